What follows belongs to an exercise in optimizing a design on an open flow for small area; a production flow would make more cautious choices.
Where RTL was checked, it was by simulation tests only, not by an equivalence proof against the original.
Runs are listed by start time; runs that overlapped did not see each other's results, and the first one shown may already differ from the original design.
Not every run is shown, and edits may drop behaviour that the tests do not exercise.
The RTL of runs 8 and 9 was laid out without a check of its function.

<file path="flow/run.sh">
#!/bin/bash
# synth_recipe.tcl (not shown) runs the flow's synth.tcl, then flattens the netlist and writes it again
# the make line also repeats each setting of config.mk as NAME=value (left out here)
make -C /OpenROAD-flow-scripts/flow DESIGN_CONFIG=/design/flow/config.mk WORK_HOME=/design/flow/orfs CLKGATE_MAP_FILE= SYNTH_SCRIPT=/design/flow/synth_recipe.tcl finish
</file>
<file path="flow/config.mk">
export PLATFORM = sky130hd
export DESIGN_NAME = PEArray2
export DESIGN_NICKNAME = PEArray2
export VERILOG_FILES = /design/flow/design.v
export SDC_FILE = /design/flow/constraint.sdc
export NUM_CORES = 4
export LEC_CHECK = 0
export CAP_MARGIN = 20
export CORE_MARGIN = 2
export CORE_UTILIZATION = 40
export SLEW_MARGIN = 20
</file>
<file path="flow/constraint.sdc">
create_clock -name core_clock -period 6.5 [get_ports {clk}]
set_input_delay 1.3000 -clock core_clock [delete_from_list [all_inputs] [get_ports {clk}]]
set_output_delay 1.3000 -clock core_clock [all_outputs]
set_load 0.01 [all_outputs]
</file>
<file path="flow/design.v">
module PE #(parameter W=8) (
    input logic clk, rst, stationaryCtrl,
    input logic [W-1:0] a_in,
    input logic [W-1:0] b_in,
    output logic [W-1:0] a_out,
    output logic [W-1:0] c_out
);
    logic [W-1:0] a;
    always_ff @(posedge clk) begin
        if (rst) begin
            a <= 0;
        end else begin
            if (stationaryCtrl)
                a <= a_in;
        end
    end
    assign a_out = a;
    assign c_out = a * b_in;
endmodule
module PEArray_inner #(
    parameter W = 8,
    parameter N = 4
)(
    input logic clk, rst, stationaryCtrl,
    input logic [N-1:0][W-1:0] a_in,
    input logic [N-1:0][W-1:0] b_in,
    input logic [N-1:0][W-1:0] c_in,
    output logic [N-1:0][W-1:0] c_out
);
    logic [N-1:0][N-1:0][W-1:0] a_ins;
    logic [N-1:0][N-1:0][W-1:0] a_outs, c_outs;
    logic [N-1:0][W-1:0] c;
    logic [N-1:0][2:0][W-1:0] layer;
    genvar i, j;
    for (i=0;i<N;i++)
        for (j=0;j<N;j++)
            PE#(.W(W)) pe( .a_in(a_ins[i][j]), .b_in(b_in[j]),
                .a_out(a_outs[i][j]), .c_out(c_outs[i][j]), .*);
    for (j=0;j<N;j++) 
        assign a_ins[0][j] = a_in[j];
    for (i=1;i<N;i++) for (j=0;j<N;j++)
        assign a_ins[i][j] = a_outs[i-1][j];
    for (i=0;i<N;i++) begin
        always_ff @(posedge clk) begin
            if (rst) begin
                layer[i][0] <= 0;
                layer[i][1] <= 0;
                layer[i][2] <= 0;
                c[i] <= 0;
            end else begin
                layer[i][0] <= layer[i][1] + layer[i][2];
                layer[i][1] <= c_outs[i][0] + c_outs[i][1];
                layer[i][2] <= c_outs[i][2] + c_outs[i][3];
                c[i] <= c_in[i] + layer[i][0];
            end
        end
        assign c_out[i] = c[i];
    end
endmodule
module PEArray2 #(
    parameter W = 8,
    parameter N = 4
)(
    input logic clk, rst, stationaryCtrl,
    input logic [N-1:0][W-1:0] a_in,
    input logic [N-1:0][W-1:0] b_in,
    input logic [N-1:0][W-1:0] c_in,
    output logic [N-1:0][W-1:0] c_out
);
    PEArray_inner #(.W(W), .N(N)) pe(.*);
endmodule
</file>
==> results of run 1 <==
[path summary, 6_finish.rpt]
| kind | startpoint | end | slack [ns] |
|---|---|---|---|
| worst max-delay path | b_in[17] | pe.layer[23] | 0.43 |
| worst min-delay path | pe.genblk1[3].genblk1[1].pe.a[7] | pe.genblk1[3].genblk1[1].pe.a[7] | 0.52 |
| worst max register to register | pe.genblk1[1].genblk1[2].pe.a[2] | pe.layer[47] | 1.31 |
| worst min register to register | pe.genblk1[3].genblk1[1].pe.a[7] | pe.genblk1[3].genblk1[1].pe.a[7] | 0.52 |
[registers in the layout, indices dropped and copies added, names as in the netlist]
| register | flops |
|---|---|
| pe.c | 32 |
| pe.layer | 96 |
| pe.genblk1.genblk1.pe.a | 128 |
[worst register-to-register path: stages (launching register included)]
cell	delay, ns
dfxtp_1	0.57
nand2_1	0.14
fa_1	0.57
fa_1	0.43
fa_1	0.52
inv_1	0.05
fa_1	0.55
fa_1	0.43
fa_1	0.40
xor2_1	0.21
xnor3_1	0.33
xnor3_1	0.38
xnor3_1	0.22
xnor3_1	0.20
nor2_1	0.04
[cells in the final DEF (no fill, tap or decap)]
| master | Yosys | layout |
|---|---|---|
| clkbuf_8 | 0 | 4 |
| nand2_2 | 1 | 1 |
| and2_1 | 280 | 280 |
| clkbuf_16 | 0 | 31 |
| a21boi_0 | 16 | 16 |
| clkinv_2 | 0 | 6 |
| diode_2 | 0 | 1 |
| xor2_1 | 40 | 40 |
| xnor2_1 | 184 | 184 |
| clkinvlp_4 | 0 | 5 |
| nor2_1 | 216 | 216 |
| a21oi_1 | 48 | 48 |
| fa_1 | 256 | 256 |
| xnor3_1 | 32 | 32 |
| nand2_1 | 307 | 307 |
| o21ai_0 | 32 | 32 |
| buf_12 | 0 | 14 |
| and2_2 | 4 | 4 |
| dfxtp_1 | 256 | 256 |
| inv_6 | 0 | 4 |
| ha_1 | 336 | 336 |
| nor3b_1 | 8 | 8 |
| inv_1 | 428 | 428 |
| buf_4 | 2 | 43 |
| clkinv_4 | 0 | 2 |
| nor2b_1 | 64 | 64 |
| buf_6 | 0 | 1 |
| bufinv_16 | 0 | 5 |
| mux2i_1 | 128 | 128 |
| clkdlybuf4s50_1 | 0 | 128 |
| o21bai_1 | 8 | 8 |
| clkbuf_1 | 86 | 2 |
| mux2_2 | 8 | 8 |
| a21o_1 | 16 | 16 |
| nor3_1 | 24 | 24 |
[final cells by class]
type / count / area [sq um]
Sequential cell: 256 / 5125
Multi-Input combinational cell: 2008 / 18420
Timing Repair Buffer: 187 / 1909
Tap cell: 846 / 1059
Clock inverter: 22 / 270.3
Inverter: 428 / 1607
Antenna cell: 1 / 2.502
Fill cell: 6158 / 33870
Clock buffer: 36 / 824.5
[kinds of logic after synthesis]
family / Yosys count
AND/OR/NAND/NOR: 904
adder cells (fa/ha/maj): 592
buffers and inverters: 530
XOR/XNOR: 256
AO/OA/AOI/OAI: 120
flip-flops: 256
multiplexers: 136
[through the flow]
stage / hold WS, ns / setup WS (ns) / std cells
after CTS: 0.5210 / 0.4319 / 3783
final: 0.5196 / 0.4290 / 3784
after global routing: 0.5426 / 0.1953 / 3784
after global placement: 0.4820 / -0.1139 / 3725
after detailed placement: 0.5027 / -0.1986 / 3725
after floorplan: 0.4602 / 0.3167 / 2794
[per-layer routing]
layer	up-vias	wire length, um	track usage
li1	8843	-	-
met1	9028	27140	0.2448
met2	330	29880	0.3326
met3	93	2301	0.02155
met4	0	1780	0.06218
met5	-	0	0
==> notes.md, run 1 <==
status complete, no violations; mean post-synth cell area a little over 9 sq um; Via density a little under 5; PostCTS Resize Cnt 0; Most used DFF post-synth dfxtp_1; core area 63080 sq um; most numerous cell in the Yosys netlist inv_1; ANT nets after route 0; final count of hold timing violations 0; Setup Crit Path Kind in -> reg; Synth Area in XOR/XNOR 0.1050; pin count of the biggest net entering global routing around 150; full die area roughly 66000 sq um; Area growth syn-to-layout 14.35%; Synth area leader dfxtp_1; Synth top area share 0.2006; gr usage total 0.1904; Yosys cell types 26; CP Depth 15; Worst Setup End Kind flip-flop; initial antenna violation count 4; worst hold path stage count 2; maxcap violations 0; Die X-Extent ~260 um; Placed Area about 28000 sq um; chip height between 200 and 300 um; Total Neg Setup Slack 0 ns; worst-skew pair later-pin latency approximately 0.6 ns; Clock Pin Slew Worst Setup and Hold Paths 0.06 ns; mux cell area share after synthesis 0.05368; Core Util, Final 0.4631; CTS root buffer clkbuf_16; Synth area leaders dfxtp_1 (20%), fa_1 (20%), ha_1 (16%); Row Count 92; CP top delay family adder cells; Period minus WS final 6.071 ns; I/O pin total about 130; Critical Path AT ~6.5 ns; slowest CP cell clkdlybuf4s50_1; Worst Path Required approximately 7 ns; GRT overflow 0; Synth Area in Compound Gates 0.02743; drt wl/cell between 15 and 20 um; gpl congestion 0.8816; Most common cell on crit path fa_1; critical path's largest stage delay around 0.69 ns; global-route wire length before repair just over 100 mm; DRC violations left 0; clk sinks ~260; initial core utilization 0.4050; layout cells sized above 1 0.04358; crit path cell chain clkdlybuf4s50_1, nand2_1, fa_1, fa_1, fa_1, inv_1, fa_1, fa_1, fa_1, xor2_1, xnor3_1, xnor3_1, xnor3_1, xnor3_1, nor2_1; HP Class reg -> reg; H-Tree Depth 1; Final Skew roughly 0.023 ns; WL final around 61 mm; Slew Viols, Final 0; HPWL Detailed ~47 mm; Critical Path Fanout Max 9; share of synthesized flip-flops with an asynchronous set or reset 0; Final setup viols 0; largest family of logic cells by synthesized area adder cells; RSZ-0062 raised after global routing false; post-synthesis cell area between 20000 and 30000 sq um; CTS tree yes; Vias about 18000; post-synthesis adder-cell area fraction 0.3652; period utilisation layout 0.9340; Synthesis Warnings 2; sequential-to-total area share from yosys stat 0.2006; Post-Layout Inst Area approximately 29000 sq um; Post-Synth Simple-Gate Area 0.1696; max_slew headroom 0.3403; Synth Instances between 2000 and 3000; Buffers & Inverters on Critical Path 2; DRT iter0 DRCs 650; Startpoint Class input pin; number of flops mapped to enable cells by yosys 0; Post-synth top cells inv_1 (428), ha_1 (336), nand2_1 (307), and2_1 (280); Slew @ Worst Pin just under 1 ns; number of buffers created by CTS 31; vias in the first global route just under 20000; Seq cells post-synth between 200 and 300; reg2reg path depth 14; Nets about 3600; Longest Clk Path Bufs 3; hold buffers post-CTS 0; post-CTS setup buffers 0; fmax between 0.15 and 0.2 GHz; drt first pass iters 5; IO buf count 130
Power of run 1 is not shown: the default activity estimate is doubtful for this run.
==> inputs of run 2 (changes only) <==
==> flow/design.v (replaced) <==
module fa_cell (input logic a, b, c, output logic s, co);
  assign s = a ^ b ^ c;
  assign co = (a & b) | (c & (a ^ b));
endmodule
module ha_cell (input logic a, b, output logic s, co);
  assign s = a ^ b;
  assign co = a & b;
endmodule
module PEArray2 #(
    parameter W = 8,
    parameter N = 4
)(
    input logic clk, rst, stationaryCtrl,
    input logic [N-1:0][W-1:0] a_in,
    input logic [N-1:0][W-1:0] b_in,
    input logic [N-1:0][W-1:0] c_in,
    output logic [N-1:0][W-1:0] c_out
);
  logic [3:0][3:0][7:0] a;
  logic [3:0] v;
  logic [3:0][7:0] z, cs, r1, r2, c;
  logic p1;
  logic p2;
  logic p3;
  logic p4;
  logic p5;
  logic p6;
  logic p7;
  logic p8;
  logic p9;
  logic p10;
  logic p11;
  logic p12;
  logic p13;
  logic p14;
  logic p15;
  logic p16;
  logic p17;
  logic p18;
  logic p19;
  logic p20;
  logic p21;
  logic p22;
  logic p23;
  logic p24;
  logic p25;
  logic p26;
  logic p27;
  logic p28;
  logic p29;
  logic p30;
  logic p31;
  logic p32;
  logic p33;
  logic p34;
  logic p35;
  logic p36;
  logic p37;
  logic p38;
  logic p39;
  logic p40;
  logic p41;
  logic p42;
  logic p43;
  logic p44;
  logic p45;
  logic p46;
  logic p47;
  logic p48;
  logic p49;
  logic p50;
  logic p51;
  logic p52;
  logic p53;
  logic p54;
  logic p55;
  logic p56;
  logic p57;
  logic p58;
  logic p59;
  logic p60;
  logic p61;
  logic p62;
  logic p63;
  logic p64;
  logic p65;
  logic p66;
  logic p67;
  logic p68;
  logic p69;
  logic p70;
  logic p71;
  logic p72;
  logic p73;
  logic p74;
  logic p75;
  logic p76;
  logic p77;
  logic p78;
  logic p79;
  logic p80;
  logic p81;
  logic p82;
  logic p83;
  logic p84;
  logic p85;
  logic p86;
  logic p87;
  logic p88;
  logic p89;
  logic p90;
  logic p91;
  logic p92;
  logic p93;
  logic p94;
  logic p95;
  logic p96;
  logic p97;
  logic p98;
  logic p99;
  logic p100;
  logic p101;
  logic p102;
  logic p103;
  logic p104;
  logic p105;
  logic p106;
  logic p107;
  logic p108;
  logic p109;
  logic p110;
  logic p111;
  logic p112;
  logic p113;
  logic p114;
  logic p115;
  logic p116;
  logic p117;
  logic p118;
  logic p119;
  logic p120;
  logic p121;
  logic p122;
  logic p123;
  logic p124;
  logic p125;
  logic p126;
  logic p127;
  logic p128;
  logic p129;
  logic p130;
  logic p131;
  logic p132;
  logic p133;
  logic p134;
  logic p135;
  logic p136;
  logic p137;
  logic p138;
  logic p139;
  logic p140;
  logic p141;
  logic p142;
  logic p143;
  logic p144;
  logic s145;
  logic k146;
  logic s147;
  logic k148;
  logic s149;
  logic k150;
  logic s151;
  logic k152;
  logic s153;
  logic k154;
  logic s155;
  logic k156;
  logic s157;
  logic k158;
  logic s159;
  logic k160;
  logic s161;
  logic k162;
  logic s163;
  logic k164;
  logic s165;
  logic k166;
  logic s167;
  logic k168;
  logic s169;
  logic k170;
  logic s171;
  logic k172;
  logic s173;
  logic k174;
  logic s175;
  logic k176;
  logic s177;
  logic k178;
  logic s179;
  logic k180;
  logic s181;
  logic k182;
  logic s183;
  logic k184;
  logic s185;
  logic k186;
  logic s187;
  logic k188;
  logic s189;
  logic k190;
  logic s191;
  logic k192;
  logic s193;
  logic k194;
  logic s195;
  logic k196;
  logic s197;
  logic k198;
  logic s199;
  logic k200;
  logic s201;
  logic k202;
  logic s203;
  logic k204;
  logic s205;
  logic k206;
  logic s207;
  logic k208;
  logic s209;
  logic k210;
  logic s211;
  logic k212;
  logic s213;
  logic k214;
  logic s215;
  logic k216;
  logic s217;
  logic k218;
  logic s219;
  logic k220;
  logic s221;
  logic k222;
  logic s223;
  logic k224;
  logic s225;
  logic k226;
  logic s227;
  logic k228;
  logic s229;
  logic k230;
  logic s231;
  logic k232;
  logic s233;
  logic k234;
  logic s235;
  logic k236;
  logic s237;
  logic k238;
  logic s239;
  logic k240;
  logic s241;
  logic k242;
  logic s243;
  logic k244;
  logic s245;
  logic k246;
  logic s247;
  logic k248;
  logic s249;
  logic k250;
  logic s251;
  logic k252;
  logic s253;
  logic k254;
  logic s255;
  logic k256;
  logic s257;
  logic k258;
  logic s259;
  logic k260;
  logic s261;
  logic k262;
  logic s263;
  logic k264;
  logic s265;
  logic k266;
  logic s267;
  logic k268;
  logic s269;
  logic k270;
  logic s271;
  logic k272;
  logic s273;
  logic k274;
  logic s275;
  logic k276;
  logic s277;
  logic k278;
  logic s279;
  logic k280;
  logic s281;
  logic k282;
  logic s283;
  logic k284;
  logic s285;
  logic k286;
  logic s287;
  logic k288;
  logic s289;
  logic k290;
  logic s291;
  logic k292;
  logic s293;
  logic k294;
  logic s295;
  logic k296;
  logic s297;
  logic k298;
  logic s299;
  logic k300;
  logic s301;
  logic k302;
  logic s303;
  logic k304;
  logic s305;
  logic k306;
  logic s307;
  logic k308;
  logic s309;
  logic k310;
  logic s311;
  logic k312;
  logic s313;
  logic k314;
  logic s315;
  logic k316;
  logic s317;
  logic k318;
  logic x319;
  logic x320;
  logic x321;
  logic x322;
  logic x323;
  logic x324;
  logic x325;
  logic x326;
  logic x327;
  logic x328;
  logic x329;
  logic x330;
  logic x331;
  logic x332;
  logic x333;
  logic x334;
  logic x335;
  logic x336;
  logic x337;
  logic x338;
  logic x339;
  logic x340;
  logic x341;
  logic x342;
  logic x343;
  logic x344;
  logic x345;
  logic x346;
  logic x347;
  logic x348;
  logic x349;
  logic x350;
  logic x351;
  logic x352;
  logic x353;
  logic x354;
  logic x355;
  logic x356;
  logic x357;
  logic x358;
  logic x359;
  logic x360;
  logic x361;
  logic x362;
  logic x363;
  logic x364;
  logic x365;
  logic x366;
  logic x367;
  logic x368;
  logic x369;
  logic x370;
  logic x371;
  logic x372;
  logic x373;
  logic x374;
  logic p375;
  logic p376;
  logic p377;
  logic p378;
  logic p379;
  logic p380;
  logic p381;
  logic p382;
  logic p383;
  logic p384;
  logic p385;
  logic p386;
  logic p387;
  logic p388;
  logic p389;
  logic p390;
  logic p391;
  logic p392;
  logic p393;
  logic p394;
  logic p395;
  logic p396;
  logic p397;
  logic p398;
  logic p399;
  logic p400;
  logic p401;
  logic p402;
  logic p403;
  logic p404;
  logic p405;
  logic p406;
  logic p407;
  logic p408;
  logic p409;
  logic p410;
  logic p411;
  logic p412;
  logic p413;
  logic p414;
  logic p415;
  logic p416;
  logic p417;
  logic p418;
  logic p419;
  logic p420;
  logic p421;
  logic p422;
  logic p423;
  logic p424;
  logic p425;
  logic p426;
  logic p427;
  logic p428;
  logic p429;
  logic p430;
  logic p431;
  logic p432;
  logic p433;
  logic p434;
  logic p435;
  logic p436;
  logic p437;
  logic p438;
  logic p439;
  logic p440;
  logic p441;
  logic p442;
  logic p443;
  logic p444;
  logic p445;
  logic p446;
  logic p447;
  logic p448;
  logic p449;
  logic p450;
  logic p451;
  logic p452;
  logic p453;
  logic p454;
  logic p455;
  logic p456;
  logic p457;
  logic p458;
  logic p459;
  logic p460;
  logic p461;
  logic p462;
  logic p463;
  logic p464;
  logic p465;
  logic p466;
  logic p467;
  logic p468;
  logic p469;
  logic p470;
  logic p471;
  logic p472;
  logic p473;
  logic p474;
  logic p475;
  logic p476;
  logic p477;
  logic p478;
  logic p479;
  logic p480;
  logic p481;
  logic p482;
  logic p483;
  logic p484;
  logic p485;
  logic p486;
  logic p487;
  logic p488;
  logic p489;
  logic p490;
  logic p491;
  logic p492;
  logic p493;
  logic p494;
  logic p495;
  logic p496;
  logic p497;
  logic p498;
  logic p499;
  logic p500;
  logic p501;
  logic p502;
  logic p503;
  logic p504;
  logic p505;
  logic p506;
  logic p507;
  logic p508;
  logic p509;
  logic p510;
  logic p511;
  logic p512;
  logic p513;
  logic p514;
  logic p515;
  logic p516;
  logic p517;
  logic p518;
  logic s519;
  logic k520;
  logic s521;
  logic k522;
  logic s523;
  logic k524;
  logic s525;
  logic k526;
  logic s527;
  logic k528;
  logic s529;
  logic k530;
  logic s531;
  logic k532;
  logic s533;
  logic k534;
  logic s535;
  logic k536;
  logic s537;
  logic k538;
  logic s539;
  logic k540;
  logic s541;
  logic k542;
  logic s543;
  logic k544;
  logic s545;
  logic k546;
  logic s547;
  logic k548;
  logic s549;
  logic k550;
  logic s551;
  logic k552;
  logic s553;
  logic k554;
  logic s555;
  logic k556;
  logic s557;
  logic k558;
  logic s559;
  logic k560;
  logic s561;
  logic k562;
  logic s563;
  logic k564;
  logic s565;
  logic k566;
  logic s567;
  logic k568;
  logic s569;
  logic k570;
  logic s571;
  logic k572;
  logic s573;
  logic k574;
  logic s575;
  logic k576;
  logic s577;
  logic k578;
  logic s579;
  logic k580;
  logic s581;
  logic k582;
  logic s583;
  logic k584;
  logic s585;
  logic k586;
  logic s587;
  logic k588;
  logic s589;
  logic k590;
  logic s591;
  logic k592;
  logic s593;
  logic k594;
  logic s595;
  logic k596;
  logic s597;
  logic k598;
  logic s599;
  logic k600;
  logic s601;
  logic k602;
  logic s603;
  logic k604;
  logic s605;
  logic k606;
  logic s607;
  logic k608;
  logic s609;
  logic k610;
  logic s611;
  logic k612;
  logic s613;
  logic k614;
  logic s615;
  logic k616;
  logic s617;
  logic k618;
  logic s619;
  logic k620;
  logic s621;
  logic k622;
  logic s623;
  logic k624;
  logic s625;
  logic k626;
  logic s627;
  logic k628;
  logic s629;
  logic k630;
  logic s631;
  logic k632;
  logic s633;
  logic k634;
  logic s635;
  logic k636;
  logic s637;
  logic k638;
  logic s639;
  logic k640;
  logic s641;
  logic k642;
  logic s643;
  logic k644;
  logic s645;
  logic k646;
  logic s647;
  logic k648;
  logic s649;
  logic k650;
  logic s651;
  logic k652;
  logic s653;
  logic k654;
  logic s655;
  logic k656;
  logic s657;
  logic k658;
  logic s659;
  logic k660;
  logic s661;
  logic k662;
  logic s663;
  logic k664;
  logic s665;
  logic k666;
  logic s667;
  logic k668;
  logic s669;
  logic k670;
  logic s671;
  logic k672;
  logic s673;
  logic k674;
  logic s675;
  logic k676;
  logic s677;
  logic k678;
  logic s679;
  logic k680;
  logic s681;
  logic k682;
  logic s683;
  logic k684;
  logic s685;
  logic k686;
  logic s687;
  logic k688;
  logic s689;
  logic k690;
  logic s691;
  logic k692;
  logic x693;
  logic x694;
  logic x695;
  logic x696;
  logic x697;
  logic x698;
  logic x699;
  logic x700;
  logic x701;
  logic x702;
  logic x703;
  logic x704;
  logic x705;
  logic x706;
  logic x707;
  logic x708;
  logic x709;
  logic x710;
  logic x711;
  logic x712;
  logic x713;
  logic x714;
  logic x715;
  logic x716;
  logic x717;
  logic x718;
  logic x719;
  logic x720;
  logic x721;
  logic x722;
  logic x723;
  logic x724;
  logic x725;
  logic x726;
  logic x727;
  logic x728;
  logic x729;
  logic x730;
  logic x731;
  logic x732;
  logic x733;
  logic x734;
  logic x735;
  logic x736;
  logic x737;
  logic x738;
  logic x739;
  logic x740;
  logic x741;
  logic x742;
  logic x743;
  logic x744;
  logic x745;
  logic x746;
  logic x747;
  logic x748;
  logic p749;
  logic p750;
  logic p751;
  logic p752;
  logic p753;
  logic p754;
  logic p755;
  logic p756;
  logic p757;
  logic p758;
  logic p759;
  logic p760;
  logic p761;
  logic p762;
  logic p763;
  logic p764;
  logic p765;
  logic p766;
  logic p767;
  logic p768;
  logic p769;
  logic p770;
  logic p771;
  logic p772;
  logic p773;
  logic p774;
  logic p775;
  logic p776;
  logic p777;
  logic p778;
  logic p779;
  logic p780;
  logic p781;
  logic p782;
  logic p783;
  logic p784;
  logic p785;
  logic p786;
  logic p787;
  logic p788;
  logic p789;
  logic p790;
  logic p791;
  logic p792;
  logic p793;
  logic p794;
  logic p795;
  logic p796;
  logic p797;
  logic p798;
  logic p799;
  logic p800;
  logic p801;
  logic p802;
  logic p803;
  logic p804;
  logic p805;
  logic p806;
  logic p807;
  logic p808;
  logic p809;
  logic p810;
  logic p811;
  logic p812;
  logic p813;
  logic p814;
  logic p815;
  logic p816;
  logic p817;
  logic p818;
  logic p819;
  logic p820;
  logic p821;
  logic p822;
  logic p823;
  logic p824;
  logic p825;
  logic p826;
  logic p827;
  logic p828;
  logic p829;
  logic p830;
  logic p831;
  logic p832;
  logic p833;
  logic p834;
  logic p835;
  logic p836;
  logic p837;
  logic p838;
  logic p839;
  logic p840;
  logic p841;
  logic p842;
  logic p843;
  logic p844;
  logic p845;
  logic p846;
  logic p847;
  logic p848;
  logic p849;
  logic p850;
  logic p851;
  logic p852;
  logic p853;
  logic p854;
  logic p855;
  logic p856;
  logic p857;
  logic p858;
  logic p859;
  logic p860;
  logic p861;
  logic p862;
  logic p863;
  logic p864;
  logic p865;
  logic p866;
  logic p867;
  logic p868;
  logic p869;
  logic p870;
  logic p871;
  logic p872;
  logic p873;
  logic p874;
  logic p875;
  logic p876;
  logic p877;
  logic p878;
  logic p879;
  logic p880;
  logic p881;
  logic p882;
  logic p883;
  logic p884;
  logic p885;
  logic p886;
  logic p887;
  logic p888;
  logic p889;
  logic p890;
  logic p891;
  logic p892;
  logic s893;
  logic k894;
  logic s895;
  logic k896;
  logic s897;
  logic k898;
  logic s899;
  logic k900;
  logic s901;
  logic k902;
  logic s903;
  logic k904;
  logic s905;
  logic k906;
  logic s907;
  logic k908;
  logic s909;
  logic k910;
  logic s911;
  logic k912;
  logic s913;
  logic k914;
  logic s915;
  logic k916;
  logic s917;
  logic k918;
  logic s919;
  logic k920;
  logic s921;
  logic k922;
  logic s923;
  logic k924;
  logic s925;
  logic k926;
  logic s927;
  logic k928;
  logic s929;
  logic k930;
  logic s931;
  logic k932;
  logic s933;
  logic k934;
  logic s935;
  logic k936;
  logic s937;
  logic k938;
  logic s939;
  logic k940;
  logic s941;
  logic k942;
  logic s943;
  logic k944;
  logic s945;
  logic k946;
  logic s947;
  logic k948;
  logic s949;
  logic k950;
  logic s951;
  logic k952;
  logic s953;
  logic k954;
  logic s955;
  logic k956;
  logic s957;
  logic k958;
  logic s959;
  logic k960;
  logic s961;
  logic k962;
  logic s963;
  logic k964;
  logic s965;
  logic k966;
  logic s967;
  logic k968;
  logic s969;
  logic k970;
  logic s971;
  logic k972;
  logic s973;
  logic k974;
  logic s975;
  logic k976;
  logic s977;
  logic k978;
  logic s979;
  logic k980;
  logic s981;
  logic k982;
  logic s983;
  logic k984;
  logic s985;
  logic k986;
  logic s987;
  logic k988;
  logic s989;
  logic k990;
  logic s991;
  logic k992;
  logic s993;
  logic k994;
  logic s995;
  logic k996;
  logic s997;
  logic k998;
  logic s999;
  logic k1000;
  logic s1001;
  logic k1002;
  logic s1003;
  logic k1004;
  logic s1005;
  logic k1006;
  logic s1007;
  logic k1008;
  logic s1009;
  logic k1010;
  logic s1011;
  logic k1012;
  logic s1013;
  logic k1014;
  logic s1015;
  logic k1016;
  logic s1017;
  logic k1018;
  logic s1019;
  logic k1020;
  logic s1021;
  logic k1022;
  logic s1023;
  logic k1024;
  logic s1025;
  logic k1026;
  logic s1027;
  logic k1028;
  logic s1029;
  logic k1030;
  logic s1031;
  logic k1032;
  logic s1033;
  logic k1034;
  logic s1035;
  logic k1036;
  logic s1037;
  logic k1038;
  logic s1039;
  logic k1040;
  logic s1041;
  logic k1042;
  logic s1043;
  logic k1044;
  logic s1045;
  logic k1046;
  logic s1047;
  logic k1048;
  logic s1049;
  logic k1050;
  logic s1051;
  logic k1052;
  logic s1053;
  logic k1054;
  logic s1055;
  logic k1056;
  logic s1057;
  logic k1058;
  logic s1059;
  logic k1060;
  logic s1061;
  logic k1062;
  logic s1063;
  logic k1064;
  logic s1065;
  logic k1066;
  logic x1067;
  logic x1068;
  logic x1069;
  logic x1070;
  logic x1071;
  logic x1072;
  logic x1073;
  logic x1074;
  logic x1075;
  logic x1076;
  logic x1077;
  logic x1078;
  logic x1079;
  logic x1080;
  logic x1081;
  logic x1082;
  logic x1083;
  logic x1084;
  logic x1085;
  logic x1086;
  logic x1087;
  logic x1088;
  logic x1089;
  logic x1090;
  logic x1091;
  logic x1092;
  logic x1093;
  logic x1094;
  logic x1095;
  logic x1096;
  logic x1097;
  logic x1098;
  logic x1099;
  logic x1100;
  logic x1101;
  logic x1102;
  logic x1103;
  logic x1104;
  logic x1105;
  logic x1106;
  logic x1107;
  logic x1108;
  logic x1109;
  logic x1110;
  logic x1111;
  logic x1112;
  logic x1113;
  logic x1114;
  logic x1115;
  logic x1116;
  logic x1117;
  logic x1118;
  logic x1119;
  logic x1120;
  logic x1121;
  logic x1122;
  logic p1123;
  logic p1124;
  logic p1125;
  logic p1126;
  logic p1127;
  logic p1128;
  logic p1129;
  logic p1130;
  logic p1131;
  logic p1132;
  logic p1133;
  logic p1134;
  logic p1135;
  logic p1136;
  logic p1137;
  logic p1138;
  logic p1139;
  logic p1140;
  logic p1141;
  logic p1142;
  logic p1143;
  logic p1144;
  logic p1145;
  logic p1146;
  logic p1147;
  logic p1148;
  logic p1149;
  logic p1150;
  logic p1151;
  logic p1152;
  logic p1153;
  logic p1154;
  logic p1155;
  logic p1156;
  logic p1157;
  logic p1158;
  logic p1159;
  logic p1160;
  logic p1161;
  logic p1162;
  logic p1163;
  logic p1164;
  logic p1165;
  logic p1166;
  logic p1167;
  logic p1168;
  logic p1169;
  logic p1170;
  logic p1171;
  logic p1172;
  logic p1173;
  logic p1174;
  logic p1175;
  logic p1176;
  logic p1177;
  logic p1178;
  logic p1179;
  logic p1180;
  logic p1181;
  logic p1182;
  logic p1183;
  logic p1184;
  logic p1185;
  logic p1186;
  logic p1187;
  logic p1188;
  logic p1189;
  logic p1190;
  logic p1191;
  logic p1192;
  logic p1193;
  logic p1194;
  logic p1195;
  logic p1196;
  logic p1197;
  logic p1198;
  logic p1199;
  logic p1200;
  logic p1201;
  logic p1202;
  logic p1203;
  logic p1204;
  logic p1205;
  logic p1206;
  logic p1207;
  logic p1208;
  logic p1209;
  logic p1210;
  logic p1211;
  logic p1212;
  logic p1213;
  logic p1214;
  logic p1215;
  logic p1216;
  logic p1217;
  logic p1218;
  logic p1219;
  logic p1220;
  logic p1221;
  logic p1222;
  logic p1223;
  logic p1224;
  logic p1225;
  logic p1226;
  logic p1227;
  logic p1228;
  logic p1229;
  logic p1230;
  logic p1231;
  logic p1232;
  logic p1233;
  logic p1234;
  logic p1235;
  logic p1236;
  logic p1237;
  logic p1238;
  logic p1239;
  logic p1240;
  logic p1241;
  logic p1242;
  logic p1243;
  logic p1244;
  logic p1245;
  logic p1246;
  logic p1247;
  logic p1248;
  logic p1249;
  logic p1250;
  logic p1251;
  logic p1252;
  logic p1253;
  logic p1254;
  logic p1255;
  logic p1256;
  logic p1257;
  logic p1258;
  logic p1259;
  logic p1260;
  logic p1261;
  logic p1262;
  logic p1263;
  logic p1264;
  logic p1265;
  logic p1266;
  logic s1267;
  logic k1268;
  logic s1269;
  logic k1270;
  logic s1271;
  logic k1272;
  logic s1273;
  logic k1274;
  logic s1275;
  logic k1276;
  logic s1277;
  logic k1278;
  logic s1279;
  logic k1280;
  logic s1281;
  logic k1282;
  logic s1283;
  logic k1284;
  logic s1285;
  logic k1286;
  logic s1287;
  logic k1288;
  logic s1289;
  logic k1290;
  logic s1291;
  logic k1292;
  logic s1293;
  logic k1294;
  logic s1295;
  logic k1296;
  logic s1297;
  logic k1298;
  logic s1299;
  logic k1300;
  logic s1301;
  logic k1302;
  logic s1303;
  logic k1304;
  logic s1305;
  logic k1306;
  logic s1307;
  logic k1308;
  logic s1309;
  logic k1310;
  logic s1311;
  logic k1312;
  logic s1313;
  logic k1314;
  logic s1315;
  logic k1316;
  logic s1317;
  logic k1318;
  logic s1319;
  logic k1320;
  logic s1321;
  logic k1322;
  logic s1323;
  logic k1324;
  logic s1325;
  logic k1326;
  logic s1327;
  logic k1328;
  logic s1329;
  logic k1330;
  logic s1331;
  logic k1332;
  logic s1333;
  logic k1334;
  logic s1335;
  logic k1336;
  logic s1337;
  logic k1338;
  logic s1339;
  logic k1340;
  logic s1341;
  logic k1342;
  logic s1343;
  logic k1344;
  logic s1345;
  logic k1346;
  logic s1347;
  logic k1348;
  logic s1349;
  logic k1350;
  logic s1351;
  logic k1352;
  logic s1353;
  logic k1354;
  logic s1355;
  logic k1356;
  logic s1357;
  logic k1358;
  logic s1359;
  logic k1360;
  logic s1361;
  logic k1362;
  logic s1363;
  logic k1364;
  logic s1365;
  logic k1366;
  logic s1367;
  logic k1368;
  logic s1369;
  logic k1370;
  logic s1371;
  logic k1372;
  logic s1373;
  logic k1374;
  logic s1375;
  logic k1376;
  logic s1377;
  logic k1378;
  logic s1379;
  logic k1380;
  logic s1381;
  logic k1382;
  logic s1383;
  logic k1384;
  logic s1385;
  logic k1386;
  logic s1387;
  logic k1388;
  logic s1389;
  logic k1390;
  logic s1391;
  logic k1392;
  logic s1393;
  logic k1394;
  logic s1395;
  logic k1396;
  logic s1397;
  logic k1398;
  logic s1399;
  logic k1400;
  logic s1401;
  logic k1402;
  logic s1403;
  logic k1404;
  logic s1405;
  logic k1406;
  logic s1407;
  logic k1408;
  logic s1409;
  logic k1410;
  logic s1411;
  logic k1412;
  logic s1413;
  logic k1414;
  logic s1415;
  logic k1416;
  logic s1417;
  logic k1418;
  logic s1419;
  logic k1420;
  logic s1421;
  logic k1422;
  logic s1423;
  logic k1424;
  logic s1425;
  logic k1426;
  logic s1427;
  logic k1428;
  logic s1429;
  logic k1430;
  logic s1431;
  logic k1432;
  logic s1433;
  logic k1434;
  logic s1435;
  logic k1436;
  logic s1437;
  logic k1438;
  logic s1439;
  logic k1440;
  logic x1441;
  logic x1442;
  logic x1443;
  logic x1444;
  logic x1445;
  logic x1446;
  logic x1447;
  logic x1448;
  logic x1449;
  logic x1450;
  logic x1451;
  logic x1452;
  logic x1453;
  logic x1454;
  logic x1455;
  logic x1456;
  logic x1457;
  logic x1458;
  logic x1459;
  logic x1460;
  logic x1461;
  logic x1462;
  logic x1463;
  logic x1464;
  logic x1465;
  logic x1466;
  logic x1467;
  logic x1468;
  logic x1469;
  logic x1470;
  logic x1471;
  logic x1472;
  logic x1473;
  logic x1474;
  logic x1475;
  logic x1476;
  logic x1477;
  logic x1478;
  logic x1479;
  logic x1480;
  logic x1481;
  logic x1482;
  logic x1483;
  logic x1484;
  logic x1485;
  logic x1486;
  logic x1487;
  logic x1488;
  logic x1489;
  logic x1490;
  logic x1491;
  logic x1492;
  logic x1493;
  logic x1494;
  logic x1495;
  logic x1496;
  logic s1497;
  logic k1498;
  logic s1499;
  logic k1500;
  logic s1501;
  logic k1502;
  logic s1503;
  logic k1504;
  logic s1505;
  logic k1506;
  logic s1507;
  logic k1508;
  logic s1509;
  logic k1510;
  logic x1511;
  logic x1512;
  logic s1513;
  logic k1514;
  logic s1515;
  logic k1516;
  logic s1517;
  logic k1518;
  logic s1519;
  logic k1520;
  logic s1521;
  logic k1522;
  logic s1523;
  logic k1524;
  logic s1525;
  logic k1526;
  logic x1527;
  logic x1528;
  logic s1529;
  logic k1530;
  logic s1531;
  logic k1532;
  logic s1533;
  logic k1534;
  logic s1535;
  logic k1536;
  logic s1537;
  logic k1538;
  logic s1539;
  logic k1540;
  logic s1541;
  logic k1542;
  logic x1543;
  logic x1544;
  logic s1545;
  logic k1546;
  logic s1547;
  logic k1548;
  logic s1549;
  logic k1550;
  logic s1551;
  logic k1552;
  logic s1553;
  logic k1554;
  logic s1555;
  logic k1556;
  logic s1557;
  logic k1558;
  logic x1559;
  logic x1560;
  assign p1 = ~(a[0][0][0] & b_in[0][0]);
  assign p2 = ~(a[0][0][0] & b_in[0][1]);
  assign p3 = ~(a[0][0][0] & b_in[0][2]);
  assign p4 = ~(a[0][0][0] & b_in[0][3]);
  assign p5 = ~(a[0][0][0] & b_in[0][4]);
  assign p6 = ~(a[0][0][0] & b_in[0][5]);
  assign p7 = ~(a[0][0][0] & b_in[0][6]);
  assign p8 = ~(a[0][0][0] & b_in[0][7]);
  assign p9 = ~(a[0][0][1] & b_in[0][0]);
  assign p10 = ~(a[0][0][1] & b_in[0][1]);
  assign p11 = ~(a[0][0][1] & b_in[0][2]);
  assign p12 = ~(a[0][0][1] & b_in[0][3]);
  assign p13 = ~(a[0][0][1] & b_in[0][4]);
  assign p14 = ~(a[0][0][1] & b_in[0][5]);
  assign p15 = ~(a[0][0][1] & b_in[0][6]);
  assign p16 = ~(a[0][0][2] & b_in[0][0]);
  assign p17 = ~(a[0][0][2] & b_in[0][1]);
  assign p18 = ~(a[0][0][2] & b_in[0][2]);
  assign p19 = ~(a[0][0][2] & b_in[0][3]);
  assign p20 = ~(a[0][0][2] & b_in[0][4]);
  assign p21 = ~(a[0][0][2] & b_in[0][5]);
  assign p22 = ~(a[0][0][3] & b_in[0][0]);
  assign p23 = ~(a[0][0][3] & b_in[0][1]);
  assign p24 = ~(a[0][0][3] & b_in[0][2]);
  assign p25 = ~(a[0][0][3] & b_in[0][3]);
  assign p26 = ~(a[0][0][3] & b_in[0][4]);
  assign p27 = ~(a[0][0][4] & b_in[0][0]);
  assign p28 = ~(a[0][0][4] & b_in[0][1]);
  assign p29 = ~(a[0][0][4] & b_in[0][2]);
  assign p30 = ~(a[0][0][4] & b_in[0][3]);
  assign p31 = ~(a[0][0][5] & b_in[0][0]);
  assign p32 = ~(a[0][0][5] & b_in[0][1]);
  assign p33 = ~(a[0][0][5] & b_in[0][2]);
  assign p34 = ~(a[0][0][6] & b_in[0][0]);
  assign p35 = ~(a[0][0][6] & b_in[0][1]);
  assign p36 = ~(a[0][0][7] & b_in[0][0]);
  assign p37 = ~(a[0][1][0] & b_in[1][0]);
  assign p38 = ~(a[0][1][0] & b_in[1][1]);
  assign p39 = ~(a[0][1][0] & b_in[1][2]);
  assign p40 = ~(a[0][1][0] & b_in[1][3]);
  assign p41 = ~(a[0][1][0] & b_in[1][4]);
  assign p42 = ~(a[0][1][0] & b_in[1][5]);
  assign p43 = ~(a[0][1][0] & b_in[1][6]);
  assign p44 = ~(a[0][1][0] & b_in[1][7]);
  assign p45 = ~(a[0][1][1] & b_in[1][0]);
  assign p46 = ~(a[0][1][1] & b_in[1][1]);
  assign p47 = ~(a[0][1][1] & b_in[1][2]);
  assign p48 = ~(a[0][1][1] & b_in[1][3]);
  assign p49 = ~(a[0][1][1] & b_in[1][4]);
  assign p50 = ~(a[0][1][1] & b_in[1][5]);
  assign p51 = ~(a[0][1][1] & b_in[1][6]);
  assign p52 = ~(a[0][1][2] & b_in[1][0]);
  assign p53 = ~(a[0][1][2] & b_in[1][1]);
  assign p54 = ~(a[0][1][2] & b_in[1][2]);
  assign p55 = ~(a[0][1][2] & b_in[1][3]);
  assign p56 = ~(a[0][1][2] & b_in[1][4]);
  assign p57 = ~(a[0][1][2] & b_in[1][5]);
  assign p58 = ~(a[0][1][3] & b_in[1][0]);
  assign p59 = ~(a[0][1][3] & b_in[1][1]);
  assign p60 = ~(a[0][1][3] & b_in[1][2]);
  assign p61 = ~(a[0][1][3] & b_in[1][3]);
  assign p62 = ~(a[0][1][3] & b_in[1][4]);
  assign p63 = ~(a[0][1][4] & b_in[1][0]);
  assign p64 = ~(a[0][1][4] & b_in[1][1]);
  assign p65 = ~(a[0][1][4] & b_in[1][2]);
  assign p66 = ~(a[0][1][4] & b_in[1][3]);
  assign p67 = ~(a[0][1][5] & b_in[1][0]);
  assign p68 = ~(a[0][1][5] & b_in[1][1]);
  assign p69 = ~(a[0][1][5] & b_in[1][2]);
  assign p70 = ~(a[0][1][6] & b_in[1][0]);
  assign p71 = ~(a[0][1][6] & b_in[1][1]);
  assign p72 = ~(a[0][1][7] & b_in[1][0]);
  assign p73 = ~(a[0][2][0] & b_in[2][0]);
  assign p74 = ~(a[0][2][0] & b_in[2][1]);
  assign p75 = ~(a[0][2][0] & b_in[2][2]);
  assign p76 = ~(a[0][2][0] & b_in[2][3]);
  assign p77 = ~(a[0][2][0] & b_in[2][4]);
  assign p78 = ~(a[0][2][0] & b_in[2][5]);
  assign p79 = ~(a[0][2][0] & b_in[2][6]);
  assign p80 = ~(a[0][2][0] & b_in[2][7]);
  assign p81 = ~(a[0][2][1] & b_in[2][0]);
  assign p82 = ~(a[0][2][1] & b_in[2][1]);
  assign p83 = ~(a[0][2][1] & b_in[2][2]);
  assign p84 = ~(a[0][2][1] & b_in[2][3]);
  assign p85 = ~(a[0][2][1] & b_in[2][4]);
  assign p86 = ~(a[0][2][1] & b_in[2][5]);
  assign p87 = ~(a[0][2][1] & b_in[2][6]);
  assign p88 = ~(a[0][2][2] & b_in[2][0]);
  assign p89 = ~(a[0][2][2] & b_in[2][1]);
  assign p90 = ~(a[0][2][2] & b_in[2][2]);
  assign p91 = ~(a[0][2][2] & b_in[2][3]);
  assign p92 = ~(a[0][2][2] & b_in[2][4]);
  assign p93 = ~(a[0][2][2] & b_in[2][5]);
  assign p94 = ~(a[0][2][3] & b_in[2][0]);
  assign p95 = ~(a[0][2][3] & b_in[2][1]);
  assign p96 = ~(a[0][2][3] & b_in[2][2]);
  assign p97 = ~(a[0][2][3] & b_in[2][3]);
  assign p98 = ~(a[0][2][3] & b_in[2][4]);
  assign p99 = ~(a[0][2][4] & b_in[2][0]);
  assign p100 = ~(a[0][2][4] & b_in[2][1]);
  assign p101 = ~(a[0][2][4] & b_in[2][2]);
  assign p102 = ~(a[0][2][4] & b_in[2][3]);
  assign p103 = ~(a[0][2][5] & b_in[2][0]);
  assign p104 = ~(a[0][2][5] & b_in[2][1]);
  assign p105 = ~(a[0][2][5] & b_in[2][2]);
  assign p106 = ~(a[0][2][6] & b_in[2][0]);
  assign p107 = ~(a[0][2][6] & b_in[2][1]);
  assign p108 = ~(a[0][2][7] & b_in[2][0]);
  assign p109 = ~(a[0][3][0] & b_in[3][0]);
  assign p110 = ~(a[0][3][0] & b_in[3][1]);
  assign p111 = ~(a[0][3][0] & b_in[3][2]);
  assign p112 = ~(a[0][3][0] & b_in[3][3]);
  assign p113 = ~(a[0][3][0] & b_in[3][4]);
  assign p114 = ~(a[0][3][0] & b_in[3][5]);
  assign p115 = ~(a[0][3][0] & b_in[3][6]);
  assign p116 = ~(a[0][3][0] & b_in[3][7]);
  assign p117 = ~(a[0][3][1] & b_in[3][0]);
  assign p118 = ~(a[0][3][1] & b_in[3][1]);
  assign p119 = ~(a[0][3][1] & b_in[3][2]);
  assign p120 = ~(a[0][3][1] & b_in[3][3]);
  assign p121 = ~(a[0][3][1] & b_in[3][4]);
  assign p122 = ~(a[0][3][1] & b_in[3][5]);
  assign p123 = ~(a[0][3][1] & b_in[3][6]);
  assign p124 = ~(a[0][3][2] & b_in[3][0]);
  assign p125 = ~(a[0][3][2] & b_in[3][1]);
  assign p126 = ~(a[0][3][2] & b_in[3][2]);
  assign p127 = ~(a[0][3][2] & b_in[3][3]);
  assign p128 = ~(a[0][3][2] & b_in[3][4]);
  assign p129 = ~(a[0][3][2] & b_in[3][5]);
  assign p130 = ~(a[0][3][3] & b_in[3][0]);
  assign p131 = ~(a[0][3][3] & b_in[3][1]);
  assign p132 = ~(a[0][3][3] & b_in[3][2]);
  assign p133 = ~(a[0][3][3] & b_in[3][3]);
  assign p134 = ~(a[0][3][3] & b_in[3][4]);
  assign p135 = ~(a[0][3][4] & b_in[3][0]);
  assign p136 = ~(a[0][3][4] & b_in[3][1]);
  assign p137 = ~(a[0][3][4] & b_in[3][2]);
  assign p138 = ~(a[0][3][4] & b_in[3][3]);
  assign p139 = ~(a[0][3][5] & b_in[3][0]);
  assign p140 = ~(a[0][3][5] & b_in[3][1]);
  assign p141 = ~(a[0][3][5] & b_in[3][2]);
  assign p142 = ~(a[0][3][6] & b_in[3][0]);
  assign p143 = ~(a[0][3][6] & b_in[3][1]);
  assign p144 = ~(a[0][3][7] & b_in[3][0]);
  fa_cell us145 (1'b1, p1, p37, s145, k146);
  fa_cell us147 (p73, p109, s145, s147, k148);
  fa_cell us149 (1'b1, p2, p9, s149, k150);
  fa_cell us151 (p38, p45, p74, s151, k152);
  fa_cell us153 (p81, p110, p117, s153, k154);
  fa_cell us155 (k146, s149, s151, s155, k156);
  fa_cell us157 (s153, k148, s155, s157, k158);
  fa_cell us159 (p3, p10, p16, s159, k160);
  fa_cell us161 (p39, p46, p52, s161, k162);
  fa_cell us163 (p75, p82, p88, s163, k164);
  fa_cell us165 (p111, p118, p124, s165, k166);
  fa_cell us167 (k150, k152, k154, s167, k168);
  fa_cell us169 (s159, s161, s163, s169, k170);
  fa_cell us171 (s165, s167, k156, s171, k172);
  fa_cell us173 (s169, k158, s171, s173, k174);
  fa_cell us175 (1'b1, p4, p11, s175, k176);
  fa_cell us177 (p17, p22, p40, s177, k178);
  fa_cell us179 (p47, p53, p58, s179, k180);
  fa_cell us181 (p76, p83, p89, s181, k182);
  fa_cell us183 (p94, p112, p119, s183, k184);
  fa_cell us185 (p125, p130, k160, s185, k186);
  fa_cell us187 (k162, k164, k166, s187, k188);
  fa_cell us189 (s175, s177, s179, s189, k190);
  fa_cell us191 (s181, s183, k168, s191, k192);
  fa_cell us193 (s185, s187, k170, s193, k194);
  fa_cell us195 (s189, k172, s191, s195, k196);
  fa_cell us197 (s193, s195, k174, s197, k198);
  fa_cell us199 (1'b1, p5, p12, s199, k200);
  fa_cell us201 (p18, p23, p27, s201, k202);
  fa_cell us203 (p41, p48, p54, s203, k204);
  fa_cell us205 (p59, p63, p77, s205, k206);
  fa_cell us207 (p84, p90, p95, s207, k208);
  fa_cell us209 (p99, p113, p120, s209, k210);
  fa_cell us211 (p126, p131, p135, s211, k212);
  fa_cell us213 (k176, k178, k180, s213, k214);
  fa_cell us215 (k182, k184, s199, s215, k216);
  fa_cell us217 (s201, s203, s205, s217, k218);
  fa_cell us219 (s207, s209, s211, s219, k220);
  fa_cell us221 (k186, k188, s213, s221, k222);
  fa_cell us223 (k190, s215, s217, s223, k224);
  fa_cell us225 (s219, k192, k194, s225, k226);
  fa_cell us227 (s221, s223, k196, s227, k228);
  fa_cell us229 (s225, k198, s227, s229, k230);
  fa_cell us231 (1'b1, p6, p13, s231, k232);
  fa_cell us233 (p19, p24, p28, s233, k234);
  fa_cell us235 (p31, p42, p49, s235, k236);
  fa_cell us237 (p55, p60, p64, s237, k238);
  fa_cell us239 (p67, p78, p85, s239, k240);
  fa_cell us241 (p91, p96, p100, s241, k242);
  fa_cell us243 (p103, p114, p121, s243, k244);
  fa_cell us245 (p127, p132, p136, s245, k246);
  fa_cell us247 (p139, k200, k202, s247, k248);
  fa_cell us249 (k204, k206, k208, s249, k250);
  fa_cell us251 (k210, k212, s231, s251, k252);
  fa_cell us253 (s233, s235, s237, s253, k254);
  fa_cell us255 (s239, s241, s243, s255, k256);
  fa_cell us257 (s245, k214, s247, s257, k258);
  fa_cell us259 (s249, k216, k218, s259, k260);
  fa_cell us261 (k220, s251, s253, s261, k262);
  fa_cell us263 (s255, k222, s257, s263, k264);
  fa_cell us265 (k224, s259, s261, s265, k266);
  fa_cell us267 (k226, s263, s265, s267, k268);
  fa_cell us269 (k228, s267, k230, s269, k270);
  fa_cell us271 (1'b1, p7, p14, s271, k272);
  fa_cell us273 (p20, p25, p29, s273, k274);
  fa_cell us275 (p32, p34, p43, s275, k276);
  fa_cell us277 (p50, p56, p61, s277, k278);
  fa_cell us279 (p65, p68, p70, s279, k280);
  fa_cell us281 (p79, p86, p92, s281, k282);
  fa_cell us283 (p97, p101, p104, s283, k284);
  fa_cell us285 (p106, p115, p122, s285, k286);
  fa_cell us287 (p128, p133, p137, s287, k288);
  fa_cell us289 (p140, p142, k232, s289, k290);
  fa_cell us291 (k234, k236, k238, s291, k292);
  fa_cell us293 (k240, k242, k244, s293, k294);
  fa_cell us295 (k246, s271, s273, s295, k296);
  fa_cell us297 (s275, s277, s279, s297, k298);
  fa_cell us299 (s281, s283, s285, s299, k300);
  fa_cell us301 (s287, k248, k250, s301, k302);
  fa_cell us303 (s289, s291, s293, s303, k304);
  fa_cell us305 (k252, k254, k256, s305, k306);
  fa_cell us307 (s295, s297, s299, s307, k308);
  fa_cell us309 (k258, k260, s301, s309, k310);
  fa_cell us311 (s303, k262, s305, s311, k312);
  fa_cell us313 (s307, k264, s309, s313, k314);
  fa_cell us315 (k266, s311, s313, s315, k316);
  fa_cell us317 (k268, s315, k270, s317, k318);
  assign x319 = 1'b1 ^ p8;
  assign x320 = p15 ^ p21;
  assign x321 = p26 ^ p30;
  assign x322 = p33 ^ p35;
  assign x323 = p36 ^ p44;
  assign x324 = p51 ^ p57;
  assign x325 = p62 ^ p66;
  assign x326 = p69 ^ p71;
  assign x327 = p72 ^ p80;
  assign x328 = p87 ^ p93;
  assign x329 = p98 ^ p102;
  assign x330 = p105 ^ p107;
  assign x331 = p108 ^ p116;
  assign x332 = p123 ^ p129;
  assign x333 = p134 ^ p138;
  assign x334 = p141 ^ p143;
  assign x335 = p144 ^ x319;
  assign x336 = x320 ^ x321;
  assign x337 = x322 ^ x323;
  assign x338 = x324 ^ x325;
  assign x339 = x326 ^ x327;
  assign x340 = x328 ^ x329;
  assign x341 = x330 ^ x331;
  assign x342 = x332 ^ x333;
  assign x343 = x334 ^ k272;
  assign x344 = k274 ^ k276;
  assign x345 = k278 ^ k280;
  assign x346 = k282 ^ k284;
  assign x347 = k286 ^ k288;
  assign x348 = x335 ^ x336;
  assign x349 = x337 ^ x338;
  assign x350 = x339 ^ x340;
  assign x351 = x341 ^ x342;
  assign x352 = x343 ^ x344;
  assign x353 = x345 ^ x346;
  assign x354 = x347 ^ x348;
  assign x355 = x349 ^ x350;
  assign x356 = x351 ^ k290;
  assign x357 = k292 ^ k294;
  assign x358 = x352 ^ x353;
  assign x359 = k296 ^ k298;
  assign x360 = k300 ^ x354;
  assign x361 = x355 ^ x356;
  assign x362 = x357 ^ x358;
  assign x363 = x359 ^ k302;
  assign x364 = x360 ^ x361;
  assign x365 = k304 ^ k306;
  assign x366 = x362 ^ k308;
  assign x367 = x363 ^ x364;
  assign x368 = x365 ^ x366;
  assign x369 = k310 ^ x367;
  assign x370 = k312 ^ x368;
  assign x371 = x369 ^ x370;
  assign x372 = k314 ^ x371;
  assign x373 = x372 ^ k316;
  assign x374 = x373 ^ k318;
  assign z[0] = {x374, s317, s269, s229, s197, s173, s157, s147};
  assign p375 = ~(a[1][0][0] & b_in[0][0]);
  assign p376 = ~(a[1][0][0] & b_in[0][1]);
  assign p377 = ~(a[1][0][0] & b_in[0][2]);
  assign p378 = ~(a[1][0][0] & b_in[0][3]);
  assign p379 = ~(a[1][0][0] & b_in[0][4]);
  assign p380 = ~(a[1][0][0] & b_in[0][5]);
  assign p381 = ~(a[1][0][0] & b_in[0][6]);
  assign p382 = ~(a[1][0][0] & b_in[0][7]);
  assign p383 = ~(a[1][0][1] & b_in[0][0]);
  assign p384 = ~(a[1][0][1] & b_in[0][1]);
  assign p385 = ~(a[1][0][1] & b_in[0][2]);
  assign p386 = ~(a[1][0][1] & b_in[0][3]);
  assign p387 = ~(a[1][0][1] & b_in[0][4]);
  assign p388 = ~(a[1][0][1] & b_in[0][5]);
  assign p389 = ~(a[1][0][1] & b_in[0][6]);
  assign p390 = ~(a[1][0][2] & b_in[0][0]);
  assign p391 = ~(a[1][0][2] & b_in[0][1]);
  assign p392 = ~(a[1][0][2] & b_in[0][2]);
  assign p393 = ~(a[1][0][2] & b_in[0][3]);
  assign p394 = ~(a[1][0][2] & b_in[0][4]);
  assign p395 = ~(a[1][0][2] & b_in[0][5]);
  assign p396 = ~(a[1][0][3] & b_in[0][0]);
  assign p397 = ~(a[1][0][3] & b_in[0][1]);
  assign p398 = ~(a[1][0][3] & b_in[0][2]);
  assign p399 = ~(a[1][0][3] & b_in[0][3]);
  assign p400 = ~(a[1][0][3] & b_in[0][4]);
  assign p401 = ~(a[1][0][4] & b_in[0][0]);
  assign p402 = ~(a[1][0][4] & b_in[0][1]);
  assign p403 = ~(a[1][0][4] & b_in[0][2]);
  assign p404 = ~(a[1][0][4] & b_in[0][3]);
  assign p405 = ~(a[1][0][5] & b_in[0][0]);
  assign p406 = ~(a[1][0][5] & b_in[0][1]);
  assign p407 = ~(a[1][0][5] & b_in[0][2]);
  assign p408 = ~(a[1][0][6] & b_in[0][0]);
  assign p409 = ~(a[1][0][6] & b_in[0][1]);
  assign p410 = ~(a[1][0][7] & b_in[0][0]);
  assign p411 = ~(a[1][1][0] & b_in[1][0]);
  assign p412 = ~(a[1][1][0] & b_in[1][1]);
  assign p413 = ~(a[1][1][0] & b_in[1][2]);
  assign p414 = ~(a[1][1][0] & b_in[1][3]);
  assign p415 = ~(a[1][1][0] & b_in[1][4]);
  assign p416 = ~(a[1][1][0] & b_in[1][5]);
  assign p417 = ~(a[1][1][0] & b_in[1][6]);
  assign p418 = ~(a[1][1][0] & b_in[1][7]);
  assign p419 = ~(a[1][1][1] & b_in[1][0]);
  assign p420 = ~(a[1][1][1] & b_in[1][1]);
  assign p421 = ~(a[1][1][1] & b_in[1][2]);
  assign p422 = ~(a[1][1][1] & b_in[1][3]);
  assign p423 = ~(a[1][1][1] & b_in[1][4]);
  assign p424 = ~(a[1][1][1] & b_in[1][5]);
  assign p425 = ~(a[1][1][1] & b_in[1][6]);
  assign p426 = ~(a[1][1][2] & b_in[1][0]);
  assign p427 = ~(a[1][1][2] & b_in[1][1]);
  assign p428 = ~(a[1][1][2] & b_in[1][2]);
  assign p429 = ~(a[1][1][2] & b_in[1][3]);
  assign p430 = ~(a[1][1][2] & b_in[1][4]);
  assign p431 = ~(a[1][1][2] & b_in[1][5]);
  assign p432 = ~(a[1][1][3] & b_in[1][0]);
  assign p433 = ~(a[1][1][3] & b_in[1][1]);
  assign p434 = ~(a[1][1][3] & b_in[1][2]);
  assign p435 = ~(a[1][1][3] & b_in[1][3]);
  assign p436 = ~(a[1][1][3] & b_in[1][4]);
  assign p437 = ~(a[1][1][4] & b_in[1][0]);
  assign p438 = ~(a[1][1][4] & b_in[1][1]);
  assign p439 = ~(a[1][1][4] & b_in[1][2]);
  assign p440 = ~(a[1][1][4] & b_in[1][3]);
  assign p441 = ~(a[1][1][5] & b_in[1][0]);
  assign p442 = ~(a[1][1][5] & b_in[1][1]);
  assign p443 = ~(a[1][1][5] & b_in[1][2]);
  assign p444 = ~(a[1][1][6] & b_in[1][0]);
  assign p445 = ~(a[1][1][6] & b_in[1][1]);
  assign p446 = ~(a[1][1][7] & b_in[1][0]);
  assign p447 = ~(a[1][2][0] & b_in[2][0]);
  assign p448 = ~(a[1][2][0] & b_in[2][1]);
  assign p449 = ~(a[1][2][0] & b_in[2][2]);
  assign p450 = ~(a[1][2][0] & b_in[2][3]);
  assign p451 = ~(a[1][2][0] & b_in[2][4]);
  assign p452 = ~(a[1][2][0] & b_in[2][5]);
  assign p453 = ~(a[1][2][0] & b_in[2][6]);
  assign p454 = ~(a[1][2][0] & b_in[2][7]);
  assign p455 = ~(a[1][2][1] & b_in[2][0]);
  assign p456 = ~(a[1][2][1] & b_in[2][1]);
  assign p457 = ~(a[1][2][1] & b_in[2][2]);
  assign p458 = ~(a[1][2][1] & b_in[2][3]);
  assign p459 = ~(a[1][2][1] & b_in[2][4]);
  assign p460 = ~(a[1][2][1] & b_in[2][5]);
  assign p461 = ~(a[1][2][1] & b_in[2][6]);
  assign p462 = ~(a[1][2][2] & b_in[2][0]);
  assign p463 = ~(a[1][2][2] & b_in[2][1]);
  assign p464 = ~(a[1][2][2] & b_in[2][2]);
  assign p465 = ~(a[1][2][2] & b_in[2][3]);
  assign p466 = ~(a[1][2][2] & b_in[2][4]);
  assign p467 = ~(a[1][2][2] & b_in[2][5]);
  assign p468 = ~(a[1][2][3] & b_in[2][0]);
  assign p469 = ~(a[1][2][3] & b_in[2][1]);
  assign p470 = ~(a[1][2][3] & b_in[2][2]);
  assign p471 = ~(a[1][2][3] & b_in[2][3]);
  assign p472 = ~(a[1][2][3] & b_in[2][4]);
  assign p473 = ~(a[1][2][4] & b_in[2][0]);
  assign p474 = ~(a[1][2][4] & b_in[2][1]);
  assign p475 = ~(a[1][2][4] & b_in[2][2]);
  assign p476 = ~(a[1][2][4] & b_in[2][3]);
  assign p477 = ~(a[1][2][5] & b_in[2][0]);
  assign p478 = ~(a[1][2][5] & b_in[2][1]);
  assign p479 = ~(a[1][2][5] & b_in[2][2]);
  assign p480 = ~(a[1][2][6] & b_in[2][0]);
  assign p481 = ~(a[1][2][6] & b_in[2][1]);
  assign p482 = ~(a[1][2][7] & b_in[2][0]);
  assign p483 = ~(a[1][3][0] & b_in[3][0]);
  assign p484 = ~(a[1][3][0] & b_in[3][1]);
  assign p485 = ~(a[1][3][0] & b_in[3][2]);
  assign p486 = ~(a[1][3][0] & b_in[3][3]);
  assign p487 = ~(a[1][3][0] & b_in[3][4]);
  assign p488 = ~(a[1][3][0] & b_in[3][5]);
  assign p489 = ~(a[1][3][0] & b_in[3][6]);
  assign p490 = ~(a[1][3][0] & b_in[3][7]);
  assign p491 = ~(a[1][3][1] & b_in[3][0]);
  assign p492 = ~(a[1][3][1] & b_in[3][1]);
  assign p493 = ~(a[1][3][1] & b_in[3][2]);
  assign p494 = ~(a[1][3][1] & b_in[3][3]);
  assign p495 = ~(a[1][3][1] & b_in[3][4]);
  assign p496 = ~(a[1][3][1] & b_in[3][5]);
  assign p497 = ~(a[1][3][1] & b_in[3][6]);
  assign p498 = ~(a[1][3][2] & b_in[3][0]);
  assign p499 = ~(a[1][3][2] & b_in[3][1]);
  assign p500 = ~(a[1][3][2] & b_in[3][2]);
  assign p501 = ~(a[1][3][2] & b_in[3][3]);
  assign p502 = ~(a[1][3][2] & b_in[3][4]);
  assign p503 = ~(a[1][3][2] & b_in[3][5]);
  assign p504 = ~(a[1][3][3] & b_in[3][0]);
  assign p505 = ~(a[1][3][3] & b_in[3][1]);
  assign p506 = ~(a[1][3][3] & b_in[3][2]);
  assign p507 = ~(a[1][3][3] & b_in[3][3]);
  assign p508 = ~(a[1][3][3] & b_in[3][4]);
  assign p509 = ~(a[1][3][4] & b_in[3][0]);
  assign p510 = ~(a[1][3][4] & b_in[3][1]);
  assign p511 = ~(a[1][3][4] & b_in[3][2]);
  assign p512 = ~(a[1][3][4] & b_in[3][3]);
  assign p513 = ~(a[1][3][5] & b_in[3][0]);
  assign p514 = ~(a[1][3][5] & b_in[3][1]);
  assign p515 = ~(a[1][3][5] & b_in[3][2]);
  assign p516 = ~(a[1][3][6] & b_in[3][0]);
  assign p517 = ~(a[1][3][6] & b_in[3][1]);
  assign p518 = ~(a[1][3][7] & b_in[3][0]);
  fa_cell us519 (1'b1, p375, p411, s519, k520);
  fa_cell us521 (p447, p483, s519, s521, k522);
  fa_cell us523 (1'b1, p376, p383, s523, k524);
  fa_cell us525 (p412, p419, p448, s525, k526);
  fa_cell us527 (p455, p484, p491, s527, k528);
  fa_cell us529 (k520, s523, s525, s529, k530);
  fa_cell us531 (s527, k522, s529, s531, k532);
  fa_cell us533 (p377, p384, p390, s533, k534);
  fa_cell us535 (p413, p420, p426, s535, k536);
  fa_cell us537 (p449, p456, p462, s537, k538);
  fa_cell us539 (p485, p492, p498, s539, k540);
  fa_cell us541 (k524, k526, k528, s541, k542);
  fa_cell us543 (s533, s535, s537, s543, k544);
  fa_cell us545 (s539, s541, k530, s545, k546);
  fa_cell us547 (s543, k532, s545, s547, k548);
  fa_cell us549 (1'b1, p378, p385, s549, k550);
  fa_cell us551 (p391, p396, p414, s551, k552);
  fa_cell us553 (p421, p427, p432, s553, k554);
  fa_cell us555 (p450, p457, p463, s555, k556);
  fa_cell us557 (p468, p486, p493, s557, k558);
  fa_cell us559 (p499, p504, k534, s559, k560);
  fa_cell us561 (k536, k538, k540, s561, k562);
  fa_cell us563 (s549, s551, s553, s563, k564);
  fa_cell us565 (s555, s557, k542, s565, k566);
  fa_cell us567 (s559, s561, k544, s567, k568);
  fa_cell us569 (s563, k546, s565, s569, k570);
  fa_cell us571 (s567, s569, k548, s571, k572);
  fa_cell us573 (1'b1, p379, p386, s573, k574);
  fa_cell us575 (p392, p397, p401, s575, k576);
  fa_cell us577 (p415, p422, p428, s577, k578);
  fa_cell us579 (p433, p437, p451, s579, k580);
  fa_cell us581 (p458, p464, p469, s581, k582);
  fa_cell us583 (p473, p487, p494, s583, k584);
  fa_cell us585 (p500, p505, p509, s585, k586);
  fa_cell us587 (k550, k552, k554, s587, k588);
  fa_cell us589 (k556, k558, s573, s589, k590);
  fa_cell us591 (s575, s577, s579, s591, k592);
  fa_cell us593 (s581, s583, s585, s593, k594);
  fa_cell us595 (k560, k562, s587, s595, k596);
  fa_cell us597 (k564, s589, s591, s597, k598);
  fa_cell us599 (s593, k566, k568, s599, k600);
  fa_cell us601 (s595, s597, k570, s601, k602);
  fa_cell us603 (s599, k572, s601, s603, k604);
  fa_cell us605 (1'b1, p380, p387, s605, k606);
  fa_cell us607 (p393, p398, p402, s607, k608);
  fa_cell us609 (p405, p416, p423, s609, k610);
  fa_cell us611 (p429, p434, p438, s611, k612);
  fa_cell us613 (p441, p452, p459, s613, k614);
  fa_cell us615 (p465, p470, p474, s615, k616);
  fa_cell us617 (p477, p488, p495, s617, k618);
  fa_cell us619 (p501, p506, p510, s619, k620);
  fa_cell us621 (p513, k574, k576, s621, k622);
  fa_cell us623 (k578, k580, k582, s623, k624);
  fa_cell us625 (k584, k586, s605, s625, k626);
  fa_cell us627 (s607, s609, s611, s627, k628);
  fa_cell us629 (s613, s615, s617, s629, k630);
  fa_cell us631 (s619, k588, s621, s631, k632);
  fa_cell us633 (s623, k590, k592, s633, k634);
  fa_cell us635 (k594, s625, s627, s635, k636);
  fa_cell us637 (s629, k596, s631, s637, k638);
  fa_cell us639 (k598, s633, s635, s639, k640);
  fa_cell us641 (k600, s637, s639, s641, k642);
  fa_cell us643 (k602, s641, k604, s643, k644);
  fa_cell us645 (1'b1, p381, p388, s645, k646);
  fa_cell us647 (p394, p399, p403, s647, k648);
  fa_cell us649 (p406, p408, p417, s649, k650);
  fa_cell us651 (p424, p430, p435, s651, k652);
  fa_cell us653 (p439, p442, p444, s653, k654);
  fa_cell us655 (p453, p460, p466, s655, k656);
  fa_cell us657 (p471, p475, p478, s657, k658);
  fa_cell us659 (p480, p489, p496, s659, k660);
  fa_cell us661 (p502, p507, p511, s661, k662);
  fa_cell us663 (p514, p516, k606, s663, k664);
  fa_cell us665 (k608, k610, k612, s665, k666);
  fa_cell us667 (k614, k616, k618, s667, k668);
  fa_cell us669 (k620, s645, s647, s669, k670);
  fa_cell us671 (s649, s651, s653, s671, k672);
  fa_cell us673 (s655, s657, s659, s673, k674);
  fa_cell us675 (s661, k622, k624, s675, k676);
  fa_cell us677 (s663, s665, s667, s677, k678);
  fa_cell us679 (k626, k628, k630, s679, k680);
  fa_cell us681 (s669, s671, s673, s681, k682);
  fa_cell us683 (k632, k634, s675, s683, k684);
  fa_cell us685 (s677, k636, s679, s685, k686);
  fa_cell us687 (s681, k638, s683, s687, k688);
  fa_cell us689 (k640, s685, s687, s689, k690);
  fa_cell us691 (k642, s689, k644, s691, k692);
  assign x693 = 1'b1 ^ p382;
  assign x694 = p389 ^ p395;
  assign x695 = p400 ^ p404;
  assign x696 = p407 ^ p409;
  assign x697 = p410 ^ p418;
  assign x698 = p425 ^ p431;
  assign x699 = p436 ^ p440;
  assign x700 = p443 ^ p445;
  assign x701 = p446 ^ p454;
  assign x702 = p461 ^ p467;
  assign x703 = p472 ^ p476;
  assign x704 = p479 ^ p481;
  assign x705 = p482 ^ p490;
  assign x706 = p497 ^ p503;
  assign x707 = p508 ^ p512;
  assign x708 = p515 ^ p517;
  assign x709 = p518 ^ x693;
  assign x710 = x694 ^ x695;
  assign x711 = x696 ^ x697;
  assign x712 = x698 ^ x699;
  assign x713 = x700 ^ x701;
  assign x714 = x702 ^ x703;
  assign x715 = x704 ^ x705;
  assign x716 = x706 ^ x707;
  assign x717 = x708 ^ k646;
  assign x718 = k648 ^ k650;
  assign x719 = k652 ^ k654;
  assign x720 = k656 ^ k658;
  assign x721 = k660 ^ k662;
  assign x722 = x709 ^ x710;
  assign x723 = x711 ^ x712;
  assign x724 = x713 ^ x714;
  assign x725 = x715 ^ x716;
  assign x726 = x717 ^ x718;
  assign x727 = x719 ^ x720;
  assign x728 = x721 ^ x722;
  assign x729 = x723 ^ x724;
  assign x730 = x725 ^ k664;
  assign x731 = k666 ^ k668;
  assign x732 = x726 ^ x727;
  assign x733 = k670 ^ k672;
  assign x734 = k674 ^ x728;
  assign x735 = x729 ^ x730;
  assign x736 = x731 ^ x732;
  assign x737 = x733 ^ k676;
  assign x738 = x734 ^ x735;
  assign x739 = k678 ^ k680;
  assign x740 = x736 ^ k682;
  assign x741 = x737 ^ x738;
  assign x742 = x739 ^ x740;
  assign x743 = k684 ^ x741;
  assign x744 = k686 ^ x742;
  assign x745 = x743 ^ x744;
  assign x746 = k688 ^ x745;
  assign x747 = x746 ^ k690;
  assign x748 = x747 ^ k692;
  assign z[1] = {x748, s691, s643, s603, s571, s547, s531, s521};
  assign p749 = ~(a[2][0][0] & b_in[0][0]);
  assign p750 = ~(a[2][0][0] & b_in[0][1]);
  assign p751 = ~(a[2][0][0] & b_in[0][2]);
  assign p752 = ~(a[2][0][0] & b_in[0][3]);
  assign p753 = ~(a[2][0][0] & b_in[0][4]);
  assign p754 = ~(a[2][0][0] & b_in[0][5]);
  assign p755 = ~(a[2][0][0] & b_in[0][6]);
  assign p756 = ~(a[2][0][0] & b_in[0][7]);
  assign p757 = ~(a[2][0][1] & b_in[0][0]);
  assign p758 = ~(a[2][0][1] & b_in[0][1]);
  assign p759 = ~(a[2][0][1] & b_in[0][2]);
  assign p760 = ~(a[2][0][1] & b_in[0][3]);
  assign p761 = ~(a[2][0][1] & b_in[0][4]);
  assign p762 = ~(a[2][0][1] & b_in[0][5]);
  assign p763 = ~(a[2][0][1] & b_in[0][6]);
  assign p764 = ~(a[2][0][2] & b_in[0][0]);
  assign p765 = ~(a[2][0][2] & b_in[0][1]);
  assign p766 = ~(a[2][0][2] & b_in[0][2]);
  assign p767 = ~(a[2][0][2] & b_in[0][3]);
  assign p768 = ~(a[2][0][2] & b_in[0][4]);
  assign p769 = ~(a[2][0][2] & b_in[0][5]);
  assign p770 = ~(a[2][0][3] & b_in[0][0]);
  assign p771 = ~(a[2][0][3] & b_in[0][1]);
  assign p772 = ~(a[2][0][3] & b_in[0][2]);
  assign p773 = ~(a[2][0][3] & b_in[0][3]);
  assign p774 = ~(a[2][0][3] & b_in[0][4]);
  assign p775 = ~(a[2][0][4] & b_in[0][0]);
  assign p776 = ~(a[2][0][4] & b_in[0][1]);
  assign p777 = ~(a[2][0][4] & b_in[0][2]);
  assign p778 = ~(a[2][0][4] & b_in[0][3]);
  assign p779 = ~(a[2][0][5] & b_in[0][0]);
  assign p780 = ~(a[2][0][5] & b_in[0][1]);
  assign p781 = ~(a[2][0][5] & b_in[0][2]);
  assign p782 = ~(a[2][0][6] & b_in[0][0]);
  assign p783 = ~(a[2][0][6] & b_in[0][1]);
  assign p784 = ~(a[2][0][7] & b_in[0][0]);
  assign p785 = ~(a[2][1][0] & b_in[1][0]);
  assign p786 = ~(a[2][1][0] & b_in[1][1]);
  assign p787 = ~(a[2][1][0] & b_in[1][2]);
  assign p788 = ~(a[2][1][0] & b_in[1][3]);
  assign p789 = ~(a[2][1][0] & b_in[1][4]);
  assign p790 = ~(a[2][1][0] & b_in[1][5]);
  assign p791 = ~(a[2][1][0] & b_in[1][6]);
  assign p792 = ~(a[2][1][0] & b_in[1][7]);
  assign p793 = ~(a[2][1][1] & b_in[1][0]);
  assign p794 = ~(a[2][1][1] & b_in[1][1]);
  assign p795 = ~(a[2][1][1] & b_in[1][2]);
  assign p796 = ~(a[2][1][1] & b_in[1][3]);
  assign p797 = ~(a[2][1][1] & b_in[1][4]);
  assign p798 = ~(a[2][1][1] & b_in[1][5]);
  assign p799 = ~(a[2][1][1] & b_in[1][6]);
  assign p800 = ~(a[2][1][2] & b_in[1][0]);
  assign p801 = ~(a[2][1][2] & b_in[1][1]);
  assign p802 = ~(a[2][1][2] & b_in[1][2]);
  assign p803 = ~(a[2][1][2] & b_in[1][3]);
  assign p804 = ~(a[2][1][2] & b_in[1][4]);
  assign p805 = ~(a[2][1][2] & b_in[1][5]);
  assign p806 = ~(a[2][1][3] & b_in[1][0]);
  assign p807 = ~(a[2][1][3] & b_in[1][1]);
  assign p808 = ~(a[2][1][3] & b_in[1][2]);
  assign p809 = ~(a[2][1][3] & b_in[1][3]);
  assign p810 = ~(a[2][1][3] & b_in[1][4]);
  assign p811 = ~(a[2][1][4] & b_in[1][0]);
  assign p812 = ~(a[2][1][4] & b_in[1][1]);
  assign p813 = ~(a[2][1][4] & b_in[1][2]);
  assign p814 = ~(a[2][1][4] & b_in[1][3]);
  assign p815 = ~(a[2][1][5] & b_in[1][0]);
  assign p816 = ~(a[2][1][5] & b_in[1][1]);
  assign p817 = ~(a[2][1][5] & b_in[1][2]);
  assign p818 = ~(a[2][1][6] & b_in[1][0]);
  assign p819 = ~(a[2][1][6] & b_in[1][1]);
  assign p820 = ~(a[2][1][7] & b_in[1][0]);
  assign p821 = ~(a[2][2][0] & b_in[2][0]);
  assign p822 = ~(a[2][2][0] & b_in[2][1]);
  assign p823 = ~(a[2][2][0] & b_in[2][2]);
  assign p824 = ~(a[2][2][0] & b_in[2][3]);
  assign p825 = ~(a[2][2][0] & b_in[2][4]);
  assign p826 = ~(a[2][2][0] & b_in[2][5]);
  assign p827 = ~(a[2][2][0] & b_in[2][6]);
  assign p828 = ~(a[2][2][0] & b_in[2][7]);
  assign p829 = ~(a[2][2][1] & b_in[2][0]);
  assign p830 = ~(a[2][2][1] & b_in[2][1]);
  assign p831 = ~(a[2][2][1] & b_in[2][2]);
  assign p832 = ~(a[2][2][1] & b_in[2][3]);
  assign p833 = ~(a[2][2][1] & b_in[2][4]);
  assign p834 = ~(a[2][2][1] & b_in[2][5]);
  assign p835 = ~(a[2][2][1] & b_in[2][6]);
  assign p836 = ~(a[2][2][2] & b_in[2][0]);
  assign p837 = ~(a[2][2][2] & b_in[2][1]);
  assign p838 = ~(a[2][2][2] & b_in[2][2]);
  assign p839 = ~(a[2][2][2] & b_in[2][3]);
  assign p840 = ~(a[2][2][2] & b_in[2][4]);
  assign p841 = ~(a[2][2][2] & b_in[2][5]);
  assign p842 = ~(a[2][2][3] & b_in[2][0]);
  assign p843 = ~(a[2][2][3] & b_in[2][1]);
  assign p844 = ~(a[2][2][3] & b_in[2][2]);
  assign p845 = ~(a[2][2][3] & b_in[2][3]);
  assign p846 = ~(a[2][2][3] & b_in[2][4]);
  assign p847 = ~(a[2][2][4] & b_in[2][0]);
  assign p848 = ~(a[2][2][4] & b_in[2][1]);
  assign p849 = ~(a[2][2][4] & b_in[2][2]);
  assign p850 = ~(a[2][2][4] & b_in[2][3]);
  assign p851 = ~(a[2][2][5] & b_in[2][0]);
  assign p852 = ~(a[2][2][5] & b_in[2][1]);
  assign p853 = ~(a[2][2][5] & b_in[2][2]);
  assign p854 = ~(a[2][2][6] & b_in[2][0]);
  assign p855 = ~(a[2][2][6] & b_in[2][1]);
  assign p856 = ~(a[2][2][7] & b_in[2][0]);
  assign p857 = ~(a[2][3][0] & b_in[3][0]);
  assign p858 = ~(a[2][3][0] & b_in[3][1]);
  assign p859 = ~(a[2][3][0] & b_in[3][2]);
  assign p860 = ~(a[2][3][0] & b_in[3][3]);
  assign p861 = ~(a[2][3][0] & b_in[3][4]);
  assign p862 = ~(a[2][3][0] & b_in[3][5]);
  assign p863 = ~(a[2][3][0] & b_in[3][6]);
  assign p864 = ~(a[2][3][0] & b_in[3][7]);
  assign p865 = ~(a[2][3][1] & b_in[3][0]);
  assign p866 = ~(a[2][3][1] & b_in[3][1]);
  assign p867 = ~(a[2][3][1] & b_in[3][2]);
  assign p868 = ~(a[2][3][1] & b_in[3][3]);
  assign p869 = ~(a[2][3][1] & b_in[3][4]);
  assign p870 = ~(a[2][3][1] & b_in[3][5]);
  assign p871 = ~(a[2][3][1] & b_in[3][6]);
  assign p872 = ~(a[2][3][2] & b_in[3][0]);
  assign p873 = ~(a[2][3][2] & b_in[3][1]);
  assign p874 = ~(a[2][3][2] & b_in[3][2]);
  assign p875 = ~(a[2][3][2] & b_in[3][3]);
  assign p876 = ~(a[2][3][2] & b_in[3][4]);
  assign p877 = ~(a[2][3][2] & b_in[3][5]);
  assign p878 = ~(a[2][3][3] & b_in[3][0]);
  assign p879 = ~(a[2][3][3] & b_in[3][1]);
  assign p880 = ~(a[2][3][3] & b_in[3][2]);
  assign p881 = ~(a[2][3][3] & b_in[3][3]);
  assign p882 = ~(a[2][3][3] & b_in[3][4]);
  assign p883 = ~(a[2][3][4] & b_in[3][0]);
  assign p884 = ~(a[2][3][4] & b_in[3][1]);
  assign p885 = ~(a[2][3][4] & b_in[3][2]);
  assign p886 = ~(a[2][3][4] & b_in[3][3]);
  assign p887 = ~(a[2][3][5] & b_in[3][0]);
  assign p888 = ~(a[2][3][5] & b_in[3][1]);
  assign p889 = ~(a[2][3][5] & b_in[3][2]);
  assign p890 = ~(a[2][3][6] & b_in[3][0]);
  assign p891 = ~(a[2][3][6] & b_in[3][1]);
  assign p892 = ~(a[2][3][7] & b_in[3][0]);
  fa_cell us893 (1'b1, p749, p785, s893, k894);
  fa_cell us895 (p821, p857, s893, s895, k896);
  fa_cell us897 (1'b1, p750, p757, s897, k898);
  fa_cell us899 (p786, p793, p822, s899, k900);
  fa_cell us901 (p829, p858, p865, s901, k902);
  fa_cell us903 (k894, s897, s899, s903, k904);
  fa_cell us905 (s901, k896, s903, s905, k906);
  fa_cell us907 (p751, p758, p764, s907, k908);
  fa_cell us909 (p787, p794, p800, s909, k910);
  fa_cell us911 (p823, p830, p836, s911, k912);
  fa_cell us913 (p859, p866, p872, s913, k914);
  fa_cell us915 (k898, k900, k902, s915, k916);
  fa_cell us917 (s907, s909, s911, s917, k918);
  fa_cell us919 (s913, s915, k904, s919, k920);
  fa_cell us921 (s917, k906, s919, s921, k922);
  fa_cell us923 (1'b1, p752, p759, s923, k924);
  fa_cell us925 (p765, p770, p788, s925, k926);
  fa_cell us927 (p795, p801, p806, s927, k928);
  fa_cell us929 (p824, p831, p837, s929, k930);
  fa_cell us931 (p842, p860, p867, s931, k932);
  fa_cell us933 (p873, p878, k908, s933, k934);
  fa_cell us935 (k910, k912, k914, s935, k936);
  fa_cell us937 (s923, s925, s927, s937, k938);
  fa_cell us939 (s929, s931, k916, s939, k940);
  fa_cell us941 (s933, s935, k918, s941, k942);
  fa_cell us943 (s937, k920, s939, s943, k944);
  fa_cell us945 (s941, s943, k922, s945, k946);
  fa_cell us947 (1'b1, p753, p760, s947, k948);
  fa_cell us949 (p766, p771, p775, s949, k950);
  fa_cell us951 (p789, p796, p802, s951, k952);
  fa_cell us953 (p807, p811, p825, s953, k954);
  fa_cell us955 (p832, p838, p843, s955, k956);
  fa_cell us957 (p847, p861, p868, s957, k958);
  fa_cell us959 (p874, p879, p883, s959, k960);
  fa_cell us961 (k924, k926, k928, s961, k962);
  fa_cell us963 (k930, k932, s947, s963, k964);
  fa_cell us965 (s949, s951, s953, s965, k966);
  fa_cell us967 (s955, s957, s959, s967, k968);
  fa_cell us969 (k934, k936, s961, s969, k970);
  fa_cell us971 (k938, s963, s965, s971, k972);
  fa_cell us973 (s967, k940, k942, s973, k974);
  fa_cell us975 (s969, s971, k944, s975, k976);
  fa_cell us977 (s973, k946, s975, s977, k978);
  fa_cell us979 (1'b1, p754, p761, s979, k980);
  fa_cell us981 (p767, p772, p776, s981, k982);
  fa_cell us983 (p779, p790, p797, s983, k984);
  fa_cell us985 (p803, p808, p812, s985, k986);
  fa_cell us987 (p815, p826, p833, s987, k988);
  fa_cell us989 (p839, p844, p848, s989, k990);
  fa_cell us991 (p851, p862, p869, s991, k992);
  fa_cell us993 (p875, p880, p884, s993, k994);
  fa_cell us995 (p887, k948, k950, s995, k996);
  fa_cell us997 (k952, k954, k956, s997, k998);
  fa_cell us999 (k958, k960, s979, s999, k1000);
  fa_cell us1001 (s981, s983, s985, s1001, k1002);
  fa_cell us1003 (s987, s989, s991, s1003, k1004);
  fa_cell us1005 (s993, k962, s995, s1005, k1006);
  fa_cell us1007 (s997, k964, k966, s1007, k1008);
  fa_cell us1009 (k968, s999, s1001, s1009, k1010);
  fa_cell us1011 (s1003, k970, s1005, s1011, k1012);
  fa_cell us1013 (k972, s1007, s1009, s1013, k1014);
  fa_cell us1015 (k974, s1011, s1013, s1015, k1016);
  fa_cell us1017 (k976, s1015, k978, s1017, k1018);
  fa_cell us1019 (1'b1, p755, p762, s1019, k1020);
  fa_cell us1021 (p768, p773, p777, s1021, k1022);
  fa_cell us1023 (p780, p782, p791, s1023, k1024);
  fa_cell us1025 (p798, p804, p809, s1025, k1026);
  fa_cell us1027 (p813, p816, p818, s1027, k1028);
  fa_cell us1029 (p827, p834, p840, s1029, k1030);
  fa_cell us1031 (p845, p849, p852, s1031, k1032);
  fa_cell us1033 (p854, p863, p870, s1033, k1034);
  fa_cell us1035 (p876, p881, p885, s1035, k1036);
  fa_cell us1037 (p888, p890, k980, s1037, k1038);
  fa_cell us1039 (k982, k984, k986, s1039, k1040);
  fa_cell us1041 (k988, k990, k992, s1041, k1042);
  fa_cell us1043 (k994, s1019, s1021, s1043, k1044);
  fa_cell us1045 (s1023, s1025, s1027, s1045, k1046);
  fa_cell us1047 (s1029, s1031, s1033, s1047, k1048);
  fa_cell us1049 (s1035, k996, k998, s1049, k1050);
  fa_cell us1051 (s1037, s1039, s1041, s1051, k1052);
  fa_cell us1053 (k1000, k1002, k1004, s1053, k1054);
  fa_cell us1055 (s1043, s1045, s1047, s1055, k1056);
  fa_cell us1057 (k1006, k1008, s1049, s1057, k1058);
  fa_cell us1059 (s1051, k1010, s1053, s1059, k1060);
  fa_cell us1061 (s1055, k1012, s1057, s1061, k1062);
  fa_cell us1063 (k1014, s1059, s1061, s1063, k1064);
  fa_cell us1065 (k1016, s1063, k1018, s1065, k1066);
  assign x1067 = 1'b1 ^ p756;
  assign x1068 = p763 ^ p769;
  assign x1069 = p774 ^ p778;
  assign x1070 = p781 ^ p783;
  assign x1071 = p784 ^ p792;
  assign x1072 = p799 ^ p805;
  assign x1073 = p810 ^ p814;
  assign x1074 = p817 ^ p819;
  assign x1075 = p820 ^ p828;
  assign x1076 = p835 ^ p841;
  assign x1077 = p846 ^ p850;
  assign x1078 = p853 ^ p855;
  assign x1079 = p856 ^ p864;
  assign x1080 = p871 ^ p877;
  assign x1081 = p882 ^ p886;
  assign x1082 = p889 ^ p891;
  assign x1083 = p892 ^ x1067;
  assign x1084 = x1068 ^ x1069;
  assign x1085 = x1070 ^ x1071;
  assign x1086 = x1072 ^ x1073;
  assign x1087 = x1074 ^ x1075;
  assign x1088 = x1076 ^ x1077;
  assign x1089 = x1078 ^ x1079;
  assign x1090 = x1080 ^ x1081;
  assign x1091 = x1082 ^ k1020;
  assign x1092 = k1022 ^ k1024;
  assign x1093 = k1026 ^ k1028;
  assign x1094 = k1030 ^ k1032;
  assign x1095 = k1034 ^ k1036;
  assign x1096 = x1083 ^ x1084;
  assign x1097 = x1085 ^ x1086;
  assign x1098 = x1087 ^ x1088;
  assign x1099 = x1089 ^ x1090;
  assign x1100 = x1091 ^ x1092;
  assign x1101 = x1093 ^ x1094;
  assign x1102 = x1095 ^ x1096;
  assign x1103 = x1097 ^ x1098;
  assign x1104 = x1099 ^ k1038;
  assign x1105 = k1040 ^ k1042;
  assign x1106 = x1100 ^ x1101;
  assign x1107 = k1044 ^ k1046;
  assign x1108 = k1048 ^ x1102;
  assign x1109 = x1103 ^ x1104;
  assign x1110 = x1105 ^ x1106;
  assign x1111 = x1107 ^ k1050;
  assign x1112 = x1108 ^ x1109;
  assign x1113 = k1052 ^ k1054;
  assign x1114 = x1110 ^ k1056;
  assign x1115 = x1111 ^ x1112;
  assign x1116 = x1113 ^ x1114;
  assign x1117 = k1058 ^ x1115;
  assign x1118 = k1060 ^ x1116;
  assign x1119 = x1117 ^ x1118;
  assign x1120 = k1062 ^ x1119;
  assign x1121 = x1120 ^ k1064;
  assign x1122 = x1121 ^ k1066;
  assign z[2] = {x1122, s1065, s1017, s977, s945, s921, s905, s895};
  assign p1123 = ~(a[3][0][0] & b_in[0][0]);
  assign p1124 = ~(a[3][0][0] & b_in[0][1]);
  assign p1125 = ~(a[3][0][0] & b_in[0][2]);
  assign p1126 = ~(a[3][0][0] & b_in[0][3]);
  assign p1127 = ~(a[3][0][0] & b_in[0][4]);
  assign p1128 = ~(a[3][0][0] & b_in[0][5]);
  assign p1129 = ~(a[3][0][0] & b_in[0][6]);
  assign p1130 = ~(a[3][0][0] & b_in[0][7]);
  assign p1131 = ~(a[3][0][1] & b_in[0][0]);
  assign p1132 = ~(a[3][0][1] & b_in[0][1]);
  assign p1133 = ~(a[3][0][1] & b_in[0][2]);
  assign p1134 = ~(a[3][0][1] & b_in[0][3]);
  assign p1135 = ~(a[3][0][1] & b_in[0][4]);
  assign p1136 = ~(a[3][0][1] & b_in[0][5]);
  assign p1137 = ~(a[3][0][1] & b_in[0][6]);
  assign p1138 = ~(a[3][0][2] & b_in[0][0]);
  assign p1139 = ~(a[3][0][2] & b_in[0][1]);
  assign p1140 = ~(a[3][0][2] & b_in[0][2]);
  assign p1141 = ~(a[3][0][2] & b_in[0][3]);
  assign p1142 = ~(a[3][0][2] & b_in[0][4]);
  assign p1143 = ~(a[3][0][2] & b_in[0][5]);
  assign p1144 = ~(a[3][0][3] & b_in[0][0]);
  assign p1145 = ~(a[3][0][3] & b_in[0][1]);
  assign p1146 = ~(a[3][0][3] & b_in[0][2]);
  assign p1147 = ~(a[3][0][3] & b_in[0][3]);
  assign p1148 = ~(a[3][0][3] & b_in[0][4]);
  assign p1149 = ~(a[3][0][4] & b_in[0][0]);
  assign p1150 = ~(a[3][0][4] & b_in[0][1]);
  assign p1151 = ~(a[3][0][4] & b_in[0][2]);
  assign p1152 = ~(a[3][0][4] & b_in[0][3]);
  assign p1153 = ~(a[3][0][5] & b_in[0][0]);
  assign p1154 = ~(a[3][0][5] & b_in[0][1]);
  assign p1155 = ~(a[3][0][5] & b_in[0][2]);
  assign p1156 = ~(a[3][0][6] & b_in[0][0]);
  assign p1157 = ~(a[3][0][6] & b_in[0][1]);
  assign p1158 = ~(a[3][0][7] & b_in[0][0]);
  assign p1159 = ~(a[3][1][0] & b_in[1][0]);
  assign p1160 = ~(a[3][1][0] & b_in[1][1]);
  assign p1161 = ~(a[3][1][0] & b_in[1][2]);
  assign p1162 = ~(a[3][1][0] & b_in[1][3]);
  assign p1163 = ~(a[3][1][0] & b_in[1][4]);
  assign p1164 = ~(a[3][1][0] & b_in[1][5]);
  assign p1165 = ~(a[3][1][0] & b_in[1][6]);
  assign p1166 = ~(a[3][1][0] & b_in[1][7]);
  assign p1167 = ~(a[3][1][1] & b_in[1][0]);
  assign p1168 = ~(a[3][1][1] & b_in[1][1]);
  assign p1169 = ~(a[3][1][1] & b_in[1][2]);
  assign p1170 = ~(a[3][1][1] & b_in[1][3]);
  assign p1171 = ~(a[3][1][1] & b_in[1][4]);
  assign p1172 = ~(a[3][1][1] & b_in[1][5]);
  assign p1173 = ~(a[3][1][1] & b_in[1][6]);
  assign p1174 = ~(a[3][1][2] & b_in[1][0]);
  assign p1175 = ~(a[3][1][2] & b_in[1][1]);
  assign p1176 = ~(a[3][1][2] & b_in[1][2]);
  assign p1177 = ~(a[3][1][2] & b_in[1][3]);
  assign p1178 = ~(a[3][1][2] & b_in[1][4]);
  assign p1179 = ~(a[3][1][2] & b_in[1][5]);
  assign p1180 = ~(a[3][1][3] & b_in[1][0]);
  assign p1181 = ~(a[3][1][3] & b_in[1][1]);
  assign p1182 = ~(a[3][1][3] & b_in[1][2]);
  assign p1183 = ~(a[3][1][3] & b_in[1][3]);
  assign p1184 = ~(a[3][1][3] & b_in[1][4]);
  assign p1185 = ~(a[3][1][4] & b_in[1][0]);
  assign p1186 = ~(a[3][1][4] & b_in[1][1]);
  assign p1187 = ~(a[3][1][4] & b_in[1][2]);
  assign p1188 = ~(a[3][1][4] & b_in[1][3]);
  assign p1189 = ~(a[3][1][5] & b_in[1][0]);
  assign p1190 = ~(a[3][1][5] & b_in[1][1]);
  assign p1191 = ~(a[3][1][5] & b_in[1][2]);
  assign p1192 = ~(a[3][1][6] & b_in[1][0]);
  assign p1193 = ~(a[3][1][6] & b_in[1][1]);
  assign p1194 = ~(a[3][1][7] & b_in[1][0]);
  assign p1195 = ~(a[3][2][0] & b_in[2][0]);
  assign p1196 = ~(a[3][2][0] & b_in[2][1]);
  assign p1197 = ~(a[3][2][0] & b_in[2][2]);
  assign p1198 = ~(a[3][2][0] & b_in[2][3]);
  assign p1199 = ~(a[3][2][0] & b_in[2][4]);
  assign p1200 = ~(a[3][2][0] & b_in[2][5]);
  assign p1201 = ~(a[3][2][0] & b_in[2][6]);
  assign p1202 = ~(a[3][2][0] & b_in[2][7]);
  assign p1203 = ~(a[3][2][1] & b_in[2][0]);
  assign p1204 = ~(a[3][2][1] & b_in[2][1]);
  assign p1205 = ~(a[3][2][1] & b_in[2][2]);
  assign p1206 = ~(a[3][2][1] & b_in[2][3]);
  assign p1207 = ~(a[3][2][1] & b_in[2][4]);
  assign p1208 = ~(a[3][2][1] & b_in[2][5]);
  assign p1209 = ~(a[3][2][1] & b_in[2][6]);
  assign p1210 = ~(a[3][2][2] & b_in[2][0]);
  assign p1211 = ~(a[3][2][2] & b_in[2][1]);
  assign p1212 = ~(a[3][2][2] & b_in[2][2]);
  assign p1213 = ~(a[3][2][2] & b_in[2][3]);
  assign p1214 = ~(a[3][2][2] & b_in[2][4]);
  assign p1215 = ~(a[3][2][2] & b_in[2][5]);
  assign p1216 = ~(a[3][2][3] & b_in[2][0]);
  assign p1217 = ~(a[3][2][3] & b_in[2][1]);
  assign p1218 = ~(a[3][2][3] & b_in[2][2]);
  assign p1219 = ~(a[3][2][3] & b_in[2][3]);
  assign p1220 = ~(a[3][2][3] & b_in[2][4]);
  assign p1221 = ~(a[3][2][4] & b_in[2][0]);
  assign p1222 = ~(a[3][2][4] & b_in[2][1]);
  assign p1223 = ~(a[3][2][4] & b_in[2][2]);
  assign p1224 = ~(a[3][2][4] & b_in[2][3]);
  assign p1225 = ~(a[3][2][5] & b_in[2][0]);
  assign p1226 = ~(a[3][2][5] & b_in[2][1]);
  assign p1227 = ~(a[3][2][5] & b_in[2][2]);
  assign p1228 = ~(a[3][2][6] & b_in[2][0]);
  assign p1229 = ~(a[3][2][6] & b_in[2][1]);
  assign p1230 = ~(a[3][2][7] & b_in[2][0]);
  assign p1231 = ~(a[3][3][0] & b_in[3][0]);
  assign p1232 = ~(a[3][3][0] & b_in[3][1]);
  assign p1233 = ~(a[3][3][0] & b_in[3][2]);
  assign p1234 = ~(a[3][3][0] & b_in[3][3]);
  assign p1235 = ~(a[3][3][0] & b_in[3][4]);
  assign p1236 = ~(a[3][3][0] & b_in[3][5]);
  assign p1237 = ~(a[3][3][0] & b_in[3][6]);
  assign p1238 = ~(a[3][3][0] & b_in[3][7]);
  assign p1239 = ~(a[3][3][1] & b_in[3][0]);
  assign p1240 = ~(a[3][3][1] & b_in[3][1]);
  assign p1241 = ~(a[3][3][1] & b_in[3][2]);
  assign p1242 = ~(a[3][3][1] & b_in[3][3]);
  assign p1243 = ~(a[3][3][1] & b_in[3][4]);
  assign p1244 = ~(a[3][3][1] & b_in[3][5]);
  assign p1245 = ~(a[3][3][1] & b_in[3][6]);
  assign p1246 = ~(a[3][3][2] & b_in[3][0]);
  assign p1247 = ~(a[3][3][2] & b_in[3][1]);
  assign p1248 = ~(a[3][3][2] & b_in[3][2]);
  assign p1249 = ~(a[3][3][2] & b_in[3][3]);
  assign p1250 = ~(a[3][3][2] & b_in[3][4]);
  assign p1251 = ~(a[3][3][2] & b_in[3][5]);
  assign p1252 = ~(a[3][3][3] & b_in[3][0]);
  assign p1253 = ~(a[3][3][3] & b_in[3][1]);
  assign p1254 = ~(a[3][3][3] & b_in[3][2]);
  assign p1255 = ~(a[3][3][3] & b_in[3][3]);
  assign p1256 = ~(a[3][3][3] & b_in[3][4]);
  assign p1257 = ~(a[3][3][4] & b_in[3][0]);
  assign p1258 = ~(a[3][3][4] & b_in[3][1]);
  assign p1259 = ~(a[3][3][4] & b_in[3][2]);
  assign p1260 = ~(a[3][3][4] & b_in[3][3]);
  assign p1261 = ~(a[3][3][5] & b_in[3][0]);
  assign p1262 = ~(a[3][3][5] & b_in[3][1]);
  assign p1263 = ~(a[3][3][5] & b_in[3][2]);
  assign p1264 = ~(a[3][3][6] & b_in[3][0]);
  assign p1265 = ~(a[3][3][6] & b_in[3][1]);
  assign p1266 = ~(a[3][3][7] & b_in[3][0]);
  fa_cell us1267 (1'b1, p1123, p1159, s1267, k1268);
  fa_cell us1269 (p1195, p1231, s1267, s1269, k1270);
  fa_cell us1271 (1'b1, p1124, p1131, s1271, k1272);
  fa_cell us1273 (p1160, p1167, p1196, s1273, k1274);
  fa_cell us1275 (p1203, p1232, p1239, s1275, k1276);
  fa_cell us1277 (k1268, s1271, s1273, s1277, k1278);
  fa_cell us1279 (s1275, k1270, s1277, s1279, k1280);
  fa_cell us1281 (p1125, p1132, p1138, s1281, k1282);
  fa_cell us1283 (p1161, p1168, p1174, s1283, k1284);
  fa_cell us1285 (p1197, p1204, p1210, s1285, k1286);
  fa_cell us1287 (p1233, p1240, p1246, s1287, k1288);
  fa_cell us1289 (k1272, k1274, k1276, s1289, k1290);
  fa_cell us1291 (s1281, s1283, s1285, s1291, k1292);
  fa_cell us1293 (s1287, s1289, k1278, s1293, k1294);
  fa_cell us1295 (s1291, k1280, s1293, s1295, k1296);
  fa_cell us1297 (1'b1, p1126, p1133, s1297, k1298);
  fa_cell us1299 (p1139, p1144, p1162, s1299, k1300);
  fa_cell us1301 (p1169, p1175, p1180, s1301, k1302);
  fa_cell us1303 (p1198, p1205, p1211, s1303, k1304);
  fa_cell us1305 (p1216, p1234, p1241, s1305, k1306);
  fa_cell us1307 (p1247, p1252, k1282, s1307, k1308);
  fa_cell us1309 (k1284, k1286, k1288, s1309, k1310);
  fa_cell us1311 (s1297, s1299, s1301, s1311, k1312);
  fa_cell us1313 (s1303, s1305, k1290, s1313, k1314);
  fa_cell us1315 (s1307, s1309, k1292, s1315, k1316);
  fa_cell us1317 (s1311, k1294, s1313, s1317, k1318);
  fa_cell us1319 (s1315, s1317, k1296, s1319, k1320);
  fa_cell us1321 (1'b1, p1127, p1134, s1321, k1322);
  fa_cell us1323 (p1140, p1145, p1149, s1323, k1324);
  fa_cell us1325 (p1163, p1170, p1176, s1325, k1326);
  fa_cell us1327 (p1181, p1185, p1199, s1327, k1328);
  fa_cell us1329 (p1206, p1212, p1217, s1329, k1330);
  fa_cell us1331 (p1221, p1235, p1242, s1331, k1332);
  fa_cell us1333 (p1248, p1253, p1257, s1333, k1334);
  fa_cell us1335 (k1298, k1300, k1302, s1335, k1336);
  fa_cell us1337 (k1304, k1306, s1321, s1337, k1338);
  fa_cell us1339 (s1323, s1325, s1327, s1339, k1340);
  fa_cell us1341 (s1329, s1331, s1333, s1341, k1342);
  fa_cell us1343 (k1308, k1310, s1335, s1343, k1344);
  fa_cell us1345 (k1312, s1337, s1339, s1345, k1346);
  fa_cell us1347 (s1341, k1314, k1316, s1347, k1348);
  fa_cell us1349 (s1343, s1345, k1318, s1349, k1350);
  fa_cell us1351 (s1347, k1320, s1349, s1351, k1352);
  fa_cell us1353 (1'b1, p1128, p1135, s1353, k1354);
  fa_cell us1355 (p1141, p1146, p1150, s1355, k1356);
  fa_cell us1357 (p1153, p1164, p1171, s1357, k1358);
  fa_cell us1359 (p1177, p1182, p1186, s1359, k1360);
  fa_cell us1361 (p1189, p1200, p1207, s1361, k1362);
  fa_cell us1363 (p1213, p1218, p1222, s1363, k1364);
  fa_cell us1365 (p1225, p1236, p1243, s1365, k1366);
  fa_cell us1367 (p1249, p1254, p1258, s1367, k1368);
  fa_cell us1369 (p1261, k1322, k1324, s1369, k1370);
  fa_cell us1371 (k1326, k1328, k1330, s1371, k1372);
  fa_cell us1373 (k1332, k1334, s1353, s1373, k1374);
  fa_cell us1375 (s1355, s1357, s1359, s1375, k1376);
  fa_cell us1377 (s1361, s1363, s1365, s1377, k1378);
  fa_cell us1379 (s1367, k1336, s1369, s1379, k1380);
  fa_cell us1381 (s1371, k1338, k1340, s1381, k1382);
  fa_cell us1383 (k1342, s1373, s1375, s1383, k1384);
  fa_cell us1385 (s1377, k1344, s1379, s1385, k1386);
  fa_cell us1387 (k1346, s1381, s1383, s1387, k1388);
  fa_cell us1389 (k1348, s1385, s1387, s1389, k1390);
  fa_cell us1391 (k1350, s1389, k1352, s1391, k1392);
  fa_cell us1393 (1'b1, p1129, p1136, s1393, k1394);
  fa_cell us1395 (p1142, p1147, p1151, s1395, k1396);
  fa_cell us1397 (p1154, p1156, p1165, s1397, k1398);
  fa_cell us1399 (p1172, p1178, p1183, s1399, k1400);
  fa_cell us1401 (p1187, p1190, p1192, s1401, k1402);
  fa_cell us1403 (p1201, p1208, p1214, s1403, k1404);
  fa_cell us1405 (p1219, p1223, p1226, s1405, k1406);
  fa_cell us1407 (p1228, p1237, p1244, s1407, k1408);
  fa_cell us1409 (p1250, p1255, p1259, s1409, k1410);
  fa_cell us1411 (p1262, p1264, k1354, s1411, k1412);
  fa_cell us1413 (k1356, k1358, k1360, s1413, k1414);
  fa_cell us1415 (k1362, k1364, k1366, s1415, k1416);
  fa_cell us1417 (k1368, s1393, s1395, s1417, k1418);
  fa_cell us1419 (s1397, s1399, s1401, s1419, k1420);
  fa_cell us1421 (s1403, s1405, s1407, s1421, k1422);
  fa_cell us1423 (s1409, k1370, k1372, s1423, k1424);
  fa_cell us1425 (s1411, s1413, s1415, s1425, k1426);
  fa_cell us1427 (k1374, k1376, k1378, s1427, k1428);
  fa_cell us1429 (s1417, s1419, s1421, s1429, k1430);
  fa_cell us1431 (k1380, k1382, s1423, s1431, k1432);
  fa_cell us1433 (s1425, k1384, s1427, s1433, k1434);
  fa_cell us1435 (s1429, k1386, s1431, s1435, k1436);
  fa_cell us1437 (k1388, s1433, s1435, s1437, k1438);
  fa_cell us1439 (k1390, s1437, k1392, s1439, k1440);
  assign x1441 = 1'b1 ^ p1130;
  assign x1442 = p1137 ^ p1143;
  assign x1443 = p1148 ^ p1152;
  assign x1444 = p1155 ^ p1157;
  assign x1445 = p1158 ^ p1166;
  assign x1446 = p1173 ^ p1179;
  assign x1447 = p1184 ^ p1188;
  assign x1448 = p1191 ^ p1193;
  assign x1449 = p1194 ^ p1202;
  assign x1450 = p1209 ^ p1215;
  assign x1451 = p1220 ^ p1224;
  assign x1452 = p1227 ^ p1229;
  assign x1453 = p1230 ^ p1238;
  assign x1454 = p1245 ^ p1251;
  assign x1455 = p1256 ^ p1260;
  assign x1456 = p1263 ^ p1265;
  assign x1457 = p1266 ^ x1441;
  assign x1458 = x1442 ^ x1443;
  assign x1459 = x1444 ^ x1445;
  assign x1460 = x1446 ^ x1447;
  assign x1461 = x1448 ^ x1449;
  assign x1462 = x1450 ^ x1451;
  assign x1463 = x1452 ^ x1453;
  assign x1464 = x1454 ^ x1455;
  assign x1465 = x1456 ^ k1394;
  assign x1466 = k1396 ^ k1398;
  assign x1467 = k1400 ^ k1402;
  assign x1468 = k1404 ^ k1406;
  assign x1469 = k1408 ^ k1410;
  assign x1470 = x1457 ^ x1458;
  assign x1471 = x1459 ^ x1460;
  assign x1472 = x1461 ^ x1462;
  assign x1473 = x1463 ^ x1464;
  assign x1474 = x1465 ^ x1466;
  assign x1475 = x1467 ^ x1468;
  assign x1476 = x1469 ^ x1470;
  assign x1477 = x1471 ^ x1472;
  assign x1478 = x1473 ^ k1412;
  assign x1479 = k1414 ^ k1416;
  assign x1480 = x1474 ^ x1475;
  assign x1481 = k1418 ^ k1420;
  assign x1482 = k1422 ^ x1476;
  assign x1483 = x1477 ^ x1478;
  assign x1484 = x1479 ^ x1480;
  assign x1485 = x1481 ^ k1424;
  assign x1486 = x1482 ^ x1483;
  assign x1487 = k1426 ^ k1428;
  assign x1488 = x1484 ^ k1430;
  assign x1489 = x1485 ^ x1486;
  assign x1490 = x1487 ^ x1488;
  assign x1491 = k1432 ^ x1489;
  assign x1492 = k1434 ^ x1490;
  assign x1493 = x1491 ^ x1492;
  assign x1494 = k1436 ^ x1493;
  assign x1495 = x1494 ^ k1438;
  assign x1496 = x1495 ^ k1440;
  assign z[3] = {x1496, s1439, s1391, s1351, s1319, s1295, s1279, s1269};
  ha_cell us1497 (c_in[0][0], r2[0][0], s1497, k1498);
  fa_cell us1499 (c_in[0][1], r2[0][1], k1498, s1499, k1500);
  fa_cell us1501 (c_in[0][2], r2[0][2], k1500, s1501, k1502);
  fa_cell us1503 (c_in[0][3], r2[0][3], k1502, s1503, k1504);
  fa_cell us1505 (c_in[0][4], r2[0][4], k1504, s1505, k1506);
  fa_cell us1507 (c_in[0][5], r2[0][5], k1506, s1507, k1508);
  fa_cell us1509 (c_in[0][6], r2[0][6], k1508, s1509, k1510);
  assign x1511 = c_in[0][7] ^ r2[0][7];
  assign x1512 = x1511 ^ k1510;
  assign cs[0] = {x1512, s1509, s1507, s1505, s1503, s1501, s1499, s1497};
  ha_cell us1513 (c_in[1][0], r2[1][0], s1513, k1514);
  fa_cell us1515 (c_in[1][1], r2[1][1], k1514, s1515, k1516);
  fa_cell us1517 (c_in[1][2], r2[1][2], k1516, s1517, k1518);
  fa_cell us1519 (c_in[1][3], r2[1][3], k1518, s1519, k1520);
  fa_cell us1521 (c_in[1][4], r2[1][4], k1520, s1521, k1522);
  fa_cell us1523 (c_in[1][5], r2[1][5], k1522, s1523, k1524);
  fa_cell us1525 (c_in[1][6], r2[1][6], k1524, s1525, k1526);
  assign x1527 = c_in[1][7] ^ r2[1][7];
  assign x1528 = x1527 ^ k1526;
  assign cs[1] = {x1528, s1525, s1523, s1521, s1519, s1517, s1515, s1513};
  ha_cell us1529 (c_in[2][0], r2[2][0], s1529, k1530);
  fa_cell us1531 (c_in[2][1], r2[2][1], k1530, s1531, k1532);
  fa_cell us1533 (c_in[2][2], r2[2][2], k1532, s1533, k1534);
  fa_cell us1535 (c_in[2][3], r2[2][3], k1534, s1535, k1536);
  fa_cell us1537 (c_in[2][4], r2[2][4], k1536, s1537, k1538);
  fa_cell us1539 (c_in[2][5], r2[2][5], k1538, s1539, k1540);
  fa_cell us1541 (c_in[2][6], r2[2][6], k1540, s1541, k1542);
  assign x1543 = c_in[2][7] ^ r2[2][7];
  assign x1544 = x1543 ^ k1542;
  assign cs[2] = {x1544, s1541, s1539, s1537, s1535, s1533, s1531, s1529};
  ha_cell us1545 (c_in[3][0], r2[3][0], s1545, k1546);
  fa_cell us1547 (c_in[3][1], r2[3][1], k1546, s1547, k1548);
  fa_cell us1549 (c_in[3][2], r2[3][2], k1548, s1549, k1550);
  fa_cell us1551 (c_in[3][3], r2[3][3], k1550, s1551, k1552);
  fa_cell us1553 (c_in[3][4], r2[3][4], k1552, s1553, k1554);
  fa_cell us1555 (c_in[3][5], r2[3][5], k1554, s1555, k1556);
  fa_cell us1557 (c_in[3][6], r2[3][6], k1556, s1557, k1558);
  assign x1559 = c_in[3][7] ^ r2[3][7];
  assign x1560 = x1559 ^ k1558;
  assign cs[3] = {x1560, s1557, s1555, s1553, s1551, s1549, s1547, s1545};
  always_ff @(posedge clk) begin
    if (stationaryCtrl) begin
      a[0] <= a_in;
      a[1] <= a[0];
      a[2] <= a[1];
      a[3] <= a[2];
    end
  end
  always_ff @(posedge clk) begin
    if (rst) v <= 4'b0;
    else if (stationaryCtrl) v <= {v[2:0], 1'b1};
  end
  genvar gi;
  for (gi = 0; gi < 4; gi++) begin : row
    always_ff @(posedge clk) begin
      if (rst || !v[gi]) r1[gi] <= 8'd0;
      else r1[gi] <= ~z[gi];
    end
    always_ff @(posedge clk) begin
      if (rst) begin
        r2[gi] <= 8'd0;
        c[gi] <= 8'd0;
      end else begin
        r2[gi] <= r1[gi];
        c[gi] <= cs[gi];
      end
    end
  end
  assign c_out = c;
endmodule
--- a/flow/config.mk
+++ b/flow/config.mk
@@ -9,3 +9,5 @@
 export CORE_MARGIN = 2
 export CORE_UTILIZATION = 40
 export SLEW_MARGIN = 20
+export SYNTH_HIERARCHICAL = 1
+export SYNTH_MINIMUM_KEEP_SIZE = 0
==> run 2 against run 1 <==
Routed wire length decreased by 2.9%. Hold slack got worse by 0.086 ns. Worst setup slack got worse by 0.25 ns. Count of clock-buffer cells in the layout unchanged. Clock skew decreased by 0.0089 ns. Fmax decreased by 4.0%. Critical path type unchanged. Highest routed layer unchanged.
==> notes.md, run 2 <==
Area growth syn-to-layout 22.28% (was 14.35%); Largest register FFs 128 (unchanged); Synth Area in XOR/XNOR 0.1106 (was 0.1050); number of flops mapped to enable cells by yosys 128 (was 0); worst-skew pair later-pin latency 0.57 ns (was 0.60 ns); full die area 48010 sq um (was 65900 sq um); HP Class reg -> reg (unchanged); Critical Path Fanout Max 9 (unchanged); crit path cell chain clkdlybuf4s50_1, buf_4, nand2_1, fa_1, fa_1, fa_1, fa_1, fa_1, fa_1, fa_1, xor2_1, xnor2_1, xnor2_1, xnor2_1, xnor2_2, xnor3_1, nor2_1 (was clkdlybuf4s50_1, nand2_1, fa_1, fa_1, fa_1, inv_1, fa_1, fa_1, fa_1, xor2_1, xnor3_1, xnor3_1, xnor3_1, xnor3_1, nor2_1); Seq cells post-synth 228 (was 256); pin count of the biggest net entering global routing 65 (was 145); IO buf count 130 (unchanged); final count of hold timing violations 0 (unchanged); Clock Pin Slew Worst Setup and Hold Paths 0.06 ns (about the same); Synthesis Warnings 7 (was 2); vias in the first global route 13690 (was 19710); maxcap violations 0 (unchanged); Final Skew 0.01422 ns (was 0.02311 ns); max_slew headroom 0.3731 (was 0.3403); largest register by flop count a (was pe.genblk1.genblk1.pe.a); Synth area leaders fa_1 (40%), edfxtp_1 (21%), nand2_1 (12%) (was dfxtp_1 (20%), fa_1 (20%), ha_1 (16%)); drt wl/cell 24.35 um (was 16.15 um); Post-synth top cells nand2_1 (575), fa_1 (372), xnor2_1 (176), edfxtp_1 (128), dfxtp_1 (100) (was inv_1 (428), ha_1 (336), nand2_1 (307), and2_1 (280)); RSZ-0062 raised after global routing true (was false); DP Cell Count 2374 (was 3725); ANT cells 0 (was 1); commonest non-fill, non-tap cell in the layout nand2_1 (was inv_1); Slew Viols, Final 0 (unchanged); critical path's largest stage delay 0.63 ns (was 0.69 ns); Seq. cell area 5846 sq um (was 5125 sq um); Synth top area share 0.4024 (was 0.2006); Final setup viols 0 (unchanged); initial core utilization 0.4070 (was 0.4050); clk sinks 228 (was 256); Post-Synth Simple-Gate Area 0.1469 (was 0.1696); number of buffers created by CTS 28 (was 31); share of synthesized flip-flops with an asynchronous set or reset 0 (unchanged); filler cell count 4151 (was 6158); slowest CP cell clkdlybuf4s50_1 (unchanged); H-Tree Depth 1 (unchanged); Longest Clk Path Bufs 3 (unchanged); DRC violations left 0 (unchanged); most numerous cell in the Yosys netlist nand2_1 (was inv_1); I/O pin total 131 (unchanged); period utilisation layout 0.9726 (was 0.9340); Synth Instances 1596 (was 2794); Period minus WS final 6.322 ns (was 6.071 ns); GRT overflow 0 (unchanged); Synth Area in Compound Gates 0 (was 0.02743); Row Count 78 (was 92); CTS root buffer clkbuf_16 (unchanged); Die X-Extent 219.1 um (was 256.7 um); sequential-to-total area share from yosys stat 0.3158 (was 0.2006); Vias 12650 (was 18290); Multi-input gate area 12420 sq um (was 18420 sq um); gr usage total 0.2514 (was 0.1904); Yosys cell types 19 (was 26); Nets 2290 (was 3603); mux cell area share after synthesis 0.001622 (was 0.05368); Worst Path Required 7.00 ns (was 6.96 ns); drt first pass iters 6 (was 5); ANT nets after route 0 (unchanged); mean post-synth cell area 11.60 sq um (was 9.143 sq um); Startpoint Class input pin (unchanged); core area 45480 sq um (was 63080 sq um); global-route wire length before repair 86.43 mm (was 101.5 mm); Synth area leader fa_1 (was dfxtp_1); Worst Setup End Kind flip-flop (unchanged); post-route insts no fill 2436 (was 3784); Setup Crit Path Kind in -> reg (unchanged); WL final 59.32 mm (was 61.11 mm); fmax 0.1582 GHz (was 0.1647 GHz); HPWL Detailed 44.36 mm (was 47.32 mm); status complete, no violations (unchanged); Critical Path AT 6.82 ns (was 6.53 ns); DRT iter0 DRCs 1214 (was 650); chip height 219.1 um (was 256.7 um); post-synthesis adder-cell area fraction 0.4051 (was 0.3652); initial antenna violation count 0 (was 4); layout cells sized above 1 0.1002 (was 0.04358); gpl congestion 0.9529 (was 0.8816); largest family of logic cells by synthesized area adder cells (unchanged); Most used DFF post-synth edfxtp_1 (was dfxtp_1); post-synthesis cell area 18510 sq um (was 25550 sq um); CTS tree yes (unchanged); most frequent cells in the layout nand2_1 (575), fa_1 (362), xnor2_1 (176) (was inv_1 (428), ha_1 (336), nand2_1 (307)); Via density 5.194 (was 4.835); Most common cell on crit path fa_1 (unchanged); Slew @ Worst Pin 0.9404 ns (was 0.9895 ns)
==> run 2: critical path, delay by kind of cell <==
family | cells | cell delay (ns)
XOR/XNOR | 6 | 1.18
AND/OR/NAND/NOR | 2 | 0.19
buffers and inverters | 2 | 0.91
adder cells (fa/ha/maj) | 7 | 3.23
==> run 2: stage by stage <==
stage | setup slack (ns) | setup TNS [ns] | util | area, sq um | hold slack (ns)
floorplan | 0.007474 | 0 | - | 18610 | 0.4138
global placement | -0.4977 | -1.777 | 0.4716 | 21450 | 0.4263
detailed placement | -0.5375 | -2.053 | 0.4716 | 21450 | 0.4231
CTS | 0.05104 | 0 | 0.4927 | 22410 | 0.4367
global route | -0.0001106 | -0.0001106 | 0.4976 | 22630 | 0.4537
finish | 0.1782 | 0 | 0.4976 | 22630 | 0.4338
==> run 2: path summary, 6_finish.rpt <==
| kind | depth (start not counted) | endpoint | from | slack [ns] |
|---|---|---|---|---|
| max reg2reg | 16 | r1[23] | a[64] | 0.88 |
| max | 17 | r1[7] | b_in[26] | 0.18 |
| min reg2reg | 1 | r2[17] | r1[17] | 0.43 |
| min | 1 | r2[17] | r1[17] | 0.43 |
==> run 2: kinds of logic after synthesis <==
logic type	Yosys count
xor+xnor	224
fa+ha+maj	376
buf+inv	83
flops	228
mux	3
other cells	1
simple gates	681
==> run 2: Yosys stat by module (local to each module, per instance) <==
module / cell area, sq um / cells
fa_cell: 20.02 / 1
ha_cell: 12.51 / 1
PEArray2: 11010 / 1220
==> run 2: what timing repair did <==
action,CTS,global route
gates resized for setup,0,19
hold buffers,0,0
setup buffers,0,8
endpoints found under the setup margin,0,4
==> run 2: cell type report <==
cell class,count,area share
Clock buffer,36,0.03599
Timing Repair Buffer,249,0.1174
Multi-Input combinational cell,1308,0.5486
Clock inverter,15,0.006469
Tap cell,600,0.03317
Sequential cell,228,0.2583
==> run 2: routing by layer <==
metal / share of wire / GRT usage
met5: 0 / 0
met4: 0.051 / 0.1115
met3: 0.099 / 0.05544
met2: 0.46 / 0.3968
met1: 0.39 / 0.3340
Power of run 2 is not shown: the default activity estimate is doubtful for this run.
==> inputs of run 3 (changes only) <==
--- a/flow/design.v
+++ b/flow/design.v
@@ -2,6 +2,16 @@
   assign s = a ^ b ^ c;
   assign co = (a & b) | (c & (a ^ b));
 endmodule
+module fa1_cell (input logic a, b, output logic s, co);
+  xnor_cell ux (a, b, s);
+  or_cell uo (a, b, co);
+endmodule
+module xnor_cell (input logic a, b, output logic y);
+  assign y = ~(a ^ b);
+endmodule
+module or_cell (input logic a, b, output logic y);
+  assign y = a | b;
+endmodule
 module ha_cell (input logic a, b, output logic s, co);
   assign s = a ^ b;
   assign co = a & b;
@@ -1723,9 +1733,9 @@
   assign p142 = ~(a[0][3][6] & b_in[3][0]);
   assign p143 = ~(a[0][3][6] & b_in[3][1]);
   assign p144 = ~(a[0][3][7] & b_in[3][0]);
-  fa_cell us145 (1'b1, p1, p37, s145, k146);
+  fa1_cell us145 (p1, p37, s145, k146);
   fa_cell us147 (p73, p109, s145, s147, k148);
-  fa_cell us149 (1'b1, p2, p9, s149, k150);
+  fa1_cell us149 (p2, p9, s149, k150);
   fa_cell us151 (p38, p45, p74, s151, k152);
   fa_cell us153 (p81, p110, p117, s153, k154);
   fa_cell us155 (k146, s149, s151, s155, k156);
@@ -1738,7 +1748,7 @@
   fa_cell us169 (s159, s161, s163, s169, k170);
   fa_cell us171 (s165, s167, k156, s171, k172);
   fa_cell us173 (s169, k158, s171, s173, k174);
-  fa_cell us175 (1'b1, p4, p11, s175, k176);
+  fa1_cell us175 (p4, p11, s175, k176);
   fa_cell us177 (p17, p22, p40, s177, k178);
   fa_cell us179 (p47, p53, p58, s179, k180);
   fa_cell us181 (p76, p83, p89, s181, k182);
@@ -1750,7 +1760,7 @@
   fa_cell us193 (s185, s187, k170, s193, k194);
   fa_cell us195 (s189, k172, s191, s195, k196);
   fa_cell us197 (s193, s195, k174, s197, k198);
-  fa_cell us199 (1'b1, p5, p12, s199, k200);
+  fa1_cell us199 (p5, p12, s199, k200);
   fa_cell us201 (p18, p23, p27, s201, k202);
   fa_cell us203 (p41, p48, p54, s203, k204);
   fa_cell us205 (p59, p63, p77, s205, k206);
@@ -1766,7 +1776,7 @@
   fa_cell us225 (s219, k192, k194, s225, k226);
   fa_cell us227 (s221, s223, k196, s227, k228);
   fa_cell us229 (s225, k198, s227, s229, k230);
-  fa_cell us231 (1'b1, p6, p13, s231, k232);
+  fa1_cell us231 (p6, p13, s231, k232);
   fa_cell us233 (p19, p24, p28, s233, k234);
   fa_cell us235 (p31, p42, p49, s235, k236);
   fa_cell us237 (p55, p60, p64, s237, k238);
@@ -1786,7 +1796,7 @@
   fa_cell us265 (k224, s259, s261, s265, k266);
   fa_cell us267 (k226, s263, s265, s267, k268);
   fa_cell us269 (k228, s267, k230, s269, k270);
-  fa_cell us271 (1'b1, p7, p14, s271, k272);
+  fa1_cell us271 (p7, p14, s271, k272);
   fa_cell us273 (p20, p25, p29, s273, k274);
   fa_cell us275 (p32, p34, p43, s275, k276);
   fa_cell us277 (p50, p56, p61, s277, k278);
@@ -2011,9 +2021,9 @@
   assign p516 = ~(a[1][3][6] & b_in[3][0]);
   assign p517 = ~(a[1][3][6] & b_in[3][1]);
   assign p518 = ~(a[1][3][7] & b_in[3][0]);
-  fa_cell us519 (1'b1, p375, p411, s519, k520);
+  fa1_cell us519 (p375, p411, s519, k520);
   fa_cell us521 (p447, p483, s519, s521, k522);
-  fa_cell us523 (1'b1, p376, p383, s523, k524);
+  fa1_cell us523 (p376, p383, s523, k524);
   fa_cell us525 (p412, p419, p448, s525, k526);
   fa_cell us527 (p455, p484, p491, s527, k528);
   fa_cell us529 (k520, s523, s525, s529, k530);
@@ -2026,7 +2036,7 @@
   fa_cell us543 (s533, s535, s537, s543, k544);
   fa_cell us545 (s539, s541, k530, s545, k546);
   fa_cell us547 (s543, k532, s545, s547, k548);
-  fa_cell us549 (1'b1, p378, p385, s549, k550);
+  fa1_cell us549 (p378, p385, s549, k550);
   fa_cell us551 (p391, p396, p414, s551, k552);
   fa_cell us553 (p421, p427, p432, s553, k554);
   fa_cell us555 (p450, p457, p463, s555, k556);
@@ -2038,7 +2048,7 @@
   fa_cell us567 (s559, s561, k544, s567, k568);
   fa_cell us569 (s563, k546, s565, s569, k570);
   fa_cell us571 (s567, s569, k548, s571, k572);
-  fa_cell us573 (1'b1, p379, p386, s573, k574);
+  fa1_cell us573 (p379, p386, s573, k574);
   fa_cell us575 (p392, p397, p401, s575, k576);
   fa_cell us577 (p415, p422, p428, s577, k578);
   fa_cell us579 (p433, p437, p451, s579, k580);
@@ -2054,7 +2064,7 @@
   fa_cell us599 (s593, k566, k568, s599, k600);
   fa_cell us601 (s595, s597, k570, s601, k602);
   fa_cell us603 (s599, k572, s601, s603, k604);
-  fa_cell us605 (1'b1, p380, p387, s605, k606);
+  fa1_cell us605 (p380, p387, s605, k606);
   fa_cell us607 (p393, p398, p402, s607, k608);
   fa_cell us609 (p405, p416, p423, s609, k610);
   fa_cell us611 (p429, p434, p438, s611, k612);
@@ -2074,7 +2084,7 @@
   fa_cell us639 (k598, s633, s635, s639, k640);
   fa_cell us641 (k600, s637, s639, s641, k642);
   fa_cell us643 (k602, s641, k604, s643, k644);
-  fa_cell us645 (1'b1, p381, p388, s645, k646);
+  fa1_cell us645 (p381, p388, s645, k646);
   fa_cell us647 (p394, p399, p403, s647, k648);
   fa_cell us649 (p406, p408, p417, s649, k650);
   fa_cell us651 (p424, p430, p435, s651, k652);
@@ -2299,9 +2309,9 @@
   assign p890 = ~(a[2][3][6] & b_in[3][0]);
   assign p891 = ~(a[2][3][6] & b_in[3][1]);
   assign p892 = ~(a[2][3][7] & b_in[3][0]);
-  fa_cell us893 (1'b1, p749, p785, s893, k894);
+  fa1_cell us893 (p749, p785, s893, k894);
   fa_cell us895 (p821, p857, s893, s895, k896);
-  fa_cell us897 (1'b1, p750, p757, s897, k898);
+  fa1_cell us897 (p750, p757, s897, k898);
   fa_cell us899 (p786, p793, p822, s899, k900);
   fa_cell us901 (p829, p858, p865, s901, k902);
   fa_cell us903 (k894, s897, s899, s903, k904);
@@ -2314,7 +2324,7 @@
   fa_cell us917 (s907, s909, s911, s917, k918);
   fa_cell us919 (s913, s915, k904, s919, k920);
   fa_cell us921 (s917, k906, s919, s921, k922);
-  fa_cell us923 (1'b1, p752, p759, s923, k924);
+  fa1_cell us923 (p752, p759, s923, k924);
   fa_cell us925 (p765, p770, p788, s925, k926);
   fa_cell us927 (p795, p801, p806, s927, k928);
   fa_cell us929 (p824, p831, p837, s929, k930);
@@ -2326,7 +2336,7 @@
   fa_cell us941 (s933, s935, k918, s941, k942);
   fa_cell us943 (s937, k920, s939, s943, k944);
   fa_cell us945 (s941, s943, k922, s945, k946);
-  fa_cell us947 (1'b1, p753, p760, s947, k948);
+  fa1_cell us947 (p753, p760, s947, k948);
   fa_cell us949 (p766, p771, p775, s949, k950);
   fa_cell us951 (p789, p796, p802, s951, k952);
   fa_cell us953 (p807, p811, p825, s953, k954);
@@ -2342,7 +2352,7 @@
   fa_cell us973 (s967, k940, k942, s973, k974);
   fa_cell us975 (s969, s971, k944, s975, k976);
   fa_cell us977 (s973, k946, s975, s977, k978);
-  fa_cell us979 (1'b1, p754, p761, s979, k980);
+  fa1_cell us979 (p754, p761, s979, k980);
   fa_cell us981 (p767, p772, p776, s981, k982);
   fa_cell us983 (p779, p790, p797, s983, k984);
   fa_cell us985 (p803, p808, p812, s985, k986);
@@ -2362,7 +2372,7 @@
   fa_cell us1013 (k972, s1007, s1009, s1013, k1014);
   fa_cell us1015 (k974, s1011, s1013, s1015, k1016);
   fa_cell us1017 (k976, s1015, k978, s1017, k1018);
-  fa_cell us1019 (1'b1, p755, p762, s1019, k1020);
+  fa1_cell us1019 (p755, p762, s1019, k1020);
   fa_cell us1021 (p768, p773, p777, s1021, k1022);
   fa_cell us1023 (p780, p782, p791, s1023, k1024);
   fa_cell us1025 (p798, p804, p809, s1025, k1026);
@@ -2587,9 +2597,9 @@
   assign p1264 = ~(a[3][3][6] & b_in[3][0]);
   assign p1265 = ~(a[3][3][6] & b_in[3][1]);
   assign p1266 = ~(a[3][3][7] & b_in[3][0]);
-  fa_cell us1267 (1'b1, p1123, p1159, s1267, k1268);
+  fa1_cell us1267 (p1123, p1159, s1267, k1268);
   fa_cell us1269 (p1195, p1231, s1267, s1269, k1270);
-  fa_cell us1271 (1'b1, p1124, p1131, s1271, k1272);
+  fa1_cell us1271 (p1124, p1131, s1271, k1272);
   fa_cell us1273 (p1160, p1167, p1196, s1273, k1274);
   fa_cell us1275 (p1203, p1232, p1239, s1275, k1276);
   fa_cell us1277 (k1268, s1271, s1273, s1277, k1278);
@@ -2602,7 +2612,7 @@
   fa_cell us1291 (s1281, s1283, s1285, s1291, k1292);
   fa_cell us1293 (s1287, s1289, k1278, s1293, k1294);
   fa_cell us1295 (s1291, k1280, s1293, s1295, k1296);
-  fa_cell us1297 (1'b1, p1126, p1133, s1297, k1298);
+  fa1_cell us1297 (p1126, p1133, s1297, k1298);
   fa_cell us1299 (p1139, p1144, p1162, s1299, k1300);
   fa_cell us1301 (p1169, p1175, p1180, s1301, k1302);
   fa_cell us1303 (p1198, p1205, p1211, s1303, k1304);
@@ -2614,7 +2624,7 @@
   fa_cell us1315 (s1307, s1309, k1292, s1315, k1316);
   fa_cell us1317 (s1311, k1294, s1313, s1317, k1318);
   fa_cell us1319 (s1315, s1317, k1296, s1319, k1320);
-  fa_cell us1321 (1'b1, p1127, p1134, s1321, k1322);
+  fa1_cell us1321 (p1127, p1134, s1321, k1322);
   fa_cell us1323 (p1140, p1145, p1149, s1323, k1324);
   fa_cell us1325 (p1163, p1170, p1176, s1325, k1326);
   fa_cell us1327 (p1181, p1185, p1199, s1327, k1328);
@@ -2630,7 +2640,7 @@
   fa_cell us1347 (s1341, k1314, k1316, s1347, k1348);
   fa_cell us1349 (s1343, s1345, k1318, s1349, k1350);
   fa_cell us1351 (s1347, k1320, s1349, s1351, k1352);
-  fa_cell us1353 (1'b1, p1128, p1135, s1353, k1354);
+  fa1_cell us1353 (p1128, p1135, s1353, k1354);
   fa_cell us1355 (p1141, p1146, p1150, s1355, k1356);
   fa_cell us1357 (p1153, p1164, p1171, s1357, k1358);
   fa_cell us1359 (p1177, p1182, p1186, s1359, k1360);
@@ -2650,7 +2660,7 @@
   fa_cell us1387 (k1346, s1381, s1383, s1387, k1388);
   fa_cell us1389 (k1348, s1385, s1387, s1389, k1390);
   fa_cell us1391 (k1350, s1389, k1352, s1391, k1392);
-  fa_cell us1393 (1'b1, p1129, p1136, s1393, k1394);
+  fa1_cell us1393 (p1129, p1136, s1393, k1394);
   fa_cell us1395 (p1142, p1147, p1151, s1395, k1396);
   fa_cell us1397 (p1154, p1156, p1165, s1397, k1398);
   fa_cell us1399 (p1172, p1178, p1183, s1399, k1400);
==> flow/flow/run.sh (new file) <==
#!/bin/bash
# Standard ORFS layout; ports are buffered with the smallest buffer and the
# clock tree uses small clock buffers without dummy loads.
set -euo pipefail
export BUFFER_PORTS_ARGS="-buffer_cell sky130_fd_sc_hd__buf_1"
export CTS_ARGS="-sink_clustering_enable -repair_clock_nets -dont_use_dummy_load -buf_list {sky130_fd_sc_hd__clkbuf_4 sky130_fd_sc_hd__clkbuf_8}"
bash standard.sh > standard.log 2>&1
==> flow/standard.sh (new file) <==
#!/bin/bash
# synth_recipe.tcl (not shown) runs the flow's synth.tcl, then flattens the netlist and writes it again
# the make line also repeats each setting of config.mk as NAME=value (left out here)
make -C /OpenROAD-flow-scripts/flow DESIGN_CONFIG=/design/flow/config.mk WORK_HOME=/design/flow/orfs CLKGATE_MAP_FILE= SYNTH_SCRIPT=/design/flow/synth_recipe.tcl "${@:-finish}"
removed: flow/run.sh
==> run 3 against run 2 <==
Die area shrank 0.66%. Clock skew grew 0.011 ns. First-iteration DRC count grew 8.1%. Critical path type unchanged. Largest cell class unchanged. Highest routed layer is now met5.
==> notes.md, run 3 <==
post-route insts no fill 2400 (was 2436); CTS tree yes (unchanged); GR Util met3 0.05191 (was 0.05544); Post-synth top cells nand2_1 (575), fa_1 (348), xnor2_1 (200), edfxtp_1 (128), dfxtp_1 (100) (was nand2_1 (575), fa_1 (372), xnor2_1 (176), edfxtp_1 (128), dfxtp_1 (100)); Synth area leaders fa_1 (38%), edfxtp_1 (21%), nand2_1 (12%) (was fa_1 (40%), edfxtp_1 (21%), nand2_1 (12%)); hold buffers post-CTS 0 (unchanged); mean post-synth cell area 11.36 sq um (was 11.60 sq um); Via density 5.300 (was 5.194); post-synthesis cell area 18380 sq um (was 18510 sq um); Placed Area 20270 sq um (was 21450 sq um); layout cells sized above 1 0.07833 (was 0.1002); Most common cell on crit path fa_1 (unchanged); Synth top area share 0.3790 (was 0.4024); Final Skew 0.02540 ns (was 0.01422 ns); maxcap violations 0 (unchanged); fmax 0.1641 GHz (was 0.1582 GHz); DP Cell Count 2359 (was 2374); most numerous cell in the Yosys netlist nand2_1 (unchanged); pin count of the biggest net entering global routing 60 (was 65); gr usage total 0.2493 (was 0.2514); Synth area leader fa_1 (unchanged); drt wl/cell 23.90 um (was 24.35 um); share of synthesized flip-flops with an asynchronous set or reset 0 (unchanged); Vias 12720 (was 12650); Total Neg Setup Slack 0 ns (unchanged); Nets 2253 (was 2290); initial antenna violation count 1 (was 0); Yosys cell types 19 (unchanged); slowest CP cell fa_1 (was clkdlybuf4s50_1); core area 45380 sq um (was 45480 sq um); period utilisation layout 0.9373 (was 0.9726); worst hold path stage count 1 (unchanged); sequential-to-total area share from yosys stat 0.3180 (was 0.3158); global-route wire length before repair 85.84 mm (was 86.43 mm); CTS root buffer clkbuf_8 (was clkbuf_16); Longest Clk Path Bufs 3 (unchanged); full die area 47690 sq um (was 48010 sq um); Area growth syn-to-layout 13.35% (was 22.28%); Row Count 78 (unchanged); Synthesis Warnings 7 (unchanged); gpl congestion 0.9192 (was 0.9529); Die X-Extent 218.4 um (was 219.1 um); critical path's largest stage delay 0.53 ns (was 0.63 ns); commonest non-fill, non-tap cell in the layout nand2_1 (unchanged); IO buf count 130 (unchanged); Post-Layout Inst Area 20840 sq um (was 22630 sq um); PostCTS Resize Cnt 0 (unchanged); Slew Viols, Final 0 (unchanged); Setup Crit Path Kind in -> reg (unchanged); DRT iter0 DRCs 1312 (was 1214); DRC violations left 0 (unchanged); Synth Instances 1619 (was 1596); Final setup viols 0 (unchanged); crit path cell chain buf_1, buf_12, nand2_1, fa_1, fa_1, fa_1, fa_1, fa_1, fa_1, fa_1, fa_1, xor2_1, xnor2_1, xnor2_1, xnor2_1, xnor2_2, xnor3_1, nor2_1 (was clkdlybuf4s50_1, buf_4, nand2_1, fa_1, fa_1, fa_1, fa_1, fa_1, fa_1, fa_1, xor2_1, xnor2_1, xnor2_1, xnor2_1, xnor2_2, xnor3_1, nor2_1); drt first pass iters 5 (was 6); vias in the first global route 13830 (was 13690); ANT nets after route 0 (unchanged); HP Class reg -> reg (unchanged); WL final 57.37 mm (was 59.32 mm); I/O pin total 131 (unchanged); Slew @ Worst Pin 0.8647 ns (was 0.9404 ns); Clock Pin Slew Worst Setup and Hold Paths 0.06 ns (about the same); worst-skew pair later-pin latency 0.58 ns (was 0.57 ns); Period minus WS final 6.093 ns (was 6.322 ns); clk sinks 228 (unchanged); number of flops mapped to enable cells by yosys 128 (unchanged); most frequent cells in the layout nand2_1 (575), fa_1 (348), xnor2_1 (200) (was nand2_1 (575), fa_1 (362), xnor2_1 (176)); Largest register FFs 128 (unchanged); Critical Path AT 6.60 ns (was 6.82 ns); reg2reg path depth 16 (unchanged); chip height 218.4 um (was 219.1 um); GRT busiest layer met2 (unchanged); Critical Path Fanout Max 8 (was 9); status complete, no violations (unchanged); Startpoint Class input pin (unchanged); Seq cells post-synth 228 (unchanged); largest register by flop count a (unchanged); final count of hold timing violations 0 (unchanged); HPWL Detailed 42.83 mm (was 44.36 mm); initial core utilization 0.4051 (was 0.4070); met2 usage 0.3853 (was 0.3968); post-CTS setup buffers 0 (unchanged); GRT overflow 0 (unchanged); max_slew headroom 0.4236 (was 0.3731); Worst Path Required 7.00 ns (about the same); number of buffers created by CTS 41 (was 28); filler cell count 4221 (was 4151); ANT cells 0 (unchanged); met1 global-route usage 0.3331 (was 0.3340); H-Tree Depth 2 (was 1); Worst Setup End Kind flip-flop (unchanged); RSZ-0062 raised after global routing false (was true); Most used DFF post-synth edfxtp_1 (unchanged)
==> run 3: per-module statistics from Yosys, one instance, submodules excluded, excerpt <==
module / cells / flip-flops and latches / area (sq um) / copies in the design
PEArray2: 1219 / 228 / 11010 / 1
fa_cell: 1 / 0 / 20.02 / 348
ha_cell: 1 / 0 / 12.51 / 4
xnor_cell: 1 / 0 / 8.758 / 24
or_cell: 1 / 0 / 6.256 / 24
==> run 3: final cells by class <==
type | instances | area [sq um] | share of cell area
multi-input cells | 1308 | 12170 | 0.5842
flip-flops and latches | 228 | 5846 | 0.2805
repair buffers | 223 | 1504 | 0.07217
well taps | 600 | 750.7 | 0.03603
clock buffers | 41 | 564.3 | 0.02708
==> run 3: per-stage QoR <==
step                  util  worst slack [ns]  hold WS (ns)
detailed placement  0.4467           -0.1738        0.4253
CTS                 0.4592            0.4224        0.4270
global route        0.4592            0.2034        0.4393
finish              0.4592            0.4075        0.4230
global placement    0.4467          -0.05636        0.4284
floorplan                -          0.007474        0.4138
==> run 3: per-layer routing <==
metal	wire, um	vias up	part of all wire
met5	13	-	0.00023
met4	3047	2	0.053
met3	5503	189	0.096
met2	25890	771	0.45
met1	22910	6460	0.40
li1	-	5299	-
==> run 3: final timing paths <==
check             startpoint  endpoint  slack [ns]
setup / recovery     b_in[9]     r1[7]        0.41
hold / removal        r1[27]    r2[27]        0.42
setup reg to reg        a[8]     r1[7]        0.78
hold reg to reg       r1[27]    r2[27]        0.42
==> run 3: cells by family (layout without fill, tap and decap cells) <==
family	after synthesis	after routing	synth area share
adder cells (fa/ha/maj)	352	352	0.3817
buffers and inverters	83	264	0.01987
multiplexers	3	3	0.001633
AND/OR/NAND/NOR	705	705	0.1561
XOR/XNOR	248	248	0.1228
flip-flops	228	228	0.3180
==> run 3: worst max-delay path: cells and delay by family <==
family | cells | cell delay [ns]
adders and majority gates | 8 | 3.59
xor gates and xnor gates | 6 | 1.19
buffers and inverters | 2 | 0.32
and+or+nand+nor | 2 | 0.17
Power of run 3 is not shown: the default activity estimate is doubtful for this run.
==> inputs of run 4 (changes only) <==
==> flow/flow/run.sh (replaced) <==
#!/bin/bash
# Standard ORFS layout; ports are buffered with the smallest buffer.
set -euo pipefail
export BUFFER_PORTS_ARGS="-buffer_cell sky130_fd_sc_hd__buf_1"
bash standard.sh > standard.log 2>&1
==> run 4 against run 3 <==
Synthesized cell count unchanged. Fmax about the same. Largest cell class unchanged. Core utilization grew 0.98 points. Cell count up 0.63%. Critical path depth unchanged. Count of clock-buffer cells in the layout grew 4. Register-to-register slack about the same. Critical path type unchanged. Still clean. Cell area is 2.1% higher. Clock skew is 0.016 ns lower.
==> notes.md, run 4 <==
status complete, no violations (unchanged); Synth top area share 0.3790 (unchanged); hold_ws 0.4349 ns (was 0.4230 ns); vias in the first global route 13690 (was 13830); most numerous cell in the Yosys netlist nand2_1 (unchanged); clk sinks 228 (unchanged); Clock Pin Slew Worst Setup and Hold Paths 0.05 ns (was 0.06 ns); Longest Clk Path Bufs 3 (unchanged); Synth Instances 1619 (unchanged); Period minus WS final 6.087 ns (was 6.093 ns); pin count of the biggest net entering global routing 60 (unchanged); FF-to-FF Start a[8] (unchanged); CTS tree yes (unchanged); Critical Path Fanout Max 8 (unchanged); commonest non-fill, non-tap cell in the layout nand2_1 (unchanged); FF-to-FF End r1[7] (unchanged); mean post-synth cell area 11.36 sq um (unchanged); GRT overflow 0 (unchanged); Die X-Extent 218.4 um (unchanged); DRC violations left 0 (unchanged); final count of hold timing violations 0 (unchanged); full die area 47690 sq um (unchanged); layout cells sized above 1 0.08099 (was 0.07833); Nets 2242 (was 2253); ANT cells 0 (unchanged); Largest register FFs 128 (unchanged); Synth area leader fa_1 (unchanged); Final setup viols 0 (unchanged); Core Util, Final 0.4690 (was 0.4592); global-route wire length before repair 85.66 mm (was 85.84 mm); initial antenna violation count 1 (unchanged); gr usage total 0.2472 (was 0.2493); IO buf count 130 (unchanged); Via density 5.234 (was 5.300); HPWL Detailed 42.83 mm (unchanged); number of buffers created by CTS 30 (was 41); period utilisation layout 0.9365 (was 0.9373); Most used DFF post-synth edfxtp_1 (unchanged); drt first pass iters 5 (unchanged); number of flops mapped to enable cells by yosys 128 (unchanged); GRT busiest layer met2 (unchanged); drt wl/cell 23.74 um (was 23.90 um); Seq cells post-synth 228 (unchanged); worst-skew pair later-pin latency 0.58 ns (about the same); Synthesis Warnings 7 (unchanged); RSZ-0062 raised after global routing false (unchanged); Worst Setup End Kind flip-flop (unchanged); maxcap violations 0 (unchanged); met2 usage 0.3869 (was 0.3853); met1 global-route usage 0.3346 (was 0.3331); worst reg2reg setup slack 0.78 ns (about the same); post-synthesis cell area 18380 sq um (unchanged); Synth area leaders fa_1 (38%), edfxtp_1 (21%), nand2_1 (12%) (unchanged); share of synthesized flip-flops with an asynchronous set or reset 0 (unchanged); largest register by flop count a (unchanged); WL final 57.34 mm (was 57.37 mm); Critical Path AT 6.60 ns (about the same); Seq. cell area 5846 sq um (unchanged); Hold Path End r2[17] (was r2[27]); ANT nets after route 0 (unchanged); HP Class reg -> reg (unchanged); worst hold path stage count 1 (unchanged); Slew @ Worst Pin 0.8662 ns (was 0.8647 ns); Slew Viols, Final 0 (unchanged); Final Skew 0.009692 ns (was 0.02540 ns); most frequent cells in the layout nand2_1 (575), fa_1 (348), xnor2_1 (200) (unchanged); reg2reg path depth 16 (unchanged); CTS root buffer clkbuf_16 (was clkbuf_8); GR Util met3 0.05052 (was 0.05191); chip height 218.4 um (unchanged); I/O pin total 131 (unchanged); max_slew headroom 0.4225 (was 0.4236); Row Count 78 (unchanged); sequential-to-total area share from yosys stat 0.3180 (unchanged); Area growth syn-to-layout 15.76% (was 13.35%); DRT iter0 DRCs 1345 (was 1312); initial core utilization 0.4051 (unchanged); filler cell count 4179 (was 4221); gpl congestion 0.9192 (unchanged); Setup Crit Path Kind in -> reg (unchanged); Startpoint Class input pin (unchanged); post-CTS setup buffers 0 (unchanged); PostCTS Resize Cnt 0 (unchanged); Worst Path Required 7.01 ns (was 7.00 ns); Yosys cell types 19 (unchanged); fmax 0.1643 GHz (was 0.1641 GHz); Multi-input gate area 12170 sq um (unchanged); Vias 12640 (was 12720); min-delay src r1[17] (was r1[27]); Post-synth top cells nand2_1 (575), fa_1 (348), xnor2_1 (200), edfxtp_1 (128), dfxtp_1 (100) (unchanged); H-Tree Depth 1 (was 2); hold buffers post-CTS 0 (unchanged); core area 45380 sq um (unchanged)
[run 4: cell types whose count changed in the layout (fill, tap and decap cells not counted)]
| cell | before | now |
|---|---|---|
| clkbuf_8 | 41 | 3 |
| clkbuf_16 | 0 | 33 |
| clkbuf_1 | 0 | 9 |
| clkinv_4 | 0 | 4 |
| inv_6 | 0 | 3 |
| clkinv_2 | 0 | 2 |
| bufinv_16 | 0 | 1 |
| inv_4 | 0 | 1 |
[run 4: worst max-delay path, cell delays in order]
cell	delay, ns
buf_1	0.15
buf_12	0.17
nand2_1	0.09
fa_1	0.51
fa_1	0.53
fa_1	0.44
fa_1	0.50
fa_1	0.43
fa_1	0.42
fa_1	0.39
fa_1	0.38
xor2_1	0.16
xnor2_1	0.19
xnor2_1	0.11
xnor2_1	0.25
xnor2_2	0.16
xnor3_1	0.32
nor2_1	0.09
[run 4: final cells by class]
type                            count  area share
Sequential cell                   228      0.2747
Clock inverter                     11    0.005056
Tap cell                          600     0.03528
Timing Repair Buffer              223     0.07067
Clock buffer                       45     0.04233
Multi-Input combinational cell   1308      0.5720
[run 4: per-layer routing]
metal / wire (um) / share of wire
met5: 13 / 0.00023
met2: 25960 / 0.45
met3: 5281 / 0.092
met4: 2867 / 0.050
met1: 23220 / 0.40
[run 4: per-module statistics from Yosys (local to each module, per instance), excerpt]
module     copies in the design  area (sq um)  cells
xnor_cell                    24         8.758      1
PEArray2                      1         11010   1219
ha_cell                       4         12.51      1
or_cell                      24         6.256      1
fa_cell                     348         20.02      1
[run 4: kinds of logic after synthesis]
| kind of cell | share of synthesized area |
|---|---|
| simple gates | 0.1561 |
| buf+inv | 0.01987 |
| xor+xnor | 0.1228 |
| flops | 0.3180 |
| mux | 0.001633 |
| fa+ha+maj | 0.3817 |
[run 4: how the worst max path moves through the flow]
stage,cells after the start,endpoint,slack (ns),from
4_1_cts,18,r1[7],0.41,b_in[9]
2_1_floorplan,18,r1[15],0.007,b_in[16]
6_report,18,r1[7],0.41,b_in[9]
3_5_place_dp,18,r1[7],-0.17,b_in[9]
3_3_place_gp,18,r1[7],-0.06,b_in[9]
5_1_grt,18,r1[7],0.20,b_in[9]
[run 4: metrics by stage]
stage                     TNS (ns)  area [sq um]  setup slack [ns]  std cells
after floorplan                  0         18390          0.007474       1619
after global placement     -0.1368         20270          -0.05636       2359
after detailed placement   -0.4578         20270           -0.1738       2359
after CTS                        0         21280            0.4094       2415
after global routing             0         21280            0.2049       2415
final                            0         21280            0.4129       2415
Power of run 4 is not shown: the default activity estimate is doubtful for this run.
==> inputs of run 5 (changes only) <==
==> flow/flow/run.sh (replaced) <==
#!/bin/bash
# Standard ORFS layout; ports are buffered with the smallest buffer and the
# clock tree uses small clock buffers without dummy loads.
set -euo pipefail
export BUFFER_PORTS_ARGS="-buffer_cell sky130_fd_sc_hd__buf_1"
export CTS_ARGS="-sink_clustering_enable -repair_clock_nets -dont_use_dummy_load -sink_clustering_size 14 -sink_clustering_max_diameter 60 -buf_list {sky130_fd_sc_hd__clkbuf_4 sky130_fd_sc_hd__clkbuf_8}"
bash standard.sh > standard.log 2>&1
--- a/flow/config.mk
+++ b/flow/config.mk
@@ -7,7 +7,7 @@
 export LEC_CHECK = 0
 export CAP_MARGIN = 20
 export CORE_MARGIN = 2
-export CORE_UTILIZATION = 40
+export CORE_UTILIZATION = 75
 export SLEW_MARGIN = 20
 export SYNTH_HIERARCHICAL = 1
 export SYNTH_MINIMUM_KEEP_SIZE = 0
==> run 5 against run 4 <==
Still clean. Routed wire length shrank 7.0%. Cell count shrank 14%. Clock skew grew 0.030 ns. Core utilization up 36 points. Count of clock-buffer cells in the layout is 24 lower. Fmax decreased by 1.4%. Via count rose by 4.6%. Global-route usage is 18 points higher. Hold slack improved by 0.0080 ns. Flip-flop and latch count is the same. Die area down 46%. Register-to-register slack worse by 0.22 ns. Largest cell class unchanged. Highest routed layer is now met4.
==> notes.md, run 5 <==
status complete, no violations (unchanged); HP Class reg -> reg (unchanged); chip height 160.6 um (was 218.4 um); WL final 53.32 mm (was 57.34 mm); number of flops mapped to enable cells by yosys 128 (unchanged); DRT iter0 DRCs 1729 (was 1345); CTS tree yes (unchanged); Most used DFF post-synth edfxtp_1 (unchanged); PostCTS Resize Cnt 0 (unchanged); Clock Pin Slew Worst Setup and Hold Paths 0.09 ns (was 0.05 ns); Critical Path Fanout Max 13 (was 8); drt first pass iters 7 (was 5); largest register by flop count a (unchanged); Yosys cell types 19 (unchanged); vias in the first global route 14490 (was 13690); CP top delay family adder cells (unchanged); RSZ-0062 raised after global routing false (unchanged); number of buffers created by CTS 21 (was 30); ANT nets after route 0 (unchanged); full die area 25780 sq um (was 47690 sq um); Period minus WS final 6.173 ns (was 6.087 ns); Final setup viols 0 (unchanged); gr usage total 0.4304 (was 0.2472); Most common cell on crit path fa_1 (unchanged); final setup margin 0.3269 ns (was 0.4129 ns); post-synthesis cell area 18380 sq um (unchanged); Synth area leader fa_1 (unchanged); Longest Clk Path Bufs 3 (unchanged); post-CTS setup buffers 0 (unchanged); gpl congestion 0.9593 (was 0.9192); final count of hold timing violations 0 (unchanged); Setup Crit Path Kind in -> reg (unchanged); commonest non-fill, non-tap cell in the layout nand2_1 (unchanged); Worst Setup SP b_in[16] (was b_in[9]); maxcap violations 0 (unchanged); Core Util, Final 0.8251 (was 0.4690); initial core utilization 0.7604 (was 0.4051); I/O pin total 131 (unchanged); worst reg2reg setup slack 0.56 ns (was 0.78 ns); filler cell count 1421 (was 4179); most frequent cells in the layout nand2_1 (575), fa_1 (348), xnor2_1 (200) (unchanged); Buffers & Inverters on Critical Path 2 (unchanged); critical path's largest stage delay 0.50 ns (was 0.53 ns); Synthesis Warnings 7 (unchanged); Slew Viols, Final 0 (unchanged); Slew @ Worst Pin 0.7498 ns (was 0.8662 ns); global-route wire length before repair 80.94 mm (was 85.66 mm); FF-to-FF End r1[7] (unchanged); mean post-synth cell area 11.36 sq um (unchanged); Worst Setup EP r1[23] (was r1[7]); H-Tree Depth 1 (unchanged); DRC violations left 0 (unchanged); Via density 6.373 (was 5.234); CTS root buffer clkbuf_8 (was clkbuf_16); Final Skew 0.04017 ns (was 0.009692 ns); Die X-Extent 160.6 um (was 218.4 um); CP Depth 18 (unchanged); hold buffers post-CTS 0 (unchanged); Seq cells post-synth 228 (unchanged); most numerous cell in the Yosys netlist nand2_1 (unchanged); slowest CP cell fa_1 (unchanged); reg2reg path depth 16 (unchanged); crit path cell chain buf_1, buf_12, nand2_1, fa_1, fa_1, fa_1, fa_1, fa_1, fa_1, fa_1, fa_1, xor2_1, xnor2_1, xnor2_1, xnor2_1, xnor2_2, xnor3_1, nor2_1 (unchanged); FF-to-FF Start a[24] (was a[8]); HPWL Detailed 38.39 mm (was 42.83 mm); Area growth syn-to-layout 8.514% (was 15.76%); dpl ws -0.2093 ns (was -0.1738 ns); drt wl/cell 25.70 um (was 23.74 um); Row Count 57 (was 78); pin count of the biggest net entering global routing 73 (was 60); GRT overflow 0 (unchanged); fmax 0.1620 GHz (was 0.1643 GHz); Synth Instances 1619 (unchanged); Worst Path Required 6.98 ns (was 7.01 ns); core area 24180 sq um (was 45380 sq um); ANT cells 0 (unchanged); Synth area leaders fa_1 (38%), edfxtp_1 (21%), nand2_1 (12%) (unchanged); Largest register FFs 128 (unchanged); max_slew headroom 0.5002 (was 0.4225); share of synthesized flip-flops with an asynchronous set or reset 0 (unchanged); Nets 2204 (was 2242); Synth top area share 0.3790 (unchanged); period utilisation layout 0.9497 (was 0.9365); Post-synth top cells nand2_1 (575), fa_1 (348), xnor2_1 (200), edfxtp_1 (128), dfxtp_1 (100) (unchanged); worst-skew pair later-pin latency 0.58 ns (about the same); sequential-to-total area share from yosys stat 0.3180 (unchanged); layout cells sized above 1 0.05254 (was 0.08099); Critical Path AT 6.66 ns (was 6.60 ns); Worst Setup End Kind flip-flop (unchanged); Vias 13220 (was 12640); IO buf count 130 (unchanged); clk sinks 228 (unchanged); Startpoint Class input pin (unchanged); initial antenna violation count 0 (was 1)
run 5: cell type report:
class / count / area (sq um) / area share
repair buffers: 194 / 1236 / 0.06197
multi-input cells: 1308 / 12170 / 0.6102
clock buffers: 21 / 289.0 / 0.01449
flip-flops and latches: 228 / 5846 / 0.2930
well taps: 324 / 405.4 / 0.02032
run 5: worst min-delay path by stage:
stage | slack (ns) | end | cells past startpoint | from
after floorplan | 0.41 | r2[0] | 1 | r1[0]
after global placement | 0.42 | r2[20] | 1 | r1[20]
after detailed placement | 0.43 | r2[19] | 1 | r1[19]
after CTS | 0.44 | r2[30] | 1 | r1[30]
after global routing | 0.45 | r2[30] | 1 | r1[30]
final | 0.44 | r2[19] | 1 | r1[19]
run 5: logic make-up (layout without fill, tap and decap cells):
family,Yosys count,in the layout,share of synthesized area
XOR/XNOR,248,248,0.1228
adder cells (fa/ha/maj),352,352,0.3817
buffers and inverters,83,215,0.01987
flip-flops,228,228,0.3180
multiplexers,3,3,0.001633
AND/OR/NAND/NOR,705,705,0.1561
run 5: metal layers:
layer / vias to the layer above / global-route usage / share of wire
met1: 6407 / 0.5601 / 0.32
met2: 1295 / 0.6607 / 0.45
met4: 0 / 0.2383 / 0.071
met5: - / 0 / 0
li1: 5188 / - / -
met3: 334 / 0.1291 / 0.16
run 5: per-module statistics from Yosys, one instance, submodules excluded, a selection:
| module | copies in the design | cells | cell area, sq um |
|---|---|---|---|
| PEArray2 | 1 | 1219 | 11010 |
| fa_cell | 348 | 1 | 20.02 |
| ha_cell | 4 | 1 | 12.51 |
| xnor_cell | 24 | 1 | 8.758 |
| or_cell | 24 | 1 | 6.256 |
run 5: worst register-to-register path, cell delays in order, from the launching register on:
cell and delay (ns):
edfxtp_1 0.84, nand2_1 0.18, fa_1 0.44, fa_1 0.48, fa_1 0.43, fa_1 0.50, fa_1 0.44, fa_1 0.43
fa_1 0.40, fa_1 0.40, xor2_1 0.17, xnor2_1 0.21, xnor2_1 0.12, xnor2_1 0.26, xnor2_2 0.16, xnor3_1 0.32
nor2_1 0.08
run 5: per-stage QoR:
step	area (sq um)	instances	setup TNS, ns	hold WS (ns)
floorplan	18390	1619	0	0.4138
global placement	19660	2054	-0.01478	0.4157
detailed placement	19660	2054	-0.6282	0.4297
CTS	19950	2075	0	0.4399
global route	19950	2075	0	0.4498
finish	19950	2075	0	0.4429
Power of run 5 is not shown: the default activity estimate is doubtful for this run.
==> inputs of run 6 (changes only) <==
==> flow/flow/run.sh (replaced) <==
#!/bin/bash
# Standard ORFS layout; ports are buffered with the smallest buffer and the
# clock tree uses small clock buffers without dummy loads.
set -euo pipefail
export BUFFER_PORTS_ARGS="-buffer_cell sky130_fd_sc_hd__buf_1"
export CTS_ARGS="-sink_clustering_enable -repair_clock_nets -dont_use_dummy_load -sink_clustering_size 16 -sink_clustering_max_diameter 80 -buf_list {sky130_fd_sc_hd__clkbuf_4 sky130_fd_sc_hd__clkbuf_8}"
bash standard.sh > standard.log 2>&1
--- a/flow/config.mk
+++ b/flow/config.mk
@@ -7,7 +7,7 @@
 export LEC_CHECK = 0
 export CAP_MARGIN = 20
 export CORE_MARGIN = 2
-export CORE_UTILIZATION = 75
+export CORE_UTILIZATION = 65
 export SLEW_MARGIN = 20
 export SYNTH_HIERARCHICAL = 1
 export SYNTH_MINIMUM_KEEP_SIZE = 0
==> run 6 against run 5 <==
Sequential share of layout area about the same. Count of clock-buffer cells in the layout decreased by 2. Hold slack got worse by 0.032 ns. Critical path type unchanged. Fmax increased by 1.9%. Cell area about the same. Die area increased by 15%. Highest routed layer is now met5. Flip-flop and latch count unchanged. Largest cell class unchanged. Global-route usage decreased by 5.6 points. First-iteration DRC count decreased by 25%. Clock skew increased by 0.027 ns.
==> notes.md, run 6 <==
number of buffers created by CTS 19 (was 21); post-synthesis cell area 18380 sq um (unchanged); pin count of the biggest net entering global routing 133 (was 73); Synthesis Warnings 7 (unchanged); share of synthesized flip-flops with an asynchronous set or reset 0 (unchanged); Post-synth top cells nand2_1 (575), fa_1 (348), xnor2_1 (200), edfxtp_1 (128), dfxtp_1 (100) (unchanged); Final setup viols 0 (unchanged); max_slew headroom 0.4877 (was 0.5002); IO buf count 130 (unchanged); hold buffers post-CTS 0 (unchanged); Setup Crit Path Kind in -> reg (unchanged); Via density 5.952 (was 6.373); fmax 0.1651 GHz (was 0.1620 GHz); Synth area leader fa_1 (unchanged); number of flops mapped to enable cells by yosys 128 (unchanged); CTS root buffer clkbuf_8 (unchanged); drt first pass iters 5 (was 7); GRT overflow 0 (unchanged); Core Util, Final 0.7182 (was 0.8251); global-route wire length before repair 78.68 mm (was 80.94 mm); post-CTS setup buffers 0 (unchanged); vias in the first global route 13560 (was 14490); Period minus WS final 6.058 ns (was 6.173 ns); I/O pin total 131 (unchanged); Worst Path Required 6.96 ns (was 6.98 ns); Die X-Extent 172.2 um (was 160.6 um); H-Tree Depth 1 (unchanged); most numerous cell in the Yosys netlist nand2_1 (unchanged); Synth Instances 1619 (unchanged); status complete, no violations (unchanged); DRC violations left 0 (unchanged); Synth top area share 0.3790 (unchanged); most frequent cells in the layout nand2_1 (575), fa_1 (348), xnor2_1 (200) (unchanged); full die area 29640 sq um (was 25780 sq um); Worst Setup End Kind flip-flop (unchanged); worst-skew pair later-pin latency 0.58 ns (about the same); Total Neg Setup Slack 0 ns (unchanged); Nets 2194 (was 2204); Startpoint Class input pin (unchanged); Final Skew 0.06709 ns (was 0.04017 ns); core area 27780 sq um (was 24180 sq um); Seq cells post-synth 228 (unchanged); Row Count 61 (was 57); Critical Path Fanout Max 13 (unchanged); final setup margin 0.4419 ns (was 0.3269 ns); Critical Path AT 6.52 ns (was 6.66 ns); commonest non-fill, non-tap cell in the layout nand2_1 (unchanged); final count of hold timing violations 0 (unchanged); HP Class reg -> reg (unchanged); period utilisation layout 0.9320 (was 0.9497); dpl ws -0.1407 ns (was -0.2093 ns); Clock Pin Slew Worst Setup and Hold Paths 0.10 ns (was 0.09 ns); sequential-to-total area share from yosys stat 0.3180 (unchanged); ANT cells 0 (unchanged); Vias 12610 (was 13220); RSZ-0062 raised after global routing false (unchanged); gpl congestion 0.9289 (was 0.9593); Synth area leaders fa_1 (38%), edfxtp_1 (21%), nand2_1 (12%) (unchanged); layout cells sized above 1 0.04710 (was 0.05254); mean post-synth cell area 11.36 sq um (unchanged); ANT nets after route 0 (unchanged); Yosys cell types 19 (unchanged); Slew Viols, Final 0 (unchanged); clk sinks 228 (unchanged); Longest Clk Path Bufs 3 (unchanged); CTS tree yes (unchanged); Area growth syn-to-layout 8.541% (was 8.514%); PostCTS Resize Cnt 0 (unchanged); HPWL Detailed 38.38 mm (was 38.39 mm); chip height 172.2 um (was 160.6 um); gr usage total 0.3748 (was 0.4304); DP Cell Count 2100 (was 2054); largest register by flop count a (unchanged); drt wl/cell 24.81 um (was 25.70 um); initial antenna violation count 1 (was 0); WL final 52.56 mm (was 53.32 mm); Largest register FFs 128 (unchanged); DRT iter0 DRCs 1290 (was 1729); initial core utilization 0.6617 (was 0.7604); maxcap violations 0 (unchanged); post-route insts no fill 2119 (was 2075); Slew @ Worst Pin 0.7684 ns (was 0.7498 ns); Most used DFF post-synth edfxtp_1 (unchanged)
[run 6: changes by cell type in the layout (fill, tap and decap cells not counted), sizes merged]
cell / change
buf: -8
clkbuf: -2
[run 6: metrics by stage]
step | cell area (sq um) | hold slack [ns]
after floorplan | 18390 | 0.4138
after global placement | 19690 | 0.4167
after detailed placement | 19690 | 0.4249
after CTS | 19950 | 0.4114
after global routing | 19950 | 0.4138
final | 19950 | 0.4105
[run 6: worst paths after layout]
path	slack [ns]	cells after the start	end	from
worst max-delay path	0.44	18	r1[31]	b_in[25]
worst min-delay path	0.41	1	r2[28]	r1[28]
worst min register to register	0.41	1	r2[28]	r1[28]
worst max register to register	0.77	16	r1[23]	a[72]
[run 6: logic make-up after synthesis]
| group | count (synthesis) | share of synthesized area |
|---|---|---|
| XOR/XNOR | 248 | 0.1228 |
| adder cells (fa/ha/maj) | 352 | 0.3817 |
| buffers and inverters | 83 | 0.01987 |
| flip-flops | 228 | 0.3180 |
| multiplexers | 3 | 0.001633 |
| AND/OR/NAND/NOR | 705 | 0.1561 |
[run 6: modules after synthesis, one instance, submodules excluded, excerpt]
module     cells inside  cell area [sq um]  copies in the design
or_cell               1              6.256                    24
fa_cell               1              20.02                   348
xnor_cell             1              8.758                    24
PEArray2           1219              11010                     1
ha_cell               1              12.51                     4
[run 6: final cells by class]
class	count	area, sq um
clock buffer	19	261.5
fill	2028	7828
multi-input combinational	1308	12170
sequential	228	5846
tap	378	473.0
timing repair buffer	186	1201
[run 6: layer usage]
layer  vias up  global-route usage  share of wire
li1       5170                   -              -
met1      6303              0.5010           0.36
met2       943              0.5769           0.45
met3       194              0.1048           0.13
met4         2              0.1746          0.056
met5         -                   0        0.00021
[run 6: critical path: stages]
cell and delay, ns:
buf_1 0.12, buf_12 0.20, nand2_1 0.10, fa_1 0.45, fa_1 0.48, fa_1 0.45
fa_1 0.50, fa_1 0.42, fa_1 0.41, fa_1 0.38, fa_1 0.38, xor2_1 0.16
xnor2_1 0.18, xnor2_1 0.12, xnor2_1 0.28, xnor2_2 0.16, xnor3_1 0.32, nor2_1 0.08
Power of run 6 is not shown: the default activity estimate is doubtful for this run.
==> inputs of run 7 (changes only) <==
--- a/flow/config.mk
+++ b/flow/config.mk
@@ -8,6 +8,7 @@
 export CAP_MARGIN = 20
 export CORE_MARGIN = 2
 export CORE_UTILIZATION = 65
+export GPL_TIMING_DRIVEN = 0
 export SLEW_MARGIN = 20
 export SYNTH_HIERARCHICAL = 1
 export SYNTH_MINIMUM_KEEP_SIZE = 0
==> run 7 against run 6 <==
Still clean. Worst setup slack worse by 0.34 ns. Cell area is 0.26% lower. Cell count is 0.85% higher. Synthesized area stayed put. Count of clock-buffer cells in the layout stayed put. Flip-flop and latch count stayed put. Core utilization is 0.18 points lower. Critical path depth is 1 higher. Non-clock buffer count is 18 higher. Die area stayed put.
==> notes.md, run 7 <==
Final setup viols 0 (unchanged); Worst Path Required 6.98 ns (was 6.96 ns); hold_ws 0.4422 ns (was 0.4105 ns); DRC violations left 0 (unchanged); Critical Path AT 6.88 ns (was 6.52 ns); Synthesis Warnings 7 (unchanged); full die area 29640 sq um (unchanged); maxcap violations 0 (unchanged); max_slew headroom 0.5910 (was 0.4877); period utilisation layout 0.9838 (was 0.9320); gr usage total 0.3782 (was 0.3748); IO buf count 118 (was 130); Hold Path End r2[6] (was r2[28]); DRT iter0 DRCs 1647 (was 1290); Vias 12920 (was 12610); number of flops mapped to enable cells by yosys 128 (unchanged); Placed Area 19400 sq um (was 19690 sq um); worst-skew pair later-pin latency 0.57 ns (was 0.58 ns); worst hold path stage count 1 (unchanged); ANT nets after route 0 (unchanged); WL final 53.06 mm (was 52.56 mm); Row Count 61 (unchanged); drt wl/cell 24.83 um (was 24.81 um); drt first pass iters 8 (was 5); final count of hold timing violations 0 (unchanged); FF-to-FF End r1[7] (was r1[23]); Final Skew 0.05594 ns (was 0.06709 ns); commonest non-fill, non-tap cell in the layout nand2_1 (unchanged); fmax 0.1564 GHz (was 0.1651 GHz); Worst Setup End Kind flip-flop (unchanged); initial antenna violation count 1 (unchanged); most numerous cell in the Yosys netlist nand2_1 (unchanged); gpl congestion 0.9749 (was 0.9289); vias in the first global route 13620 (was 13560); FF-to-FF Start a[0] (was a[72]); Synth Instances 1619 (unchanged); Post-synth top cells nand2_1 (575), fa_1 (348), xnor2_1 (200), edfxtp_1 (128), dfxtp_1 (100) (unchanged); CTS tree yes (unchanged); pin count of the biggest net entering global routing 36 (was 133); sequential-to-total area share from yosys stat 0.3180 (unchanged); Slew Viols, Final 0 (unchanged); Clock Pin Slew Worst Setup and Hold Paths 0.09 ns (was 0.10 ns); RSZ-0062 raised after global routing false (unchanged); Via density 6.044 (was 5.952); GRT overflow 0 (unchanged); ANT cells 0 (unchanged); Total Neg Setup Slack 0 ns (unchanged); Synth area leaders fa_1 (38%), edfxtp_1 (21%), nand2_1 (12%) (unchanged); status complete, no violations (unchanged); core area 27780 sq um (unchanged); chip height 172.2 um (unchanged); Area growth syn-to-layout 8.262% (was 8.541%); Post-Layout Inst Area 19900 sq um (was 19950 sq um); I/O pin total 131 (unchanged); largest register by flop count a (unchanged); share of synthesized flip-flops with an asynchronous set or reset 0 (unchanged); initial core utilization 0.6617 (unchanged); Setup Crit Path Kind in -> reg (unchanged); layout cells sized above 1 0.06481 (was 0.04710); Nets 2212 (was 2194); Largest register FFs 128 (unchanged); Most used DFF post-synth edfxtp_1 (unchanged); post-synthesis cell area 18380 sq um (unchanged); Slew @ Worst Pin 0.6135 ns (was 0.7684 ns); number of buffers created by CTS 19 (unchanged); mean post-synth cell area 11.36 sq um (unchanged); Seq cells post-synth 228 (unchanged); H-Tree Depth 1 (unchanged); Synth top area share 0.3790 (unchanged); Longest Clk Path Bufs 3 (unchanged); Startpoint Class input pin (unchanged); reg2reg path depth 17 (was 16); Critical Path Fanout Max 10 (was 13); worst reg2reg setup slack 0.63 ns (was 0.77 ns); Yosys cell types 19 (unchanged); Period minus WS final 6.394 ns (was 6.058 ns); Die X-Extent 172.2 um (unchanged); min-delay src r1[6] (was r1[28]); global-route wire length before repair 79.25 mm (was 78.68 mm); HP Class reg -> reg (unchanged); most frequent cells in the layout nand2_1 (575), fa_1 (345), xnor2_1 (198) (was nand2_1 (575), fa_1 (348), xnor2_1 (200)); clk sinks 228 (unchanged); filler cell count 2063 (was 2028); HPWL Detailed 40.42 mm (was 38.38 mm); CTS root buffer clkbuf_8 (unchanged); Synth area leader fa_1 (unchanged)
run 7: worst max-delay path by stage:
stage / startpoint / endpoint / slack, ns / cells past startpoint
CTS: b_in[16] / r1[23] / 0.0001 / 20
finish: b_in[8] / r1[7] / 0.11 / 19
global placement: b_in[16] / r1[7] / -1.30 / 19
global route: b_in[8] / r1[15] / 0.009 / 19
floorplan: b_in[16] / r1[15] / 0.007 / 18
detailed placement: b_in[0] / r1[7] / -1.36 / 19
run 7: per-stage QoR:
stage / instances / utilization / worst slack, ns
after floorplan: 1619 / - / 0.007474
after global placement: 2115 / 0.6950 / -1.295
after detailed placement: 2119 / 0.6982 / -1.365
after CTS: 2137 / 0.7141 / 0.00009903
after global routing: 2137 / 0.7164 / 0.009392
final: 2137 / 0.7164 / 0.1055
run 7: critical path, stage by stage:
cell	delay, ns
buf_2	0.14
clkbuf_8	0.18
buf_4	0.20
nand2_1	0.09
fa_1	0.44
fa_1	0.50
fa_1	0.44
fa_1	0.51
fa_1	0.43
fa_1	0.42
fa_1	0.39
fa_1	0.43
xor2_1	0.17
xnor2_1	0.14
xnor2_1	0.28
xnor2_2	0.18
xnor2_2	0.14
xnor3_2	0.34
nor2_1	0.12
run 7: metal layers:
metal	routed length (um)	global-route usage	share of wire
met1	19390	0.5035	0.37
met2	23800	0.5829	0.45
met3	7148	0.1138	0.13
met4	2709	0.1666	0.051
met5	12	0	0.00023
run 7: area by class of cell:
type	count	area (sq um)	share of cell area
buffer	77	524.3	0.02634
clock buffer	19	261.5	0.01314
multi-input combinational	1308	12210	0.6134
sequential	228	5846	0.2937
tap	378	473.0	0.02376
timing repair buffer	127	590.6	0.02967
run 7: repair_timing:
item	CTS	global route
buffers inserted	5	0
pin swaps	4	8
setup endpoints to repair	4	4
hold buffers	0	0
cloned	0	0
gates resized for setup	64	29
run 7: modules after synthesis, one instance, submodules excluded, excerpt:
module     times used  flip-flops and latches  cell area [sq um]
PEArray2            1                     228              11010
fa_cell           348                       0              20.02
ha_cell             4                       0              12.51
xnor_cell          24                       0              8.758
or_cell            24                       0              6.256
run 7: cells by family (layout without fill, tap and decap cells):
group	count (synthesis)	count (layout)	share of synthesized area
xor+xnor	248	248	0.1228
fa+ha+maj	352	352	0.3817
buf+inv	83	223	0.01987
flops	228	228	0.3180
mux	3	3	0.001633
simple gates	705	705	0.1561
Power of run 7 is not shown: the default activity estimate is doubtful for this run.
==> inputs of run 8 (changes only) <==
==> flow/design.v (replaced) <==
module fa_cell (input logic a, b, c, output logic s, co);
  assign s = a ^ b ^ c;
  assign co = (a & b) | (c & (a ^ b));
endmodule
module fa1_cell (input logic a, b, output logic s, co);
  xnor_cell ux (a, b, s);
  or_cell uo (a, b, co);
endmodule
module xnor_cell (input logic a, b, output logic y);
  assign y = ~(a ^ b);
endmodule
module or_cell (input logic a, b, output logic y);
  assign y = a | b;
endmodule
module bsel_cell (input logic one, two, neg, x, xm1, output logic p);
  logic q;
  ao22_cell ua (one, x, two, xm1, q);
  xor_cell ux (q, neg, p);
endmodule
module bsel0_cell (input logic one, neg, x, output logic p);
  logic q;
  nand_cell ua (one, x, q);
  xnor_cell ux (q, neg, p);
endmodule
module aoi22_cell (input logic a, b, c, d, output logic y);
  assign y = ~((a & b) | (c & d));
endmodule
module ao22_cell (input logic a, b, c, d, output logic y);
  assign y = (a & b) | (c & d);
endmodule
module xor_cell (input logic a, b, output logic y);
  assign y = a ^ b;
endmodule
module nand_cell (input logic a, b, output logic y);
  assign y = ~(a & b);
endmodule
module ha_cell (input logic a, b, output logic s, co);
  assign s = a ^ b;
  assign co = a & b;
endmodule
module PEArray2 #(
    parameter W = 8,
    parameter N = 4
)(
    input logic clk, rst, stationaryCtrl,
    input logic [N-1:0][W-1:0] a_in,
    input logic [N-1:0][W-1:0] b_in,
    input logic [N-1:0][W-1:0] c_in,
    output logic [N-1:0][W-1:0] c_out
);
  logic [3:0][3:0][7:0] a;
  logic [3:0] v;
  logic [3:0][7:0] z, cs, r1, r2, c;
  logic [3:0][3:0] bneg, bone, btwo;
  logic [7:0] nsum;
  logic s1;
  logic k2;
  logic s3;
  logic k4;
  logic s5;
  logic k6;
  logic s7;
  logic k8;
  logic s9;
  logic k10;
  logic s11;
  logic k12;
  logic s13;
  logic k14;
  logic s15;
  logic k16;
  logic s17;
  logic k18;
  logic s19;
  logic k20;
  logic s21;
  logic k22;
  logic x23;
  logic p24;
  logic p25;
  logic p26;
  logic p27;
  logic p28;
  logic p29;
  logic p30;
  logic p31;
  logic p32;
  logic p33;
  logic p34;
  logic p35;
  logic p36;
  logic p37;
  logic p38;
  logic p39;
  logic p40;
  logic p41;
  logic p42;
  logic p43;
  logic p44;
  logic p45;
  logic p46;
  logic p47;
  logic p48;
  logic p49;
  logic p50;
  logic p51;
  logic p52;
  logic p53;
  logic p54;
  logic p55;
  logic p56;
  logic p57;
  logic p58;
  logic p59;
  logic p60;
  logic p61;
  logic p62;
  logic p63;
  logic p64;
  logic p65;
  logic p66;
  logic p67;
  logic p68;
  logic p69;
  logic p70;
  logic p71;
  logic p72;
  logic p73;
  logic p74;
  logic p75;
  logic p76;
  logic p77;
  logic p78;
  logic p79;
  logic p80;
  logic p81;
  logic p82;
  logic p83;
  logic p84;
  logic p85;
  logic p86;
  logic p87;
  logic p88;
  logic p89;
  logic p90;
  logic p91;
  logic p92;
  logic p93;
  logic p94;
  logic p95;
  logic p96;
  logic p97;
  logic p98;
  logic p99;
  logic p100;
  logic p101;
  logic p102;
  logic p103;
  logic s104;
  logic k105;
  logic s106;
  logic k107;
  logic s108;
  logic k109;
  logic s110;
  logic k111;
  logic s112;
  logic k113;
  logic s114;
  logic k115;
  logic s116;
  logic k117;
  logic s118;
  logic k119;
  logic s120;
  logic k121;
  logic s122;
  logic k123;
  logic s124;
  logic k125;
  logic s126;
  logic k127;
  logic s128;
  logic k129;
  logic s130;
  logic k131;
  logic s132;
  logic k133;
  logic s134;
  logic k135;
  logic s136;
  logic k137;
  logic s138;
  logic k139;
  logic s140;
  logic k141;
  logic s142;
  logic k143;
  logic s144;
  logic k145;
  logic s146;
  logic k147;
  logic s148;
  logic k149;
  logic s150;
  logic k151;
  logic s152;
  logic k153;
  logic s154;
  logic k155;
  logic s156;
  logic k157;
  logic s158;
  logic k159;
  logic s160;
  logic k161;
  logic s162;
  logic k163;
  logic s164;
  logic k165;
  logic s166;
  logic k167;
  logic s168;
  logic k169;
  logic s170;
  logic k171;
  logic s172;
  logic k173;
  logic s174;
  logic k175;
  logic s176;
  logic k177;
  logic s178;
  logic k179;
  logic s180;
  logic k181;
  logic s182;
  logic k183;
  logic s184;
  logic k185;
  logic s186;
  logic k187;
  logic s188;
  logic k189;
  logic s190;
  logic k191;
  logic s192;
  logic k193;
  logic s194;
  logic k195;
  logic s196;
  logic k197;
  logic s198;
  logic k199;
  logic s200;
  logic k201;
  logic s202;
  logic k203;
  logic s204;
  logic k205;
  logic s206;
  logic k207;
  logic s208;
  logic k209;
  logic x210;
  logic x211;
  logic x212;
  logic x213;
  logic x214;
  logic x215;
  logic x216;
  logic x217;
  logic x218;
  logic x219;
  logic x220;
  logic x221;
  logic x222;
  logic x223;
  logic x224;
  logic x225;
  logic x226;
  logic x227;
  logic x228;
  logic x229;
  logic x230;
  logic x231;
  logic x232;
  logic x233;
  logic x234;
  logic x235;
  logic x236;
  logic x237;
  logic x238;
  logic x239;
  logic p240;
  logic p241;
  logic p242;
  logic p243;
  logic p244;
  logic p245;
  logic p246;
  logic p247;
  logic p248;
  logic p249;
  logic p250;
  logic p251;
  logic p252;
  logic p253;
  logic p254;
  logic p255;
  logic p256;
  logic p257;
  logic p258;
  logic p259;
  logic p260;
  logic p261;
  logic p262;
  logic p263;
  logic p264;
  logic p265;
  logic p266;
  logic p267;
  logic p268;
  logic p269;
  logic p270;
  logic p271;
  logic p272;
  logic p273;
  logic p274;
  logic p275;
  logic p276;
  logic p277;
  logic p278;
  logic p279;
  logic p280;
  logic p281;
  logic p282;
  logic p283;
  logic p284;
  logic p285;
  logic p286;
  logic p287;
  logic p288;
  logic p289;
  logic p290;
  logic p291;
  logic p292;
  logic p293;
  logic p294;
  logic p295;
  logic p296;
  logic p297;
  logic p298;
  logic p299;
  logic p300;
  logic p301;
  logic p302;
  logic p303;
  logic p304;
  logic p305;
  logic p306;
  logic p307;
  logic p308;
  logic p309;
  logic p310;
  logic p311;
  logic p312;
  logic p313;
  logic p314;
  logic p315;
  logic p316;
  logic p317;
  logic p318;
  logic p319;
  logic s320;
  logic k321;
  logic s322;
  logic k323;
  logic s324;
  logic k325;
  logic s326;
  logic k327;
  logic s328;
  logic k329;
  logic s330;
  logic k331;
  logic s332;
  logic k333;
  logic s334;
  logic k335;
  logic s336;
  logic k337;
  logic s338;
  logic k339;
  logic s340;
  logic k341;
  logic s342;
  logic k343;
  logic s344;
  logic k345;
  logic s346;
  logic k347;
  logic s348;
  logic k349;
  logic s350;
  logic k351;
  logic s352;
  logic k353;
  logic s354;
  logic k355;
  logic s356;
  logic k357;
  logic s358;
  logic k359;
  logic s360;
  logic k361;
  logic s362;
  logic k363;
  logic s364;
  logic k365;
  logic s366;
  logic k367;
  logic s368;
  logic k369;
  logic s370;
  logic k371;
  logic s372;
  logic k373;
  logic s374;
  logic k375;
  logic s376;
  logic k377;
  logic s378;
  logic k379;
  logic s380;
  logic k381;
  logic s382;
  logic k383;
  logic s384;
  logic k385;
  logic s386;
  logic k387;
  logic s388;
  logic k389;
  logic s390;
  logic k391;
  logic s392;
  logic k393;
  logic s394;
  logic k395;
  logic s396;
  logic k397;
  logic s398;
  logic k399;
  logic s400;
  logic k401;
  logic s402;
  logic k403;
  logic s404;
  logic k405;
  logic s406;
  logic k407;
  logic s408;
  logic k409;
  logic s410;
  logic k411;
  logic s412;
  logic k413;
  logic s414;
  logic k415;
  logic s416;
  logic k417;
  logic s418;
  logic k419;
  logic s420;
  logic k421;
  logic s422;
  logic k423;
  logic s424;
  logic k425;
  logic x426;
  logic x427;
  logic x428;
  logic x429;
  logic x430;
  logic x431;
  logic x432;
  logic x433;
  logic x434;
  logic x435;
  logic x436;
  logic x437;
  logic x438;
  logic x439;
  logic x440;
  logic x441;
  logic x442;
  logic x443;
  logic x444;
  logic x445;
  logic x446;
  logic x447;
  logic x448;
  logic x449;
  logic x450;
  logic x451;
  logic x452;
  logic x453;
  logic x454;
  logic x455;
  logic p456;
  logic p457;
  logic p458;
  logic p459;
  logic p460;
  logic p461;
  logic p462;
  logic p463;
  logic p464;
  logic p465;
  logic p466;
  logic p467;
  logic p468;
  logic p469;
  logic p470;
  logic p471;
  logic p472;
  logic p473;
  logic p474;
  logic p475;
  logic p476;
  logic p477;
  logic p478;
  logic p479;
  logic p480;
  logic p481;
  logic p482;
  logic p483;
  logic p484;
  logic p485;
  logic p486;
  logic p487;
  logic p488;
  logic p489;
  logic p490;
  logic p491;
  logic p492;
  logic p493;
  logic p494;
  logic p495;
  logic p496;
  logic p497;
  logic p498;
  logic p499;
  logic p500;
  logic p501;
  logic p502;
  logic p503;
  logic p504;
  logic p505;
  logic p506;
  logic p507;
  logic p508;
  logic p509;
  logic p510;
  logic p511;
  logic p512;
  logic p513;
  logic p514;
  logic p515;
  logic p516;
  logic p517;
  logic p518;
  logic p519;
  logic p520;
  logic p521;
  logic p522;
  logic p523;
  logic p524;
  logic p525;
  logic p526;
  logic p527;
  logic p528;
  logic p529;
  logic p530;
  logic p531;
  logic p532;
  logic p533;
  logic p534;
  logic p535;
  logic s536;
  logic k537;
  logic s538;
  logic k539;
  logic s540;
  logic k541;
  logic s542;
  logic k543;
  logic s544;
  logic k545;
  logic s546;
  logic k547;
  logic s548;
  logic k549;
  logic s550;
  logic k551;
  logic s552;
  logic k553;
  logic s554;
  logic k555;
  logic s556;
  logic k557;
  logic s558;
  logic k559;
  logic s560;
  logic k561;
  logic s562;
  logic k563;
  logic s564;
  logic k565;
  logic s566;
  logic k567;
  logic s568;
  logic k569;
  logic s570;
  logic k571;
  logic s572;
  logic k573;
  logic s574;
  logic k575;
  logic s576;
  logic k577;
  logic s578;
  logic k579;
  logic s580;
  logic k581;
  logic s582;
  logic k583;
  logic s584;
  logic k585;
  logic s586;
  logic k587;
  logic s588;
  logic k589;
  logic s590;
  logic k591;
  logic s592;
  logic k593;
  logic s594;
  logic k595;
  logic s596;
  logic k597;
  logic s598;
  logic k599;
  logic s600;
  logic k601;
  logic s602;
  logic k603;
  logic s604;
  logic k605;
  logic s606;
  logic k607;
  logic s608;
  logic k609;
  logic s610;
  logic k611;
  logic s612;
  logic k613;
  logic s614;
  logic k615;
  logic s616;
  logic k617;
  logic s618;
  logic k619;
  logic s620;
  logic k621;
  logic s622;
  logic k623;
  logic s624;
  logic k625;
  logic s626;
  logic k627;
  logic s628;
  logic k629;
  logic s630;
  logic k631;
  logic s632;
  logic k633;
  logic s634;
  logic k635;
  logic s636;
  logic k637;
  logic s638;
  logic k639;
  logic s640;
  logic k641;
  logic x642;
  logic x643;
  logic x644;
  logic x645;
  logic x646;
  logic x647;
  logic x648;
  logic x649;
  logic x650;
  logic x651;
  logic x652;
  logic x653;
  logic x654;
  logic x655;
  logic x656;
  logic x657;
  logic x658;
  logic x659;
  logic x660;
  logic x661;
  logic x662;
  logic x663;
  logic x664;
  logic x665;
  logic x666;
  logic x667;
  logic x668;
  logic x669;
  logic x670;
  logic x671;
  logic p672;
  logic p673;
  logic p674;
  logic p675;
  logic p676;
  logic p677;
  logic p678;
  logic p679;
  logic p680;
  logic p681;
  logic p682;
  logic p683;
  logic p684;
  logic p685;
  logic p686;
  logic p687;
  logic p688;
  logic p689;
  logic p690;
  logic p691;
  logic p692;
  logic p693;
  logic p694;
  logic p695;
  logic p696;
  logic p697;
  logic p698;
  logic p699;
  logic p700;
  logic p701;
  logic p702;
  logic p703;
  logic p704;
  logic p705;
  logic p706;
  logic p707;
  logic p708;
  logic p709;
  logic p710;
  logic p711;
  logic p712;
  logic p713;
  logic p714;
  logic p715;
  logic p716;
  logic p717;
  logic p718;
  logic p719;
  logic p720;
  logic p721;
  logic p722;
  logic p723;
  logic p724;
  logic p725;
  logic p726;
  logic p727;
  logic p728;
  logic p729;
  logic p730;
  logic p731;
  logic p732;
  logic p733;
  logic p734;
  logic p735;
  logic p736;
  logic p737;
  logic p738;
  logic p739;
  logic p740;
  logic p741;
  logic p742;
  logic p743;
  logic p744;
  logic p745;
  logic p746;
  logic p747;
  logic p748;
  logic p749;
  logic p750;
  logic p751;
  logic s752;
  logic k753;
  logic s754;
  logic k755;
  logic s756;
  logic k757;
  logic s758;
  logic k759;
  logic s760;
  logic k761;
  logic s762;
  logic k763;
  logic s764;
  logic k765;
  logic s766;
  logic k767;
  logic s768;
  logic k769;
  logic s770;
  logic k771;
  logic s772;
  logic k773;
  logic s774;
  logic k775;
  logic s776;
  logic k777;
  logic s778;
  logic k779;
  logic s780;
  logic k781;
  logic s782;
  logic k783;
  logic s784;
  logic k785;
  logic s786;
  logic k787;
  logic s788;
  logic k789;
  logic s790;
  logic k791;
  logic s792;
  logic k793;
  logic s794;
  logic k795;
  logic s796;
  logic k797;
  logic s798;
  logic k799;
  logic s800;
  logic k801;
  logic s802;
  logic k803;
  logic s804;
  logic k805;
  logic s806;
  logic k807;
  logic s808;
  logic k809;
  logic s810;
  logic k811;
  logic s812;
  logic k813;
  logic s814;
  logic k815;
  logic s816;
  logic k817;
  logic s818;
  logic k819;
  logic s820;
  logic k821;
  logic s822;
  logic k823;
  logic s824;
  logic k825;
  logic s826;
  logic k827;
  logic s828;
  logic k829;
  logic s830;
  logic k831;
  logic s832;
  logic k833;
  logic s834;
  logic k835;
  logic s836;
  logic k837;
  logic s838;
  logic k839;
  logic s840;
  logic k841;
  logic s842;
  logic k843;
  logic s844;
  logic k845;
  logic s846;
  logic k847;
  logic s848;
  logic k849;
  logic s850;
  logic k851;
  logic s852;
  logic k853;
  logic s854;
  logic k855;
  logic s856;
  logic k857;
  logic x858;
  logic x859;
  logic x860;
  logic x861;
  logic x862;
  logic x863;
  logic x864;
  logic x865;
  logic x866;
  logic x867;
  logic x868;
  logic x869;
  logic x870;
  logic x871;
  logic x872;
  logic x873;
  logic x874;
  logic x875;
  logic x876;
  logic x877;
  logic x878;
  logic x879;
  logic x880;
  logic x881;
  logic x882;
  logic x883;
  logic x884;
  logic x885;
  logic x886;
  logic x887;
  logic s888;
  logic k889;
  logic s890;
  logic k891;
  logic s892;
  logic k893;
  logic s894;
  logic k895;
  logic s896;
  logic k897;
  logic s898;
  logic k899;
  logic s900;
  logic k901;
  logic x902;
  logic x903;
  logic s904;
  logic k905;
  logic s906;
  logic k907;
  logic s908;
  logic k909;
  logic s910;
  logic k911;
  logic s912;
  logic k913;
  logic s914;
  logic k915;
  logic s916;
  logic k917;
  logic x918;
  logic x919;
  logic s920;
  logic k921;
  logic s922;
  logic k923;
  logic s924;
  logic k925;
  logic s926;
  logic k927;
  logic s928;
  logic k929;
  logic s930;
  logic k931;
  logic s932;
  logic k933;
  logic x934;
  logic x935;
  logic s936;
  logic k937;
  logic s938;
  logic k939;
  logic s940;
  logic k941;
  logic s942;
  logic k943;
  logic s944;
  logic k945;
  logic s946;
  logic k947;
  logic s948;
  logic k949;
  logic x950;
  logic x951;
  assign bneg[0][0] = b_in[0][1];
  assign bone[0][0] = b_in[0][0] ^ 1'b0;
  assign btwo[0][0] = (b_in[0][1] & ~b_in[0][0] & ~1'b0) | (~b_in[0][1] & b_in[0][0] & 1'b0);
  assign bneg[0][1] = b_in[0][3];
  assign bone[0][1] = b_in[0][2] ^ b_in[0][1];
  assign btwo[0][1] = (b_in[0][3] & ~b_in[0][2] & ~b_in[0][1]) | (~b_in[0][3] & b_in[0][2] & b_in[0][1]);
  assign bneg[0][2] = b_in[0][5];
  assign bone[0][2] = b_in[0][4] ^ b_in[0][3];
  assign btwo[0][2] = (b_in[0][5] & ~b_in[0][4] & ~b_in[0][3]) | (~b_in[0][5] & b_in[0][4] & b_in[0][3]);
  assign bneg[0][3] = b_in[0][7];
  assign bone[0][3] = b_in[0][6] ^ b_in[0][5];
  assign btwo[0][3] = (b_in[0][7] & ~b_in[0][6] & ~b_in[0][5]) | (~b_in[0][7] & b_in[0][6] & b_in[0][5]);
  assign bneg[1][0] = b_in[1][1];
  assign bone[1][0] = b_in[1][0] ^ 1'b0;
  assign btwo[1][0] = (b_in[1][1] & ~b_in[1][0] & ~1'b0) | (~b_in[1][1] & b_in[1][0] & 1'b0);
  assign bneg[1][1] = b_in[1][3];
  assign bone[1][1] = b_in[1][2] ^ b_in[1][1];
  assign btwo[1][1] = (b_in[1][3] & ~b_in[1][2] & ~b_in[1][1]) | (~b_in[1][3] & b_in[1][2] & b_in[1][1]);
  assign bneg[1][2] = b_in[1][5];
  assign bone[1][2] = b_in[1][4] ^ b_in[1][3];
  assign btwo[1][2] = (b_in[1][5] & ~b_in[1][4] & ~b_in[1][3]) | (~b_in[1][5] & b_in[1][4] & b_in[1][3]);
  assign bneg[1][3] = b_in[1][7];
  assign bone[1][3] = b_in[1][6] ^ b_in[1][5];
  assign btwo[1][3] = (b_in[1][7] & ~b_in[1][6] & ~b_in[1][5]) | (~b_in[1][7] & b_in[1][6] & b_in[1][5]);
  assign bneg[2][0] = b_in[2][1];
  assign bone[2][0] = b_in[2][0] ^ 1'b0;
  assign btwo[2][0] = (b_in[2][1] & ~b_in[2][0] & ~1'b0) | (~b_in[2][1] & b_in[2][0] & 1'b0);
  assign bneg[2][1] = b_in[2][3];
  assign bone[2][1] = b_in[2][2] ^ b_in[2][1];
  assign btwo[2][1] = (b_in[2][3] & ~b_in[2][2] & ~b_in[2][1]) | (~b_in[2][3] & b_in[2][2] & b_in[2][1]);
  assign bneg[2][2] = b_in[2][5];
  assign bone[2][2] = b_in[2][4] ^ b_in[2][3];
  assign btwo[2][2] = (b_in[2][5] & ~b_in[2][4] & ~b_in[2][3]) | (~b_in[2][5] & b_in[2][4] & b_in[2][3]);
  assign bneg[2][3] = b_in[2][7];
  assign bone[2][3] = b_in[2][6] ^ b_in[2][5];
  assign btwo[2][3] = (b_in[2][7] & ~b_in[2][6] & ~b_in[2][5]) | (~b_in[2][7] & b_in[2][6] & b_in[2][5]);
  assign bneg[3][0] = b_in[3][1];
  assign bone[3][0] = b_in[3][0] ^ 1'b0;
  assign btwo[3][0] = (b_in[3][1] & ~b_in[3][0] & ~1'b0) | (~b_in[3][1] & b_in[3][0] & 1'b0);
  assign bneg[3][1] = b_in[3][3];
  assign bone[3][1] = b_in[3][2] ^ b_in[3][1];
  assign btwo[3][1] = (b_in[3][3] & ~b_in[3][2] & ~b_in[3][1]) | (~b_in[3][3] & b_in[3][2] & b_in[3][1]);
  assign bneg[3][2] = b_in[3][5];
  assign bone[3][2] = b_in[3][4] ^ b_in[3][3];
  assign btwo[3][2] = (b_in[3][5] & ~b_in[3][4] & ~b_in[3][3]) | (~b_in[3][5] & b_in[3][4] & b_in[3][3]);
  assign bneg[3][3] = b_in[3][7];
  assign bone[3][3] = b_in[3][6] ^ b_in[3][5];
  assign btwo[3][3] = (b_in[3][7] & ~b_in[3][6] & ~b_in[3][5]) | (~b_in[3][7] & b_in[3][6] & b_in[3][5]);
  fa_cell us1 (bneg[0][0], bneg[1][0], bneg[2][0], s1, k2);
  ha_cell us3 (bneg[3][0], s1, s3, k4);
  ha_cell us5 (k2, k4, s5, k6);
  fa_cell us7 (bneg[0][1], bneg[1][1], bneg[2][1], s7, k8);
  fa_cell us9 (bneg[3][1], s7, k6, s9, k10);
  ha_cell us11 (k8, k10, s11, k12);
  fa_cell us13 (bneg[0][2], bneg[1][2], bneg[2][2], s13, k14);
  fa_cell us15 (bneg[3][2], s13, k12, s15, k16);
  ha_cell us17 (k14, k16, s17, k18);
  fa_cell us19 (bneg[0][3], bneg[1][3], bneg[2][3], s19, k20);
  fa_cell us21 (bneg[3][3], s19, k18, s21, k22);
  assign x23 = k20 ^ k22;
  assign nsum = {x23, s21, s17, s15, s11, s9, s5, s3};
  bsel0_cell up24 (bone[0][0], bneg[0][0], a[0][0][0], p24);
  bsel_cell up25 (bone[0][0], btwo[0][0], bneg[0][0], a[0][0][1], a[0][0][0], p25);
  bsel_cell up26 (bone[0][0], btwo[0][0], bneg[0][0], a[0][0][2], a[0][0][1], p26);
  bsel_cell up27 (bone[0][0], btwo[0][0], bneg[0][0], a[0][0][3], a[0][0][2], p27);
  bsel_cell up28 (bone[0][0], btwo[0][0], bneg[0][0], a[0][0][4], a[0][0][3], p28);
  bsel_cell up29 (bone[0][0], btwo[0][0], bneg[0][0], a[0][0][5], a[0][0][4], p29);
  bsel_cell up30 (bone[0][0], btwo[0][0], bneg[0][0], a[0][0][6], a[0][0][5], p30);
  bsel_cell up31 (bone[0][0], btwo[0][0], bneg[0][0], a[0][0][7], a[0][0][6], p31);
  bsel0_cell up32 (bone[0][1], bneg[0][1], a[0][0][0], p32);
  bsel_cell up33 (bone[0][1], btwo[0][1], bneg[0][1], a[0][0][1], a[0][0][0], p33);
  bsel_cell up34 (bone[0][1], btwo[0][1], bneg[0][1], a[0][0][2], a[0][0][1], p34);
  bsel_cell up35 (bone[0][1], btwo[0][1], bneg[0][1], a[0][0][3], a[0][0][2], p35);
  bsel_cell up36 (bone[0][1], btwo[0][1], bneg[0][1], a[0][0][4], a[0][0][3], p36);
  bsel_cell up37 (bone[0][1], btwo[0][1], bneg[0][1], a[0][0][5], a[0][0][4], p37);
  bsel0_cell up38 (bone[0][2], bneg[0][2], a[0][0][0], p38);
  bsel_cell up39 (bone[0][2], btwo[0][2], bneg[0][2], a[0][0][1], a[0][0][0], p39);
  bsel_cell up40 (bone[0][2], btwo[0][2], bneg[0][2], a[0][0][2], a[0][0][1], p40);
  bsel_cell up41 (bone[0][2], btwo[0][2], bneg[0][2], a[0][0][3], a[0][0][2], p41);
  bsel0_cell up42 (bone[0][3], bneg[0][3], a[0][0][0], p42);
  bsel_cell up43 (bone[0][3], btwo[0][3], bneg[0][3], a[0][0][1], a[0][0][0], p43);
  bsel0_cell up44 (bone[1][0], bneg[1][0], a[0][1][0], p44);
  bsel_cell up45 (bone[1][0], btwo[1][0], bneg[1][0], a[0][1][1], a[0][1][0], p45);
  bsel_cell up46 (bone[1][0], btwo[1][0], bneg[1][0], a[0][1][2], a[0][1][1], p46);
  bsel_cell up47 (bone[1][0], btwo[1][0], bneg[1][0], a[0][1][3], a[0][1][2], p47);
  bsel_cell up48 (bone[1][0], btwo[1][0], bneg[1][0], a[0][1][4], a[0][1][3], p48);
  bsel_cell up49 (bone[1][0], btwo[1][0], bneg[1][0], a[0][1][5], a[0][1][4], p49);
  bsel_cell up50 (bone[1][0], btwo[1][0], bneg[1][0], a[0][1][6], a[0][1][5], p50);
  bsel_cell up51 (bone[1][0], btwo[1][0], bneg[1][0], a[0][1][7], a[0][1][6], p51);
  bsel0_cell up52 (bone[1][1], bneg[1][1], a[0][1][0], p52);
  bsel_cell up53 (bone[1][1], btwo[1][1], bneg[1][1], a[0][1][1], a[0][1][0], p53);
  bsel_cell up54 (bone[1][1], btwo[1][1], bneg[1][1], a[0][1][2], a[0][1][1], p54);
  bsel_cell up55 (bone[1][1], btwo[1][1], bneg[1][1], a[0][1][3], a[0][1][2], p55);
  bsel_cell up56 (bone[1][1], btwo[1][1], bneg[1][1], a[0][1][4], a[0][1][3], p56);
  bsel_cell up57 (bone[1][1], btwo[1][1], bneg[1][1], a[0][1][5], a[0][1][4], p57);
  bsel0_cell up58 (bone[1][2], bneg[1][2], a[0][1][0], p58);
  bsel_cell up59 (bone[1][2], btwo[1][2], bneg[1][2], a[0][1][1], a[0][1][0], p59);
  bsel_cell up60 (bone[1][2], btwo[1][2], bneg[1][2], a[0][1][2], a[0][1][1], p60);
  bsel_cell up61 (bone[1][2], btwo[1][2], bneg[1][2], a[0][1][3], a[0][1][2], p61);
  bsel0_cell up62 (bone[1][3], bneg[1][3], a[0][1][0], p62);
  bsel_cell up63 (bone[1][3], btwo[1][3], bneg[1][3], a[0][1][1], a[0][1][0], p63);
  bsel0_cell up64 (bone[2][0], bneg[2][0], a[0][2][0], p64);
  bsel_cell up65 (bone[2][0], btwo[2][0], bneg[2][0], a[0][2][1], a[0][2][0], p65);
  bsel_cell up66 (bone[2][0], btwo[2][0], bneg[2][0], a[0][2][2], a[0][2][1], p66);
  bsel_cell up67 (bone[2][0], btwo[2][0], bneg[2][0], a[0][2][3], a[0][2][2], p67);
  bsel_cell up68 (bone[2][0], btwo[2][0], bneg[2][0], a[0][2][4], a[0][2][3], p68);
  bsel_cell up69 (bone[2][0], btwo[2][0], bneg[2][0], a[0][2][5], a[0][2][4], p69);
  bsel_cell up70 (bone[2][0], btwo[2][0], bneg[2][0], a[0][2][6], a[0][2][5], p70);
  bsel_cell up71 (bone[2][0], btwo[2][0], bneg[2][0], a[0][2][7], a[0][2][6], p71);
  bsel0_cell up72 (bone[2][1], bneg[2][1], a[0][2][0], p72);
  bsel_cell up73 (bone[2][1], btwo[2][1], bneg[2][1], a[0][2][1], a[0][2][0], p73);
  bsel_cell up74 (bone[2][1], btwo[2][1], bneg[2][1], a[0][2][2], a[0][2][1], p74);
  bsel_cell up75 (bone[2][1], btwo[2][1], bneg[2][1], a[0][2][3], a[0][2][2], p75);
  bsel_cell up76 (bone[2][1], btwo[2][1], bneg[2][1], a[0][2][4], a[0][2][3], p76);
  bsel_cell up77 (bone[2][1], btwo[2][1], bneg[2][1], a[0][2][5], a[0][2][4], p77);
  bsel0_cell up78 (bone[2][2], bneg[2][2], a[0][2][0], p78);
  bsel_cell up79 (bone[2][2], btwo[2][2], bneg[2][2], a[0][2][1], a[0][2][0], p79);
  bsel_cell up80 (bone[2][2], btwo[2][2], bneg[2][2], a[0][2][2], a[0][2][1], p80);
  bsel_cell up81 (bone[2][2], btwo[2][2], bneg[2][2], a[0][2][3], a[0][2][2], p81);
  bsel0_cell up82 (bone[2][3], bneg[2][3], a[0][2][0], p82);
  bsel_cell up83 (bone[2][3], btwo[2][3], bneg[2][3], a[0][2][1], a[0][2][0], p83);
  bsel0_cell up84 (bone[3][0], bneg[3][0], a[0][3][0], p84);
  bsel_cell up85 (bone[3][0], btwo[3][0], bneg[3][0], a[0][3][1], a[0][3][0], p85);
  bsel_cell up86 (bone[3][0], btwo[3][0], bneg[3][0], a[0][3][2], a[0][3][1], p86);
  bsel_cell up87 (bone[3][0], btwo[3][0], bneg[3][0], a[0][3][3], a[0][3][2], p87);
  bsel_cell up88 (bone[3][0], btwo[3][0], bneg[3][0], a[0][3][4], a[0][3][3], p88);
  bsel_cell up89 (bone[3][0], btwo[3][0], bneg[3][0], a[0][3][5], a[0][3][4], p89);
  bsel_cell up90 (bone[3][0], btwo[3][0], bneg[3][0], a[0][3][6], a[0][3][5], p90);
  bsel_cell up91 (bone[3][0], btwo[3][0], bneg[3][0], a[0][3][7], a[0][3][6], p91);
  bsel0_cell up92 (bone[3][1], bneg[3][1], a[0][3][0], p92);
  bsel_cell up93 (bone[3][1], btwo[3][1], bneg[3][1], a[0][3][1], a[0][3][0], p93);
  bsel_cell up94 (bone[3][1], btwo[3][1], bneg[3][1], a[0][3][2], a[0][3][1], p94);
  bsel_cell up95 (bone[3][1], btwo[3][1], bneg[3][1], a[0][3][3], a[0][3][2], p95);
  bsel_cell up96 (bone[3][1], btwo[3][1], bneg[3][1], a[0][3][4], a[0][3][3], p96);
  bsel_cell up97 (bone[3][1], btwo[3][1], bneg[3][1], a[0][3][5], a[0][3][4], p97);
  bsel0_cell up98 (bone[3][2], bneg[3][2], a[0][3][0], p98);
  bsel_cell up99 (bone[3][2], btwo[3][2], bneg[3][2], a[0][3][1], a[0][3][0], p99);
  bsel_cell up100 (bone[3][2], btwo[3][2], bneg[3][2], a[0][3][2], a[0][3][1], p100);
  bsel_cell up101 (bone[3][2], btwo[3][2], bneg[3][2], a[0][3][3], a[0][3][2], p101);
  bsel0_cell up102 (bone[3][3], bneg[3][3], a[0][3][0], p102);
  bsel_cell up103 (bone[3][3], btwo[3][3], bneg[3][3], a[0][3][1], a[0][3][0], p103);
  fa_cell us104 (p24, p44, p64, s104, k105);
  fa_cell us106 (p84, s104, nsum[0], s106, k107);
  fa_cell us108 (p25, p45, p65, s108, k109);
  fa_cell us110 (p85, k105, s108, s110, k111);
  fa_cell us112 (nsum[1], k107, s110, s112, k113);
  fa_cell us114 (p26, p32, p46, s114, k115);
  fa_cell us116 (p52, p66, p72, s116, k117);
  fa_cell us118 (p86, p92, k109, s118, k119);
  fa_cell us120 (s114, s116, nsum[2], s120, k121);
  fa_cell us122 (k111, s118, s120, s122, k123);
  ha_cell us124 (k113, s122, s124, k125);
  fa_cell us126 (p27, p33, p47, s126, k127);
  fa_cell us128 (p53, p67, p73, s128, k129);
  fa_cell us130 (p87, p93, k115, s130, k131);
  fa_cell us132 (k117, s126, s128, s132, k133);
  fa_cell us134 (nsum[3], k119, s130, s134, k135);
  fa_cell us136 (k121, s132, s134, s136, k137);
  fa_cell us138 (k123, s136, k125, s138, k139);
  fa_cell us140 (p28, p34, p38, s140, k141);
  fa_cell us142 (p48, p54, p58, s142, k143);
  fa_cell us144 (p68, p74, p78, s144, k145);
  fa_cell us146 (p88, p94, p98, s146, k147);
  fa_cell us148 (k127, k129, s140, s148, k149);
  fa_cell us150 (s142, s144, s146, s150, k151);
  fa_cell us152 (nsum[4], k131, k133, s152, k153);
  fa_cell us154 (s148, s150, k135, s154, k155);
  fa_cell us156 (s152, k137, s154, s156, k157);
  ha_cell us158 (s156, k139, s158, k159);
  fa_cell us160 (p29, p35, p39, s160, k161);
  fa_cell us162 (p49, p55, p59, s162, k163);
  fa_cell us164 (p69, p75, p79, s164, k165);
  fa_cell us166 (p89, p95, p99, s166, k167);
  fa_cell us168 (k141, k143, k145, s168, k169);
  fa_cell us170 (k147, s160, s162, s170, k171);
  fa_cell us172 (s164, s166, nsum[5], s172, k173);
  fa_cell us174 (k149, k151, s168, s174, k175);
  fa_cell us176 (s170, s172, k153, s176, k177);
  fa_cell us178 (s174, k155, s176, s178, k179);
  fa_cell us180 (k157, s178, k159, s180, k181);
  fa_cell us182 (p30, p36, p40, s182, k183);
  fa_cell us184 (p42, p50, p56, s184, k185);
  fa_cell us186 (p60, p62, p70, s186, k187);
  fa_cell us188 (p76, p80, p82, s188, k189);
  fa_cell us190 (p90, p96, p100, s190, k191);
  fa_cell us192 (p102, k161, k163, s192, k193);
  fa_cell us194 (k165, k167, s182, s194, k195);
  fa_cell us196 (s184, s186, s188, s196, k197);
  fa_cell us198 (s190, nsum[6], k169, s198, k199);
  fa_cell us200 (k171, s192, k173, s200, k201);
  fa_cell us202 (s194, s196, k175, s202, k203);
  fa_cell us204 (s198, s200, k177, s204, k205);
  fa_cell us206 (s202, k179, s204, s206, k207);
  ha_cell us208 (s206, k181, s208, k209);
  assign x210 = p31 ^ p37;
  assign x211 = p41 ^ p43;
  assign x212 = p51 ^ p57;
  assign x213 = p61 ^ p63;
  assign x214 = p71 ^ p77;
  assign x215 = p81 ^ p83;
  assign x216 = p91 ^ p97;
  assign x217 = p101 ^ p103;
  assign x218 = x210 ^ x211;
  assign x219 = x212 ^ x213;
  assign x220 = x214 ^ x215;
  assign x221 = x216 ^ x217;
  assign x222 = k183 ^ k185;
  assign x223 = k187 ^ k189;
  assign x224 = k191 ^ x218;
  assign x225 = x219 ^ x220;
  assign x226 = x221 ^ nsum[7];
  assign x227 = x222 ^ x223;
  assign x228 = x224 ^ x225;
  assign x229 = k193 ^ x226;
  assign x230 = x227 ^ k195;
  assign x231 = k197 ^ x228;
  assign x232 = x229 ^ x230;
  assign x233 = k199 ^ x231;
  assign x234 = k201 ^ x232;
  assign x235 = x233 ^ x234;
  assign x236 = k203 ^ x235;
  assign x237 = k205 ^ x236;
  assign x238 = x237 ^ k207;
  assign x239 = x238 ^ k209;
  assign z[0] = {x239, s208, s180, s158, s138, s124, s112, s106};
  bsel0_cell up240 (bone[0][0], bneg[0][0], a[1][0][0], p240);
  bsel_cell up241 (bone[0][0], btwo[0][0], bneg[0][0], a[1][0][1], a[1][0][0], p241);
  bsel_cell up242 (bone[0][0], btwo[0][0], bneg[0][0], a[1][0][2], a[1][0][1], p242);
  bsel_cell up243 (bone[0][0], btwo[0][0], bneg[0][0], a[1][0][3], a[1][0][2], p243);
  bsel_cell up244 (bone[0][0], btwo[0][0], bneg[0][0], a[1][0][4], a[1][0][3], p244);
  bsel_cell up245 (bone[0][0], btwo[0][0], bneg[0][0], a[1][0][5], a[1][0][4], p245);
  bsel_cell up246 (bone[0][0], btwo[0][0], bneg[0][0], a[1][0][6], a[1][0][5], p246);
  bsel_cell up247 (bone[0][0], btwo[0][0], bneg[0][0], a[1][0][7], a[1][0][6], p247);
  bsel0_cell up248 (bone[0][1], bneg[0][1], a[1][0][0], p248);
  bsel_cell up249 (bone[0][1], btwo[0][1], bneg[0][1], a[1][0][1], a[1][0][0], p249);
  bsel_cell up250 (bone[0][1], btwo[0][1], bneg[0][1], a[1][0][2], a[1][0][1], p250);
  bsel_cell up251 (bone[0][1], btwo[0][1], bneg[0][1], a[1][0][3], a[1][0][2], p251);
  bsel_cell up252 (bone[0][1], btwo[0][1], bneg[0][1], a[1][0][4], a[1][0][3], p252);
  bsel_cell up253 (bone[0][1], btwo[0][1], bneg[0][1], a[1][0][5], a[1][0][4], p253);
  bsel0_cell up254 (bone[0][2], bneg[0][2], a[1][0][0], p254);
  bsel_cell up255 (bone[0][2], btwo[0][2], bneg[0][2], a[1][0][1], a[1][0][0], p255);
  bsel_cell up256 (bone[0][2], btwo[0][2], bneg[0][2], a[1][0][2], a[1][0][1], p256);
  bsel_cell up257 (bone[0][2], btwo[0][2], bneg[0][2], a[1][0][3], a[1][0][2], p257);
  bsel0_cell up258 (bone[0][3], bneg[0][3], a[1][0][0], p258);
  bsel_cell up259 (bone[0][3], btwo[0][3], bneg[0][3], a[1][0][1], a[1][0][0], p259);
  bsel0_cell up260 (bone[1][0], bneg[1][0], a[1][1][0], p260);
  bsel_cell up261 (bone[1][0], btwo[1][0], bneg[1][0], a[1][1][1], a[1][1][0], p261);
  bsel_cell up262 (bone[1][0], btwo[1][0], bneg[1][0], a[1][1][2], a[1][1][1], p262);
  bsel_cell up263 (bone[1][0], btwo[1][0], bneg[1][0], a[1][1][3], a[1][1][2], p263);
  bsel_cell up264 (bone[1][0], btwo[1][0], bneg[1][0], a[1][1][4], a[1][1][3], p264);
  bsel_cell up265 (bone[1][0], btwo[1][0], bneg[1][0], a[1][1][5], a[1][1][4], p265);
  bsel_cell up266 (bone[1][0], btwo[1][0], bneg[1][0], a[1][1][6], a[1][1][5], p266);
  bsel_cell up267 (bone[1][0], btwo[1][0], bneg[1][0], a[1][1][7], a[1][1][6], p267);
  bsel0_cell up268 (bone[1][1], bneg[1][1], a[1][1][0], p268);
  bsel_cell up269 (bone[1][1], btwo[1][1], bneg[1][1], a[1][1][1], a[1][1][0], p269);
  bsel_cell up270 (bone[1][1], btwo[1][1], bneg[1][1], a[1][1][2], a[1][1][1], p270);
  bsel_cell up271 (bone[1][1], btwo[1][1], bneg[1][1], a[1][1][3], a[1][1][2], p271);
  bsel_cell up272 (bone[1][1], btwo[1][1], bneg[1][1], a[1][1][4], a[1][1][3], p272);
  bsel_cell up273 (bone[1][1], btwo[1][1], bneg[1][1], a[1][1][5], a[1][1][4], p273);
  bsel0_cell up274 (bone[1][2], bneg[1][2], a[1][1][0], p274);
  bsel_cell up275 (bone[1][2], btwo[1][2], bneg[1][2], a[1][1][1], a[1][1][0], p275);
  bsel_cell up276 (bone[1][2], btwo[1][2], bneg[1][2], a[1][1][2], a[1][1][1], p276);
  bsel_cell up277 (bone[1][2], btwo[1][2], bneg[1][2], a[1][1][3], a[1][1][2], p277);
  bsel0_cell up278 (bone[1][3], bneg[1][3], a[1][1][0], p278);
  bsel_cell up279 (bone[1][3], btwo[1][3], bneg[1][3], a[1][1][1], a[1][1][0], p279);
  bsel0_cell up280 (bone[2][0], bneg[2][0], a[1][2][0], p280);
  bsel_cell up281 (bone[2][0], btwo[2][0], bneg[2][0], a[1][2][1], a[1][2][0], p281);
  bsel_cell up282 (bone[2][0], btwo[2][0], bneg[2][0], a[1][2][2], a[1][2][1], p282);
  bsel_cell up283 (bone[2][0], btwo[2][0], bneg[2][0], a[1][2][3], a[1][2][2], p283);
  bsel_cell up284 (bone[2][0], btwo[2][0], bneg[2][0], a[1][2][4], a[1][2][3], p284);
  bsel_cell up285 (bone[2][0], btwo[2][0], bneg[2][0], a[1][2][5], a[1][2][4], p285);
  bsel_cell up286 (bone[2][0], btwo[2][0], bneg[2][0], a[1][2][6], a[1][2][5], p286);
  bsel_cell up287 (bone[2][0], btwo[2][0], bneg[2][0], a[1][2][7], a[1][2][6], p287);
  bsel0_cell up288 (bone[2][1], bneg[2][1], a[1][2][0], p288);
  bsel_cell up289 (bone[2][1], btwo[2][1], bneg[2][1], a[1][2][1], a[1][2][0], p289);
  bsel_cell up290 (bone[2][1], btwo[2][1], bneg[2][1], a[1][2][2], a[1][2][1], p290);
  bsel_cell up291 (bone[2][1], btwo[2][1], bneg[2][1], a[1][2][3], a[1][2][2], p291);
  bsel_cell up292 (bone[2][1], btwo[2][1], bneg[2][1], a[1][2][4], a[1][2][3], p292);
  bsel_cell up293 (bone[2][1], btwo[2][1], bneg[2][1], a[1][2][5], a[1][2][4], p293);
  bsel0_cell up294 (bone[2][2], bneg[2][2], a[1][2][0], p294);
  bsel_cell up295 (bone[2][2], btwo[2][2], bneg[2][2], a[1][2][1], a[1][2][0], p295);
  bsel_cell up296 (bone[2][2], btwo[2][2], bneg[2][2], a[1][2][2], a[1][2][1], p296);
  bsel_cell up297 (bone[2][2], btwo[2][2], bneg[2][2], a[1][2][3], a[1][2][2], p297);
  bsel0_cell up298 (bone[2][3], bneg[2][3], a[1][2][0], p298);
  bsel_cell up299 (bone[2][3], btwo[2][3], bneg[2][3], a[1][2][1], a[1][2][0], p299);
  bsel0_cell up300 (bone[3][0], bneg[3][0], a[1][3][0], p300);
  bsel_cell up301 (bone[3][0], btwo[3][0], bneg[3][0], a[1][3][1], a[1][3][0], p301);
  bsel_cell up302 (bone[3][0], btwo[3][0], bneg[3][0], a[1][3][2], a[1][3][1], p302);
  bsel_cell up303 (bone[3][0], btwo[3][0], bneg[3][0], a[1][3][3], a[1][3][2], p303);
  bsel_cell up304 (bone[3][0], btwo[3][0], bneg[3][0], a[1][3][4], a[1][3][3], p304);
  bsel_cell up305 (bone[3][0], btwo[3][0], bneg[3][0], a[1][3][5], a[1][3][4], p305);
  bsel_cell up306 (bone[3][0], btwo[3][0], bneg[3][0], a[1][3][6], a[1][3][5], p306);
  bsel_cell up307 (bone[3][0], btwo[3][0], bneg[3][0], a[1][3][7], a[1][3][6], p307);
  bsel0_cell up308 (bone[3][1], bneg[3][1], a[1][3][0], p308);
  bsel_cell up309 (bone[3][1], btwo[3][1], bneg[3][1], a[1][3][1], a[1][3][0], p309);
  bsel_cell up310 (bone[3][1], btwo[3][1], bneg[3][1], a[1][3][2], a[1][3][1], p310);
  bsel_cell up311 (bone[3][1], btwo[3][1], bneg[3][1], a[1][3][3], a[1][3][2], p311);
  bsel_cell up312 (bone[3][1], btwo[3][1], bneg[3][1], a[1][3][4], a[1][3][3], p312);
  bsel_cell up313 (bone[3][1], btwo[3][1], bneg[3][1], a[1][3][5], a[1][3][4], p313);
  bsel0_cell up314 (bone[3][2], bneg[3][2], a[1][3][0], p314);
  bsel_cell up315 (bone[3][2], btwo[3][2], bneg[3][2], a[1][3][1], a[1][3][0], p315);
  bsel_cell up316 (bone[3][2], btwo[3][2], bneg[3][2], a[1][3][2], a[1][3][1], p316);
  bsel_cell up317 (bone[3][2], btwo[3][2], bneg[3][2], a[1][3][3], a[1][3][2], p317);
  bsel0_cell up318 (bone[3][3], bneg[3][3], a[1][3][0], p318);
  bsel_cell up319 (bone[3][3], btwo[3][3], bneg[3][3], a[1][3][1], a[1][3][0], p319);
  fa_cell us320 (p240, p260, p280, s320, k321);
  fa_cell us322 (p300, s320, nsum[0], s322, k323);
  fa_cell us324 (p241, p261, p281, s324, k325);
  fa_cell us326 (p301, k321, s324, s326, k327);
  fa_cell us328 (nsum[1], k323, s326, s328, k329);
  fa_cell us330 (p242, p248, p262, s330, k331);
  fa_cell us332 (p268, p282, p288, s332, k333);
  fa_cell us334 (p302, p308, k325, s334, k335);
  fa_cell us336 (s330, s332, nsum[2], s336, k337);
  fa_cell us338 (k327, s334, s336, s338, k339);
  ha_cell us340 (k329, s338, s340, k341);
  fa_cell us342 (p243, p249, p263, s342, k343);
  fa_cell us344 (p269, p283, p289, s344, k345);
  fa_cell us346 (p303, p309, k331, s346, k347);
  fa_cell us348 (k333, s342, s344, s348, k349);
  fa_cell us350 (nsum[3], k335, s346, s350, k351);
  fa_cell us352 (k337, s348, s350, s352, k353);
  fa_cell us354 (k339, s352, k341, s354, k355);
  fa_cell us356 (p244, p250, p254, s356, k357);
  fa_cell us358 (p264, p270, p274, s358, k359);
  fa_cell us360 (p284, p290, p294, s360, k361);
  fa_cell us362 (p304, p310, p314, s362, k363);
  fa_cell us364 (k343, k345, s356, s364, k365);
  fa_cell us366 (s358, s360, s362, s366, k367);
  fa_cell us368 (nsum[4], k347, k349, s368, k369);
  fa_cell us370 (s364, s366, k351, s370, k371);
  fa_cell us372 (s368, k353, s370, s372, k373);
  ha_cell us374 (s372, k355, s374, k375);
  fa_cell us376 (p245, p251, p255, s376, k377);
  fa_cell us378 (p265, p271, p275, s378, k379);
  fa_cell us380 (p285, p291, p295, s380, k381);
  fa_cell us382 (p305, p311, p315, s382, k383);
  fa_cell us384 (k357, k359, k361, s384, k385);
  fa_cell us386 (k363, s376, s378, s386, k387);
  fa_cell us388 (s380, s382, nsum[5], s388, k389);
  fa_cell us390 (k365, k367, s384, s390, k391);
  fa_cell us392 (s386, s388, k369, s392, k393);
  fa_cell us394 (s390, k371, s392, s394, k395);
  fa_cell us396 (k373, s394, k375, s396, k397);
  fa_cell us398 (p246, p252, p256, s398, k399);
  fa_cell us400 (p258, p266, p272, s400, k401);
  fa_cell us402 (p276, p278, p286, s402, k403);
  fa_cell us404 (p292, p296, p298, s404, k405);
  fa_cell us406 (p306, p312, p316, s406, k407);
  fa_cell us408 (p318, k377, k379, s408, k409);
  fa_cell us410 (k381, k383, s398, s410, k411);
  fa_cell us412 (s400, s402, s404, s412, k413);
  fa_cell us414 (s406, nsum[6], k385, s414, k415);
  fa_cell us416 (k387, s408, k389, s416, k417);
  fa_cell us418 (s410, s412, k391, s418, k419);
  fa_cell us420 (s414, s416, k393, s420, k421);
  fa_cell us422 (s418, k395, s420, s422, k423);
  ha_cell us424 (s422, k397, s424, k425);
  assign x426 = p247 ^ p253;
  assign x427 = p257 ^ p259;
  assign x428 = p267 ^ p273;
  assign x429 = p277 ^ p279;
  assign x430 = p287 ^ p293;
  assign x431 = p297 ^ p299;
  assign x432 = p307 ^ p313;
  assign x433 = p317 ^ p319;
  assign x434 = x426 ^ x427;
  assign x435 = x428 ^ x429;
  assign x436 = x430 ^ x431;
  assign x437 = x432 ^ x433;
  assign x438 = k399 ^ k401;
  assign x439 = k403 ^ k405;
  assign x440 = k407 ^ x434;
  assign x441 = x435 ^ x436;
  assign x442 = x437 ^ nsum[7];
  assign x443 = x438 ^ x439;
  assign x444 = x440 ^ x441;
  assign x445 = k409 ^ x442;
  assign x446 = x443 ^ k411;
  assign x447 = k413 ^ x444;
  assign x448 = x445 ^ x446;
  assign x449 = k415 ^ x447;
  assign x450 = k417 ^ x448;
  assign x451 = x449 ^ x450;
  assign x452 = k419 ^ x451;
  assign x453 = k421 ^ x452;
  assign x454 = x453 ^ k423;
  assign x455 = x454 ^ k425;
  assign z[1] = {x455, s424, s396, s374, s354, s340, s328, s322};
  bsel0_cell up456 (bone[0][0], bneg[0][0], a[2][0][0], p456);
  bsel_cell up457 (bone[0][0], btwo[0][0], bneg[0][0], a[2][0][1], a[2][0][0], p457);
  bsel_cell up458 (bone[0][0], btwo[0][0], bneg[0][0], a[2][0][2], a[2][0][1], p458);
  bsel_cell up459 (bone[0][0], btwo[0][0], bneg[0][0], a[2][0][3], a[2][0][2], p459);
  bsel_cell up460 (bone[0][0], btwo[0][0], bneg[0][0], a[2][0][4], a[2][0][3], p460);
  bsel_cell up461 (bone[0][0], btwo[0][0], bneg[0][0], a[2][0][5], a[2][0][4], p461);
  bsel_cell up462 (bone[0][0], btwo[0][0], bneg[0][0], a[2][0][6], a[2][0][5], p462);
  bsel_cell up463 (bone[0][0], btwo[0][0], bneg[0][0], a[2][0][7], a[2][0][6], p463);
  bsel0_cell up464 (bone[0][1], bneg[0][1], a[2][0][0], p464);
  bsel_cell up465 (bone[0][1], btwo[0][1], bneg[0][1], a[2][0][1], a[2][0][0], p465);
  bsel_cell up466 (bone[0][1], btwo[0][1], bneg[0][1], a[2][0][2], a[2][0][1], p466);
  bsel_cell up467 (bone[0][1], btwo[0][1], bneg[0][1], a[2][0][3], a[2][0][2], p467);
  bsel_cell up468 (bone[0][1], btwo[0][1], bneg[0][1], a[2][0][4], a[2][0][3], p468);
  bsel_cell up469 (bone[0][1], btwo[0][1], bneg[0][1], a[2][0][5], a[2][0][4], p469);
  bsel0_cell up470 (bone[0][2], bneg[0][2], a[2][0][0], p470);
  bsel_cell up471 (bone[0][2], btwo[0][2], bneg[0][2], a[2][0][1], a[2][0][0], p471);
  bsel_cell up472 (bone[0][2], btwo[0][2], bneg[0][2], a[2][0][2], a[2][0][1], p472);
  bsel_cell up473 (bone[0][2], btwo[0][2], bneg[0][2], a[2][0][3], a[2][0][2], p473);
  bsel0_cell up474 (bone[0][3], bneg[0][3], a[2][0][0], p474);
  bsel_cell up475 (bone[0][3], btwo[0][3], bneg[0][3], a[2][0][1], a[2][0][0], p475);
  bsel0_cell up476 (bone[1][0], bneg[1][0], a[2][1][0], p476);
  bsel_cell up477 (bone[1][0], btwo[1][0], bneg[1][0], a[2][1][1], a[2][1][0], p477);
  bsel_cell up478 (bone[1][0], btwo[1][0], bneg[1][0], a[2][1][2], a[2][1][1], p478);
  bsel_cell up479 (bone[1][0], btwo[1][0], bneg[1][0], a[2][1][3], a[2][1][2], p479);
  bsel_cell up480 (bone[1][0], btwo[1][0], bneg[1][0], a[2][1][4], a[2][1][3], p480);
  bsel_cell up481 (bone[1][0], btwo[1][0], bneg[1][0], a[2][1][5], a[2][1][4], p481);
  bsel_cell up482 (bone[1][0], btwo[1][0], bneg[1][0], a[2][1][6], a[2][1][5], p482);
  bsel_cell up483 (bone[1][0], btwo[1][0], bneg[1][0], a[2][1][7], a[2][1][6], p483);
  bsel0_cell up484 (bone[1][1], bneg[1][1], a[2][1][0], p484);
  bsel_cell up485 (bone[1][1], btwo[1][1], bneg[1][1], a[2][1][1], a[2][1][0], p485);
  bsel_cell up486 (bone[1][1], btwo[1][1], bneg[1][1], a[2][1][2], a[2][1][1], p486);
  bsel_cell up487 (bone[1][1], btwo[1][1], bneg[1][1], a[2][1][3], a[2][1][2], p487);
  bsel_cell up488 (bone[1][1], btwo[1][1], bneg[1][1], a[2][1][4], a[2][1][3], p488);
  bsel_cell up489 (bone[1][1], btwo[1][1], bneg[1][1], a[2][1][5], a[2][1][4], p489);
  bsel0_cell up490 (bone[1][2], bneg[1][2], a[2][1][0], p490);
  bsel_cell up491 (bone[1][2], btwo[1][2], bneg[1][2], a[2][1][1], a[2][1][0], p491);
  bsel_cell up492 (bone[1][2], btwo[1][2], bneg[1][2], a[2][1][2], a[2][1][1], p492);
  bsel_cell up493 (bone[1][2], btwo[1][2], bneg[1][2], a[2][1][3], a[2][1][2], p493);
  bsel0_cell up494 (bone[1][3], bneg[1][3], a[2][1][0], p494);
  bsel_cell up495 (bone[1][3], btwo[1][3], bneg[1][3], a[2][1][1], a[2][1][0], p495);
  bsel0_cell up496 (bone[2][0], bneg[2][0], a[2][2][0], p496);
  bsel_cell up497 (bone[2][0], btwo[2][0], bneg[2][0], a[2][2][1], a[2][2][0], p497);
  bsel_cell up498 (bone[2][0], btwo[2][0], bneg[2][0], a[2][2][2], a[2][2][1], p498);
  bsel_cell up499 (bone[2][0], btwo[2][0], bneg[2][0], a[2][2][3], a[2][2][2], p499);
  bsel_cell up500 (bone[2][0], btwo[2][0], bneg[2][0], a[2][2][4], a[2][2][3], p500);
  bsel_cell up501 (bone[2][0], btwo[2][0], bneg[2][0], a[2][2][5], a[2][2][4], p501);
  bsel_cell up502 (bone[2][0], btwo[2][0], bneg[2][0], a[2][2][6], a[2][2][5], p502);
  bsel_cell up503 (bone[2][0], btwo[2][0], bneg[2][0], a[2][2][7], a[2][2][6], p503);
  bsel0_cell up504 (bone[2][1], bneg[2][1], a[2][2][0], p504);
  bsel_cell up505 (bone[2][1], btwo[2][1], bneg[2][1], a[2][2][1], a[2][2][0], p505);
  bsel_cell up506 (bone[2][1], btwo[2][1], bneg[2][1], a[2][2][2], a[2][2][1], p506);
  bsel_cell up507 (bone[2][1], btwo[2][1], bneg[2][1], a[2][2][3], a[2][2][2], p507);
  bsel_cell up508 (bone[2][1], btwo[2][1], bneg[2][1], a[2][2][4], a[2][2][3], p508);
  bsel_cell up509 (bone[2][1], btwo[2][1], bneg[2][1], a[2][2][5], a[2][2][4], p509);
  bsel0_cell up510 (bone[2][2], bneg[2][2], a[2][2][0], p510);
  bsel_cell up511 (bone[2][2], btwo[2][2], bneg[2][2], a[2][2][1], a[2][2][0], p511);
  bsel_cell up512 (bone[2][2], btwo[2][2], bneg[2][2], a[2][2][2], a[2][2][1], p512);
  bsel_cell up513 (bone[2][2], btwo[2][2], bneg[2][2], a[2][2][3], a[2][2][2], p513);
  bsel0_cell up514 (bone[2][3], bneg[2][3], a[2][2][0], p514);
  bsel_cell up515 (bone[2][3], btwo[2][3], bneg[2][3], a[2][2][1], a[2][2][0], p515);
  bsel0_cell up516 (bone[3][0], bneg[3][0], a[2][3][0], p516);
  bsel_cell up517 (bone[3][0], btwo[3][0], bneg[3][0], a[2][3][1], a[2][3][0], p517);
  bsel_cell up518 (bone[3][0], btwo[3][0], bneg[3][0], a[2][3][2], a[2][3][1], p518);
  bsel_cell up519 (bone[3][0], btwo[3][0], bneg[3][0], a[2][3][3], a[2][3][2], p519);
  bsel_cell up520 (bone[3][0], btwo[3][0], bneg[3][0], a[2][3][4], a[2][3][3], p520);
  bsel_cell up521 (bone[3][0], btwo[3][0], bneg[3][0], a[2][3][5], a[2][3][4], p521);
  bsel_cell up522 (bone[3][0], btwo[3][0], bneg[3][0], a[2][3][6], a[2][3][5], p522);
  bsel_cell up523 (bone[3][0], btwo[3][0], bneg[3][0], a[2][3][7], a[2][3][6], p523);
  bsel0_cell up524 (bone[3][1], bneg[3][1], a[2][3][0], p524);
  bsel_cell up525 (bone[3][1], btwo[3][1], bneg[3][1], a[2][3][1], a[2][3][0], p525);
  bsel_cell up526 (bone[3][1], btwo[3][1], bneg[3][1], a[2][3][2], a[2][3][1], p526);
  bsel_cell up527 (bone[3][1], btwo[3][1], bneg[3][1], a[2][3][3], a[2][3][2], p527);
  bsel_cell up528 (bone[3][1], btwo[3][1], bneg[3][1], a[2][3][4], a[2][3][3], p528);
  bsel_cell up529 (bone[3][1], btwo[3][1], bneg[3][1], a[2][3][5], a[2][3][4], p529);
  bsel0_cell up530 (bone[3][2], bneg[3][2], a[2][3][0], p530);
  bsel_cell up531 (bone[3][2], btwo[3][2], bneg[3][2], a[2][3][1], a[2][3][0], p531);
  bsel_cell up532 (bone[3][2], btwo[3][2], bneg[3][2], a[2][3][2], a[2][3][1], p532);
  bsel_cell up533 (bone[3][2], btwo[3][2], bneg[3][2], a[2][3][3], a[2][3][2], p533);
  bsel0_cell up534 (bone[3][3], bneg[3][3], a[2][3][0], p534);
  bsel_cell up535 (bone[3][3], btwo[3][3], bneg[3][3], a[2][3][1], a[2][3][0], p535);
  fa_cell us536 (p456, p476, p496, s536, k537);
  fa_cell us538 (p516, s536, nsum[0], s538, k539);
  fa_cell us540 (p457, p477, p497, s540, k541);
  fa_cell us542 (p517, k537, s540, s542, k543);
  fa_cell us544 (nsum[1], k539, s542, s544, k545);
  fa_cell us546 (p458, p464, p478, s546, k547);
  fa_cell us548 (p484, p498, p504, s548, k549);
  fa_cell us550 (p518, p524, k541, s550, k551);
  fa_cell us552 (s546, s548, nsum[2], s552, k553);
  fa_cell us554 (k543, s550, s552, s554, k555);
  ha_cell us556 (k545, s554, s556, k557);
  fa_cell us558 (p459, p465, p479, s558, k559);
  fa_cell us560 (p485, p499, p505, s560, k561);
  fa_cell us562 (p519, p525, k547, s562, k563);
  fa_cell us564 (k549, s558, s560, s564, k565);
  fa_cell us566 (nsum[3], k551, s562, s566, k567);
  fa_cell us568 (k553, s564, s566, s568, k569);
  fa_cell us570 (k555, s568, k557, s570, k571);
  fa_cell us572 (p460, p466, p470, s572, k573);
  fa_cell us574 (p480, p486, p490, s574, k575);
  fa_cell us576 (p500, p506, p510, s576, k577);
  fa_cell us578 (p520, p526, p530, s578, k579);
  fa_cell us580 (k559, k561, s572, s580, k581);
  fa_cell us582 (s574, s576, s578, s582, k583);
  fa_cell us584 (nsum[4], k563, k565, s584, k585);
  fa_cell us586 (s580, s582, k567, s586, k587);
  fa_cell us588 (s584, k569, s586, s588, k589);
  ha_cell us590 (s588, k571, s590, k591);
  fa_cell us592 (p461, p467, p471, s592, k593);
  fa_cell us594 (p481, p487, p491, s594, k595);
  fa_cell us596 (p501, p507, p511, s596, k597);
  fa_cell us598 (p521, p527, p531, s598, k599);
  fa_cell us600 (k573, k575, k577, s600, k601);
  fa_cell us602 (k579, s592, s594, s602, k603);
  fa_cell us604 (s596, s598, nsum[5], s604, k605);
  fa_cell us606 (k581, k583, s600, s606, k607);
  fa_cell us608 (s602, s604, k585, s608, k609);
  fa_cell us610 (s606, k587, s608, s610, k611);
  fa_cell us612 (k589, s610, k591, s612, k613);
  fa_cell us614 (p462, p468, p472, s614, k615);
  fa_cell us616 (p474, p482, p488, s616, k617);
  fa_cell us618 (p492, p494, p502, s618, k619);
  fa_cell us620 (p508, p512, p514, s620, k621);
  fa_cell us622 (p522, p528, p532, s622, k623);
  fa_cell us624 (p534, k593, k595, s624, k625);
  fa_cell us626 (k597, k599, s614, s626, k627);
  fa_cell us628 (s616, s618, s620, s628, k629);
  fa_cell us630 (s622, nsum[6], k601, s630, k631);
  fa_cell us632 (k603, s624, k605, s632, k633);
  fa_cell us634 (s626, s628, k607, s634, k635);
  fa_cell us636 (s630, s632, k609, s636, k637);
  fa_cell us638 (s634, k611, s636, s638, k639);
  ha_cell us640 (s638, k613, s640, k641);
  assign x642 = p463 ^ p469;
  assign x643 = p473 ^ p475;
  assign x644 = p483 ^ p489;
  assign x645 = p493 ^ p495;
  assign x646 = p503 ^ p509;
  assign x647 = p513 ^ p515;
  assign x648 = p523 ^ p529;
  assign x649 = p533 ^ p535;
  assign x650 = x642 ^ x643;
  assign x651 = x644 ^ x645;
  assign x652 = x646 ^ x647;
  assign x653 = x648 ^ x649;
  assign x654 = k615 ^ k617;
  assign x655 = k619 ^ k621;
  assign x656 = k623 ^ x650;
  assign x657 = x651 ^ x652;
  assign x658 = x653 ^ nsum[7];
  assign x659 = x654 ^ x655;
  assign x660 = x656 ^ x657;
  assign x661 = k625 ^ x658;
  assign x662 = x659 ^ k627;
  assign x663 = k629 ^ x660;
  assign x664 = x661 ^ x662;
  assign x665 = k631 ^ x663;
  assign x666 = k633 ^ x664;
  assign x667 = x665 ^ x666;
  assign x668 = k635 ^ x667;
  assign x669 = k637 ^ x668;
  assign x670 = x669 ^ k639;
  assign x671 = x670 ^ k641;
  assign z[2] = {x671, s640, s612, s590, s570, s556, s544, s538};
  bsel0_cell up672 (bone[0][0], bneg[0][0], a[3][0][0], p672);
  bsel_cell up673 (bone[0][0], btwo[0][0], bneg[0][0], a[3][0][1], a[3][0][0], p673);
  bsel_cell up674 (bone[0][0], btwo[0][0], bneg[0][0], a[3][0][2], a[3][0][1], p674);
  bsel_cell up675 (bone[0][0], btwo[0][0], bneg[0][0], a[3][0][3], a[3][0][2], p675);
  bsel_cell up676 (bone[0][0], btwo[0][0], bneg[0][0], a[3][0][4], a[3][0][3], p676);
  bsel_cell up677 (bone[0][0], btwo[0][0], bneg[0][0], a[3][0][5], a[3][0][4], p677);
  bsel_cell up678 (bone[0][0], btwo[0][0], bneg[0][0], a[3][0][6], a[3][0][5], p678);
  bsel_cell up679 (bone[0][0], btwo[0][0], bneg[0][0], a[3][0][7], a[3][0][6], p679);
  bsel0_cell up680 (bone[0][1], bneg[0][1], a[3][0][0], p680);
  bsel_cell up681 (bone[0][1], btwo[0][1], bneg[0][1], a[3][0][1], a[3][0][0], p681);
  bsel_cell up682 (bone[0][1], btwo[0][1], bneg[0][1], a[3][0][2], a[3][0][1], p682);
  bsel_cell up683 (bone[0][1], btwo[0][1], bneg[0][1], a[3][0][3], a[3][0][2], p683);
  bsel_cell up684 (bone[0][1], btwo[0][1], bneg[0][1], a[3][0][4], a[3][0][3], p684);
  bsel_cell up685 (bone[0][1], btwo[0][1], bneg[0][1], a[3][0][5], a[3][0][4], p685);
  bsel0_cell up686 (bone[0][2], bneg[0][2], a[3][0][0], p686);
  bsel_cell up687 (bone[0][2], btwo[0][2], bneg[0][2], a[3][0][1], a[3][0][0], p687);
  bsel_cell up688 (bone[0][2], btwo[0][2], bneg[0][2], a[3][0][2], a[3][0][1], p688);
  bsel_cell up689 (bone[0][2], btwo[0][2], bneg[0][2], a[3][0][3], a[3][0][2], p689);
  bsel0_cell up690 (bone[0][3], bneg[0][3], a[3][0][0], p690);
  bsel_cell up691 (bone[0][3], btwo[0][3], bneg[0][3], a[3][0][1], a[3][0][0], p691);
  bsel0_cell up692 (bone[1][0], bneg[1][0], a[3][1][0], p692);
  bsel_cell up693 (bone[1][0], btwo[1][0], bneg[1][0], a[3][1][1], a[3][1][0], p693);
  bsel_cell up694 (bone[1][0], btwo[1][0], bneg[1][0], a[3][1][2], a[3][1][1], p694);
  bsel_cell up695 (bone[1][0], btwo[1][0], bneg[1][0], a[3][1][3], a[3][1][2], p695);
  bsel_cell up696 (bone[1][0], btwo[1][0], bneg[1][0], a[3][1][4], a[3][1][3], p696);
  bsel_cell up697 (bone[1][0], btwo[1][0], bneg[1][0], a[3][1][5], a[3][1][4], p697);
  bsel_cell up698 (bone[1][0], btwo[1][0], bneg[1][0], a[3][1][6], a[3][1][5], p698);
  bsel_cell up699 (bone[1][0], btwo[1][0], bneg[1][0], a[3][1][7], a[3][1][6], p699);
  bsel0_cell up700 (bone[1][1], bneg[1][1], a[3][1][0], p700);
  bsel_cell up701 (bone[1][1], btwo[1][1], bneg[1][1], a[3][1][1], a[3][1][0], p701);
  bsel_cell up702 (bone[1][1], btwo[1][1], bneg[1][1], a[3][1][2], a[3][1][1], p702);
  bsel_cell up703 (bone[1][1], btwo[1][1], bneg[1][1], a[3][1][3], a[3][1][2], p703);
  bsel_cell up704 (bone[1][1], btwo[1][1], bneg[1][1], a[3][1][4], a[3][1][3], p704);
  bsel_cell up705 (bone[1][1], btwo[1][1], bneg[1][1], a[3][1][5], a[3][1][4], p705);
  bsel0_cell up706 (bone[1][2], bneg[1][2], a[3][1][0], p706);
  bsel_cell up707 (bone[1][2], btwo[1][2], bneg[1][2], a[3][1][1], a[3][1][0], p707);
  bsel_cell up708 (bone[1][2], btwo[1][2], bneg[1][2], a[3][1][2], a[3][1][1], p708);
  bsel_cell up709 (bone[1][2], btwo[1][2], bneg[1][2], a[3][1][3], a[3][1][2], p709);
  bsel0_cell up710 (bone[1][3], bneg[1][3], a[3][1][0], p710);
  bsel_cell up711 (bone[1][3], btwo[1][3], bneg[1][3], a[3][1][1], a[3][1][0], p711);
  bsel0_cell up712 (bone[2][0], bneg[2][0], a[3][2][0], p712);
  bsel_cell up713 (bone[2][0], btwo[2][0], bneg[2][0], a[3][2][1], a[3][2][0], p713);
  bsel_cell up714 (bone[2][0], btwo[2][0], bneg[2][0], a[3][2][2], a[3][2][1], p714);
  bsel_cell up715 (bone[2][0], btwo[2][0], bneg[2][0], a[3][2][3], a[3][2][2], p715);
  bsel_cell up716 (bone[2][0], btwo[2][0], bneg[2][0], a[3][2][4], a[3][2][3], p716);
  bsel_cell up717 (bone[2][0], btwo[2][0], bneg[2][0], a[3][2][5], a[3][2][4], p717);
  bsel_cell up718 (bone[2][0], btwo[2][0], bneg[2][0], a[3][2][6], a[3][2][5], p718);
  bsel_cell up719 (bone[2][0], btwo[2][0], bneg[2][0], a[3][2][7], a[3][2][6], p719);
  bsel0_cell up720 (bone[2][1], bneg[2][1], a[3][2][0], p720);
  bsel_cell up721 (bone[2][1], btwo[2][1], bneg[2][1], a[3][2][1], a[3][2][0], p721);
  bsel_cell up722 (bone[2][1], btwo[2][1], bneg[2][1], a[3][2][2], a[3][2][1], p722);
  bsel_cell up723 (bone[2][1], btwo[2][1], bneg[2][1], a[3][2][3], a[3][2][2], p723);
  bsel_cell up724 (bone[2][1], btwo[2][1], bneg[2][1], a[3][2][4], a[3][2][3], p724);
  bsel_cell up725 (bone[2][1], btwo[2][1], bneg[2][1], a[3][2][5], a[3][2][4], p725);
  bsel0_cell up726 (bone[2][2], bneg[2][2], a[3][2][0], p726);
  bsel_cell up727 (bone[2][2], btwo[2][2], bneg[2][2], a[3][2][1], a[3][2][0], p727);
  bsel_cell up728 (bone[2][2], btwo[2][2], bneg[2][2], a[3][2][2], a[3][2][1], p728);
  bsel_cell up729 (bone[2][2], btwo[2][2], bneg[2][2], a[3][2][3], a[3][2][2], p729);
  bsel0_cell up730 (bone[2][3], bneg[2][3], a[3][2][0], p730);
  bsel_cell up731 (bone[2][3], btwo[2][3], bneg[2][3], a[3][2][1], a[3][2][0], p731);
  bsel0_cell up732 (bone[3][0], bneg[3][0], a[3][3][0], p732);
  bsel_cell up733 (bone[3][0], btwo[3][0], bneg[3][0], a[3][3][1], a[3][3][0], p733);
  bsel_cell up734 (bone[3][0], btwo[3][0], bneg[3][0], a[3][3][2], a[3][3][1], p734);
  bsel_cell up735 (bone[3][0], btwo[3][0], bneg[3][0], a[3][3][3], a[3][3][2], p735);
  bsel_cell up736 (bone[3][0], btwo[3][0], bneg[3][0], a[3][3][4], a[3][3][3], p736);
  bsel_cell up737 (bone[3][0], btwo[3][0], bneg[3][0], a[3][3][5], a[3][3][4], p737);
  bsel_cell up738 (bone[3][0], btwo[3][0], bneg[3][0], a[3][3][6], a[3][3][5], p738);
  bsel_cell up739 (bone[3][0], btwo[3][0], bneg[3][0], a[3][3][7], a[3][3][6], p739);
  bsel0_cell up740 (bone[3][1], bneg[3][1], a[3][3][0], p740);
  bsel_cell up741 (bone[3][1], btwo[3][1], bneg[3][1], a[3][3][1], a[3][3][0], p741);
  bsel_cell up742 (bone[3][1], btwo[3][1], bneg[3][1], a[3][3][2], a[3][3][1], p742);
  bsel_cell up743 (bone[3][1], btwo[3][1], bneg[3][1], a[3][3][3], a[3][3][2], p743);
  bsel_cell up744 (bone[3][1], btwo[3][1], bneg[3][1], a[3][3][4], a[3][3][3], p744);
  bsel_cell up745 (bone[3][1], btwo[3][1], bneg[3][1], a[3][3][5], a[3][3][4], p745);
  bsel0_cell up746 (bone[3][2], bneg[3][2], a[3][3][0], p746);
  bsel_cell up747 (bone[3][2], btwo[3][2], bneg[3][2], a[3][3][1], a[3][3][0], p747);
  bsel_cell up748 (bone[3][2], btwo[3][2], bneg[3][2], a[3][3][2], a[3][3][1], p748);
  bsel_cell up749 (bone[3][2], btwo[3][2], bneg[3][2], a[3][3][3], a[3][3][2], p749);
  bsel0_cell up750 (bone[3][3], bneg[3][3], a[3][3][0], p750);
  bsel_cell up751 (bone[3][3], btwo[3][3], bneg[3][3], a[3][3][1], a[3][3][0], p751);
  fa_cell us752 (p672, p692, p712, s752, k753);
  fa_cell us754 (p732, s752, nsum[0], s754, k755);
  fa_cell us756 (p673, p693, p713, s756, k757);
  fa_cell us758 (p733, k753, s756, s758, k759);
  fa_cell us760 (nsum[1], k755, s758, s760, k761);
  fa_cell us762 (p674, p680, p694, s762, k763);
  fa_cell us764 (p700, p714, p720, s764, k765);
  fa_cell us766 (p734, p740, k757, s766, k767);
  fa_cell us768 (s762, s764, nsum[2], s768, k769);
  fa_cell us770 (k759, s766, s768, s770, k771);
  ha_cell us772 (k761, s770, s772, k773);
  fa_cell us774 (p675, p681, p695, s774, k775);
  fa_cell us776 (p701, p715, p721, s776, k777);
  fa_cell us778 (p735, p741, k763, s778, k779);
  fa_cell us780 (k765, s774, s776, s780, k781);
  fa_cell us782 (nsum[3], k767, s778, s782, k783);
  fa_cell us784 (k769, s780, s782, s784, k785);
  fa_cell us786 (k771, s784, k773, s786, k787);
  fa_cell us788 (p676, p682, p686, s788, k789);
  fa_cell us790 (p696, p702, p706, s790, k791);
  fa_cell us792 (p716, p722, p726, s792, k793);
  fa_cell us794 (p736, p742, p746, s794, k795);
  fa_cell us796 (k775, k777, s788, s796, k797);
  fa_cell us798 (s790, s792, s794, s798, k799);
  fa_cell us800 (nsum[4], k779, k781, s800, k801);
  fa_cell us802 (s796, s798, k783, s802, k803);
  fa_cell us804 (s800, k785, s802, s804, k805);
  ha_cell us806 (s804, k787, s806, k807);
  fa_cell us808 (p677, p683, p687, s808, k809);
  fa_cell us810 (p697, p703, p707, s810, k811);
  fa_cell us812 (p717, p723, p727, s812, k813);
  fa_cell us814 (p737, p743, p747, s814, k815);
  fa_cell us816 (k789, k791, k793, s816, k817);
  fa_cell us818 (k795, s808, s810, s818, k819);
  fa_cell us820 (s812, s814, nsum[5], s820, k821);
  fa_cell us822 (k797, k799, s816, s822, k823);
  fa_cell us824 (s818, s820, k801, s824, k825);
  fa_cell us826 (s822, k803, s824, s826, k827);
  fa_cell us828 (k805, s826, k807, s828, k829);
  fa_cell us830 (p678, p684, p688, s830, k831);
  fa_cell us832 (p690, p698, p704, s832, k833);
  fa_cell us834 (p708, p710, p718, s834, k835);
  fa_cell us836 (p724, p728, p730, s836, k837);
  fa_cell us838 (p738, p744, p748, s838, k839);
  fa_cell us840 (p750, k809, k811, s840, k841);
  fa_cell us842 (k813, k815, s830, s842, k843);
  fa_cell us844 (s832, s834, s836, s844, k845);
  fa_cell us846 (s838, nsum[6], k817, s846, k847);
  fa_cell us848 (k819, s840, k821, s848, k849);
  fa_cell us850 (s842, s844, k823, s850, k851);
  fa_cell us852 (s846, s848, k825, s852, k853);
  fa_cell us854 (s850, k827, s852, s854, k855);
  ha_cell us856 (s854, k829, s856, k857);
  assign x858 = p679 ^ p685;
  assign x859 = p689 ^ p691;
  assign x860 = p699 ^ p705;
  assign x861 = p709 ^ p711;
  assign x862 = p719 ^ p725;
  assign x863 = p729 ^ p731;
  assign x864 = p739 ^ p745;
  assign x865 = p749 ^ p751;
  assign x866 = x858 ^ x859;
  assign x867 = x860 ^ x861;
  assign x868 = x862 ^ x863;
  assign x869 = x864 ^ x865;
  assign x870 = k831 ^ k833;
  assign x871 = k835 ^ k837;
  assign x872 = k839 ^ x866;
  assign x873 = x867 ^ x868;
  assign x874 = x869 ^ nsum[7];
  assign x875 = x870 ^ x871;
  assign x876 = x872 ^ x873;
  assign x877 = k841 ^ x874;
  assign x878 = x875 ^ k843;
  assign x879 = k845 ^ x876;
  assign x880 = x877 ^ x878;
  assign x881 = k847 ^ x879;
  assign x882 = k849 ^ x880;
  assign x883 = x881 ^ x882;
  assign x884 = k851 ^ x883;
  assign x885 = k853 ^ x884;
  assign x886 = x885 ^ k855;
  assign x887 = x886 ^ k857;
  assign z[3] = {x887, s856, s828, s806, s786, s772, s760, s754};
  ha_cell us888 (c_in[0][0], r2[0][0], s888, k889);
  fa_cell us890 (c_in[0][1], r2[0][1], k889, s890, k891);
  fa_cell us892 (c_in[0][2], r2[0][2], k891, s892, k893);
  fa_cell us894 (c_in[0][3], r2[0][3], k893, s894, k895);
  fa_cell us896 (c_in[0][4], r2[0][4], k895, s896, k897);
  fa_cell us898 (c_in[0][5], r2[0][5], k897, s898, k899);
  fa_cell us900 (c_in[0][6], r2[0][6], k899, s900, k901);
  assign x902 = c_in[0][7] ^ r2[0][7];
  assign x903 = x902 ^ k901;
  assign cs[0] = {x903, s900, s898, s896, s894, s892, s890, s888};
  ha_cell us904 (c_in[1][0], r2[1][0], s904, k905);
  fa_cell us906 (c_in[1][1], r2[1][1], k905, s906, k907);
  fa_cell us908 (c_in[1][2], r2[1][2], k907, s908, k909);
  fa_cell us910 (c_in[1][3], r2[1][3], k909, s910, k911);
  fa_cell us912 (c_in[1][4], r2[1][4], k911, s912, k913);
  fa_cell us914 (c_in[1][5], r2[1][5], k913, s914, k915);
  fa_cell us916 (c_in[1][6], r2[1][6], k915, s916, k917);
  assign x918 = c_in[1][7] ^ r2[1][7];
  assign x919 = x918 ^ k917;
  assign cs[1] = {x919, s916, s914, s912, s910, s908, s906, s904};
  ha_cell us920 (c_in[2][0], r2[2][0], s920, k921);
  fa_cell us922 (c_in[2][1], r2[2][1], k921, s922, k923);
  fa_cell us924 (c_in[2][2], r2[2][2], k923, s924, k925);
  fa_cell us926 (c_in[2][3], r2[2][3], k925, s926, k927);
  fa_cell us928 (c_in[2][4], r2[2][4], k927, s928, k929);
  fa_cell us930 (c_in[2][5], r2[2][5], k929, s930, k931);
  fa_cell us932 (c_in[2][6], r2[2][6], k931, s932, k933);
  assign x934 = c_in[2][7] ^ r2[2][7];
  assign x935 = x934 ^ k933;
  assign cs[2] = {x935, s932, s930, s928, s926, s924, s922, s920};
  ha_cell us936 (c_in[3][0], r2[3][0], s936, k937);
  fa_cell us938 (c_in[3][1], r2[3][1], k937, s938, k939);
  fa_cell us940 (c_in[3][2], r2[3][2], k939, s940, k941);
  fa_cell us942 (c_in[3][3], r2[3][3], k941, s942, k943);
  fa_cell us944 (c_in[3][4], r2[3][4], k943, s944, k945);
  fa_cell us946 (c_in[3][5], r2[3][5], k945, s946, k947);
  fa_cell us948 (c_in[3][6], r2[3][6], k947, s948, k949);
  assign x950 = c_in[3][7] ^ r2[3][7];
  assign x951 = x950 ^ k949;
  assign cs[3] = {x951, s948, s946, s944, s942, s940, s938, s936};
  always_ff @(posedge clk) begin
    if (stationaryCtrl) begin
      a[0] <= a_in;
      a[1] <= a[0];
      a[2] <= a[1];
      a[3] <= a[2];
    end
  end
  always_ff @(posedge clk) begin
    if (rst) v <= 4'b0;
    else if (stationaryCtrl) v <= {v[2:0], 1'b1};
  end
  genvar gi;
  for (gi = 0; gi < 4; gi++) begin : row
    always_ff @(posedge clk) begin
      if (rst || !v[gi]) r1[gi] <= 8'd0;
      else r1[gi] <= z[gi];
    end
    always_ff @(posedge clk) begin
      if (rst) begin
        r2[gi] <= 8'd0;
        c[gi] <= 8'd0;
      end else begin
        r2[gi] <= r1[gi];
        c[gi] <= cs[gi];
      end
    end
  end
  assign c_out = c;
endmodule
--- a/flow/config.mk
+++ b/flow/config.mk
@@ -8,7 +8,6 @@
 export CAP_MARGIN = 20
 export CORE_MARGIN = 2
 export CORE_UTILIZATION = 65
-export GPL_TIMING_DRIVEN = 0
 export SLEW_MARGIN = 20
 export SYNTH_HIERARCHICAL = 1
 export SYNTH_MINIMUM_KEEP_SIZE = 0
==> run 8 against run 7 <==
Still clean. Fmax up 1.1%. Register-to-register slack better by 0.73 ns. Count of clock-buffer cells in the layout unchanged. First-iteration DRC count down 35%. Global-route usage down 3.6 points. Flip-flop and latch count unchanged. Critical path depth up 1. Hold slack worse by 0.016 ns.
==> notes.md, run 8 <==
status complete, no violations (unchanged); slowest CP cell fa_1 (unchanged); Final setup viols 0 (unchanged); Area growth syn-to-layout 10.72% (was 8.262%); sequential-to-total area share from yosys stat 0.3215 (was 0.3180); CP Depth 20 (was 19); post-synthesis adder-cell area fraction 0.2681 (was 0.3817); worst hold path stage count 1 (unchanged); DRC violations left 0 (unchanged); I/O pin total 131 (unchanged); initial antenna violation count 1 (unchanged); RSZ-0062 raised after global routing false (unchanged); WL final 48.74 mm (was 53.06 mm); clk sinks 228 (unchanged); DRT iter0 DRCs 1068 (was 1647); drt wl/cell 24.26 um (was 24.83 um); Startpoint Class input pin (unchanged); Nets 1982 (was 2212); H-Tree Depth 1 (unchanged); Longest Clk Path Bufs 3 (unchanged); largest family of logic cells by synthesized area adder cells (unchanged); Critical Path AT 6.75 ns (was 6.88 ns); Via density 6.094 (was 6.044); Worst Path Required 6.93 ns (was 6.98 ns); gpl congestion 0.9614 (was 0.9749); Synth Area in Compound Gates 0.1266 (was 0); Setup Crit Path Kind in -> reg (unchanged); core area 27630 sq um (was 27780 sq um); pin count of the biggest net entering global routing 73 (was 36); IO buf count 130 (was 118); Die X-Extent 171.3 um (was 172.2 um); Synthesis Warnings 7 (unchanged); dpl ws -0.5597 ns (was -1.365 ns); number of buffers created by CTS 19 (unchanged); fmax 0.1581 GHz (was 0.1564 GHz); hold buffers post-CTS 0 (unchanged); Seq cells post-synth 228 (unchanged); max_slew headroom 0.4741 (was 0.5910); Placed Area 19840 sq um (was 19400 sq um); Vias 12240 (was 12920); Synth top area share 0.2543 (was 0.3790); CTS root buffer clkbuf_8 (unchanged); CTS tree yes (unchanged); global-route wire length before repair 73.28 mm (was 79.25 mm); chip height 171.3 um (was 172.2 um); post-route insts no fill 2009 (was 2137); maxcap violations 0 (unchanged); reg2reg path depth 16 (was 17); Slew Viols, Final 0 (unchanged); Clock Pin Slew Worst Setup and Hold Paths 0.09 ns (about the same); Multi-input gate area 12350 sq um (was 12210 sq um); ANT nets after route 0 (unchanged); worst-skew pair later-pin latency 0.56 ns (was 0.57 ns); Row Count 61 (unchanged); commonest non-fill, non-tap cell in the layout xor2_1 (was nand2_1); crit path cell chain clkbuf_2, fa_1, ha_1, ha_1, fa_1, ha_1, fa_1, ha_1, fa_1, buf_4, fa_1, fa_1, fa_1, ha_1, xor2_1, xnor2_1, xnor2_1, xnor2_1, xnor2_1, and2_1 (was buf_2, clkbuf_8, buf_4, nand2_1, fa_1, fa_1, fa_1, fa_1, fa_1, fa_1, fa_1, fa_1, xor2_1, xnor2_1, xnor2_1, xnor2_2, xnor2_2, xnor3_2, nor2_1); Most common cell on crit path fa_1 (unchanged); largest register by flop count a (unchanged); Synth area leaders fa_1 (25%), edfxtp_1 (21%), xor2_1 (14%) (was fa_1 (38%), edfxtp_1 (21%), nand2_1 (12%)); CP top delay family adder cells (unchanged); full die area 29330 sq um (was 29640 sq um); final setup margin 0.1767 ns (was 0.1055 ns); share of synthesized flip-flops with an asynchronous set or reset 0 (unchanged); Total Neg Setup Slack 0 ns (unchanged); Seq. cell area 5846 sq um (unchanged); Yosys cell types 17 (was 19); Final Skew 0.05661 ns (was 0.05594 ns); period utilisation layout 0.9728 (was 0.9838); mux cell area share after synthesis 0.001651 (was 0.001633); most frequent cells in the layout xor2_1 (287), a22o_1 (256), fa_1 (231) (was nand2_1 (575), fa_1 (345), xnor2_1 (198)); initial core utilization 0.6581 (was 0.6617); filler cell count 2005 (was 2063); HPWL Detailed 37.99 mm (was 40.42 mm); Synth Area in XOR/XNOR 0.2225 (was 0.1228); Synth Instances 1417 (was 1619); layout cells sized above 1 0.06626 (was 0.06481); post-CTS setup buffers 0 (was 5); final count of hold timing violations 0 (unchanged); Critical Path Fanout Max 3 (was 10); gr usage total 0.3423 (was 0.3782); Post-Layout Inst Area 20130 sq um (was 19900 sq um); Worst Setup End Kind flip-flop (unchanged); most numerous cell in the Yosys netlist xor2_1 (was nand2_1); Slew @ Worst Pin 0.7806 ns (was 0.6135 ns); Period minus WS final 6.323 ns (was 6.394 ns); Buffers & Inverters on Critical Path 2 (was 3); HP Class reg -> reg (unchanged); mean post-synth cell area 12.83 sq um (was 11.36 sq um); critical path's largest stage delay 0.57 ns (was 0.51 ns); GRT overflow 0 (unchanged); DP Cell Count 1989 (was 2119); Synth area leader fa_1 (unchanged); number of flops mapped to enable cells by yosys 128 (unchanged); Largest register FFs 128 (unchanged); Post-synth top cells xor2_1 (288), a22o_1 (256), fa_1 (231), xnor2_1 (172), edfxtp_1 (128) (was nand2_1 (575), fa_1 (348), xnor2_1 (200), edfxtp_1 (128), dfxtp_1 (100)); Most used DFF post-synth edfxtp_1 (unchanged); post-synthesis cell area 18180 sq um (was 18380 sq um); drt first pass iters 5 (was 8); Post-Synth Simple-Gate Area 0.05828 (was 0.1561); vias in the first global route 12340 (was 13620)
## run 8: metrics by stage
step                hold WS, ns  utilization
floorplan                0.4138            -
global placement         0.4172       0.7181
detailed placement       0.4226       0.7181
CTS                      0.4272       0.7275
global route             0.4523       0.7286
finish                   0.4261       0.7287
## run 8: per-module statistics from Yosys, one instance, submodules excluded, a selection
| module | times used | cell area [sq um] | flip-flops and latches |
|---|---|---|---|
| xor_cell | 256 | 8.758 | 0 |
| ao22_cell | 256 | 8.758 | 0 |
| fa_cell | 231 | 20.02 | 0 |
| nand_cell | 64 | 3.754 | 0 |
| xnor_cell | 64 | 8.758 | 0 |
| ha_cell | 20 | 12.51 | 0 |
| PEArray2 | 1 | 8024 | 228 |
## run 8: metal layers
metal	vias up	GRT usage	part of all wire
met1	6163	0.4430	0.37
li1	5364	-	-
met4	0	0.1993	0.072
met2	601	0.5535	0.47
met5	-	0	0
met3	114	0.05154	0.083
## run 8: worst paths after layout
| check | startpoint | endpoint | slack (ns) |
|---|---|---|---|
| worst max-delay path | b_in[1] | r1[23] | 0.18 |
| worst min-delay path | r1[22] | r2[22] | 0.43 |
| worst max register to register | a[9] | r1[7] | 1.36 |
| worst min register to register | r1[22] | r2[22] | 0.43 |
## run 8: final cells by class
cell class              count  share of cell area
multi-input cells        1182              0.6134
flip-flops and latches    228              0.2903
diodes                      1           0.0001243
well taps                 378             0.02349
clock buffers              19             0.01299
repair buffers            201             0.05966
## run 8: logic make-up (layout without fill, tap and decap cells)
logic type | Yosys count | count (layout)
mux | 3 | 3
other cells | 0 | 1
flops | 228 | 228
xor+xnor | 461 | 461
simple gates | 199 | 199
buf+inv | 7 | 220
compound gates | 268 | 268
fa+ha+maj | 251 | 251
## run 8: what timing repair did
action / 4_1_cts / 5_1_grt
setup endpoints to repair: 0 / 4
gates resized for setup: 0 / 7
endpoints found under the hold margin: 0 / 0
Power of run 8 is not shown: the default activity estimate is doubtful for this run.
--- run 9: outline of the changes from run 8 ---
flow/design.v: 1793 -> 2829 lines; modules unchanged: 8
  bsel_cell: edited, 5 -> 5 lines
  PEArray2: edited, 1753 -> 2795 lines, shown in part
  removed: ao22_cell, xor_cell
==> module bsel_cell as of run 9 <==
module bsel_cell (input logic one, two, neg, x, xm1, output logic p);
  logic q;
  aoi22_cell ua (one, x, two, xm1, q);
  xnor_cell ux (q, neg, p);
endmodule
==> module PEArray2, changes in run 9, first 118 of 4203 lines <==
@@ -11,31 +11,29 @@
   logic [3:0][3:0][7:0] a;
   logic [3:0] v;
   logic [3:0][7:0] z, cs, r1, r2, c;
-  logic [3:0][3:0] bneg, bone, btwo;
-  logic [7:0] nsum;
-  logic s1;
-  logic k2;
-  logic s3;
-  logic k4;
-  logic s5;
-  logic k6;
-  logic s7;
-  logic k8;
-  logic s9;
-  logic k10;
-  logic s11;
-  logic k12;
-  logic s13;
-  logic k14;
-  logic s15;
-  logic k16;
-  logic s17;
-  logic k18;
-  logic s19;
-  logic k20;
-  logic s21;
-  logic k22;
-  logic x23;
+  logic p1;
+  logic p2;
+  logic p3;
+  logic p4;
+  logic p5;
+  logic p6;
+  logic p7;
+  logic p8;
+  logic p9;
+  logic p10;
+  logic p11;
+  logic p12;
+  logic p13;
+  logic p14;
+  logic p15;
+  logic p16;
+  logic p17;
+  logic p18;
+  logic p19;
+  logic p20;
+  logic p21;
+  logic p22;
+  logic p23;
   logic p24;
   logic p25;
   logic p26;
@@ -116,358 +114,358 @@
   logic p101;
   logic p102;
   logic p103;
-  logic s104;
-  logic k105;
-  logic s106;
-  logic k107;
-  logic s108;
-  logic k109;
-  logic s110;
-  logic k111;
-  logic s112;
-  logic k113;
-  logic s114;
-  logic k115;
-  logic s116;
-  logic k117;
-  logic s118;
-  logic k119;
-  logic s120;
-  logic k121;
-  logic s122;
-  logic k123;
-  logic s124;
-  logic k125;
-  logic s126;
-  logic k127;
-  logic s128;
-  logic k129;
-  logic s130;
-  logic k131;
-  logic s132;
-  logic k133;
-  logic s134;
-  logic k135;
-  logic s136;
-  logic k137;
-  logic s138;
-  logic k139;
-  logic s140;
-  logic k141;
-  logic s142;
-  logic k143;
-  logic s144;
-  logic k145;
-  logic s146;
-  logic k147;
-  logic s148;
-  logic k149;
-  logic s150;
-  logic k151;
-  logic s152;
-  logic k153;
-  logic s154;
-  logic k155;
-  logic s156;
-  logic k157;
-  logic s158;
-  logic k159;
-  logic s160;
-  logic k161;
-  logic s162;
==> run 9 against run 8 <==
Still clean on timing, DRC and antenna. Non-clock buffer count down 4. Routed wire length increased by 9.8%. Synthesized area is 1.1% higher.
==> notes.md, run 9 <==
commonest non-fill, non-tap cell in the layout nand2_1 (was xor2_1); Area growth syn-to-layout 8.826% (was 10.72%); Synth Instances 1619 (was 1417); Worst Setup SP b_in[9] (was b_in[1]); Synthesis Warnings 7 (unchanged); crit path cell chain buf_1, buf_12, nand2_1, fa_1, fa_1, fa_1, fa_1, fa_1, fa_1, fa_1, fa_1, xor2_1, xnor2_1, xnor2_1, xnor2_1, xnor2_2, xnor3_1, nor2_1 (was clkbuf_2, fa_1, ha_1, ha_1, fa_1, ha_1, fa_1, ha_1, fa_1, buf_4, fa_1, fa_1, fa_1, ha_1, xor2_1, xnor2_1, xnor2_1, xnor2_1, xnor2_1, and2_1); Synth top area share 0.3789 (was 0.2543); hold buffers post-CTS 0 (unchanged); number of buffers created by CTS 19 (unchanged); Synth area leaders fa_1 (38%), edfxtp_1 (21%), nand2_1 (12%) (was fa_1 (25%), edfxtp_1 (21%), xor2_1 (14%)); Total Neg Setup Slack 0 ns (unchanged); DRT iter0 DRCs 1637 (was 1068); IO buf count 130 (unchanged); max_slew headroom 0.4041 (was 0.4741); critical path's largest stage delay 0.55 ns (was 0.57 ns); min-delay src r1[0] (was r1[22]); WL final 53.54 mm (was 48.74 mm); period utilisation layout 0.9389 (was 0.9728); filler cell count 2099 (was 2005); Slew @ Worst Pin 0.8938 ns (was 0.7806 ns); post-CTS setup buffers 0 (unchanged); ANT nets after route 0 (unchanged); Post-synth top cells nand2_1 (576), fa_1 (348), xnor2_1 (200), edfxtp_1 (128), dfxtp_1 (100) (was xor2_1 (288), a22o_1 (256), fa_1 (231), xnor2_1 (172), edfxtp_1 (128)); dpl ws -0.1291 ns (was -0.5597 ns); Setup Crit Path Kind in -> reg (unchanged); FF-to-FF Start a[9] (unchanged); chip height 172.2 um (was 171.3 um); Largest register FFs 128 (unchanged); Period minus WS final 6.103 ns (was 6.323 ns); post-synthesis cell area 18390 sq um (was 18180 sq um); HP Class reg -> reg (unchanged); Critical Path AT 6.60 ns (was 6.75 ns); clk sinks 228 (unchanged); drt wl/cell 25.14 um (was 24.26 um); mean post-synth cell area 11.36 sq um (was 12.83 sq um); Final setup viols 0 (unchanged); CTS tree yes (unchanged); gpl congestion 0.9855 (was 0.9614); pin count of the biggest net entering global routing 73 (unchanged); ANT cells 0 (was 1); global-route wire length before repair 79.17 mm (was 73.28 mm); core area 27780 sq um (was 27630 sq um); Multi-input gate area 12170 sq um (was 12350 sq um); I/O pin total 131 (unchanged); CTS root buffer clkbuf_8 (unchanged); Clock Pin Slew Worst Setup and Hold Paths 0.09 ns (about the same); Placed Area 19750 sq um (was 19840 sq um); Row Count 61 (unchanged); Worst Setup End Kind flip-flop (unchanged); Post-Layout Inst Area 20010 sq um (was 20130 sq um); most frequent cells in the layout nand2_1 (576), fa_1 (348), xnor2_1 (200) (was xor2_1 (287), a22o_1 (256), fa_1 (231)); Critical Path Fanout Max 17 (was 3); Die X-Extent 172.2 um (was 171.3 um); slowest CP cell fa_1 (unchanged); Via density 6.058 (was 6.094); Vias 12900 (was 12240); status complete, no violations (unchanged); final count of hold timing violations 0 (unchanged); Most used DFF post-synth edfxtp_1 (unchanged); Yosys cell types 19 (was 17); layout cells sized above 1 0.05251 (was 0.06626); DP Cell Count 2111 (was 1989); full die area 29650 sq um (was 29330 sq um); initial antenna violation count 0 (was 1); Most common cell on crit path fa_1 (unchanged); gr usage total 0.3775 (was 0.3423); Seq. cell area 5846 sq um (unchanged); PostCTS Resize Cnt 0 (unchanged); H-Tree Depth 1 (unchanged); DRC violations left 0 (unchanged); drt first pass iters 8 (was 5); number of flops mapped to enable cells by yosys 128 (unchanged); Slew Viols, Final 0 (unchanged); Synth area leader fa_1 (unchanged); Worst Path Required 6.99 ns (was 6.93 ns); final setup margin 0.3973 ns (was 0.1767 ns); post-route insts no fill 2130 (was 2009); fmax 0.1639 GHz (was 0.1581 GHz); CP top delay family adder cells (unchanged); largest register by flop count a (unchanged); Buffers & Inverters on Critical Path 2 (unchanged); vias in the first global route 13360 (was 12340); initial core utilization 0.6618 (was 0.6581); worst-skew pair later-pin latency 0.57 ns (was 0.56 ns); share of synthesized flip-flops with an asynchronous set or reset 0 (unchanged); RSZ-0062 raised after global routing false (unchanged); Longest Clk Path Bufs 3 (unchanged); most numerous cell in the Yosys netlist nand2_1 (was xor2_1); GRT overflow 0 (unchanged); Final Skew 0.06736 ns (was 0.05661 ns); Startpoint Class input pin (unchanged); maxcap violations 0 (unchanged); Nets 2205 (was 1982); HPWL Detailed 38.98 mm (was 37.99 mm); Seq cells post-synth 228 (unchanged); sequential-to-total area share from yosys stat 0.3179 (was 0.3215)
## run 9: changes by cell type after synthesis, moves of 12 or more
cell      before  now
nor2_1        11   41
xor2_1       288   40
nand2_1       68  576
buf_2          0   22
a22o_1       256    0
fa_1         231  348
or2_1          0   24
o21ai_0       12    0
xnor2_1      172  200
ha_1          20    4
clkbuf_1       7   43
and2_1        32    0
## run 9: metrics by stage
step / hold slack [ns] / utilization
floorplan: 0.4138 / -
global placement: 0.4178 / 0.7108
global route: 0.4474 / 0.7202
finish: 0.4428 / 0.7202
CTS: 0.4427 / 0.7202
detailed placement: 0.4242 / 0.7108
## run 9: modules after synthesis (local to each module, per instance), excerpt
module	area (sq um)	flip-flops and latches
fa_cell	20.02	0
PEArray2	11010	228
xnor_cell	8.758	0
ha_cell	12.51	0
or_cell	6.256	0
## run 9: worst paths after layout
kind | to | slack, ns | depth (start not counted)
setup / recovery | r1[7] | 0.40 | 18
hold / removal | r2[0] | 0.44 | 1
setup reg to reg | r1[7] | 0.84 | 16
hold reg to reg | r2[0] | 0.44 | 1
## run 9: cells by family after synthesis
group                      after synthesis  share of synthesized area
DFF                                    228                     0.3179
adders and majority gates              352                     0.3816
muxes                                    3                   0.001633
buffers and inverters                   83                    0.02014
and+or+nand+nor                        705                     0.1559
xor gates and xnor gates               248                     0.1228
## run 9: layout make-up
class	instances	share of cell area
repair buffers	197	0.06291
multi-input cells	1308	0.6082
clock buffers	19	0.01307
flip-flops and latches	228	0.2921
well taps	378	0.02364
## run 9: layer usage
layer	vias up	global-route usage	routed length, um
li1	5194	-	-
met1	6388	0.5238	19180
met2	1094	0.5741	23990
met3	228	0.09316	7593
met4	0	0.1670	2777
met5	-	0	0
## run 9: worst register-to-register path, delay by kind of cell, from the launching register on
family | cells | cell delay [ns]
XOR/XNOR | 6 | 1.23
AND/OR/NAND/NOR | 2 | 0.26
adder cells (fa/ha/maj) | 8 | 3.51
flip-flops | 1 | 0.62
Power of run 9 is not shown: the default activity estimate is doubtful for this run.
==> inputs of run 10 (changes only) <==
==> flow/design.v: back to that of run 3 <==
--- a/flow/flow/run.sh
+++ b/flow/flow/run.sh
@@ -4,4 +4,5 @@
 set -euo pipefail
 export BUFFER_PORTS_ARGS="-buffer_cell sky130_fd_sc_hd__buf_1"
 export CTS_ARGS="-sink_clustering_enable -repair_clock_nets -dont_use_dummy_load -sink_clustering_size 16 -sink_clustering_max_diameter 80 -buf_list {sky130_fd_sc_hd__clkbuf_4 sky130_fd_sc_hd__clkbuf_8}"
+export RECOVER_POWER=100
 bash standard.sh > standard.log 2>&1
==> run 10 against run 9 <==
Now fails the layout checks on max-capacitance violations, max-slew violations. Largest cell class unchanged. Core utilization decreased by 0.29 points. Synthesized area about the same. Routed wire length is 1.7% lower. Flip-flop and latch count is the same. Cell count fell by 0.52%. Hold slack worse by 0.037 ns. Die area is essentially flat.
==> notes.md, run 10 <==
post-route insts no fill 2119 (was 2130); full die area 29640 sq um (was 29650 sq um); Area growth syn-to-layout 8.399% (was 8.826%); largest register by flop count a (unchanged); mux cell area share after synthesis 0.001633 (about the same); crit path cell chain buf_1, buf_12, nand2_1, fa_1, fa_1, fa_1, fa_1, fa_1, fa_1, fa_1, fa_1, xor2_1, xnor2_1, xnor2_1, xnor2_1, xnor2_2, xnor3_1, nor2_1 (unchanged); clk sinks 228 (unchanged); final setup margin 0.4395 ns (was 0.3973 ns); slowest CP cell fa_1 (unchanged); Final Skew 0.07191 ns (was 0.06736 ns); core area 27780 sq um (unchanged); status failed layout checks (was complete, no violations); drt wl/cell 24.84 um (was 25.14 um); global-route wire length before repair 78.68 mm (was 79.17 mm); CP top delay family adder cells (unchanged); ANT nets after route 0 (unchanged); most frequent cells in the layout nand2_1 (575), fa_1 (348), xnor2_1 (200) (was nand2_1 (576), fa_1 (348), xnor2_1 (200)); Synth Area in Compound Gates 0 (unchanged); maxcap violations 2 (was 0); Nets 2194 (was 2205); worst-skew pair later-pin latency 0.58 ns (was 0.57 ns); HP Class reg -> reg (unchanged); Row Count 61 (unchanged); gpl congestion 0.9289 (was 0.9855); CTS tree yes (unchanged); Synth area leader fa_1 (unchanged); Placed Area 19690 sq um (was 19750 sq um); period utilisation layout 0.9324 (was 0.9389); violated checks max-capacitance violations, max-slew violations; Buffers & Inverters on Critical Path 2 (unchanged); initial antenna violation count 1 (was 0); Slew @ Worst Pin 3.409 ns (was 0.8938 ns); fmax 0.1650 GHz (was 0.1639 GHz); reg2reg path depth 16 (unchanged); commonest non-fill, non-tap cell in the layout nand2_1 (unchanged); post-synthesis adder-cell area fraction 0.3817 (was 0.3816); number of flops mapped to enable cells by yosys 128 (unchanged); I/O pin total 131 (unchanged); Setup Crit Path Kind in -> reg (unchanged); ANT cells 0 (unchanged); DRC violations left 0 (unchanged); most numerous cell in the Yosys netlist nand2_1 (unchanged); Post-Synth Simple-Gate Area 0.1561 (was 0.1559); Synthesis Warnings 7 (unchanged); CTS root buffer clkbuf_8 (unchanged); DRT iter0 DRCs 1297 (was 1637); chip height 172.2 um (about the same); dpl ws -0.1407 ns (was -0.1291 ns); FF-to-FF Start a[24] (was a[9]); GRT overflow 0 (unchanged); Synth top area share 0.3790 (was 0.3789); Synth Instances 1619 (unchanged); vias in the first global route 13560 (was 13360); Post-synth top cells nand2_1 (575), fa_1 (348), xnor2_1 (200), edfxtp_1 (128), dfxtp_1 (100) (was nand2_1 (576), fa_1 (348), xnor2_1 (200), edfxtp_1 (128), dfxtp_1 (100)); share of synthesized flip-flops with an asynchronous set or reset 0 (unchanged); HPWL Detailed 38.38 mm (was 38.98 mm); Seq cells post-synth 228 (unchanged); PostCTS Resize Cnt 0 (unchanged); Final setup viols 0 (unchanged); Synth Area in XOR/XNOR 0.1228 (about the same); Worst Setup End Kind flip-flop (unchanged); worst hold path stage count 1 (unchanged); Die X-Extent 172.2 um (about the same); max_slew headroom -1.272 (was 0.4041); Largest register FFs 128 (unchanged); Hold Path End r2[28] (was r2[0]); Post-Layout Inst Area 19930 sq um (was 20010 sq um); FF-to-FF End r1[7] (unchanged); IO buf count 130 (unchanged); number of buffers created by CTS 19 (unchanged); min-delay src r1[28] (was r1[0]); gr usage total 0.3748 (was 0.3775); Clock Pin Slew Worst Setup and Hold Paths 0.10 ns (was 0.09 ns); largest family of logic cells by synthesized area adder cells (unchanged); H-Tree Depth 1 (unchanged); Startpoint Class input pin (unchanged); post-synthesis cell area 18380 sq um (was 18390 sq um); Most common cell on crit path fa_1 (unchanged); Total Neg Setup Slack 0 ns (unchanged); critical path's largest stage delay 0.50 ns (was 0.55 ns); Synth area leaders fa_1 (38%), edfxtp_1 (21%), nand2_1 (12%) (unchanged); Slew Viols, Final 206 (was 0); Yosys cell types 19 (unchanged); DP Cell Count 2100 (was 2111); RSZ-0062 raised after global routing false (unchanged); Longest Clk Path Bufs 3 (unchanged); hold buffers post-CTS 0 (unchanged); Worst Path Required 6.96 ns (was 6.99 ns); Most used DFF post-synth edfxtp_1 (unchanged); Vias 12580 (was 12900); Via density 5.935 (was 6.058); drt first pass iters 6 (was 8); final count of hold timing violations 0 (unchanged); Critical Path AT 6.52 ns (was 6.60 ns); Period minus WS final 6.061 ns (was 6.103 ns); worst reg2reg setup slack 0.77 ns (was 0.84 ns); mean post-synth cell area 11.36 sq um (about the same); WL final 52.63 mm (was 53.54 mm); post-CTS setup buffers 0 (unchanged); initial core utilization 0.6617 (was 0.6618); pin count of the biggest net entering global routing 133 (was 73); sequential-to-total area share from yosys stat 0.3180 (was 0.3179); layout cells sized above 1 0.04538 (was 0.05251); Critical Path Fanout Max 13 (was 17)
## run 10: layer usage
metal  routed length [um]  GRT usage  share of wire
met3                 6845     0.1048           0.13
met2                23720     0.5769           0.45
met1                19000     0.5010           0.36
met5                   11          0        0.00021
met4                 3054     0.1746          0.058
## run 10: layout make-up
cell class / instances / area [sq um]
Multi-Input combinational cell: 1308 / 12170
Fill cell: 2032 / 7854
Sequential cell: 228 / 5846
Timing Repair Buffer: 186 / 1175
Tap cell: 378 / 473.0
Clock buffer: 19 / 261.5
## run 10: worst max-delay path by stage
stage                   from     end  depth (start not counted)
CTS                  b_in[9]  r1[23]                         18
global placement     b_in[9]   r1[7]                         18
finish              b_in[25]  r1[31]                         18
global route         b_in[9]   r1[7]                         18
detailed placement   b_in[9]  r1[23]                         18
floorplan           b_in[16]  r1[15]                         18
## run 10: cells by family (layout without fill, tap and decap cells)
kind of cell / count (synthesis) / after routing
multiplexers: 3 / 3
adder cells (fa/ha/maj): 352 / 352
buffers and inverters: 83 / 205
AND/OR/NAND/NOR: 705 / 705
XOR/XNOR: 248 / 248
flip-flops: 228 / 228
## run 10: worst reg2reg max path, stage by stage (launching register included)
cell and delay (ns):
edfxtp_1 0.45, clkbuf_1 0.48, nand2_1 0.15, fa_1 0.45, fa_1 0.59, fa_1 0.45
fa_1 0.53, fa_1 0.44, fa_1 0.41, fa_1 0.38, xor2_1 0.16, xnor2_1 0.18
xnor2_1 0.11, xnor2_1 0.24, xnor2_2 0.16, xnor3_1 0.34, nor2_1 0.09
## run 10: Yosys stat by module, one instance, submodules excluded, excerpt
module | cell area, sq um | cells inside | times used | flops+latches
PEArray2 | 11010 | 1219 | 1 | 228
xnor_cell | 8.758 | 1 | 24 | 0
fa_cell | 20.02 | 1 | 348 | 0
or_cell | 6.256 | 1 | 24 | 0
ha_cell | 12.51 | 1 | 4 | 0
## run 10: metrics by stage
stage	hold WS, ns	utilization
finish	0.4058	0.7173
floorplan	0.4138	-
global route	0.4138	0.7173
CTS	0.4114	0.7182
detailed placement	0.4249	0.7088
global placement	0.4167	0.7088
Power of run 10 is not shown: the default activity estimate is doubtful for this run.
==> inputs of run 11 (changes only) <==
--- a/flow/design.v
+++ b/flow/design.v
@@ -9,9 +9,28 @@
 module xnor_cell (input logic a, b, output logic y);
   assign y = ~(a ^ b);
 endmodule
+module xor_cell (input logic a, b, output logic y);
+  assign y = a ^ b;
+endmodule
 module or_cell (input logic a, b, output logic y);
   assign y = a | b;
 endmodule
+module bsel_cell (input logic one, two, neg, x, xm1, output logic p);
+  logic q;
+  aoi22_cell ua (one, x, two, xm1, q);
+  xnor_cell ux (q, neg, p);
+endmodule
+module bsel0_cell (input logic one, neg, x, output logic p);
+  logic q;
+  nand_cell ua (one, x, q);
+  xnor_cell ux (q, neg, p);
+endmodule
+module aoi22_cell (input logic a, b, c, d, output logic y);
+  assign y = ~((a & b) | (c & d));
+endmodule
+module nand_cell (input logic a, b, output logic y);
+  assign y = ~(a & b);
+endmodule
 module ha_cell (input logic a, b, output logic s, co);
   assign s = a ^ b;
   assign co = a & b;
@@ -1746,7 +1765,7 @@
   fa_cell us165 (p111, p118, p124, s165, k166);
   fa_cell us167 (k150, k152, k154, s167, k168);
   fa_cell us169 (s159, s161, s163, s169, k170);
-  fa_cell us171 (s165, s167, k156, s171, k172);
+  fa_cell us171 (s165, k156, s167, s171, k172);
   fa_cell us173 (s169, k158, s171, s173, k174);
   fa1_cell us175 (p4, p11, s175, k176);
   fa_cell us177 (p17, p22, p40, s177, k178);
@@ -1757,9 +1776,9 @@
   fa_cell us187 (k162, k164, k166, s187, k188);
   fa_cell us189 (s175, s177, s179, s189, k190);
   fa_cell us191 (s181, s183, k168, s191, k192);
-  fa_cell us193 (s185, s187, k170, s193, k194);
+  fa_cell us193 (k170, s185, s187, s193, k194);
   fa_cell us195 (s189, k172, s191, s195, k196);
-  fa_cell us197 (s193, s195, k174, s197, k198);
+  fa_cell us197 (s193, k174, s195, s197, k198);
   fa1_cell us199 (p5, p12, s199, k200);
   fa_cell us201 (p18, p23, p27, s201, k202);
   fa_cell us203 (p41, p48, p54, s203, k204);
@@ -1771,8 +1790,8 @@
   fa_cell us215 (k182, k184, s199, s215, k216);
   fa_cell us217 (s201, s203, s205, s217, k218);
   fa_cell us219 (s207, s209, s211, s219, k220);
-  fa_cell us221 (k186, k188, s213, s221, k222);
-  fa_cell us223 (k190, s215, s217, s223, k224);
+  fa_cell us221 (k186, k188, k190, s221, k222);
+  fa_cell us223 (s213, s215, s217, s223, k224);
   fa_cell us225 (s219, k192, k194, s225, k226);
   fa_cell us227 (s221, s223, k196, s227, k228);
   fa_cell us229 (s225, k198, s227, s229, k230);
@@ -1789,11 +1808,11 @@
   fa_cell us251 (k210, k212, s231, s251, k252);
   fa_cell us253 (s233, s235, s237, s253, k254);
   fa_cell us255 (s239, s241, s243, s255, k256);
-  fa_cell us257 (s245, k214, s247, s257, k258);
-  fa_cell us259 (s249, k216, k218, s259, k260);
-  fa_cell us261 (k220, s251, s253, s261, k262);
-  fa_cell us263 (s255, k222, s257, s263, k264);
-  fa_cell us265 (k224, s259, s261, s265, k266);
+  fa_cell us257 (s245, k214, k216, s257, k258);
+  fa_cell us259 (k218, k220, s247, s259, k260);
+  fa_cell us261 (s249, s251, s253, s261, k262);
+  fa_cell us263 (s255, k222, k224, s263, k264);
+  fa_cell us265 (s257, s259, s261, s265, k266);
   fa_cell us267 (k226, s263, s265, s267, k268);
   fa_cell us269 (k228, s267, k230, s269, k270);
   fa1_cell us271 (p7, p14, s271, k272);
@@ -1812,70 +1831,70 @@
   fa_cell us297 (s275, s277, s279, s297, k298);
   fa_cell us299 (s281, s283, s285, s299, k300);
   fa_cell us301 (s287, k248, k250, s301, k302);
-  fa_cell us303 (s289, s291, s293, s303, k304);
-  fa_cell us305 (k252, k254, k256, s305, k306);
+  fa_cell us303 (k252, k254, k256, s303, k304);
+  fa_cell us305 (s289, s291, s293, s305, k306);
   fa_cell us307 (s295, s297, s299, s307, k308);
   fa_cell us309 (k258, k260, s301, s309, k310);
-  fa_cell us311 (s303, k262, s305, s311, k312);
+  fa_cell us311 (k262, s303, s305, s311, k312);
   fa_cell us313 (s307, k264, s309, s313, k314);
   fa_cell us315 (k266, s311, s313, s315, k316);
   fa_cell us317 (k268, s315, k270, s317, k318);
-  assign x319 = 1'b1 ^ p8;
-  assign x320 = p15 ^ p21;
-  assign x321 = p26 ^ p30;
-  assign x322 = p33 ^ p35;
-  assign x323 = p36 ^ p44;
-  assign x324 = p51 ^ p57;
-  assign x325 = p62 ^ p66;
-  assign x326 = p69 ^ p71;
-  assign x327 = p72 ^ p80;
-  assign x328 = p87 ^ p93;
-  assign x329 = p98 ^ p102;
-  assign x330 = p105 ^ p107;
-  assign x331 = p108 ^ p116;
-  assign x332 = p123 ^ p129;
-  assign x333 = p134 ^ p138;
-  assign x334 = p141 ^ p143;
-  assign x335 = p144 ^ x319;
-  assign x336 = x320 ^ x321;
-  assign x337 = x322 ^ x323;
-  assign x338 = x324 ^ x325;
-  assign x339 = x326 ^ x327;
-  assign x340 = x328 ^ x329;
-  assign x341 = x330 ^ x331;
-  assign x342 = x332 ^ x333;
-  assign x343 = x334 ^ k272;
-  assign x344 = k274 ^ k276;
-  assign x345 = k278 ^ k280;
-  assign x346 = k282 ^ k284;
-  assign x347 = k286 ^ k288;
-  assign x348 = x335 ^ x336;
-  assign x349 = x337 ^ x338;
-  assign x350 = x339 ^ x340;
-  assign x351 = x341 ^ x342;
-  assign x352 = x343 ^ x344;
-  assign x353 = x345 ^ x346;
-  assign x354 = x347 ^ x348;
-  assign x355 = x349 ^ x350;
-  assign x356 = x351 ^ k290;
-  assign x357 = k292 ^ k294;
-  assign x358 = x352 ^ x353;
-  assign x359 = k296 ^ k298;
-  assign x360 = k300 ^ x354;
-  assign x361 = x355 ^ x356;
-  assign x362 = x357 ^ x358;
-  assign x363 = x359 ^ k302;
-  assign x364 = x360 ^ x361;
-  assign x365 = k304 ^ k306;
-  assign x366 = x362 ^ k308;
-  assign x367 = x363 ^ x364;
-  assign x368 = x365 ^ x366;
-  assign x369 = k310 ^ x367;
-  assign x370 = k312 ^ x368;
-  assign x371 = x369 ^ x370;
-  assign x372 = k314 ^ x371;
-  assign x373 = x372 ^ k316;
-  assign x374 = x373 ^ k318;
+  xor_cell ux319 (1'b1, p8, x319);
+  xor_cell ux320 (p15, p21, x320);
+  xor_cell ux321 (p26, p30, x321);
+  xor_cell ux322 (p33, p35, x322);
+  xor_cell ux323 (p36, p44, x323);
+  xor_cell ux324 (p51, p57, x324);
+  xor_cell ux325 (p62, p66, x325);
+  xor_cell ux326 (p69, p71, x326);
+  xor_cell ux327 (p72, p80, x327);
+  xor_cell ux328 (p87, p93, x328);
+  xor_cell ux329 (p98, p102, x329);
+  xor_cell ux330 (p105, p107, x330);
+  xor_cell ux331 (p108, p116, x331);
+  xor_cell ux332 (p123, p129, x332);
+  xor_cell ux333 (p134, p138, x333);
+  xor_cell ux334 (p141, p143, x334);
+  xor_cell ux335 (p144, x319, x335);
+  xor_cell ux336 (x320, x321, x336);
+  xor_cell ux337 (x322, x323, x337);
+  xor_cell ux338 (x324, x325, x338);
+  xor_cell ux339 (x326, x327, x339);
+  xor_cell ux340 (x328, x329, x340);
+  xor_cell ux341 (x330, x331, x341);
+  xor_cell ux342 (x332, x333, x342);
+  xor_cell ux343 (x334, x335, x343);
+  xor_cell ux344 (x336, x337, x344);
+  xor_cell ux345 (x338, x339, x345);
+  xor_cell ux346 (x340, x341, x346);
+  xor_cell ux347 (x342, k272, x347);
+  xor_cell ux348 (k274, k276, x348);
+  xor_cell ux349 (k278, k280, x349);
+  xor_cell ux350 (k282, k284, x350);
+  xor_cell ux351 (k286, k288, x351);
+  xor_cell ux352 (x343, x344, x352);
+  xor_cell ux353 (x345, x346, x353);
+  xor_cell ux354 (x347, x348, x354);
+  xor_cell ux355 (x349, x350, x355);
+  xor_cell ux356 (x351, x352, x356);
+  xor_cell ux357 (x353, x354, x357);
+  xor_cell ux358 (x355, k290, x358);
+  xor_cell ux359 (k292, k294, x359);
+  xor_cell ux360 (x356, k296, x360);
+  xor_cell ux361 (k298, k300, x361);
+  xor_cell ux362 (x357, x358, x362);
+  xor_cell ux363 (x359, x360, x363);
+  xor_cell ux364 (x361, x362, x364);
+  xor_cell ux365 (k302, x363, x365);
+  xor_cell ux366 (k304, k306, x366);
+  xor_cell ux367 (x364, k308, x367);
+  xor_cell ux368 (x365, x366, x368);
+  xor_cell ux369 (x367, x368, x369);
+  xor_cell ux370 (k310, k312, x370);
+  xor_cell ux371 (x369, x370, x371);
+  xor_cell ux372 (x371, k314, x372);
+  xor_cell ux373 (x372, k316, x373);
+  xor_cell ux374 (x373, k318, x374);
   assign z[0] = {x374, s317, s269, s229, s197, s173, s157, s147};
   assign p375 = ~(a[1][0][0] & b_in[0][0]);
   assign p376 = ~(a[1][0][0] & b_in[0][1]);
@@ -2034,7 +2053,7 @@
   fa_cell us539 (p485, p492, p498, s539, k540);
   fa_cell us541 (k524, k526, k528, s541, k542);
   fa_cell us543 (s533, s535, s537, s543, k544);
-  fa_cell us545 (s539, s541, k530, s545, k546);
+  fa_cell us545 (s539, k530, s541, s545, k546);
   fa_cell us547 (s543, k532, s545, s547, k548);
   fa1_cell us549 (p378, p385, s549, k550);
   fa_cell us551 (p391, p396, p414, s551, k552);
@@ -2045,9 +2064,9 @@
   fa_cell us561 (k536, k538, k540, s561, k562);
   fa_cell us563 (s549, s551, s553, s563, k564);
   fa_cell us565 (s555, s557, k542, s565, k566);
-  fa_cell us567 (s559, s561, k544, s567, k568);
+  fa_cell us567 (k544, s559, s561, s567, k568);
   fa_cell us569 (s563, k546, s565, s569, k570);
-  fa_cell us571 (s567, s569, k548, s571, k572);
+  fa_cell us571 (s567, k548, s569, s571, k572);
   fa1_cell us573 (p379, p386, s573, k574);
   fa_cell us575 (p392, p397, p401, s575, k576);
   fa_cell us577 (p415, p422, p428, s577, k578);
@@ -2059,8 +2078,8 @@
   fa_cell us589 (k556, k558, s573, s589, k590);
   fa_cell us591 (s575, s577, s579, s591, k592);
   fa_cell us593 (s581, s583, s585, s593, k594);
-  fa_cell us595 (k560, k562, s587, s595, k596);
-  fa_cell us597 (k564, s589, s591, s597, k598);
+  fa_cell us595 (k560, k562, k564, s595, k596);
+  fa_cell us597 (s587, s589, s591, s597, k598);
   fa_cell us599 (s593, k566, k568, s599, k600);
   fa_cell us601 (s595, s597, k570, s601, k602);
   fa_cell us603 (s599, k572, s601, s603, k604);
@@ -2077,11 +2096,11 @@
   fa_cell us625 (k584, k586, s605, s625, k626);
   fa_cell us627 (s607, s609, s611, s627, k628);
   fa_cell us629 (s613, s615, s617, s629, k630);
-  fa_cell us631 (s619, k588, s621, s631, k632);
-  fa_cell us633 (s623, k590, k592, s633, k634);
-  fa_cell us635 (k594, s625, s627, s635, k636);
-  fa_cell us637 (s629, k596, s631, s637, k638);
-  fa_cell us639 (k598, s633, s635, s639, k640);
+  fa_cell us631 (s619, k588, k590, s631, k632);
+  fa_cell us633 (k592, k594, s621, s633, k634);
+  fa_cell us635 (s623, s625, s627, s635, k636);
+  fa_cell us637 (s629, k596, k598, s637, k638);
+  fa_cell us639 (s631, s633, s635, s639, k640);
   fa_cell us641 (k600, s637, s639, s641, k642);
   fa_cell us643 (k602, s641, k604, s643, k644);
   fa1_cell us645 (p381, p388, s645, k646);
@@ -2100,70 +2119,70 @@
   fa_cell us671 (s649, s651, s653, s671, k672);
   fa_cell us673 (s655, s657, s659, s673, k674);
   fa_cell us675 (s661, k622, k624, s675, k676);
-  fa_cell us677 (s663, s665, s667, s677, k678);
-  fa_cell us679 (k626, k628, k630, s679, k680);
+  fa_cell us677 (k626, k628, k630, s677, k678);
+  fa_cell us679 (s663, s665, s667, s679, k680);
   fa_cell us681 (s669, s671, s673, s681, k682);
   fa_cell us683 (k632, k634, s675, s683, k684);
-  fa_cell us685 (s677, k636, s679, s685, k686);
+  fa_cell us685 (k636, s677, s679, s685, k686);
   fa_cell us687 (s681, k638, s683, s687, k688);
   fa_cell us689 (k640, s685, s687, s689, k690);
   fa_cell us691 (k642, s689, k644, s691, k692);
-  assign x693 = 1'b1 ^ p382;
-  assign x694 = p389 ^ p395;
-  assign x695 = p400 ^ p404;
-  assign x696 = p407 ^ p409;
-  assign x697 = p410 ^ p418;
-  assign x698 = p425 ^ p431;
-  assign x699 = p436 ^ p440;
-  assign x700 = p443 ^ p445;
-  assign x701 = p446 ^ p454;
-  assign x702 = p461 ^ p467;
-  assign x703 = p472 ^ p476;
-  assign x704 = p479 ^ p481;
-  assign x705 = p482 ^ p490;
-  assign x706 = p497 ^ p503;
-  assign x707 = p508 ^ p512;
-  assign x708 = p515 ^ p517;
-  assign x709 = p518 ^ x693;
-  assign x710 = x694 ^ x695;
-  assign x711 = x696 ^ x697;
-  assign x712 = x698 ^ x699;
-  assign x713 = x700 ^ x701;
-  assign x714 = x702 ^ x703;
-  assign x715 = x704 ^ x705;
-  assign x716 = x706 ^ x707;
-  assign x717 = x708 ^ k646;
-  assign x718 = k648 ^ k650;
-  assign x719 = k652 ^ k654;
-  assign x720 = k656 ^ k658;
-  assign x721 = k660 ^ k662;
-  assign x722 = x709 ^ x710;
-  assign x723 = x711 ^ x712;
-  assign x724 = x713 ^ x714;
-  assign x725 = x715 ^ x716;
-  assign x726 = x717 ^ x718;
-  assign x727 = x719 ^ x720;
-  assign x728 = x721 ^ x722;
-  assign x729 = x723 ^ x724;
-  assign x730 = x725 ^ k664;
-  assign x731 = k666 ^ k668;
-  assign x732 = x726 ^ x727;
-  assign x733 = k670 ^ k672;
-  assign x734 = k674 ^ x728;
-  assign x735 = x729 ^ x730;
-  assign x736 = x731 ^ x732;
-  assign x737 = x733 ^ k676;
-  assign x738 = x734 ^ x735;
-  assign x739 = k678 ^ k680;
-  assign x740 = x736 ^ k682;
-  assign x741 = x737 ^ x738;
-  assign x742 = x739 ^ x740;
-  assign x743 = k684 ^ x741;
-  assign x744 = k686 ^ x742;
-  assign x745 = x743 ^ x744;
-  assign x746 = k688 ^ x745;
-  assign x747 = x746 ^ k690;
-  assign x748 = x747 ^ k692;
+  xor_cell ux693 (1'b1, p382, x693);
+  xor_cell ux694 (p389, p395, x694);
+  xor_cell ux695 (p400, p404, x695);
+  xor_cell ux696 (p407, p409, x696);
+  xor_cell ux697 (p410, p418, x697);
+  xor_cell ux698 (p425, p431, x698);
+  xor_cell ux699 (p436, p440, x699);
+  xor_cell ux700 (p443, p445, x700);
+  xor_cell ux701 (p446, p454, x701);
+  xor_cell ux702 (p461, p467, x702);
+  xor_cell ux703 (p472, p476, x703);
+  xor_cell ux704 (p479, p481, x704);
+  xor_cell ux705 (p482, p490, x705);
+  xor_cell ux706 (p497, p503, x706);
+  xor_cell ux707 (p508, p512, x707);
+  xor_cell ux708 (p515, p517, x708);
+  xor_cell ux709 (p518, x693, x709);
+  xor_cell ux710 (x694, x695, x710);
+  xor_cell ux711 (x696, x697, x711);
+  xor_cell ux712 (x698, x699, x712);
+  xor_cell ux713 (x700, x701, x713);
+  xor_cell ux714 (x702, x703, x714);
+  xor_cell ux715 (x704, x705, x715);
+  xor_cell ux716 (x706, x707, x716);
+  xor_cell ux717 (x708, x709, x717);
+  xor_cell ux718 (x710, x711, x718);
+  xor_cell ux719 (x712, x713, x719);
+  xor_cell ux720 (x714, x715, x720);
+  xor_cell ux721 (x716, k646, x721);
+  xor_cell ux722 (k648, k650, x722);
+  xor_cell ux723 (k652, k654, x723);
+  xor_cell ux724 (k656, k658, x724);
+  xor_cell ux725 (k660, k662, x725);
+  xor_cell ux726 (x717, x718, x726);
+  xor_cell ux727 (x719, x720, x727);
+  xor_cell ux728 (x721, x722, x728);
+  xor_cell ux729 (x723, x724, x729);
+  xor_cell ux730 (x725, x726, x730);
+  xor_cell ux731 (x727, x728, x731);
+  xor_cell ux732 (x729, k664, x732);
+  xor_cell ux733 (k666, k668, x733);
+  xor_cell ux734 (x730, k670, x734);
+  xor_cell ux735 (k672, k674, x735);
+  xor_cell ux736 (x731, x732, x736);
+  xor_cell ux737 (x733, x734, x737);
+  xor_cell ux738 (x735, x736, x738);
+  xor_cell ux739 (k676, x737, x739);
+  xor_cell ux740 (k678, k680, x740);
+  xor_cell ux741 (x738, k682, x741);
+  xor_cell ux742 (x739, x740, x742);
+  xor_cell ux743 (x741, x742, x743);
+  xor_cell ux744 (k684, k686, x744);
+  xor_cell ux745 (x743, x744, x745);
+  xor_cell ux746 (x745, k688, x746);
+  xor_cell ux747 (x746, k690, x747);
+  xor_cell ux748 (x747, k692, x748);
   assign z[1] = {x748, s691, s643, s603, s571, s547, s531, s521};
   assign p749 = ~(a[2][0][0] & b_in[0][0]);
   assign p750 = ~(a[2][0][0] & b_in[0][1]);
@@ -2322,7 +2341,7 @@
   fa_cell us913 (p859, p866, p872, s913, k914);
   fa_cell us915 (k898, k900, k902, s915, k916);
   fa_cell us917 (s907, s909, s911, s917, k918);
-  fa_cell us919 (s913, s915, k904, s919, k920);
+  fa_cell us919 (s913, k904, s915, s919, k920);
   fa_cell us921 (s917, k906, s919, s921, k922);
   fa1_cell us923 (p752, p759, s923, k924);
   fa_cell us925 (p765, p770, p788, s925, k926);
@@ -2333,9 +2352,9 @@
   fa_cell us935 (k910, k912, k914, s935, k936);
   fa_cell us937 (s923, s925, s927, s937, k938);
   fa_cell us939 (s929, s931, k916, s939, k940);
-  fa_cell us941 (s933, s935, k918, s941, k942);
+  fa_cell us941 (k918, s933, s935, s941, k942);
   fa_cell us943 (s937, k920, s939, s943, k944);
-  fa_cell us945 (s941, s943, k922, s945, k946);
+  fa_cell us945 (s941, k922, s943, s945, k946);
   fa1_cell us947 (p753, p760, s947, k948);
   fa_cell us949 (p766, p771, p775, s949, k950);
   fa_cell us951 (p789, p796, p802, s951, k952);
@@ -2347,8 +2366,8 @@
   fa_cell us963 (k930, k932, s947, s963, k964);
   fa_cell us965 (s949, s951, s953, s965, k966);
   fa_cell us967 (s955, s957, s959, s967, k968);
-  fa_cell us969 (k934, k936, s961, s969, k970);
-  fa_cell us971 (k938, s963, s965, s971, k972);
+  fa_cell us969 (k934, k936, k938, s969, k970);
+  fa_cell us971 (s961, s963, s965, s971, k972);
   fa_cell us973 (s967, k940, k942, s973, k974);
   fa_cell us975 (s969, s971, k944, s975, k976);
   fa_cell us977 (s973, k946, s975, s977, k978);
@@ -2365,11 +2384,11 @@
   fa_cell us999 (k958, k960, s979, s999, k1000);
   fa_cell us1001 (s981, s983, s985, s1001, k1002);
   fa_cell us1003 (s987, s989, s991, s1003, k1004);
-  fa_cell us1005 (s993, k962, s995, s1005, k1006);
-  fa_cell us1007 (s997, k964, k966, s1007, k1008);
-  fa_cell us1009 (k968, s999, s1001, s1009, k1010);
-  fa_cell us1011 (s1003, k970, s1005, s1011, k1012);
-  fa_cell us1013 (k972, s1007, s1009, s1013, k1014);
+  fa_cell us1005 (s993, k962, k964, s1005, k1006);
+  fa_cell us1007 (k966, k968, s995, s1007, k1008);
+  fa_cell us1009 (s997, s999, s1001, s1009, k1010);
+  fa_cell us1011 (s1003, k970, k972, s1011, k1012);
+  fa_cell us1013 (s1005, s1007, s1009, s1013, k1014);
   fa_cell us1015 (k974, s1011, s1013, s1015, k1016);
   fa_cell us1017 (k976, s1015, k978, s1017, k1018);
   fa1_cell us1019 (p755, p762, s1019, k1020);
@@ -2388,70 +2407,70 @@
   fa_cell us1045 (s1023, s1025, s1027, s1045, k1046);
   fa_cell us1047 (s1029, s1031, s1033, s1047, k1048);
   fa_cell us1049 (s1035, k996, k998, s1049, k1050);
-  fa_cell us1051 (s1037, s1039, s1041, s1051, k1052);
-  fa_cell us1053 (k1000, k1002, k1004, s1053, k1054);
+  fa_cell us1051 (k1000, k1002, k1004, s1051, k1052);
+  fa_cell us1053 (s1037, s1039, s1041, s1053, k1054);
   fa_cell us1055 (s1043, s1045, s1047, s1055, k1056);
   fa_cell us1057 (k1006, k1008, s1049, s1057, k1058);
-  fa_cell us1059 (s1051, k1010, s1053, s1059, k1060);
+  fa_cell us1059 (k1010, s1051, s1053, s1059, k1060);
   fa_cell us1061 (s1055, k1012, s1057, s1061, k1062);
   fa_cell us1063 (k1014, s1059, s1061, s1063, k1064);
   fa_cell us1065 (k1016, s1063, k1018, s1065, k1066);
-  assign x1067 = 1'b1 ^ p756;
-  assign x1068 = p763 ^ p769;
-  assign x1069 = p774 ^ p778;
-  assign x1070 = p781 ^ p783;
-  assign x1071 = p784 ^ p792;
-  assign x1072 = p799 ^ p805;
-  assign x1073 = p810 ^ p814;
-  assign x1074 = p817 ^ p819;
-  assign x1075 = p820 ^ p828;
-  assign x1076 = p835 ^ p841;
-  assign x1077 = p846 ^ p850;
-  assign x1078 = p853 ^ p855;
-  assign x1079 = p856 ^ p864;
-  assign x1080 = p871 ^ p877;
-  assign x1081 = p882 ^ p886;
-  assign x1082 = p889 ^ p891;
-  assign x1083 = p892 ^ x1067;
-  assign x1084 = x1068 ^ x1069;
-  assign x1085 = x1070 ^ x1071;
-  assign x1086 = x1072 ^ x1073;
-  assign x1087 = x1074 ^ x1075;
-  assign x1088 = x1076 ^ x1077;
-  assign x1089 = x1078 ^ x1079;
-  assign x1090 = x1080 ^ x1081;
-  assign x1091 = x1082 ^ k1020;
-  assign x1092 = k1022 ^ k1024;
-  assign x1093 = k1026 ^ k1028;
-  assign x1094 = k1030 ^ k1032;
-  assign x1095 = k1034 ^ k1036;
-  assign x1096 = x1083 ^ x1084;
-  assign x1097 = x1085 ^ x1086;
-  assign x1098 = x1087 ^ x1088;
-  assign x1099 = x1089 ^ x1090;
-  assign x1100 = x1091 ^ x1092;
-  assign x1101 = x1093 ^ x1094;
-  assign x1102 = x1095 ^ x1096;
-  assign x1103 = x1097 ^ x1098;
-  assign x1104 = x1099 ^ k1038;
-  assign x1105 = k1040 ^ k1042;
-  assign x1106 = x1100 ^ x1101;
-  assign x1107 = k1044 ^ k1046;
-  assign x1108 = k1048 ^ x1102;
-  assign x1109 = x1103 ^ x1104;
-  assign x1110 = x1105 ^ x1106;
-  assign x1111 = x1107 ^ k1050;
-  assign x1112 = x1108 ^ x1109;
-  assign x1113 = k1052 ^ k1054;
-  assign x1114 = x1110 ^ k1056;
-  assign x1115 = x1111 ^ x1112;
-  assign x1116 = x1113 ^ x1114;
-  assign x1117 = k1058 ^ x1115;
-  assign x1118 = k1060 ^ x1116;
-  assign x1119 = x1117 ^ x1118;
-  assign x1120 = k1062 ^ x1119;
-  assign x1121 = x1120 ^ k1064;
-  assign x1122 = x1121 ^ k1066;
+  xor_cell ux1067 (1'b1, p756, x1067);
+  xor_cell ux1068 (p763, p769, x1068);
+  xor_cell ux1069 (p774, p778, x1069);
+  xor_cell ux1070 (p781, p783, x1070);
+  xor_cell ux1071 (p784, p792, x1071);
+  xor_cell ux1072 (p799, p805, x1072);
+  xor_cell ux1073 (p810, p814, x1073);
+  xor_cell ux1074 (p817, p819, x1074);
+  xor_cell ux1075 (p820, p828, x1075);
+  xor_cell ux1076 (p835, p841, x1076);
+  xor_cell ux1077 (p846, p850, x1077);
+  xor_cell ux1078 (p853, p855, x1078);
+  xor_cell ux1079 (p856, p864, x1079);
+  xor_cell ux1080 (p871, p877, x1080);
+  xor_cell ux1081 (p882, p886, x1081);
+  xor_cell ux1082 (p889, p891, x1082);
+  xor_cell ux1083 (p892, x1067, x1083);
+  xor_cell ux1084 (x1068, x1069, x1084);
+  xor_cell ux1085 (x1070, x1071, x1085);
+  xor_cell ux1086 (x1072, x1073, x1086);
+  xor_cell ux1087 (x1074, x1075, x1087);
+  xor_cell ux1088 (x1076, x1077, x1088);
+  xor_cell ux1089 (x1078, x1079, x1089);
+  xor_cell ux1090 (x1080, x1081, x1090);
+  xor_cell ux1091 (x1082, x1083, x1091);
+  xor_cell ux1092 (x1084, x1085, x1092);
+  xor_cell ux1093 (x1086, x1087, x1093);
+  xor_cell ux1094 (x1088, x1089, x1094);
+  xor_cell ux1095 (x1090, k1020, x1095);
+  xor_cell ux1096 (k1022, k1024, x1096);
+  xor_cell ux1097 (k1026, k1028, x1097);
+  xor_cell ux1098 (k1030, k1032, x1098);
+  xor_cell ux1099 (k1034, k1036, x1099);
+  xor_cell ux1100 (x1091, x1092, x1100);
+  xor_cell ux1101 (x1093, x1094, x1101);
+  xor_cell ux1102 (x1095, x1096, x1102);
+  xor_cell ux1103 (x1097, x1098, x1103);
+  xor_cell ux1104 (x1099, x1100, x1104);
+  xor_cell ux1105 (x1101, x1102, x1105);
+  xor_cell ux1106 (x1103, k1038, x1106);
+  xor_cell ux1107 (k1040, k1042, x1107);
+  xor_cell ux1108 (x1104, k1044, x1108);
+  xor_cell ux1109 (k1046, k1048, x1109);
+  xor_cell ux1110 (x1105, x1106, x1110);
+  xor_cell ux1111 (x1107, x1108, x1111);
+  xor_cell ux1112 (x1109, x1110, x1112);
+  xor_cell ux1113 (k1050, x1111, x1113);
+  xor_cell ux1114 (k1052, k1054, x1114);
+  xor_cell ux1115 (x1112, k1056, x1115);
+  xor_cell ux1116 (x1113, x1114, x1116);
+  xor_cell ux1117 (x1115, x1116, x1117);
+  xor_cell ux1118 (k1058, k1060, x1118);
+  xor_cell ux1119 (x1117, x1118, x1119);
+  xor_cell ux1120 (x1119, k1062, x1120);
+  xor_cell ux1121 (x1120, k1064, x1121);
+  xor_cell ux1122 (x1121, k1066, x1122);
   assign z[2] = {x1122, s1065, s1017, s977, s945, s921, s905, s895};
   assign p1123 = ~(a[3][0][0] & b_in[0][0]);
   assign p1124 = ~(a[3][0][0] & b_in[0][1]);
@@ -2610,7 +2629,7 @@
   fa_cell us1287 (p1233, p1240, p1246, s1287, k1288);
   fa_cell us1289 (k1272, k1274, k1276, s1289, k1290);
   fa_cell us1291 (s1281, s1283, s1285, s1291, k1292);
-  fa_cell us1293 (s1287, s1289, k1278, s1293, k1294);
+  fa_cell us1293 (s1287, k1278, s1289, s1293, k1294);
   fa_cell us1295 (s1291, k1280, s1293, s1295, k1296);
   fa1_cell us1297 (p1126, p1133, s1297, k1298);
   fa_cell us1299 (p1139, p1144, p1162, s1299, k1300);
@@ -2621,9 +2640,9 @@
   fa_cell us1309 (k1284, k1286, k1288, s1309, k1310);
   fa_cell us1311 (s1297, s1299, s1301, s1311, k1312);
   fa_cell us1313 (s1303, s1305, k1290, s1313, k1314);
-  fa_cell us1315 (s1307, s1309, k1292, s1315, k1316);
+  fa_cell us1315 (k1292, s1307, s1309, s1315, k1316);
   fa_cell us1317 (s1311, k1294, s1313, s1317, k1318);
-  fa_cell us1319 (s1315, s1317, k1296, s1319, k1320);
+  fa_cell us1319 (s1315, k1296, s1317, s1319, k1320);
   fa1_cell us1321 (p1127, p1134, s1321, k1322);
   fa_cell us1323 (p1140, p1145, p1149, s1323, k1324);
   fa_cell us1325 (p1163, p1170, p1176, s1325, k1326);
@@ -2635,8 +2654,8 @@
   fa_cell us1337 (k1304, k1306, s1321, s1337, k1338);
   fa_cell us1339 (s1323, s1325, s1327, s1339, k1340);
   fa_cell us1341 (s1329, s1331, s1333, s1341, k1342);
-  fa_cell us1343 (k1308, k1310, s1335, s1343, k1344);
-  fa_cell us1345 (k1312, s1337, s1339, s1345, k1346);
+  fa_cell us1343 (k1308, k1310, k1312, s1343, k1344);
+  fa_cell us1345 (s1335, s1337, s1339, s1345, k1346);
   fa_cell us1347 (s1341, k1314, k1316, s1347, k1348);
   fa_cell us1349 (s1343, s1345, k1318, s1349, k1350);
   fa_cell us1351 (s1347, k1320, s1349, s1351, k1352);
@@ -2653,11 +2672,11 @@
   fa_cell us1373 (k1332, k1334, s1353, s1373, k1374);
   fa_cell us1375 (s1355, s1357, s1359, s1375, k1376);
   fa_cell us1377 (s1361, s1363, s1365, s1377, k1378);
-  fa_cell us1379 (s1367, k1336, s1369, s1379, k1380);
-  fa_cell us1381 (s1371, k1338, k1340, s1381, k1382);
-  fa_cell us1383 (k1342, s1373, s1375, s1383, k1384);
-  fa_cell us1385 (s1377, k1344, s1379, s1385, k1386);
-  fa_cell us1387 (k1346, s1381, s1383, s1387, k1388);
+  fa_cell us1379 (s1367, k1336, k1338, s1379, k1380);
+  fa_cell us1381 (k1340, k1342, s1369, s1381, k1382);
+  fa_cell us1383 (s1371, s1373, s1375, s1383, k1384);
+  fa_cell us1385 (s1377, k1344, k1346, s1385, k1386);
+  fa_cell us1387 (s1379, s1381, s1383, s1387, k1388);
   fa_cell us1389 (k1348, s1385, s1387, s1389, k1390);
   fa_cell us1391 (k1350, s1389, k1352, s1391, k1392);
   fa1_cell us1393 (p1129, p1136, s1393, k1394);
@@ -2676,70 +2695,70 @@
   fa_cell us1419 (s1397, s1399, s1401, s1419, k1420);
   fa_cell us1421 (s1403, s1405, s1407, s1421, k1422);
   fa_cell us1423 (s1409, k1370, k1372, s1423, k1424);
-  fa_cell us1425 (s1411, s1413, s1415, s1425, k1426);
-  fa_cell us1427 (k1374, k1376, k1378, s1427, k1428);
+  fa_cell us1425 (k1374, k1376, k1378, s1425, k1426);
+  fa_cell us1427 (s1411, s1413, s1415, s1427, k1428);
   fa_cell us1429 (s1417, s1419, s1421, s1429, k1430);
   fa_cell us1431 (k1380, k1382, s1423, s1431, k1432);
-  fa_cell us1433 (s1425, k1384, s1427, s1433, k1434);
+  fa_cell us1433 (k1384, s1425, s1427, s1433, k1434);
   fa_cell us1435 (s1429, k1386, s1431, s1435, k1436);
   fa_cell us1437 (k1388, s1433, s1435, s1437, k1438);
   fa_cell us1439 (k1390, s1437, k1392, s1439, k1440);
-  assign x1441 = 1'b1 ^ p1130;
-  assign x1442 = p1137 ^ p1143;
-  assign x1443 = p1148 ^ p1152;
-  assign x1444 = p1155 ^ p1157;
-  assign x1445 = p1158 ^ p1166;
-  assign x1446 = p1173 ^ p1179;
-  assign x1447 = p1184 ^ p1188;
-  assign x1448 = p1191 ^ p1193;
-  assign x1449 = p1194 ^ p1202;
-  assign x1450 = p1209 ^ p1215;
-  assign x1451 = p1220 ^ p1224;
-  assign x1452 = p1227 ^ p1229;
-  assign x1453 = p1230 ^ p1238;
-  assign x1454 = p1245 ^ p1251;
-  assign x1455 = p1256 ^ p1260;
-  assign x1456 = p1263 ^ p1265;
-  assign x1457 = p1266 ^ x1441;
-  assign x1458 = x1442 ^ x1443;
-  assign x1459 = x1444 ^ x1445;
-  assign x1460 = x1446 ^ x1447;
-  assign x1461 = x1448 ^ x1449;
-  assign x1462 = x1450 ^ x1451;
-  assign x1463 = x1452 ^ x1453;
-  assign x1464 = x1454 ^ x1455;
-  assign x1465 = x1456 ^ k1394;
-  assign x1466 = k1396 ^ k1398;
-  assign x1467 = k1400 ^ k1402;
-  assign x1468 = k1404 ^ k1406;
-  assign x1469 = k1408 ^ k1410;
-  assign x1470 = x1457 ^ x1458;
-  assign x1471 = x1459 ^ x1460;
-  assign x1472 = x1461 ^ x1462;
-  assign x1473 = x1463 ^ x1464;
-  assign x1474 = x1465 ^ x1466;
-  assign x1475 = x1467 ^ x1468;
-  assign x1476 = x1469 ^ x1470;
-  assign x1477 = x1471 ^ x1472;
-  assign x1478 = x1473 ^ k1412;
-  assign x1479 = k1414 ^ k1416;
-  assign x1480 = x1474 ^ x1475;
-  assign x1481 = k1418 ^ k1420;
-  assign x1482 = k1422 ^ x1476;
-  assign x1483 = x1477 ^ x1478;
-  assign x1484 = x1479 ^ x1480;
-  assign x1485 = x1481 ^ k1424;
-  assign x1486 = x1482 ^ x1483;
-  assign x1487 = k1426 ^ k1428;
-  assign x1488 = x1484 ^ k1430;
-  assign x1489 = x1485 ^ x1486;
-  assign x1490 = x1487 ^ x1488;
-  assign x1491 = k1432 ^ x1489;
-  assign x1492 = k1434 ^ x1490;
-  assign x1493 = x1491 ^ x1492;
-  assign x1494 = k1436 ^ x1493;
-  assign x1495 = x1494 ^ k1438;
-  assign x1496 = x1495 ^ k1440;
+  xor_cell ux1441 (1'b1, p1130, x1441);
+  xor_cell ux1442 (p1137, p1143, x1442);
+  xor_cell ux1443 (p1148, p1152, x1443);
+  xor_cell ux1444 (p1155, p1157, x1444);
+  xor_cell ux1445 (p1158, p1166, x1445);
+  xor_cell ux1446 (p1173, p1179, x1446);
+  xor_cell ux1447 (p1184, p1188, x1447);
+  xor_cell ux1448 (p1191, p1193, x1448);
+  xor_cell ux1449 (p1194, p1202, x1449);
+  xor_cell ux1450 (p1209, p1215, x1450);
+  xor_cell ux1451 (p1220, p1224, x1451);
+  xor_cell ux1452 (p1227, p1229, x1452);
+  xor_cell ux1453 (p1230, p1238, x1453);
+  xor_cell ux1454 (p1245, p1251, x1454);
+  xor_cell ux1455 (p1256, p1260, x1455);
+  xor_cell ux1456 (p1263, p1265, x1456);
+  xor_cell ux1457 (p1266, x1441, x1457);
+  xor_cell ux1458 (x1442, x1443, x1458);
+  xor_cell ux1459 (x1444, x1445, x1459);
+  xor_cell ux1460 (x1446, x1447, x1460);
+  xor_cell ux1461 (x1448, x1449, x1461);
+  xor_cell ux1462 (x1450, x1451, x1462);
+  xor_cell ux1463 (x1452, x1453, x1463);
+  xor_cell ux1464 (x1454, x1455, x1464);
+  xor_cell ux1465 (x1456, x1457, x1465);
+  xor_cell ux1466 (x1458, x1459, x1466);
+  xor_cell ux1467 (x1460, x1461, x1467);
+  xor_cell ux1468 (x1462, x1463, x1468);
+  xor_cell ux1469 (x1464, k1394, x1469);
+  xor_cell ux1470 (k1396, k1398, x1470);
+  xor_cell ux1471 (k1400, k1402, x1471);
+  xor_cell ux1472 (k1404, k1406, x1472);
+  xor_cell ux1473 (k1408, k1410, x1473);
+  xor_cell ux1474 (x1465, x1466, x1474);
+  xor_cell ux1475 (x1467, x1468, x1475);
+  xor_cell ux1476 (x1469, x1470, x1476);
+  xor_cell ux1477 (x1471, x1472, x1477);
+  xor_cell ux1478 (x1473, x1474, x1478);
+  xor_cell ux1479 (x1475, x1476, x1479);
+  xor_cell ux1480 (x1477, k1412, x1480);
+  xor_cell ux1481 (k1414, k1416, x1481);
+  xor_cell ux1482 (x1478, k1418, x1482);
+  xor_cell ux1483 (k1420, k1422, x1483);
+  xor_cell ux1484 (x1479, x1480, x1484);
+  xor_cell ux1485 (x1481, x1482, x1485);
+  xor_cell ux1486 (x1483, x1484, x1486);
+  xor_cell ux1487 (k1424, x1485, x1487);
+  xor_cell ux1488 (k1426, k1428, x1488);
+  xor_cell ux1489 (x1486, k1430, x1489);
+  xor_cell ux1490 (x1487, x1488, x1490);
+  xor_cell ux1491 (x1489, x1490, x1491);
+  xor_cell ux1492 (k1432, k1434, x1492);
+  xor_cell ux1493 (x1491, x1492, x1493);
+  xor_cell ux1494 (x1493, k1436, x1494);
+  xor_cell ux1495 (x1494, k1438, x1495);
+  xor_cell ux1496 (x1495, k1440, x1496);
   assign z[3] = {x1496, s1439, s1391, s1351, s1319, s1295, s1279, s1269};
   ha_cell us1497 (c_in[0][0], r2[0][0], s1497, k1498);
   fa_cell us1499 (c_in[0][1], r2[0][1], k1498, s1499, k1500);
@@ -2748,8 +2767,8 @@
   fa_cell us1505 (c_in[0][4], r2[0][4], k1504, s1505, k1506);
   fa_cell us1507 (c_in[0][5], r2[0][5], k1506, s1507, k1508);
   fa_cell us1509 (c_in[0][6], r2[0][6], k1508, s1509, k1510);
-  assign x1511 = c_in[0][7] ^ r2[0][7];
-  assign x1512 = x1511 ^ k1510;
+  xor_cell ux1511 (c_in[0][7], r2[0][7], x1511);
+  xor_cell ux1512 (x1511, k1510, x1512);
   assign cs[0] = {x1512, s1509, s1507, s1505, s1503, s1501, s1499, s1497};
   ha_cell us1513 (c_in[1][0], r2[1][0], s1513, k1514);
   fa_cell us1515 (c_in[1][1], r2[1][1], k1514, s1515, k1516);
@@ -2758,8 +2777,8 @@
   fa_cell us1521 (c_in[1][4], r2[1][4], k1520, s1521, k1522);
   fa_cell us1523 (c_in[1][5], r2[1][5], k1522, s1523, k1524);
   fa_cell us1525 (c_in[1][6], r2[1][6], k1524, s1525, k1526);
-  assign x1527 = c_in[1][7] ^ r2[1][7];
-  assign x1528 = x1527 ^ k1526;
+  xor_cell ux1527 (c_in[1][7], r2[1][7], x1527);
+  xor_cell ux1528 (x1527, k1526, x1528);
   assign cs[1] = {x1528, s1525, s1523, s1521, s1519, s1517, s1515, s1513};
   ha_cell us1529 (c_in[2][0], r2[2][0], s1529, k1530);
   fa_cell us1531 (c_in[2][1], r2[2][1], k1530, s1531, k1532);
@@ -2768,8 +2787,8 @@
   fa_cell us1537 (c_in[2][4], r2[2][4], k1536, s1537, k1538);
   fa_cell us1539 (c_in[2][5], r2[2][5], k1538, s1539, k1540);
   fa_cell us1541 (c_in[2][6], r2[2][6], k1540, s1541, k1542);
-  assign x1543 = c_in[2][7] ^ r2[2][7];
-  assign x1544 = x1543 ^ k1542;
+  xor_cell ux1543 (c_in[2][7], r2[2][7], x1543);
+  xor_cell ux1544 (x1543, k1542, x1544);
   assign cs[2] = {x1544, s1541, s1539, s1537, s1535, s1533, s1531, s1529};
   ha_cell us1545 (c_in[3][0], r2[3][0], s1545, k1546);
   fa_cell us1547 (c_in[3][1], r2[3][1], k1546, s1547, k1548);
@@ -2778,8 +2797,8 @@
   fa_cell us1553 (c_in[3][4], r2[3][4], k1552, s1553, k1554);
   fa_cell us1555 (c_in[3][5], r2[3][5], k1554, s1555, k1556);
   fa_cell us1557 (c_in[3][6], r2[3][6], k1556, s1557, k1558);
-  assign x1559 = c_in[3][7] ^ r2[3][7];
-  assign x1560 = x1559 ^ k1558;
+  xor_cell ux1559 (c_in[3][7], r2[3][7], x1559);
+  xor_cell ux1560 (x1559, k1558, x1560);
   assign cs[3] = {x1560, s1557, s1555, s1553, s1551, s1549, s1547, s1545};
   always_ff @(posedge clk) begin
     if (stationaryCtrl) begin
--- a/flow/flow/run.sh
+++ b/flow/flow/run.sh
@@ -4,5 +4,4 @@
 set -euo pipefail
 export BUFFER_PORTS_ARGS="-buffer_cell sky130_fd_sc_hd__buf_1"
 export CTS_ARGS="-sink_clustering_enable -repair_clock_nets -dont_use_dummy_load -sink_clustering_size 16 -sink_clustering_max_diameter 80 -buf_list {sky130_fd_sc_hd__clkbuf_4 sky130_fd_sc_hd__clkbuf_8}"
-export RECOVER_POWER=100
 bash standard.sh > standard.log 2>&1
--- a/flow/config.mk
+++ b/flow/config.mk
@@ -8,6 +8,7 @@
 export CAP_MARGIN = 20
 export CORE_MARGIN = 2
 export CORE_UTILIZATION = 65
+export GPL_TIMING_DRIVEN = 0
 export SLEW_MARGIN = 20
 export SYNTH_HIERARCHICAL = 1
 export SYNTH_MINIMUM_KEEP_SIZE = 0
==> run 11 against run 10 <==
The run now finishes clean. Sequential share of layout area grew 0.35 points. Hold slack gained 0.011 ns. Core utilization shrank 1.0 points. Cell area shrank 1.2%. Routed wire length shrank 5.4%. Global-route usage shrank 2.2 points. Clock skew shrank 0.012 ns. Non-clock buffer count grew 15. Fmax grew 6.1%. Critical path depth shrank 6. Synthesized area grew 0.16%. Synthesized cell count grew 0.62%. Largest cell class unchanged.
==> notes.md, run 11 <==
status complete, no violations (was failed layout checks); number of buffers created by CTS 20 (was 19); Most used DFF post-synth edfxtp_1 (unchanged); Worst Setup End Kind flip-flop (unchanged); Critical Path Fanout Max 10 (was 13); Slew @ Worst Pin 0.9220 ns (was 3.409 ns); FF-to-FF Start a[8] (was a[24]); HPWL Detailed 39.84 mm (was 38.38 mm); Via density 5.773 (was 5.935); HP Class reg -> reg (unchanged); H-Tree Depth 1 (unchanged); final setup margin 0.7858 ns (was 0.4395 ns); dpl ws 0.3485 ns (was -0.1407 ns); largest family of logic cells by synthesized area adder cells (unchanged); ANT nets after route 0 (unchanged); Area growth syn-to-layout 6.951% (was 8.399%); clk sinks 228 (unchanged); post-synthesis adder-cell area fraction 0.3811 (was 0.3817); post-CTS setup buffers 0 (unchanged); commonest non-fill, non-tap cell in the layout nand2_1 (unchanged); final count of hold timing violations 0 (unchanged); drt first pass iters 8 (was 6); worst reg2reg setup slack 1.35 ns (was 0.77 ns); Final Skew 0.05944 ns (was 0.07191 ns); Setup Crit Path Kind in -> reg (unchanged); GRT overflow 0 (unchanged); WL final 49.79 mm (was 52.63 mm); Die X-Extent 172.3 um (was 172.2 um); mean post-synth cell area 11.30 sq um (was 11.36 sq um); Post-Synth Simple-Gate Area 0.1562 (was 0.1561); Row Count 61 (unchanged); FF-to-FF End r1[7] (unchanged); fmax 0.1750 GHz (was 0.1650 GHz); Critical Path AT 6.13 ns (was 6.52 ns); DRT iter0 DRCs 1097 (was 1297); Worst Path Required 6.92 ns (was 6.96 ns); ANT cells 0 (unchanged); Synth area leader fa_1 (unchanged); Seq cells post-synth 228 (unchanged); number of flops mapped to enable cells by yosys 128 (unchanged); Most common cell on crit path fa_1 (unchanged); Post-synth top cells nand2_1 (576), fa_1 (348), xor2_1 (232), edfxtp_1 (128), dfxtp_1 (100) (was nand2_1 (575), fa_1 (348), xnor2_1 (200), edfxtp_1 (128), dfxtp_1 (100)); Period minus WS final 5.714 ns (was 6.061 ns); Vias 12400 (was 12580); Synthesis Warnings 7 (unchanged); largest register by flop count a (unchanged); full die area 29690 sq um (was 29640 sq um); Startpoint Class input pin (unchanged); Synth Instances 1629 (was 1619); slowest CP cell fa_1 (unchanged); Final setup viols 0 (unchanged); Synth Area in XOR/XNOR 0.1218 (was 0.1228); vias in the first global route 12850 (was 13560); IO buf count 113 (was 130); PostCTS Resize Cnt 0 (unchanged); mux cell area share after synthesis 0.001631 (was 0.001633); initial core utilization 0.6610 (was 0.6617); post-synthesis cell area 18410 sq um (was 18380 sq um); global-route wire length before repair 74.97 mm (was 78.68 mm); RSZ-0062 raised after global routing false (unchanged); Synth Area in Compound Gates 0 (unchanged); most frequent cells in the layout nand2_1 (576), fa_1 (348), xor2_1 (232) (was nand2_1 (575), fa_1 (348), xnor2_1 (200)); Clock Pin Slew Worst Setup and Hold Paths 0.09 ns (was 0.10 ns); max_slew headroom 0.3854 (was -1.272); Largest register FFs 128 (unchanged); worst-skew pair later-pin latency 0.55 ns (was 0.58 ns); Slew Viols, Final 0 (was 206); hold buffers post-CTS 0 (unchanged); Buffers & Inverters on Critical Path 2 (unchanged); crit path cell chain buf_1, buf_2, nand2_1, fa_1, fa_1, fa_1, fa_1, fa_1, fa_1, fa_1, xor2_1, nor2_1 (was buf_1, buf_12, nand2_1, fa_1, fa_1, fa_1, fa_1, fa_1, fa_1, fa_1, fa_1, xor2_1, xnor2_1, xnor2_1, xnor2_1, xnor2_2, xnor3_1, nor2_1); maxcap violations 0 (was 2); period utilisation layout 0.8791 (was 0.9324); critical path's largest stage delay 0.58 ns (was 0.50 ns); Core Util, Final 0.7069 (was 0.7173); Hold Path End r2[27] (was r2[28]); initial antenna violation count 0 (was 1); layout cells sized above 1 0.04353 (was 0.04538); CTS root buffer clkbuf_8 (unchanged); drt wl/cell 23.19 um (was 24.84 um); DRC violations left 0 (unchanged); sequential-to-total area share from yosys stat 0.3175 (was 0.3180); gr usage total 0.3524 (was 0.3748); core area 27860 sq um (was 27780 sq um); Synth top area share 0.3783 (was 0.3790); gpl congestion 0.9559 (was 0.9289); Longest Clk Path Bufs 3 (unchanged); share of synthesized flip-flops with an asynchronous set or reset 0 (unchanged); CP top delay family adder cells (unchanged); most numerous cell in the Yosys netlist nand2_1 (unchanged); chip height 172.3 um (was 172.2 um); worst hold path stage count 1 (unchanged); Synth area leaders fa_1 (38%), edfxtp_1 (21%), nand2_1 (12%) (unchanged); pin count of the biggest net entering global routing 34 (was 133); Nets 2222 (was 2194); Yosys cell types 16 (was 19); I/O pin total 131 (unchanged); min-delay src r1[27] (was r1[28]); CTS tree yes (unchanged); reg2reg path depth 12 (was 16)
-- run 11: cell types whose count changed in the layout (fill, tap and decap cells not counted), sizes merged --
cell    delta
buf       -11
clkbuf    +27
conb       +4
nor2       -4
nor2b      +4
xnor2    -180
xnor3      -4
xor2     +192
-- run 11: worst reg2reg max path: stages, from the launching register on --
cell and delay (ns):
edfxtp_1 0.35, clkbuf_1 0.51, nand2_1 0.21, fa_1 0.60
fa_1 0.44, fa_1 0.41, fa_1 0.43, fa_1 0.42
fa_1 0.41, fa_1 0.39, fa_1 0.38, xor2_1 0.38
nor2_1 0.10
-- run 11: per-stage QoR --
step | instance area (sq um) | hold WS, ns | std cells | setup TNS [ns]
CTS | 19690 | 0.4229 | 2147 | 0
global route | 19690 | 0.4337 | 2147 | 0
global placement | 19320 | 0.4184 | 2123 | -57.12
detailed placement | 19420 | 0.4204 | 2127 | 0
floorplan | 18430 | 0.4138 | 1632 | 0
finish | 19690 | 0.4168 | 2147 | 0
-- run 11: kinds of logic after synthesis --
logic type               Yosys count
XOR/XNOR                         256
adder cells (fa/ha/maj)          352
buffers and inverters             84
flip-flops                       228
multiplexers                       3
other                              1
AND/OR/NAND/NOR                  705
-- run 11: layout make-up --
cell class,instances,area [sq um]
Timing Repair Buffer,117,520.5
Fill cell,2099,8164
Clock buffer,20,275.3
Tap cell,378,473.0
Buffer,84,399.1
Sequential cell,228,5846
Multi-Input combinational cell,1320,12180
-- run 11: layer usage --
| metal | vias up | global-route usage | wire length, um |
|---|---|---|---|
| met5 | - | 0 | 0 |
| met4 | 0 | 0.1374 | 2173 |
| met3 | 109 | 0.09133 | 6097 |
| met2 | 864 | 0.5340 | 22140 |
| met1 | 6196 | 0.4950 | 19380 |
| li1 | 5226 | - | - |
-- run 11: worst max-delay path by stage --
stage,startpoint,end,slack [ns],cells past startpoint
after detailed placement,b_in[2],r1[7],0.35,12
after global placement,stationaryCtrl,v[1],-0.52,3
after CTS,b_in[2],r1[7],0.94,12
after floorplan,b_in[9],r1[15],1.09,13
final,b_in[2],r1[31],0.79,12
after global routing,b_in[2],r1[7],0.71,12
-- run 11: Yosys stat by module (local to each module, per instance), excerpt --
module | copies in the design | area, sq um | cells inside | flops+latches
xnor_cell | 24 | 8.758 | 1 | 0
or_cell | 24 | 6.256 | 1 | 0
fa_cell | 348 | 20.02 | 1 | 0
xor_cell | 232 | 8.758 | 1 | 0
PEArray2 | 1 | 9005 | 997 | 228
ha_cell | 4 | 12.51 | 1 | 0
Power of run 11 is not shown: the default activity estimate is doubtful for this run.
==> inputs of run 12 (changes only) <==
--- a/flow/config.mk
+++ b/flow/config.mk
@@ -8,7 +8,6 @@
 export CAP_MARGIN = 20
 export CORE_MARGIN = 2
 export CORE_UTILIZATION = 65
-export GPL_TIMING_DRIVEN = 0
 export SLEW_MARGIN = 20
 export SYNTH_HIERARCHICAL = 1
 export SYNTH_MINIMUM_KEEP_SIZE = 0
==> run 12 against run 11 <==
Still clean. Critical endpoint is now r1[15]. Die area stayed put. Flip-flop and latch count stayed put. Synthesized cell count stayed put. Synthesized area stayed put. First-iteration DRC count is 3.0% lower. Cell count is 2.0% lower. Routed wire length is 3.3% lower. Core utilization is 0.53 points lower. Register-to-register slack better by 0.35 ns. Count of clock-buffer cells in the layout is 1 lower.
==> notes.md, run 12 <==
layout cells sized above 1 0.02897 (was 0.04353); IO buf count 130 (was 113); filler cell count 2101 (was 2099); PostCTS Resize Cnt 0 (unchanged); Core Util, Final 0.7016 (was 0.7069); H-Tree Depth 1 (unchanged); full die area 29690 sq um (unchanged); Die X-Extent 172.3 um (unchanged); mean post-synth cell area 11.30 sq um (unchanged); Critical Path AT 5.63 ns (was 6.13 ns); Period minus WS final 5.202 ns (was 5.714 ns); Multi-input gate area 12180 sq um (unchanged); post-synthesis cell area 18410 sq um (unchanged); worst-skew pair later-pin latency 0.54 ns (was 0.55 ns); fmax 0.1922 GHz (was 0.1750 GHz); maxcap violations 0 (unchanged); WL final 48.17 mm (was 49.79 mm); critical path's largest stage delay 0.59 ns (was 0.58 ns); HPWL Detailed 35.92 mm (was 39.84 mm); Most common cell on crit path fa_1 (unchanged); status complete, no violations (unchanged); pin count of the biggest net entering global routing 80 (was 34); DRC violations left 0 (unchanged); core area 27860 sq um (unchanged); initial antenna violation count 0 (unchanged); gpl congestion 0.9470 (was 0.9559); Synth Instances 1629 (unchanged); global-route wire length before repair 74.13 mm (was 74.97 mm); Largest register FFs 128 (unchanged); gr usage total 0.3450 (was 0.3524); Yosys cell types 16 (unchanged); commonest non-fill, non-tap cell in the layout nand2_1 (unchanged); largest register by flop count a (unchanged); Synth area leader fa_1 (unchanged); Setup Crit Path Kind in -> reg (unchanged); Worst Path Required 6.93 ns (was 6.92 ns); Worst Setup End Kind flip-flop (unchanged); Critical Path Fanout Max 12 (was 10); Synth top area share 0.3783 (unchanged); Area growth syn-to-layout 6.149% (was 6.951%); Final Skew 0.04712 ns (was 0.05944 ns); most numerous cell in the Yosys netlist nand2_1 (unchanged); hold buffers post-CTS 0 (unchanged); Slew @ Worst Pin 1.039 ns (was 0.9220 ns); Seq. cell area 5846 sq um (unchanged); Nets 2179 (was 2222); final count of hold timing violations 0 (unchanged); Final setup viols 0 (unchanged); number of flops mapped to enable cells by yosys 128 (unchanged); Vias 12070 (was 12400); Row Count 61 (unchanged); Via density 5.735 (was 5.773); GRT overflow 0 (unchanged); Total Neg Setup Slack 0 ns (unchanged); initial core utilization 0.6610 (unchanged); drt wl/cell 22.89 um (was 23.19 um); post-CTS setup buffers 0 (unchanged); number of buffers created by CTS 19 (was 20); Most used DFF post-synth edfxtp_1 (unchanged); slowest CP cell buf_1 (was fa_1); vias in the first global route 12810 (was 12850); Clock Pin Slew Worst Setup and Hold Paths 0.11 ns (was 0.09 ns); period utilisation layout 0.8003 (was 0.8791); RSZ-0062 raised after global routing false (unchanged); Synth area leaders fa_1 (38%), edfxtp_1 (21%), nand2_1 (12%) (unchanged); drt first pass iters 5 (was 8); Seq cells post-synth 228 (unchanged); I/O pin total 131 (unchanged); crit path cell chain buf_1, nand2_1, fa_1, fa_1, fa_1, fa_1, fa_1, fa_1, fa_1, xor2_1, nor2_1 (was buf_1, buf_2, nand2_1, fa_1, fa_1, fa_1, fa_1, fa_1, fa_1, fa_1, xor2_1, nor2_1); CTS root buffer clkbuf_8 (unchanged); Synthesis Warnings 7 (unchanged); HP Class reg -> reg (unchanged); Startpoint Class input pin (unchanged); chip height 172.3 um (unchanged); max_slew headroom 0.3075 (was 0.3854); most frequent cells in the layout nand2_1 (576), fa_1 (348), xor2_1 (232) (unchanged); ANT cells 0 (unchanged); sequential-to-total area share from yosys stat 0.3175 (unchanged); Post-synth top cells nand2_1 (576), fa_1 (348), xor2_1 (232), edfxtp_1 (128), dfxtp_1 (100) (unchanged); clk sinks 228 (unchanged); CTS tree yes (unchanged); Slew Viols, Final 0 (unchanged); share of synthesized flip-flops with an asynchronous set or reset 0 (unchanged); ANT nets after route 0 (unchanged); Longest Clk Path Bufs 3 (unchanged); DRT iter0 DRCs 1064 (was 1097)
run 12: cell families (layout without fill, tap and decap cells):
family | Yosys count | after routing | synth area share
mux | 3 | 3 | 0.001631
buf+inv | 84 | 178 | 0.02168
other cells | 1 | 4 | 0.0002037
fa+ha+maj | 352 | 352 | 0.3811
xor+xnor | 256 | 256 | 0.1218
simple gates | 705 | 705 | 0.1562
flops | 228 | 228 | 0.3175
run 12: cell type report:
| type | instances | area share |
|---|---|---|
| multi-input cells | 1320 | 0.6232 |
| flip-flops and latches | 228 | 0.2991 |
| repair buffers | 159 | 0.04020 |
| well taps | 378 | 0.02420 |
| clock buffers | 19 | 0.01338 |
run 12: worst max-delay path: cells and delay by family:
kind,cells,cell delay [ns]
fa+ha+maj,7,3.31
buf+inv,1,0.59
simple gates,2,0.23
xor+xnor,1,0.18
run 12: Yosys stat by module, one instance, submodules excluded, excerpt:
module | cells inside | area, sq um
ha_cell | 1 | 12.51
or_cell | 1 | 6.256
xnor_cell | 1 | 8.758
xor_cell | 1 | 8.758
PEArray2 | 997 | 9005
fa_cell | 1 | 20.02
run 12: worst paths after layout:
| check | endpoint | startpoint | slack (ns) | depth (start not counted) |
|---|---|---|---|---|
| worst max-delay path | r1[15] | b_in[13] | 1.30 | 11 |
| worst min-delay path | a[79] | a[47] | 0.42 | 0 |
| worst max register to register | r1[15] | a[40] | 1.70 | 11 |
| worst min register to register | a[79] | a[47] | 0.42 | 0 |
run 12: through the flow:
| stage | setup WS [ns] | instance area, sq um | std cells | hold slack, ns |
|---|---|---|---|---|
| final | 1.298 | 19550 | 2104 | 0.4214 |
| after global routing | 1.199 | 19550 | 2104 | 0.4558 |
| after CTS | 1.333 | 19550 | 2104 | 0.4447 |
| after detailed placement | 0.7802 | 19280 | 2085 | 0.4212 |
| after global placement | 0.8486 | 19280 | 2085 | 0.4189 |
| after floorplan | 1.093 | 18430 | 1632 | 0.4138 |
run 12: metal layers:
layer	routed length, um	GRT usage	vias to the layer above
met2	21440	0.5254	787
met3	5890	0.09979	105
met1	19480	0.4894	6038
met4	1355	0.1008	0
li1	-	-	5136
met5	0	0	-
Power of run 12 is not shown: the default activity estimate is doubtful for this run.
==> inputs of run 13 (changes only) <==
--- a/flow/config.mk
+++ b/flow/config.mk
@@ -7,7 +7,7 @@
 export LEC_CHECK = 0
 export CAP_MARGIN = 20
 export CORE_MARGIN = 2
-export CORE_UTILIZATION = 65
+export CORE_UTILIZATION = 72
 export SLEW_MARGIN = 20
 export SYNTH_HIERARCHICAL = 1
 export SYNTH_MINIMUM_KEEP_SIZE = 0
==> run 13 against run 12 <==
Still clean. Synthesized area did not move. Critical endpoint is now r1[23]. Synthesized cell count unchanged. Count of clock-buffer cells in the layout increased by 1. First-iteration DRC count increased by 12%. Global-route usage is 3.1 points higher. Routed wire length decreased by 0.12%. Non-clock buffer count grew 3. Register-to-register slack better by 0.06 ns.
==> notes.md, run 13 <==
Synth Instances 1629 (unchanged); share of synthesized flip-flops with an asynchronous set or reset 0 (unchanged); HP Class reg -> reg (unchanged); Nets 2183 (was 2179); commonest non-fill, non-tap cell in the layout nand2_1 (unchanged); period utilisation layout 0.8348 (was 0.8003); Largest register FFs 128 (unchanged); core area 25180 sq um (was 27860 sq um); Post-synth top cells nand2_1 (576), fa_1 (348), xor2_1 (232), edfxtp_1 (128), dfxtp_1 (100) (unchanged); max_slew headroom 0.3690 (was 0.3075); vias in the first global route 13360 (was 12810); initial antenna violation count 0 (unchanged); most numerous cell in the Yosys netlist nand2_1 (unchanged); Vias 12500 (was 12070); number of flops mapped to enable cells by yosys 128 (unchanged); Area growth syn-to-layout 6.020% (was 6.149%); layout cells sized above 1 0.03121 (was 0.02897); Total Neg Setup Slack 0 ns (unchanged); final count of hold timing violations 0 (unchanged); Clock Pin Slew Worst Setup and Hold Paths 0.09 ns (was 0.11 ns); Via density 6.070 (was 5.735); gpl congestion 0.9162 (was 0.9470); filler cell count 1667 (was 2101); GRT overflow 0 (unchanged); status complete, no violations (unchanged); Setup Crit Path Kind in -> reg (unchanged); ANT cells 0 (unchanged); CP top delay family adder cells (unchanged); maxcap violations 0 (unchanged); Period minus WS final 5.427 ns (was 5.202 ns); HPWL Detailed 35.90 mm (was 35.92 mm); PostCTS Resize Cnt 0 (unchanged); Most common cell on crit path fa_1 (unchanged); clk sinks 228 (unchanged); Row Count 58 (was 61); Die X-Extent 163.9 um (was 172.3 um); Final setup viols 0 (unchanged); chip height 163.9 um (was 172.3 um); global-route wire length before repair 73.56 mm (was 74.13 mm); drt wl/cell 23.35 um (was 22.89 um); largest register by flop count a (unchanged); most frequent cells in the layout nand2_1 (576), fa_1 (348), xor2_1 (232) (unchanged); fmax 0.1843 GHz (was 0.1922 GHz); Slew Viols, Final 0 (unchanged); drt first pass iters 8 (was 5); full die area 26870 sq um (was 29690 sq um); hold buffers post-CTS 0 (unchanged); DRC violations left 0 (unchanged); Seq cells post-synth 228 (unchanged); Final Skew 0.09132 ns (was 0.04712 ns); Slew @ Worst Pin 0.9466 ns (was 1.039 ns); Synth top area share 0.3783 (unchanged); Synth area leaders fa_1 (38%), edfxtp_1 (21%), nand2_1 (12%) (unchanged); RSZ-0062 raised after global routing false (unchanged); Critical Path AT 5.85 ns (was 5.63 ns); ANT nets after route 0 (unchanged); CTS root buffer clkbuf_8 (unchanged); post-synthesis cell area 18410 sq um (unchanged); Worst Path Required 6.92 ns (was 6.93 ns); H-Tree Depth 1 (unchanged); number of buffers created by CTS 20 (was 19); WL final 48.11 mm (was 48.17 mm); gr usage total 0.3757 (was 0.3450); crit path cell chain buf_1, nand2_1, fa_1, fa_1, fa_1, fa_1, fa_1, fa_1, fa_1, fa_1, xor2_1, nor2_1 (was buf_1, nand2_1, fa_1, fa_1, fa_1, fa_1, fa_1, fa_1, fa_1, xor2_1, nor2_1); Startpoint Class input pin (unchanged); initial core utilization 0.7312 (was 0.6610); post-CTS setup buffers 0 (unchanged); Longest Clk Path Bufs 3 (unchanged); sequential-to-total area share from yosys stat 0.3175 (unchanged); Worst Setup End Kind flip-flop (unchanged); Most used DFF post-synth edfxtp_1 (unchanged); Yosys cell types 16 (unchanged); pin count of the biggest net entering global routing 55 (was 80); CTS tree yes (unchanged); Synth area leader fa_1 (unchanged); mean post-synth cell area 11.30 sq um (unchanged); Buffers & Inverters on Critical Path 1 (unchanged); Synthesis Warnings 7 (unchanged); Critical Path Fanout Max 8 (was 12); worst-skew pair later-pin latency 0.57 ns (was 0.54 ns); critical path's largest stage delay 0.60 ns (was 0.59 ns); slowest CP cell buf_1 (unchanged); IO buf count 130 (unchanged); I/O pin total 131 (unchanged); DRT iter0 DRCs 1193 (was 1064)
[run 13: metrics by stage]
stage               area [sq um]  hold WS, ns    util  std cells  worst slack (ns)
finish                     19520       0.4138  0.7753       2060             1.073
global route               19520       0.4289  0.7753       2060            0.9836
CTS                        19520       0.4171  0.7753       2060             1.171
detailed placement         19250       0.4220  0.7643       2040            0.5935
global placement           19250       0.4185  0.7643       2040            0.7086
floorplan                  18430       0.4138       -       1632             1.093
[run 13: final timing paths]
path / from / end / slack [ns] / depth (start not counted)
hold / removal: r1[29] / r2[29] / 0.41 / 1
setup reg to reg: a[40] / r1[15] / 1.76 / 11
hold reg to reg: r1[29] / r2[29] / 0.41 / 1
setup / recovery: b_in[9] / r1[23] / 1.07 / 12
[run 13: cell families after synthesis]
| logic type | share of synthesized area |
|---|---|
| and+or+nand+nor | 0.1562 |
| adders and majority gates | 0.3811 |
| xor gates and xnor gates | 0.1218 |
| DFF | 0.3175 |
| buffers and inverters | 0.02168 |
| muxes | 0.001631 |
| other | 0.0002037 |
[run 13: cell type report]
type	instances	area, sq um	share of cell area
timing repair buffer	162	808.3	0.04140
multi-input combinational	1320	12180	0.6239
sequential	228	5846	0.2994
tap	330	412.9	0.02115
clock buffer	20	275.3	0.01410
[run 13: worst register-to-register path, stage by stage (launching register included)]
cell and delay, ns:
edfxtp_1 0.76, nand2_1 0.19, fa_1 0.60, fa_1 0.44
fa_1 0.42, fa_1 0.43, fa_1 0.43, fa_1 0.42
fa_1 0.39, fa_1 0.39, xor2_1 0.17, nor2_1 0.10
[run 13: metal layers]
| layer | track usage | vias to the layer above | share of wire |
|---|---|---|---|
| met4 | 0.1396 | 0 | 0.042 |
| met5 | 0 | - | 0 |
| met2 | 0.5829 | 922 | 0.45 |
| met1 | 0.5073 | 6269 | 0.38 |
| met3 | 0.1164 | 164 | 0.13 |
| li1 | - | 5149 | - |
[run 13: Yosys stat by module, one instance, submodules excluded, excerpt]
| module | cells | copies in the design | area (sq um) |
|---|---|---|---|
| xnor_cell | 1 | 24 | 8.758 |
| ha_cell | 1 | 4 | 12.51 |
| or_cell | 1 | 24 | 6.256 |
| fa_cell | 1 | 348 | 20.02 |
| xor_cell | 1 | 232 | 8.758 |
| PEArray2 | 997 | 1 | 9005 |
Power of run 13 is not shown: the default activity estimate is doubtful for this run.
==> inputs of run 14 (changes only) <==
==> flow/flow/run.sh (replaced) <==
#!/bin/bash
# Standard ORFS layout; ports are buffered with the smallest buffer and the
# clock tree uses small clock buffers without dummy loads.
set -euo pipefail
export BUFFER_PORTS_ARGS="-buffer_cell sky130_fd_sc_hd__buf_1"
export CTS_ARGS="-sink_clustering_enable -repair_clock_nets -dont_use_dummy_load -sink_clustering_size 12 -sink_clustering_max_diameter 60 -buf_list {sky130_fd_sc_hd__clkbuf_4}"
bash standard.sh > standard.log 2>&1
--- a/flow/config.mk
+++ b/flow/config.mk
@@ -7,7 +7,7 @@
 export LEC_CHECK = 0
 export CAP_MARGIN = 20
 export CORE_MARGIN = 2
-export CORE_UTILIZATION = 72
+export CORE_UTILIZATION = 65
 export SLEW_MARGIN = 20
 export SYNTH_HIERARCHICAL = 1
 export SYNTH_MINIMUM_KEEP_SIZE = 0
==> run 14 against run 13 <==
Die area is 10% higher. Worst setup slack improved by 0.42 ns. Cell area shrank 0.13%. Synthesized area is the same. Critical path depth fell by 1. Synthesized cell count unchanged. Still clean. Global-route usage shrank 2.9 points. Sequential share of layout area hardly changed. Routed wire length grew 0.52%. Count of clock-buffer cells in the layout up 8. First-iteration DRC count is 5.4% lower. Critical endpoint is now r1[15]. Non-clock buffer count is 3 lower.
==> notes.md, run 14 <==
WL final 48.36 mm (was 48.11 mm); Synth Instances 1629 (unchanged); initial core utilization 0.6610 (was 0.7312); maxcap violations 0 (unchanged); final count of hold timing violations 0 (unchanged); commonest non-fill, non-tap cell in the layout nand2_1 (unchanged); DRC violations left 0 (unchanged); Nets 2188 (was 2183); uppermost layer routed met4 (unchanged); status complete, no violations (unchanged); most numerous cell in the Yosys netlist nand2_1 (unchanged); gpl congestion 0.9470 (was 0.9162); Synth Area in Compound Gates 0 (unchanged); Final setup viols 0 (unchanged); GRT overflow 0 (unchanged); sequential-to-total area share from yosys stat 0.3175 (unchanged); Via density 5.758 (was 6.070); Largest register FFs 128 (unchanged); Most used DFF post-synth edfxtp_1 (unchanged); Startpoint Class input pin (unchanged); core area 27860 sq um (was 25180 sq um); PostCTS Resize Cnt 0 (unchanged); Clock Pin Slew Worst Setup and Hold Paths 0.12 ns (was 0.09 ns); DRT iter0 DRCs 1128 (was 1193); Critical Path Fanout Max 12 (was 8); Vias 12170 (was 12500); Slew Viols, Final 0 (unchanged); Synthesis Warnings 7 (unchanged); hold buffers post-CTS 0 (unchanged); Met1 Wirelength 19.45 mm (was 18.12 mm); Critical Path AT 5.62 ns (was 5.85 ns); Longest Clk Path Bufs 3 (unchanged); largest family of logic cells by synthesized area adder cells (unchanged); max_slew headroom 0.2975 (was 0.3690); drt first pass iters 5 (was 8); Setup Crit Path Kind in -> reg (unchanged); HPWL Detailed 35.92 mm (was 35.90 mm); RSZ-0062 raised after global routing false (unchanged); post-synthesis adder-cell area fraction 0.3811 (unchanged); worst-skew pair later-pin latency 0.75 ns (was 0.57 ns); mean post-synth cell area 11.30 sq um (unchanged); CTS root buffer clkbuf_4 (was clkbuf_8); met3 wire len 5.880 mm (was 6.190 mm); Final Skew 0.1197 ns (was 0.09132 ns); Seq cells post-synth 228 (unchanged); global-route wire length before repair 74.31 mm (was 73.56 mm); HP Class reg -> reg (unchanged); gr usage total 0.3462 (was 0.3757); Synth Area in XOR/XNOR 0.1218 (unchanged); Area growth syn-to-layout 5.884% (was 6.020%); Synth area leaders fa_1 (38%), edfxtp_1 (21%), nand2_1 (12%) (unchanged); most frequent cells in the layout nand2_1 (576), fa_1 (348), xor2_1 (232) (unchanged); IO buf count 130 (unchanged); met2 routed WL 21.56 mm (was 21.76 mm); Synth area leader fa_1 (unchanged); Slew @ Worst Pin 1.054 ns (was 0.9466 ns); largest register by flop count a (unchanged); CTS tree yes (unchanged); post-CTS setup buffers 0 (unchanged); Period minus WS final 5.004 ns (was 5.427 ns); Die X-Extent 172.3 um (was 163.9 um); post-synthesis cell area 18410 sq um (unchanged); pin count of the biggest net entering global routing 80 (was 55); H-Tree Depth 1 (unchanged); initial antenna violation count 1 (was 0); chip height 172.3 um (was 163.9 um); period utilisation layout 0.7698 (was 0.8348); mux cell area share after synthesis 0.001631 (unchanged); Row Count 61 (was 58); full die area 29690 sq um (was 26870 sq um); layout cells sized above 1 0.03401 (was 0.03121); ANT nets after route 0 (unchanged); Yosys cell types 16 (unchanged); Synth top area share 0.3783 (unchanged); Post-synth top cells nand2_1 (576), fa_1 (348), xor2_1 (232), edfxtp_1 (128), dfxtp_1 (100) (unchanged); Post-Synth Simple-Gate Area 0.1562 (unchanged); vias in the first global route 12820 (was 13360); drt wl/cell 22.87 um (was 23.35 um); I/O pin total 131 (unchanged); hold_ws 0.4319 ns (was 0.4138 ns); Worst Setup End Kind flip-flop (unchanged); clk sinks 228 (unchanged); number of flops mapped to enable cells by yosys 128 (unchanged); Worst Path Required 7.12 ns (was 6.92 ns); number of buffers created by CTS 28 (was 20); fmax 0.1999 GHz (was 0.1843 GHz); share of synthesized flip-flops with an asynchronous set or reset 0 (unchanged); Total Neg Setup Slack 0 ns (unchanged)
run 14: through the flow:
step,setup slack (ns),util,instance area (sq um),std cells
final,1.496,0.6999,19500,2114
after global routing,1.383,0.6999,19500,2114
after CTS,1.555,0.6998,19490,2113
after detailed placement,0.7802,0.6923,19280,2085
after global placement,0.8486,0.6923,19280,2085
after floorplan,1.093,-,18430,1632
run 14: cell type report:
type,instances,area (sq um)
tap,378,473.0
antenna,1,2.502
fill,2120,8361
multi-input combinational,1320,12180
timing repair buffer,159,785.8
sequential,228,5846
clock buffer,28,210.2
run 14: critical path, stage by stage:
cell and delay [ns]:
buf_1 0.59, nand2_1 0.17, fa_1 0.52, fa_1 0.55, fa_1 0.46, fa_1 0.53, fa_1 0.44, fa_1 0.43
fa_1 0.40, xor2_1 0.17, nor2_1 0.06
run 14: layer usage:
layer,global-route usage,vias to the layer above
met5,0.003478,-
met4,0.1012,0
met3,0.09476,128
met2,0.5284,803
met1,0.4936,6076
li1,-,5166
run 14: logic make-up after synthesis:
| family | Yosys count |
|---|---|
| XOR/XNOR | 256 |
| flip-flops | 228 |
| AND/OR/NAND/NOR | 705 |
| buffers and inverters | 84 |
| adder cells (fa/ha/maj) | 352 |
| multiplexers | 3 |
| other | 1 |
run 14: worst paths after layout:
kind / from / endpoint / slack [ns] / depth (start not counted)
min: r1[22] / r2[22] / 0.43 / 1
min reg2reg: r1[22] / r2[22] / 0.43 / 1
max reg2reg: a[40] / r1[15] / 1.74 / 11
max: b_in[13] / r1[15] / 1.50 / 11
run 14: per-module statistics from Yosys, one instance, submodules excluded, a selection:
module	copies in the design	cells
PEArray2	1	997
fa_cell	348	1
ha_cell	4	1
or_cell	24	1
xnor_cell	24	1
xor_cell	232	1
Power of run 14 is not shown: the default activity estimate is doubtful for this run.
==> inputs of run 15 (changes only) <==
==> flow/flow/run.sh (replaced) <==
#!/bin/bash
# Standard ORFS layout; ports are buffered with the smallest buffer and the
# clock tree uses small clock buffers without dummy loads.
set -euo pipefail
export BUFFER_PORTS_ARGS="-buffer_cell sky130_fd_sc_hd__buf_1"
export CTS_ARGS="-sink_clustering_enable -repair_clock_nets -dont_use_dummy_load -sink_clustering_size 14 -sink_clustering_max_diameter 70 -buf_list {sky130_fd_sc_hd__clkbuf_4 sky130_fd_sc_hd__clkbuf_8}"
bash standard.sh > standard.log 2>&1
==> run 15 against run 14 <==
Still clean on timing, DRC and antenna. Global-route usage rose by 0.093 points. Register-to-register slack hardly changed. Cell count decreased by 0.19%. Synthesized area unchanged. Worst setup slack worse by 0.18 ns. Clock skew shrank 0.067 ns. Hold slack improved by 0.0080 ns. Non-clock buffer count stayed put. Synthesized cell count stayed put. Critical path type unchanged. Largest cell class unchanged.
==> notes.md, run 15 <==
Final setup viols 0 (unchanged); share of synthesized flip-flops with an asynchronous set or reset 0 (unchanged); post-synthesis cell area 18410 sq um (unchanged); CTS tree yes (unchanged); Post-synth top cells nand2_1 (576), fa_1 (348), xor2_1 (232), edfxtp_1 (128), dfxtp_1 (100) (unchanged); hold_ws 0.4398 ns (was 0.4319 ns); Synthesis Warnings 7 (unchanged); pin count of the biggest net entering global routing 80 (unchanged); full die area 29690 sq um (unchanged); WL final 48.46 mm (was 48.36 mm); drt wl/cell 22.96 um (was 22.87 um); hold buffers post-CTS 0 (unchanged); ANT nets after route 0 (unchanged); Final Skew 0.05298 ns (was 0.1197 ns); layout cells sized above 1 0.03233 (was 0.03401); fmax 0.1930 GHz (was 0.1999 GHz); Yosys cell types 16 (unchanged); Synth Instances 1629 (unchanged); FF-to-FF End r1[15] (unchanged); Longest Clk Path Bufs 3 (unchanged); ANT cells 0 (was 1); Critical Path Fanout Max 12 (unchanged); Nets 2185 (was 2188); initial antenna violation count 0 (was 1); global-route wire length before repair 74.44 mm (was 74.31 mm); min-delay src r1[30] (was r1[22]); CTS root buffer clkbuf_8 (was clkbuf_4); Worst Setup EP r1[23] (was r1[15]); FF-to-FF Start a[40] (unchanged); status complete, no violations (unchanged); reg2reg path depth 11 (unchanged); clk sinks 228 (unchanged); HP Class reg -> reg (unchanged); GRT overflow 0 (unchanged); gpl congestion 0.9470 (unchanged); final count of hold timing violations 0 (unchanged); RSZ-0062 raised after global routing false (unchanged); I/O pin total 131 (unchanged); worst reg2reg setup slack 1.75 ns (was 1.74 ns); Placed Area 19280 sq um (unchanged); Area growth syn-to-layout 6.598% (was 5.884%); period utilisation layout 0.7973 (was 0.7698); number of flops mapped to enable cells by yosys 128 (unchanged); Total Neg Setup Slack 0 ns (unchanged); Synth area leaders fa_1 (38%), edfxtp_1 (21%), nand2_1 (12%) (unchanged); Post-Layout Inst Area 19630 sq um (was 19500 sq um); chip height 172.3 um (unchanged); Clock Pin Slew Worst Setup and Hold Paths 0.08 ns (was 0.12 ns); Row Count 61 (unchanged); Period minus WS final 5.183 ns (was 5.004 ns); Startpoint Class input pin (unchanged); Synth area leader fa_1 (unchanged); most numerous cell in the Yosys netlist nand2_1 (unchanged); vias in the first global route 12810 (was 12820); gr usage total 0.3471 (was 0.3462); Setup Crit Path Kind in -> reg (unchanged); Largest register FFs 128 (unchanged); Slew Viols, Final 0 (unchanged); initial core utilization 0.6610 (unchanged); max_slew headroom 0.3025 (was 0.2975); Seq cells post-synth 228 (unchanged); Synth top area share 0.3783 (unchanged); Worst Setup SP b_in[13] (unchanged); worst-skew pair later-pin latency 0.58 ns (was 0.75 ns); drt first pass iters 8 (was 5); Via density 5.745 (was 5.758); DRC violations left 0 (unchanged); IO buf count 130 (unchanged); maxcap violations 0 (unchanged); commonest non-fill, non-tap cell in the layout nand2_1 (unchanged); number of buffers created by CTS 25 (was 28); Vias 12120 (was 12170); most frequent cells in the layout nand2_1 (576), fa_1 (348), xor2_1 (232) (unchanged); Most used DFF post-synth edfxtp_1 (unchanged); Die X-Extent 172.3 um (unchanged); PostCTS Resize Cnt 0 (unchanged); Worst Setup End Kind flip-flop (unchanged); HPWL Detailed 35.92 mm (unchanged); largest register by flop count a (unchanged); DRT iter0 DRCs 1108 (was 1128); Worst Path Required 6.98 ns (was 7.12 ns); post-CTS setup buffers 0 (unchanged); H-Tree Depth 1 (unchanged); Critical Path AT 5.67 ns (was 5.62 ns); core area 27860 sq um (unchanged); Slew @ Worst Pin 1.046 ns (was 1.054 ns); mean post-synth cell area 11.30 sq um (unchanged); sequential-to-total area share from yosys stat 0.3175 (unchanged)
run 15: logic make-up after synthesis:
| family | synth area share |
|---|---|
| DFF | 0.3175 |
| xor gates and xnor gates | 0.1218 |
| muxes | 0.001631 |
| other | 0.0002037 |
| and+or+nand+nor | 0.1562 |
| buffers and inverters | 0.02168 |
| adders and majority gates | 0.3811 |
run 15: critical path, cell delays in order:
cell and delay (ns):
buf_1 0.58, nand2_1 0.19, fa_1 0.52, fa_1 0.57, fa_1 0.46, fa_1 0.53
fa_1 0.44, fa_1 0.42, fa_1 0.38, xor2_1 0.17, nor2_1 0.10
run 15: worst min-delay path by stage:
stage | endpoint | slack (ns) | cells after the start
floorplan | r2[0] | 0.41 | 1
global placement | r2[20] | 0.42 | 1
detailed placement | r2[19] | 0.42 | 1
CTS | r2[29] | 0.44 | 1
global route | r2[29] | 0.44 | 1
finish | r2[30] | 0.44 | 1
run 15: per-module statistics from Yosys, one instance, submodules excluded, excerpt:
module,cell area [sq um],flops+latches
xor_cell,8.758,0
fa_cell,20.02,0
or_cell,6.256,0
PEArray2,9005,228
ha_cell,12.51,0
xnor_cell,8.758,0
run 15: final cells by class:
class | count | area, sq um
Sequential cell | 228 | 5846
Clock buffer | 25 | 344.1
Timing Repair Buffer | 159 | 785.8
Multi-Input combinational cell | 1320 | 12180
Tap cell | 378 | 473.0
Fill cell | 2094 | 8229
run 15: routing by layer:
metal	up-vias	share of wire	track usage
met5	-	0	0
met1	6079	0.40	0.4922
met3	105	0.12	0.09728
li1	5144	-	-
met4	0	0.030	0.1005
met2	795	0.45	0.5319
run 15: per-stage QoR:
stage                     setup slack (ns)  utilization  std cells
after floorplan                      1.093            -       1632
after global placement              0.8486       0.6923       2085
after detailed placement            0.7802       0.6923       2085
after CTS                            1.357       0.7046       2110
after global routing                 1.209       0.7046       2110
final                                1.317       0.7046       2110
Power of run 15 is not shown: the default activity estimate is doubtful for this run.
==> inputs of run 16 (changes only) <==
==> flow/flow/run.sh (replaced) <==
#!/bin/bash
# Standard ORFS layout; ports are buffered with the smallest buffer and the
# clock tree uses small clock buffers without dummy loads.
set -euo pipefail
export BUFFER_PORTS_ARGS="-buffer_cell sky130_fd_sc_hd__buf_1"
export CTS_ARGS="-sink_clustering_enable -repair_clock_nets -dont_use_dummy_load -sink_clustering_size 10 -sink_clustering_max_diameter 50 -buf_list {sky130_fd_sc_hd__clkbuf_4}"
bash standard.sh > standard.log 2>&1
==> run 16 against run 15 <==
Critical path depth is the same. Core utilization is 0.26 points lower. Worst setup slack gained 0.071 ns. Critical endpoint unchanged. Via count grew 0.87%. Sequential share of layout area grew 0.11 points. Still clean on timing, DRC and antenna. Synthesized cell count stayed put. Hold slack lost 0.036 ns. Highest routed layer unchanged. Count of clock-buffer cells in the layout rose by 11. Non-clock buffer count is the same.
==> notes.md, run 16 <==
status complete, no violations (unchanged); Worst Setup End Kind flip-flop (unchanged); Longest Clk Path Bufs 3 (unchanged); Synth area leader fa_1 (unchanged); largest register by flop count a (unchanged); Slew Viols, Final 0 (unchanged); Final Skew 0.08646 ns (was 0.05298 ns); most frequent cells in the layout nand2_1 (576), fa_1 (348), xor2_1 (232) (unchanged); vias in the first global route 12890 (was 12810); Vias 12230 (was 12120); crit path cell chain buf_1, nand2_1, fa_1, fa_1, fa_1, fa_1, fa_1, fa_1, fa_1, xor2_1, nor2_1 (unchanged); Worst Path Required 6.99 ns (was 6.98 ns); Setup Crit Path Kind in -> reg (unchanged); Synth Instances 1629 (unchanged); Post-Layout Inst Area 19560 sq um (was 19630 sq um); CTS tree yes (unchanged); global-route wire length before repair 74.51 mm (was 74.44 mm); Synthesis Warnings 7 (unchanged); Via density 5.762 (was 5.745); period utilisation layout 0.7863 (was 0.7973); number of buffers created by CTS 36 (was 25); WL final 48.55 mm (was 48.46 mm); Nets 2196 (was 2185); PostCTS Resize Cnt 0 (unchanged); gpl congestion 0.9470 (unchanged); Yosys cell types 16 (unchanged); CP top delay family adder cells (unchanged); Slew @ Worst Pin 1.049 ns (was 1.046 ns); HPWL Detailed 35.92 mm (unchanged); CTS root buffer clkbuf_4 (was clkbuf_8); Most common cell on crit path fa_1 (unchanged); full die area 29690 sq um (unchanged); hold_ws 0.4042 ns (was 0.4398 ns); chip height 172.3 um (unchanged); commonest non-fill, non-tap cell in the layout nand2_1 (unchanged); ANT nets after route 0 (unchanged); filler cell count 2113 (was 2094); layout cells sized above 1 0.03844 (was 0.03233); Placed Area 19280 sq um (unchanged); Startpoint Class input pin (unchanged); fmax 0.1956 GHz (was 0.1930 GHz); Post-synth top cells nand2_1 (576), fa_1 (348), xor2_1 (232), edfxtp_1 (128), dfxtp_1 (100) (unchanged); Final setup viols 0 (unchanged); clk sinks 228 (unchanged); Synth area leaders fa_1 (38%), edfxtp_1 (21%), nand2_1 (12%) (unchanged); number of flops mapped to enable cells by yosys 128 (unchanged); post-synthesis cell area 18410 sq um (unchanged); maxcap violations 0 (unchanged); Seq cells post-synth 228 (unchanged); drt wl/cell 22.88 um (was 22.96 um); worst-skew pair later-pin latency 0.66 ns (was 0.58 ns); most numerous cell in the Yosys netlist nand2_1 (unchanged); I/O pin total 131 (unchanged); mean post-synth cell area 11.30 sq um (unchanged); RSZ-0062 raised after global routing false (unchanged); sequential-to-total area share from yosys stat 0.3175 (unchanged); HP Class reg -> reg (unchanged); Largest register FFs 128 (unchanged); Synth top area share 0.3783 (unchanged); share of synthesized flip-flops with an asynchronous set or reset 0 (unchanged); Clock Pin Slew Worst Setup and Hold Paths 0.10 ns (was 0.08 ns); Buffers & Inverters on Critical Path 1 (unchanged); pin count of the biggest net entering global routing 80 (unchanged); Area growth syn-to-layout 6.210% (was 6.598%); drt first pass iters 8 (unchanged); hold buffers post-CTS 0 (unchanged); Period minus WS final 5.111 ns (was 5.183 ns); initial core utilization 0.6610 (unchanged); core area 27860 sq um (unchanged); IO buf count 130 (unchanged); H-Tree Depth 2 (was 1); Total Neg Setup Slack 0 ns (unchanged); max_slew headroom 0.3005 (was 0.3025); DRC violations left 0 (unchanged); critical path's largest stage delay 0.58 ns (about the same); Row Count 61 (unchanged); gr usage total 0.3484 (was 0.3471); initial antenna violation count 1 (was 0); Die X-Extent 172.3 um (unchanged); slowest CP cell buf_1 (unchanged); Most used DFF post-synth edfxtp_1 (unchanged); post-CTS setup buffers 0 (unchanged); GRT overflow 0 (unchanged); DRT iter0 DRCs 1111 (was 1108); Critical Path AT 5.60 ns (was 5.67 ns); final count of hold timing violations 0 (unchanged); Critical Path Fanout Max 12 (unchanged)
run 16: kinds of logic after synthesis:
kind of cell  synth area share
fa+ha+maj               0.3811
simple gates            0.1562
xor+xnor                0.1218
mux                   0.001631
buf+inv                0.02168
flops                   0.3175
other cells          0.0002037
run 16: metrics by stage:
step                std cells  worst slack (ns)    util
global placement         2085            0.8486  0.6923
finish                   2122             1.389  0.7020
floorplan                1632             1.093       -
CTS                      2121             1.447  0.7020
detailed placement       2085            0.7802  0.6923
global route             2122             1.289  0.7020
run 16: area by class of cell:
type | count | area (sq um) | area share
multi-input cells | 1320 | 12180 | 0.6228
flip-flops and latches | 228 | 5846 | 0.2989
repair buffers | 159 | 785.8 | 0.04018
well taps | 378 | 473.0 | 0.02418
clock buffers | 36 | 270.3 | 0.01382
diodes | 1 | 2.502 | 0.0001280
run 16: Yosys stat by module, one instance, submodules excluded, a selection:
| module | cell area [sq um] | flip-flops and latches |
|---|---|---|
| ha_cell | 12.51 | 0 |
| xnor_cell | 8.758 | 0 |
| or_cell | 6.256 | 0 |
| PEArray2 | 9005 | 228 |
| xor_cell | 8.758 | 0 |
| fa_cell | 20.02 | 0 |
run 16: worst paths after layout:
| check | start | cells after the start | slack [ns] | to |
|---|---|---|---|---|
| setup / recovery | b_in[13] | 11 | 1.39 | r1[23] |
| hold / removal | r1[30] | 1 | 0.40 | r2[30] |
| setup reg to reg | a[40] | 11 | 1.71 | r1[15] |
| hold reg to reg | r1[30] | 1 | 0.40 | r2[30] |
run 16: layer usage:
layer / vias up / global-route usage / wire length [um]
met4: 0 / 0.1060 / 1412
met5: - / 0 / 0
met3: 115 / 0.1057 / 6247
met2: 823 / 0.5299 / 21670
li1: 5184 / - / -
met1: 6106 / 0.4897 / 19220
run 16: worst reg2reg max path: cells and delay by family, from the launching register on:
kind	cells	cell delay [ns]
AND/OR/NAND/NOR	2	0.24
adder cells (fa/ha/maj)	8	3.51
flip-flops	1	0.74
XOR/XNOR	1	0.18
Power of run 16 is not shown: the default activity estimate is doubtful for this run.

[afterwards: timing with drivers on the ports]
Ports are ideal in the flow. The routed layouts listed here were re-timed in OpenROAD. Step 1 assumes that a clkbuf_16 drives the clock port and a buf_2 every other input. Step 2, shift: input delay + t, output delay - t, t = (earliest + latest rising clock arrival at the registers) / 2. This alone moves slack from input paths to output paths. Three values: ideal ports, drivers, drivers and shift; two values: the first two.
| run | shift t [ns] | slack for setup (ns) | hold WS [ns] | slew at the worst register clock pin (ns) | worst data-port slew with drivers (ns) |
|---|---|---|---|---|---|
| run 1 | 0.646 | 0.429 / 0.446 / -0.200 | 0.520 / 0.520 / 0.520 | 0.07 / 0.07 | 0.07 |
| run 2 | 0.619 | 0.178 / 0.203 / -0.416 | 0.434 / 0.434 / 0.434 | 0.07 / 0.07 | 0.06 |
| run 3 | 0.620 | 0.407 / 0.436 / -0.184 | 0.423 / 0.423 / 0.423 | 0.06 / 0.06 | 0.05 |
| run 4 | 0.630 | 0.413 / 0.447 / -0.183 | 0.435 / 0.435 / 0.435 | 0.06 / 0.06 | 0.05 |
| run 5 | 0.605 | 0.327 / 0.352 / -0.253 | 0.443 / 0.443 / 0.443 | 0.11 / 0.11 | 0.04 |
| run 6 | 0.593 | 0.442 / 0.467 / -0.126 | 0.411 / 0.411 / 0.411 | 0.10 / 0.10 | 0.05 |
| run 7 | 0.587 | 0.106 / 0.134 / -0.453 | 0.442 / 0.442 / 0.442 | 0.11 / 0.11 | 0.04 |
| run 8 | 0.582 | 0.177 / 0.202 / -0.380 | 0.426 / 0.426 / 0.426 | 0.11 / 0.11 | 0.06 |
| run 9 | 0.587 | 0.397 / 0.422 / -0.164 | 0.443 / 0.443 / 0.443 | 0.11 / 0.11 | 0.04 |
| run 10 | 0.591 | 0.439 / 0.464 / -0.126 | 0.406 / 0.406 / 0.406 | 0.10 / 0.10 | 0.05 |
| run 11 | 0.571 | 0.786 / 0.810 / 0.239 | 0.417 / 0.417 / 0.417 | 0.12 / 0.12 | 0.07 |
| run 12 | 0.577 | 1.298 / 1.322 / 0.745 | 0.421 / 0.421 / 0.421 | 0.12 / 0.12 | 0.04 |
| run 13 | 0.576 | 1.073 / 1.095 / 0.519 | 0.414 / 0.414 / 0.414 | 0.11 / 0.11 | 0.07 |
| run 14 | 0.740 | 1.496 / 1.516 / 0.777 | 0.432 / 0.432 / 0.432 | 0.12 / 0.12 | 0.04 |
| run 15 | 0.598 | 1.317 / 1.340 / 0.742 | 0.440 / 0.440 / 0.440 | 0.10 / 0.10 | 0.04 |
| run 16 | 0.666 | 1.389 / 1.412 / 0.745 | 0.404 / 0.404 / 0.404 | 0.11 / 0.11 | 0.04 |
The setup slack of run 14, which loses most, moves by +0.020 ns with the drivers and by -0.719 ns with both steps.
